What follows belongs to an exercise in optimizing a design on an open flow for small area, a short achievable clock period and few clock cycles per item; a production flow would make more cautious choices.
RTL that was checked went through simulation tests only; none was proved equivalent to the original.
The runs stand in the order in which they began. Some may have run side by side, so a run need not build on the results above it, and the first need not be the original design.
Not every run is shown, and edits may drop behaviour that the tests do not exercise.
For runs 7 to 9, 18, 25, 27, 31 to 33, 35 to 38 and 40, only the layout was checked, not whether the RTL still works.
The clock cells of runs 12 to 14 and 16 to 50 come from the design's own scripts or RTL, not from TritonCTS.
The clock input has no modelled driver; a real chip could not lean on it and would need a root buffer or a full tree.
No activity file was given, so power comes from the tool's default toggle rates.

[flow/config.mk]
export PLATFORM = sky130hd
export DESIGN_NAME = sys
export DESIGN_NICKNAME = sys
export VERILOG_FILES = /design/flow/design.v
export SDC_FILE = /design/flow/constraint.sdc
export NUM_CORES = 4
export LEC_CHECK = 0
export CAP_MARGIN = 20
export CORE_AREA = 5 5 295 295
export DIE_AREA = 0 0 300 300
export SLEW_MARGIN = 20
[flow/constraint.sdc]
create_clock -name core_clock -period 3.2 [get_ports {clk}]
set_input_delay 0.6400 -clock core_clock [delete_from_list [all_inputs] [get_ports {clk}]]
set_output_delay 0.6400 -clock core_clock [all_outputs]
set_load 0.01 [all_outputs]
[flow/design.v]
module gups(
    clk,
    reset,
    address,
    data_in,
    dout,
    req,
    wr,
    ready,
    seed,
    range
);
input           clk, reset;
input   [63:0]  data_in;
output  [63:0]  dout;
output  [63:0]  address;
input   [63:0]  seed;
output          req;
output          wr;
input           ready;
input   [63:0]  range;
reg             write;
reg     [63:0]  data_out;
reg             request;
reg     [63:0]  addr;
reg     [31:0]  mask;
reg     [2:0]   count;
reg     [63:0]  data;
always @(posedge clk) begin
    if(reset == 1'b1) begin
        addr  <= seed;
        mask  <= 32'b1010_0001_1110_0110_0010_1011_1011_1000;
        count <= 3'b000;
        request <= 1'b0;
    end
    else if (count < 3'b100) begin
        addr  <= {addr[47:0], addr[63:48]^mask[15:0]};
        mask  <= {mask[30:0], mask[31]};
        count <= count + 1;
    end 
    if(count == 3'b100 && request == 1'b0) begin
        request <= 1'b1;
        write   <= 1'b0;
    end
    if(ready == 1'b1 && write == 1'b0) begin
        data_out <= data_in + 1;
        write    <= 1'b1;
    end
    if(ready == 1'b1 && write == 1'b1) begin
        request <= 1'b0;
        count   <= 2'b00;
    end
end 
assign req      = request;
assign dout     = data_out;
assign address  = addr & range;
assign wr       = write;
endmodule
module arb (
	clk,
	reset,
	addr_a,
	din_a,
	dout_a,
	req_a,
	wr_a,
	rdy_a,
	addr_m,
	din_m,
	dout_m,
	req_m,
	wr_m,
	rdy_m
);
input			clk, reset;
input	[255:0]	addr_a;
output	[255:0] din_a;
input	[255:0] dout_a;
input	[3:0]	req_a;
input	[3:0]	wr_a;
output	reg [3:0]	rdy_a;
output	reg [63:0]	addr_m;
input	[63:0]	din_m;
output	reg [63:0]	dout_m;
output	reg		req_m;
output	reg		wr_m;
input			rdy_m;
reg		[1:0]	current;
reg		[1:0]	last;
reg				working;
wire	[3:0]	shfand;
always @(posedge clk) begin
	if(reset == 1'b1) begin
		current <= 2'b00;
		last	<= 2'b11;
		working	<= 1'b0;
	end
	else if (working == 1'b0) begin
		if (((1 << ((last + 1) % 4)) & req_a) != 0) begin
			current <= (last + 1) % 4;
			working <= 1'b1;
		end
		else if (((1 << ((last + 2) % 4)) & req_a) != 0) begin
			current <= (last + 2) % 4;
			working <= 1'b1;
		end
		else if (((1 << ((last + 3) % 4)) & req_a) != 0) begin
			current <= (last + 3) % 4;
			working <= 1'b1;
		end
		else if (((1 << ((last + 4) % 4)) & req_a) != 0) begin
			current <= (last + 4) % 4;
			working <= 1'b1;
		end
	end
	else if (rdy_m == 1'b1) begin
		last 	<= current;
		working <= 1'b0;
	end
end
always @(posedge clk) begin
    if(working != 1'b1) begin
        req_m   = 1'b0;
        rdy_a   = 4'b0000;
        wr_m    = 1'b0;
    end
	else if (current == 2'b00) begin
		rdy_a 	= rdy_m ? 4'b0001 : 4'b0000; 
		addr_m 	= addr_a[063:000];
		dout_m	= dout_a[063:000];
		req_m	= req_a[0];
		wr_m	= wr_a[0];
	end
	else if (current == 2'b01) begin
		rdy_a 	= rdy_m ? 4'b0010 : 4'b0000; 
		addr_m 	= addr_a[127:064];
		dout_m	= dout_a[127:064];
		req_m	= req_a[1];
		wr_m	= wr_a[1];
	end
	else if (current == 2'b10) begin
		rdy_a 	= rdy_m ? 4'b0100 : 4'b0000; 
		addr_m 	= addr_a[191:128];
		dout_m	= dout_a[191:128];
		req_m	= req_a[2];
		wr_m	= wr_a[2];
	end
	else if (current == 2'b11) begin
		rdy_a 	= rdy_m ? 4'b1000 : 4'b0000; 
		addr_m 	= addr_a[255:192];
		dout_m	= dout_a[255:192];
		req_m	= req_a[3];
		wr_m	= wr_a[3];
	end		
end
assign din_a[255:192] = din_m;
assign din_a[191:128] = din_m;
assign din_a[127:064] = din_m;
assign din_a[063:000] = din_m;
endmodule
module sys (
	clk,
	reset,
	addr,
	din,
	dout,
	req,
	wr,
	rdy,
	seed0,
	seed1,
	seed2,
	seed3,
	range
);
input           clk, reset;
input   [63:0]  din;
output  [63:0]  dout;
output  [63:0]  addr;
input   [63:0]  seed0, seed1, seed2, seed3;
output          req;
output          wr;
input           rdy;
input   [63:0]  range;
wire	[255:0]	addr_a;
wire	[255:0] din_a;
wire	[255:0] dout_a;
wire	[3:0]	req_a;
wire	[3:0]	wr_a;
wire	[3:0]	rdy_a;
arb arbiter(clk, reset, addr_a, din_a, dout_a, req_a, wr_a,
	rdy_a, addr, din, dout,req, wr, rdy);
gups g0(clk, reset, addr_a[063:000], din_a[063:000], dout_a[063:000],
	req_a[0], wr_a[0], rdy_a[0], seed0, range);
gups g1(clk, reset, addr_a[127:064], din_a[127:064], dout_a[127:064],
	req_a[1], wr_a[1], rdy_a[1], seed1, range);
gups g2(clk, reset, addr_a[191:128], din_a[191:128], dout_a[191:128],
	req_a[2], wr_a[2], rdy_a[2], seed2, range);
gups g3(clk, reset, addr_a[255:192], din_a[255:192], dout_a[255:192],
	req_a[3], wr_a[3], rdy_a[3], seed3, range);
endmodule
[flow/run.sh]
#!/bin/bash
# synth_recipe.tcl (not shown) runs the flow's synth.tcl, then flattens the netlist and writes it again
# the make line also repeats each setting of config.mk as NAME=value (left out here)
make -C /OpenROAD-flow-scripts/flow DESIGN_CONFIG=/design/flow/config.mk WORK_HOME=/design/flow/orfs CLKGATE_MAP_FILE= SYNTH_SCRIPT=/design/flow/synth_recipe.tcl finish
==> run summary, run 1 <==
- Most common cell in the netlist: edfxtp_1
- Critical path fanouts, max: 5
- Detailed Route WL: 92900 um
- Boundary Pins: 517
- Total power: 31.2 mW
- Area share of the largest cell type after synthesis: 57.9%
- Crit path DAT: 2.87 ns
- Clk Latency, worst-skew pair: 0.63 ns
- Peak supply drop: 670 uV
- TritonRoute pass-1 iters: 7
- Initial antenna violation count: 25
- Post CTS Setup Buffer Count: 0
- Worst Path Required: 3.62 ns
- Clk sinks: 799
- Clock slew at the register clock pins of the worst setup and hold paths: 0.06 ns
- NumNets Final: 3007
- R2R cell count: 7
- Vias in the first global route: 20800
- Die ar.: 90000 um2
- Slew @ Worst Pin: 0.839 ns
- Crit path time final: 2.45 ns
- Post-synth net total: 2455
- Max Buffers Root-to-Sink: 3
- Switching share of power: 26.8%
- Die height: 300 um
- Core area: 83600 um2
- Clock Skew: 0.0238 ns
- Sequential Power Share: 45.6%
- Hold WS: 0.469 ns
- Mapped Avg Cell Area: 16.2 um2
- Cells after Synth: 2055
- Fmax: 0.409 GHz
- Number of max-cap violations: 0
- Max-slew violation count: 0
- Register-to-register setup slack: 0.91 ns
- Rows: 106
- Hold Buf Count CTS: 0
- Initial Util: 39.7%
- WHS Path Cells: 2
- Worst Setup End Kind: flip-flop
- Clock share of power: 31.8%
- Tcrit/Tclk final: 76.5%
- Clock buffer count from CTS: 87
- H-tree level count: 3
- CP Launch Type: primary input
- HPWL after DPL: 64600 um
- Sw power: 8.37 mW
- RSZ-0062 raised after global routing: false
- Residual DRC: 0
- GRT overflow: 0
- Seq/Total Area, Yosys: 67.5%
- PD cells: 728 nW/um2
- Final Wtd Congestion: 0.881
- Via count: 19600
- Combinational Power Share: 22.6%
- Most frequent cells after synthesis: edfxtp_1, mux2_2, nand2_1
- Final Hold Violating Endpoints: 0
- Synth cell types: 41
- Post-synth EDFFs: 640
- Root Buffer: clkbuf_16
- Mapped Area: 33200 um2
- Synth Warn #: 2
- Final setup viols: 0
- Async S/R FF share, synth: 0%
- Post-CTS sizing: 0
- TritonCTS clock tree: built
- Port bufs: 516
- Int Power: 22.8 mW
- Layout cells sized above 1: 19.3%
- First-pass GRT wire length: 137000 um
- Synth area leader: edfxtp_1
- WHS Endpoint: g3.mask[18]
- Worst R2R End: arbiter.current[1]
- Reg2reg start: arbiter.last[0]
- Lkg Pwr: 14.6 nW
- Util after Layout: 51.2%
- Worst hold start: g3.mask[17]
- Crit Path Category: in2reg
- Synth area leaders: edfxtp_1, dfxtp_1, mux4_2
- DP Area: 40000 um2
- Main synth FF type: edfxtp_1
- Outcome: timing/DRC/antenna clean
- Iteration-0 DRC Markers: 1345
- Via density: 5.19
- Post-route ant nets: 0
- Largest net degree at the start of global routing: 147
- Die width: 300 um
- Fin area: 42800 um2
- Headroom to the max-slew limit: 44.1%
- Syn-to-layout area delta: 28.9%
- HP Class: reg2reg
- Register bit total from synthesis: 799
- GRT Util Overall: 20.1%
- Avg WL per Cell: 24.6 um
-- power by group through the flow --
stage / combinational (mW) / sequential [mW] / clock, mW
2_1_floorplan: 4.09 / 14.2 / 0
3_3_place_gp: 7.13 / 14.4 / 0
3_5_place_dp: 7.19 / 14.4 / 0
4_1_cts: 7.22 / 14.2 / 10.2
5_1_grt: 7.59 / 14.4 / 10.6
6_report: 7.05 / 14.2 / 9.92
-- critical path, cell delays in order --
cell and delay, ns:
clkdlybuf4s50_1 0.52, and4_1 0.31, and4_1 0.42, buf_4 0.20, nand4_2 0.15, buf_4 0.21, nor2_1 0.14, xor2_1 0.28
-- area by class of cell --
type / instances / area (um2)
timing repair buffer: 564 / 5740
multi-input combinational: 1136 / 10400
clock inverter: 36 / 422
inverter: 19 / 72.6
sequential: 799 / 22400
antenna: 18 / 45.0
clock buffer: 122 / 2380
tap: 1080 / 1350
fill: 6879 / 40700
-- layout by cell type, fill, tap and decap left out, types with 3 or more instances in the layout --
cell type	Yosys	final
mux4_2	130	130
clkinv_1	0	8
a22oi_1	4	4
nand2_4	0	4
nor2_1	111	111
clkbuf_16	0	88
edfxtp_1	640	640
clkbuf_8	0	5
inv_1	18	18
o21ai_0	66	66
nor2b_4	0	4
buf_12	0	17
dfxtp_4	0	3
a221oi_1	3	3
mux2_2	192	192
xnor2_1	105	105
ha_1	13	13
dfxtp_2	0	4
and4_1	7	7
a21oi_1	15	15
nor3_1	11	11
nand4_1	20	20
mux2i_1	132	132
clkinv_2	0	13
clkdlybuf4s50_1	0	515
clkbuf_1	48	27
and2_1	71	71
diode_2	0	18
bufinv_16	0	7
and3_1	9	9
dfxtp_1	159	152
buf_4	0	31
nand3_1	25	25
xor2_1	26	26
nand4_2	3	3
nand2_1	174	170
-- per-stage QoR --
step	std cells	setup TNS [ns]	setup slack, ns
after floorplan	2055	-9.59	-0.0375
after global placement	3598	0	0.172
after detailed placement	3598	0	0.0822
after CTS	3756	0	0.761
after global routing	3761	0	0.632
final	3774	0	0.753
-- worst max-delay path by stage --
| stage | from | end | slack, ns |
|---|---|---|---|
| after detailed placement | din[12] | g3.data_out[46] | 0.08 |
| after global placement | din[12] | g0.data_out[46] | 0.17 |
| after floorplan | reset | g1.addr[0] | -0.04 |
| after global routing | din[12] | g0.data_out[46] | 0.63 |
| final | din[12] | g0.data_out[46] | 0.75 |
| after CTS | din[12] | g1.data_out[46] | 0.76 |
-- metal layers --
layer	part of all wire [%]	global-route usage (%)	vias up
met4	1.6	4.55	16
met1	41	25.7	9910
met3	8.5	6.36	114
li1	-	-	8931
met2	49	33.8	625
met5	0.11	0	-
-- sequential cells by signal (all words and copies together) (netlist names), 3 cells and up --
name,cells
g3.mask,32
g3.count,3
g0.addr,64
g0.data_out,64
g0.count,3
g2.mask,32
g2.addr,64
arbiter.dout_m,64
arbiter.rdy_a,4
g3.addr,64
arbiter.addr_m,64
g2.data_out,64
g3.data_out,64
g1.count,3
g0.mask,32
g1.mask,32
g1.data_out,64
g1.addr,64
g2.count,3
-- cell families (layout without fill, tap and decap cells) --
| group | count (synthesis) | in the layout | synth area share (%) |
|---|---|---|---|
| xor+xnor | 131 | 131 | 3.45 |
| compound gates | 94 | 94 | 1.54 |
| fa+ha+maj | 13 | 13 | 0.490 |
| simple gates | 444 | 444 | 6.29 |
| flops | 799 | 799 | 67.5 |
| other cells | 0 | 18 | 0 |
| mux | 454 | 454 | 19.3 |
| buf+inv | 120 | 741 | 1.47 |
Testbench counts, summed over its fixed seeds: cycles 160,019, items 16,000.
==> run 2, diff against run 1 <==
==> flow/design.v (replaced) <==
module sys (
	clk,
	reset,
	addr,
	din,
	dout,
	req,
	wr,
	rdy,
	seed0,
	seed1,
	seed2,
	seed3,
	range
);
input           clk, reset;
input   [63:0]  din;
output  [63:0]  dout;
output  [63:0]  addr;
input   [63:0]  seed0, seed1, seed2, seed3;
output          req;
output          wr;
input           rdy;
input   [63:0]  range;
reg     [63:0]  s0, s1, s2, s3;      
reg     [6:0]   t;                   
reg     [63:0]  addr_r;
reg     [63:0]  dout_r;
reg             req_r;
reg             wr_r;
reg     [63:0]  xpat;
always @(*) begin
	case (t[6:3])
		4'd0: xpat = 64'h2bb85771aee25dc5;
		4'd1: xpat = 64'h9032206540ca8195;
		4'd2: xpat = 64'h28935126a24d449a;
		4'd3: xpat = 64'ha28d451a8a341469;
		4'd4: xpat = 64'h036b06d60dac1b58;
		4'd5: xpat = 64'h1d093a137426e84d;
		4'd6: xpat = 64'hfb22f644ec88d910;
		4'd7: xpat = 64'h999933336666cccc;
		4'd8: xpat = 64'hb2216442c8849109;
		4'd9: xpat = 64'h09ab135626ac4d59;
		4'd10: xpat = 64'hb10a6215c42b8856;
		4'd11: xpat = 64'h3b147629ec52d8a5;
		4'd12: xpat = 64'h9af235e56bcad794;
		4'd13: xpat = 64'h8490092012402481;
		4'd14: xpat = 64'h62bbc5778aee15dc;
		4'd15: xpat = 64'h0000000000000000;
	default: xpat = 64'h0;
	endcase
end
reg     [63:0]  cur;
always @(*) begin
	case (t[2:1])
	2'd0: cur = s0;
	2'd1: cur = s1;
	2'd2: cur = s2;
	default: cur = s3;
	endcase
end
always @(posedge clk) begin
	if (reset) begin
		s0 <= seed0;
		s1 <= seed1;
		s2 <= seed2;
		s3 <= seed3;
	end
	if (reset)
		t <= 7'd0;
	else if (rdy)
		t <= t + 7'd1;
	req_r  <= ~reset;
	wr_r   <= t[0];
	addr_r <= (cur ^ xpat) & range;
	dout_r <= din + 64'd1;
end
assign req  = req_r;
assign wr   = wr_r;
assign addr = addr_r;
assign dout = dout_r;
endmodule
==> run 2 against run 1 <==
Compared with the run above:
- synthesized cell count down 56%
- critical endpoint is now dout_r[40]
- sequential power down 57%
- still clean
- power shrank 58%
- combinational power fell by about 80%
- area after synthesis decreased by 54%
- die area unchanged
- largest cell class unchanged
==> run summary, run 2 <==
- Outcome: timing/DRC/antenna clean
- Crit path largest cell delay: 0.52 ns
- First-pass GRT wire length: 74000 um
- Synth area leaders: edfxtp_1, dfxtp_1, mux4_2
- Clock slew at the register clock pins of the worst setup and hold paths: 0.06 ns
- Worst Setup End Kind: flip-flop
- Post-synth net total: 1297
- Initial Util: 18.2%
- Detailed Route WL: 52400 um
- Die width: 300 um
- Final setup TNS: 0 ns
- Die height: 300 um
- Max layer used: met5
- Peak supply drop: 317 uV
- Most common cell in the netlist: edfxtp_1
- Async S/R FF share, synth: 0%
- PD cells: 564 nW/um2
- HP Class: in2reg
- Worst path cell trace: clkdlybuf4s50_1 > ha_1 > and4_1 > nor3b_4 > nand4_1 > buf_4 > nor3_1 > xor2_1
- Largest net degree at the start of global routing: 170
- Area share of the largest cell type after synthesis: 50.6%
- RSZ-0062 raised after global routing: false
- Die ar.: 90000 um2
- H-tree level count: 2
- Synth Warn #: 1
- Switching share of power: 21.9%
- Synth cell types: 42
- Slowest stage cell, crit path: clkdlybuf4s50_1
- Max-slew violation count: 0
- CP Buf/Inv Count: 2
- Seq/Total Area, Yosys: 71.1%
- Crit path time final: 2.38 ns
- Rows: 106
- Final Hold Violating Endpoints: 0
- Residual DRC: 0
- Clock buffer count from CTS: 50
- Post CTS Setup Buffer Count: 0
- TritonCTS clock tree: built
- Most frequent cells in the layout: clkdlybuf4s50_1, edfxtp_1, dfxtp_1, xor2_1, and2_1
- Mapped Avg Cell Area: 16.9 um2
- Hold Buf Count CTS: 0
- Fin area: 23500 um2
- Max Buffers Root-to-Sink: 3
- GRT overflow: 0
- Main synth FF type: edfxtp_1
- HPWL after DPL: 39700 um
- Clock share of power: 42.8%
- Initial antenna violation count: 15
- Post-CTS sizing: 0
- Synth area leader: edfxtp_1
- Headroom to the max-slew limit: 22.3%
- Tcrit/Tclk final: 74.2%
- Sequential Power Share: 46.6%
- Layout cells sized above 1: 11.4%
- Met2 wire len: 25100 um
- Final WS setup: 0.824 ns
- Sw power: 2.89 mW
- Met1 WL: 19700 um
- Avg WL per Cell: 20.3 um
- Crit path DAT: 2.88 ns
- GRT Util Overall: 11.2%
- DP Area: 21800 um2
- Iteration-0 DRC Markers: 444
- Core area: 83600 um2
- Final Wtd Congestion: 0.928
- Clock Skew: 0.0172 ns
- Layout fillers: 8450
- Worst path top cell family by delay: simple AND/OR/NAND/NOR gates
- Fmax: 0.421 GHz
- TritonRoute pass-1 iters: 4
- Int Power: 10.3 mW
- Post-route ant nets: 0
- Setup WS pre-CTS: 0.261 ns
- Post-synth EDFFs: 256
- Register bit total from synthesis: 412
- Root Buffer: clkbuf_16
- Via density: 3.76
- Vias in the first global route: 10800
- CP Launch Type: primary input
- Port bufs: 516
- Util after Layout: 28.1%
- Met3 WL: 5720 um
- Worst Path Required: 3.71 ns
- Clk Latency, worst-skew pair: 0.59 ns
- Boundary Pins: 517
- Combinational Power Share: 10.6%
- Most frequent cells after synthesis: edfxtp_1, dfxtp_1, xor2_1
- NumNets Final: 1858
- Via count: 9724
- Mapped Area: 15200 um2
- Clk sinks: 412
- Slew @ Worst Pin: 1.17 ns
- Commonest non-fill, non-tap cell in the layout: clkdlybuf4s50_1
- Cells after Synth: 900
- Crit Path Category: in2reg
- Syn-to-layout area delta: 54.3%
- Final setup viols: 0
- Lkg Pwr: 8.17 nW
- Number of max-cap violations: 0
- Critical path fanouts, max: 11
==> run 2: changes by cell type after synthesis, sizes merged, moves of 35 or more <==
cell,change
buf,-35
clkbuf,-44
edfxtp,-384
mux2,-192
mux2i,-120
mux4,-66
nand2,-140
nor2,-82
o21ai,-66
xnor2,-64
xor2,+70
==> run 2: cells by family after synthesis <==
kind of cell	after synthesis	synth area share, %
flip-flops	412	71.1
multiplexers	76	10.3
adder cells (fa/ha/maj)	10	0.823
AND/OR/NAND/NOR	222	8.60
AO/OA/AOI/OAI	7	0.321
XOR/XNOR	137	7.89
buffers and inverters	36	1.01
==> run 2: routing by layer <==
metal | vias up | global-route usage [%]
li1 | 4458 | -
met1 | 4685 | 12.3
met2 | 461 | 19.1
met3 | 102 | 5.44
met4 | 18 | 3.82
met5 | - | 0
==> run 2: metrics by stage <==
| stage | std cells | hold slack, ns | total power [mW] |
|---|---|---|---|
| 3_3_place_gp | 2489 | 0.419 | 7.69 |
| 2_1_floorplan | 900 | 0.392 | 6.71 |
| 4_1_cts | 2583 | 0.237 | 13.5 |
| 3_5_place_dp | 2489 | 0.418 | 7.72 |
| 5_1_grt | 2585 | 0.261 | 13.8 |
| 6_report | 2587 | 0.291 | 13.2 |
==> run 2: path summary, 6_finish.rpt <==
path | from | to | slack, ns | cells past startpoint
worst min-delay path | reset | t[4] | 0.29 | 2
worst max register to register | t[1] | addr_r[47] | 1.04 | 4
worst max-delay path | din[0] | dout_r[40] | 0.82 | 8
worst min register to register | t[0] | wr_r | 0.43 | 0
==> run 2: final cells by class <==
type	count	area (um2)	area share [%]
timing repair buffer	531	5330	22.7
clock inverter	26	258	1.10
clock buffer	68	1400	5.98
inverter	14	52.6	0.224
sequential	412	10800	46.1
multi-input combinational	452	4240	18.1
antenna	4	10.0	0.0427
tap	1080	1350	5.76
==> run 2: power by group through the flow <==
stage               Clock (mW)  Combinational [mW]  Sequential [mW]
floorplan                    0               0.403             6.30
global placement             0                1.42             6.27
detailed placement           0                1.43             6.29
CTS                       5.91                1.43             6.18
global route              6.13                1.50             6.21
finish                    5.67                1.40             6.17
Testbench counts for the RTL of run 2, summed over its fixed seeds: cycles 128,027, items 16,000.
==> run 3, diff against run 2 <==
--- a/flow/config.mk
+++ b/flow/config.mk
@@ -6,6 +6,7 @@
 export NUM_CORES = 4
 export LEC_CHECK = 0
 export CAP_MARGIN = 20
-export CORE_AREA = 5 5 295 295
-export DIE_AREA = 0 0 300 300
+export CORE_MARGIN = 2
+export CORE_UTILIZATION = 50
+export PLACE_DENSITY = 0.7
 export SLEW_MARGIN = 20
==> run 3 against run 2 <==
Compared with the run above:
- area after synthesis stayed put
- register-to-register slack better by 0.11 ns
- worst setup slack worse by 0.038 ns
==> run summary, run 3 <==
- Initial Util: 51.0%
- Final setup TNS: 0 ns
- Commonest non-fill, non-tap cell in the layout: clkdlybuf4s50_1
- Initial antenna violation count: 23
- Post-route ant nets: 0
- Die ar.: 31800 um2
- Worst Path Required: 3.64 ns
- Residual DRC: 0
- Cells after Synth: 900
- Mapped Area: 15200 um2
- Tcrit/Tclk final: 75.4%
- PD cells: 561 nW/um2
- Vias in the first global route: 9758
- First-pass GRT wire length: 58700 um
- Headroom to the max-slew limit: 40.9%
- Port bufs: 516
- Root Buffer: clkbuf_16
- Post-synth net total: 1297
- Synth cell types: 42
- Clock slew at the register clock pins of the worst setup and hold paths: 0.06 ns
- Via density: 5.02
- Seq/Total Area, Yosys: 71.1%
- Slew @ Worst Pin: 0.887 ns
- NumNets Final: 1849
- Final WS setup: 0.786 ns
- RSZ-0062 raised after global routing: false
- Syn-to-layout area delta: 47.2%
- Clock Skew: 0.0172 ns
- Critical path fanouts, max: 11
- Crit path DAT: 2.85 ns
- Peak supply drop: 329 uV
- GRT overflow: 0
- Iteration-0 DRC Markers: 486
- Main synth FF type: edfxtp_1
- Hold Buf Count CTS: 0
- Fin area: 22400 um2
- Most frequent cells after synthesis: edfxtp_1, dfxtp_1, xor2_1
- Crit path time final: 2.41 ns
- H-tree level count: 2
- Max Buffers Root-to-Sink: 3
- Via count: 9487
- Synth area leaders: edfxtp_1, dfxtp_1, mux4_2
- HP Class: reg2reg
- CP Launch Type: primary input
- Post-CTS sizing: 0
- Clk sinks: 412
- GRT Util Overall: 25.7%
- Final Wtd Congestion: 0.880
- Die height: 178 um
- Crit Path Category: in2reg
- Post CTS Setup Buffer Count: 0
- Most common cell in the netlist: edfxtp_1
- Lkg Pwr: 8.07 nW
- HPWL after DPL: 31500 um
- Setup WS pre-CTS: 0.352 ns
- Util after Layout: 75.1%
- Fmax: 0.414 GHz
- Area share of the largest cell type after synthesis: 50.6%
- Worst Setup End Kind: flip-flop
- Clk Latency, worst-skew pair: 0.52 ns
- Post-synth EDFFs: 256
- Final setup viols: 0
- Async S/R FF share, synth: 0%
- Boundary Pins: 517
- Rows: 63
- Largest net degree at the start of global routing: 105
- Number of max-cap violations: 0
- TritonRoute pass-1 iters: 5
- Most frequent cells in the layout: clkdlybuf4s50_1, edfxtp_1, dfxtp_1, xor2_1, and2_1
- Register bit total from synthesis: 412
- Outcome: timing/DRC/antenna clean
- Avg WL per Cell: 22.2 um
- Synth area leader: edfxtp_1
- TritonCTS clock tree: built
- Max-slew violation count: 0
- Mapped Avg Cell Area: 16.9 um2
- Clock buffer count from CTS: 42
- Final Hold Violating Endpoints: 0
- Synth Warn #: 1
- Die width: 178 um
- Detailed Route WL: 41900 um
- Layout cells sized above 1: 10.9%
- DP Area: 20900 um2
- Core area: 29800 um2
-- run 3: cell count changes in the layout (fill, tap and decap cells not counted), sizes merged --
cell	delta
diode	+12
clkbuf	-7
clkinv	-7
clkinvlp	-3
buf	-1
bufinv	+1
inv	-1
-- run 3: final cells by class --
cell class                      count  area [um2]
Sequential cell                   412       10800
Fill cell                        1929        7410
Timing Repair Buffer              530        5310
Multi-Input combinational cell    452        4240
Clock buffer                       61        1220
Tap cell                          390         488
Clock inverter                     16         205
Inverter                           14        52.6
Antenna cell                       16        40.0
-- run 3: path summary, 6_finish.rpt --
kind	start	to	slack (ns)	cells after the start
min reg2reg	t[0]	wr_r	0.45	0
max reg2reg	t[0]	xpat[51]	1.15	8
max	din[0]	dout_r[38]	0.79	8
min	t[0]	wr_r	0.45	0
-- run 3: kinds of logic after synthesis --
kind of cell             share of synthesized area (%)
buffers and inverters                             1.01
multiplexers                                      10.3
XOR/XNOR                                          7.89
AND/OR/NAND/NOR                                   8.60
AO/OA/AOI/OAI                                    0.321
adder cells (fa/ha/maj)                          0.823
flip-flops                                        71.1
-- run 3: power breakdown --
group	total, mW	internal [mW]	switching [mW]
Clock	5.03	3.06	1.98
Combinational	1.36	0.886	0.470
Sequential	6.16	6.05	0.106
Total	12.6	10.0	2.55
-- run 3: per-layer routing --
metal	vias to the layer above	track usage [%]	wire, um
met5	-	0	81
met4	12	10.4	1440
met3	92	9.27	4050
met2	383	45.0	21800
met1	4561	28.3	14500
li1	4439	-	-
-- run 3: metrics by stage --
step / cells / total power [mW] / hold WS (ns)
after floorplan: 900 / 6.71 / 0.392
after global placement: 1798 / 7.61 / 0.428
after detailed placement: 1798 / 7.64 / 0.431
after CTS: 1875 / 12.7 / 0.438
after global routing: 1888 / 13.0 / 0.466
final: 1891 / 12.6 / 0.447
-- run 3: critical path, stage by stage --
cell,delay [ns]
clkdlybuf4s50_1,0.52
ha_1,0.22
and4_1,0.25
nor3b_4,0.35
nand4_1,0.18
buf_4,0.24
nor3_1,0.24
xor2_1,0.20
==> run 4, diff against run 3 <==
--- a/flow/config.mk
+++ b/flow/config.mk
@@ -9,4 +9,5 @@
 export CORE_MARGIN = 2
 export CORE_UTILIZATION = 50
 export PLACE_DENSITY = 0.7
+export SETUP_SLACK_MARGIN = 1.2
 export SLEW_MARGIN = 20
==> run 4 against run 3 <==
Compared with the run above:
- still clean
- worst setup slack gained 0.42 ns
- via count up 3.2%
- area after synthesis is the same
- clock power is 3% lower
- critical path type unchanged
==> run summary, run 4 <==
- Outcome: timing/DRC/antenna clean
- Util after Layout: 76.3%
- Largest net degree at the start of global routing: 135
- Boundary Pins: 517
- TritonRoute pass-1 iters: 5
- Via count: 9786
- Headroom to the max-slew limit: 52.7%
- Final Hold Violating Endpoints: 0
- Synth Warn #: 1
- HPWL after DPL: 31700 um
- Iteration-0 DRC Markers: 588
- Sequential Power Share: 49.8%
- Hold Buf Count CTS: 0
- Port bufs: 516
- Slowest stage cell, crit path: or4_4
- Reg2reg start: t[1]
- Residual DRC: 0
- Most common cell in the netlist: edfxtp_1
- Clock share of power: 39.6%
- NumNets Final: 1879
- Main synth FF type: edfxtp_1
- Core area: 29800 um2
- Synth cell types: 42
- Final Wtd Congestion: 0.925
- Crit Path Category: in2reg
- Final setup TNS: 0 ns
- RSZ-0062 raised after global routing: true
- Area share of the largest cell type after synthesis: 50.6%
- Die ar.: 31800 um2
- Initial antenna violation count: 18
- Fmax: 0.502 GHz
- Seq/Total Area, Yosys: 71.1%
- Initial Util: 51.0%
- Most frequent cells after synthesis: edfxtp_1, dfxtp_1, xor2_1
- Max-slew violation count: 0
- TritonCTS clock tree: built
- CP Launch Type: primary input
- Max Buffers Root-to-Sink: 3
- Critical path fanouts, max: 3
- Register bit total from synthesis: 412
- Lkg Pwr: 8.75 nW
- Crit path largest cell delay: 0.58 ns
- Int Power: 9.78 mW
- Clock Skew: 0.0177 ns
- Worst path cell trace: clkdlybuf4s50_1 > nand3_1 > or2_4 > or4_4 > nor3_2 > xor2_1
- Number of max-cap violations: 0
- Avg WL per Cell: 22.5 um
- Switching share of power: 20.8%
- Crit path launch: din[48]
- Mapped Avg Cell Area: 16.9 um2
- First-pass GRT wire length: 59500 um
- H-tree level count: 2
- Worst R2R End: xpat[0]
- Sw power: 2.57 mW
- Tcrit/Tclk final: 62.3%
- Async S/R FF share, synth: 0%
- Final setup viols: 0
- Clk Latency, worst-skew pair: 0.53 ns
- Rows: 63
- Die height: 178 um
- Mapped Area: 15200 um2
- Die width: 178 um
- HP Class: in2reg
- GRT Util Overall: 26.1%
- Post-synth net total: 1297
- Crit path DAT: 2.45 ns
- Synth area leaders: edfxtp_1, dfxtp_1, mux4_2
- Placed Cells: 1797
- Register-to-register setup slack: 1.26 ns
- Crit path time final: 1.99 ns
- Worst Setup End Kind: flip-flop
- R2R cell count: 8
- Slew @ Worst Pin: 0.710 ns
- Synth area leader: edfxtp_1
- Clock buffer count from CTS: 43
- Clk sinks: 412
- GRT overflow: 0
- Via density: 5.09
- Syn-to-layout area delta: 49.5%
- Total power: 12.4 mW
- Post-route ant nets: 0
- Worst Path Required: 3.66 ns
- Detailed Route WL: 43300 um
- Clock slew at the register clock pins of the worst setup and hold paths: 0.06 ns
- Non-Filler Instances: 1922
- Combinational Power Share: 10.6%
- Peak supply drop: 480 uV
- Vias in the first global route: 10100
- Layout cells sized above 1: 14.7%
- Worst setup path endpoint: dout_r[60]
- Root Buffer: clkbuf_16
- Most frequent cells in the layout: clkdlybuf4s50_1, edfxtp_1, dfxtp_1, dlygate4sd2_1, xor2_1
- PD cells: 543 nW/um2
- Commonest non-fill, non-tap cell in the layout: clkdlybuf4s50_1
- Cells after Synth: 900
- Post-synth EDFFs: 256
-- run 4: cell counts after synthesis --
Identical to the previous run, type by type.
-- run 4: timing repair --
| item | 4_1_cts | 5_1_grt |
|---|---|---|
| buffers inserted | 16 | 12 |
| gates resized for setup | 171 | 44 |
| setup endpoints to repair | 233 | 34 |
| pin swaps | 11 | 12 |
| cloned | 1 | 1 |
-- run 4: worst max-delay path: cells and delay by family --
kind          cells  cell delay [ns]
buf+inv           1             0.54
xor+xnor          1             0.15
simple gates      4             1.11
-- run 4: cell families (layout without fill, tap and decap cells) --
logic type                 Yosys count  in the layout  synth area share (%)
and+or+nand+nor                    222            222                  8.60
other                                0             16                     0
DFF                                412            412                  71.1
buffers and inverters               36            652                  1.01
muxes                               76             76                  10.3
adders and majority gates           10             10                 0.823
xor gates and xnor gates           137            137                  7.89
AOI/OAI and AO/OA                    7              7                 0.321
-- run 4: per-layer routing --
metal / track usage [%] / part of all wire [%]
met5: 0 / 0.21
met4: 10.2 / 3.4
met3: 10.5 / 10
met2: 47.0 / 53
met1: 26.9 / 33
-- run 4: metrics by stage --
step,setup slack [ns],hold slack (ns),area [um2]
after floorplan,1.12,0.392,15300
after global placement,0.385,0.429,21000
after detailed placement,0.358,0.426,21000
after CTS,1.19,0.439,22400
after global routing,1.12,0.336,22700
final,1.21,0.343,22700
-- run 4: worst min path at each step --
stage	depth (start not counted)	slack, ns	startpoint	end
6_report	2	0.34	din[0]	dout_r[0]
5_1_grt	2	0.34	din[0]	dout_r[0]
4_1_cts	0	0.44	t[0]	wr_r
3_5_place_dp	0	0.43	t[0]	wr_r
3_3_place_gp	0	0.43	t[0]	wr_r
2_1_floorplan	0	0.39	t[0]	wr_r
-- run 4: area by class of cell --
cell class	count	area (um2)
clock buffers	64	1280
repair buffers	559	5440
fillers	1889	7060
well taps	390	488
clock inverters	15	121
flip-flops and latches	412	10800
inverters	14	57.6
multi-input cells	452	4490
diodes	16	40.0
-- run 4: power by group through the flow --
stage               combinational (mW)  clock [mW]  sequential (mW)
global placement                  1.34           0             6.27
global route                      1.40        5.20             6.19
CTS                               1.31        4.99             6.16
finish                            1.31        4.89             6.16
floorplan                        0.405           0             6.30
detailed placement                1.36           0             6.29
==> run 5, diff against run 4 <==
==> flow/flow/run.sh (new file) <==
#!/bin/bash
# Standard ORFS layout, except that the port buffers are buf_1 cells
# (buffer_ports otherwise picks clkdlybuf4s50_1, a slow delay cell).
set -euo pipefail
bash standard.sh BUFFER_PORTS_ARGS="-buffer_cell sky130_fd_sc_hd__buf_1" finish > make_finish.log 2>&1
==> flow/standard.sh (new file) <==
#!/bin/bash
# synth_recipe.tcl (not shown) runs the flow's synth.tcl, then flattens the netlist and writes it again
# the make line also repeats each setting of config.mk as NAME=value (left out here)
make -C /OpenROAD-flow-scripts/flow DESIGN_CONFIG=/design/flow/config.mk WORK_HOME=/design/flow/orfs CLKGATE_MAP_FILE= SYNTH_SCRIPT=/design/flow/synth_recipe.tcl "${@:-finish}"
removed: flow/run.sh
==> run 5 against run 4 <==
Compared with the run above:
- count of clock-buffer cells in the layout fell by 6
- register-to-register slack improved by 0.03 ns
- flip-flop and latch count did not move
- core utilization fell by 11 points
- critical path type unchanged
- largest cell class unchanged
==> run summary, run 5 <==
- RSZ-0062 raised after global routing: true
- Rows: 63
- Most frequent cells in the layout: buf_1, edfxtp_1, dfxtp_1, xor2_1, and2_1
- Mapped Avg Cell Area: 16.9 um2
- TritonCTS clock tree: built
- GRT overflow: 0
- Clk Latency, worst-skew pair: 0.53 ns
- Max Buffers Root-to-Sink: 3
- Lkg Pwr: 6.77 nW
- Layout fillers: 2244
- Via density: 5.03
- Die width: 178 um
- Tcrit/Tclk final: 60.2%
- Worst Path Required: 3.65 ns
- TritonRoute pass-1 iters: 5
- Residual DRC: 0
- Final setup viols: 0
- HPWL after DPL: 28300 um
- Root Buffer: clkbuf_16
- Main synth FF type: edfxtp_1
- Initial Util: 51.0%
- Register bit total from synthesis: 412
- Area taken by multi-input logic gates: 4340 um2
- Clk sinks: 412
- Non-Filler Instances: 1888
- Headroom to the max-slew limit: 45.9%
- Layout cells sized above 1: 12.7%
- Synth area leader: edfxtp_1
- Peak supply drop: 575 uV
- Slew @ Worst Pin: 0.812 ns
- Fmax: 0.519 GHz
- Worst Setup End Kind: flip-flop
- Clock Skew: 0.0207 ns
- PD cells: 640 nW/um2
- Register-to-register setup slack: 1.29 ns
- Most frequent cells after synthesis: edfxtp_1, dfxtp_1, xor2_1
- Initial antenna violation count: 6
- GRT Util Overall: 23.6%
- Slowest stage cell, crit path: nor4_1
- Worst path top cell family by delay: simple AND/OR/NAND/NOR gates
- Mapped Area: 15200 um2
- Port bufs: 516
- Final Wtd Congestion: 0.886
- Boundary Pins: 517
- Crit path DAT: 2.38 ns
- Clock slew at the register clock pins of the worst setup and hold paths: 0.06 ns
- First-pass GRT wire length: 55300 um
- Most common cell in the netlist: edfxtp_1
- Iteration-0 DRC Markers: 520
- Die height: 178 um
- Die ar.: 31800 um2
- Detailed Route WL: 38600 um
- Async S/R FF share, synth: 0%
- Via count: 9496
- Largest net degree at the start of global routing: 133
- NumNets Final: 1855
- CP Buf/Inv Count: 3
- Placed Cells: 1793
- Post-synth EDFFs: 256
- Cells after Synth: 900
- Cell repeated most along the worst path: buf_4
- Core area: 29800 um2
- Avg WL per Cell: 20.4 um
- Synth area leaders: edfxtp_1, dfxtp_1, mux4_2
- Synth Warn #: 1
- Outcome: timing/DRC/antenna clean
- Seq/Total Area, Yosys: 71.1%
- Hold Buf Count CTS: 0
- Crit path largest cell delay: 0.30 ns
- Critical path fanouts, max: 11
- Clock buffer count from CTS: 43
- Crit Path Category: in2reg
- Reg area: 10800 um2
- H-tree level count: 2
- Post-synth net total: 1297
- Post-route ant nets: 0
- Util after Layout: 65.2%
- HP Class: in2reg
- Final setup TNS: 0 ns
- Synth cell types: 42
- Number of max-cap violations: 0
- Final Hold Violating Endpoints: 0
- Area share of the largest cell type after synthesis: 50.6%
- Max-slew violation count: 0
- Commonest non-fill, non-tap cell in the layout: buf_1
- Syn-to-layout area delta: 27.7%
- Crit path time final: 1.93 ns
- Worst path cell trace: buf_1 > ha_4 > and4_1 > nor3b_4 > buf_4 > nand4_1 > buf_4 > nor4_1 > xor2_1
- Vias in the first global route: 9826
- CP Launch Type: primary input
## run 5: worst reg2reg max path, stage by stage, from the launching register on
cell and delay, ns:
dfxtp_4 0.40, buf_16 0.35, mux4_2 0.62, xor2_1 0.26, and2_1 0.21
## run 5: cell families (layout without fill, tap and decap cells)
kind of cell,Yosys count,count (layout),share of synthesized area (%)
other,0,6,0
adder cells (fa/ha/maj),10,10,0.823
buffers and inverters,36,628,1.01
multiplexers,76,76,10.3
XOR/XNOR,137,137,7.89
flip-flops,412,412,71.1
AND/OR/NAND/NOR,222,222,8.60
AO/OA/AOI/OAI,7,7,0.321
## run 5: cell type report
class,instances,area share [%]
Clock inverter,21,1.43
Multi-Input combinational cell,452,22.3
Tap cell,390,2.51
Sequential cell,412,55.7
Inverter,14,0.296
Timing Repair Buffer,535,11.1
Clock buffer,58,6.59
Antenna cell,6,0.0773
## run 5: path summary, 6_finish.rpt
kind              startpoint          to  cells past startpoint
hold / removal     seed3[44]      s3[44]                      1
setup / recovery      din[0]  dout_r[48]                      9
setup reg to reg        t[1]  addr_r[25]                      4
hold reg to reg         t[0]        wr_r                      0
## run 5: repair_timing
item                                    CTS  global route
hold endpoints to repair                  0             0
buffers inserted                          4             6
endpoints found under the setup margin   62            20
pin swaps                                 1             0
gates cloned                              0             0
resized for setup                         7            10
## run 5: metal layers
layer / share of wire [%] / track usage, % / up-vias
li1: - / - / 4448
met1: 35 / 26.3 / 4567
met2: 53 / 42.7 / 401
met3: 9.1 / 6.84 / 78
met4: 3.1 / 8.71 / 2
met5: 0.034 / 0 / -
## run 5: stage by stage
step                      hold slack [ns]  setup WS [ns]  cell area (um2)  total power [mW]
final                               0.276           1.27            19400              12.4
after global placement              0.441          0.681            17700              7.15
after CTS                           0.254           1.18            19300              12.5
after global routing                0.253           1.19            19400              12.9
after floorplan                     0.392           1.12            15300              6.71
after detailed placement            0.434          0.631            17700              7.19
## run 5: where the power goes
group	total, mW	internal (mW)	leakage, nW	switching [mW]
combinational	0.911	0.441	2.20	0.469
sequential	6.17	6.06	3.81	0.109
clock	5.35	3.37	0.770	1.98
==> run 6, diff against run 5 <==
==> flow/flow/run.sh (replaced) <==
#!/bin/bash
# Standard ORFS layout, except that the port buffers are buf_2 cells
# (buffer_ports otherwise picks clkdlybuf4s50_1, a slow delay cell).
set -euo pipefail
bash standard.sh BUFFER_PORTS_ARGS="-buffer_cell sky130_fd_sc_hd__buf_2" finish > make_finish.log 2>&1
==> run 6 against run 5 <==
Compared with the run above:
- die area unchanged
- final area grew 3.0%
- flip-flop and latch count is the same
- wire length up 2.8%
- clock power decreased by 8.4%
- critical path type is now reg2reg
- critical endpoint is now xpat[0]
- largest power group unchanged
==> run summary, run 6 <==
- Outcome: timing/DRC/antenna clean
- Headroom to the max-slew limit: 38.1%
- First-pass GRT wire length: 56100 um
- Worst Path Required: 3.60 ns
- Mapped Area: 15200 um2
- Most frequent cells in the layout: buf_2, edfxtp_1, dfxtp_1, xor2_1, and2_1
- Die height: 178 um
- Worst hold start: seed1[33]
- H-tree level count: 2
- Die width: 178 um
- TritonRoute pass-1 iters: 4
- Crit Path Category: reg2reg
- Rows: 63
- Synth area leaders: edfxtp_1, dfxtp_1, mux4_2
- Final Wtd Congestion: 0.864
- Via count: 9528
- Port bufs: 516
- Non-Filler Instances: 1902
- Avg WL per Cell: 20.8 um
- Post-synth EDFFs: 256
- Hold WS: 0.282 ns
- Clock Skew: 0.0141 ns
- Detailed Route WL: 39700 um
- Crit path launch: t[0]
- Seq/Total Area, Yosys: 71.1%
- Post-synth net total: 1297
- Final setup TNS: 0 ns
- Tcrit/Tclk final: 59.5%
- Post-route ant nets: 0
- PD cells: 604 nW/um2
- Synth area leader: edfxtp_1
- Final setup viols: 0
- Vias in the first global route: 9864
- Initial Util: 51.0%
- RSZ-0062 raised after global routing: true
- Crit path DAT: 2.30 ns
- Mapped Avg Cell Area: 16.9 um2
- Placed Cells: 1791
- Setup WS pre-CTS: 0.742 ns
- HP Class: in2reg
- Final Hold Violating Endpoints: 0
- Register bit total from synthesis: 412
- Clk sinks: 412
- Fmax: 0.525 GHz
- TritonCTS clock tree: built
- Via density: 5.01
- Async S/R FF share, synth: 0%
- Iteration-0 DRC Markers: 559
- Lkg Pwr: 8.21 nW
- Core area: 29800 um2
- Slew @ Worst Pin: 0.929 ns
- Most common cell in the netlist: edfxtp_1
- Util after Layout: 67.1%
- Clock slew at the register clock pins of the worst setup and hold paths: 0.06 ns
- Max-slew violation count: 0
- Residual DRC: 0
- Main synth FF type: edfxtp_1
- Crit path time final: 1.90 ns
- Area share of the largest cell type after synthesis: 50.6%
- Worst Setup End Kind: flip-flop
- Syn-to-layout area delta: 31.6%
- Boundary Pins: 517
- GRT overflow: 0
- Hold Buf Count CTS: 0
- Initial antenna violation count: 21
- NumNets Final: 1857
- Most frequent cells after synthesis: edfxtp_1, dfxtp_1, xor2_1
- HPWL after DPL: 29300 um
- Layout cells sized above 1: 46.8%
- Layout fillers: 2199
- Synth cell types: 42
- Critical path fanouts, max: 8
- Final WS setup: 1.30 ns
- Commonest non-fill, non-tap cell in the layout: buf_2
- Cells after Synth: 900
- Clk Latency, worst-skew pair: 0.53 ns
- Reg2reg start: t[0]
- Clock buffer count from CTS: 42
- Peak supply drop: 519 uV
- GRT Util Overall: 24.1%
- Number of max-cap violations: 0
- Synth Warn #: 1
- CP Launch Type: flip-flop
- Largest net degree at the start of global routing: 155
- Die ar.: 31800 um2
- Max Buffers Root-to-Sink: 3
- Root Buffer: clkbuf_16
[run 6: cell counts after synthesis]
Identical to the previous run, type by type.
[run 6: final cells by class]
class,instances,area (um2),share of cell area (%)
clock buffers,70,1310,6.55
repair buffers,538,2850,14.2
inverters,14,57.6,0.288
flip-flops and latches,412,10800,54.1
diodes,18,45.0,0.225
well taps,390,488,2.44
clock inverters,8,93.8,0.469
multi-input cells,452,4340,21.7
[run 6: cell families after synthesis]
| group | after synthesis | synth area share (%) |
|---|---|---|
| xor+xnor | 137 | 7.89 |
| buf+inv | 36 | 1.01 |
| compound gates | 7 | 0.321 |
| mux | 76 | 10.3 |
| fa+ha+maj | 10 | 0.823 |
| simple gates | 222 | 8.60 |
| flops | 412 | 71.1 |
[run 6: per-layer routing]
layer | wire length [um] | up-vias | track usage, %
li1 | - | 4473 | -
met1 | 13700 | 4544 | 26.5
met2 | 21100 | 412 | 44.0
met3 | 3680 | 87 | 7.33
met4 | 1160 | 12 | 8.30
met5 | 79 | - | 0
[run 6: worst max-delay path, cell delays in order, from the launching register on]
cell and delay [ns]:
dfxtp_4 0.37, ha_2 0.19, nand4_1 0.14, xor2_2 0.22
nor2_4 0.16, clkinvlp_4 0.20, ha_2 0.22, and2_1 0.14
o21bai_1 0.15
[run 6: path summary, 6_finish.rpt]
check	end	slack (ns)	depth (start not counted)
hold / removal	s1[33]	0.28	1
setup reg to reg	xpat[0]	1.30	8
hold reg to reg	wr_r	0.39	0
setup / recovery	xpat[0]	1.30	8
[run 6: repair_timing]
item,4_1_cts,5_1_grt
endpoints found under the setup margin,67,26
resized for setup,1,10
pin swaps,1,4
gates cloned,0,1
buffers inserted,10,4
[run 6: per-stage QoR]
step / power [mW] / cell area [um2]
after global routing: 12.5 / 20000
after global placement: 7.24 / 18300
after floorplan: 6.71 / 15300
final: 12.1 / 20000
after CTS: 12.2 / 19900
after detailed placement: 7.28 / 18300
[run 6: power breakdown]
part           internal (mW)  switching (mW)  leakage [nW]
Clock                   2.96            1.95         0.689
Combinational          0.545           0.479          3.71
Sequential              6.06           0.101          3.81
==> run 7, diff against run 6 <==
==> flow/design.v (replaced) <==
module sys (
	clk,
	reset,
	addr,
	din,
	dout,
	req,
	wr,
	rdy,
	seed0,
	seed1,
	seed2,
	seed3,
	range
);
input           clk, reset;
input   [63:0]  din;
output  [63:0]  dout;
output  [63:0]  addr;
input   [63:0]  seed0, seed1, seed2, seed3;
output          req;
output          wr;
input           rdy;
input   [63:0]  range;
reg     [63:0]  s0, s1, s2, s3;      
reg     [6:0]   t;                   
reg     [63:0]  addr_r;
reg     [63:0]  dout_r;
reg             req_r;
reg             wr_r;
reg     [7:1]   pre;                 
wire    [63:0]  xpat;
localparam [15:0] X0 = 16'h2b2b;
assign xpat[0] = X0[t[6:3]];
localparam [15:0] X1 = 16'h0404;
assign xpat[1] = X1[t[6:3]];
localparam [15:0] X2 = 16'h5ca3;
assign xpat[2] = X2[t[6:3]];
localparam [15:0] X3 = 16'h43bc;
assign xpat[3] = X3[t[6:3]];
localparam [15:0] X4 = 16'h5656;
assign xpat[4] = X4[t[6:3]];
localparam [15:0] X5 = 16'h0808;
assign xpat[5] = X5[t[6:3]];
localparam [15:0] X6 = 16'h46b9;
assign xpat[6] = X6[t[6:3]];
localparam [15:0] X7 = 16'h7887;
assign xpat[7] = X7[t[6:3]];
localparam [15:0] X8 = 16'h5353;
assign xpat[8] = X8[t[6:3]];
localparam [15:0] X9 = 16'h1010;
assign xpat[9] = X9[t[6:3]];
localparam [15:0] X10 = 16'h728d;
assign xpat[10] = X10[t[6:3]];
localparam [15:0] X11 = 16'h0ef1;
assign xpat[11] = X11[t[6:3]];
localparam [15:0] X12 = 16'h5959;
assign xpat[12] = X12[t[6:3]];
localparam [15:0] X13 = 16'h2020;
assign xpat[13] = X13[t[6:3]];
localparam [15:0] X14 = 16'h1ae5;
assign xpat[14] = X14[t[6:3]];
localparam [15:0] X15 = 16'h1de2;
assign xpat[15] = X15[t[6:3]];
localparam [15:0] X16 = 16'h0404;
assign xpat[16] = X16[t[6:3]];
localparam [15:0] X17 = 16'h5ca3;
assign xpat[17] = X17[t[6:3]];
localparam [15:0] X18 = 16'h43bc;
assign xpat[18] = X18[t[6:3]];
localparam [15:0] X19 = 16'h5656;
assign xpat[19] = X19[t[6:3]];
localparam [15:0] X20 = 16'h0808;
assign xpat[20] = X20[t[6:3]];
localparam [15:0] X21 = 16'h46b9;
assign xpat[21] = X21[t[6:3]];
localparam [15:0] X22 = 16'h7887;
assign xpat[22] = X22[t[6:3]];
localparam [15:0] X23 = 16'h5353;
assign xpat[23] = X23[t[6:3]];
localparam [15:0] X24 = 16'h1010;
assign xpat[24] = X24[t[6:3]];
localparam [15:0] X25 = 16'h728d;
assign xpat[25] = X25[t[6:3]];
localparam [15:0] X26 = 16'h0ef1;
assign xpat[26] = X26[t[6:3]];
localparam [15:0] X27 = 16'h5959;
assign xpat[27] = X27[t[6:3]];
localparam [15:0] X28 = 16'h2020;
assign xpat[28] = X28[t[6:3]];
localparam [15:0] X29 = 16'h1ae5;
assign xpat[29] = X29[t[6:3]];
localparam [15:0] X30 = 16'h1de2;
assign xpat[30] = X30[t[6:3]];
localparam [15:0] X31 = 16'h4d4d;
assign xpat[31] = X31[t[6:3]];
localparam [15:0] X32 = 16'h5ca3;
assign xpat[32] = X32[t[6:3]];
localparam [15:0] X33 = 16'h43bc;
assign xpat[33] = X33[t[6:3]];
localparam [15:0] X34 = 16'h5656;
assign xpat[34] = X34[t[6:3]];
localparam [15:0] X35 = 16'h0808;
assign xpat[35] = X35[t[6:3]];
localparam [15:0] X36 = 16'h46b9;
assign xpat[36] = X36[t[6:3]];
localparam [15:0] X37 = 16'h7887;
assign xpat[37] = X37[t[6:3]];
localparam [15:0] X38 = 16'h5353;
assign xpat[38] = X38[t[6:3]];
localparam [15:0] X39 = 16'h1010;
assign xpat[39] = X39[t[6:3]];
localparam [15:0] X40 = 16'h728d;
assign xpat[40] = X40[t[6:3]];
localparam [15:0] X41 = 16'h0ef1;
assign xpat[41] = X41[t[6:3]];
localparam [15:0] X42 = 16'h5959;
assign xpat[42] = X42[t[6:3]];
localparam [15:0] X43 = 16'h2020;
assign xpat[43] = X43[t[6:3]];
localparam [15:0] X44 = 16'h1ae5;
assign xpat[44] = X44[t[6:3]];
localparam [15:0] X45 = 16'h1de2;
assign xpat[45] = X45[t[6:3]];
localparam [15:0] X46 = 16'h4d4d;
assign xpat[46] = X46[t[6:3]];
localparam [15:0] X47 = 16'h4040;
assign xpat[47] = X47[t[6:3]];
localparam [15:0] X48 = 16'h43bc;
assign xpat[48] = X48[t[6:3]];
localparam [15:0] X49 = 16'h5656;
assign xpat[49] = X49[t[6:3]];
localparam [15:0] X50 = 16'h0808;
assign xpat[50] = X50[t[6:3]];
localparam [15:0] X51 = 16'h46b9;
assign xpat[51] = X51[t[6:3]];
localparam [15:0] X52 = 16'h7887;
assign xpat[52] = X52[t[6:3]];
localparam [15:0] X53 = 16'h5353;
assign xpat[53] = X53[t[6:3]];
localparam [15:0] X54 = 16'h1010;
assign xpat[54] = X54[t[6:3]];
localparam [15:0] X55 = 16'h728d;
assign xpat[55] = X55[t[6:3]];
localparam [15:0] X56 = 16'h0ef1;
assign xpat[56] = X56[t[6:3]];
localparam [15:0] X57 = 16'h5959;
assign xpat[57] = X57[t[6:3]];
localparam [15:0] X58 = 16'h2020;
assign xpat[58] = X58[t[6:3]];
localparam [15:0] X59 = 16'h1ae5;
assign xpat[59] = X59[t[6:3]];
localparam [15:0] X60 = 16'h1de2;
assign xpat[60] = X60[t[6:3]];
localparam [15:0] X61 = 16'h4d4d;
assign xpat[61] = X61[t[6:3]];
localparam [15:0] X62 = 16'h4040;
assign xpat[62] = X62[t[6:3]];
localparam [15:0] X63 = 16'h35ca;
assign xpat[63] = X63[t[6:3]];
reg     [63:0]  cur;
always @(*) begin
	case (t[2:1])
	2'd0: cur = s0;
	2'd1: cur = s1;
	2'd2: cur = s2;
	default: cur = s3;
	endcase
end
wire    [63:0]  carry;
genvar          i;
generate
	for (i = 0; i < 64; i = i + 1) begin : g_carry
		if (i < 8)
			assign carry[i] = &{1'b1, din[i - i%8 +: 8] | (8'hff << (i%8))};
		else
			assign carry[i] = pre[i/8] & &(din[i - i%8 +: 8] | (8'hff << (i%8)));
	end
	for (i = 1; i < 8; i = i + 1) begin : g_pre
		always @(posedge clk)
			pre[i] <= &din[8*i-1:0];
	end
endgenerate
always @(posedge clk) begin
	if (reset) begin
		s0 <= seed0;
		s1 <= seed1;
		s2 <= seed2;
		s3 <= seed3;
	end
	if (reset)
		t <= 7'd0;
	else if (rdy)
		t <= t + 7'd1;
	req_r  <= ~reset;
	wr_r   <= t[0];
	addr_r <= (cur ^ xpat) & range;
	dout_r <= din ^ carry;
end
assign req  = req_r;
assign wr   = wr_r;
assign addr = addr_r;
assign dout = dout_r;
endmodule
==> flow/flow/run.sh (replaced) <==
#!/bin/bash
# Standard ORFS layout, except that the port buffers are buf_1 cells
# (buffer_ports otherwise picks clkdlybuf4s50_1, a slow delay cell).
set -euo pipefail
bash standard.sh BUFFER_PORTS_ARGS="-buffer_cell sky130_fd_sc_hd__buf_1" finish > make_finish.log 2>&1
--- a/flow/config.mk
+++ b/flow/config.mk
@@ -9,5 +9,5 @@
 export CORE_MARGIN = 2
 export CORE_UTILIZATION = 50
 export PLACE_DENSITY = 0.7
-export SETUP_SLACK_MARGIN = 1.2
+export SETUP_SLACK_MARGIN = 1.6
 export SLEW_MARGIN = 20
==> run 7 against run 6 <==
Compared with the run above:
- still clean
- flip-flop and latch count fell by 12
- register-to-register slack is essentially flat
- die area shrank 2.8%
- sequential share of layout area down 1.6 points
- non-clock buffer count grew 38
- clock skew down 0.0019 ns
- global-route usage up 0.33 points
- combinational power rose by 13%
- maximum frequency fell by 0.20%
- count of clock-buffer cells in the layout decreased by 14
- worst setup slack lost 0.0038 ns
- critical path type unchanged
- largest power group unchanged
- highest routed layer unchanged
==> run summary, run 7 <==
- Outcome: timing/DRC/antenna clean
- Layout cells sized above 1: 30.9%
- CP Buf/Inv Count: 1
- Most frequent cells after synthesis: edfxtp_1, dfxtp_1, mux4_2
- Sequential Power Share: 50.6%
- Max-slew violation count: 0
- Slowest stage cell, crit path: mux4_2
- Vias in the first global route: 9907
- Setup WS pre-CTS: 1.01 ns
- Via count: 9378
- Avg WL per Cell: 20.9 um
- Largest net degree at the start of global routing: 56
- HPWL after DPL: 27500 um
- Detailed Route WL: 38700 um
- Final Wtd Congestion: 0.839
- TritonCTS clock tree: built
- Layout fillers: 1962
- Tcrit/Tclk final: 59.6%
- Most common cell in the netlist: edfxtp_1
- Boundary Pins: 517
- Synth Warn #: 1
- Util after Layout: 70.4%
- Int Power: 9.42 mW
- Fmax: 0.524 GHz
- NumNets Final: 1843
- Worst path top cell family by delay: multiplexers
- Port bufs: 516
- PD cells: 586 nW/um2
- Initial antenna violation count: 8
- GRT Util Overall: 24.4%
- Fin area: 20400 um2
- Residual DRC: 0
- Peak supply drop: 465 uV
- Clk sinks: 400
- DP Area: 17300 um2
- Cells after Synth: 839
- Commonest non-fill, non-tap cell in the layout: buf_1
- Via density: 5.05
- Register bit total from synthesis: 400
- Hold WS: 0.282 ns
- HP Class: in2reg
- Rows: 62
- Die width: 176 um
- Crit path time final: 1.91 ns
- Switching share of power: 21.2%
- Post-synth net total: 1245
- GRT overflow: 0
- Max Buffers Root-to-Sink: 3
- Core area: 28900 um2
- Most frequent cells in the layout: buf_1, edfxtp_1, buf_6, dfxtp_2, mux4_2
- H-tree level count: 2
- Main synth FF type: edfxtp_1
- Mapped Avg Cell Area: 17.6 um2
- Initial Util: 51.1%
- Final setup viols: 0
- Synth area leader: edfxtp_1
- Async S/R FF share, synth: 0%
- Post-route ant nets: 0
- Combinational Power Share: 9.6%
- Number of max-cap violations: 0
- Die ar.: 30900 um2
- Clock Skew: 0.0122 ns
- Critical path fanouts, max: 4
- Final setup TNS: 0 ns
- Lkg Pwr: 7.49 nW
- Total power: 11.9 mW
- Crit path largest cell delay: 0.59 ns
- Synth cell types: 38
- Hold Buf Count CTS: 0
- Die height: 176 um
- Clock slew at the register clock pins of the worst setup and hold paths: 0.06 ns
- Clock share of power: 39.8%
- Worst path cell trace: buf_12 > ha_4 > or2_4 > mux4_2 > xor2_1 > and2_1
- Worst Path Required: 3.61 ns
- First-pass GRT wire length: 55900 um
- CP Launch Type: flip-flop
- Synth area leaders: edfxtp_1, dfxtp_1, mux4_2
- Clk Latency, worst-skew pair: 0.52 ns
- Mapped Area: 14800 um2
- Sw power: 2.53 mW
- Syn-to-layout area delta: 37.9%
- Crit path DAT: 2.32 ns
- Final WS setup: 1.29 ns
- Root Buffer: clkbuf_16
- Non-Filler Instances: 1856
- Crit Path Category: reg2reg
- Placed Cells: 1733
- Final Hold Violating Endpoints: 0
- Area share of the largest cell type after synthesis: 52.0%
- TritonRoute pass-1 iters: 4
- Seq/Total Area, Yosys: 71.5%
- Headroom to the max-slew limit: 58.5%
- RSZ-0062 raised after global routing: true
- Iteration-0 DRC Markers: 408
- Slew @ Worst Pin: 0.623 ns
- Clock buffer count from CTS: 41
- Post-synth EDFFs: 256
- Worst Setup End Kind: flip-flop
[run 7: power groups by stage]
stage,sequential (mW),clock (mW),combinational (mW)
final,6.05,4.75,1.15
after global routing,6.07,5.05,1.24
after CTS,6.03,4.84,1.10
after detailed placement,6.15,0,0.880
after global placement,6.13,0,0.858
after floorplan,6.15,0,0.407
[run 7: cells by family after synthesis]
family,Yosys count,share of synthesized area [%]
AOI/OAI and AO/OA,22,0.948
xor gates and xnor gates,119,7.75
adders and majority gates,19,1.61
buffers and inverters,32,1.35
DFF,400,71.5
muxes,71,10.3
and+or+nand+nor,176,6.48
[run 7: final cells by class]
cell class,instances,area [um2],area share [%]
Sequential cell,400,10700,52.5
Multi-Input combinational cell,407,4300,21.1
Timing Repair Buffer,576,3490,17.1
Clock buffer,56,1180,5.81
Tap cell,384,480,2.36
Clock inverter,17,168,0.823
Inverter,11,48.8,0.239
Antenna cell,5,12.5,0.0614
[run 7: timing repair]
action	4_1_cts	5_1_grt
endpoints found under the setup margin	197	195
pin swaps	58	53
resized for setup	265	123
gates cloned	6	0
buffers inserted	28	11
[run 7: final timing paths]
kind / start / end / slack (ns) / cells after the start
worst max-delay path: t[4] / addr_r[14] / 1.29 / 6
worst min-delay path: din[0] / dout_r[0] / 0.28 / 2
worst max register to register: t[4] / addr_r[14] / 1.29 / 6
worst min register to register: t[0] / wr_r / 0.43 / 0
[run 7: metal layers]
layer | global-route usage (%) | vias to the layer above | routed length [um]
li1 | - | 4330 | -
met1 | 26.6 | 4543 | 13400
met2 | 45.0 | 411 | 20900
met3 | 6.32 | 86 | 2970
met4 | 10.3 | 8 | 1450
met5 | 0 | - | 48
[run 7: worst register-to-register path, cell delays in order (launching register included)]
cell and delay (ns):
dfxtp_4 0.36, buf_12 0.13, ha_4 0.16, or2_4 0.23
mux4_2 0.59, xor2_1 0.20, and2_1 0.13
==> run 8, diff against run 7 <==
--- a/flow/config.mk
+++ b/flow/config.mk
@@ -8,6 +8,9 @@
 export CAP_MARGIN = 20
 export CORE_MARGIN = 2
 export CORE_UTILIZATION = 50
+export CTS_BUF_LIST = sky130_fd_sc_hd__clkbuf_8
+export CTS_CLUSTER_DIAMETER = 60
+export CTS_CLUSTER_SIZE = 30
 export PLACE_DENSITY = 0.7
 export SETUP_SLACK_MARGIN = 1.6
 export SLEW_MARGIN = 20
==> run 8 against run 7 <==
Compared with the run above:
- wire length fell by 1.9%
- register-to-register slack barely moved
- global-route usage down 0.53 points
- count of clock-buffer cells in the layout shrank 25
- synthesized cell count unchanged
- area after synthesis did not move
- maximum frequency is 0.29% higher
==> run summary, run 8 <==
- Outcome: timing/DRC/antenna clean
- Lkg Pwr: 7.18 nW
- Peak supply drop: 512 uV
- HP Class: in2reg
- Post-synth EDFFs: 256
- Most frequent cells in the layout: buf_1, edfxtp_1, buf_6, dfxtp_2, mux4_2
- RSZ-0062 raised after global routing: true
- Tcrit/Tclk final: 59.4%
- Initial Util: 51.1%
- Clock share of power: 31.9%
- Mapped Area: 14800 um2
- Initial antenna violation count: 10
- Boundary Pins: 517
- Port bufs: 516
- Avg WL per Cell: 20.6 um
- Sequential Power Share: 57.4%
- Worst Path Required: 3.72 ns
- Final setup TNS: 0 ns
- Iteration-0 DRC Markers: 407
- Register-to-register setup slack: 1.30 ns
- Sw power: 2.49 mW
- Most frequent cells after synthesis: edfxtp_1, dfxtp_1, mux4_2
- TritonRoute pass-1 iters: 4
- Layout cells sized above 1: 30.0%
- Largest net degree at the start of global routing: 56
- CP Launch Type: flip-flop
- HPWL after DPL: 27500 um
- Clk sinks: 400
- Area share of the largest cell type after synthesis: 52.0%
- Fmax: 0.526 GHz
- Async S/R FF share, synth: 0%
- Cells after Synth: 839
- PD cells: 532 nW/um2
- Clock Skew: 0.0288 ns
- Final setup viols: 0
- Final Wtd Congestion: 0.839
- Switching share of power: 23.7%
- Critical path fanouts, max: 4
- Headroom to the max-slew limit: 58.6%
- Seq/Total Area, Yosys: 71.5%
- Via density: 5.02
- Die width: 176 um
- WHS Path Cells: 1
- GRT Util Overall: 23.9%
- Worst R2R End: addr_r[14]
- Slew @ Worst Pin: 0.621 ns
- Number of max-cap violations: 0
- H-tree level count: 1
- Reg2reg start: t[4]
- Worst Setup End Kind: flip-flop
- Final Hold Violating Endpoints: 0
- Residual DRC: 0
- Util after Layout: 68.3%
- Register bit total from synthesis: 400
- Crit path DAT: 2.42 ns
- WHS Endpoint: s3[32]
- Worst hold start: seed3[32]
- Most common cell in the netlist: edfxtp_1
- Commonest non-fill, non-tap cell in the layout: buf_1
- Die height: 176 um
- Synth cell types: 38
- R2R cell count: 6
- Synth Warn #: 1
- Clock buffer count from CTS: 31
- DP Area: 17300 um2
- TritonCTS clock tree: built
- Root Buffer: clkbuf_8
- Clk Latency, worst-skew pair: 0.63 ns
- Via count: 9252
- Int Power: 8.01 mW
- Clock slew at the register clock pins of the worst setup and hold paths: 0.12 ns
- Core area: 28900 um2
- Main synth FF type: edfxtp_1
- Syn-to-layout area delta: 33.7%
- Fin area: 19800 um2
- Synth area leader: edfxtp_1
- Max Buffers Root-to-Sink: 3
- Max-slew violation count: 0
- Crit Path Category: reg2reg
- Detailed Route WL: 38000 um
- Crit path time final: 1.90 ns
- Mapped Avg Cell Area: 17.6 um2
- Combinational Power Share: 10.7%
- Post-synth net total: 1245
- NumNets Final: 1833
- Vias in the first global route: 9664
- GRT overflow: 0
- Rows: 62
- Post-route ant nets: 0
- Die ar.: 30900 um2
- Synth area leaders: edfxtp_1, dfxtp_1, mux4_2
- First-pass GRT wire length: 54600 um
run 8: cell counts after synthesis:
Identical to the previous run, type by type.
run 8: kinds of logic (layout without fill, tap and decap cells):
kind of cell,after synthesis,after routing,synth area share (%)
flip-flops,400,400,71.5
AND/OR/NAND/NOR,176,176,6.48
XOR/XNOR,119,119,7.75
multiplexers,71,71,10.3
buffers and inverters,32,645,1.35
AO/OA/AOI/OAI,22,22,0.948
adder cells (fa/ha/maj),19,19,1.61
other,0,8,0
run 8: worst max-delay path by stage:
stage | start | to | slack [ns] | cells after the start
finish | t[4] | addr_r[14] | 1.30 | 6
global route | t[4] | addr_r[14] | 1.25 | 6
CTS | t[4] | addr_r[14] | 1.27 | 6
detailed placement | t[3] | addr_r[6] | 1.01 | 6
global placement | t[3] | addr_r[6] | 1.02 | 6
floorplan | t[3] | addr_r[14] | 1.36 | 7
run 8: repair_timing:
action,CTS,global route
hold buffers,0,0
setup buffers,27,12
resized for setup,260,112
endpoints found under the setup margin,196,196
pin swaps,46,42
cloned,6,0
run 8: area by class of cell:
type,instances,area [um2]
Clock buffer,31,427
Clock inverter,27,379
Antenna cell,8,20.0
Inverter,11,51.3
Sequential cell,400,10700
Fill cell,2053,9170
Timing Repair Buffer,576,3470
Tap cell,384,480
Multi-Input combinational cell,407,4240
run 8: per-layer routing:
layer / vias to the layer above / wire length, um / track usage (%)
met5: - / 50 / 0
met4: 8 / 1400 / 8.92
met3: 83 / 3030 / 6.26
met2: 386 / 20300 / 44.0
met1: 4475 / 13100 / 26.5
li1: 4300 / - / -
run 8: metrics by stage:
| stage | instances | power, mW | hold WS, ns | worst slack [ns] |
|---|---|---|---|---|
| 2_1_floorplan | 839 | 6.56 | 0.375 | 1.36 |
| 3_3_place_gp | 1733 | 6.99 | 0.392 | 1.02 |
| 3_5_place_dp | 1733 | 7.03 | 0.388 | 1.01 |
| 4_1_cts | 1824 | 10.5 | 0.123 | 1.27 |
| 5_1_grt | 1841 | 10.9 | 0.119 | 1.25 |
| 6_report | 1844 | 10.5 | 0.171 | 1.30 |
run 8: critical path, cell delays in order (launching register included):
cell and delay, ns:
dfxtp_4 0.38, buf_12 0.13, ha_4 0.16, or2_4 0.22
mux4_2 0.59, xor2_1 0.18, and2_1 0.14
run 8: power groups by stage:
stage,combinational (mW),clock [mW],sequential [mW]
CTS,1.09,3.43,6.02
detailed placement,0.880,0,6.15
finish,1.13,3.35,6.03
floorplan,0.407,0,6.15
global placement,0.858,0,6.13
global route,1.22,3.63,6.06
==> run 9, diff against run 8 <==
==> flow/design.v (replaced) <==
module sys (
	clk,
	reset,
	addr,
	din,
	dout,
	req,
	wr,
	rdy,
	seed0,
	seed1,
	seed2,
	seed3,
	range
);
input           clk, reset;
input   [63:0]  din;
output  [63:0]  dout;
output  [63:0]  addr;
input   [63:0]  seed0, seed1, seed2, seed3;
output          req;
output          wr;
input           rdy;
input   [63:0]  range;
reg     [63:0]  s0, s1, s2, s3;      
reg     [6:0]   t;                   
reg     [63:0]  addr_r;
reg     [63:0]  dout_r;
reg             req_r;
reg             wr_r;
reg     [7:1]   pre;                 
wire    [1:0]   gn = t[2:1] + {1'b0, t[0]};
wire    [3:0]   kn = t[6:3] + {3'b000, &t[2:0]};
reg     [3:0]   h;                   
reg     [18:0]  xc;                  
localparam [15:0] X0 = 16'h0404;
localparam [15:0] X1 = 16'h0808;
localparam [15:0] X2 = 16'h0ef1;
localparam [15:0] X3 = 16'h1010;
localparam [15:0] X4 = 16'h1ae5;
localparam [15:0] X5 = 16'h1de2;
localparam [15:0] X6 = 16'h2020;
localparam [15:0] X7 = 16'h2b2b;
localparam [15:0] X8 = 16'h35ca;
localparam [15:0] X9 = 16'h4040;
localparam [15:0] X10 = 16'h43bc;
localparam [15:0] X11 = 16'h46b9;
localparam [15:0] X12 = 16'h4d4d;
localparam [15:0] X13 = 16'h5353;
localparam [15:0] X14 = 16'h5656;
localparam [15:0] X15 = 16'h5959;
localparam [15:0] X16 = 16'h5ca3;
localparam [15:0] X17 = 16'h728d;
localparam [15:0] X18 = 16'h7887;
wire    [63:0]  xpat;
assign xpat[0] = xc[7];
assign xpat[1] = xc[0];
assign xpat[2] = xc[16];
assign xpat[3] = xc[10];
assign xpat[4] = xc[14];
assign xpat[5] = xc[1];
assign xpat[6] = xc[11];
assign xpat[7] = xc[18];
assign xpat[8] = xc[13];
assign xpat[9] = xc[3];
assign xpat[10] = xc[17];
assign xpat[11] = xc[2];
assign xpat[12] = xc[15];
assign xpat[13] = xc[6];
assign xpat[14] = xc[4];
assign xpat[15] = xc[5];
assign xpat[16] = xc[0];
assign xpat[17] = xc[16];
assign xpat[18] = xc[10];
assign xpat[19] = xc[14];
assign xpat[20] = xc[1];
assign xpat[21] = xc[11];
assign xpat[22] = xc[18];
assign xpat[23] = xc[13];
assign xpat[24] = xc[3];
assign xpat[25] = xc[17];
assign xpat[26] = xc[2];
assign xpat[27] = xc[15];
assign xpat[28] = xc[6];
assign xpat[29] = xc[4];
assign xpat[30] = xc[5];
assign xpat[31] = xc[12];
assign xpat[32] = xc[16];
assign xpat[33] = xc[10];
assign xpat[34] = xc[14];
assign xpat[35] = xc[1];
assign xpat[36] = xc[11];
assign xpat[37] = xc[18];
assign xpat[38] = xc[13];
assign xpat[39] = xc[3];
assign xpat[40] = xc[17];
assign xpat[41] = xc[2];
assign xpat[42] = xc[15];
assign xpat[43] = xc[6];
assign xpat[44] = xc[4];
assign xpat[45] = xc[5];
assign xpat[46] = xc[12];
assign xpat[47] = xc[9];
assign xpat[48] = xc[10];
assign xpat[49] = xc[14];
assign xpat[50] = xc[1];
assign xpat[51] = xc[11];
assign xpat[52] = xc[18];
assign xpat[53] = xc[13];
assign xpat[54] = xc[3];
assign xpat[55] = xc[17];
assign xpat[56] = xc[2];
assign xpat[57] = xc[15];
assign xpat[58] = xc[6];
assign xpat[59] = xc[4];
assign xpat[60] = xc[5];
assign xpat[61] = xc[12];
assign xpat[62] = xc[9];
assign xpat[63] = xc[8];
wire    [63:0]  cur = (s0 & {64{h[0]}}) | (s1 & {64{h[1]}}) |
                      (s2 & {64{h[2]}}) | (s3 & {64{h[3]}});
wire    [63:0]  carry;
genvar          i;
generate
	for (i = 0; i < 64; i = i + 1) begin : g_carry
		if (i < 8)
			assign carry[i] = &{1'b1, din[i - i%8 +: 8] | (8'hff << (i%8))};
		else
			assign carry[i] = pre[i/8] & &(din[i - i%8 +: 8] | (8'hff << (i%8)));
	end
	for (i = 1; i < 8; i = i + 1) begin : g_pre
		always @(posedge clk)
			pre[i] <= &din[8*i-1:0];
	end
endgenerate
always @(posedge clk) begin
	if (reset) begin
		s0 <= seed0;
		s1 <= seed1;
		s2 <= seed2;
		s3 <= seed3;
	end
	if (reset)
		t <= 7'd0;
	else if (rdy)
		t <= t + 7'd1;
	h      <= 4'b0001 << gn;
	xc[0] <= X0[kn];
	xc[1] <= X1[kn];
	xc[2] <= X2[kn];
	xc[3] <= X3[kn];
	xc[4] <= X4[kn];
	xc[5] <= X5[kn];
	xc[6] <= X6[kn];
	xc[7] <= X7[kn];
	xc[8] <= X8[kn];
	xc[9] <= X9[kn];
	xc[10] <= X10[kn];
	xc[11] <= X11[kn];
	xc[12] <= X12[kn];
	xc[13] <= X13[kn];
	xc[14] <= X14[kn];
	xc[15] <= X15[kn];
	xc[16] <= X16[kn];
	xc[17] <= X17[kn];
	xc[18] <= X18[kn];
	req_r  <= ~reset;
	wr_r   <= t[0];
	addr_r <= (cur ^ xpat) & range;
	dout_r <= din ^ carry;
end
assign req  = req_r;
assign wr   = wr_r;
assign addr = addr_r;
assign dout = dout_r;
endmodule
--- a/flow/config.mk
+++ b/flow/config.mk
@@ -8,9 +8,6 @@
 export CAP_MARGIN = 20
 export CORE_MARGIN = 2
 export CORE_UTILIZATION = 50
-export CTS_BUF_LIST = sky130_fd_sc_hd__clkbuf_8
-export CTS_CLUSTER_DIAMETER = 60
-export CTS_CLUSTER_SIZE = 30
 export PLACE_DENSITY = 0.7
-export SETUP_SLACK_MARGIN = 1.6
+export SETUP_SLACK_MARGIN = 1.4
 export SLEW_MARGIN = 20
==> run 9 against run 8 <==
Compared with the run above:
- worst setup slack worse by 0.014 ns
- critical path type unchanged
- die area is 3.7% higher
- largest power group unchanged
- still clean
- first-iteration DRC count is 36% higher
- highest routed layer unchanged
- core utilization is 4.3 points lower
- register-to-register slack hardly changed
- via count is 7.8% higher
==> run summary, run 9 <==
- H-tree level count: 2
- Synth cell types: 36
- First-pass GRT wire length: 58200 um
- Synth area leaders: edfxtp_1, dfxtp_1, a221oi_2
- Post-route ant nets: 0
- Cell repeated most along the worst path: ha_4
- WHS Path Cells: 1
- HP Class: in2reg
- Clock Skew: 0.0137 ns
- Most frequent cells in the layout: buf_1, edfxtp_1, dfxtp_1, xnor2_1, and2_1
- Slew @ Worst Pin: 0.616 ns
- Synth Warn #: 1
- Iteration-0 DRC Markers: 555
- Max-slew violation count: 0
- Mapped Area: 15300 um2
- Clk sinks: 423
- Avg WL per Cell: 21.4 um
- R2R cell count: 7
- Commonest non-fill, non-tap cell in the layout: buf_1
- Number of max-cap violations: 0
- Outcome: timing/DRC/antenna clean
- Lkg Pwr: 6.92 nW
- Worst R2R End: xc[10]
- Initial Util: 50.4%
- Root Buffer: clkbuf_16
- Peak supply drop: 455 uV
- GRT Util Overall: 24.6%
- RSZ-0062 raised after global routing: true
- Worst path cell trace: ha_4 > ha_4 > ha_4 > ha_4 > ha_4 > inv_2 > mux4_2
- Syn-to-layout area delta: 26.8%
- Final setup viols: 0
- Via density: 5.18
- DP Area: 17800 um2
- Vias in the first global route: 10100
- Die ar.: 32100 um2
- Max Buffers Root-to-Sink: 3
- Post-synth EDFFs: 256
- Register bit total from synthesis: 423
- CP Launch Type: flip-flop
- Tcrit/Tclk final: 59.9%
- Largest net degree at the start of global routing: 88
- Cells after Synth: 950
- WHS Endpoint: s0[42]
- Seq/Total Area, Yosys: 71.9%
- Fmax: 0.522 GHz
- Final Wtd Congestion: 0.828
- Async S/R FF share, synth: 0%
- Worst hold start: seed0[42]
- Die height: 179 um
- Crit path time final: 1.92 ns
- Most frequent cells after synthesis: edfxtp_1, dfxtp_1, xnor2_1
- Die width: 179 um
- Initial antenna violation count: 5
- Clock buffer count from CTS: 44
- Worst Path Required: 3.61 ns
- Port bufs: 516
- Rows: 64
- Post-synth net total: 1360
- TritonRoute pass-1 iters: 4
- PD cells: 655 nW/um2
- Layout cells sized above 1: 11.5%
- Layout fillers: 2367
- Final setup TNS: 0 ns
- HPWL after DPL: 29600 um
- Residual DRC: 0
- Crit Path Category: reg2reg
- Crit path largest cell delay: 0.45 ns
- Detailed Route WL: 41300 um
- Boundary Pins: 517
- GRT overflow: 0
- Area share of the largest cell type after synthesis: 50.1%
- Reg2reg start: t[0]
- NumNets Final: 1901
- Synth area leader: edfxtp_1
- Core area: 30400 um2
- Register-to-register setup slack: 1.28 ns
- Headroom to the max-slew limit: 58.9%
- Slowest stage cell, crit path: mux4_2
- Main synth FF type: edfxtp_1
- Via count: 9976
- Critical path fanouts, max: 5
- TritonCTS clock tree: built
- Most common cell in the netlist: edfxtp_1
- Crit path DAT: 2.32 ns
- Hold Buf Count CTS: 0
- Fin area: 19500 um2
- Clock slew at the register clock pins of the worst setup and hold paths: 0.06 ns
- Clk Latency, worst-skew pair: 0.54 ns
- Worst Setup End Kind: flip-flop
- Final Hold Violating Endpoints: 0
- Mapped Avg Cell Area: 16.2 um2
## run 9: cell count changes in the layout (fill, tap and decap cells not counted), sizes merged, moves of 36 or more
cell    delta
a221oi    +64
xnor2     +43
a22o      +64
mux4      -64
clkbuf    +36
buf       -39
## run 9: power breakdown
group / switching [mW] / internal (mW)
Sequential: 0.230 / 6.25
Combinational: 0.686 / 0.670
Clock: 2.01 / 2.89
Total: 2.93 / 9.81
## run 9: critical path, delay by kind of cell, from the launching register on
family                     cells  cell delay, ns
adders and majority gates      5            0.96
buffers and inverters          1            0.04
DFF                            1            0.35
muxes                          1            0.45
## run 9: what timing repair did
action	CTS	global route
endpoints found under the hold margin	0	0
gates resized for setup	11	10
pin swaps	4	4
endpoints found under the setup margin	41	14
setup buffers	11	1
cloned	1	1
## run 9: kinds of logic after synthesis
logic type      count (synthesis)  synth area share (%)
flops                         423                  71.9
simple gates                  171                  6.40
compound gates                149                  10.5
xor+xnor                      126                  7.46
buf+inv                        54                  1.53
fa+ha+maj                      23                  1.88
mux                             4                 0.342
## run 9: how the worst max path moves through the flow
stage	start	end	slack (ns)	cells after the start
2_1_floorplan	t[0]	xc[10]	1.36	7
3_3_place_gp	din[0]	pre[7]	1.12	6
3_5_place_dp	din[0]	pre[7]	1.01	6
4_1_cts	t[1]	xc[10]	1.27	6
5_1_grt	t[1]	xc[18]	1.23	7
6_report	t[0]	xc[10]	1.28	7
## run 9: stage by stage
stage                     utilization (%)  std cells  setup slack (ns)  hold slack, ns  power (mW)
after global placement               58.6       1827              1.12           0.393        7.91
after floorplan                         -        950              1.36           0.386        7.33
after CTS                            63.7       1921              1.27           0.246        12.8
final                                64.0       1927              1.28           0.265        12.7
after global routing                 63.9       1926              1.23           0.253        13.2
after detailed placement             58.6       1827              1.01           0.401        7.95
## run 9: cell type report
type	instances	area [um2]	share of cell area (%)
Inverter	10	43.8	0.225
Timing Repair Buffer	538	2250	11.6
Multi-Input combinational cell	474	4220	21.7
Tap cell	396	495	2.55
Antenna cell	4	10.0	0.0514
Sequential cell	423	11100	56.8
Clock buffer	66	1260	6.50
Clock inverter	16	129	0.662
## run 9: routing by layer
metal	wire length [um]	GRT usage [%]	vias to the layer above
li1	-	-	4657
met1	14800	27.2	4802
met2	21800	45.5	430
met3	3450	6.68	83
met4	1170	8.17	4
met5	34	0	-
==> run 10, diff against run 9 <==
--- a/flow/design.v
+++ b/flow/design.v
@@ -23,14 +23,9 @@
 input           rdy;
 input   [63:0]  range;
 reg     [63:0]  s0, s1, s2, s3;      
-reg     [6:0]   t;                   
-reg     [63:0]  addr_r;
-reg     [63:0]  dout_r;
-reg             req_r;
-reg             wr_r;
-reg     [7:1]   pre;                 
-wire    [1:0]   gn = t[2:1] + {1'b0, t[0]};
-wire    [3:0]   kn = t[6:3] + {3'b000, &t[2:0]};
+reg             wr_n;                
+reg     [3:0]   g_n;                 
+reg     [3:0]   k_n;                 
 reg     [3:0]   h;                   
 reg     [18:0]  xc;                  
 localparam [15:0] X0 = 16'h0404;
@@ -52,6 +47,11 @@
 localparam [15:0] X16 = 16'h5ca3;
 localparam [15:0] X17 = 16'h728d;
 localparam [15:0] X18 = 16'h7887;
+reg     [63:0]  addr_r;
+reg     [63:0]  dout_r;
+reg             req_r;
+reg             wr_r;
+reg     [6:0]   gq;                  
 wire    [63:0]  xpat;
 assign xpat[0] = xc[7];
 assign xpat[1] = xc[0];
@@ -126,11 +126,11 @@
 		if (i < 8)
 			assign carry[i] = &{1'b1, din[i - i%8 +: 8] | (8'hff << (i%8))};
 		else
-			assign carry[i] = pre[i/8] & &(din[i - i%8 +: 8] | (8'hff << (i%8)));
+			assign carry[i] = &gq[i/8-1:0] & &(din[i - i%8 +: 8] | (8'hff << (i%8)));
 	end
-	for (i = 1; i < 8; i = i + 1) begin : g_pre
+	for (i = 0; i < 7; i = i + 1) begin : g_gq
 		always @(posedge clk)
-			pre[i] <= &din[8*i-1:0];
+			gq[i] <= &din[8*i+7:8*i];
 	end
 endgenerate
 always @(posedge clk) begin
@@ -140,32 +140,41 @@
 		s2 <= seed2;
 		s3 <= seed3;
 	end
-	if (reset)
-		t <= 7'd0;
-	else if (rdy)
-		t <= t + 7'd1;
-	h      <= 4'b0001 << gn;
-	xc[0] <= X0[kn];
-	xc[1] <= X1[kn];
-	xc[2] <= X2[kn];
-	xc[3] <= X3[kn];
-	xc[4] <= X4[kn];
-	xc[5] <= X5[kn];
-	xc[6] <= X6[kn];
-	xc[7] <= X7[kn];
-	xc[8] <= X8[kn];
-	xc[9] <= X9[kn];
-	xc[10] <= X10[kn];
-	xc[11] <= X11[kn];
-	xc[12] <= X12[kn];
-	xc[13] <= X13[kn];
-	xc[14] <= X14[kn];
-	xc[15] <= X15[kn];
-	xc[16] <= X16[kn];
-	xc[17] <= X17[kn];
-	xc[18] <= X18[kn];
+	if (reset) begin
+		wr_n <= 1'b0;
+		g_n  <= 4'b0001;
+		k_n  <= 4'd0;
+	end
+	else if (rdy) begin
+		wr_n <= ~wr_n;
+		if (!wr_n) begin
+			g_n <= {g_n[2:0], g_n[3]};
+			if (g_n[3])
+				k_n <= k_n + 4'd1;
+		end
+	end
+	h      <= g_n;
+	xc[0] <= X0[k_n];
+	xc[1] <= X1[k_n];
+	xc[2] <= X2[k_n];
+	xc[3] <= X3[k_n];
+	xc[4] <= X4[k_n];
+	xc[5] <= X5[k_n];
+	xc[6] <= X6[k_n];
+	xc[7] <= X7[k_n];
+	xc[8] <= X8[k_n];
+	xc[9] <= X9[k_n];
+	xc[10] <= X10[k_n];
+	xc[11] <= X11[k_n];
+	xc[12] <= X12[k_n];
+	xc[13] <= X13[k_n];
+	xc[14] <= X14[k_n];
+	xc[15] <= X15[k_n];
+	xc[16] <= X16[k_n];
+	xc[17] <= X17[k_n];
+	xc[18] <= X18[k_n];
 	req_r  <= ~reset;
-	wr_r   <= t[0];
+	wr_r   <= wr_n;
 	addr_r <= (cur ^ xpat) & range;
 	dout_r <= din ^ carry;
 end
--- a/flow/config.mk
+++ b/flow/config.mk
@@ -7,7 +7,9 @@
 export LEC_CHECK = 0
 export CAP_MARGIN = 20
 export CORE_MARGIN = 2
-export CORE_UTILIZATION = 50
-export PLACE_DENSITY = 0.7
-export SETUP_SLACK_MARGIN = 1.4
+export CORE_UTILIZATION = 65
+export CTS_CLUSTER_DIAMETER = 50
+export CTS_CLUSTER_SIZE = 25
+export PLACE_DENSITY = 0.8
+export SETUP_SLACK_MARGIN = 1.5
 export SLEW_MARGIN = 20
==> run 10 against run 9 <==
Compared with the run above:
- clock skew is 0.0018 ns higher
- cell count is 5.4% lower
- combinational power is 26% lower
- first-iteration DRC count is 39% higher
- largest cell class unchanged
==> run summary, run 10 <==
- H-tree level count: 2
- Clock slew at the register clock pins of the worst setup and hold paths: 0.08 ns
- Initial antenna violation count: 11
- Setup WS pre-CTS: 1.29 ns
- Rows: 56
- Final WS setup: 1.52 ns
- Number of max-cap violations: 0
- First-pass GRT wire length: 57900 um
- Post-synth net total: 1347
- GRT Util Overall: 32.1%
- Core area: 23300 um2
- Clock buffer count from CTS: 37
- Boundary Pins: 517
- Crit Path Category: reg2out
- GRT overflow: 0
- Largest net degree at the start of global routing: 77
- Max Buffers Root-to-Sink: 3
- Final setup viols: 0
- Root Buffer: clkbuf_16
- TritonCTS clock tree: built
- Final setup TNS: 0 ns
- Mapped Avg Cell Area: 16.3 um2
- Post-synthesis mux area share: 0.456%
- Lkg Pwr: 6.86 nW
- Synth Area in XOR/XNOR: 7.24%
- Worst path cell trace: buf_1
- Synth area leader: edfxtp_1
- Area share of the largest cell type after synthesis: 50.0%
- TritonRoute pass-1 iters: 5
- Vias in the first global route: 10300
- Seq/Total Area, Yosys: 72.1%
- Via density: 5.57
- Most frequent cells after synthesis: edfxtp_1, dfxtp_1, xnor2_1
- Commonest non-fill, non-tap cell in the layout: buf_1
- Avg WL per Cell: 22.8 um
- Worst Setup End Kind: output pin
- Async S/R FF share, synth: 0%
- Crit path DAT: 1.04 ns
- NumNets Final: 1869
- Layout cells sized above 1: 12.4%
- Initial Util: 65.8%
- Most common cell in the netlist: edfxtp_1
- Tcrit/Tclk final: 52.5%
- Hold WS: 0.280 ns
- Via count: 10100
- Detailed Route WL: 41600 um
- Main synth FF type: edfxtp_1
- Clk Latency, worst-skew pair: 0.52 ns
- Clock Skew: 0.0155 ns
- Most frequent cells in the layout: buf_1, edfxtp_1, dfxtp_1, xnor2_1, and2_1
- Fmax: 0.596 GHz
- Port bufs: 516
- Total power: 12.1 mW
- Register bit total from synthesis: 425
- Worst path top cell family by delay: flip-flops
- Post-Synth Adder-Cell Area: 1.38%
- Crit path largest cell delay: 0.32 ns
- Final Hold Violating Endpoints: 0
- Synth area leaders: edfxtp_1, dfxtp_1, a221oi_2
- Clk sinks: 425
- Synth Area in Simple Gates: 6.34%
- Synth cell types: 34
- Syn-to-layout area delta: 23.5%
- Final Wtd Congestion: 0.869
- HP Class: in2reg
- RSZ-0062 raised after global routing: false
- HPWL after DPL: 29500 um
- Iteration-0 DRC Markers: 774
- Crit path time final: 1.68 ns
- Slowest stage cell, crit path: dfxtp_1
- Max-slew violation count: 0
- Outcome: timing/DRC/antenna clean
- Post-synth EDFFs: 256
- Synth Area in Compound Gates: 10.3%
- Die ar.: 24900 um2
- Critical path fanouts, max: 1
- Peak supply drop: 605 uV
- Mapped Area: 15400 um2
- Largest family of logic cells by synthesized area: compound AO/OA/AOI/OAI gates
- Worst Path Required: 2.56 ns
- Cells after Synth: 943
- Die height: 158 um
- Slew @ Worst Pin: 0.593 ns
- PD cells: 637 nW/um2
- Die width: 158 um
- Residual DRC: 0
- CP Buf/Inv Count: 1
- Post-route ant nets: 0
- CP Launch Type: flip-flop
- Synth Warn #: 1
- Headroom to the max-slew limit: 60.4%
run 10: what timing repair did:
| item | CTS | global route |
|---|---|---|
| endpoints found under the setup margin | 79 | 33 |
| hold buffers | 0 | 0 |
| gates resized for setup | 23 | 19 |
| buffers inserted | 2 | 0 |
run 10: cell type report:
| type | count | area [um2] |
|---|---|---|
| Timing Repair Buffer | 530 | 2170 |
| Inverter | 10 | 37.5 |
| Clock inverter | 24 | 250 |
| Sequential cell | 425 | 11100 |
| Multi-Input combinational cell | 461 | 3950 |
| Fill cell | 1344 | 4360 |
| Clock buffer | 41 | 1030 |
| Tap cell | 319 | 399 |
| Antenna cell | 12 | 30.0 |
run 10: path summary, 6_finish.rpt:
| kind | slack, ns | to | startpoint | cells past startpoint |
|---|---|---|---|---|
| max reg2reg | 1.52 | addr_r[3] | h[0] | 5 |
| max | 1.52 | addr[20] | addr_r[20] | 1 |
| min reg2reg | 0.36 | h[0] | g_n[0] | 0 |
| min | 0.28 | s0[44] | seed0[44] | 1 |
run 10: power by group:
group          switching [mW]  leakage (nW)  internal, mW  total [mW]
logic                   0.525          2.31         0.483        1.01
registers               0.186          3.92          6.23        6.41
clock network            2.10         0.635          2.57        4.67
total                    2.81          6.86          9.28        12.1
run 10: metrics by stage:
stage                     util [%]  cell area (um2)  std cells
after floorplan                  -            15400        943
after global placement        75.3            17600       1743
after detailed placement      75.3            17600       1743
after CTS                     81.1            18900       1810
after global routing          81.2            19000       1816
final                         81.3            19000       1822
run 10: cells by family (layout without fill, tap and decap cells):
family                   count (synthesis)  after routing
flip-flops                             425            425
AND/OR/NAND/NOR                        171            171
AO/OA/AOI/OAI                          139            139
XOR/XNOR                               127            127
buffers and inverters                   57            605
adder cells (fa/ha/maj)                 17             17
multiplexers                             7              7
other                                    0             12
run 10: layer usage:
metal | share of wire, % | GRT usage [%]
met1 | 33 | 34.7
met2 | 52 | 56.3
met3 | 9.7 | 10.2
met4 | 4.4 | 16.7
met5 | 0.12 | 0
Testbench counts for the RTL of run 10, summed over its fixed seeds: cycles 128,027, items 16,000.
==> run 11, diff against run 10 <==
--- a/flow/config.mk
+++ b/flow/config.mk
@@ -8,8 +8,6 @@
 export CAP_MARGIN = 20
 export CORE_MARGIN = 2
 export CORE_UTILIZATION = 65
-export CTS_CLUSTER_DIAMETER = 50
-export CTS_CLUSTER_SIZE = 25
 export PLACE_DENSITY = 0.8
 export SETUP_SLACK_MARGIN = 1.5
 export SLEW_MARGIN = 20
==> run 11 against run 10 <==
Compared with the run above:
- flip-flop and latch count is the same
- count of clock-buffer cells in the layout is 24 higher
- critical endpoint is now addr[56]
- global-route usage unchanged
- sequential share of layout area decreased by 0.26 points
- largest power group unchanged
- area after synthesis is the same
- combinational power barely moved
- sequential power about the same
- non-clock buffer count unchanged
- cell count is 0.66% higher
- still clean
==> run summary, run 11 <==
- Outcome: timing/DRC/antenna clean
- DP Area: 17600 um2
- Placed Cells: 1743
- Post-synthesis mux area share: 0.456%
- NumNets Final: 1874
- Hold WS: 0.273 ns
- Final Wtd Congestion: 0.869
- Die width: 158 um
- Area share of the largest cell type after synthesis: 50.0%
- Mapped Avg Cell Area: 16.3 um2
- Lkg Pwr: 6.91 nW
- Boundary Pins: 517
- Clock slew at the register clock pins of the worst setup and hold paths: 0.06 ns
- PD cells: 639 nW/um2
- Residual DRC: 0
- Synth Area in Simple Gates: 6.34%
- Die height: 158 um
- Largest family of logic cells by synthesized area: compound AO/OA/AOI/OAI gates
- Slowest stage cell, crit path: dfxtp_2
- Worst Setup End Kind: output pin
- Post-synth EDFFs: 256
- Clock Skew: 0.0153 ns
- Via count: 10100
- Via density: 5.51
- Synth cell types: 34
- HP Class: in2reg
- Synth Warn #: 1
- Non-Filler Instances: 1834
- Most frequent cells in the layout: buf_1, edfxtp_1, dfxtp_1, xnor2_1, and2_1
- Avg WL per Cell: 22.6 um
- Clk Latency, worst-skew pair: 0.53 ns
- Worst path top cell family by delay: flip-flops
- Synth Area in Compound Gates: 10.3%
- H-tree level count: 2
- Clk sinks: 425
- Final WS setup: 1.52 ns
- Most common cell in the netlist: edfxtp_1
- Register bit total from synthesis: 425
- Crit Path Category: reg2out
- Async S/R FF share, synth: 0%
- Crit path largest cell delay: 0.37 ns
- CP Buf/Inv Count: 1
- Hold Buf Count CTS: 0
- Die ar.: 24900 um2
- Critical path fanouts, max: 1
- HPWL after DPL: 29500 um
- Synth area leader: edfxtp_1
- Worst Path Required: 2.56 ns
- Headroom to the max-slew limit: 60.7%
- Port bufs: 516
- Most frequent cells after synthesis: edfxtp_1, dfxtp_1, xnor2_1
- Initial antenna violation count: 10
- Crit path DAT: 1.04 ns
- Number of max-cap violations: 0
- Mapped Area: 15400 um2
- Post-route ant nets: 0
- Synth area leaders: edfxtp_1, dfxtp_1, a221oi_2
- Setup WS pre-CTS: 1.29 ns
- Max Buffers Root-to-Sink: 3
- Synth Area in XOR/XNOR: 7.24%
- Core area: 23300 um2
- Util after Layout: 81.7%
- Fmax: 0.594 GHz
- Layout cells sized above 1: 12.6%
- TritonRoute pass-1 iters: 6
- Final Hold Violating Endpoints: 0
- Rows: 56
- Seq/Total Area, Yosys: 72.1%
- First-pass GRT wire length: 57800 um
- Root Buffer: clkbuf_16
- Final setup viols: 0
- RSZ-0062 raised after global routing: false
- Cells after Synth: 943
- GRT overflow: 0
- Detailed Route WL: 41500 um
- Layout fillers: 1331
- Commonest non-fill, non-tap cell in the layout: buf_1
- Worst path cell trace: buf_2
- Fin area: 19100 um2
- Largest net degree at the start of global routing: 77
- Post-Synth Adder-Cell Area: 1.38%
- Clock buffer count from CTS: 42
- Vias in the first global route: 10200
- Post-synth net total: 1347
- Syn-to-layout area delta: 24.0%
- Crit path time final: 1.68 ns
- Slew @ Worst Pin: 0.589 ns
- Final setup TNS: 0 ns
- Iteration-0 DRC Markers: 736
- CP Launch Type: flip-flop
- Max-slew violation count: 0
- Main synth FF type: edfxtp_1
- Initial Util: 65.8%
- Tcrit/Tclk final: 52.6%
- Total power: 12.2 mW
- TritonCTS clock tree: built
- GRT Util Overall: 32.1%
- Peak supply drop: 515 uV
==> run 11: cell counts after synthesis <==
Identical to the previous run, type by type.
==> run 11: repair_timing <==
action / 4_1_cts / 5_1_grt
setup endpoints to repair: 71 / 43
resized for setup: 23 / 25
buffers inserted: 2 / 0
pin swaps: 0 / 0
==> run 11: routing by layer <==
layer	up-vias	wire, um	global-route usage (%)
met5	-	25	0
met2	505	21700	56.8
met3	113	3910	9.53
met1	4890	14200	35.2
met4	4	1730	15.5
li1	4589	-	-
==> run 11: area by class of cell <==
type	instances	area, um2	area share (%)
clock buffer	65	1280	6.73
antenna	11	27.5	0.144
timing repair buffer	530	2190	11.5
sequential	425	11100	58.3
clock inverter	13	65.1	0.341
multi-input combinational	461	3950	20.8
tap	319	399	2.09
inverter	10	37.5	0.197
==> run 11: kinds of logic (layout without fill, tap and decap cells) <==
logic type	count (synthesis)	in the layout
flip-flops	425	425
AND/OR/NAND/NOR	171	171
multiplexers	7	7
buffers and inverters	57	618
adder cells (fa/ha/maj)	17	17
XOR/XNOR	127	127
AO/OA/AOI/OAI	139	139
other	0	11
==> run 11: where the power goes <==
| part | total (mW) | internal [mW] | leakage (nW) | switching (mW) |
|---|---|---|---|---|
| sequential | 6.42 | 6.23 | 3.92 | 0.186 |
| combinational | 1.01 | 0.486 | 2.33 | 0.525 |
| clock | 4.74 | 2.76 | 0.659 | 1.97 |
==> run 11: worst paths after layout <==
check	from	to	slack (ns)	cells after the start
worst min register to register	g_n[0]	h[0]	0.36	0
worst max register to register	h[0]	addr_r[3]	1.56	5
worst min-delay path	seed1[38]	s1[38]	0.27	1
worst max-delay path	addr_r[56]	addr[56]	1.52	1
==> run 12, diff against run 11 <==
==> flow/flow/run.sh (replaced) <==
#!/bin/bash
# Standard ORFS layout with two changes:
#  - port buffers are buf_1 cells (buffer_ports otherwise picks
#    clkdlybuf4s50_1, a slow delay cell);
#  - the clock tree is built by flow/cts.tcl (two buffer levels) instead of
#    TritonCTS (three levels), which lowers the clock latency.
# Each step's full output goes to make_<step>.log here; ORFS's own logs are
# under orfs/logs.
set -euo pipefail
here=$(pwd)
export CTREE_TCL=$here/flow/ctree.tcl
A=(BUFFER_PORTS_ARGS="-buffer_cell sky130_fd_sc_hd__buf_1")
bash standard.sh "${A[@]}" place > make_place.log 2>&1
bash standard.sh "${A[@]}" run RUN_SCRIPT="$here/flow/cts.tcl" RUN_LOG_NAME_STEM=4_1_cts > make_cts.log 2>&1
bash standard.sh "${A[@]}" finish > make_finish.log 2>&1
==> flow/flow/ctree.tcl (new file) <==
# Custom two-level clock tree: the clock port drives NMID buffers, each of
# which drives NLEAF/NMID leaf buffers; each leaf drives one cluster of
# flip-flops. Clusters come from splitting the sinks into equal-count
# columns by x, then each column into equal-count groups by y.
proc ctree_build {clk_port nmid_x nmid_y nleaf_x nleaf_y mid_cell leaf_cell} {
  set block [ord::get_db_block]
  set net [[$block findBTerm $clk_port] getNet]
  set sinks {}
  foreach it [$net getITerms] {
    set inst [$it getInst]
    set bb [$inst getBBox]
    set x [expr {([$bb xMin] + [$bb xMax]) / 2}]
    set y [expr {([$bb yMin] + [$bb yMax]) / 2}]
    lappend sinks [list $x $y [$inst getName] [[$it getMTerm] getName]]
  }
  set n [llength $sinks]
  puts "ctree: $n sinks"
  # split into nmid_x*nleaf_x columns, then each into nmid_y*nleaf_y rows
  set ncol [expr {$nmid_x * $nleaf_x}]
  set nrow [expr {$nmid_y * $nleaf_y}]
  set byx [lsort -integer -index 0 $sinks]
  set leaves {}
  for {set c 0} {$c < $ncol} {incr c} {
    set lo [expr {($c * $n) / $ncol}]
    set hi [expr {(($c + 1) * $n) / $ncol - 1}]
    set col [lsort -integer -index 1 [lrange $byx $lo $hi]]
    set m [llength $col]
    for {set r 0} {$r < $nrow} {incr r} {
      set lo2 [expr {($r * $m) / $nrow}]
      set hi2 [expr {(($r + 1) * $m) / $nrow - 1}]
      lappend leaves [list $c $r [lrange $col $lo2 $hi2]]
    }
  }
  set site_w 460
  set row_h 2720
  # leaf buffers
  set li 0
  array set mids {}
  foreach lf $leaves {
    lassign $lf c r members
    set sx 0; set sy 0
    foreach s $members { incr sx [lindex $s 0]; incr sy [lindex $s 1] }
    set cx [expr {$sx / [llength $members]}]
    set cy [expr {$sy / [llength $members]}]
    set name "ctree_leaf_$li"
    set nname "ctree_leafnet_$li"
    make_instance $name $leaf_cell
    odb::dbNet_create $block $nname
    foreach s $members {
      set pin "[lindex $s 2]/[lindex $s 3]"
      disconnect_pin $clk_port $pin
      connect_pin $nname $pin
    }
    connect_pin $nname $name/X
    set inst [$block findInst $name]
    $inst setLocation [expr {($cx / $site_w) * $site_w}] [expr {($cy / $row_h) * $row_h}]
    $inst setPlacementStatus PLACED
    [$block findNet $nname] setSigType CLOCK
    set mx [expr {$c / $nleaf_x}]
    set my [expr {$r / $nleaf_y}]
    lappend mids($mx,$my) [list $name $cx $cy]
    incr li
  }
  # mid buffers
  set mi 0
  foreach key [lsort [array names mids]] {
    set sx 0; set sy 0
    foreach l $mids($key) { incr sx [lindex $l 1]; incr sy [lindex $l 2] }
    set k [llength $mids($key)]
    set cx [expr {$sx / $k}]; set cy [expr {$sy / $k}]
    set name "ctree_mid_$mi"
    set nname "ctree_midnet_$mi"
    make_instance $name $mid_cell
    odb::dbNet_create $block $nname
    foreach l $mids($key) { connect_pin $nname [lindex $l 0]/A }
    connect_pin $nname $name/X
    connect_pin $clk_port $name/A
    set inst [$block findInst $name]
    $inst setLocation [expr {($cx / $site_w) * $site_w}] [expr {($cy / $row_h) * $row_h}]
    $inst setPlacementStatus PLACED
    [$block findNet $nname] setSigType CLOCK
    incr mi
  }
  $net setSigType CLOCK
  puts "ctree: $li leaf buffers, $mi mid buffers"
}
==> flow/flow/cts.tcl (new file) <==
# ORFS's cts.tcl with TritonCTS replaced by a two-level clock tree built by
# ctree.tcl (clock port -> 4 buffers -> 16 leaf buffers -> flip-flops).
utl::set_metrics_stage "cts__{}"
source $::env(SCRIPTS_DIR)/load.tcl
erase_non_stage_variables cts
load_design 3_place.odb 3_place.sdc

repair_clock_inverters

set_dont_use $::env(DONT_USE_CELLS)

source $::env(CTREE_TCL)
ctree_build clk 2 2 2 2 sky130_fd_sc_hd__clkbuf_16 sky130_fd_sc_hd__clkbuf_16
set_propagated_clock [all_clocks]

estimate_parasitics -placement

set_placement_padding -global \
  -left $::env(CELL_PAD_IN_SITES_DETAIL_PLACEMENT) \
  -right $::env(CELL_PAD_IN_SITES_DETAIL_PLACEMENT)
detailed_placement
estimate_parasitics -placement

repair_timing_helper
detailed_placement
check_placement -verbose

report_clock_latency
report_metrics 4 "cts final"

orfs_write_db $::env(RESULTS_DIR)/4_1_cts.odb
orfs_write_sdc $::env(RESULTS_DIR)/4_cts.sdc
==> run 12 against run 11 <==
Compared with the run above:
- cell count shrank 2.9%
- power shrank 18%
- final area shrank 4.7%
- critical path type is now reg2reg
- largest cell class unchanged
==> run summary, run 12 <==
- Final Wtd Congestion: 0.869
- Critical path fanouts, max: 24
- Via count: 9835
- Syn-to-layout area delta: 18.2%
- Area taken by multi-input logic gates: 3950 um2
- Fin area: 18200 um2
- Post-synth EDFFs: 256
- Synth area leader: edfxtp_1
- Final WS setup: 1.59 ns
- HP Class: reg2reg
- Most frequent cells in the layout: buf_1, edfxtp_1, dfxtp_1, xnor2_1, and2_1
- Largest family of logic cells by synthesized area: compound AO/OA/AOI/OAI gates
- Placed Cells: 1743
- Register bit total from synthesis: 425
- Synth cell types: 34
- Rows: 56
- Initial antenna violation count: 11
- Boundary Pins: 517
- Main synth FF type: edfxtp_1
- Setup WS pre-CTS: 1.29 ns
- Mapped Avg Cell Area: 16.3 um2
- HPWL after DPL: 29500 um
- GRT Util Overall: 30.3%
- Synth Area in Compound Gates: 10.3%
- Post-Synth Adder-Cell Area: 1.38%
- Largest net degree at the start of global routing: 77
- Avg WL per Cell: 22.4 um
- Port bufs: 516
- Final setup viols: 0
- Post-synth net total: 1347
- Crit Path Category: reg2reg
- Via density: 5.53
- Synth Warn #: 1
- Worst Setup End Kind: flip-flop
- Core area: 23300 um2
- CP Launch Type: flip-flop
- Layout cells sized above 1: 7.54%
- Die width: 158 um
- Synth Area in XOR/XNOR: 7.24%
- Fmax: 0.621 GHz
- Crit path time final: 1.61 ns
- Clock slew at the register clock pins of the worst setup and hold paths: 0.10 ns
- Seq/Total Area, Yosys: 72.1%
- DP Area: 17600 um2
- Commonest non-fill, non-tap cell in the layout: buf_1
- Lkg Pwr: 6.38 nW
- Iteration-0 DRC Markers: 757
- Slew @ Worst Pin: 0.584 ns
- Mapped Area: 15400 um2
- Worst Path Required: 3.44 ns
- GRT overflow: 0
- Cells after Synth: 943
- Number of max-cap violations: 0
- Hold Buf Count CTS: 0
- Non-Filler Instances: 1780
- Crit path DAT: 1.85 ns
- First-pass GRT wire length: 55100 um
- Post-synthesis mux area share: 0.456%
- Vias in the first global route: 9738
- Reg area: 11100 um2
- Most frequent cells after synthesis: edfxtp_1, dfxtp_1, xnor2_1
- Area share of the largest cell type after synthesis: 50.0%
- Outcome: timing/DRC/antenna clean
- Detailed Route WL: 39900 um
- Synth area leaders: edfxtp_1, dfxtp_1, a221oi_2
- Tcrit/Tclk final: 50.3%
- Initial Util: 65.8%
- Synth Area in Simple Gates: 6.34%
- PD cells: 551 nW/um2
- Die ar.: 24900 um2
- Clock Skew: 0.0139 ns
- Die height: 158 um
- Clk Latency, worst-skew pair: 0.33 ns
- Headroom to the max-slew limit: 61.0%
- Layout fillers: 1476
- Peak supply drop: 340 uV
- Most common cell in the netlist: edfxtp_1
- Final Hold Violating Endpoints: 0
- Max-slew violation count: 0
- Final setup TNS: 0 ns
- TritonRoute pass-1 iters: 4
- Post-route ant nets: 0
- Residual DRC: 0
- NumNets Final: 1852
- Async S/R FF share, synth: 0%
- Total power: 10.0 mW
- RSZ-0062 raised after global routing: false
[run 12: cell types whose count changed in the layout (fill, tap and decap cells not counted), sizes merged]
cell      change
clkinvlp      -2
diode         +4
clkbuf       -63
clkinv       -11
buf          +18
[run 12: metal layers]
metal / routed length, um / global-route usage [%] / up-vias / part of all wire (%)
met5: 40 / 0 / - / 0.10
met2: 20500 / 53.8 / 492 / 51
li1: - / - / 4511 / -
met4: 1880 / 13.7 / 6 / 4.7
met3: 3860 / 8.16 / 106 / 9.7
met1: 13600 / 34.2 / 4720 / 34
[run 12: logic make-up (layout without fill, tap and decap cells)]
kind of cell               Yosys count  in the layout
AOI/OAI and AO/OA                  139            139
xor gates and xnor gates           127            127
adders and majority gates           17             17
buffers and inverters               57            560
DFF                                425            425
muxes                                7              7
other                                0             15
and+or+nand+nor                    171            171
[run 12: what timing repair did]
action                                  4_1_cts  5_1_grt
setup buffers                                 2        0
resized for setup                             3        3
endpoints found under the setup margin       60       23
[run 12: worst max-delay path: stages (launching register included)]
cell,delay (ns)
dfxtp_4,0.46
buf_4,0.25
a22o_1,0.23
a221oi_2,0.30
xnor2_1,0.10
and2_1,0.16
[run 12: report_power, final]
group	internal [mW]	total, mW	switching [mW]
clock	1.13	2.62	1.48
combinational	0.474	0.988	0.514
sequential	6.22	6.40	0.181
[run 12: worst paths after layout]
path	startpoint	to	slack [ns]	cells after the start
setup / recovery	h[0]	addr_r[3]	1.59	5
hold / removal	g_n[0]	h[0]	0.37	0
setup reg to reg	h[0]	addr_r[3]	1.59	5
hold reg to reg	g_n[0]	h[0]	0.37	0
[run 12: area by class of cell]
cell class | instances | area share [%]
Buffer | 20 | 2.76
Tap cell | 319 | 2.20
Antenna cell | 15 | 0.207
Timing Repair Buffer | 530 | 11.8
Multi-Input combinational cell | 461 | 21.8
Inverter | 10 | 0.207
Sequential cell | 425 | 61.1
[run 12: through the flow]
stage	hold slack, ns	utilization [%]
floorplan	0.350	-
detailed placement	0.354	75.3
finish	0.368	77.8
global route	0.376	77.7
global placement	0.350	75.3
==> run 13, diff against run 12 <==
--- a/flow/design.v
+++ b/flow/design.v
@@ -24,9 +24,9 @@
 input   [63:0]  range;
 reg     [63:0]  s0, s1, s2, s3;      
 reg             wr_n;                
-reg     [3:0]   g_n;                 
 reg     [3:0]   k_n;                 
-reg     [3:0]   h;                   
+reg             rr;                  
+reg     [15:0]  h;                   
 reg     [18:0]  xc;                  
 localparam [15:0] X0 = 16'h0404;
 localparam [15:0] X1 = 16'h0808;
@@ -117,10 +117,17 @@
 assign xpat[61] = xc[12];
 assign xpat[62] = xc[9];
 assign xpat[63] = xc[8];
-wire    [63:0]  cur = (s0 & {64{h[0]}}) | (s1 & {64{h[1]}}) |
-                      (s2 & {64{h[2]}}) | (s3 & {64{h[3]}});
+wire    [63:0]  cur;
+genvar          i;
+integer         c;
+generate
+	for (i = 0; i < 4; i = i + 1) begin : g_cur
+		assign cur[16*i +: 16] =
+			(s0[16*i +: 16] & {16{h[4*i]}})   | (s1[16*i +: 16] & {16{h[4*i+1]}}) |
+			(s2[16*i +: 16] & {16{h[4*i+2]}}) | (s3[16*i +: 16] & {16{h[4*i+3]}});
+	end
+endgenerate
 wire    [63:0]  carry;
-genvar          i;
 generate
 	for (i = 0; i < 64; i = i + 1) begin : g_carry
 		if (i < 8)
@@ -142,18 +149,19 @@
 	end
 	if (reset) begin
 		wr_n <= 1'b0;
-		g_n  <= 4'b0001;
 		k_n  <= 4'd0;
 	end
 	else if (rdy) begin
 		wr_n <= ~wr_n;
-		if (!wr_n) begin
-			g_n <= {g_n[2:0], g_n[3]};
-			if (g_n[3])
-				k_n <= k_n + 4'd1;
-		end
+		if (!wr_n && h[3])
+			k_n <= k_n + 4'd1;
 	end
-	h      <= g_n;
+	rr     <= ~reset & rdy & ~wr_n;
+	for (c = 0; c < 4; c = c + 1)
+		if (reset)
+			h[4*c +: 4] <= 4'b0001;
+		else if (rr)
+			h[4*c +: 4] <= {h[4*c +: 3], h[4*c+3]};
 	xc[0] <= X0[k_n];
 	xc[1] <= X1[k_n];
 	xc[2] <= X2[k_n];
==> run 13 against run 12 <==
Compared with the run above:
- core utilization increased by 0.46 points
- clock skew decreased by 0.0040 ns
- synthesized cell count increased by 13%
- sequential share of layout area increased by 0.057 points
- via count increased by 12%
- final area increased by 1.5%
- maximum frequency decreased by 1.6%
- worst setup slack got worse by 0.026 ns
- flip-flop and latch count increased by 9
- critical endpoint is now addr_r[31]
- largest power group unchanged
==> run summary, run 13 <==
- Synth area leader: edfxtp_1
- Crit path DAT: 1.86 ns
- Vias in the first global route: 11000
- Clock slew at the register clock pins of the worst setup and hold paths: 0.10 ns
- Iteration-0 DRC Markers: 987
- Boundary Pins: 517
- Syn-to-layout area delta: 17.9%
- RSZ-0062 raised after global routing: false
- Setup WS pre-CTS: 1.12 ns
- Met1 usage in global routing: 39.6%
- Max-slew violation count: 0
- Worst hold start: wr_n
- Core area: 23500 um2
- Layout cells sized above 1: 3.00%
- Peak supply drop: 411 uV
- Seq/Total Area, Yosys: 72.0%
- First-pass GRT wire length: 63100 um
- Die width: 159 um
- Final setup viols: 0
- Clock Skew: 0.00992 ns
- Area share of the largest cell type after synthesis: 49.2%
- Synth cell types: 36
- Crit path time final: 1.64 ns
- GRT Util Overall: 32.7%
- Die height: 159 um
- Residual DRC: 0
- HPWL after DPL: 32200 um
- Largest net degree at the start of global routing: 88
- GRT overflow: 0
- HP Class: reg2reg
- Detailed Route WL: 42800 um
- Async S/R FF share, synth: 0%
- Fmax: 0.611 GHz
- Outcome: timing/DRC/antenna clean
- Initial Util: 66.4%
- Tcrit/Tclk final: 51.1%
- CP Launch Type: flip-flop
- Main synth FF type: edfxtp_1
- GRT Max-Usage Layer: met2
- Worst Setup End Kind: flip-flop
- Post-route ant nets: 0
- Mapped Avg Cell Area: 14.7 um2
- Reg2reg start: h[7]
- Initial antenna violation count: 7
- Die ar.: 25300 um2
- Synth Warn #: 1
- Final Hold Violating Endpoints: 0
- Crit path launch: h[7]
- Synth area leaders: edfxtp_1, dfxtp_1, a22o_1
- Placed Cells: 1859
- Slew @ Worst Pin: 0.966 ns
- Most frequent cells after synthesis: edfxtp_1, dfxtp_1, a22o_1
- Port bufs: 516
- Final Wtd Congestion: 0.987
- Final WS setup: 1.56 ns
- Mapped Area: 15600 um2
- Crit Path Category: reg2reg
- Number of max-cap violations: 0
- Non-Filler Instances: 1893
- PD cells: 541 nW/um2
- Lkg Pwr: 6.65 nW
- Clk Latency, worst-skew pair: 0.33 ns
- Most frequent cells in the layout: buf_1, edfxtp_1, dfxtp_1, a22o_1, nor3_1
- Commonest non-fill, non-tap cell in the layout: buf_1
- Worst Path Required: 3.43 ns
- Layout fillers: 1474
- Headroom to the max-slew limit: 35.5%
- Util after Layout: 78.3%
- Most common cell in the netlist: edfxtp_1
- Critical path fanouts, max: 18
- Cells after Synth: 1063
- TritonRoute pass-1 iters: 7
- Post-synth EDFFs: 256
- Post-synth net total: 1469
- Register bit total from synthesis: 434
- Final setup TNS: 0 ns
- GR Layer Usage met3: 6.41%
- Met2 Use GR: 57.0%
- Via density: 5.80
- NumNets Final: 1974
- Avg WL per Cell: 22.6 um
- Via count: 11000
- Rows: 56
- Register-to-register setup slack: 1.56 ns
==> run 13: logic make-up after synthesis <==
logic type	Yosys count	synth area share, %
fa+ha+maj	19	1.52
mux	19	1.22
buf+inv	63	1.86
simple gates	258	10.2
xor+xnor	60	3.36
compound gates	210	9.89
flops	434	72.0
==> run 13: routing by layer <==
layer	part of all wire, %	routed length [um]
met5	0.061	26
met4	5.1	2200
met3	8.4	3590
met2	50	21400
met1	37	15600
==> run 13: area by class of cell <==
| cell class | count | area [um2] | share of cell area [%] |
|---|---|---|---|
| flip-flops and latches | 434 | 11300 | 61.1 |
| multi-input cells | 567 | 4110 | 22.3 |
| repair buffers | 525 | 2050 | 11.1 |
| plain buffers | 20 | 500 | 2.72 |
| well taps | 319 | 399 | 2.17 |
| inverters | 20 | 75.1 | 0.407 |
| diodes | 8 | 20.0 | 0.109 |
==> run 13: metrics by stage <==
step	instance area, um2	power [mW]	hold WS (ns)
2_1_floorplan	15600	6.95	0.371
3_3_place_gp	17800	7.39	0.383
3_5_place_dp	17800	7.44	0.385
5_1_grt	18400	10.3	0.410
6_report	18400	9.97	0.397
==> run 13: critical path: stages, from the launching register on <==
cell,delay [ns]
dfxtp_1,0.92
a22o_1,0.30
o21ai_0,0.11
and3b_1,0.21
==> run 13: final timing paths <==
kind,to,cells past startpoint
worst max register to register,addr_r[31],3
worst min register to register,wr_r,0
worst min-delay path,wr_r,0
worst max-delay path,addr_r[31],3
==> run 13: timing repair <==
action / in CTS / in global routing
pin swaps: 1 / 1
endpoints found under the setup margin: 31 / 70
resized for setup: 3 / 10
cloned: 1 / 0
buffers inserted: 0 / 5
hold buffers: 0 / 0
==> run 13: where the power goes <==
group          leakage (nW)  internal [mW]  switching (mW)
clock                 0.247           1.13            1.51
sequential             3.99           6.33           0.200
combinational          2.41          0.367           0.424
total                  6.65           7.83            2.14
Testbench counts for the RTL of run 13, summed over its fixed seeds: cycles 128,027, items 16,000.
==> run 14, diff against run 13 <==
--- a/flow/config.mk
+++ b/flow/config.mk
@@ -9,5 +9,5 @@
 export CORE_MARGIN = 2
 export CORE_UTILIZATION = 65
 export PLACE_DENSITY = 0.8
-export SETUP_SLACK_MARGIN = 1.5
+export SETUP_SLACK_MARGIN = 1.9
 export SLEW_MARGIN = 20
==> run 14 against run 13 <==
Compared with the run above:
- largest cell class unchanged
- synthesized cell count did not move
- highest routed layer is now met4
- sequential share of layout area fell by 3.1 points
- power rose by 1.8%
- critical path type is now reg2out
- largest power group unchanged
==> run summary, run 14 <==
- GR Layer Usage met3: 7.84%
- Seq/Total Area, Yosys: 72.0%
- Met1 usage in global routing: 38.4%
- Layout cells sized above 1: 20.3%
- TritonRoute pass-1 iters: 5
- Residual DRC: 0
- Total power: 10.1 mW
- Register bit total from synthesis: 434
- HP Class: reg2reg
- Worst Path Required: 2.56 ns
- Synth area leader: edfxtp_1
- Synth cell types: 36
- Die width: 159 um
- Crit path largest cell delay: 0.38 ns
- Main synth FF type: edfxtp_1
- GRT Util Overall: 32.9%
- Worst Setup End Kind: output pin
- Final Wtd Congestion: 0.907
- NumNets Final: 1992
- Crit path DAT: 0.82 ns
- First-pass GRT wire length: 63000 um
- Vias in the first global route: 10900
- Fmax: 0.685 GHz
- Synth Warn #: 1
- Worst path cell trace: buf_6
- Worst hold start: wr_n
- Crit Path Category: reg2out
- Initial antenna violation count: 12
- Met2 Use GR: 58.0%
- Crit path launch: addr_r[43]
- Via density: 5.86
- GRT Max-Usage Layer: met2
- Post-route ant nets: 0
- Headroom to the max-slew limit: 66.0%
- Slowest stage cell, crit path: dfxtp_4
- Final WS setup: 1.74 ns
- Post-synth net total: 1469
- Crit path time final: 1.46 ns
- Via count: 11200
- Most frequent cells in the layout: buf_1, edfxtp_1, a22o_1, dfxtp_2, buf_6
- CP Buf/Inv Count: 1
- Post-synth EDFFs: 256
- Syn-to-layout area delta: 25.9%
- Final setup viols: 0
- Avg WL per Cell: 23.2 um
- Iteration-0 DRC Markers: 921
- Final Hold Violating Endpoints: 0
- Clk Latency, worst-skew pair: 0.33 ns
- Lkg Pwr: 7.38 nW
- Number of max-cap violations: 0
- Outcome: timing/DRC/antenna clean
- Setup WS pre-CTS: 1.24 ns
- Die ar.: 25300 um2
- Area share of the largest cell type after synthesis: 49.2%
- Most frequent cells after synthesis: edfxtp_1, dfxtp_1, a22o_1
- Mapped Area: 15600 um2
- Detailed Route WL: 44500 um
- RSZ-0062 raised after global routing: true
- Most common cell in the netlist: edfxtp_1
- Mapped Avg Cell Area: 14.7 um2
- Initial Util: 66.4%
- Worst path top cell family by delay: flip-flops
- Util after Layout: 83.6%
- Clock slew at the register clock pins of the worst setup and hold paths: 0.10 ns
- Layout fillers: 1261
- Final setup TNS: 0 ns
- Commonest non-fill, non-tap cell in the layout: buf_1
- Boundary Pins: 517
- Tcrit/Tclk final: 45.6%
- Core area: 23500 um2
- PD cells: 516 nW/um2
- Port bufs: 516
- Max-slew violation count: 0
- Reg2reg start: gq[0]
- Cells after Synth: 1063
- CP Launch Type: flip-flop
- GRT overflow: 0
- Rows: 56
- Die height: 159 um
- Async S/R FF share, synth: 0%
- Slew @ Worst Pin: 0.510 ns
- HPWL after DPL: 31800 um
- Largest net degree at the start of global routing: 51
- Critical path fanouts, max: 1
- Peak supply drop: 464 uV
- Clock Skew: 0.0153 ns
- Synth area leaders: edfxtp_1, dfxtp_1, a22o_1
==> run 14: per-layer routing <==
| layer | share of wire (%) | up-vias |
|---|---|---|
| li1 | - | 5076 |
| met4 | 5.2 | 0 |
| met5 | 0 | - |
| met1 | 34 | 5371 |
| met3 | 9.7 | 131 |
| met2 | 51 | 647 |
==> run 14: path summary, 6_finish.rpt <==
check,end,depth (start not counted),slack [ns]
setup reg to reg,dout_r[45],4,1.83
setup / recovery,addr[43],1,1.74
hold / removal,wr_r,0,0.39
hold reg to reg,wr_r,0,0.39
==> run 14: through the flow <==
| stage | hold WS (ns) | std cells | instance area [um2] |
|---|---|---|---|
| after global placement | 0.381 | 1865 | 17900 |
| after floorplan | 0.371 | 1063 | 15700 |
| after detailed placement | 0.384 | 1865 | 17900 |
| final | 0.393 | 1917 | 19700 |
| after global routing | 0.401 | 1912 | 19700 |
==> run 14: logic make-up (layout without fill, tap and decap cells) <==
group	count (synthesis)	count (layout)	synth area share [%]
AO/OA/AOI/OAI	210	210	9.89
XOR/XNOR	60	60	3.36
adder cells (fa/ha/maj)	19	19	1.52
buffers and inverters	63	584	1.86
flip-flops	434	434	72.0
multiplexers	19	19	1.22
other	0	14	0
AND/OR/NAND/NOR	258	258	10.2
==> run 14: cell type report <==
type                            count  area (um2)  share of cell area [%]
Tap cell                          319         399                    2.03
Inverter                           20        82.6                   0.420
Multi-Input combinational cell    566        4300                    21.9
Antenna cell                       14        35.0                   0.178
Buffer                             20         500                    2.54
Timing Repair Buffer              544        2930                    14.9
Sequential cell                   434       11400                    58.1
==> run 14: repair_timing <==
item	CTS	global route
hold buffers	0	0
endpoints found under the setup margin	475	202
gates resized for setup	305	97
pin swaps	4	10
buffers inserted	12	6
==> run 14: power by group <==
| group | internal [mW] | leakage (nW) | total (mW) | switching, mW |
|---|---|---|---|---|
| sequential | 6.34 | 4.01 | 6.56 | 0.218 |
| clock | 1.14 | 0.247 | 2.65 | 1.52 |
| combinational | 0.502 | 3.12 | 0.940 | 0.438 |
==> run 15, diff against run 14 <==
--- a/flow/config.mk
+++ b/flow/config.mk
@@ -7,7 +7,7 @@
 export LEC_CHECK = 0
 export CAP_MARGIN = 20
 export CORE_MARGIN = 2
-export CORE_UTILIZATION = 65
-export PLACE_DENSITY = 0.8
+export CORE_UTILIZATION = 75
+export PLACE_DENSITY = 0.85
 export SETUP_SLACK_MARGIN = 1.9
 export SLEW_MARGIN = 20
==> run 15 against run 14 <==
Compared with the run above:
- the run now fails in global routing (5_1_grt)
- area after synthesis is the same
- synthesized cell count is the same
==> run summary, run 15 <==
- Synth Warn #: 1
- Area share of the largest cell type after synthesis: 49.2%
- HPWL after DPL: 33900 um
- Port bufs: 516
- Synth area leaders: edfxtp_1, dfxtp_1, a22o_1
- Most frequent cells after synthesis: edfxtp_1, dfxtp_1, a22o_1
- Mapped Avg Cell Area: 14.7 um2
- Die width: 148 um
- Boundary Pins: 517
- Register bit total from synthesis: 434
- GRT worst endpoint: addr[31]
- Worst endpoint type: top-level output
- Err: [ERROR GRT-0232] Routing congestion too high. Check the congestion heatmap in the GUI.
- Synth cell types: 36
- Post-synth EDFFs: 256
- Main synth FF type: edfxtp_1
- Largest net degree at the start of global routing: 54
- Post-synth net total: 1469
- Synth area leader: edfxtp_1
- Async S/R FF share, synth: 0%
- Final Wtd Congestion: 0.879
- Stopped at: global routing (5_1_grt)
- Seq/Total Area, Yosys: 72.0%
- Mapped Area: 15600 um2
- GRT Util Overall: 98.9%
- Outcome: stopped before the end
- GRT overflow: 1199
- Most common cell in the netlist: edfxtp_1
- Die height: 148 um
- Cells after Synth: 1063
- Initial Util: 76.8%
- Rows: 52
run 15: worst max-delay path by stage:
stage,from,to,slack [ns]
after global placement,reset,s2[17],1.38
after floorplan,k_n[1],xc[4],1.84
after detailed placement,reset,s2[20],1.36
after CTS,addr_r[31],addr[31],1.74
run 15: layer usage:
metal | GRT usage (%) | GRT overflow
met2 | 117 | 758
met5 | 53.2 | 4
met3 | 82.1 | 10
met1 | 89.5 | 3
met4 | 117 | 424
run 15: power by group through the flow:
| stage | sequential (mW) | combinational (mW) | clock, mW |
|---|---|---|---|
| floorplan | 6.61 | 0.344 | 0 |
| global placement | 6.63 | 0.756 | 0 |
| detailed placement | 6.66 | 0.805 | 0 |
| CTS | 6.56 | 0.952 | 2.63 |
run 15: timing repair:
item                                    4_1_cts
hold buffers                                  0
cloned                                        2
endpoints found under the setup margin      457
pin swaps                                     5
gates resized for setup                     339
buffers inserted                             10
run 15: logic make-up after synthesis:
family,Yosys count,share of synthesized area [%]
multiplexers,19,1.22
XOR/XNOR,60,3.36
AND/OR/NAND/NOR,258,10.2
AO/OA/AOI/OAI,210,9.89
flip-flops,434,72.0
buffers and inverters,63,1.86
adder cells (fa/ha/maj),19,1.52
run 15: through the flow:
step                      hold WS (ns)  worst slack, ns  power, mW  area (um2)  instances
after detailed placement         0.386             1.36       7.47       17800       1812
after global placement           0.379             1.38       7.39       17800       1812
after floorplan                  0.371             1.84       6.96       15700       1063
==> run 16, diff against run 15 <==
--- a/flow/config.mk
+++ b/flow/config.mk
@@ -7,7 +7,7 @@
 export LEC_CHECK = 0
 export CAP_MARGIN = 20
 export CORE_MARGIN = 2
-export CORE_UTILIZATION = 75
-export PLACE_DENSITY = 0.85
-export SETUP_SLACK_MARGIN = 1.9
+export CORE_UTILIZATION = 65
+export PLACE_DENSITY = 0.8
+export SETUP_SLACK_MARGIN = 1.75
 export SLEW_MARGIN = 20
==> run 16 against run 15 <==
Compared with the run above:
- the run now finishes clean
- area after synthesis stayed put
- synthesized cell count unchanged
==> run summary, run 16 <==
- Rows: 56
- Clock Skew: 0.0131 ns
- Peak supply drop: 387 uV
- Fmax: 0.684 GHz
- Lkg Pwr: 7.11 nW
- Syn-to-layout area delta: 21.0%
- Slew @ Worst Pin: 0.633 ns
- Seq/Total Area, Yosys: 72.0%
- Crit path DAT: 0.82 ns
- Port bufs: 516
- Clock slew at the register clock pins of the worst setup and hold paths: 0.10 ns
- Worst path cell trace: buf_4
- Initial Util: 66.4%
- DP Area: 17900 um2
- Combinational Power Share: 8.5%
- Synth Warn #: 1
- Die ar.: 25300 um2
- Initial antenna violation count: 11
- Clk Latency, worst-skew pair: 0.33 ns
- Fin area: 18900 um2
- Residual DRC: 0
- Crit path largest cell delay: 0.35 ns
- Mapped Area: 15600 um2
- Die width: 159 um
- Register bit total from synthesis: 434
- Via density: 5.80
- Final Wtd Congestion: 0.925
- Main synth FF type: edfxtp_1
- Register-to-register setup slack: 1.78 ns
- Via count: 11100
- GRT overflow: 0
- Synth cell types: 36
- Avg WL per Cell: 22.3 um
- Switching share of power: 21.3%
- Most frequent cells after synthesis: edfxtp_1, dfxtp_1, a22o_1
- HP Class: reg2reg
- Area share of the largest cell type after synthesis: 49.2%
- Final WS setup: 1.74 ns
- Final setup TNS: 0 ns
- Worst R2R End: xc[4]
- Crit Path Category: reg2out
- GRT Util Overall: 32.4%
- Mapped Avg Cell Area: 14.7 um2
- Layout cells sized above 1: 15.0%
- Commonest non-fill, non-tap cell in the layout: buf_1
- Vias in the first global route: 11300
- Boundary Pins: 517
- R2R cell count: 5
- Detailed Route WL: 42500 um
- PD cells: 530 nW/um2
- WP depth: 1
- WHS Endpoint: wr_r
- First-pass GRT wire length: 62600 um
- Setup WS pre-CTS: 1.23 ns
- CP Buf/Inv Count: 1
- Async S/R FF share, synth: 0%
- Final Hold Violating Endpoints: 0
- Clock share of power: 26.3%
- Core area: 23500 um2
- Headroom to the max-slew limit: 57.7%
- HPWL after DPL: 31500 um
- Sequential Power Share: 65.2%
- Worst hold start: wr_n
- Post-synth EDFFs: 256
- CP Launch Type: flip-flop
- Hold Buf Count CTS: 0
- Worst path top cell family by delay: flip-flops
- Number of max-cap violations: 0
- Post-synth net total: 1469
- Int Power: 7.90 mW
- TritonRoute pass-1 iters: 5
- Die height: 159 um
- Slowest stage cell, crit path: dfxtp_1
- NumNets Final: 1981
- WHS Path Cells: 0
- Most frequent cells in the layout: buf_1, edfxtp_1, a22o_1, dfxtp_1, nor3_1
- Cells after Synth: 1063
- Max-slew violation count: 0
- RSZ-0062 raised after global routing: true
- Worst Path Required: 2.56 ns
- Worst Setup End Kind: output pin
- Synth area leader: edfxtp_1
- Post-route ant nets: 0
- Tcrit/Tclk final: 45.7%
- Sw power: 2.13 mW
- Iteration-0 DRC Markers: 1232
- Reg2reg start: k_n[0]
- Final setup viols: 0
- Critical path fanouts, max: 1
- Most common cell in the netlist: edfxtp_1
- Synth area leaders: edfxtp_1, dfxtp_1, a22o_1
- Largest net degree at the start of global routing: 79
- Crit path time final: 1.46 ns
- Outcome: timing/DRC/antenna clean
run 16: cell counts after synthesis:
No cell type changed its count.
run 16: per-layer routing:
metal	share of wire, %	wire length [um]	GRT usage (%)
met1	35	14900	37.6
met2	51	21600	57.9
met3	8.7	3700	5.99
met4	5.5	2360	15.7
met5	0.031	13	0
run 16: power groups by stage:
stage / Sequential (mW) / Clock [mW] / Combinational [mW]
floorplan: 6.61 / 0 / 0.342
global placement: 6.63 / 0 / 0.761
detailed placement: 6.65 / 0 / 0.788
CTS: 6.53 / 2.67 / 0.821
global route: 6.57 / 2.85 / 0.932
finish: 6.54 / 2.64 / 0.854
run 16: metrics by stage:
| step | utilization (%) | total power [mW] | hold slack, ns | instances |
|---|---|---|---|---|
| after floorplan | - | 6.95 | 0.371 | 1063 |
| after global placement | 75.8 | 7.39 | 0.381 | 1863 |
| after detailed placement | 75.8 | 7.44 | 0.390 | 1863 |
| after global routing | 80.3 | 10.4 | 0.415 | 1903 |
| final | 80.4 | 10.0 | 0.404 | 1906 |
run 16: worst register-to-register path, cell delays in order, from the launching register on:
cell and delay (ns):
dfxtp_4 0.38, clkinvlp_4 0.15, ha_4 0.21, or3_4 0.36
a21oi_2 0.12, a21oi_1 0.06
run 16: worst max-delay path by stage:
stage                     from  endpoint  slack, ns
global placement         reset     s2[1]       1.27
finish              addr_r[54]  addr[54]       1.74
floorplan               k_n[1]     xc[4]       1.75
CTS                 addr_r[40]  addr[40]       1.73
global route        dout_r[58]  dout[58]       1.71
detailed placement       reset     s2[1]       1.23
run 16: cell families after synthesis:
kind of cell | count (synthesis) | share of synthesized area, %
DFF | 434 | 72.0
and+or+nand+nor | 258 | 10.2
AOI/OAI and AO/OA | 210 | 9.89
buffers and inverters | 63 | 1.86
xor gates and xnor gates | 60 | 3.36
muxes | 19 | 1.22
adders and majority gates | 19 | 1.52
run 16: layout make-up:
class                   instances  area (um2)
well taps                     319         399
inverters                      20        78.8
multi-input cells             566        4160
repair buffers                533        2410
flip-flops and latches        434       11300
fillers                      1406        4620
diodes                         14        35.0
plain buffers                  20         500
run 16: repair_timing:
item / 4_1_cts / 5_1_grt
setup buffers: 5 / 4
setup endpoints to repair: 416 / 148
gates resized for setup: 119 / 117
hold endpoints to repair: 0 / 0
pin swaps: 1 / 3
==> run 17, diff against run 16 <==
--- a/flow/config.mk
+++ b/flow/config.mk
@@ -7,7 +7,7 @@
 export LEC_CHECK = 0
 export CAP_MARGIN = 20
 export CORE_MARGIN = 2
-export CORE_UTILIZATION = 65
+export CORE_UTILIZATION = 70
 export PLACE_DENSITY = 0.8
 export SETUP_SLACK_MARGIN = 1.75
 export SLEW_MARGIN = 20
==> run 17 against run 16 <==
Compared with the run above:
- critical path type is now reg2reg
- core utilization grew 5.6 points
- via count grew 3.8%
- flip-flop and latch count is the same
- power grew 0.56%
- area after synthesis is the same
- cell count shrank 2.4%
- hold slack gained 0.012 ns
- worst setup slack lost 0.0095 ns
- sequential share of layout area grew 0.30 points
- clock skew grew 0.0023 ns
==> run summary, run 17 <==
- Critical path fanouts, max: 18
- Number of max-cap violations: 0
- Most frequent cells in the layout: buf_1, edfxtp_1, a22o_1, dfxtp_1, nor3_1
- Die height: 153 um
- Die ar.: 23500 um2
- Crit path launch: h[4]
- Fmax: 0.680 GHz
- Crit path largest cell delay: 0.66 ns
- Cells after Synth: 1063
- RSZ-0062 raised after global routing: true
- Layout cells sized above 1: 14.3%
- Reg area: 11300 um2
- Max-slew violation count: 0
- Vias in the first global route: 11300
- Crit path time final: 1.47 ns
- Synth area leaders: edfxtp_1, dfxtp_1, a22o_1
- Hold Buf Count CTS: 0
- Worst R2R End: addr_r[30]
- Initial Util: 71.4%
- Async S/R FF share, synth: 0%
- Port bufs: 516
- Register bit total from synthesis: 434
- Die width: 153 um
- Worst setup path endpoint: addr_r[30]
- Boundary Pins: 517
- Reg2reg start: h[4]
- Peak supply drop: 475 uV
- Post-route ant nets: 0
- Lkg Pwr: 7.08 nW
- Slowest stage cell, crit path: dfxtp_2
- Worst path cell trace: a22o_1 > o21ai_0 > and3b_1
- Tcrit/Tclk final: 46.0%
- Via count: 11500
- Area taken by multi-input logic gates: 4160 um2
- Final setup viols: 0
- Detailed Route WL: 45400 um
- GRT overflow: 0
- Area share of the largest cell type after synthesis: 49.2%
- WP depth: 3
- Worst path top cell family by delay: flip-flops
- CP Buf/Inv Count: 0
- Worst Path Required: 3.42 ns
- Residual DRC: 0
- Largest net degree at the start of global routing: 69
- Layout fillers: 1104
- Post-synth net total: 1469
- Seq/Total Area, Yosys: 72.0%
- TritonRoute pass-1 iters: 5
- Synth cell types: 36
- Crit path DAT: 1.69 ns
- Clock slew at the register clock pins of the worst setup and hold paths: 0.10 ns
- Initial antenna violation count: 12
- Clock Skew: 0.0154 ns
- Outcome: timing/DRC/antenna clean
- Final Wtd Congestion: 0.919
- CP Launch Type: flip-flop
- Iteration-0 DRC Markers: 1200
- Crit Path Category: reg2reg
- Mapped Avg Cell Area: 14.7 um2
- Post-synth EDFFs: 256
- HP Class: reg2reg
- Syn-to-layout area delta: 20.4%
- GRT Util Overall: 35.6%
- Most common cell in the netlist: edfxtp_1
- NumNets Final: 1978
- PD cells: 536 nW/um2
- Rows: 54
- Core area: 21900 um2
- Main synth FF type: edfxtp_1
- Most frequent cells after synthesis: edfxtp_1, dfxtp_1, a22o_1
- Worst Setup End Kind: flip-flop
- Avg WL per Cell: 24.4 um
- Register-to-register setup slack: 1.73 ns
- HPWL after DPL: 32500 um
- Via density: 6.17
- Placed Cells: 1823
- Headroom to the max-slew limit: 58.1%
- Clk Latency, worst-skew pair: 0.33 ns
- Final setup TNS: 0 ns
- Final Hold Violating Endpoints: 0
- Mapped Area: 15600 um2
- Synth Warn #: 1
- Slew @ Worst Pin: 0.627 ns
- Synth area leader: edfxtp_1
- Non-Filler Instances: 1861
- R2R cell count: 3
- First-pass GRT wire length: 63500 um
- Commonest non-fill, non-tap cell in the layout: buf_1
[run 17: cell types whose count changed in the layout (fill, tap and decap cells not counted), moves of 2 or more]
cell	change
diode_2	-3
buf_2	+6
buf_1	+4
buf_4	-10
dfxtp_1	+2
buf_12	+2
clkbuf_2	-3
buf_6	-3
dfxtp_2	-2
[run 17: area by class of cell]
cell class	instances	area share, %
Antenna cell	11	0.146
Buffer	20	2.66
Inverter	20	0.399
Multi-Input combinational cell	567	22.1
Sequential cell	434	60.2
Tap cell	280	1.86
Timing Repair Buffer	529	12.6
[run 17: worst min path at each step]
| stage | start | to | slack (ns) | depth (start not counted) |
|---|---|---|---|---|
| 6_report | wr_n | wr_r | 0.42 | 0 |
| 5_1_grt | wr_n | wr_r | 0.43 | 0 |
| 4_1_cts | wr_n | wr_r | 0.41 | 0 |
| 3_5_place_dp | wr_n | wr_r | 0.39 | 0 |
| 3_3_place_gp | wr_n | wr_r | 0.38 | 0 |
| 2_1_floorplan | wr_n | wr_r | 0.37 | 0 |
[run 17: kinds of logic (layout without fill, tap and decap cells)]
kind of cell             count (synthesis)  after routing  share of synthesized area (%)
flip-flops                             434            434                           72.0
AND/OR/NAND/NOR                        258            259                           10.2
AO/OA/AOI/OAI                          210            210                           9.89
buffers and inverters                   63            569                           1.86
XOR/XNOR                                60             60                           3.36
adder cells (fa/ha/maj)                 19             19                           1.52
multiplexers                            19             19                           1.22
other                                    0             11                              0
[run 17: metal layers]
layer | wire length [um] | GRT usage [%] | up-vias
met4 | 2580 | 15.9 | 4
met1 | 15000 | 40.4 | 5530
li1 | - | - | 5033
met2 | 23100 | 64.0 | 752
met3 | 4710 | 8.56 | 160
met5 | 27 | 0 | -
[run 17: power breakdown]
group          internal [mW]  switching (mW)
combinational          0.427           0.446
sequential              6.34           0.209
clock                   1.14            1.53
[run 17: timing repair]
| item | 4_1_cts | 5_1_grt |
|---|---|---|
| gates resized for setup | 111 | 105 |
| pin swaps | 1 | 2 |
| hold endpoints to repair | 0 | 0 |
| setup buffers | 4 | 2 |
| gates cloned | 1 | 0 |
| setup endpoints to repair | 395 | 118 |
[run 17: metrics by stage]
step | utilization (%) | total power [mW] | area, um2 | setup slack (ns) | hold WS [ns]
floorplan | - | 6.95 | 15600 | 1.75 | 0.371
global placement | 81.4 | 7.39 | 17800 | 1.25 | 0.384
detailed placement | 81.4 | 7.45 | 17800 | 1.14 | 0.391
global route | 86.0 | 10.4 | 18800 | 1.71 | 0.426
finish | 86.0 | 10.1 | 18800 | 1.73 | 0.416
==> run 18, diff against run 17 <==
==> flow/design.v (replaced) <==
module sys (
	clk,
	reset,
	addr,
	din,
	dout,
	req,
	wr,
	rdy,
	seed0,
	seed1,
	seed2,
	seed3,
	range
);
input           clk, reset;
input   [63:0]  din;
output  [63:0]  dout;
output  [63:0]  addr;
input   [63:0]  seed0, seed1, seed2, seed3;
output          req;
output          wr;
input           rdy;
input   [63:0]  range;
reg     [63:0]  s0, s1, s2, s3;      
reg             wr_n;                
reg     [3:0]   k_n;                 
reg             rr;                  
reg     [15:0]  h;                   
reg     [3:0]   k_d;                 
reg     [63:0]  addr_r;
reg     [63:0]  dout_r;
reg             req_r;
reg             wr_r;
reg     [6:0]   gq;                  
wire    [63:0]  xpat;
localparam [15:0] X0 = 16'h2b2b;
assign xpat[0] = X0[k_d];
localparam [15:0] X1 = 16'h0404;
assign xpat[1] = X1[k_d];
localparam [15:0] X2 = 16'h5ca3;
assign xpat[2] = X2[k_d];
localparam [15:0] X3 = 16'h43bc;
assign xpat[3] = X3[k_d];
localparam [15:0] X4 = 16'h5656;
assign xpat[4] = X4[k_d];
localparam [15:0] X5 = 16'h0808;
assign xpat[5] = X5[k_d];
localparam [15:0] X6 = 16'h46b9;
assign xpat[6] = X6[k_d];
localparam [15:0] X7 = 16'h7887;
assign xpat[7] = X7[k_d];
localparam [15:0] X8 = 16'h5353;
assign xpat[8] = X8[k_d];
localparam [15:0] X9 = 16'h1010;
assign xpat[9] = X9[k_d];
localparam [15:0] X10 = 16'h728d;
assign xpat[10] = X10[k_d];
localparam [15:0] X11 = 16'h0ef1;
assign xpat[11] = X11[k_d];
localparam [15:0] X12 = 16'h5959;
assign xpat[12] = X12[k_d];
localparam [15:0] X13 = 16'h2020;
assign xpat[13] = X13[k_d];
localparam [15:0] X14 = 16'h1ae5;
assign xpat[14] = X14[k_d];
localparam [15:0] X15 = 16'h1de2;
assign xpat[15] = X15[k_d];
localparam [15:0] X16 = 16'h0404;
assign xpat[16] = X16[k_d];
localparam [15:0] X17 = 16'h5ca3;
assign xpat[17] = X17[k_d];
localparam [15:0] X18 = 16'h43bc;
assign xpat[18] = X18[k_d];
localparam [15:0] X19 = 16'h5656;
assign xpat[19] = X19[k_d];
localparam [15:0] X20 = 16'h0808;
assign xpat[20] = X20[k_d];
localparam [15:0] X21 = 16'h46b9;
assign xpat[21] = X21[k_d];
localparam [15:0] X22 = 16'h7887;
assign xpat[22] = X22[k_d];
localparam [15:0] X23 = 16'h5353;
assign xpat[23] = X23[k_d];
localparam [15:0] X24 = 16'h1010;
assign xpat[24] = X24[k_d];
localparam [15:0] X25 = 16'h728d;
assign xpat[25] = X25[k_d];
localparam [15:0] X26 = 16'h0ef1;
assign xpat[26] = X26[k_d];
localparam [15:0] X27 = 16'h5959;
assign xpat[27] = X27[k_d];
localparam [15:0] X28 = 16'h2020;
assign xpat[28] = X28[k_d];
localparam [15:0] X29 = 16'h1ae5;
assign xpat[29] = X29[k_d];
localparam [15:0] X30 = 16'h1de2;
assign xpat[30] = X30[k_d];
localparam [15:0] X31 = 16'h4d4d;
assign xpat[31] = X31[k_d];
localparam [15:0] X32 = 16'h5ca3;
assign xpat[32] = X32[k_d];
localparam [15:0] X33 = 16'h43bc;
assign xpat[33] = X33[k_d];
localparam [15:0] X34 = 16'h5656;
assign xpat[34] = X34[k_d];
localparam [15:0] X35 = 16'h0808;
assign xpat[35] = X35[k_d];
localparam [15:0] X36 = 16'h46b9;
assign xpat[36] = X36[k_d];
localparam [15:0] X37 = 16'h7887;
assign xpat[37] = X37[k_d];
localparam [15:0] X38 = 16'h5353;
assign xpat[38] = X38[k_d];
localparam [15:0] X39 = 16'h1010;
assign xpat[39] = X39[k_d];
localparam [15:0] X40 = 16'h728d;
assign xpat[40] = X40[k_d];
localparam [15:0] X41 = 16'h0ef1;
assign xpat[41] = X41[k_d];
localparam [15:0] X42 = 16'h5959;
assign xpat[42] = X42[k_d];
localparam [15:0] X43 = 16'h2020;
assign xpat[43] = X43[k_d];
localparam [15:0] X44 = 16'h1ae5;
assign xpat[44] = X44[k_d];
localparam [15:0] X45 = 16'h1de2;
assign xpat[45] = X45[k_d];
localparam [15:0] X46 = 16'h4d4d;
assign xpat[46] = X46[k_d];
localparam [15:0] X47 = 16'h4040;
assign xpat[47] = X47[k_d];
localparam [15:0] X48 = 16'h43bc;
assign xpat[48] = X48[k_d];
localparam [15:0] X49 = 16'h5656;
assign xpat[49] = X49[k_d];
localparam [15:0] X50 = 16'h0808;
assign xpat[50] = X50[k_d];
localparam [15:0] X51 = 16'h46b9;
assign xpat[51] = X51[k_d];
localparam [15:0] X52 = 16'h7887;
assign xpat[52] = X52[k_d];
localparam [15:0] X53 = 16'h5353;
assign xpat[53] = X53[k_d];
localparam [15:0] X54 = 16'h1010;
assign xpat[54] = X54[k_d];
localparam [15:0] X55 = 16'h728d;
assign xpat[55] = X55[k_d];
localparam [15:0] X56 = 16'h0ef1;
assign xpat[56] = X56[k_d];
localparam [15:0] X57 = 16'h5959;
assign xpat[57] = X57[k_d];
localparam [15:0] X58 = 16'h2020;
assign xpat[58] = X58[k_d];
localparam [15:0] X59 = 16'h1ae5;
assign xpat[59] = X59[k_d];
localparam [15:0] X60 = 16'h1de2;
assign xpat[60] = X60[k_d];
localparam [15:0] X61 = 16'h4d4d;
assign xpat[61] = X61[k_d];
localparam [15:0] X62 = 16'h4040;
assign xpat[62] = X62[k_d];
localparam [15:0] X63 = 16'h35ca;
assign xpat[63] = X63[k_d];
wire    [63:0]  cur;
genvar          i;
integer         c;
generate
	for (i = 0; i < 4; i = i + 1) begin : g_cur
		assign cur[16*i +: 16] =
			(s0[16*i +: 16] & {16{h[4*i]}})   | (s1[16*i +: 16] & {16{h[4*i+1]}}) |
			(s2[16*i +: 16] & {16{h[4*i+2]}}) | (s3[16*i +: 16] & {16{h[4*i+3]}});
	end
endgenerate
wire    [63:0]  carry;
generate
	for (i = 0; i < 64; i = i + 1) begin : g_carry
		if (i < 8)
			assign carry[i] = &{1'b1, din[i - i%8 +: 8] | (8'hff << (i%8))};
		else
			assign carry[i] = &gq[i/8-1:0] & &(din[i - i%8 +: 8] | (8'hff << (i%8)));
	end
	for (i = 0; i < 7; i = i + 1) begin : g_gq
		always @(posedge clk)
			gq[i] <= &din[8*i+7:8*i];
	end
endgenerate
always @(posedge clk) begin
	if (reset) begin
		s0 <= seed0;
		s1 <= seed1;
		s2 <= seed2;
		s3 <= seed3;
	end
	if (reset) begin
		wr_n <= 1'b0;
		k_n  <= 4'd0;
	end
	else if (rdy) begin
		wr_n <= ~wr_n;
		if (!wr_n && h[3])
			k_n <= k_n + 4'd1;
	end
	rr     <= ~reset & rdy & ~wr_n;
	for (c = 0; c < 4; c = c + 1)
		if (reset)
			h[4*c +: 4] <= 4'b0001;
		else if (rr)
			h[4*c +: 4] <= {h[4*c +: 3], h[4*c+3]};
	k_d    <= k_n;
	req_r  <= ~reset;
	wr_r   <= wr_n;
	addr_r <= (cur ^ xpat) & range;
	dout_r <= din ^ carry;
end
assign req  = req_r;
assign wr   = wr_r;
assign addr = addr_r;
assign dout = dout_r;
endmodule
--- a/flow/config.mk
+++ b/flow/config.mk
@@ -7,7 +7,7 @@
 export LEC_CHECK = 0
 export CAP_MARGIN = 20
 export CORE_MARGIN = 2
-export CORE_UTILIZATION = 70
+export CORE_UTILIZATION = 65
 export PLACE_DENSITY = 0.8
 export SETUP_SLACK_MARGIN = 1.75
 export SLEW_MARGIN = 20
==> run 18 against run 17 <==
Compared with the run above:
- sequential share of layout area down 1.4 points
- largest power group unchanged
- critical endpoint is now addr_r[21]
- wire length fell by 6.2%
- via count down 9.4%
==> run summary, run 18 <==
- Worst path top cell family by delay: flip-flops
- Synth area leader: edfxtp_1
- Register-to-register setup slack: 1.50 ns
- NumNets Final: 1924
- Post-synthesis mux area share: 2.18%
- Crit path DAT: 1.93 ns
- Final setup viols: 0
- Fmax: 0.588 GHz
- Syn-to-layout area delta: 24.4%
- Synth cell types: 44
- Async S/R FF share, synth: 0%
- GRT Util Overall: 32.3%
- Crit path largest cell delay: 0.62 ns
- Total power: 9.91 mW
- WHS Endpoint: k_d[3]
- Final Hold Violating Endpoints: 0
- Die height: 156 um
- Non-Filler Instances: 1812
- Max-slew violation count: 0
- Placed Cells: 1759
- Peak supply drop: 419 uV
- Rows: 55
- Core area: 22700 um2
- Largest net degree at the start of global routing: 59
- Register bit total from synthesis: 419
- Clock slew at the register clock pins of the worst setup and hold paths: 0.10 ns
- Commonest non-fill, non-tap cell in the layout: buf_1
- WHS Path Cells: 0
- RSZ-0062 raised after global routing: true
- Post-synth EDFFs: 256
- Vias in the first global route: 9963
- First-pass GRT wire length: 58200 um
- Clk Latency, worst-skew pair: 0.33 ns
- Seq/Total Area, Yosys: 72.7%
- Lkg Pwr: 7.01 nW
- Largest family of logic cells by synthesized area: compound AO/OA/AOI/OAI gates
- Crit Path Category: reg2reg
- Initial antenna violation count: 5
- Die ar.: 24400 um2
- Tcrit/Tclk final: 53.1%
- R2R cell count: 5
- Worst Setup End Kind: flip-flop
- Die width: 156 um
- Synth Area in Simple Gates: 7.11%
- Most common cell in the netlist: edfxtp_1
- Avg WL per Cell: 23.5 um
- Synth Area in Compound Gates: 8.23%
- Via count: 10400
- Post-synth net total: 1392
- TritonRoute pass-1 iters: 5
- Layout cells sized above 1: 17.6%
- Util after Layout: 82.6%
- Most frequent cells in the layout: buf_1, edfxtp_1, dfxtp_1, xor2_1, and2_1
- Slew @ Worst Pin: 0.567 ns
- Clock Skew: 0.0144 ns
- Final WS setup: 1.50 ns
- Boundary Pins: 517
- Final setup TNS: 0 ns
- Final Wtd Congestion: 0.942
- Area share of the largest cell type after synthesis: 51.0%
- Synth area leaders: edfxtp_1, dfxtp_1, xor2_1
- Headroom to the max-slew limit: 62.2%
- HPWL after DPL: 31200 um
- Reg2reg start: k_d[2]
- PD cells: 528 nW/um2
- GRT overflow: 0
- Synth Warn #: 1
- CP Launch Type: flip-flop
- Detailed Route WL: 42600 um
- Critical path fanouts, max: 27
- Via density: 5.74
- CP Buf/Inv Count: 1
- Hold Buf Count CTS: 0
- Worst R2R End: addr_r[21]
- Most frequent cells after synthesis: edfxtp_1, dfxtp_1, xor2_1
- Main synth FF type: edfxtp_1
- Post-route ant nets: 0
- Outcome: timing/DRC/antenna clean
- Number of max-cap violations: 0
- Cells after Synth: 986
- Post-Synth Adder-Cell Area: 1.58%
- Worst hold start: k_n[3]
- Worst Path Required: 3.43 ns
- Mapped Area: 15100 um2
- Slowest stage cell, crit path: dfxtp_4
- Iteration-0 DRC Markers: 861
- HP Class: reg2reg
- Port bufs: 516
- Synth Area in XOR/XNOR: 6.74%
- Mapped Avg Cell Area: 15.3 um2
- Worst path cell trace: mux2_2 > mux2i_4 > buf_12 > xor2_1 > and2_1
- Setup WS pre-CTS: 1.02 ns
- Crit path time final: 1.70 ns
- Residual DRC: 0
- Initial Util: 66.3%
-- run 18: cell types whose count changed after synthesis, sizes merged, moves of 23 or more --
cell    before  now
xor2        33   63
nor3        87    2
o21ai       69    2
a221oi       0   53
nand2       20   49
and3b       64    1
a22oi        0   23
and2         3   54
xnor2       27   52
a22o       128   53
-- run 18: timing repair --
action | 4_1_cts | 5_1_grt
pin swaps | 20 | 9
endpoints found under the setup margin | 405 | 148
setup buffers | 15 | 7
resized for setup | 143 | 117
-- run 18: cell families after synthesis --
kind of cell / Yosys count
flip-flops: 419
AND/OR/NAND/NOR: 207
AO/OA/AOI/OAI: 144
XOR/XNOR: 115
buffers and inverters: 51
multiplexers: 31
adder cells (fa/ha/maj): 19
-- run 18: layout make-up --
| class | count | area, um2 |
|---|---|---|
| Buffer | 20 | 500 |
| Timing Repair Buffer | 551 | 2620 |
| Fill cell | 1268 | 3960 |
| Multi-Input combinational cell | 516 | 4160 |
| Sequential cell | 419 | 11000 |
| Antenna cell | 11 | 27.5 |
| Tap cell | 285 | 357 |
| Inverter | 10 | 51.3 |
-- run 18: where the power goes --
group / switching, mW / internal, mW / total (mW) / leakage (nW)
clock network: 1.48 / 1.13 / 2.61 / 0.247
registers: 0.198 / 6.15 / 6.35 / 3.88
logic: 0.473 / 0.470 / 0.944 / 2.89
-- run 18: metal layers --
layer / routed length (um) / track usage, % / vias to the layer above / part of all wire [%]
li1: - / - / 4727 / -
met1: 14400 / 37.0 / 5008 / 34
met2: 22100 / 58.8 / 554 / 52
met3: 4030 / 7.53 / 115 / 9.5
met4: 1990 / 12.3 / 0 / 4.7
met5: 0 / 0 / - / 0
-- run 18: per-stage QoR --
| step | hold WS, ns | instance area [um2] |
|---|---|---|
| 3_3_place_gp | 0.359 | 17400 |
| 6_report | 0.365 | 18700 |
| 3_5_place_dp | 0.365 | 17400 |
| 2_1_floorplan | 0.349 | 15100 |
| 5_1_grt | 0.372 | 18700 |
-- run 18: worst max-delay path by stage --
stage	from	endpoint	slack (ns)	cells past startpoint
2_1_floorplan	k_d[1]	addr_r[14]	1.59	6
3_3_place_gp	k_d[2]	addr_r[46]	1.08	4
3_5_place_dp	k_d[2]	addr_r[15]	1.02	4
4_1_cts	k_d[0]	addr_r[59]	1.52	6
5_1_grt	k_d[2]	addr_r[21]	1.43	5
6_report	k_d[2]	addr_r[21]	1.50	5
==> run 19, diff against run 18 <==
==> flow/design.v: back to that of run 13 <==
--- a/flow/config.mk
+++ b/flow/config.mk
@@ -8,6 +8,6 @@
 export CAP_MARGIN = 20
 export CORE_MARGIN = 2
 export CORE_UTILIZATION = 65
-export PLACE_DENSITY = 0.8
+export PLACE_DENSITY = 0.9
 export SETUP_SLACK_MARGIN = 1.75
 export SLEW_MARGIN = 20
==> run 19 against run 18 <==
Compared with the run above:
- still clean on timing, DRC and antenna
- sequential share of layout area rose by 0.82 points
- combinational power fell by 6.1%
- clock power rose by 3%
- area after synthesis rose by 3.8%
- wire length rose by 6.5%
- largest power group unchanged
==> run summary, run 19 <==
- GRT overflow: 0
- Register bit total from synthesis: 434
- First-pass GRT wire length: 65300 um
- Hold Buf Count CTS: 0
- Final setup viols: 0
- Post-synth net total: 1469
- Layout cells sized above 1: 15.7%
- Post-route ant nets: 0
- Tcrit/Tclk final: 46.1%
- Slowest stage cell, crit path: dfxtp_4
- Final setup TNS: 0 ns
- Final Hold Violating Endpoints: 0
- Number of max-cap violations: 0
- CP Buf/Inv Count: 1
- Die ar.: 25300 um2
- Vias in the first global route: 11500
- Crit path DAT: 0.83 ns
- GRT Util Overall: 33.9%
- RSZ-0062 raised after global routing: true
- Via density: 6.01
- Most frequent cells after synthesis: edfxtp_1, dfxtp_1, a22o_1
- Worst R2R End: xc[4]
- Fmax: 0.678 GHz
- Reg area: 11400 um2
- Headroom to the max-slew limit: 58.3%
- Crit Path Category: reg2out
- Syn-to-layout area delta: 21.8%
- Avg WL per Cell: 23.8 um
- HP Class: reg2reg
- CP Launch Type: flip-flop
- Rows: 56
- Area share of the largest cell type after synthesis: 49.2%
- Register-to-register setup slack: 1.76 ns
- Port bufs: 516
- Final WS setup: 1.73 ns
- Worst path cell trace: buf_6
- Post-synth EDFFs: 256
- Crit path time final: 1.47 ns
- Worst Setup End Kind: output pin
- Max-slew violation count: 0
- Mapped Area: 15600 um2
- Critical path fanouts, max: 1
- Core area: 23500 um2
- Clock slew at the register clock pins of the worst setup and hold paths: 0.10 ns
- Outcome: timing/DRC/antenna clean
- R2R cell count: 5
- Synth Warn #: 1
- HPWL after DPL: 32800 um
- Most common cell in the netlist: edfxtp_1
- Clock Skew: 0.0112 ns
- Die height: 159 um
- Most frequent cells in the layout: buf_1, edfxtp_1, a22o_1, dfxtp_1, nor3_1
- Die width: 159 um
- Async S/R FF share, synth: 0%
- Via count: 11400
- Main synth FF type: edfxtp_1
- Synth cell types: 36
- Commonest non-fill, non-tap cell in the layout: buf_1
- Peak supply drop: 431 uV
- Worst hold start: wr_n
- Layout fillers: 1305
- Placed Cells: 1860
- Boundary Pins: 517
- Lkg Pwr: 7.15 nW
- Clk Latency, worst-skew pair: 0.33 ns
- NumNets Final: 1978
- Reg2reg start: k_n[0]
- Area taken by multi-input logic gates: 4150 um2
- Non-Filler Instances: 1904
- Initial antenna violation count: 12
- TritonRoute pass-1 iters: 5
- Initial Util: 66.4%
- Iteration-0 DRC Markers: 1160
- PD cells: 531 nW/um2
- WHS Path Cells: 0
- Seq/Total Area, Yosys: 72.0%
- Mapped Avg Cell Area: 14.7 um2
- Synth area leader: edfxtp_1
- Residual DRC: 0
- Detailed Route WL: 45400 um
- Cells after Synth: 1063
- Synth area leaders: edfxtp_1, dfxtp_1, a22o_1
- Crit path largest cell delay: 0.38 ns
- Setup WS pre-CTS: 1.18 ns
- Worst Path Required: 2.56 ns
- WHS Endpoint: wr_r
- Slew @ Worst Pin: 0.624 ns
- Largest net degree at the start of global routing: 68
- Worst path top cell family by delay: flip-flops
- Final Wtd Congestion: 0.965
==> run 19: report_power, final <==
part | internal (mW) | switching [mW] | leakage, nW
Combinational | 0.444 | 0.442 | 2.90
Sequential | 6.34 | 0.211 | 4.00
Clock | 1.14 | 1.54 | 0.247
Total | 7.92 | 2.20 | 7.15
==> run 19: final cells by class <==
cell class	instances	area share (%)
well taps	319	2.10
diodes	15	0.197
flip-flops and latches	434	59.7
multi-input cells	567	21.8
inverters	20	0.394
repair buffers	529	13.2
plain buffers	20	2.63
==> run 19: cells by family after synthesis <==
| group | synth area share [%] |
|---|---|
| and+or+nand+nor | 10.2 |
| AOI/OAI and AO/OA | 9.89 |
| adders and majority gates | 1.52 |
| DFF | 72.0 |
| xor gates and xnor gates | 3.36 |
| muxes | 1.22 |
| buffers and inverters | 1.86 |
==> run 19: what timing repair did <==
| action | 4_1_cts | 5_1_grt |
|---|---|---|
| gates cloned | 1 | 0 |
| endpoints found under the hold margin | 0 | 0 |
| endpoints found under the setup margin | 382 | 106 |
| setup buffers | 3 | 5 |
| resized for setup | 145 | 125 |
| pin swaps | 1 | 1 |
==> run 19: worst max-delay path by stage <==
stage,from,end,slack (ns),cells past startpoint
finish,addr_r[55],addr[55],1.73,1
global route,k_n[0],xc[4],1.70,5
CTS,addr_r[55],addr[55],1.73,1
detailed placement,gq[0],dout_r[41],1.18,5
global placement,gq[0],dout_r[41],1.26,5
floorplan,k_n[1],xc[4],1.75,6
==> run 19: per-stage QoR <==
step                      hold WS (ns)  instance area (um2)  utilization (%)  total power, mW
after floorplan                  0.371                15600                -             6.95
after global placement           0.383                17900             75.8             7.39
after detailed placement         0.390                17900             75.8             7.45
after global routing             0.418                19000             80.8             10.4
final                            0.405                19000             80.9             10.1
==> run 19: routing by layer <==
metal	up-vias	track usage [%]	share of wire (%)
met4	2	19.0	6.4
met3	177	7.11	9.2
met1	5462	37.8	33
met5	-	0	0.029
met2	751	60.7	51
li1	5046	-	-
Testbench counts for the RTL of run 19, summed over its fixed seeds: cycles 128,027, items 16,000.
==> run 20, diff against run 19 <==
--- a/flow/config.mk
+++ b/flow/config.mk
@@ -7,7 +7,7 @@
 export LEC_CHECK = 0
 export CAP_MARGIN = 20
 export CORE_MARGIN = 2
-export CORE_UTILIZATION = 65
-export PLACE_DENSITY = 0.9
+export CORE_UTILIZATION = 60
+export PLACE_DENSITY = 0.75
 export SETUP_SLACK_MARGIN = 1.75
 export SLEW_MARGIN = 20
==> run 20 against run 19 <==
Compared with the run above:
- maximum frequency about the same
- clock power about the same
- cell count rose by 0.68%
- area after synthesis did not move
- wire length decreased by 8.5%
==> run summary, run 20 <==
- Clk Latency, worst-skew pair: 0.34 ns
- Lkg Pwr: 7.19 nW
- Post-synth EDFFs: 256
- Most common cell in the netlist: edfxtp_1
- Worst path top cell family by delay: flip-flops
- Setup WS pre-CTS: 1.33 ns
- Met1 usage in global routing: 36.1%
- Slowest stage cell, crit path: dfxtp_4
- Number of max-cap violations: 0
- Synth cell types: 36
- Tcrit/Tclk final: 46.1%
- Sw power: 2.15 mW
- Die width: 165 um
- Main synth FF type: edfxtp_1
- Async S/R FF share, synth: 0%
- Layout cells sized above 1: 17.1%
- Final Hold Violating Endpoints: 0
- Mapped Area: 15600 um2
- GRT Max-Usage Layer: met2
- Final WS setup: 1.73 ns
- Switching share of power: 21.3%
- Hold Buf Count CTS: 0
- Clock slew at the register clock pins of the worst setup and hold paths: 0.11 ns
- Initial antenna violation count: 5
- Rows: 59
- Iteration-0 DRC Markers: 1077
- Syn-to-layout area delta: 22.3%
- Final Wtd Congestion: 0.832
- Boundary Pins: 517
- NumNets Final: 1983
- Register-to-register setup slack: 1.75 ns
- Reg2reg start: k_n[0]
- Crit Path Category: reg2out
- Via density: 5.65
- Avg WL per Cell: 21.7 um
- Worst R2R End: xc[4]
- WHS Path Cells: 0
- Fmax: 0.678 GHz
- Int Power: 7.93 mW
- Most frequent cells in the layout: buf_1, edfxtp_1, a22o_1, dfxtp_1, nor3_1
- RSZ-0062 raised after global routing: true
- Post-synth net total: 1469
- Crit path DAT: 0.83 ns
- Register bit total from synthesis: 434
- Residual DRC: 0
- First-pass GRT wire length: 57800 um
- WHS Endpoint: wr_r
- Most frequent cells after synthesis: edfxtp_1, dfxtp_1, a22o_1
- CP Launch Type: flip-flop
- Sequential Power Share: 64.9%
- Mapped Avg Cell Area: 14.7 um2
- Peak supply drop: 496 uV
- Outcome: timing/DRC/antenna clean
- Synth Warn #: 1
- Initial Util: 60.5%
- R2R cell count: 5
- Met2 Use GR: 49.8%
- Headroom to the max-slew limit: 60.5%
- PD cells: 527 nW/um2
- Clock share of power: 26.4%
- Crit path time final: 1.47 ns
- Largest net degree at the start of global routing: 82
- Commonest non-fill, non-tap cell in the layout: buf_1
- Die ar.: 27400 um2
- Vias in the first global route: 10200
- Synth area leader: edfxtp_1
- HP Class: reg2reg
- TritonRoute pass-1 iters: 5
- GRT Util Overall: 28.5%
- Crit path largest cell delay: 0.38 ns
- Worst Path Required: 2.56 ns
- Post-route ant nets: 0
- HPWL after DPL: 30500 um
- Area share of the largest cell type after synthesis: 49.2%
- Max-slew violation count: 0
- Clock Skew: 0.0186 ns
- Cells after Synth: 1063
- Final setup TNS: 0 ns
- Critical path fanouts, max: 1
- CP Buf/Inv Count: 1
- Slew @ Worst Pin: 0.591 ns
- Detailed Route WL: 41500 um
- GR Layer Usage met3: 5.59%
- Via count: 10800
- Combinational Power Share: 8.6%
- Worst hold start: wr_n
- Port bufs: 516
- Synth area leaders: edfxtp_1, dfxtp_1, a22o_1
- Final setup viols: 0
- Die height: 165 um
- GRT overflow: 0
- Worst Setup End Kind: output pin
- Core area: 25800 um2
- Worst path cell trace: buf_6
- Seq/Total Area, Yosys: 72.0%
-- run 20: worst max path at each step --
stage	slack, ns	depth (start not counted)	startpoint	endpoint
after global placement	1.36	2	reset	s2[47]
after floorplan	1.75	6	k_n[1]	xc[4]
after CTS	1.72	4	k_n[2]	k_n[2]
final	1.73	1	dout_r[56]	dout[56]
after global routing	1.66	5	k_n[0]	xc[4]
after detailed placement	1.33	2	reset	s2[59]
-- run 20: timing repair --
action,4_1_cts,5_1_grt
setup buffers,3,8
pin swaps,1,2
cloned,1,0
endpoints found under the hold margin,0,0
endpoints found under the setup margin,335,129
resized for setup,130,177
-- run 20: area by class of cell --
class,instances,area [um2]
timing repair buffer,535,2600
sequential,434,11400
antenna,7,17.5
buffer,20,500
tap,335,419
multi-input combinational,566,4140
fill,1715,6710
inverter,20,78.8
-- run 20: through the flow --
stage	utilization [%]	cells	hold WS, ns	area [um2]	power [mW]
floorplan	-	1063	0.371	15600	6.95
global placement	69.1	1878	0.381	17900	7.39
detailed placement	69.1	1878	0.387	17900	7.43
global route	74.0	1913	0.419	19100	10.4
finish	74.0	1917	0.402	19100	10.1
-- run 20: cell families after synthesis --
| kind of cell | after synthesis | share of synthesized area, % |
|---|---|---|
| DFF | 434 | 72.0 |
| and+or+nand+nor | 258 | 10.2 |
| AOI/OAI and AO/OA | 210 | 9.89 |
| buffers and inverters | 63 | 1.86 |
| xor gates and xnor gates | 60 | 3.36 |
| muxes | 19 | 1.22 |
| adders and majority gates | 19 | 1.52 |
-- run 20: power by group through the flow --
stage / registers (mW) / clock network, mW / logic (mW)
finish: 6.54 / 2.67 / 0.871
global route: 6.58 / 2.87 / 0.959
CTS: 6.53 / 2.68 / 0.824
detailed placement: 6.65 / 0 / 0.778
global placement: 6.64 / 0 / 0.754
floorplan: 6.61 / 0 / 0.342
-- run 20: routing by layer --
layer  up-vias  routed length, um
li1       5042                  -
met3        89               3810
met4         4               1300
met1      5190              15500
met2       506              20900
met5         -                 29
==> run 21, diff against run 20 <==
--- a/flow/config.mk
+++ b/flow/config.mk
@@ -7,7 +7,7 @@
 export LEC_CHECK = 0
 export CAP_MARGIN = 20
 export CORE_MARGIN = 2
-export CORE_UTILIZATION = 60
-export PLACE_DENSITY = 0.75
-export SETUP_SLACK_MARGIN = 1.75
+export CORE_UTILIZATION = 65
+export PLACE_DENSITY = 0.8
+export SETUP_SLACK_MARGIN = 1.68
 export SLEW_MARGIN = 20
==> run 21 against run 20 <==
Compared with the run above:
- still clean
- power shrank 1.3%
- area after synthesis did not move
- worst setup slack got worse by 0.026 ns
- hold slack lost 0.00054 ns
- sequential share of layout area is 1.6 points higher
- clock power fell by 1%
- via count up 1.5%
- first-iteration DRC count shrank 22%
- core utilization is 4.5 points higher
- critical path type unchanged
==> run summary, run 21 <==
- Worst path cell trace: buf_1
- Initial Util: 66.4%
- Via density: 5.80
- Crit path launch: addr_r[33]
- Reg2reg start: k_n[1]
- Slowest stage cell, crit path: dfxtp_1
- Crit path largest cell delay: 0.33 ns
- Residual DRC: 0
- Reg area: 11300 um2
- Most frequent cells after synthesis: edfxtp_1, dfxtp_1, a22o_1
- Initial antenna violation count: 7
- Synth cell types: 36
- Clock slew at the register clock pins of the worst setup and hold paths: 0.10 ns
- Most frequent cells in the layout: buf_1, edfxtp_1, dfxtp_1, a22o_1, nor3_1
- Layout cells sized above 1: 5.55%
- Setup WS pre-CTS: 1.30 ns
- Post-synth EDFFs: 256
- Seq/Total Area, Yosys: 72.0%
- Crit Path Category: reg2out
- GRT overflow: 0
- WHS Path Cells: 0
- Rows: 56
- Final setup TNS: 0 ns
- Core area: 23500 um2
- Final Wtd Congestion: 0.943
- Crit path time final: 1.50 ns
- Critical path fanouts, max: 1
- Detailed Route WL: 42200 um
- Via count: 11000
- Boundary Pins: 517
- Slew @ Worst Pin: 0.596 ns
- Worst R2R End: xc[4]
- Cells after Synth: 1063
- WP depth: 1
- Area taken by multi-input logic gates: 4110 um2
- Lkg Pwr: 6.72 nW
- Tcrit/Tclk final: 46.9%
- Mapped Area: 15600 um2
- Register-to-register setup slack: 1.74 ns
- Number of max-cap violations: 0
- Worst Path Required: 2.56 ns
- Register bit total from synthesis: 434
- Met1 usage in global routing: 37.4%
- Crit path DAT: 0.86 ns
- HPWL after DPL: 32300 um
- Headroom to the max-slew limit: 60.2%
- R2R cell count: 5
- Clock Skew: 0.0112 ns
- Die ar.: 25300 um2
- Die width: 159 um
- Mapped Avg Cell Area: 14.7 um2
- Final WS setup: 1.70 ns
- Iteration-0 DRC Markers: 844
- Synth Warn #: 1
- Port bufs: 516
- TritonRoute pass-1 iters: 5
- GR Layer Usage met3: 7.48%
- Max-slew violation count: 0
- Fmax: 0.666 GHz
- GRT Util Overall: 32.3%
- Commonest non-fill, non-tap cell in the layout: buf_1
- Worst Setup End Kind: output pin
- Async S/R FF share, synth: 0%
- CP Buf/Inv Count: 1
- Syn-to-layout area delta: 18.3%
- GRT Max-Usage Layer: met2
- Clk Latency, worst-skew pair: 0.33 ns
- HP Class: reg2reg
- PD cells: 538 nW/um2
- Vias in the first global route: 10800
- Met2 Use GR: 58.7%
- Post-synth net total: 1469
- Largest net degree at the start of global routing: 77
- Die height: 159 um
- NumNets Final: 1976
- Most common cell in the netlist: edfxtp_1
- Outcome: timing/DRC/antenna clean
- Post-route ant nets: 0
- Worst path top cell family by delay: flip-flops
- Synth area leader: edfxtp_1
- Hold Buf Count CTS: 0
- Area share of the largest cell type after synthesis: 49.2%
- Synth area leaders: edfxtp_1, dfxtp_1, a22o_1
- Avg WL per Cell: 22.3 um
- Main synth FF type: edfxtp_1
- Final setup viols: 0
- Final Hold Violating Endpoints: 0
- CP Launch Type: flip-flop
- Worst setup path endpoint: addr[33]
- Peak supply drop: 418 uV
- RSZ-0062 raised after global routing: true
- Layout fillers: 1462
- First-pass GRT wire length: 62100 um
[run 21: cell count changes in the layout (fill, tap and decap cells not counted), moves of 15 or more]
cell      previous run  this run
buf_1              386       496
dfxtp_1             94       151
dfxtp_2             78        23
buf_6               43         0
buf_2               47         8
clkbuf_2            31        11
buf_4               24         9
[run 21: layer usage]
layer,vias up,wire length (um)
met2,549,21600
met5,-,44
met1,5308,14900
met3,109,3820
li1,5022,-
met4,6,1800
[run 21: area by class of cell]
cell class | instances | share of cell area, %
flip-flops and latches | 434 | 61.1
multi-input cells | 566 | 22.2
plain buffers | 20 | 2.71
repair buffers | 528 | 11.3
inverters | 20 | 0.406
diodes | 7 | 0.0947
well taps | 319 | 2.16
[run 21: worst min path at each step]
stage,from,end,slack [ns]
finish,wr_n,wr_r,0.40
global route,wr_n,wr_r,0.41
CTS,wr_n,wr_r,0.40
detailed placement,wr_n,wr_r,0.38
global placement,wr_n,wr_r,0.38
floorplan,wr_n,wr_r,0.37
[run 21: timing repair]
item / CTS / global route
pin swaps: 1 / 1
endpoints found under the setup margin: 300 / 30
buffers inserted: 5 / 1
resized for setup: 32 / 21
[run 21: per-stage QoR]
step / power (mW) / hold slack, ns / std cells / utilization, % / instance area [um2]
after global routing: 10.3 / 0.409 / 1890 / 78.5 / 18500
final: 9.95 / 0.402 / 1894 / 78.5 / 18500
after floorplan: 6.95 / 0.371 / 1063 / - / 15600
after detailed placement: 7.44 / 0.385 / 1861 / 75.8 / 17800
after global placement: 7.39 / 0.378 / 1861 / 75.8 / 17800
[run 21: cells by family (layout without fill, tap and decap cells)]
family,Yosys count,in the layout,synth area share [%]
simple gates,258,258,10.2
compound gates,210,210,9.89
xor+xnor,60,60,3.36
flops,434,434,72.0
other cells,0,7,0
fa+ha+maj,19,19,1.52
mux,19,19,1.22
buf+inv,63,568,1.86
[run 21: report_power, final]
part | internal (mW) | switching [mW]
Clock | 1.13 | 1.50
Combinational | 0.373 | 0.422
Sequential | 6.33 | 0.194
Total | 7.84 | 2.11
==> run 22, diff against run 21 <==
--- a/flow/config.mk
+++ b/flow/config.mk
@@ -9,5 +9,5 @@
 export CORE_MARGIN = 2
 export CORE_UTILIZATION = 65
 export PLACE_DENSITY = 0.8
-export SETUP_SLACK_MARGIN = 1.68
+export SETUP_SLACK_MARGIN = 1.82
 export SLEW_MARGIN = 20
==> run 22 against run 21 <==
Compared with the run above:
- clock power about the same
- die area unchanged
- maximum frequency increased by 2.5%
- via count increased by 2.2%
- critical path type unchanged
==> run summary, run 22 <==
- Async S/R FF share, synth: 0%
- Via count: 11200
- Port bufs: 516
- Die height: 159 um
- Worst hold start: wr_n
- Area share of the largest cell type after synthesis: 49.2%
- Number of max-cap violations: 0
- Boundary Pins: 517
- Commonest non-fill, non-tap cell in the layout: buf_1
- Clock slew at the register clock pins of the worst setup and hold paths: 0.10 ns
- Lkg Pwr: 7.28 nW
- Worst Setup End Kind: output pin
- Final Wtd Congestion: 0.906
- Avg WL per Cell: 23.1 um
- Detailed Route WL: 44200 um
- Reg2reg start: h[14]
- Syn-to-layout area delta: 24.4%
- Hold WS: 0.403 ns
- Max-slew violation count: 0
- Die width: 159 um
- Slew @ Worst Pin: 0.635 ns
- CP Buf/Inv Count: 1
- Main synth FF type: edfxtp_1
- Synth Warn #: 1
- Register bit total from synthesis: 434
- Final WS setup: 1.74 ns
- Synth cell types: 36
- Worst path top cell family by delay: flip-flops
- Initial Util: 66.4%
- HPWL after DPL: 31800 um
- Cells after Synth: 1063
- Clk Latency, worst-skew pair: 0.33 ns
- Crit path DAT: 0.82 ns
- Register-to-register setup slack: 1.84 ns
- Core area: 23500 um2
- Most frequent cells in the layout: buf_1, edfxtp_1, a22o_1, dfxtp_2, dfxtp_1
- Final Hold Violating Endpoints: 0
- Crit Path Category: reg2out
- First-pass GRT wire length: 62800 um
- Worst R2R End: addr_r[60]
- Fmax: 0.683 GHz
- Clock Skew: 0.0139 ns
- Synth area leader: edfxtp_1
- R2R cell count: 3
- Residual DRC: 0
- CP Launch Type: flip-flop
- Most frequent cells after synthesis: edfxtp_1, dfxtp_1, a22o_1
- Initial antenna violation count: 15
- Rows: 56
- Util after Layout: 82.6%
- Mapped Area: 15600 um2
- Worst Path Required: 2.56 ns
- Setup WS pre-CTS: 1.28 ns
- Die ar.: 25300 um2
- Largest net degree at the start of global routing: 93
- GRT Util Overall: 32.7%
- Layout fillers: 1292
- Placed Cells: 1861
- Total power: 10.2 mW
- Fin area: 19500 um2
- Post-synth net total: 1469
- RSZ-0062 raised after global routing: true
- Worst path cell trace: buf_6
- Peak supply drop: 423 uV
- Final setup TNS: 0 ns
- Vias in the first global route: 11100
- Critical path fanouts, max: 1
- Synth area leaders: edfxtp_1, dfxtp_1, a22o_1
- HP Class: reg2reg
- Mapped Avg Cell Area: 14.7 um2
- WP depth: 1
- Tcrit/Tclk final: 45.8%
- GRT overflow: 0
- Outcome: timing/DRC/antenna clean
- Non-Filler Instances: 1914
- Reg area: 11400 um2
- Area taken by multi-input logic gates: 4190 um2
- Iteration-0 DRC Markers: 968
- Final setup viols: 0
- Post-route ant nets: 0
- Slowest stage cell, crit path: dfxtp_4
- TritonRoute pass-1 iters: 5
- Layout cells sized above 1: 18.8%
- WHS Path Cells: 0
- Most common cell in the netlist: edfxtp_1
- Crit path time final: 1.46 ns
- Headroom to the max-slew limit: 57.6%
- Crit path largest cell delay: 0.38 ns
- PD cells: 522 nW/um2
- WHS Endpoint: wr_r
- Seq/Total Area, Yosys: 72.0%
- Post-synth EDFFs: 256
- DP Area: 17900 um2
- NumNets Final: 1987
- Via density: 5.87
run 22: cell types whose count changed in the layout (fill, tap and decap cells not counted), sizes merged:
cell    before  now
clkbuf      32   23
buf        516  535
diode        7   16
bufbuf       0    1
run 22: cell type report:
class / count / share of cell area, %
diodes: 16 / 0.206
repair buffers: 539 / 14.6
multi-input cells: 566 / 21.5
inverters: 20 / 0.399
well taps: 319 / 2.05
flip-flops and latches: 434 / 58.6
plain buffers: 20 / 2.57
run 22: layer usage:
metal | global-route usage, % | wire [um] | share of wire, % | up-vias
met3 | 5.89 | 3820 | 8.6 | 138
met5 | 0 | 0 | 0 | -
li1 | - | - | - | 5057
met2 | 57.7 | 22500 | 51 | 639
met4 | 17.5 | 2590 | 5.9 | 0
met1 | 38.4 | 15300 | 35 | 5406
run 22: worst max-delay path by stage:
stage	from	end	slack, ns
5_1_grt	addr_r[63]	addr[63]	1.71
4_1_cts	addr_r[41]	addr[41]	1.73
2_1_floorplan	k_n[0]	xc[4]	1.80
6_report	addr_r[63]	addr[63]	1.74
3_5_place_dp	gq[0]	dout_r[54]	1.28
3_3_place_gp	reset	s3[36]	1.36
run 22: power breakdown:
part | internal (mW) | switching [mW] | leakage [nW]
clock | 1.14 | 1.52 | 0.247
sequential | 6.34 | 0.224 | 4.01
combinational | 0.495 | 0.434 | 3.02
run 22: cells by family after synthesis:
logic type                 count (synthesis)  synth area share [%]
adders and majority gates                 19                  1.52
muxes                                     19                  1.22
AOI/OAI and AO/OA                        210                  9.89
and+or+nand+nor                          258                  10.2
buffers and inverters                     63                  1.86
xor gates and xnor gates                  60                  3.36
DFF                                      434                  72.0
run 22: timing repair:
action | 4_1_cts | 5_1_grt
pin swaps | 1 | 5
setup endpoints to repair | 426 | 205
hold buffers | 0 | 0
gates cloned | 1 | 1
setup buffers | 10 | 5
resized for setup | 277 | 65
==> run 23, diff against run 22 <==
--- a/flow/flow/run.sh
+++ b/flow/flow/run.sh
@@ -9,6 +9,7 @@
 set -euo pipefail
 here=$(pwd)
 export CTREE_TCL=$here/flow/ctree.tcl
+export PULL_TCL=$here/flow/pull.tcl
 A=(BUFFER_PORTS_ARGS="-buffer_cell sky130_fd_sc_hd__buf_1")
 bash standard.sh "${A[@]}" place > make_place.log 2>&1
 bash standard.sh "${A[@]}" run RUN_SCRIPT="$here/flow/cts.tcl" RUN_LOG_NAME_STEM=4_1_cts > make_cts.log 2>&1
--- a/flow/flow/ctree.tcl
+++ b/flow/flow/ctree.tcl
@@ -63,6 +63,14 @@
   }
   # mid buffers
   set mi 0
+  if {$mid_cell eq "none"} {
+    foreach key [lsort [array names mids]] {
+      foreach l $mids($key) { connect_pin $clk_port [lindex $l 0]/A }
+    }
+    $net setSigType CLOCK
+    puts "ctree: $li leaf buffers driven by the port"
+    return
+  }
   foreach key [lsort [array names mids]] {
     set sx 0; set sy 0
     foreach l $mids($key) { incr sx [lindex $l 1]; incr sy [lindex $l 2] }
--- a/flow/flow/cts.tcl
+++ b/flow/flow/cts.tcl
@@ -1,5 +1,7 @@
 # ORFS's cts.tcl with TritonCTS replaced by a two-level clock tree built by
 # ctree.tcl (clock port -> 4 buffers -> 16 leaf buffers -> flip-flops).
+# Before that, pull.tcl moves each output port's flip-flop next to the
+# port's buffer.
 utl::set_metrics_stage "cts__{}"
 source $::env(SCRIPTS_DIR)/load.tcl
 erase_non_stage_variables cts
@@ -10,6 +12,8 @@
 set_dont_use $::env(DONT_USE_CELLS)
 
 source $::env(CTREE_TCL)
+source $::env(PULL_TCL)
+pull_output_flops
 ctree_build clk 2 2 2 2 sky130_fd_sc_hd__clkbuf_16 sky130_fd_sc_hd__clkbuf_16
 set_propagated_clock [all_clocks]
 
==> flow/flow/pull.tcl (new file) <==
# Move the flip-flop that drives each output port's buffer next to that
# buffer, so the flip-flop's output wire is short.
proc pull_output_flops {} {
  set block [ord::get_db_block]
  set n 0
  foreach bt [$block getBTerms] {
    if {[$bt getIoType] ne "OUTPUT"} { continue }
    set net [$bt getNet]
    if {$net eq "NULL"} { continue }
    set buf ""
    foreach it [$net getITerms] { if {[$it isOutputSignal]} { set buf [$it getInst] } }
    if {$buf eq ""} { continue }
    set in_net ""
    foreach it [$buf getITerms] { if {[$it isInputSignal]} { set in_net [$it getNet] } }
    if {$in_net eq "" || $in_net eq "NULL"} { continue }
    set drv ""
    foreach it [$in_net getITerms] { if {[$it isOutputSignal]} { set drv [$it getInst] } }
    if {$drv eq ""} { continue }
    if {![[$drv getMaster] isSequential]} { continue }
    if {[llength [$in_net getITerms]] != 2} { continue }
    set loc [$buf getLocation]
    $drv setLocation [lindex $loc 0] [lindex $loc 1]
    incr n
  }
  puts "pull_output_flops: moved $n flip-flops"
}
--- a/flow/config.mk
+++ b/flow/config.mk
@@ -9,5 +9,5 @@
 export CORE_MARGIN = 2
 export CORE_UTILIZATION = 65
 export PLACE_DENSITY = 0.8
-export SETUP_SLACK_MARGIN = 1.82
+export SETUP_SLACK_MARGIN = 1.75
 export SLEW_MARGIN = 20
==> run 23 against run 22 <==
Compared with the run above:
- still clean on timing, DRC and antenna
- clock skew rose by 0.0058 ns
- cell count fell by 0.31%
- flip-flop and latch count stayed put
- final area is 2.5% lower
- worst setup slack better by 0.014 ns
- wire length rose by 2.9%
- maximum frequency rose by 0.95%
- sequential share of layout area rose by 1.2 points
- register-to-register slack lost 0.05 ns
==> run summary, run 23 <==
- Outcome: timing/DRC/antenna clean
- Final setup viols: 0
- Crit path DAT: 0.81 ns
- Seq/Total Area, Yosys: 72.0%
- Register bit total from synthesis: 434
- Post-synth EDFFs: 256
- CP Launch Type: flip-flop
- Boundary Pins: 517
- Initial Util: 66.4%
- Peak supply drop: 533 uV
- Int Power: 7.91 mW
- Syn-to-layout area delta: 21.3%
- Worst path cell trace: buf_6
- Worst path top cell family by delay: flip-flops
- Clock share of power: 26.4%
- Clk Latency, worst-skew pair: 0.33 ns
- Worst Setup End Kind: output pin
- Clock Skew: 0.0198 ns
- Most frequent cells after synthesis: edfxtp_1, dfxtp_1, a22o_1
- Largest net degree at the start of global routing: 79
- Layout fillers: 1373
- Area share of the largest cell type after synthesis: 49.2%
- Sequential Power Share: 64.7%
- Final setup TNS: 0 ns
- Post-synthesis mux area share: 1.22%
- Tcrit/Tclk final: 45.3%
- PD cells: 533 nW/um2
- Main synth FF type: edfxtp_1
- TritonRoute pass-1 iters: 6
- Clock slew at the register clock pins of the worst setup and hold paths: 0.10 ns
- R2R cell count: 5
- Hold Buf Count CTS: 0
- Hold WS: 0.401 ns
- NumNets Final: 1982
- Lkg Pwr: 7.11 nW
- Crit Path Category: reg2out
- Synth Warn #: 1
- Mapped Avg Cell Area: 14.7 um2
- Cells after Synth: 1063
- Most frequent cells in the layout: buf_1, edfxtp_1, a22o_1, dfxtp_1, nor3_1
- Critical path fanouts, max: 1
- Die width: 159 um
- Most common cell in the netlist: edfxtp_1
- Synth Area in XOR/XNOR: 3.36%
- Fmax: 0.689 GHz
- Sw power: 2.20 mW
- Synth Area in Compound Gates: 9.89%
- Synth Area in Simple Gates: 10.2%
- Synth area leaders: edfxtp_1, dfxtp_1, a22o_1
- Initial antenna violation count: 12
- Slew @ Worst Pin: 0.587 ns
- Commonest non-fill, non-tap cell in the layout: buf_1
- Final Wtd Congestion: 0.925
- Via count: 11400
- Rows: 56
- Largest family of logic cells by synthesized area: simple AND/OR/NAND/NOR gates
- Vias in the first global route: 11700
- GRT Util Overall: 34.5%
- RSZ-0062 raised after global routing: true
- Post-route ant nets: 0
- WHS Path Cells: 0
- Post-synth net total: 1469
- Die height: 159 um
- Post-Synth Adder-Cell Area: 1.52%
- Synth area leader: edfxtp_1
- Mapped Area: 15600 um2
- WP depth: 1
- Number of max-cap violations: 0
- Combinational Power Share: 8.9%
- Final Hold Violating Endpoints: 0
- Worst Path Required: 2.56 ns
- Crit path largest cell delay: 0.37 ns
- Layout cells sized above 1: 15.1%
- Residual DRC: 0
- Async S/R FF share, synth: 0%
- Via density: 5.99
- Switching share of power: 21.8%
- Die ar.: 25300 um2
- CP Buf/Inv Count: 1
- Core area: 23500 um2
- Slowest stage cell, crit path: dfxtp_1
- Detailed Route WL: 45500 um
- Port bufs: 516
- First-pass GRT wire length: 66700 um
- Avg WL per Cell: 23.9 um
- Synth cell types: 36
- Headroom to the max-slew limit: 60.8%
- HP Class: reg2reg
- Iteration-0 DRC Markers: 1298
- GRT overflow: 0
- Max-slew violation count: 0
- Crit path time final: 1.45 ns
- HPWL after DPL: 31500 um
-- run 23: area by class of cell --
class	instances	area [um2]	area share, %
multi-input cells	566	4120	21.7
plain buffers	20	500	2.64
well taps	319	399	2.10
inverters	20	75.1	0.396
diodes	15	37.5	0.198
flip-flops and latches	434	11300	59.8
repair buffers	534	2480	13.1
-- run 23: through the flow --
stage	setup slack (ns)	utilization [%]	total power, mW	cell area (um2)	std cells
2_1_floorplan	1.75	-	6.95	15600	1063
3_3_place_gp	1.27	75.8	7.39	17900	1863
3_5_place_dp	1.23	75.8	7.44	17900	1863
5_1_grt	1.71	80.5	10.4	18900	1903
6_report	1.75	80.5	10.1	19000	1908
-- run 23: power groups by stage --
stage / sequential, mW / clock (mW) / combinational [mW]
2_1_floorplan: 6.61 / 0 / 0.342
3_3_place_gp: 6.63 / 0 / 0.761
3_5_place_dp: 6.65 / 0 / 0.788
4_1_cts: 6.52 / 2.68 / 0.843
5_1_grt: 6.57 / 2.85 / 0.966
6_report: 6.54 / 2.67 / 0.896
-- run 23: final timing paths --
check,startpoint,end,slack [ns]
worst min-delay path,wr_n,wr_r,0.40
worst max register to register,k_n[0],xc[4],1.79
worst min register to register,wr_n,wr_r,0.40
worst max-delay path,addr_r[55],addr[55],1.75
-- run 23: cells by family (layout without fill, tap and decap cells) --
kind of cell               count (synthesis)  in the layout
DFF                                      434            434
xor gates and xnor gates                  60             60
and+or+nand+nor                          258            258
buffers and inverters                     63            574
other                                      0             15
AOI/OAI and AO/OA                        210            210
adders and majority gates                 19             19
muxes                                     19             19
-- run 23: per-layer routing --
layer | up-vias | share of wire (%) | track usage, %
met2 | 755 | 50 | 59.2
li1 | 5053 | - | -
met5 | - | 0 | 0
met3 | 195 | 8.6 | 6.25
met1 | 5422 | 35 | 40.5
met4 | 0 | 6.8 | 21.4
-- run 23: timing repair --
action                     in CTS  in global routing
gates cloned                    0                  0
setup buffers                   6                  4
pin swaps                       1                  2
gates resized for setup       105                145
setup endpoints to repair     424                199
-- run 23: worst reg2reg max path, delay by kind of cell, from the launching register on --
family                     cells  cell delay (ns)
buffers and inverters          1             0.11
DFF                            1             0.36
adders and majority gates      1             0.24
AOI/OAI and AO/OA              2             0.22
and+or+nand+nor                1             0.34
==> run 24, diff against run 23 <==
--- a/flow/config.mk
+++ b/flow/config.mk
@@ -5,6 +5,7 @@
 export SDC_FILE = /design/flow/constraint.sdc
 export NUM_CORES = 4
 export LEC_CHECK = 0
+export ABC_AREA = 1
 export CAP_MARGIN = 20
 export CORE_MARGIN = 2
 export CORE_UTILIZATION = 65
==> run 24 against run 23 <==
Compared with the run above:
- worst setup slack worse by 0.011 ns
- register-to-register slack better by 0.05 ns
- sequential share of layout area down 1.1 points
- maximum frequency down 0.73%
- cell count up 23%
- wire length up 1.8%
- hold slack worse by 0.021 ns
- global-route usage down 1.0 points
- critical endpoint is now dout[37]
- largest power group unchanged
==> run summary, run 24 <==
- Synth area leader: edfxtp_1
- Die width: 161 um
- Commonest non-fill, non-tap cell in the layout: nand2_1
- Fmax: 0.684 GHz
- Residual DRC: 0
- HP Class: reg2reg
- Area share of the largest cell type after synthesis: 48.1%
- Iteration-0 DRC Markers: 1586
- Clock slew at the register clock pins of the worst setup and hold paths: 0.11 ns
- Detailed Route WL: 46300 um
- Via count: 12800
- CP Launch Type: flip-flop
- NumNets Final: 2409
- Final setup TNS: 0 ns
- WP depth: 1
- Main synth FF type: edfxtp_1
- Layout cells sized above 1: 12.4%
- Outcome: timing/DRC/antenna clean
- Seq/Total Area, Yosys: 70.4%
- Hold Buf Count CTS: 0
- Via density: 5.48
- First-pass GRT wire length: 66000 um
- Post-synth net total: 1902
- Sequential Power Share: 63.9%
- TritonRoute pass-1 iters: 5
- Port bufs: 516
- Combinational Power Share: 10.3%
- Synth cell types: 27
- Tcrit/Tclk final: 45.7%
- Most common cell in the netlist: nand2_1
- CP Buf/Inv Count: 1
- Lkg Pwr: 8.12 nW
- WHS Path Cells: 0
- GRT overflow: 0
- Mapped Area: 16000 um2
- Clock Skew: 0.0160 ns
- Critical path fanouts, max: 1
- Worst Path Required: 2.56 ns
- Async S/R FF share, synth: 0%
- Worst path top cell family by delay: flip-flops
- RSZ-0062 raised after global routing: true
- Worst Setup End Kind: output pin
- Post-route ant nets: 0
- Die height: 161 um
- Crit path DAT: 0.82 ns
- Cells after Synth: 1496
- Rows: 57
- Post-synth EDFFs: 256
- Avg WL per Cell: 19.8 um
- Clock share of power: 25.8%
- Die ar.: 25900 um2
- R2R cell count: 6
- Mapped Avg Cell Area: 10.7 um2
- Switching share of power: 23.6%
- Max-slew violation count: 0
- Final setup viols: 0
- HPWL after DPL: 31000 um
- Vias in the first global route: 12200
- Sw power: 2.46 mW
- Final Wtd Congestion: 0.924
- Final Hold Violating Endpoints: 0
- Hold WS: 0.380 ns
- Synth Warn #: 1
- Initial antenna violation count: 11
- Initial Util: 65.9%
- Layout fillers: 1478
- Crit path time final: 1.46 ns
- Clk Latency, worst-skew pair: 0.33 ns
- Worst path cell trace: clkbuf_2
- Largest net degree at the start of global routing: 64
- Slowest stage cell, crit path: dfxtp_1
- Most frequent cells in the layout: nand2_1, buf_1, edfxtp_1, nor2_1, dfxtp_1
- Number of max-cap violations: 0
- Syn-to-layout area delta: 21.0%
- Boundary Pins: 517
- Headroom to the max-slew limit: 54.1%
- Register bit total from synthesis: 434
- Crit Path Category: reg2out
- Crit path largest cell delay: 0.34 ns
- Synth area leaders: edfxtp_1, dfxtp_1, nand2_1
- Slew @ Worst Pin: 0.687 ns
- Most frequent cells after synthesis: nand2_1, edfxtp_1, dfxtp_1
- Core area: 24200 um2
- Peak supply drop: 509 uV
- PD cells: 540 nW/um2
- GRT Util Overall: 33.5%
- Int Power: 7.97 mW
## run 24: cell count changes after synthesis, sizes merged, moves of 22 or more
cell / change
inv: +23
o21ai: +30
xnor2: -22
a22o: -128
nand2: +551
and3b: -64
nor2: +104
## run 24: logic make-up after synthesis
| logic type | Yosys count | share of synthesized area (%) |
|---|---|---|
| AND/OR/NAND/NOR | 822 | 20.9 |
| XOR/XNOR | 25 | 1.37 |
| flip-flops | 434 | 70.4 |
| AO/OA/AOI/OAI | 110 | 3.47 |
| buffers and inverters | 86 | 2.40 |
| adder cells (fa/ha/maj) | 19 | 1.49 |
## run 24: final cells by class
cell class / instances / area (um2) / share of cell area, %
inverter: 46 / 191 / 0.990
antenna: 17 / 42.5 / 0.220
sequential: 434 / 11400 / 58.7
multi-input combinational: 976 / 4360 / 22.5
timing repair inverter: 1 / 7.51 / 0.0388
timing repair buffer: 524 / 2480 / 12.8
buffer: 20 / 500 / 2.59
tap: 324 / 405 / 2.10
## run 24: through the flow
stage,total power [mW],utilization (%),instances,setup WS [ns],area (um2)
3_5_place_dp,7.70,75.1,2300,1.35,18200
3_3_place_gp,7.64,75.1,2300,1.37,18200
2_1_floorplan,7.14,-,1496,1.79,16000
5_1_grt,10.8,79.7,2336,1.72,19300
6_report,10.4,79.7,2342,1.74,19300
## run 24: per-layer routing
layer	up-vias	global-route usage [%]	wire, um
met5	-	0	0
met4	0	16.0	2480
met3	155	4.96	3770
met2	728	60.3	23800
met1	5965	39.7	16300
li1	5985	-	-
## run 24: final timing paths
path,start,end,slack (ns)
max,dout_r[37],dout[37],1.74
max reg2reg,gq[0],dout_r[49],1.84
min,wr_n,wr_r,0.38
min reg2reg,wr_n,wr_r,0.38
## run 24: power by group through the flow
stage	sequential (mW)	clock (mW)	combinational, mW
floorplan	6.68	0	0.453
global placement	6.74	0	0.896
global route	6.71	2.87	1.19
CTS	6.64	2.67	1.00
finish	6.67	2.69	1.08
detailed placement	6.76	0	0.932
## run 24: repair_timing
item	in CTS	in global routing
setup buffers	0	3
cloned	1	1
pin swaps	0	1
resized for setup	103	170
endpoints found under the setup margin	203	173
hold endpoints to repair	0	0
==> run 25, diff against run 24 <==
--- a/flow/design.v
+++ b/flow/design.v
@@ -26,7 +26,7 @@
 reg             wr_n;                
 reg     [3:0]   k_n;                 
 reg             rr;                  
-reg     [15:0]  h;                   
+reg     [7:0]   h;                   
 reg     [18:0]  xc;                  
 localparam [15:0] X0 = 16'h0404;
 localparam [15:0] X1 = 16'h0808;
@@ -121,10 +121,10 @@
 genvar          i;
 integer         c;
 generate
-	for (i = 0; i < 4; i = i + 1) begin : g_cur
-		assign cur[16*i +: 16] =
-			(s0[16*i +: 16] & {16{h[4*i]}})   | (s1[16*i +: 16] & {16{h[4*i+1]}}) |
-			(s2[16*i +: 16] & {16{h[4*i+2]}}) | (s3[16*i +: 16] & {16{h[4*i+3]}});
+	for (i = 0; i < 2; i = i + 1) begin : g_cur
+		assign cur[32*i +: 32] =
+			(s0[32*i +: 32] & {32{h[4*i]}})   | (s1[32*i +: 32] & {32{h[4*i+1]}}) |
+			(s2[32*i +: 32] & {32{h[4*i+2]}}) | (s3[32*i +: 32] & {32{h[4*i+3]}});
 	end
 endgenerate
 wire    [63:0]  carry;
@@ -157,7 +157,7 @@
 			k_n <= k_n + 4'd1;
 	end
 	rr     <= ~reset & rdy & ~wr_n;
-	for (c = 0; c < 4; c = c + 1)
+	for (c = 0; c < 2; c = c + 1)
 		if (reset)
 			h[4*c +: 4] <= 4'b0001;
 		else if (rr)
--- a/flow/config.mk
+++ b/flow/config.mk
@@ -5,7 +5,6 @@
 export SDC_FILE = /design/flow/constraint.sdc
 export NUM_CORES = 4
 export LEC_CHECK = 0
-export ABC_AREA = 1
 export CAP_MARGIN = 20
 export CORE_MARGIN = 2
 export CORE_UTILIZATION = 65
==> run 25 against run 24 <==
Compared with the run above:
- maximum frequency up 0.60%
- final area down 1.7%
- die area down 3.1%
- sequential power down 3.7%
- cell count down 23%
- sequential share of layout area up 0.16 points
- combinational power up 5%
- flip-flop and latch count down 8
- clock power down 2%
- area after synthesis down 3.1%
- global-route usage down 0.37 points
- synthesized cell count down 36%
- critical path type unchanged
==> run summary, run 25 <==
- Outcome: timing/DRC/antenna clean
- Mapped Avg Cell Area: 16.2 um2
- Cells after Synth: 955
- CP Buf/Inv Count: 1
- PD cells: 535 nW/um2
- Most common cell in the netlist: edfxtp_1
- Crit path largest cell delay: 0.34 ns
- Tcrit/Tclk final: 45.4%
- Die width: 158 um
- RSZ-0062 raised after global routing: true
- Post-synth EDFFs: 256
- Die height: 158 um
- GRT overflow: 0
- Final Wtd Congestion: 0.835
- WP depth: 1
- Crit path time final: 1.45 ns
- Initial Util: 66.2%
- Worst Setup End Kind: output pin
- Post-synth net total: 1359
- First-pass GRT wire length: 60600 um
- Synth Warn #: 1
- Async S/R FF share, synth: 0%
- Die ar.: 25100 um2
- Synth area leader: edfxtp_1
- Layout fillers: 1332
- Synth area leaders: edfxtp_1, dfxtp_1, a221oi_2
- Port bufs: 516
- Seq/Total Area, Yosys: 71.6%
- Critical path fanouts, max: 1
- Worst path top cell family by delay: flip-flops
- HP Class: reg2reg
- Crit path DAT: 0.81 ns
- HPWL after DPL: 30800 um
- Via count: 10300
- Syn-to-layout area delta: 22.8%
- Boundary Pins: 517
- Clock Skew: 0.0159 ns
- Worst hold start: wr_n
- Slowest stage cell, crit path: dfxtp_2
- Avg WL per Cell: 24.6 um
- Lkg Pwr: 7.06 nW
- Layout cells sized above 1: 22.1%
- Worst Path Required: 2.56 ns
- Commonest non-fill, non-tap cell in the layout: buf_1
- CP Launch Type: flip-flop
- Hold Buf Count CTS: 0
- Slew @ Worst Pin: 0.584 ns
- Fmax: 0.688 GHz
- Most frequent cells in the layout: buf_1, edfxtp_1, dfxtp_1, xnor2_1, and2_1
- Final setup TNS: 0 ns
- Peak supply drop: 416 uV
- Detailed Route WL: 44300 um
- Mapped Area: 15500 um2
- Most frequent cells after synthesis: edfxtp_1, dfxtp_1, xnor2_1
- Rows: 56
- WHS Path Cells: 0
- Util after Layout: 81.3%
- Via density: 5.73
- Worst path cell trace: buf_4
- Post-route ant nets: 0
- Clk Latency, worst-skew pair: 0.33 ns
- Final setup viols: 0
- Number of max-cap violations: 0
- Area share of the largest cell type after synthesis: 49.7%
- Iteration-0 DRC Markers: 680
- Core area: 23400 um2
- Vias in the first global route: 10300
- Headroom to the max-slew limit: 61.0%
- Clock slew at the register clock pins of the worst setup and hold paths: 0.10 ns
- Crit path launch: addr_r[6]
- Max-slew violation count: 0
- Final Hold Violating Endpoints: 0
- TritonRoute pass-1 iters: 5
- Residual DRC: 0
- Synth cell types: 35
- R2R cell count: 5
- Reg2reg start: h[0]
- Largest net degree at the start of global routing: 53
- Total power: 10.2 mW
- Main synth FF type: edfxtp_1
- NumNets Final: 1883
- GRT Util Overall: 33.1%
- Crit Path Category: reg2out
- Register bit total from synthesis: 426
- Initial antenna violation count: 7
## run 25: cell count changes after synthesis, sizes merged, moves of 11 or more
cell	delta
a221oi	+64
a22o	+64
and2	+67
clkbuf	+15
inv	-33
mux2i	+11
nand2	-554
nand3b	-14
nand4	+11
nor2	-102
nor3	-63
o21ai	-96
xnor2	+100
## run 25: path summary, 6_finish.rpt
check | endpoint | slack [ns]
worst max-delay path | addr[6] | 1.75
worst min-delay path | wr_r | 0.41
worst max register to register | addr_r[29] | 1.75
worst min register to register | wr_r | 0.41
## run 25: cells by family after synthesis
family,share of synthesized area (%)
simple gates,6.38
compound gates,10.2
flops,71.6
fa+ha+maj,1.37
xor+xnor,7.24
mux,0.711
buf+inv,2.44
## run 25: timing repair
item,4_1_cts,5_1_grt
cloned,0,1
buffers inserted,17,5
resized for setup,92,174
pin swaps,0,6
hold endpoints to repair,0,0
setup endpoints to repair,379,142
## run 25: power by group
group	internal [mW]	switching [mW]	leakage, nW
clock network	1.13	1.50	0.247
logic	0.578	0.556	2.88
registers	6.24	0.182	3.94
## run 25: area by class of cell
class	count	area (um2)	share of cell area, %
Sequential cell	426	11200	58.9
Buffer	20	500	2.63
Tap cell	319	399	2.10
Multi-Input combinational cell	466	4050	21.3
Antenna cell	9	22.5	0.118
Timing Repair Buffer	555	2820	14.8
Inverter	10	37.5	0.197
## run 25: layer usage
layer / GRT usage [%] / vias up / wire length (um)
met5: 0 / - / 43
li1: - / 4585 / -
met2: 60.6 / 580 / 23600
met4: 11.0 / 6 / 1700
met3: 7.08 / 116 / 4010
met1: 38.8 / 5047 / 15000
## run 25: metrics by stage
stage / worst slack, ns / hold WS, ns / area, um2 / instances
2_1_floorplan: 1.77 / 0.372 / 15500 / 955
3_3_place_gp: 1.22 / 0.385 / 17700 / 1753
3_5_place_dp: 1.18 / 0.387 / 17700 / 1753
5_1_grt: 1.70 / 0.417 / 19000 / 1799
6_report: 1.75 / 0.406 / 19000 / 1805
## run 25: worst register-to-register path, cell delays in order, from the launching register on
cell	delay, ns
dfxtp_4	0.44
clkbuf_16	0.20
a22o_1	0.23
a221oi_2	0.21
xnor2_1	0.10
and2_1	0.17
==> run 26, diff against run 25 <==
--- a/flow/design.v
+++ b/flow/design.v
@@ -26,7 +26,7 @@
 reg             wr_n;                
 reg     [3:0]   k_n;                 
 reg             rr;                  
-reg     [7:0]   h;                   
+reg     [15:0]  h;                   
 reg     [18:0]  xc;                  
 localparam [15:0] X0 = 16'h0404;
 localparam [15:0] X1 = 16'h0808;
@@ -121,10 +121,10 @@
 genvar          i;
 integer         c;
 generate
-	for (i = 0; i < 2; i = i + 1) begin : g_cur
-		assign cur[32*i +: 32] =
-			(s0[32*i +: 32] & {32{h[4*i]}})   | (s1[32*i +: 32] & {32{h[4*i+1]}}) |
-			(s2[32*i +: 32] & {32{h[4*i+2]}}) | (s3[32*i +: 32] & {32{h[4*i+3]}});
+	for (i = 0; i < 4; i = i + 1) begin : g_cur
+		assign cur[16*i +: 16] =
+			(s0[16*i +: 16] & {16{h[4*i]}})   | (s1[16*i +: 16] & {16{h[4*i+1]}}) |
+			(s2[16*i +: 16] & {16{h[4*i+2]}}) | (s3[16*i +: 16] & {16{h[4*i+3]}});
 	end
 endgenerate
 wire    [63:0]  carry;
@@ -157,7 +157,7 @@
 			k_n <= k_n + 4'd1;
 	end
 	rr     <= ~reset & rdy & ~wr_n;
-	for (c = 0; c < 2; c = c + 1)
+	for (c = 0; c < 4; c = c + 1)
 		if (reset)
 			h[4*c +: 4] <= 4'b0001;
 		else if (rr)
--- a/flow/config.mk
+++ b/flow/config.mk
@@ -8,6 +8,7 @@
 export CAP_MARGIN = 20
 export CORE_MARGIN = 2
 export CORE_UTILIZATION = 65
+export GPL_ROUTABILITY_DRIVEN = 0
 export PLACE_DENSITY = 0.8
 export SETUP_SLACK_MARGIN = 1.75
 export SLEW_MARGIN = 20
==> run 26 against run 25 <==
Compared with the run above:
- clock skew rose by 0.0039 ns
- worst setup slack better by 0.0020 ns
- sequential share of layout area grew 0.98 points
- final area down 0.30%
- core utilization down 0.72 points
- power is 0.74% lower
- maximum frequency grew 0.14%
- clock power rose by 2%
- area after synthesis rose by 0.97%
- first-iteration DRC count rose by 91%
- combinational power fell by 21%
- sequential power grew 2%
- critical path type unchanged
==> run summary, run 26 <==
- Outcome: timing/DRC/antenna clean
- Layout fillers: 1373
- Final Hold Violating Endpoints: 0
- Worst Path Required: 2.56 ns
- Worst path cell trace: buf_6
- Avg WL per Cell: 23.9 um
- Tcrit/Tclk final: 45.3%
- Max-slew violation count: 0
- Fmax: 0.689 GHz
- Lkg Pwr: 7.11 nW
- Peak supply drop: 533 uV
- Seq/Total Area, Yosys: 72.0%
- Initial antenna violation count: 12
- GRT Util Overall: 34.5%
- Clock Skew: 0.0198 ns
- Async S/R FF share, synth: 0%
- Hold WS: 0.401 ns
- Post-synth net total: 1469
- Detailed Route WL: 45500 um
- PD cells: 533 nW/um2
- Commonest non-fill, non-tap cell in the layout: buf_1
- Vias in the first global route: 11700
- Hold Buf Count CTS: 0
- Final setup viols: 0
- Register-to-register setup slack: 1.79 ns
- Clk Latency, worst-skew pair: 0.33 ns
- Most common cell in the netlist: edfxtp_1
- Synth Warn #: 1
- Clock slew at the register clock pins of the worst setup and hold paths: 0.10 ns
- Crit path DAT: 0.81 ns
- Largest net degree at the start of global routing: 79
- Core area: 23500 um2
- R2R cell count: 5
- Area share of the largest cell type after synthesis: 49.2%
- Initial Util: 66.4%
- CP Launch Type: flip-flop
- Most frequent cells after synthesis: edfxtp_1, dfxtp_1, a22o_1
- Setup WS pre-CTS: 1.23 ns
- Worst R2R End: xc[4]
- WHS Path Cells: 0
- Crit path largest cell delay: 0.37 ns
- RSZ-0062 raised after global routing: true
- Crit Path Category: reg2out
- Boundary Pins: 517
- Via density: 5.99
- Reg2reg start: k_n[0]
- CP Buf/Inv Count: 1
- Rows: 56
- HPWL after DPL: 31500 um
- Final setup TNS: 0 ns
- Fin area: 19000 um2
- TritonRoute pass-1 iters: 6
- Mapped Area: 15600 um2
- Iteration-0 DRC Markers: 1298
- Die ar.: 25300 um2
- Slowest stage cell, crit path: dfxtp_1
- Register bit total from synthesis: 434
- Worst hold start: wr_n
- Worst Setup End Kind: output pin
- Headroom to the max-slew limit: 60.8%
- Layout cells sized above 1: 15.1%
- First-pass GRT wire length: 66700 um
- Cells after Synth: 1063
- Die width: 159 um
- Main synth FF type: edfxtp_1
- WHS Endpoint: wr_r
- Syn-to-layout area delta: 21.3%
- Slew @ Worst Pin: 0.587 ns
- Number of max-cap violations: 0
- HP Class: reg2reg
- Synth area leader: edfxtp_1
- Port bufs: 516
- Most frequent cells in the layout: buf_1, edfxtp_1, a22o_1, dfxtp_1, nor3_1
- NumNets Final: 1982
- Die height: 159 um
- Post-route ant nets: 0
- Residual DRC: 0
- GRT overflow: 0
- Mapped Avg Cell Area: 14.7 um2
- Synth area leaders: edfxtp_1, dfxtp_1, a22o_1
- Final WS setup: 1.75 ns
- Worst path top cell family by delay: flip-flops
- Via count: 11400
- Post-synth EDFFs: 256
- DP Area: 17900 um2
- Crit path time final: 1.45 ns
- Synth cell types: 36
- Critical path fanouts, max: 1
## run 26: routing by layer
metal / GRT usage (%) / wire length (um) / vias to the layer above
li1: - / - / 5053
met1: 40.5 / 15800 / 5422
met2: 59.2 / 22700 / 755
met3: 6.25 / 3920 / 195
met4: 21.4 / 3080 / 0
met5: 0 / 0 / -
## run 26: kinds of logic (layout without fill, tap and decap cells)
group	after synthesis	in the layout	synth area share, %
XOR/XNOR	60	60	3.36
adder cells (fa/ha/maj)	19	19	1.52
multiplexers	19	19	1.22
other	0	15	0
flip-flops	434	434	72.0
AND/OR/NAND/NOR	258	258	10.2
buffers and inverters	63	574	1.86
AO/OA/AOI/OAI	210	210	9.89
## run 26: timing repair
item / 4_1_cts / 5_1_grt
setup buffers: 6 / 4
pin swaps: 1 / 2
endpoints found under the setup margin: 424 / 199
resized for setup: 105 / 145
## run 26: worst max-delay path by stage
stage               start  endpoint  slack, ns  cells past startpoint
2_1_floorplan      k_n[1]     xc[4]       1.75                      6
3_3_place_gp        reset     s2[1]       1.27                      2
3_5_place_dp        reset     s2[1]       1.23                      2
4_1_cts        addr_r[15]  addr[15]       1.75                      1
5_1_grt            k_n[1]     xc[4]       1.71                      5
6_report       addr_r[55]  addr[55]       1.75                      1
## run 26: power breakdown
part	internal [mW]	leakage [nW]	switching [mW]
Clock	1.14	0.247	1.54
Sequential	6.34	4.00	0.201
Combinational	0.434	2.87	0.461
## run 26: metrics by stage
step / util [%] / std cells / total power [mW]
2_1_floorplan: - / 1063 / 6.95
3_3_place_gp: 75.8 / 1863 / 7.39
3_5_place_dp: 75.8 / 1863 / 7.44
5_1_grt: 80.5 / 1903 / 10.4
6_report: 80.5 / 1908 / 10.1
## run 26: layout make-up
class | count | area [um2] | share of cell area, %
antenna | 15 | 37.5 | 0.198
buffer | 20 | 500 | 2.64
sequential | 434 | 11300 | 59.8
tap | 319 | 399 | 2.10
inverter | 20 | 75.1 | 0.396
timing repair buffer | 534 | 2480 | 13.1
multi-input combinational | 566 | 4120 | 21.7
Testbench counts for the RTL of run 26, summed over its fixed seeds: cycles 128,027, items 16,000.
==> run 27, diff against run 26 <==
--- a/flow/design.v
+++ b/flow/design.v
@@ -51,7 +51,6 @@
 reg     [63:0]  dout_r;
 reg             req_r;
 reg             wr_r;
-reg     [6:0]   gq;                  
 wire    [63:0]  xpat;
 assign xpat[0] = xc[7];
 assign xpat[1] = xc[0];
@@ -130,14 +129,10 @@
 wire    [63:0]  carry;
 generate
 	for (i = 0; i < 64; i = i + 1) begin : g_carry
-		if (i < 8)
-			assign carry[i] = &{1'b1, din[i - i%8 +: 8] | (8'hff << (i%8))};
+		if (i == 0)
+			assign carry[i] = 1'b1;
 		else
-			assign carry[i] = &gq[i/8-1:0] & &(din[i - i%8 +: 8] | (8'hff << (i%8)));
-	end
-	for (i = 0; i < 7; i = i + 1) begin : g_gq
-		always @(posedge clk)
-			gq[i] <= &din[8*i+7:8*i];
+			assign carry[i] = &din[i-1:0];
 	end
 endgenerate
 always @(posedge clk) begin
--- a/flow/config.mk
+++ b/flow/config.mk
@@ -8,7 +8,6 @@
 export CAP_MARGIN = 20
 export CORE_MARGIN = 2
 export CORE_UTILIZATION = 65
-export GPL_ROUTABILITY_DRIVEN = 0
 export PLACE_DENSITY = 0.8
 export SETUP_SLACK_MARGIN = 1.75
 export SLEW_MARGIN = 20
==> run 27 against run 26 <==
Compared with the run above:
- clock skew barely moved
- register-to-register slack got worse by 0.04 ns
- highest routed layer is now met5
- clock power rose by 1%
- critical endpoint is now dout_r[38]
==> run summary, run 27 <==
- Outcome: timing/DRC/antenna clean
- Final Hold Violating Endpoints: 0
- Area share of the largest cell type after synthesis: 50.2%
- Int Power: 7.98 mW
- CP Launch Type: primary input
- Synth cell types: 38
- Synth area leader: edfxtp_1
- Lkg Pwr: 7.58 nW
- Most frequent cells in the layout: buf_1, edfxtp_1, xnor2_1, dfxtp_1, buf_6
- Via density: 6.14
- Final Wtd Congestion: 0.879
- Met1 WL: 16300 um
- Final setup TNS: 0 ns
- DP Area: 17700 um2
- Boundary Pins: 517
- Crit path DAT: 2.21 ns
- GRT Util Overall: 35.2%
- Worst Path Required: 3.41 ns
- Synth Warn #: 1
- Headroom to the max-slew limit: 62.2%
- Sw power: 2.35 mW
- Worst hold start: wr_n
- Setup WS pre-CTS: 0.726 ns
- Hold WS: 0.408 ns
- Clk Latency, worst-skew pair: 0.34 ns
- Sequential Power Share: 62.6%
- Slew @ Worst Pin: 0.567 ns
- First-pass GRT wire length: 64300 um
- Final setup viols: 0
- Vias in the first global route: 11200
- Max-slew violation count: 0
- Avg WL per Cell: 27.3 um
- Commonest non-fill, non-tap cell in the layout: buf_1
- Fmax: 0.498 GHz
- Worst Setup End Kind: flip-flop
- Met3 WL: 5380 um
- Post-synth EDFFs: 256
- Synth area leaders: edfxtp_1, dfxtp_1, xnor2_1
- Cell repeated most along the worst path: nand4_1
- Reg2reg start: h[4]
- Core area: 23300 um2
- Most frequent cells after synthesis: edfxtp_1, dfxtp_1, xnor2_1
- Cells after Synth: 1008
- Layout cells sized above 1: 28.3%
- RSZ-0062 raised after global routing: true
- Combinational Power Share: 11.2%
- Initial antenna violation count: 16
- Clock slew at the register clock pins of the worst setup and hold paths: 0.11 ns
- Largest net degree at the start of global routing: 82
- Post-route ant nets: 0
- Detailed Route WL: 51700 um
- Via count: 11600
- Critical path fanouts, max: 5
- HPWL after DPL: 30700 um
- Clock share of power: 26.2%
- PD cells: 513 nW/um2
- NumNets Final: 1954
- Final WS setup: 1.19 ns
- Async S/R FF share, synth: 0%
- Crit path largest cell delay: 0.37 ns
- Met2 wire len: 25700 um
- Post-synth net total: 1409
- Die width: 158 um
- Tcrit/Tclk final: 62.8%
- Number of max-cap violations: 0
- Hold Buf Count CTS: 0
- Worst path cell trace: buf_8 > nand4_1 > nor4_4 > buf_4 > nand3_4 > clkinv_4 > nand4_1 > xnor2_1
- Peak supply drop: 435 uV
- Register-to-register setup slack: 1.75 ns
- Main synth FF type: edfxtp_1
- Residual DRC: 0
- Die ar.: 24800 um2
- Max layer used: met5
- Slowest stage cell, crit path: xnor2_1
- Switching share of power: 22.8%
- Die height: 158 um
- HP Class: reg2reg
- Initial Util: 65.7%
- Crit path time final: 2.01 ns
- Seq/Total Area, Yosys: 72.5%
- Clock Skew: 0.0200 ns
- GRT overflow: 0
- Fin area: 20200 um2
- Mapped Avg Cell Area: 15.2 um2
- Crit Path Category: in2reg
- Iteration-0 DRC Markers: 1388
- Port bufs: 516
- Syn-to-layout area delta: 31.6%
- Register bit total from synthesis: 427
- TritonRoute pass-1 iters: 5
- Mapped Area: 15300 um2
- Crit path launch: din[18]
- Most common cell in the netlist: edfxtp_1
- Rows: 56
-- run 27: cell count changes after synthesis, sizes merged, moves of 7 or more --
cell	delta
and2	+64
inv	-9
and3b	-63
clkbuf	+44
o21ai	-64
nor2	+7
a22o	-64
buf	-30
xnor2	+76
a221oi	+64
nor3	-70
dfxtp	-7
-- run 27: power by group through the flow --
stage	sequential [mW]	clock [mW]	combinational, mW
after floorplan	6.52	0	0.426
after global placement	6.53	0	0.879
after detailed placement	6.55	0	0.907
final	6.47	2.71	1.16
after CTS	6.43	2.67	1.01
after global routing	6.50	2.86	1.23
-- run 27: timing repair --
item | CTS | global route
buffers inserted | 34 | 19
resized for setup | 262 | 244
endpoints found under the setup margin | 292 | 344
gates cloned | 2 | 1
pin swaps | 53 | 48
-- run 27: cells by family after synthesis --
kind of cell / synth area share [%]
xor gates and xnor gates: 7.49
muxes: 1.31
DFF: 72.5
buffers and inverters: 1.78
AOI/OAI and AO/OA: 7.85
and+or+nand+nor: 7.91
adders and majority gates: 1.14
-- run 27: routing by layer --
layer  track usage, %  up-vias
met5                0        -
met4             19.4       10
met3             8.34      305
met2             62.2      902
met1             39.2     5562
li1                 -     4832
-- run 27: worst max-delay path: cells and delay by family --
kind	cells	cell delay, ns
simple gates	4	0.78
buf+inv	3	0.42
xor+xnor	1	0.37
-- run 27: final timing paths --
path / endpoint / cells past startpoint
max: dout_r[38] / 8
min: wr_r / 0
max reg2reg: addr_r[27] / 5
min reg2reg: wr_r / 0
-- run 27: final cells by class --
type,count,area [um2]
Antenna cell,21,52.6
Buffer,20,500
Fill cell,1013,3170
Inverter,13,62.6
Multi-Input combinational cell,512,4630
Sequential cell,427,11200
Tap cell,319,399
Timing Repair Buffer,578,3260
Timing Repair inverter,1,16.3
-- run 27: stage by stage --
stage / power [mW] / util (%) / cells
finish: 10.3 / 86.4 / 1891
detailed placement: 7.46 / 75.7 / 1794
global placement: 7.41 / 75.7 / 1794
floorplan: 6.95 / - / 1008
global route: 10.6 / 86.4 / 1884
==> run 28, diff against run 27 <==
--- a/flow/design.v
+++ b/flow/design.v
@@ -51,6 +51,7 @@
 reg     [63:0]  dout_r;
 reg             req_r;
 reg             wr_r;
+reg     [6:0]   gq;                  
 wire    [63:0]  xpat;
 assign xpat[0] = xc[7];
 assign xpat[1] = xc[0];
@@ -129,10 +130,14 @@
 wire    [63:0]  carry;
 generate
 	for (i = 0; i < 64; i = i + 1) begin : g_carry
-		if (i == 0)
-			assign carry[i] = 1'b1;
+		if (i < 8)
+			assign carry[i] = &{1'b1, din[i - i%8 +: 8] | (8'hff << (i%8))};
 		else
-			assign carry[i] = &din[i-1:0];
+			assign carry[i] = &gq[i/8-1:0] & &(din[i - i%8 +: 8] | (8'hff << (i%8)));
+	end
+	for (i = 0; i < 7; i = i + 1) begin : g_gq
+		always @(posedge clk)
+			gq[i] <= &din[8*i+7:8*i];
 	end
 endgenerate
 always @(posedge clk) begin
--- a/flow/flow/run.sh
+++ b/flow/flow/run.sh
@@ -3,7 +3,8 @@
 #  - port buffers are buf_1 cells (buffer_ports otherwise picks
 #    clkdlybuf4s50_1, a slow delay cell);
 #  - the clock tree is built by flow/cts.tcl (two buffer levels) instead of
-#    TritonCTS (three levels), which lowers the clock latency.
+#    TritonCTS (three levels of buffers): two levels of clock inverters,
+#    which lowers the clock latency.
 # Each step's full output goes to make_<step>.log here; ORFS's own logs are
 # under orfs/logs.
 set -euo pipefail
--- a/flow/flow/ctree.tcl
+++ b/flow/flow/ctree.tcl
@@ -2,8 +2,18 @@
 # which drives NLEAF/NMID leaf buffers; each leaf drives one cluster of
 # flip-flops. Clusters come from splitting the sinks into equal-count
 # columns by x, then each column into equal-count groups by y.
+proc ctree_outpin {cell} {
+  set m [[ord::get_db] findMaster $cell]
+  foreach mt [$m getMTerms] {
+    if {[$mt getIoType] eq "OUTPUT"} { return [$mt getName] }
+  }
+  error "no output pin on $cell"
+}
+
 proc ctree_build {clk_port nmid_x nmid_y nleaf_x nleaf_y mid_cell leaf_cell} {
   set block [ord::get_db_block]
+  set leaf_out [ctree_outpin $leaf_cell]
+  if {$mid_cell ne "none"} { set mid_out [ctree_outpin $mid_cell] }
   set net [[$block findBTerm $clk_port] getNet]
   set sinks {}
   foreach it [$net getITerms] {
@@ -51,7 +61,7 @@
       disconnect_pin $clk_port $pin
       connect_pin $nname $pin
     }
-    connect_pin $nname $name/X
+    connect_pin $nname $name/$leaf_out
     set inst [$block findInst $name]
     $inst setLocation [expr {($cx / $site_w) * $site_w}] [expr {($cy / $row_h) * $row_h}]
     $inst setPlacementStatus PLACED
@@ -81,7 +91,7 @@
     make_instance $name $mid_cell
     odb::dbNet_create $block $nname
     foreach l $mids($key) { connect_pin $nname [lindex $l 0]/A }
-    connect_pin $nname $name/X
+    connect_pin $nname $name/$mid_out
     connect_pin $clk_port $name/A
     set inst [$block findInst $name]
     $inst setLocation [expr {($cx / $site_w) * $site_w}] [expr {($cy / $row_h) * $row_h}]
--- a/flow/flow/cts.tcl
+++ b/flow/flow/cts.tcl
@@ -1,5 +1,5 @@
 # ORFS's cts.tcl with TritonCTS replaced by a two-level clock tree built by
-# ctree.tcl (clock port -> 4 buffers -> 16 leaf buffers -> flip-flops).
+# ctree.tcl (clock port -> 4 inverters -> 16 leaf inverters -> flip-flops).
 # Before that, pull.tcl moves each output port's flip-flop next to the
 # port's buffer.
 utl::set_metrics_stage "cts__{}"
@@ -14,7 +14,7 @@
 source $::env(CTREE_TCL)
 source $::env(PULL_TCL)
 pull_output_flops
-ctree_build clk 2 2 2 2 sky130_fd_sc_hd__clkbuf_16 sky130_fd_sc_hd__clkbuf_16
+ctree_build clk 2 2 2 2 sky130_fd_sc_hd__clkinv_16 sky130_fd_sc_hd__clkinv_16
 set_propagated_clock [all_clocks]
 
 estimate_parasitics -placement
--- a/flow/config.mk
+++ b/flow/config.mk
@@ -9,5 +9,5 @@
 export CORE_MARGIN = 2
 export CORE_UTILIZATION = 65
 export PLACE_DENSITY = 0.8
-export SETUP_SLACK_MARGIN = 1.75
+export SETUP_SLACK_MARGIN = 1.9
 export SLEW_MARGIN = 20
==> run 28 against run 27 <==
Compared with the run above:
- die area rose by 2.0%
- maximum frequency rose by 26%
- core utilization up 0.089 points
- flip-flop and latch count up 7
- clock skew is essentially flat
- largest cell class unchanged
==> run summary, run 28 <==
- First-pass GRT wire length: 69100 um
- Sequential Power Share: 64.3%
- Post-Synth Adder-Cell Area: 1.52%
- Slew @ Worst Pin: 0.548 ns
- Core area: 23500 um2
- Clk Latency, worst-skew pair: 0.22 ns
- Residual DRC: 0
- Detailed Route WL: 55900 um
- CP Buf/Inv Count: 2
- Register bit total from synthesis: 434
- Switching share of power: 27.9%
- Seq/Total Area, Yosys: 72.0%
- Synth Warn #: 1
- Async S/R FF share, synth: 0%
- Final setup viols: 0
- Int Power: 7.39 mW
- Commonest non-fill, non-tap cell in the layout: buf_1
- Die ar.: 25300 um2
- Main synth FF type: edfxtp_1
- Port bufs: 516
- Crit Path Category: in2reg
- Post-synth net total: 1469
- Worst Setup End Kind: flip-flop
- Die width: 159 um
- Combinational Power Share: 10.7%
- Largest net degree at the start of global routing: 50
- TritonRoute pass-1 iters: 7
- Peak supply drop: 429 uV
- GRT overflow: 0
- Boundary Pins: 517
- Synth cell types: 36
- Post-synthesis mux area share: 1.22%
- Avg WL per Cell: 28.8 um
- Cells after Synth: 1063
- Lkg Pwr: 7.64 nW
- Initial Util: 66.4%
- Die height: 159 um
- Via density: 6.35
- Synth Area in Compound Gates: 9.89%
- Most frequent cells after synthesis: edfxtp_1, dfxtp_1, a22o_1
- PD cells: 503 nW/um2
- Largest family of logic cells by synthesized area: simple AND/OR/NAND/NOR gates
- Max-slew violation count: 0
- Post-route ant nets: 0
- Most frequent cells in the layout: buf_1, edfxtp_1, a22o_1, buf_6, dfxtp_2
- Worst path top cell family by delay: simple AND/OR/NAND/NOR gates
- Final Wtd Congestion: 0.907
- Synth Area in Simple Gates: 10.2%
- Mapped Avg Cell Area: 14.7 um2
- Total power: 10.2 mW
- Tcrit/Tclk final: 49.6%
- Post-synth EDFFs: 256
- Area share of the largest cell type after synthesis: 49.2%
- Crit path largest cell delay: 0.43 ns
- Synth area leader: edfxtp_1
- Final Hold Violating Endpoints: 0
- NumNets Final: 2011
- Reg2reg start: s0[34]
- Clock share of power: 25.0%
- Clock Skew: 0.0199 ns
- Vias in the first global route: 11500
- HP Class: reg2reg
- Rows: 56
- GRT Util Overall: 36.1%
- Worst Path Required: 3.25 ns
- Crit path launch: din[32]
- Initial antenna violation count: 19
- Via count: 12300
- Slowest stage cell, crit path: nor3_1
- Synth Area in XOR/XNOR: 3.36%
- Crit path DAT: 1.64 ns
- Worst path cell trace: buf_8 > nand4_1 > buf_4 > nor3_1
- Outcome: timing/DRC/antenna clean
- Number of max-cap violations: 0
- Crit path time final: 1.59 ns
- Most common cell in the netlist: edfxtp_1
- Syn-to-layout area delta: 30.3%
- Worst hold start: wr_n
- Layout cells sized above 1: 24.6%
- Clock slew at the register clock pins of the worst setup and hold paths: 0.07 ns
- CP Launch Type: primary input
- Mapped Area: 15600 um2
- Final setup TNS: 0 ns
- RSZ-0062 raised after global routing: true
- Sw power: 2.86 mW
- Iteration-0 DRC Markers: 1574
- Synth area leaders: edfxtp_1, dfxtp_1, a22o_1
- Headroom to the max-slew limit: 63.4%
- Fmax: 0.630 GHz
- HPWL after DPL: 31800 um
- Critical path fanouts, max: 4
-- run 28: cell types whose count changed after synthesis, sizes merged, moves of 7 or more --
cell    delta
xnor2     -76
nor3      +70
a221oi    -64
a22o      +64
and2      -64
o21ai     +64
and3b     +63
clkbuf    -44
buf       +30
inv        +9
dfxtp      +7
nor2       -7
-- run 28: power by group through the flow --
stage                     Sequential (mW)  Combinational, mW  Clock, mW
after global routing                 6.61               1.15       2.76
after global placement               6.64              0.764          0
final                                6.59               1.09       2.56
after CTS                            6.54              0.915       2.53
after detailed placement             6.65              0.796          0
after floorplan                      6.61              0.344          0
-- run 28: cell families (layout without fill, tap and decap cells) --
kind of cell	after synthesis	in the layout
compound gates	210	210
mux	19	19
buf+inv	63	603
other cells	0	17
fa+ha+maj	19	19
xor+xnor	60	60
flops	434	434
simple gates	258	258
-- run 28: final timing paths --
path	endpoint	slack (ns)	depth (start not counted)
max reg2reg	addr_r[34]	1.69	3
max	gq[4]	1.61	4
min	wr_r	0.39	0
min reg2reg	wr_r	0.39	0
-- run 28: repair_timing --
action	CTS	global route
buffers inserted	16	19
pin swaps	10	24
hold buffers	0	0
endpoints found under the setup margin	513	262
gates cloned	2	0
resized for setup	270	254
-- run 28: metrics by stage --
| step | utilization (%) | worst slack, ns | cell area (um2) | hold WS (ns) | instances |
|---|---|---|---|---|---|
| 2_1_floorplan | - | 1.84 | 15700 | 0.371 | 1063 |
| 3_3_place_gp | 76.2 | 1.27 | 17900 | 0.381 | 1865 |
| 3_5_place_dp | 76.2 | 1.24 | 17900 | 0.384 | 1865 |
| 5_1_grt | 86.5 | 1.53 | 20400 | 0.393 | 1936 |
| 6_report | 86.5 | 1.61 | 20400 | 0.386 | 1939 |
-- run 28: cell type report --
| cell class | instances | area (um2) |
|---|---|---|
| fill | 1058 | 3170 |
| antenna | 17 | 42.5 |
| tap | 319 | 399 |
| timing repair buffer | 563 | 3410 |
| inverter | 40 | 683 |
| multi-input combinational | 566 | 4380 |
| sequential | 434 | 11500 |
-- run 28: routing by layer --
| metal | vias to the layer above | GRT usage, % | wire, um |
|---|---|---|---|
| li1 | 5094 | - | - |
| met1 | 5893 | 42.9 | 17200 |
| met4 | 8 | 16.8 | 4580 |
| met2 | 1027 | 63.3 | 27500 |
| met3 | 297 | 7.84 | 6440 |
| met5 | - | 0 | 106 |
Testbench counts for the RTL of run 28, summed over its fixed seeds: cycles 128,027, items 16,000.
==> run 29, diff against run 28 <==
--- a/flow/config.mk
+++ b/flow/config.mk
@@ -9,5 +9,5 @@
 export CORE_MARGIN = 2
 export CORE_UTILIZATION = 65
 export PLACE_DENSITY = 0.8
-export SETUP_SLACK_MARGIN = 1.9
+export SETUP_SLACK_MARGIN = 1.8
 export SLEW_MARGIN = 20
==> run 29 against run 28 <==
Compared with the run above:
- worst setup slack improved by 0.15 ns
- synthesized cell count unchanged
- cell count decreased by 1.4%
- first-iteration DRC count decreased by 27%
- still clean
- sequential share of layout area increased by 3.4 points
- final area decreased by 7.0%
- core utilization decreased by 6.1 points
- critical path depth increased by 1
- largest cell class unchanged
- register-to-register slack improved by 0.07 ns
- maximum frequency increased by 10%
- sequential power decreased by 0.9%
==> run summary, run 29 <==
- Tcrit/Tclk final: 45.1%
- Clock slew at the register clock pins of the worst setup and hold paths: 0.07 ns
- Final Hold Violating Endpoints: 0
- Avg WL per Cell: 23.7 um
- Die height: 159 um
- Worst Path Required: 3.27 ns
- Port bufs: 516
- Final Wtd Congestion: 0.889
- Slew @ Worst Pin: 0.658 ns
- Clock Skew: 0.0108 ns
- Core area: 23500 um2
- Lkg Pwr: 6.83 nW
- Clk Latency, worst-skew pair: 0.21 ns
- Util after Layout: 80.4%
- Outcome: timing/DRC/antenna clean
- Number of max-cap violations: 0
- Worst Setup End Kind: flip-flop
- Synth Warn #: 1
- Most frequent cells in the layout: buf_1, edfxtp_1, dfxtp_1, a22o_1, nor3_1
- Most common cell in the netlist: edfxtp_1
- Detailed Route WL: 45300 um
- Layout cells sized above 1: 8.03%
- Max-slew violation count: 0
- Met1 WL: 16000 um
- WHS Path Cells: 0
- Crit Path Category: reg2reg
- RSZ-0062 raised after global routing: true
- Seq/Total Area, Yosys: 72.0%
- NumNets Final: 1990
- Main synth FF type: edfxtp_1
- Most frequent cells after synthesis: edfxtp_1, dfxtp_1, a22o_1
- HPWL after DPL: 31900 um
- Fmax: 0.693 GHz
- Crit path DAT: 1.51 ns
- Synth area leader: edfxtp_1
- Synth area leaders: edfxtp_1, dfxtp_1, a22o_1
- Post-synth EDFFs: 256
- R2R cell count: 5
- CP Launch Type: flip-flop
- TritonRoute pass-1 iters: 5
- Post-route ant nets: 0
- Via density: 5.90
- HP Class: reg2reg
- Residual DRC: 0
- Commonest non-fill, non-tap cell in the layout: buf_1
- Async S/R FF share, synth: 0%
- GRT Util Overall: 34.4%
- Total power: 9.89 mW
- Via count: 11300
- Iteration-0 DRC Markers: 1156
- Met2 wire len: 22700 um
- Hold WS: 0.402 ns
- Boundary Pins: 517
- Initial Util: 66.4%
- Hold Buf Count CTS: 0
- Mapped Area: 15600 um2
- Area share of the largest cell type after synthesis: 49.2%
- GRT overflow: 0
- Die ar.: 25300 um2
- Mapped Avg Cell Area: 14.7 um2
- Register bit total from synthesis: 434
- Initial antenna violation count: 6
- Rows: 56
- Headroom to the max-slew limit: 56.1%
- PD cells: 522 nW/um2
- Syn-to-layout area delta: 21.1%
- Vias in the first global route: 11400
- Final setup viols: 0
- Largest net degree at the start of global routing: 59
- Peak supply drop: 402 uV
- Final setup TNS: 0 ns
- First-pass GRT wire length: 66400 um
- Crit path time final: 1.44 ns
- Max layer used: met4
- Post-synth net total: 1469
- Critical path fanouts, max: 6
- Cells after Synth: 1063
- Met3 WL: 4290 um
- Synth cell types: 36
- Die width: 159 um
-- run 29: cell counts after synthesis --
Identical to the previous run, type by type.
-- run 29: metrics by stage --
stage	std cells	instance area [um2]	setup slack, ns
finish	1911	18900	1.76
global route	1906	18900	1.69
detailed placement	1861	17900	1.21
global placement	1861	17900	1.25
floorplan	1063	15700	1.77
-- run 29: per-layer routing --
layer | up-vias | global-route usage, %
met4 | 0 | 14.5
met1 | 5451 | 40.7
li1 | 5055 | -
met3 | 147 | 8.54
met5 | - | 0
met2 | 630 | 60.2
-- run 29: final timing paths --
| check | from | to | slack (ns) |
|---|---|---|---|
| max | k_n[0] | xc[4] | 1.76 |
| min | wr_n | wr_r | 0.40 |
| max reg2reg | k_n[0] | xc[4] | 1.76 |
| min reg2reg | wr_n | wr_r | 0.40 |
-- run 29: power by group --
part / switching [mW] / internal, mW
combinational: 0.452 / 0.383
clock: 2.04 / 0.479
sequential: 0.205 / 6.33
total: 2.70 / 7.19
-- run 29: logic make-up (layout without fill, tap and decap cells) --
logic type / count (synthesis) / in the layout / synth area share (%)
other: 0 / 10 / 0
and+or+nand+nor: 258 / 258 / 10.2
adders and majority gates: 19 / 19 / 1.52
muxes: 19 / 19 / 1.22
buffers and inverters: 63 / 582 / 1.86
xor gates and xnor gates: 60 / 60 / 3.36
DFF: 434 / 434 / 72.0
AOI/OAI and AO/OA: 210 / 210 / 9.89
-- run 29: critical path, cell delays in order (launching register included) --
cell        delay [ns]
dfxtp_4           0.36
clkinvlp_4        0.19
ha_4              0.23
or3_1             0.34
a21oi_1           0.13
a21oi_1           0.05
-- run 29: final cells by class --
type	instances	area [um2]
multi-input combinational	566	4270
timing repair buffer	542	2260
antenna	10	25.0
fill	1367	4600
tap	319	399
sequential	434	11300
inverter	40	682
-- run 29: timing repair --
action | in CTS | in global routing
setup endpoints to repair | 354 | 111
buffers inserted | 10 | 10
resized for setup | 44 | 45
pin swaps | 6 | 11
==> run 30, diff against run 29 <==
--- a/flow/config.mk
+++ b/flow/config.mk
@@ -9,5 +9,5 @@
 export CORE_MARGIN = 2
 export CORE_UTILIZATION = 65
 export PLACE_DENSITY = 0.8
-export SETUP_SLACK_MARGIN = 1.8
+export SETUP_SLACK_MARGIN = 1.85
 export SLEW_MARGIN = 20
==> run 30 against run 29 <==
Compared with the run above:
- still clean
- combinational power rose by 6.4%
- synthesized cell count did not move
- wire length rose by 3.9%
- maximum frequency fell by 0.63%
- clock power barely moved
- register-to-register slack improved by 0.02 ns
- critical path type is now in2reg
- largest cell class unchanged
- highest routed layer unchanged
==> run summary, run 30 <==
- Syn-to-layout area delta: 22.6%
- TritonRoute pass-1 iters: 5
- Sw power: 2.73 mW
- Boundary Pins: 517
- Die height: 159 um
- Slowest stage cell, crit path: nor4_4
- Worst path cell trace: buf_1 > nand3_2 > nor4_4 > xor2_1
- Slew @ Worst Pin: 0.614 ns
- Worst Setup End Kind: flip-flop
- Tcrit/Tclk final: 45.4%
- Vias in the first global route: 11500
- R2R cell count: 6
- CP Launch Type: primary input
- Layout fillers: 1317
- Switching share of power: 27.5%
- Final Hold Violating Endpoints: 0
- Outcome: timing/DRC/antenna clean
- WHS Path Cells: 0
- Main synth FF type: edfxtp_1
- Crit path DAT: 1.58 ns
- Seq/Total Area, Yosys: 72.0%
- Most common cell in the netlist: edfxtp_1
- Mapped Area: 15600 um2
- Number of max-cap violations: 0
- GRT overflow: 0
- WP depth: 4
- Commonest non-fill, non-tap cell in the layout: buf_1
- Post-route ant nets: 0
- Area share of the largest cell type after synthesis: 49.2%
- Initial Util: 66.4%
- Crit Path Category: in2reg
- Synth cell types: 36
- Peak supply drop: 413 uV
- Worst Path Required: 3.33 ns
- Worst path top cell family by delay: simple AND/OR/NAND/NOR gates
- HPWL after DPL: 31900 um
- Final setup viols: 0
- Post-synth EDFFs: 256
- Async S/R FF share, synth: 0%
- NumNets Final: 1991
- Lkg Pwr: 7.07 nW
- Synth Warn #: 1
- Via count: 11600
- Cells after Synth: 1063
- Most frequent cells in the layout: buf_1, edfxtp_1, dfxtp_1, a22o_1, nor3_1
- Sequential Power Share: 65.6%
- Post-synth net total: 1469
- Iteration-0 DRC Markers: 1331
- Most frequent cells after synthesis: edfxtp_1, dfxtp_1, a22o_1
- Crit path largest cell delay: 0.27 ns
- Core area: 23500 um2
- Initial antenna violation count: 12
- Int Power: 7.22 mW
- Port bufs: 516
- Register bit total from synthesis: 434
- Final Wtd Congestion: 0.897
- Layout cells sized above 1: 12.7%
- Clock share of power: 25.5%
- Max-slew violation count: 0
- Worst hold start: wr_n
- Largest net degree at the start of global routing: 42
- GRT Util Overall: 35.1%
- RSZ-0062 raised after global routing: true
- Critical path fanouts, max: 4
- Die width: 159 um
- Via density: 6.04
- PD cells: 519 nW/um2
- Die ar.: 25300 um2
- CP Buf/Inv Count: 1
- Detailed Route WL: 47000 um
- Final setup TNS: 0 ns
- Clock Skew: 0.0144 ns
- Total power: 9.95 mW
- Headroom to the max-slew limit: 59.0%
- Crit path time final: 1.45 ns
- Residual DRC: 0
- First-pass GRT wire length: 67400 um
- Rows: 56
- Clk Latency, worst-skew pair: 0.22 ns
- Synth area leader: edfxtp_1
- Fmax: 0.689 GHz
- Crit path launch: din[51]
- Mapped Avg Cell Area: 14.7 um2
- Avg WL per Cell: 24.5 um
- Hold Buf Count CTS: 0
- Reg2reg start: gq[0]
- HP Class: reg2reg
- Synth area leaders: edfxtp_1, dfxtp_1, a22o_1
- Combinational Power Share: 8.9%
- Clock slew at the register clock pins of the worst setup and hold paths: 0.07 ns
[run 30: cell counts after synthesis]
Identical to the previous run, type by type.
[run 30: final cells by class]
type | count | area [um2] | area share [%]
Antenna cell | 18 | 45.0 | 0.235
Inverter | 40 | 682 | 3.56
Multi-Input combinational cell | 566 | 4270 | 22.3
Sequential cell | 434 | 11300 | 59.1
Tap cell | 319 | 399 | 2.08
Timing Repair Buffer | 543 | 2450 | 12.8
[run 30: cells by family (layout without fill, tap and decap cells)]
group	count (synthesis)	count (layout)	synth area share, %
flops	434	434	72.0
simple gates	258	258	10.2
compound gates	210	210	9.89
buf+inv	63	583	1.86
xor+xnor	60	60	3.36
fa+ha+maj	19	19	1.52
mux	19	19	1.22
other cells	0	18	0
[run 30: power groups by stage]
stage	clock, mW	sequential [mW]	combinational, mW
final	2.54	6.53	0.887
after floorplan	0	6.61	0.343
after global routing	2.77	6.56	0.955
after detailed placement	0	6.65	0.796
after global placement	0	6.63	0.770
after CTS	2.55	6.53	0.854
[run 30: layer usage]
layer  vias up  wire [um]  GRT usage (%)
met5         -          0              0
met3       163       4250           5.60
met1      5597      16200           42.5
met4         0       2860           19.1
li1       5054          -              -
met2       791      23700           60.6
[run 30: stage by stage]
stage | util (%) | setup slack [ns] | cells | instance area, um2 | hold WS [ns]
3_3_place_gp | 75.9 | 1.29 | 1861 | 17900 | 0.384
6_report | 81.4 | 1.75 | 1920 | 19200 | 0.398
3_5_place_dp | 75.9 | 1.27 | 1861 | 17900 | 0.390
2_1_floorplan | - | 1.80 | 1063 | 15700 | 0.371
5_1_grt | 81.4 | 1.72 | 1914 | 19200 | 0.415
[run 30: repair_timing]
| item | 4_1_cts | 5_1_grt |
|---|---|---|
| endpoints found under the hold margin | 0 | 0 |
| setup buffers | 11 | 6 |
| gates cloned | 3 | 1 |
| setup endpoints to repair | 384 | 114 |
| resized for setup | 74 | 115 |
| pin swaps | 4 | 9 |
[run 30: path summary, 6_finish.rpt]
kind	end	slack (ns)
max reg2reg	dout_r[41]	1.78
min reg2reg	wr_r	0.40
min	wr_r	0.40
max	dout_r[54]	1.75
==> run 31, diff against run 30 <==
--- a/flow/design.v
+++ b/flow/design.v
@@ -24,7 +24,7 @@
 input   [63:0]  range;
 reg     [63:0]  s0, s1, s2, s3;      
 reg             wr_n;                
-reg     [3:0]   k_n;                 
+reg     [7:0]   k_n;                 
 reg             rr;                  
 reg     [15:0]  h;                   
 reg     [18:0]  xc;                  
@@ -53,6 +53,16 @@
 reg             wr_r;
 reg     [6:0]   gq;                  
 wire    [63:0]  xpat;
+genvar          i;
+wire    [15:0]  kd;
+assign kd[0] = ~k_n[7] & ~k_n[0];
+assign kd[8] =  k_n[7] &  k_n[0];
+generate
+	for (i = 1; i < 8; i = i + 1) begin : g_kd
+		assign kd[i]     =  k_n[i-1] & ~k_n[i];
+		assign kd[i + 8] = ~k_n[i-1] &  k_n[i];
+	end
+endgenerate
 assign xpat[0] = xc[7];
 assign xpat[1] = xc[0];
 assign xpat[2] = xc[16];
@@ -118,7 +128,6 @@
 assign xpat[62] = xc[9];
 assign xpat[63] = xc[8];
 wire    [63:0]  cur;
-genvar          i;
 integer         c;
 generate
 	for (i = 0; i < 4; i = i + 1) begin : g_cur
@@ -149,12 +158,12 @@
 	end
 	if (reset) begin
 		wr_n <= 1'b0;
-		k_n  <= 4'd0;
+		k_n  <= 8'd0;
 	end
 	else if (rdy) begin
 		wr_n <= ~wr_n;
 		if (!wr_n && h[3])
-			k_n <= k_n + 4'd1;
+			k_n <= {k_n[6:0], ~k_n[7]};
 	end
 	rr     <= ~reset & rdy & ~wr_n;
 	for (c = 0; c < 4; c = c + 1)
@@ -162,25 +171,25 @@
 			h[4*c +: 4] <= 4'b0001;
 		else if (rr)
 			h[4*c +: 4] <= {h[4*c +: 3], h[4*c+3]};
-	xc[0] <= X0[k_n];
-	xc[1] <= X1[k_n];
-	xc[2] <= X2[k_n];
-	xc[3] <= X3[k_n];
-	xc[4] <= X4[k_n];
-	xc[5] <= X5[k_n];
-	xc[6] <= X6[k_n];
-	xc[7] <= X7[k_n];
-	xc[8] <= X8[k_n];
-	xc[9] <= X9[k_n];
-	xc[10] <= X10[k_n];
-	xc[11] <= X11[k_n];
-	xc[12] <= X12[k_n];
-	xc[13] <= X13[k_n];
-	xc[14] <= X14[k_n];
-	xc[15] <= X15[k_n];
-	xc[16] <= X16[k_n];
-	xc[17] <= X17[k_n];
-	xc[18] <= X18[k_n];
+	xc[0] <= |(kd & X0);
+	xc[1] <= |(kd & X1);
+	xc[2] <= |(kd & X2);
+	xc[3] <= |(kd & X3);
+	xc[4] <= |(kd & X4);
+	xc[5] <= |(kd & X5);
+	xc[6] <= |(kd & X6);
+	xc[7] <= |(kd & X7);
+	xc[8] <= |(kd & X8);
+	xc[9] <= |(kd & X9);
+	xc[10] <= |(kd & X10);
+	xc[11] <= |(kd & X11);
+	xc[12] <= |(kd & X12);
+	xc[13] <= |(kd & X13);
+	xc[14] <= |(kd & X14);
+	xc[15] <= |(kd & X15);
+	xc[16] <= |(kd & X16);
+	xc[17] <= |(kd & X17);
+	xc[18] <= |(kd & X18);
 	req_r  <= ~reset;
 	wr_r   <= wr_n;
 	addr_r <= (cur ^ xpat) & range;
--- a/flow/config.mk
+++ b/flow/config.mk
@@ -9,5 +9,5 @@
 export CORE_MARGIN = 2
 export CORE_UTILIZATION = 65
 export PLACE_DENSITY = 0.8
-export SETUP_SLACK_MARGIN = 1.85
+export SETUP_SLACK_MARGIN = 1.88
 export SLEW_MARGIN = 20
==> run 31 against run 30 <==
Compared with the run above:
- cell count is 1.1% lower
- highest routed layer unchanged
- maximum frequency is 4.6% lower
- final area is 5.6% higher
- wire length is 2.9% higher
- area after synthesis is 0.60% higher
- core utilization is 4.3 points higher
==> run summary, run 31 <==
- Mapped Area: 15700 um2
- Clock slew at the register clock pins of the worst setup and hold paths: 0.07 ns
- Fmax: 0.657 GHz
- Outcome: timing/DRC/antenna clean
- Layout cells sized above 1: 26.7%
- Hold WS: 0.389 ns
- Post-synth net total: 1423
- Final Hold Violating Endpoints: 0
- Post-synthesis mux area share: 1.15%
- Die height: 160 um
- Largest net degree at the start of global routing: 47
- Headroom to the max-slew limit: 63.5%
- Post-route ant nets: 0
- Port bufs: 516
- Tcrit/Tclk final: 47.5%
- Peak supply drop: 404 uV
- Synth Warn #: 1
- Most frequent cells after synthesis: edfxtp_1, dfxtp_1, xnor2_1
- Slew @ Worst Pin: 0.547 ns
- Worst Setup End Kind: flip-flop
- Most common cell in the netlist: edfxtp_1
- Residual DRC: 0
- Non-Filler Instances: 1899
- Placed Cells: 1805
- Seq/Total Area, Yosys: 72.1%
- GRT overflow: 0
- Initial Util: 66.6%
- Crit Path Category: reg2reg
- Area share of the largest cell type after synthesis: 48.9%
- Critical path fanouts, max: 5
- Util after Layout: 85.8%
- GRT Max-Usage Layer: met2
- Vias in the first global route: 11200
- Initial antenna violation count: 19
- Most frequent cells in the layout: buf_1, edfxtp_1, dfxtp_1, xnor2_1, dfxtp_2
- Synth cell types: 38
- Final Wtd Congestion: 0.939
- Register bit total from synthesis: 438
- Core area: 23600 um2
- Synth Area in XOR/XNOR: 6.68%
- GRT Util Overall: 33.5%
- Hold Buf Count CTS: 0
- Synth area leaders: edfxtp_1, dfxtp_1, xnor2_1
- Met1 usage in global routing: 37.8%
- Crit path time final: 1.52 ns
- Max-slew violation count: 0
- HPWL after DPL: 30700 um
- Main synth FF type: edfxtp_1
- Largest family of logic cells by synthesized area: compound AO/OA/AOI/OAI gates
- Clk Latency, worst-skew pair: 0.21 ns
- Async S/R FF share, synth: 0%
- Crit path DAT: 1.60 ns
- CP Launch Type: flip-flop
- Layout fillers: 1103
- Met2 Use GR: 62.1%
- Post-synth EDFFs: 256
- TritonRoute pass-1 iters: 5
- Clock Skew: 0.0120 ns
- RSZ-0062 raised after global routing: true
- Via count: 11300
- Detailed Route WL: 48400 um
- Via density: 5.96
- Avg WL per Cell: 25.5 um
- Boundary Pins: 517
- Rows: 56
- Post-Synth Adder-Cell Area: 1.59%
- Syn-to-layout area delta: 28.8%
- Iteration-0 DRC Markers: 1088
- Synth area leader: edfxtp_1
- First-pass GRT wire length: 64500 um
- Final setup viols: 0
- PD cells: 512 nW/um2
- Synth Area in Simple Gates: 7.19%
- Final setup TNS: 0 ns
- GR Layer Usage met3: 5.70%
- HP Class: reg2reg
- Mapped Avg Cell Area: 15.5 um2
- Die ar.: 25500 um2
- Lkg Pwr: 7.52 nW
- Number of max-cap violations: 0
- Cells after Synth: 1016
- Total power: 10.4 mW
- Worst Path Required: 3.28 ns
- NumNets Final: 1968
- Die width: 160 um
- Commonest non-fill, non-tap cell in the layout: buf_1
- Synth Area in Compound Gates: 9.21%
-- run 31: report_power, final --
part,internal (mW),switching (mW),leakage (nW)
Combinational,0.627,0.573,3.25
Sequential,6.39,0.222,4.04
Clock,0.481,2.07,0.228
-- run 31: metal layers --
layer  vias to the layer above  wire, um
li1                       4838         -
met1                      5508     15600
met2                       775     25200
met3                       194      4280
met4                         0      3250
met5                         -         0
-- run 31: repair_timing --
item,in CTS,in global routing
endpoints found under the setup margin,459,207
cloned,5,1
pin swaps,32,69
hold endpoints to repair,0,0
setup buffers,29,18
resized for setup,203,205
-- run 31: worst max-delay path, cell delays in order, from the launching register on --
cell and delay, ns:
dfxtp_4 0.37, and2b_1 0.22, a21oi_1 0.04, or3_1 0.34, or4_1 0.42
-- run 31: path summary, 6_finish.rpt --
kind	slack, ns	to	from	cells past startpoint
setup / recovery	1.68	xc[17]	k_n[1]	4
hold / removal	0.39	wr_r	wr_n	0
setup reg to reg	1.68	xc[17]	k_n[1]	4
hold reg to reg	0.39	wr_r	wr_n	0
-- run 31: cells by family after synthesis --
| group | count (synthesis) |
|---|---|
| DFF | 438 |
| and+or+nand+nor | 207 |
| AOI/OAI and AO/OA | 141 |
| xor gates and xnor gates | 120 |
| buffers and inverters | 72 |
| adders and majority gates | 20 |
| muxes | 18 |
-- run 31: stage by stage --
step	area (um2)	worst slack, ns
after floorplan	15800	1.78
after global placement	18000	1.19
after detailed placement	18000	1.15
after global routing	20200	1.60
final	20200	1.68
-- run 31: cell type report --
| type | instances | area, um2 | share of cell area [%] |
|---|---|---|---|
| timing repair buffer | 575 | 3210 | 15.9 |
| sequential | 438 | 11500 | 56.6 |
| inverter | 40 | 678 | 3.35 |
| tap | 319 | 399 | 1.97 |
| multi-input combinational | 506 | 4440 | 21.9 |
| antenna | 21 | 52.6 | 0.260 |
==> run 32, diff against run 31 <==
--- a/flow/config.mk
+++ b/flow/config.mk
@@ -9,5 +9,5 @@
 export CORE_MARGIN = 2
 export CORE_UTILIZATION = 65
 export PLACE_DENSITY = 0.8
-export SETUP_SLACK_MARGIN = 1.88
+export SETUP_SLACK_MARGIN = 1.8
 export SLEW_MARGIN = 20
==> run 32 against run 31 <==
Compared with the run above:
- global-route usage fell by 1.3 points
- first-iteration DRC count fell by 2.1%
- critical path depth did not move
- still clean on timing, DRC and antenna
- final area fell by 5.8%
- register-to-register slack barely moved
- clock power barely moved
- worst setup slack got worse by 0.015 ns
- flip-flop and latch count did not move
- largest power group unchanged
- critical path type unchanged
- maximum frequency fell by 0.95%
- wire length fell by 9.8%
- power fell by 2.4%
==> run summary, run 32 <==
- Cells after Synth: 1016
- Mapped Avg Cell Area: 15.5 um2
- Critical path fanouts, max: 5
- Clock slew at the register clock pins of the worst setup and hold paths: 0.07 ns
- Register-to-register setup slack: 1.66 ns
- Util after Layout: 80.8%
- WHS Path Cells: 0
- Non-Filler Instances: 1877
- Layout cells sized above 1: 11.9%
- Peak supply drop: 378 uV
- HPWL after DPL: 30400 um
- Largest net degree at the start of global routing: 53
- Clock Skew: 0.0117 ns
- Synth area leaders: edfxtp_1, dfxtp_1, xnor2_1
- Final setup TNS: 0 ns
- Hold WS: 0.411 ns
- Worst path top cell family by delay: simple AND/OR/NAND/NOR gates
- Synth cell types: 38
- Slew @ Worst Pin: 0.599 ns
- Post-route ant nets: 0
- CP Launch Type: flip-flop
- Hold Buf Count CTS: 0
- Outcome: timing/DRC/antenna clean
- Tcrit/Tclk final: 48.0%
- RSZ-0062 raised after global routing: true
- Main synth FF type: edfxtp_1
- Synth Warn #: 1
- Number of max-cap violations: 0
- Syn-to-layout area delta: 21.3%
- Final WS setup: 1.66 ns
- Slowest stage cell, crit path: or4_1
- Crit path time final: 1.54 ns
- Via count: 10700
- Max-slew violation count: 0
- Reg area: 11400 um2
- Initial antenna violation count: 17
- Crit Path Category: reg2reg
- Crit path DAT: 1.61 ns
- TritonRoute pass-1 iters: 5
- Fmax: 0.651 GHz
- Crit path largest cell delay: 0.43 ns
- Die height: 160 um
- Final Wtd Congestion: 0.918
- Residual DRC: 0
- Final setup viols: 0
- Boundary Pins: 517
- Vias in the first global route: 10900
- Avg WL per Cell: 23.3 um
- Rows: 56
- Final Hold Violating Endpoints: 0
- Setup WS pre-CTS: 1.30 ns
- PD cells: 530 nW/um2
- Worst Path Required: 3.28 ns
- Lkg Pwr: 6.76 nW
- Via density: 5.69
- NumNets Final: 1942
- Layout fillers: 1364
- CP Buf/Inv Count: 0
- Headroom to the max-slew limit: 60.1%
- Placed Cells: 1812
- Mapped Area: 15700 um2
- Worst path cell trace: and2b_1 > a21oi_1 > or3_1 > or4_1
- HP Class: reg2reg
- Port bufs: 516
- GRT overflow: 0
- Most common cell in the netlist: edfxtp_1
- Area taken by multi-input logic gates: 4230 um2
- Post-synth EDFFs: 256
- Synth area leader: edfxtp_1
- Worst R2R End: xc[17]
- Total power: 10.1 mW
- Initial Util: 66.6%
- Iteration-0 DRC Markers: 1065
- Core area: 23600 um2
- WHS Endpoint: wr_r
- First-pass GRT wire length: 62100 um
- GRT Util Overall: 32.2%
- Fin area: 19100 um2
- Die width: 160 um
- Seq/Total Area, Yosys: 72.1%
- Register bit total from synthesis: 438
- Worst Setup End Kind: flip-flop
- Worst hold start: wr_n
- Async S/R FF share, synth: 0%
- R2R cell count: 4
- Detailed Route WL: 43700 um
- Area share of the largest cell type after synthesis: 48.9%
- Post-synth net total: 1423
- DP Area: 18000 um2
- Commonest non-fill, non-tap cell in the layout: buf_1
- Most frequent cells in the layout: buf_1, edfxtp_1, dfxtp_1, xnor2_1, and2_1
- Reg2reg start: k_n[1]
- Most frequent cells after synthesis: edfxtp_1, dfxtp_1, xnor2_1
- Die ar.: 25500 um2
- Clk Latency, worst-skew pair: 0.21 ns
## run 32: power by group
group / internal (mW) / switching (mW)
Clock: 0.479 / 2.07
Combinational: 0.471 / 0.505
Sequential: 6.38 / 0.211
## run 32: worst register-to-register path, cell delays in order, from the launching register on
cell     delay [ns]
dfxtp_4        0.37
and2b_1        0.21
a21oi_1        0.06
or3_1          0.33
or4_1          0.43
## run 32: how the worst max path moves through the flow
stage / endpoint / depth (start not counted) / start / slack (ns)
after floorplan: xc[18] / 4 / k_n[5] / 1.78
after global placement: s2[60] / 2 / reset / 1.30
after detailed placement: s0[58] / 2 / reset / 1.30
after CTS: xc[17] / 4 / k_n[2] / 1.69
after global routing: xc[17] / 4 / k_n[1] / 1.64
final: xc[17] / 4 / k_n[1] / 1.66
## run 32: per-layer routing
metal	vias up	wire length, um	global-route usage [%]
met5	-	0	0
met4	0	2160	17.0
met3	126	3270	5.50
met2	584	23000	58.0
met1	5184	15300	36.8
li1	4789	-	-
## run 32: kinds of logic (layout without fill, tap and decap cells)
kind of cell / after synthesis / count (layout) / synth area share [%]
XOR/XNOR: 120 / 120 / 6.68
multiplexers: 18 / 18 / 1.15
buffers and inverters: 72 / 589 / 2.12
AO/OA/AOI/OAI: 141 / 141 / 9.21
adder cells (fa/ha/maj): 20 / 20 / 1.59
other: 0 / 25 / 0
flip-flops: 438 / 438 / 72.1
AND/OR/NAND/NOR: 207 / 207 / 7.19
## run 32: repair_timing
action,4_1_cts,5_1_grt
endpoints found under the setup margin,345,66
setup buffers,7,13
gates resized for setup,42,51
pin swaps,2,8
## run 32: final cells by class
class                   instances  area share [%]
flip-flops and latches        438            59.8
multi-input cells             506            22.1
repair buffers                549            12.1
inverters                      40            3.55
well taps                     319            2.09
diodes                         25           0.328
==> run 33, diff against run 32 <==
--- a/flow/design.v
+++ b/flow/design.v
@@ -24,7 +24,7 @@
 input   [63:0]  range;
 reg     [63:0]  s0, s1, s2, s3;      
 reg             wr_n;                
-reg     [7:0]   k_n;                 
+reg     [15:0]  k_n;                 
 reg             rr;                  
 reg     [15:0]  h;                   
 reg     [18:0]  xc;                  
@@ -54,15 +54,6 @@
 reg     [6:0]   gq;                  
 wire    [63:0]  xpat;
 genvar          i;
-wire    [15:0]  kd;
-assign kd[0] = ~k_n[7] & ~k_n[0];
-assign kd[8] =  k_n[7] &  k_n[0];
-generate
-	for (i = 1; i < 8; i = i + 1) begin : g_kd
-		assign kd[i]     =  k_n[i-1] & ~k_n[i];
-		assign kd[i + 8] = ~k_n[i-1] &  k_n[i];
-	end
-endgenerate
 assign xpat[0] = xc[7];
 assign xpat[1] = xc[0];
 assign xpat[2] = xc[16];
@@ -158,12 +149,12 @@
 	end
 	if (reset) begin
 		wr_n <= 1'b0;
-		k_n  <= 8'd0;
+		k_n  <= 16'd1;
 	end
 	else if (rdy) begin
 		wr_n <= ~wr_n;
 		if (!wr_n && h[3])
-			k_n <= {k_n[6:0], ~k_n[7]};
+			k_n <= {k_n[14:0], k_n[15]};
 	end
 	rr     <= ~reset & rdy & ~wr_n;
 	for (c = 0; c < 4; c = c + 1)
@@ -171,25 +162,25 @@
 			h[4*c +: 4] <= 4'b0001;
 		else if (rr)
 			h[4*c +: 4] <= {h[4*c +: 3], h[4*c+3]};
-	xc[0] <= |(kd & X0);
-	xc[1] <= |(kd & X1);
-	xc[2] <= |(kd & X2);
-	xc[3] <= |(kd & X3);
-	xc[4] <= |(kd & X4);
-	xc[5] <= |(kd & X5);
-	xc[6] <= |(kd & X6);
-	xc[7] <= |(kd & X7);
-	xc[8] <= |(kd & X8);
-	xc[9] <= |(kd & X9);
-	xc[10] <= |(kd & X10);
-	xc[11] <= |(kd & X11);
-	xc[12] <= |(kd & X12);
-	xc[13] <= |(kd & X13);
-	xc[14] <= |(kd & X14);
-	xc[15] <= |(kd & X15);
-	xc[16] <= |(kd & X16);
-	xc[17] <= |(kd & X17);
-	xc[18] <= |(kd & X18);
+	xc[0] <= |(k_n & X0);
+	xc[1] <= |(k_n & X1);
+	xc[2] <= |(k_n & X2);
+	xc[3] <= |(k_n & X3);
+	xc[4] <= |(k_n & X4);
+	xc[5] <= |(k_n & X5);
+	xc[6] <= |(k_n & X6);
+	xc[7] <= |(k_n & X7);
+	xc[8] <= |(k_n & X8);
+	xc[9] <= |(k_n & X9);
+	xc[10] <= |(k_n & X10);
+	xc[11] <= |(k_n & X11);
+	xc[12] <= |(k_n & X12);
+	xc[13] <= |(k_n & X13);
+	xc[14] <= |(k_n & X14);
+	xc[15] <= |(k_n & X15);
+	xc[16] <= |(k_n & X16);
+	xc[17] <= |(k_n & X17);
+	xc[18] <= |(k_n & X18);
 	req_r  <= ~reset;
 	wr_r   <= wr_n;
 	addr_r <= (cur ^ xpat) & range;
==> run 33 against run 32 <==
Compared with the run above:
- hold slack improved by 0.035 ns
- final area up 0.13%
- worst setup slack better by 0.076 ns
- critical path depth stayed put
- flip-flop and latch count grew 8
- global-route usage increased by 2.5 points
- clock power hardly changed
- power is essentially flat
- sequential power grew 1%
- area after synthesis increased by 0.79%
- via count rose by 10%
- largest power group unchanged
==> run summary, run 33 <==
- Outcome: timing/DRC/antenna clean
- Post-synth net total: 1497
- Most frequent cells in the layout: buf_1, edfxtp_1, dfxtp_1, a22o_1, nor3_1
- CP Launch Type: primary input
- First-pass GRT wire length: 67200 um
- Crit path DAT: 1.58 ns
- Initial Util: 65.8%
- Number of max-cap violations: 0
- Most frequent cells after synthesis: edfxtp_1, dfxtp_1, a22o_1
- Critical path fanouts, max: 4
- Via density: 6.03
- HP Class: reg2reg
- Iteration-0 DRC Markers: 1439
- Layout fillers: 1417
- GRT Util Overall: 34.7%
- Register bit total from synthesis: 446
- Detailed Route WL: 47300 um
- Most common cell in the netlist: edfxtp_1
- Worst Setup End Kind: flip-flop
- Mapped Avg Cell Area: 14.4 um2
- Crit Path Category: in2reg
- Vias in the first global route: 11400
- R2R cell count: 4
- NumNets Final: 2013
- Fin area: 19100 um2
- WHS Endpoint: wr_r
- Rows: 57
- Clock Skew: 0.0142 ns
- Final Hold Violating Endpoints: 0
- Layout cells sized above 1: 6.20%
- Max-slew violation count: 0
- WHS Path Cells: 0
- Post-synth EDFFs: 256
- Synth area leader: edfxtp_1
- TritonRoute pass-1 iters: 9
- PD cells: 530 nW/um2
- Final setup TNS: 0 ns
- Syn-to-layout area delta: 20.5%
- Clock slew at the register clock pins of the worst setup and hold paths: 0.07 ns
- Worst Path Required: 3.32 ns
- GRT overflow: 0
- Initial antenna violation count: 13
- Final Wtd Congestion: 0.945
- HPWL after DPL: 31900 um
- Fmax: 0.685 GHz
- Synth Warn #: 1
- Slew @ Worst Pin: 0.535 ns
- Worst R2R End: dout_r[54]
- Avg WL per Cell: 24.2 um
- DP Area: 18100 um2
- Via count: 11800
- Die width: 160 um
- Peak supply drop: 457 uV
- Headroom to the max-slew limit: 64.3%
- Reg2reg start: gq[3]
- Cells after Synth: 1100
- Synth cell types: 34
- Final setup viols: 0
- Final WS setup: 1.74 ns
- Synth area leaders: edfxtp_1, dfxtp_1, a22o_1
- Mapped Area: 15900 um2
- Worst hold start: wr_n
- Core area: 24100 um2
- Setup WS pre-CTS: 1.18 ns
- Lkg Pwr: 6.86 nW
- Largest net degree at the start of global routing: 91
- Async S/R FF share, synth: 0%
- Boundary Pins: 517
- Tcrit/Tclk final: 45.6%
- Seq/Total Area, Yosys: 72.5%
- Commonest non-fill, non-tap cell in the layout: buf_1
- Die height: 160 um
- Main synth FF type: edfxtp_1
- Clk Latency, worst-skew pair: 0.22 ns
- Residual DRC: 0
- Port bufs: 516
- Post-route ant nets: 0
- Area share of the largest cell type after synthesis: 48.5%
- Crit path time final: 1.46 ns
- Register-to-register setup slack: 1.84 ns
- RSZ-0062 raised after global routing: true
- Die ar.: 25600 um2
run 33: cell types whose count changed in the layout (fill, tap and decap cells not counted), sizes merged, moves of 9 or more:
cell / delta
a22o: +64
ha: -10
o21ai: +63
clkbuf: -9
diode: -9
nor3: +86
nand2: +33
and3b: +66
nor2: -22
xnor2: -71
a221oi: -64
and2: -63
run 33: how the worst max path moves through the flow:
| stage | startpoint | endpoint | cells after the start |
|---|---|---|---|
| after CTS | reset | s2[56] | 2 |
| after global placement | gq[0] | dout_r[41] | 5 |
| after global routing | din[17] | dout_r[23] | 4 |
| after floorplan | din[0] | gq[0] | 4 |
| final | din[43] | dout_r[46] | 4 |
| after detailed placement | gq[0] | dout_r[41] | 5 |
run 33: final cells by class:
class,count,area (um2),share of cell area [%]
Timing Repair Buffer,534,2250,11.8
Antenna cell,16,40.0,0.210
Sequential cell,446,11500,60.4
Multi-Input combinational cell,596,4210,22.0
Tap cell,324,405,2.12
Inverter,38,668,3.50
run 33: critical path, cell delays in order:
cell     delay [ns]
buf_1          0.20
and3_1         0.28
nand4_1        0.18
xnor2_1        0.28
run 33: metal layers:
metal  part of all wire, %  GRT usage, %  vias up
met1                    35          42.8     5584
met5                 0.028             0        -
met4                   4.8          13.6        2
met3                    10          6.52      156
li1                      -             -     5200
met2                    50          61.1      831
run 33: logic make-up after synthesis:
logic type | Yosys count | synth area share [%]
AOI/OAI and AO/OA | 207 | 9.57
xor gates and xnor gates | 54 | 2.98
and+or+nand+nor | 307 | 11.4
adders and majority gates | 10 | 0.789
buffers and inverters | 60 | 1.76
muxes | 16 | 1.01
DFF | 446 | 72.5
run 33: through the flow:
step	hold slack, ns	instances	util (%)	power, mW
finish	0.446	1954	79.2	10.1
global route	0.460	1949	79.2	10.4
detailed placement	0.407	1902	74.9	7.60
global placement	0.395	1902	74.9	7.55
floorplan	0.379	1100	-	7.11
run 33: power breakdown:
group | internal (mW) | switching (mW)
logic | 0.390 | 0.470
clock network | 0.480 | 2.10
registers | 6.48 | 0.204
total | 7.35 | 2.78
run 33: repair_timing:
item	in CTS	in global routing
buffers inserted	4	6
gates resized for setup	32	43
pin swaps	4	10
cloned	2	4
endpoints found under the setup margin	381	300
hold buffers	0	0
==> run 34, diff against run 33 <==
--- a/flow/design.v
+++ b/flow/design.v
@@ -24,7 +24,7 @@
 input   [63:0]  range;
 reg     [63:0]  s0, s1, s2, s3;      
 reg             wr_n;                
-reg     [15:0]  k_n;                 
+reg     [3:0]   k_n;                 
 reg             rr;                  
 reg     [15:0]  h;                   
 reg     [18:0]  xc;                  
@@ -53,7 +53,6 @@
 reg             wr_r;
 reg     [6:0]   gq;                  
 wire    [63:0]  xpat;
-genvar          i;
 assign xpat[0] = xc[7];
 assign xpat[1] = xc[0];
 assign xpat[2] = xc[16];
@@ -119,6 +118,7 @@
 assign xpat[62] = xc[9];
 assign xpat[63] = xc[8];
 wire    [63:0]  cur;
+genvar          i;
 integer         c;
 generate
 	for (i = 0; i < 4; i = i + 1) begin : g_cur
@@ -149,12 +149,12 @@
 	end
 	if (reset) begin
 		wr_n <= 1'b0;
-		k_n  <= 16'd1;
+		k_n  <= 4'd0;
 	end
 	else if (rdy) begin
 		wr_n <= ~wr_n;
 		if (!wr_n && h[3])
-			k_n <= {k_n[14:0], k_n[15]};
+			k_n <= k_n + 4'd1;
 	end
 	rr     <= ~reset & rdy & ~wr_n;
 	for (c = 0; c < 4; c = c + 1)
@@ -162,25 +162,25 @@
 			h[4*c +: 4] <= 4'b0001;
 		else if (rr)
 			h[4*c +: 4] <= {h[4*c +: 3], h[4*c+3]};
-	xc[0] <= |(k_n & X0);
-	xc[1] <= |(k_n & X1);
-	xc[2] <= |(k_n & X2);
-	xc[3] <= |(k_n & X3);
-	xc[4] <= |(k_n & X4);
-	xc[5] <= |(k_n & X5);
-	xc[6] <= |(k_n & X6);
-	xc[7] <= |(k_n & X7);
-	xc[8] <= |(k_n & X8);
-	xc[9] <= |(k_n & X9);
-	xc[10] <= |(k_n & X10);
-	xc[11] <= |(k_n & X11);
-	xc[12] <= |(k_n & X12);
-	xc[13] <= |(k_n & X13);
-	xc[14] <= |(k_n & X14);
-	xc[15] <= |(k_n & X15);
-	xc[16] <= |(k_n & X16);
-	xc[17] <= |(k_n & X17);
-	xc[18] <= |(k_n & X18);
+	xc[0] <= X0[k_n];
+	xc[1] <= X1[k_n];
+	xc[2] <= X2[k_n];
+	xc[3] <= X3[k_n];
+	xc[4] <= X4[k_n];
+	xc[5] <= X5[k_n];
+	xc[6] <= X6[k_n];
+	xc[7] <= X7[k_n];
+	xc[8] <= X8[k_n];
+	xc[9] <= X9[k_n];
+	xc[10] <= X10[k_n];
+	xc[11] <= X11[k_n];
+	xc[12] <= X12[k_n];
+	xc[13] <= X13[k_n];
+	xc[14] <= X14[k_n];
+	xc[15] <= X15[k_n];
+	xc[16] <= X16[k_n];
+	xc[17] <= X17[k_n];
+	xc[18] <= X18[k_n];
 	req_r  <= ~reset;
 	wr_r   <= wr_n;
 	addr_r <= (cur ^ xpat) & range;
--- a/flow/config.mk
+++ b/flow/config.mk
@@ -9,5 +9,5 @@
 export CORE_MARGIN = 2
 export CORE_UTILIZATION = 65
 export PLACE_DENSITY = 0.8
-export SETUP_SLACK_MARGIN = 1.8
+export SETUP_SLACK_MARGIN = 1.75
 export SLEW_MARGIN = 20
==> run 34 against run 33 <==
Compared with the run above:
- critical endpoint is now k_n[2]
- die area down 1.3%
- clock power shrank 2%
- largest power group unchanged
- cell count decreased by 2.4%
- worst setup slack gained 0.011 ns
- still clean
==> run summary, run 34 <==
- Async S/R FF share, synth: 0%
- Placed Cells: 1863
- Vias in the first global route: 11600
- Synth area leaders: edfxtp_1, dfxtp_1, a22o_1
- Crit path largest cell delay: 0.36 ns
- Fin area: 18700 um2
- Crit Path Category: reg2reg
- GRT Util Overall: 34.5%
- Tcrit/Tclk final: 45.3%
- WHS Endpoint: wr_r
- HPWL after DPL: 31500 um
- Worst path cell trace: buf_4 > ha_1 > ha_1 > or2_2 > a21oi_2
- NumNets Final: 1983
- Syn-to-layout area delta: 19.8%
- Peak supply drop: 402 uV
- Final setup TNS: 0 ns
- Die height: 159 um
- Worst path top cell family by delay: adder cells
- Critical path fanouts, max: 3
- Cells after Synth: 1063
- Synth area leader: edfxtp_1
- Hold Buf Count CTS: 0
- Mapped Area: 15600 um2
- Boundary Pins: 517
- Hold WS: 0.405 ns
- Detailed Route WL: 45100 um
- Outcome: timing/DRC/antenna clean
- Headroom to the max-slew limit: 61.3%
- Area share of the largest cell type after synthesis: 49.2%
- Iteration-0 DRC Markers: 1268
- CP Buf/Inv Count: 1
- Most common cell in the netlist: edfxtp_1
- Clock slew at the register clock pins of the worst setup and hold paths: 0.07 ns
- Final setup viols: 0
- TritonRoute pass-1 iters: 5
- Util after Layout: 79.5%
- Post-synth net total: 1469
- Worst Path Required: 3.34 ns
- Residual DRC: 0
- Avg WL per Cell: 23.7 um
- R2R cell count: 5
- Clk Latency, worst-skew pair: 0.21 ns
- HP Class: reg2reg
- Crit path launch: k_n[0]
- Commonest non-fill, non-tap cell in the layout: buf_1
- Register-to-register setup slack: 1.75 ns
- Synth cell types: 36
- Initial antenna violation count: 13
- Mapped Avg Cell Area: 14.7 um2
- Max-slew violation count: 0
- Via density: 5.93
- Number of max-cap violations: 0
- Lkg Pwr: 6.69 nW
- Rows: 56
- Die width: 159 um
- First-pass GRT wire length: 66500 um
- Post-synth EDFFs: 256
- GRT overflow: 0
- Crit path DAT: 1.59 ns
- Reg2reg start: k_n[0]
- Slew @ Worst Pin: 0.579 ns
- Main synth FF type: edfxtp_1
- Crit path time final: 1.45 ns
- Largest net degree at the start of global routing: 67
- PD cells: 528 nW/um2
- Port bufs: 516
- Core area: 23500 um2
- Final Hold Violating Endpoints: 0
- RSZ-0062 raised after global routing: true
- Layout cells sized above 1: 5.14%
- Worst Setup End Kind: flip-flop
- Most frequent cells in the layout: buf_1, edfxtp_1, dfxtp_1, a22o_1, nor3_1
- Cell repeated most along the worst path: ha_1
- Seq/Total Area, Yosys: 72.0%
- DP Area: 17900 um2
- CP Launch Type: flip-flop
- Initial Util: 66.4%
- Non-Filler Instances: 1907
- Most frequent cells after synthesis: edfxtp_1, dfxtp_1, a22o_1
- Register bit total from synthesis: 434
- Worst R2R End: k_n[2]
- Fmax: 0.690 GHz
- WP depth: 5
- Clock Skew: 0.0129 ns
- Final Wtd Congestion: 0.925
- Post-route ant nets: 0
- Slowest stage cell, crit path: dfxtp_4
- Worst hold start: wr_n
- WHS Path Cells: 0
- Synth Warn #: 1
- Via count: 11300
- Die ar.: 25300 um2
run 34: cell count changes in the layout (fill, tap and decap cells not counted), sizes merged, moves of 8 or more:
| cell | before | now |
|---|---|---|
| buf | 519 | 532 |
| nand2 | 51 | 20 |
| clkbuf | 15 | 2 |
| dfxtp | 190 | 178 |
| ha | 10 | 19 |
| a21oi | 15 | 7 |
run 34: what timing repair did:
item,in CTS,in global routing
gates resized for setup,29,12
pin swaps,2,4
setup buffers,9,1
endpoints found under the setup margin,346,21
gates cloned,1,0
run 34: where the power goes:
part / internal [mW] / total, mW / switching [mW]
registers: 6.33 / 6.53 / 0.197
clock network: 0.480 / 2.53 / 2.05
logic: 0.378 / 0.838 / 0.461
run 34: cell families after synthesis:
logic type | share of synthesized area (%)
flops | 72.0
compound gates | 9.89
mux | 1.22
simple gates | 10.2
xor+xnor | 3.36
fa+ha+maj | 1.52
buf+inv | 1.86
run 34: stage by stage:
step / power, mW / setup WS (ns)
after floorplan: 6.95 / 1.75
after global placement: 7.39 / 1.27
after detailed placement: 7.44 / 1.23
after global routing: 10.2 / 1.69
final: 9.90 / 1.75
run 34: worst max-delay path by stage:
stage          slack (ns)      to
2_1_floorplan        1.75   xc[4]
3_3_place_gp         1.27   s2[1]
3_5_place_dp         1.23   s2[1]
4_1_cts              1.76   xc[4]
5_1_grt              1.69   xc[4]
6_report             1.75  k_n[2]
run 34: cell type report:
class / instances / area [um2]
Antenna cell: 13 / 32.5
Inverter: 40 / 679
Tap cell: 319 / 399
Sequential cell: 434 / 11300
Fill cell: 1398 / 4820
Multi-Input combinational cell: 566 / 4150
Timing Repair Buffer: 535 / 2180
run 34: layer usage:
metal	GRT usage [%]	share of wire, %
met5	0	0.029
met4	20.3	7.0
met3	6.20	8.5
met2	59.4	49
met1	40.8	35
Testbench counts for the RTL of run 34, summed over its fixed seeds: cycles 128,027, items 16,000.
==> run 35, diff against run 34 <==
--- a/flow/design.v
+++ b/flow/design.v
@@ -24,7 +24,7 @@
 input   [63:0]  range;
 reg     [63:0]  s0, s1, s2, s3;      
 reg             wr_n;                
-reg     [3:0]   k_n;                 
+reg     [15:0]  k_n;                 
 reg             rr;                  
 reg     [15:0]  h;                   
 reg     [18:0]  xc;                  
@@ -51,8 +51,9 @@
 reg     [63:0]  dout_r;
 reg             req_r;
 reg             wr_r;
-reg     [6:0]   gq;                  
+reg     [14:0]  gq;                  
 wire    [63:0]  xpat;
+genvar          i;
 assign xpat[0] = xc[7];
 assign xpat[1] = xc[0];
 assign xpat[2] = xc[16];
@@ -118,7 +119,6 @@
 assign xpat[62] = xc[9];
 assign xpat[63] = xc[8];
 wire    [63:0]  cur;
-genvar          i;
 integer         c;
 generate
 	for (i = 0; i < 4; i = i + 1) begin : g_cur
@@ -130,14 +130,14 @@
 wire    [63:0]  carry;
 generate
 	for (i = 0; i < 64; i = i + 1) begin : g_carry
-		if (i < 8)
-			assign carry[i] = &{1'b1, din[i - i%8 +: 8] | (8'hff << (i%8))};
+		if (i < 4)
+			assign carry[i] = &{1'b1, din[i - i%4 +: 4] | (4'hf << (i%4))};
 		else
-			assign carry[i] = &gq[i/8-1:0] & &(din[i - i%8 +: 8] | (8'hff << (i%8)));
+			assign carry[i] = &gq[i/4-1:0] & &(din[i - i%4 +: 4] | (4'hf << (i%4)));
 	end
-	for (i = 0; i < 7; i = i + 1) begin : g_gq
+	for (i = 0; i < 15; i = i + 1) begin : g_gq
 		always @(posedge clk)
-			gq[i] <= &din[8*i+7:8*i];
+			gq[i] <= &din[4*i+3:4*i];
 	end
 endgenerate
 always @(posedge clk) begin
@@ -149,12 +149,12 @@
 	end
 	if (reset) begin
 		wr_n <= 1'b0;
-		k_n  <= 4'd0;
+		k_n  <= 16'd1;
 	end
 	else if (rdy) begin
 		wr_n <= ~wr_n;
 		if (!wr_n && h[3])
-			k_n <= k_n + 4'd1;
+			k_n <= {k_n[14:0], k_n[15]};
 	end
 	rr     <= ~reset & rdy & ~wr_n;
 	for (c = 0; c < 4; c = c + 1)
@@ -162,25 +162,25 @@
 			h[4*c +: 4] <= 4'b0001;
 		else if (rr)
 			h[4*c +: 4] <= {h[4*c +: 3], h[4*c+3]};
-	xc[0] <= X0[k_n];
-	xc[1] <= X1[k_n];
-	xc[2] <= X2[k_n];
-	xc[3] <= X3[k_n];
-	xc[4] <= X4[k_n];
-	xc[5] <= X5[k_n];
-	xc[6] <= X6[k_n];
-	xc[7] <= X7[k_n];
-	xc[8] <= X8[k_n];
-	xc[9] <= X9[k_n];
-	xc[10] <= X10[k_n];
-	xc[11] <= X11[k_n];
-	xc[12] <= X12[k_n];
-	xc[13] <= X13[k_n];
-	xc[14] <= X14[k_n];
-	xc[15] <= X15[k_n];
-	xc[16] <= X16[k_n];
-	xc[17] <= X17[k_n];
-	xc[18] <= X18[k_n];
+	xc[0] <= |(k_n & X0);
+	xc[1] <= |(k_n & X1);
+	xc[2] <= |(k_n & X2);
+	xc[3] <= |(k_n & X3);
+	xc[4] <= |(k_n & X4);
+	xc[5] <= |(k_n & X5);
+	xc[6] <= |(k_n & X6);
+	xc[7] <= |(k_n & X7);
+	xc[8] <= |(k_n & X8);
+	xc[9] <= |(k_n & X9);
+	xc[10] <= |(k_n & X10);
+	xc[11] <= |(k_n & X11);
+	xc[12] <= |(k_n & X12);
+	xc[13] <= |(k_n & X13);
+	xc[14] <= |(k_n & X14);
+	xc[15] <= |(k_n & X15);
+	xc[16] <= |(k_n & X16);
+	xc[17] <= |(k_n & X17);
+	xc[18] <= |(k_n & X18);
 	req_r  <= ~reset;
 	wr_r   <= wr_n;
 	addr_r <= (cur ^ xpat) & range;
--- a/flow/config.mk
+++ b/flow/config.mk
@@ -9,5 +9,5 @@
 export CORE_MARGIN = 2
 export CORE_UTILIZATION = 65
 export PLACE_DENSITY = 0.8
-export SETUP_SLACK_MARGIN = 1.75
+export SETUP_SLACK_MARGIN = 1.8
 export SLEW_MARGIN = 20
==> run 35 against run 34 <==
Compared with the run above:
- core utilization up 1.2 points
- die area increased by 2.3%
- cell count down 0.63%
- largest cell class unchanged
- highest routed layer unchanged
==> run summary, run 35 <==
- Async S/R FF share, synth: 0%
- Util after Layout: 80.7%
- Hold WS: 0.428 ns
- Final WS setup: 1.72 ns
- Headroom to the max-slew limit: 61.0%
- Core area: 24200 um2
- GRT Util Overall: 33.7%
- Synth Warn #: 1
- GRT overflow: 0
- Post-synth net total: 1433
- Vias in the first global route: 11100
- Worst Setup End Kind: flip-flop
- Via count: 11100
- Register bit total from synthesis: 454
- Final setup TNS: 0 ns
- Rows: 57
- Largest net degree at the start of global routing: 71
- HP Class: reg2reg
- Die width: 161 um
- Crit path DAT: 1.61 ns
- HPWL after DPL: 31600 um
- Avg WL per Cell: 24.7 um
- Synth cell types: 40
- Slew @ Worst Pin: 0.585 ns
- Die height: 161 um
- Boundary Pins: 517
- CP Launch Type: flip-flop
- Detailed Route WL: 46700 um
- Cells after Synth: 1037
- Clock Skew: 0.0109 ns
- Hold Buf Count CTS: 0
- Most frequent cells in the layout: buf_1, edfxtp_1, dfxtp_1, xnor2_1, and2_1
- Layout cells sized above 1: 11.5%
- Most frequent cells after synthesis: edfxtp_1, dfxtp_1, xnor2_1
- Lkg Pwr: 6.87 nW
- Post-synth EDFFs: 256
- Initial Util: 66.0%
- Final Hold Violating Endpoints: 0
- Setup WS pre-CTS: 1.37 ns
- Final setup viols: 0
- Via density: 5.87
- Iteration-0 DRC Markers: 1399
- Final Wtd Congestion: 0.913
- Max-slew violation count: 0
- Initial antenna violation count: 15
- Syn-to-layout area delta: 22.4%
- Tcrit/Tclk final: 46.3%
- Clock slew at the register clock pins of the worst setup and hold paths: 0.07 ns
- Clk Latency, worst-skew pair: 0.21 ns
- Crit Path Category: reg2reg
- TritonRoute pass-1 iters: 5
- Total power: 10.4 mW
- PD cells: 531 nW/um2
- First-pass GRT wire length: 65000 um
- Synth area leader: edfxtp_1
- Layout fillers: 1329
- Main synth FF type: edfxtp_1
- Most common cell in the netlist: edfxtp_1
- Synth area leaders: edfxtp_1, dfxtp_1, xnor2_1
- Worst Path Required: 3.33 ns
- Outcome: timing/DRC/antenna clean
- Post-route ant nets: 0
- Residual DRC: 0
- NumNets Final: 1951
- Seq/Total Area, Yosys: 72.8%
- Area share of the largest cell type after synthesis: 48.1%
- Port bufs: 516
- Mapped Avg Cell Area: 15.4 um2
- Critical path fanouts, max: 6
- Mapped Area: 16000 um2
- Crit path time final: 1.48 ns
- Commonest non-fill, non-tap cell in the layout: buf_1
- RSZ-0062 raised after global routing: true
- Number of max-cap violations: 0
- Die ar.: 25900 um2
- Peak supply drop: 491 uV
- Fmax: 0.676 GHz
## run 35: cell count changes in the layout (fill, tap and decap cells not counted), moves of 13 or more
cell,delta
xor2_1,-21
and3b_1,-64
a22o_1,-64
xnor2_1,+72
dfxtp_1,+13
a221oi_1,+14
o21ai_0,-69
nand2_1,+33
dfxtp_4,+15
and2_1,+69
nor3_1,-78
a221oi_2,+50
inv_1,-15
## run 35: critical path, cell delays in order, from the launching register on
cell     delay, ns
dfxtp_2       0.36
nand4_4       0.11
buf_12        0.16
nor3_4        0.27
and2_1        0.17
ha_1          0.15
xor2_1        0.18
## run 35: worst paths after layout
check	start	to	slack (ns)	cells after the start
max	gq[2]	dout_r[53]	1.72	6
min	wr_n	wr_r	0.43	0
max reg2reg	gq[2]	dout_r[53]	1.72	6
min reg2reg	wr_n	wr_r	0.43	0
## run 35: metal layers
layer	global-route usage [%]	wire length [um]
met1	40.6	16700
met2	58.0	23300
met3	7.59	4320
met4	16.2	2390
met5	0	69
## run 35: through the flow
stage          area [um2]  cells
5_1_grt             19600   1886
2_1_floorplan       16000   1037
6_report            19600   1895
3_3_place_gp        18200   1828
3_5_place_dp        18200   1828
## run 35: cells by family after synthesis
group,count (synthesis),share of synthesized area [%]
fa+ha+maj,9,0.704
flops,454,72.8
compound gates,143,8.73
mux,16,1.00
simple gates,238,8.59
xor+xnor,119,6.52
buf+inv,58,1.61
## run 35: power by group
group	internal [mW]	switching, mW
Clock	0.482	2.10
Combinational	0.482	0.523
Sequential	6.58	0.225
## run 35: final cells by class
cell class | instances | area, um2 | area share (%)
multi-input cells | 526 | 4380 | 22.4
diodes | 18 | 45.0 | 0.230
repair buffers | 550 | 2400 | 12.3
well taps | 324 | 405 | 2.07
flip-flops and latches | 454 | 11700 | 59.9
inverters | 23 | 612 | 3.12
## run 35: timing repair
item,in CTS,in global routing
resized for setup,58,58
setup endpoints to repair,268,185
pin swaps,11,21
setup buffers,15,10
cloned,1,3
==> run 36, diff against run 35 <==
--- a/flow/config.mk
+++ b/flow/config.mk
@@ -9,5 +9,5 @@
 export CORE_MARGIN = 2
 export CORE_UTILIZATION = 65
 export PLACE_DENSITY = 0.8
-export SETUP_SLACK_MARGIN = 1.8
+export SETUP_SLACK_MARGIN = 1.86
 export SLEW_MARGIN = 20
==> run 36 against run 35 <==
Compared with the run above:
- sequential power barely moved
- clock skew rose by 0.0049 ns
- core utilization rose by 3.4 points
- flip-flop and latch count did not move
- final area rose by 4.3%
- wire length rose by 9.7%
- power rose by 2.2%
- die area did not move
- critical endpoint is now addr_r[5]
- highest routed layer unchanged
- worst setup slack got worse by 0.036 ns
- via count rose by 4.9%
- register-to-register slack got worse by 0.04 ns
- sequential share of layout area fell by 2.3 points
- still clean on timing, DRC and antenna
==> run summary, run 36 <==
- CP Buf/Inv Count: 1
- First-pass GRT wire length: 68200 um
- Slowest stage cell, crit path: dfxtp_4
- Synth area leader: edfxtp_1
- HPWL after DPL: 31800 um
- Hold Buf Count CTS: 0
- GRT overflow: 0
- Async S/R FF share, synth: 0%
- Fmax: 0.660 GHz
- Largest net degree at the start of global routing: 43
- Synth area leaders: edfxtp_1, dfxtp_1, xnor2_1
- NumNets Final: 1983
- Crit path DAT: 1.64 ns
- Post-synth EDFFs: 256
- Seq/Total Area, Yosys: 72.8%
- Tcrit/Tclk final: 47.4%
- Int Power: 7.66 mW
- Die width: 161 um
- Iteration-0 DRC Markers: 1411
- Crit path largest cell delay: 0.39 ns
- Reg area: 11800 um2
- Headroom to the max-slew limit: 63.5%
- PD cells: 521 nW/um2
- Combinational Power Share: 11.2%
- GRT Util Overall: 35.5%
- Non-Filler Instances: 1926
- Via density: 6.05
- Die ar.: 25900 um2
- Critical path fanouts, max: 7
- Total power: 10.6 mW
- Most frequent cells in the layout: buf_1, edfxtp_1, dfxtp_1, xnor2_1, clkbuf_2
- Via count: 11700
- Final setup viols: 0
- RSZ-0062 raised after global routing: true
- Clock share of power: 24.6%
- Setup WS pre-CTS: 1.23 ns
- TritonRoute pass-1 iters: 6
- Avg WL per Cell: 26.6 um
- Clock slew at the register clock pins of the worst setup and hold paths: 0.07 ns
- Vias in the first global route: 11400
- Clk Latency, worst-skew pair: 0.22 ns
- Slew @ Worst Pin: 0.548 ns
- Layout cells sized above 1: 22.4%
- Synth Warn #: 1
- Peak supply drop: 425 uV
- Detailed Route WL: 51300 um
- Final setup TNS: 0 ns
- Worst Setup End Kind: flip-flop
- Final Hold Violating Endpoints: 0
- Initial antenna violation count: 18
- Final Wtd Congestion: 0.938
- Worst path top cell family by delay: compound AO/OA/AOI/OAI gates
- Cells after Synth: 1037
- Sw power: 2.97 mW
- Post-route ant nets: 0
- Max-slew violation count: 0
- Number of max-cap violations: 0
- Initial Util: 66.0%
- Crit path time final: 1.52 ns
- Worst Path Required: 3.32 ns
- Switching share of power: 28.0%
- Worst path cell trace: buf_6 > a22o_1 > a221oi_2 > xnor2_1 > and2_1
- Clock Skew: 0.0159 ns
- Synth cell types: 40
- Core area: 24200 um2
- Sequential Power Share: 64.1%
- CP Launch Type: flip-flop
- Residual DRC: 0
- Die height: 161 um
- Crit Path Category: reg2reg
- Layout fillers: 1184
- Hold WS: 0.451 ns
- HP Class: reg2reg
- Placed Cells: 1831
- Lkg Pwr: 7.49 nW
- Most common cell in the netlist: edfxtp_1
- Boundary Pins: 517
- Final WS setup: 1.68 ns
- Syn-to-layout area delta: 27.6%
- Main synth FF type: edfxtp_1
- Outcome: timing/DRC/antenna clean
- Register bit total from synthesis: 454
- Most frequent cells after synthesis: edfxtp_1, dfxtp_1, xnor2_1
- Commonest non-fill, non-tap cell in the layout: buf_1
- Post-synth net total: 1433
- Area share of the largest cell type after synthesis: 48.1%
- Rows: 57
- Mapped Area: 16000 um2
- Port bufs: 516
- Mapped Avg Cell Area: 15.4 um2
- Area taken by multi-input logic gates: 4620 um2
[run 36: area by class of cell]
class | instances | area share, %
sequential | 454 | 57.6
multi-input combinational | 526 | 22.6
timing repair buffer | 582 | 14.6
inverter | 23 | 3.00
tap | 324 | 1.99
antenna | 17 | 0.208
[run 36: logic make-up (layout without fill, tap and decap cells)]
kind of cell               Yosys count  in the layout  synth area share, %
muxes                               16             16                 1.00
DFF                                454            454                 72.8
buffers and inverters               58            605                 1.61
xor gates and xnor gates           119            119                 6.52
other                                0             17                    0
adders and majority gates            9              9                0.704
AOI/OAI and AO/OA                  143            143                 8.73
and+or+nand+nor                    238            239                 8.59
[run 36: worst paths after layout]
check,from,end,slack (ns),depth (start not counted)
setup / recovery,h[0],addr_r[5],1.68,5
hold reg to reg,wr_n,wr_r,0.45,0
setup reg to reg,h[0],addr_r[5],1.68,5
hold / removal,wr_n,wr_r,0.45,0
[run 36: metal layers]
| layer | up-vias | global-route usage, % | routed length, um |
|---|---|---|---|
| met2 | 839 | 59.7 | 25300 |
| met1 | 5661 | 43.9 | 17400 |
| met4 | 12 | 16.7 | 3090 |
| met5 | - | 0 | 72 |
| met3 | 215 | 8.47 | 5340 |
| li1 | 4930 | - | - |
[run 36: stage by stage]
step | util [%] | instance area [um2]
after floorplan | - | 16000
after global placement | 75.3 | 18300
after detailed placement | 75.3 | 18300
after global routing | 84.1 | 20400
final | 84.2 | 20400
[run 36: power by group through the flow]
stage / combinational [mW] / clock, mW / sequential [mW]
global placement: 0.882 / 0 / 6.91
CTS: 1.06 / 2.62 / 6.79
floorplan: 0.440 / 0 / 6.89
global route: 1.26 / 2.85 / 6.84
detailed placement: 0.908 / 0 / 6.94
finish: 1.19 / 2.62 / 6.81
[run 36: repair_timing]
action	in CTS	in global routing
cloned	4	1
pin swaps	22	82
setup buffers	36	17
resized for setup	138	169
setup endpoints to repair	435	211
==> run 37, diff against run 36 <==
--- a/flow/config.mk
+++ b/flow/config.mk
@@ -5,9 +5,10 @@
 export SDC_FILE = /design/flow/constraint.sdc
 export NUM_CORES = 4
 export LEC_CHECK = 0
+export ABC_CLOCK_PERIOD_IN_PS = 1300
 export CAP_MARGIN = 20
 export CORE_MARGIN = 2
 export CORE_UTILIZATION = 65
 export PLACE_DENSITY = 0.8
-export SETUP_SLACK_MARGIN = 1.86
+export SETUP_SLACK_MARGIN = 1.8
 export SLEW_MARGIN = 20
==> run 37 against run 36 <==
Compared with the run above:
- still clean on timing, DRC and antenna
- final area shrank 4.1%
- clock skew fell by 0.0049 ns
- synthesized cell count unchanged
==> run summary, run 37 <==
- Post-synth net total: 1433
- Worst path top cell family by delay: simple AND/OR/NAND/NOR gates
- Boundary Pins: 517
- Clk Latency, worst-skew pair: 0.21 ns
- Commonest non-fill, non-tap cell in the layout: buf_1
- Mapped Area: 16000 um2
- Lkg Pwr: 6.87 nW
- Crit path launch: gq[2]
- Vias in the first global route: 11100
- Synth area leaders: edfxtp_1, dfxtp_1, xnor2_1
- Hold WS: 0.428 ns
- Tcrit/Tclk final: 46.3%
- Final Wtd Congestion: 0.913
- Slowest stage cell, crit path: dfxtp_2
- Via density: 5.87
- Initial Util: 66.0%
- Syn-to-layout area delta: 22.4%
- Crit Path Category: reg2reg
- Port bufs: 516
- Worst Setup End Kind: flip-flop
- CP Launch Type: flip-flop
- Hold Buf Count CTS: 0
- Detailed Route WL: 46700 um
- GRT Max-Usage Layer: met2
- Synth cell types: 40
- Final setup viols: 0
- Worst hold start: wr_n
- Max-slew violation count: 0
- Headroom to the max-slew limit: 61.0%
- Core area: 24200 um2
- Die width: 161 um
- Final setup TNS: 0 ns
- Synth area leader: edfxtp_1
- Die height: 161 um
- Initial antenna violation count: 15
- Final WS setup: 1.72 ns
- Critical path fanouts, max: 6
- Avg WL per Cell: 24.7 um
- Slew @ Worst Pin: 0.585 ns
- First-pass GRT wire length: 65000 um
- Met1 usage in global routing: 40.6%
- Crit path time final: 1.48 ns
- NumNets Final: 1951
- Die ar.: 25900 um2
- Crit path DAT: 1.61 ns
- Residual DRC: 0
- Iteration-0 DRC Markers: 1399
- Most common cell in the netlist: edfxtp_1
- GRT Util Overall: 33.7%
- Rows: 57
- Most frequent cells in the layout: buf_1, edfxtp_1, dfxtp_1, xnor2_1, and2_1
- Clock Skew: 0.0109 ns
- GR Layer Usage met3: 7.59%
- Cells after Synth: 1037
- Worst Path Required: 3.33 ns
- Number of max-cap violations: 0
- Non-Filler Instances: 1895
- Seq/Total Area, Yosys: 72.8%
- Clock slew at the register clock pins of the worst setup and hold paths: 0.07 ns
- Layout cells sized above 1: 11.5%
- Fmax: 0.676 GHz
- Register bit total from synthesis: 454
- Synth Warn #: 1
- RSZ-0062 raised after global routing: true
- Setup WS pre-CTS: 1.37 ns
- Async S/R FF share, synth: 0%
- Placed Cells: 1828
- Via count: 11100
- HPWL after DPL: 31600 um
- PD cells: 531 nW/um2
- Worst path cell trace: nand4_4 > buf_12 > nor3_4 > and2_1 > ha_1 > xor2_1
- HP Class: reg2reg
- Peak supply drop: 491 uV
- Main synth FF type: edfxtp_1
- Most frequent cells after synthesis: edfxtp_1, dfxtp_1, xnor2_1
- Post-route ant nets: 0
- Area share of the largest cell type after synthesis: 48.1%
- Met2 Use GR: 58.0%
- Reg2reg start: gq[2]
- GRT overflow: 0
- CP Buf/Inv Count: 1
- Crit path largest cell delay: 0.36 ns
- Outcome: timing/DRC/antenna clean
- TritonRoute pass-1 iters: 5
- Mapped Avg Cell Area: 15.4 um2
- Post-synth EDFFs: 256
- Largest net degree at the start of global routing: 71
- Final Hold Violating Endpoints: 0
run 37: cell count changes in the layout (fill, tap and decap cells not counted), moves of 23 or more:
cell,delta
buf_2,-27
buf_4,-23
buf_1,+103
clkbuf_2,-62
run 37: what timing repair did:
action / in CTS / in global routing
pin swaps: 11 / 21
gates resized for setup: 58 / 58
buffers inserted: 15 / 10
setup endpoints to repair: 268 / 185
gates cloned: 1 / 3
run 37: power by group:
| part | switching (mW) | internal [mW] | leakage (nW) |
|---|---|---|---|
| logic | 0.523 | 0.482 | 2.48 |
| registers | 0.225 | 6.58 | 4.16 |
| clock network | 2.10 | 0.482 | 0.228 |
| total | 2.85 | 7.55 | 6.87 |
run 37: metal layers:
metal / up-vias / routed length (um) / share of wire (%)
li1: 4873 / - / -
met1: 5447 / 16700 / 36
met2: 652 / 23300 / 50
met3: 134 / 4320 / 9.3
met4: 10 / 2390 / 5.1
met5: - / 69 / 0.15
run 37: path summary, 6_finish.rpt:
check | to | slack (ns) | cells after the start
worst min-delay path | wr_r | 0.43 | 0
worst max-delay path | dout_r[53] | 1.72 | 6
worst min register to register | wr_r | 0.43 | 0
worst max register to register | dout_r[53] | 1.72 | 6
run 37: logic make-up (layout without fill, tap and decap cells):
family / count (synthesis) / in the layout / synth area share [%]
compound gates: 143 / 143 / 8.73
xor+xnor: 119 / 119 / 6.52
fa+ha+maj: 9 / 9 / 0.704
buf+inv: 58 / 573 / 1.61
flops: 454 / 454 / 72.8
mux: 16 / 16 / 1.00
other cells: 0 / 18 / 0
simple gates: 238 / 239 / 8.59
run 37: worst reg2reg max path, stage by stage (launching register included):
cell     delay, ns
dfxtp_2       0.36
nand4_4       0.11
buf_12        0.16
nor3_4        0.27
and2_1        0.17
ha_1          0.15
xor2_1        0.18
run 37: per-stage QoR:
stage	util (%)	instance area (um2)	total power, mW
final	80.7	19600	10.4
after detailed placement	75.0	18200	7.83
after floorplan	-	16000	7.33
after global routing	80.7	19600	10.8
after global placement	75.0	18200	7.79
run 37: area by class of cell:
type,instances,area (um2)
antenna,18,45.0
sequential,454,11700
timing repair buffer,550,2400
tap,324,405
inverter,23,612
multi-input combinational,526,4380
fill,1329,4670
==> run 38, diff against run 37 <==
--- a/flow/design.v
+++ b/flow/design.v
@@ -51,7 +51,7 @@
 reg     [63:0]  dout_r;
 reg             req_r;
 reg             wr_r;
-reg     [14:0]  gq;                  
+reg     [6:0]   gq;                  
 wire    [63:0]  xpat;
 genvar          i;
 assign xpat[0] = xc[7];
@@ -130,14 +130,14 @@
 wire    [63:0]  carry;
 generate
 	for (i = 0; i < 64; i = i + 1) begin : g_carry
-		if (i < 4)
-			assign carry[i] = &{1'b1, din[i - i%4 +: 4] | (4'hf << (i%4))};
+		if (i < 8)
+			assign carry[i] = &{1'b1, din[i - i%8 +: 8] | (8'hff << (i%8))};
 		else
-			assign carry[i] = &gq[i/4-1:0] & &(din[i - i%4 +: 4] | (4'hf << (i%4)));
+			assign carry[i] = &gq[i/8-1:0] & &(din[i - i%8 +: 8] | (8'hff << (i%8)));
 	end
-	for (i = 0; i < 15; i = i + 1) begin : g_gq
+	for (i = 0; i < 7; i = i + 1) begin : g_gq
 		always @(posedge clk)
-			gq[i] <= &din[4*i+3:4*i];
+			gq[i] <= &din[8*i+7:8*i];
 	end
 endgenerate
 always @(posedge clk) begin
==> run 38 against run 37 <==
Compared with the run above:
- still clean on timing, DRC and antenna
- sequential power is 2% lower
- power is 2.6% lower
- register-to-register slack better by 0.12 ns
- maximum frequency is 1.4% higher
- worst setup slack better by 0.020 ns
- first-iteration DRC count is 2.9% higher
- via count is 5.9% higher
- critical path depth is 2 lower
- critical endpoint is now dout_r[46]
- largest power group unchanged
- highest routed layer unchanged
==> run summary, run 38 <==
- Met1 WL: 16400 um
- Detailed Route WL: 47300 um
- Die width: 160 um
- NumNets Final: 2013
- Crit path largest cell delay: 0.28 ns
- Final Hold Violating Endpoints: 0
- Rows: 57
- Residual DRC: 0
- Area share of the largest cell type after synthesis: 48.5%
- Met2 wire len: 23900 um
- Boundary Pins: 517
- Most frequent cells in the layout: buf_1, edfxtp_1, dfxtp_1, a22o_1, nor3_1
- Synth cell types: 34
- Commonest non-fill, non-tap cell in the layout: buf_1
- Avg WL per Cell: 24.2 um
- Non-Filler Instances: 1954
- TritonRoute pass-1 iters: 9
- Iteration-0 DRC Markers: 1439
- WHS Path Cells: 0
- Crit path DAT: 1.58 ns
- Max-slew violation count: 0
- RSZ-0062 raised after global routing: true
- Register-to-register setup slack: 1.84 ns
- Crit path time final: 1.46 ns
- Cells after Synth: 1100
- HP Class: reg2reg
- Util after Layout: 79.2%
- Core area: 24100 um2
- Most common cell in the netlist: edfxtp_1
- Clock slew at the register clock pins of the worst setup and hold paths: 0.07 ns
- Initial Util: 65.8%
- Syn-to-layout area delta: 20.5%
- GRT overflow: 0
- Total power: 10.1 mW
- Vias in the first global route: 11400
- GRT Util Overall: 34.7%
- Die ar.: 25600 um2
- Fmax: 0.685 GHz
- Mapped Avg Cell Area: 14.4 um2
- Clk Latency, worst-skew pair: 0.22 ns
- Worst hold start: wr_n
- HPWL after DPL: 31900 um
- Worst path cell trace: buf_1 > and3_1 > nand4_1 > xnor2_1
- Post-synth net total: 1497
- Peak supply drop: 457 uV
- Clock Skew: 0.0142 ns
- Final setup viols: 0
- Main synth FF type: edfxtp_1
- Number of max-cap violations: 0
- Placed Cells: 1902
- Final setup TNS: 0 ns
- Synth area leaders: edfxtp_1, dfxtp_1, a22o_1
- Post-synth EDFFs: 256
- Crit Path Category: in2reg
- Tcrit/Tclk final: 45.6%
- CP Launch Type: primary input
- R2R cell count: 4
- Slew @ Worst Pin: 0.535 ns
- Outcome: timing/DRC/antenna clean
- Slowest stage cell, crit path: and3_1
- Synth area leader: edfxtp_1
- First-pass GRT wire length: 67200 um
- Mapped Area: 15900 um2
- Via density: 6.03
- Seq/Total Area, Yosys: 72.5%
- WHS Endpoint: wr_r
- Worst Path Required: 3.32 ns
- Initial antenna violation count: 13
- Lkg Pwr: 6.86 nW
- Via count: 11800
- Largest net degree at the start of global routing: 91
- Final Wtd Congestion: 0.945
- Most frequent cells after synthesis: edfxtp_1, dfxtp_1, a22o_1
- Async S/R FF share, synth: 0%
- PD cells: 530 nW/um2
- Critical path fanouts, max: 4
- Worst R2R End: dout_r[54]
- Die height: 160 um
- Met3 WL: 4760 um
- Layout cells sized above 1: 6.20%
- Max layer used: met5
- Register bit total from synthesis: 446
- Port bufs: 516
- Synth Warn #: 1
- Post-route ant nets: 0
- Reg2reg start: gq[3]
- Worst Setup End Kind: flip-flop
- Headroom to the max-slew limit: 64.3%
-- run 38: final cells by class --
cell class	count	area [um2]
fillers	1417	5000
well taps	324	405
repair buffers	534	2250
inverters	38	668
diodes	16	40.0
flip-flops and latches	446	11500
multi-input cells	596	4210
-- run 38: worst max-delay path by stage --
stage / from / end / slack [ns] / cells past startpoint
after detailed placement: gq[0] / dout_r[41] / 1.18 / 5
after CTS: reset / s2[56] / 1.71 / 2
after global routing: din[17] / dout_r[23] / 1.73 / 4
final: din[43] / dout_r[46] / 1.74 / 4
after floorplan: din[0] / gq[0] / 1.77 / 4
after global placement: gq[0] / dout_r[41] / 1.23 / 5
-- run 38: worst max-delay path: cells and delay by family --
family | cells | cell delay, ns
AND/OR/NAND/NOR | 2 | 0.46
XOR/XNOR | 1 | 0.28
buffers and inverters | 1 | 0.20
-- run 38: logic make-up (layout without fill, tap and decap cells) --
group                      after synthesis  after routing  synth area share [%]
adders and majority gates               10             10                 0.789
muxes                                   16             16                  1.01
xor gates and xnor gates                54             54                  2.98
AOI/OAI and AO/OA                      207            207                  9.57
other                                    0             16                     0
and+or+nand+nor                        307            309                  11.4
DFF                                    446            446                  72.5
buffers and inverters                   60            572                  1.76
-- run 38: power breakdown --
group | internal, mW | switching (mW)
registers | 6.48 | 0.204
logic | 0.390 | 0.470
clock network | 0.480 | 2.10
total | 7.35 | 2.78
-- run 38: through the flow --
step | area (um2) | hold WS, ns | worst slack [ns]
final | 19100 | 0.446 | 1.74
after global routing | 19100 | 0.460 | 1.73
after detailed placement | 18100 | 0.407 | 1.18
after global placement | 18100 | 0.395 | 1.23
after floorplan | 15900 | 0.379 | 1.77
-- run 38: per-layer routing --
layer	up-vias	track usage [%]
met5	-	0
met4	2	13.6
met3	156	6.52
met2	831	61.1
met1	5584	42.8
li1	5200	-
-- run 38: what timing repair did --
action,in CTS,in global routing
endpoints found under the setup margin,381,300
gates resized for setup,32,43
setup buffers,4,6
pin swaps,4,10
endpoints found under the hold margin,0,0
cloned,2,4
hold buffers,0,0
==> run 39, diff against run 38 <==
--- a/flow/design.v
+++ b/flow/design.v
@@ -24,7 +24,7 @@
 input   [63:0]  range;
 reg     [63:0]  s0, s1, s2, s3;      
 reg             wr_n;                
-reg     [15:0]  k_n;                 
+reg     [3:0]   k_n;                 
 reg             rr;                  
 reg     [15:0]  h;                   
 reg     [18:0]  xc;                  
@@ -53,7 +53,6 @@
 reg             wr_r;
 reg     [6:0]   gq;                  
 wire    [63:0]  xpat;
-genvar          i;
 assign xpat[0] = xc[7];
 assign xpat[1] = xc[0];
 assign xpat[2] = xc[16];
@@ -119,6 +118,7 @@
 assign xpat[62] = xc[9];
 assign xpat[63] = xc[8];
 wire    [63:0]  cur;
+genvar          i;
 integer         c;
 generate
 	for (i = 0; i < 4; i = i + 1) begin : g_cur
@@ -149,12 +149,12 @@
 	end
 	if (reset) begin
 		wr_n <= 1'b0;
-		k_n  <= 16'd1;
+		k_n  <= 4'd0;
 	end
 	else if (rdy) begin
 		wr_n <= ~wr_n;
 		if (!wr_n && h[3])
-			k_n <= {k_n[14:0], k_n[15]};
+			k_n <= k_n + 4'd1;
 	end
 	rr     <= ~reset & rdy & ~wr_n;
 	for (c = 0; c < 4; c = c + 1)
@@ -162,25 +162,25 @@
 			h[4*c +: 4] <= 4'b0001;
 		else if (rr)
 			h[4*c +: 4] <= {h[4*c +: 3], h[4*c+3]};
-	xc[0] <= |(k_n & X0);
-	xc[1] <= |(k_n & X1);
-	xc[2] <= |(k_n & X2);
-	xc[3] <= |(k_n & X3);
-	xc[4] <= |(k_n & X4);
-	xc[5] <= |(k_n & X5);
-	xc[6] <= |(k_n & X6);
-	xc[7] <= |(k_n & X7);
-	xc[8] <= |(k_n & X8);
-	xc[9] <= |(k_n & X9);
-	xc[10] <= |(k_n & X10);
-	xc[11] <= |(k_n & X11);
-	xc[12] <= |(k_n & X12);
-	xc[13] <= |(k_n & X13);
-	xc[14] <= |(k_n & X14);
-	xc[15] <= |(k_n & X15);
-	xc[16] <= |(k_n & X16);
-	xc[17] <= |(k_n & X17);
-	xc[18] <= |(k_n & X18);
+	xc[0] <= X0[k_n];
+	xc[1] <= X1[k_n];
+	xc[2] <= X2[k_n];
+	xc[3] <= X3[k_n];
+	xc[4] <= X4[k_n];
+	xc[5] <= X5[k_n];
+	xc[6] <= X6[k_n];
+	xc[7] <= X7[k_n];
+	xc[8] <= X8[k_n];
+	xc[9] <= X9[k_n];
+	xc[10] <= X10[k_n];
+	xc[11] <= X11[k_n];
+	xc[12] <= X12[k_n];
+	xc[13] <= X13[k_n];
+	xc[14] <= X14[k_n];
+	xc[15] <= X15[k_n];
+	xc[16] <= X16[k_n];
+	xc[17] <= X17[k_n];
+	xc[18] <= X18[k_n];
 	req_r  <= ~reset;
 	wr_r   <= wr_n;
 	addr_r <= (cur ^ xpat) & range;
--- a/flow/flow/cts.tcl
+++ b/flow/flow/cts.tcl
@@ -14,7 +14,7 @@
 source $::env(CTREE_TCL)
 source $::env(PULL_TCL)
 pull_output_flops
-ctree_build clk 2 2 2 2 sky130_fd_sc_hd__clkinv_16 sky130_fd_sc_hd__clkinv_16
+ctree_build clk 2 2 2 2 sky130_fd_sc_hd__clkinv_16 sky130_fd_sc_hd__clkinv_8
 set_propagated_clock [all_clocks]
 
 estimate_parasitics -placement
==> flow/config.mk (replaced) <==
export PLATFORM = sky130hd
export DESIGN_NAME = sys
export DESIGN_NICKNAME = sys
export VERILOG_FILES = /design/flow/design.v
export SDC_FILE = /design/flow/constraint.sdc
export NUM_CORES = 4
export LEC_CHECK = 0
export CAP_MARGIN = 20
export CORE_MARGIN = 2
export CORE_UTILIZATION = 65
export PLACE_DENSITY = 0.8
export SETUP_SLACK_MARGIN = 1.75
export SLEW_MARGIN = 20
==> run 39 against run 38 <==
Compared with the run above:
- hold slack worse by 0.045 ns
- register-to-register slack worse by 0.06 ns
- first-iteration DRC count is 19% lower
- clock power is about 20% lower
- final area is 2.8% lower
- core utilization is 0.38 points lower
- combinational power is 3.5% lower
- worst setup slack worse by 0.0012 ns
- sequential power is 2% lower
- critical path type unchanged
- highest routed layer is now met4
==> run summary, run 39 <==
- HPWL after DPL: 31500 um
- GRT Max-Usage Layer: met2
- GRT Util Overall: 33.9%
- Placed Cells: 1863
- Area share of the largest cell type after synthesis: 49.2%
- Crit path DAT: 1.58 ns
- TritonRoute pass-1 iters: 7
- WHS Path Cells: 0
- Met2 Use GR: 59.4%
- Layout cells sized above 1: 5.90%
- Detailed Route WL: 44600 um
- Initial antenna violation count: 10
- Via count: 11300
- Final Hold Violating Endpoints: 0
- Mapped Avg Cell Area: 14.7 um2
- Critical path fanouts, max: 5
- Synth area leaders: edfxtp_1, dfxtp_1, a22o_1
- HP Class: reg2reg
- Boundary Pins: 517
- Clock Skew: 0.0193 ns
- Most frequent cells in the layout: buf_1, edfxtp_1, dfxtp_1, a22o_1, nor3_1
- Post-synth net total: 1469
- Worst path cell trace: buf_1 > nand4_1 > nor3_1 > xnor2_1
- WHS Endpoint: wr_r
- Headroom to the max-slew limit: 57.8%
- Slowest stage cell, crit path: nor3_1
- Async S/R FF share, synth: 0%
- Crit path largest cell delay: 0.32 ns
- Most common cell in the netlist: edfxtp_1
- Max-slew violation count: 0
- Post-route ant nets: 0
- Crit path time final: 1.46 ns
- Peak supply drop: 355 uV
- Post-synth EDFFs: 256
- Register bit total from synthesis: 434
- Lkg Pwr: 6.63 nW
- Layout fillers: 1429
- Port bufs: 516
- First-pass GRT wire length: 65700 um
- PD cells: 507 nW/um2
- Final Wtd Congestion: 0.925
- Clk Latency, worst-skew pair: 0.19 ns
- Fmax: 0.684 GHz
- Synth area leader: edfxtp_1
- Worst Setup End Kind: flip-flop
- Seq/Total Area, Yosys: 72.0%
- Worst hold start: wr_n
- Number of max-cap violations: 0
- Crit Path Category: in2reg
- Core area: 23500 um2
- Main synth FF type: edfxtp_1
- Tcrit/Tclk final: 45.7%
- Iteration-0 DRC Markers: 1170
- RSZ-0062 raised after global routing: true
- Die ar.: 25300 um2
- Final setup viols: 0
- Clock slew at the register clock pins of the worst setup and hold paths: 0.10 ns
- Met1 usage in global routing: 40.1%
- Final setup TNS: 0 ns
- Worst R2R End: xc[4]
- Via density: 5.94
- Avg WL per Cell: 23.4 um
- Commonest non-fill, non-tap cell in the layout: buf_1
- GRT overflow: 0
- Reg2reg start: k_n[0]
- CP Launch Type: primary input
- NumNets Final: 1985
- Setup WS pre-CTS: 1.23 ns
- Residual DRC: 0
- Vias in the first global route: 11600
- Most frequent cells after synthesis: edfxtp_1, dfxtp_1, a22o_1
- Syn-to-layout area delta: 18.8%
- Mapped Area: 15600 um2
- Register-to-register setup slack: 1.78 ns
- Die width: 159 um
- Slew @ Worst Pin: 0.632 ns
- Hold WS: 0.401 ns
- Hold Buf Count CTS: 0
- Outcome: timing/DRC/antenna clean
- Synth cell types: 36
- Cells after Synth: 1063
- Initial Util: 66.4%
- Final WS setup: 1.74 ns
- R2R cell count: 5
- Synth Warn #: 1
- Util after Layout: 78.9%
- Die height: 159 um
- Non-Filler Instances: 1907
- Rows: 56
- GR Layer Usage met3: 5.89%
- Largest net degree at the start of global routing: 67
- Worst Path Required: 3.32 ns
run 39: changes by cell type after synthesis, sizes merged, moves of 4 or more:
cell   delta
ha        +9
nor2      -4
dfxtp    -12
xnor2     +6
nand2    -31
nor4      -6
a21oi     -8
buf       +4
o21ai     +5
nor3      -5
nand3     -4
run 39: cell families (layout without fill, tap and decap cells):
kind of cell	count (synthesis)	count (layout)	synth area share, %
compound gates	210	210	9.89
xor+xnor	60	60	3.36
fa+ha+maj	19	19	1.52
buf+inv	63	577	1.86
flops	434	434	72.0
mux	19	19	1.22
other cells	0	11	0
simple gates	258	258	10.2
run 39: worst max-delay path by stage:
| stage | startpoint | end | slack, ns | cells after the start |
|---|---|---|---|---|
| after floorplan | k_n[1] | xc[4] | 1.75 | 6 |
| after global placement | reset | s2[1] | 1.27 | 2 |
| after detailed placement | reset | s2[1] | 1.23 | 2 |
| after CTS | k_n[0] | k_n[2] | 1.76 | 5 |
| after global routing | din[49] | dout_r[51] | 1.69 | 4 |
| final | din[33] | dout_r[39] | 1.74 | 4 |
run 39: area by class of cell:
class / count / area (um2) / share of cell area (%)
sequential: 434 / 11300 / 60.8
multi-input combinational: 566 / 4220 / 22.7
timing repair buffer: 537 / 2180 / 11.7
inverter: 40 / 459 / 2.47
tap: 319 / 399 / 2.15
antenna: 11 / 27.5 / 0.148
run 39: stage by stage:
step                instance area [um2]  power [mW]
floorplan                         15600        6.95
global placement                  17900        7.39
detailed placement                17900        7.44
global route                      18600        9.73
finish                            18600        9.42
run 39: power by group:
| group | internal [mW] | leakage (nW) | total (mW) | switching, mW |
|---|---|---|---|---|
| clock | 0.335 | 0.156 | 2.06 | 1.72 |
| combinational | 0.376 | 2.48 | 0.830 | 0.454 |
| sequential | 6.33 | 3.99 | 6.53 | 0.194 |
| total | 7.04 | 6.63 | 9.42 | 2.37 |
run 39: worst max-delay path: cells and delay by family:
family	cells	cell delay [ns]
xor+xnor	1	0.15
buf+inv	1	0.18
simple gates	2	0.61
run 39: what timing repair did:
item / in CTS / in global routing
cloned: 1 / 0
endpoints found under the setup margin: 347 / 65
setup buffers: 8 / 4
pin swaps: 2 / 4
gates resized for setup: 29 / 26
endpoints found under the hold margin: 0 / 0
run 39: routing by layer:
metal / up-vias / wire [um]
met2: 688 / 22200
met3: 156 / 3890
li1: 5045 / -
met4: 0 / 2860
met1: 5446 / 15600
met5: - / 0
Testbench counts for the RTL of run 39, summed over its fixed seeds: cycles 128,027, items 16,000.
==> run 40, diff against run 39 <==
--- a/flow/design.v
+++ b/flow/design.v
@@ -24,7 +24,7 @@
 input   [63:0]  range;
 reg     [63:0]  s0, s1, s2, s3;      
 reg             wr_n;                
-reg     [3:0]   k_n;                 
+reg     [15:0]  k_n;                 
 reg             rr;                  
 reg     [15:0]  h;                   
 reg     [18:0]  xc;                  
@@ -53,6 +53,7 @@
 reg             wr_r;
 reg     [6:0]   gq;                  
 wire    [63:0]  xpat;
+genvar          i;
 assign xpat[0] = xc[7];
 assign xpat[1] = xc[0];
 assign xpat[2] = xc[16];
@@ -118,7 +119,6 @@
 assign xpat[62] = xc[9];
 assign xpat[63] = xc[8];
 wire    [63:0]  cur;
-genvar          i;
 integer         c;
 generate
 	for (i = 0; i < 4; i = i + 1) begin : g_cur
@@ -149,12 +149,12 @@
 	end
 	if (reset) begin
 		wr_n <= 1'b0;
-		k_n  <= 4'd0;
+		k_n  <= 16'd1;
 	end
 	else if (rdy) begin
 		wr_n <= ~wr_n;
 		if (!wr_n && h[3])
-			k_n <= k_n + 4'd1;
+			k_n <= {k_n[14:0], k_n[15]};
 	end
 	rr     <= ~reset & rdy & ~wr_n;
 	for (c = 0; c < 4; c = c + 1)
@@ -162,25 +162,25 @@
 			h[4*c +: 4] <= 4'b0001;
 		else if (rr)
 			h[4*c +: 4] <= {h[4*c +: 3], h[4*c+3]};
-	xc[0] <= X0[k_n];
-	xc[1] <= X1[k_n];
-	xc[2] <= X2[k_n];
-	xc[3] <= X3[k_n];
-	xc[4] <= X4[k_n];
-	xc[5] <= X5[k_n];
-	xc[6] <= X6[k_n];
-	xc[7] <= X7[k_n];
-	xc[8] <= X8[k_n];
-	xc[9] <= X9[k_n];
-	xc[10] <= X10[k_n];
-	xc[11] <= X11[k_n];
-	xc[12] <= X12[k_n];
-	xc[13] <= X13[k_n];
-	xc[14] <= X14[k_n];
-	xc[15] <= X15[k_n];
-	xc[16] <= X16[k_n];
-	xc[17] <= X17[k_n];
-	xc[18] <= X18[k_n];
+	xc[0] <= |(k_n & X0);
+	xc[1] <= |(k_n & X1);
+	xc[2] <= |(k_n & X2);
+	xc[3] <= |(k_n & X3);
+	xc[4] <= |(k_n & X4);
+	xc[5] <= |(k_n & X5);
+	xc[6] <= |(k_n & X6);
+	xc[7] <= |(k_n & X7);
+	xc[8] <= |(k_n & X8);
+	xc[9] <= |(k_n & X9);
+	xc[10] <= |(k_n & X10);
+	xc[11] <= |(k_n & X11);
+	xc[12] <= |(k_n & X12);
+	xc[13] <= |(k_n & X13);
+	xc[14] <= |(k_n & X14);
+	xc[15] <= |(k_n & X15);
+	xc[16] <= |(k_n & X16);
+	xc[17] <= |(k_n & X17);
+	xc[18] <= |(k_n & X18);
 	req_r  <= ~reset;
 	wr_r   <= wr_n;
 	addr_r <= (cur ^ xpat) & range;
==> run 40 against run 39 <==
Compared with the run above:
- worst setup slack worse by 0.0096 ns
- critical path depth unchanged
- maximum frequency fell by 0.65%
- combinational power rose by 0.6%
- sequential share of layout area up 0.71 points
- cell count rose by 2.1%
- wire length up 1.4%
- clock power is 2% higher
- area after synthesis rose by 1.4%
- first-iteration DRC count fell by 2.4%
- critical endpoint is now dout_r[28]
==> run summary, run 40 <==
- Outcome: timing/DRC/antenna clean
- Lkg Pwr: 6.68 nW
- Core area: 24100 um2
- Main synth FF type: edfxtp_1
- Clk Latency, worst-skew pair: 0.19 ns
- Vias in the first global route: 11300
- Headroom to the max-slew limit: 64.1%
- Detailed Route WL: 45200 um
- Crit path time final: 1.47 ns
- Commonest non-fill, non-tap cell in the layout: buf_1
- Max-slew violation count: 0
- Clock Skew: 0.0169 ns
- Most common cell in the netlist: edfxtp_1
- Seq/Total Area, Yosys: 72.5%
- Final Hold Violating Endpoints: 0
- Post-synth EDFFs: 256
- Post-synth net total: 1497
- Largest net degree at the start of global routing: 52
- Via density: 5.91
- Die width: 160 um
- Crit Path Category: in2reg
- Worst path cell trace: buf_1 > nand3_2 > nor3_2 > xor2_1
- Port bufs: 516
- Crit path largest cell delay: 0.36 ns
- Die height: 160 um
- Avg WL per Cell: 23.2 um
- Initial Util: 65.8%
- Boundary Pins: 517
- Final Wtd Congestion: 0.912
- Combinational Power Share: 8.7%
- First-pass GRT wire length: 65800 um
- Initial antenna violation count: 11
- Int Power: 7.20 mW
- Most frequent cells in the layout: buf_1, edfxtp_1, dfxtp_1, a22o_1, nor3_1
- CP Launch Type: primary input
- Tcrit/Tclk final: 46.0%
- Switching share of power: 25.2%
- Slowest stage cell, crit path: xor2_1
- Mapped Area: 15900 um2
- Peak supply drop: 410 uV
- Register bit total from synthesis: 446
- Worst path top cell family by delay: XOR/XNOR gates
- TritonRoute pass-1 iters: 6
- HP Class: reg2reg
- Layout fillers: 1493
- PD cells: 514 nW/um2
- Crit path DAT: 1.53 ns
- Final setup viols: 0
- Clock slew at the register clock pins of the worst setup and hold paths: 0.10 ns
- Rows: 57
- Die ar.: 25600 um2
- Synth area leaders: edfxtp_1, dfxtp_1, a22o_1
- Total power: 9.63 mW
- Iteration-0 DRC Markers: 1142
- Via count: 11500
- GRT overflow: 0
- Layout cells sized above 1: 5.03%
- Post-route ant nets: 0
- Synth Warn #: 1
- Mapped Avg Cell Area: 14.4 um2
- Slew @ Worst Pin: 0.538 ns
- Final setup TNS: 0 ns
- NumNets Final: 2010
- Async S/R FF share, synth: 0%
- Worst Path Required: 3.26 ns
- Reg area: 11500 um2
- GRT Util Overall: 33.9%
- Area share of the largest cell type after synthesis: 48.5%
- Sequential Power Share: 69.4%
- Number of max-cap violations: 0
- Fmax: 0.680 GHz
- RSZ-0062 raised after global routing: true
- CP Buf/Inv Count: 1
- Most frequent cells after synthesis: edfxtp_1, dfxtp_1, a22o_1
- Synth cell types: 34
- HPWL after DPL: 32000 um
- Residual DRC: 0
- Clock share of power: 21.9%
- Synth area leader: edfxtp_1
- Cells after Synth: 1100
- Worst Setup End Kind: flip-flop
- Sw power: 2.43 mW
- Critical path fanouts, max: 6
- Area taken by multi-input logic gates: 4160 um2
- Syn-to-layout area delta: 18.1%
==> run 40: cell types whose count changed after synthesis, sizes merged, moves of 6 or more <==
cell,previous run,this run
nand2,20,51
dfxtp,178,190
ha,19,10
a21oi,7,15
nor4,5,11
xnor2,27,21
==> run 40: what timing repair did <==
item / CTS / global route
endpoints found under the setup margin: 355 / 32
gates resized for setup: 22 / 16
buffers inserted: 4 / 2
pin swaps: 4 / 4
hold buffers: 0 / 0
endpoints found under the hold margin: 0 / 0
==> run 40: worst register-to-register path, cell delays in order (launching register included) <==
cell and delay (ns):
dfxtp_1 0.43, nand4_4 0.20, buf_4 0.24, nor3_1 0.28, xor2_1 0.19
==> run 40: metal layers <==
metal | wire length (um) | up-vias | global-route usage [%]
met4 | 2110 | 0 | 13.5
met3 | 4560 | 127 | 7.74
met1 | 15700 | 5508 | 40.4
li1 | - | 5179 | -
met2 | 22800 | 692 | 60.0
met5 | 0 | - | 0
==> run 40: cells by family (layout without fill, tap and decap cells) <==
group / Yosys count / count (layout) / synth area share, %
compound gates: 207 / 207 / 9.57
xor+xnor: 54 / 54 / 2.98
fa+ha+maj: 10 / 10 / 0.789
buf+inv: 60 / 571 / 1.76
flops: 446 / 446 / 72.5
mux: 16 / 16 / 1.01
other cells: 0 / 13 / 0
simple gates: 307 / 307 / 11.4
==> run 40: through the flow <==
step	area (um2)	instances	setup slack (ns)	utilization [%]	hold WS, ns
final	18700	1948	1.73	77.7	0.420
after global routing	18700	1946	1.69	77.6	0.436
after detailed placement	18200	1909	1.25	75.3	0.401
after global placement	18200	1909	1.26	75.3	0.398
after floorplan	15900	1100	1.76	-	0.379
==> run 40: final timing paths <==
path            from    endpoint  slack (ns)  cells after the start
min             wr_n        wr_r        0.42                      0
max reg2reg    gq[1]  dout_r[37]        1.79                      4
min reg2reg     wr_n        wr_r        0.42                      0
max          din[25]  dout_r[28]        1.73                      4
==> run 40: power by group through the flow <==
stage / registers [mW] / logic [mW] / clock network (mW)
after floorplan: 6.77 / 0.344 / 0
after global placement: 6.79 / 0.767 / 0
after detailed placement: 6.81 / 0.796 / 0
after CTS: 6.68 / 0.829 / 2.13
after global routing: 6.71 / 0.908 / 2.31
final: 6.68 / 0.835 / 2.11
==> run 40: layout make-up <==
type	count	area share (%)
Tap cell	324	2.17
Antenna cell	13	0.174
Timing Repair Buffer	533	11.6
Inverter	38	2.39
Multi-Input combinational cell	594	22.2
Sequential cell	446	61.5
==> run 41, diff against run 40 <==
--- a/flow/design.v
+++ b/flow/design.v
@@ -24,7 +24,7 @@
 input   [63:0]  range;
 reg     [63:0]  s0, s1, s2, s3;      
 reg             wr_n;                
-reg     [15:0]  k_n;                 
+reg     [3:0]   k_n;                 
 reg             rr;                  
 reg     [15:0]  h;                   
 reg     [18:0]  xc;                  
@@ -51,9 +51,9 @@
 reg     [63:0]  dout_r;
 reg             req_r;
 reg             wr_r;
-reg     [6:0]   gq;                  
+reg     [15:0]  gq;                  
+reg     [2:0]   gb;                  
 wire    [63:0]  xpat;
-genvar          i;
 assign xpat[0] = xc[7];
 assign xpat[1] = xc[0];
 assign xpat[2] = xc[16];
@@ -119,6 +119,7 @@
 assign xpat[62] = xc[9];
 assign xpat[63] = xc[8];
 wire    [63:0]  cur;
+genvar          i;
 integer         c;
 generate
 	for (i = 0; i < 4; i = i + 1) begin : g_cur
@@ -130,14 +131,18 @@
 wire    [63:0]  carry;
 generate
 	for (i = 0; i < 64; i = i + 1) begin : g_carry
-		if (i < 8)
-			assign carry[i] = &{1'b1, din[i - i%8 +: 8] | (8'hff << (i%8))};
-		else
-			assign carry[i] = &gq[i/8-1:0] & &(din[i - i%8 +: 8] | (8'hff << (i%8)));
+		wire [3:0] blk = (i < 16) ? 4'hf : {1'b1, gb | ~(3'b111 >> (3 - i/16))};
+		wire [3:0] nib = (i % 16 < 4) ? 4'hf :
+		                 (4'hf & ({1'b1, gq[(i/16)*4 +: 3]} | ~(4'hf >> (4 - (i%16)/4))));
+		assign carry[i] = &blk & &nib & &(din[i - i%4 +: 4] | (4'hf << (i%4)));
 	end
-	for (i = 0; i < 7; i = i + 1) begin : g_gq
+	for (i = 0; i < 16; i = i + 1) begin : g_gq
 		always @(posedge clk)
-			gq[i] <= &din[8*i+7:8*i];
+			gq[i] <= &din[4*i+3:4*i];
+	end
+	for (i = 0; i < 3; i = i + 1) begin : g_gb
+		always @(posedge clk)
+			gb[i] <= &din[16*i+15:16*i];
 	end
 endgenerate
 always @(posedge clk) begin
@@ -149,12 +154,12 @@
 	end
 	if (reset) begin
 		wr_n <= 1'b0;
-		k_n  <= 16'd1;
+		k_n  <= 4'd0;
 	end
 	else if (rdy) begin
 		wr_n <= ~wr_n;
 		if (!wr_n && h[3])
-			k_n <= {k_n[14:0], k_n[15]};
+			k_n <= k_n + 4'd1;
 	end
 	rr     <= ~reset & rdy & ~wr_n;
 	for (c = 0; c < 4; c = c + 1)
@@ -162,25 +167,25 @@
 			h[4*c +: 4] <= 4'b0001;
 		else if (rr)
 			h[4*c +: 4] <= {h[4*c +: 3], h[4*c+3]};
-	xc[0] <= |(k_n & X0);
-	xc[1] <= |(k_n & X1);
-	xc[2] <= |(k_n & X2);
-	xc[3] <= |(k_n & X3);
-	xc[4] <= |(k_n & X4);
-	xc[5] <= |(k_n & X5);
-	xc[6] <= |(k_n & X6);
-	xc[7] <= |(k_n & X7);
-	xc[8] <= |(k_n & X8);
-	xc[9] <= |(k_n & X9);
-	xc[10] <= |(k_n & X10);
-	xc[11] <= |(k_n & X11);
-	xc[12] <= |(k_n & X12);
-	xc[13] <= |(k_n & X13);
-	xc[14] <= |(k_n & X14);
-	xc[15] <= |(k_n & X15);
-	xc[16] <= |(k_n & X16);
-	xc[17] <= |(k_n & X17);
-	xc[18] <= |(k_n & X18);
+	xc[0] <= X0[k_n];
+	xc[1] <= X1[k_n];
+	xc[2] <= X2[k_n];
+	xc[3] <= X3[k_n];
+	xc[4] <= X4[k_n];
+	xc[5] <= X5[k_n];
+	xc[6] <= X6[k_n];
+	xc[7] <= X7[k_n];
+	xc[8] <= X8[k_n];
+	xc[9] <= X9[k_n];
+	xc[10] <= X10[k_n];
+	xc[11] <= X11[k_n];
+	xc[12] <= X12[k_n];
+	xc[13] <= X13[k_n];
+	xc[14] <= X14[k_n];
+	xc[15] <= X15[k_n];
+	xc[16] <= X16[k_n];
+	xc[17] <= X17[k_n];
+	xc[18] <= X18[k_n];
 	req_r  <= ~reset;
 	wr_r   <= wr_n;
 	addr_r <= (cur ^ xpat) & range;
==> run 41 against run 40 <==
Compared with the run above:
- power shrank 0.76%
- clock skew is 0.0051 ns higher
- flip-flop and latch count fell by 4
- die area up 0.39%
- wire length is 2.8% lower
- core utilization fell by 1.1 points
- critical path type is now reg2reg
- largest cell class unchanged
- highest routed layer is now met5
==> run summary, run 41 <==
- Outcome: timing/DRC/antenna clean
- Most common cell in the netlist: edfxtp_1
- Die width: 160 um
- Register bit total from synthesis: 442
- WHS Endpoint: wr_r
- CP Launch Type: flip-flop
- Vias in the first global route: 11000
- Syn-to-layout area delta: 16.4%
- Register-to-register setup slack: 1.75 ns
- Post-synth net total: 1454
- Die height: 160 um
- WHS Path Cells: 0
- GRT overflow: 0
- Core area: 24200 um2
- Synth area leader: edfxtp_1
- Final Wtd Congestion: 0.930
- Area share of the largest cell type after synthesis: 48.3%
- Die ar.: 25800 um2
- Peak supply drop: 398 uV
- Initial Util: 65.8%
- Synth cell types: 38
- Synth Warn #: 1
- HPWL after DPL: 31400 um
- DP Area: 18000 um2
- Initial antenna violation count: 12
- Via count: 11000
- Lkg Pwr: 6.59 nW
- Worst Setup End Kind: flip-flop
- Worst R2R End: xc[4]
- NumNets Final: 1961
- Final setup viols: 0
- Worst path cell trace: clkinvlp_4 > ha_2 > or3_1 > a21oi_1 > a21oi_1
- Cell repeated most along the worst path: a21oi_1
- Tcrit/Tclk final: 45.4%
- Post-synth EDFFs: 256
- Mapped Area: 15900 um2
- Iteration-0 DRC Markers: 1120
- Util after Layout: 76.6%
- Synth area leaders: edfxtp_1, dfxtp_1, a22o_1
- Via density: 5.83
- Layout cells sized above 1: 6.39%
- First-pass GRT wire length: 63000 um
- Most frequent cells after synthesis: edfxtp_1, dfxtp_1, a22o_1
- HP Class: reg2reg
- Mapped Avg Cell Area: 15.2 um2
- R2R cell count: 5
- Setup WS pre-CTS: 1.17 ns
- Largest net degree at the start of global routing: 57
- Avg WL per Cell: 23.2 um
- Cells after Synth: 1045
- Final Hold Violating Endpoints: 0
- Fin area: 18500 um2
- Worst Path Required: 3.26 ns
- Crit path DAT: 1.51 ns
- Most frequent cells in the layout: buf_1, edfxtp_1, dfxtp_1, a22o_1, nor3_1
- Fmax: 0.688 GHz
- Final setup TNS: 0 ns
- Clock slew at the register clock pins of the worst setup and hold paths: 0.10 ns
- GRT Util Overall: 32.6%
- Slowest stage cell, crit path: dfxtp_4
- Slew @ Worst Pin: 0.583 ns
- Post-route ant nets: 0
- Async S/R FF share, synth: 0%
- Crit path time final: 1.45 ns
- Port bufs: 516
- Clk Latency, worst-skew pair: 0.19 ns
- Crit path largest cell delay: 0.38 ns
- Detailed Route WL: 43900 um
- PD cells: 516 nW/um2
- Rows: 57
- Headroom to the max-slew limit: 61.1%
- Max-slew violation count: 0
- RSZ-0062 raised after global routing: true
- Critical path fanouts, max: 5
- Hold Buf Count CTS: 0
- Residual DRC: 0
- Reg2reg start: k_n[0]
- Worst hold start: wr_n
- Boundary Pins: 517
- CP Buf/Inv Count: 1
- Crit Path Category: reg2reg
- Final WS setup: 1.75 ns
- Clock Skew: 0.0220 ns
- Worst path top cell family by delay: flip-flops
- Main synth FF type: edfxtp_1
- Commonest non-fill, non-tap cell in the layout: buf_1
- Seq/Total Area, Yosys: 71.7%
- Number of max-cap violations: 0
- TritonRoute pass-1 iters: 4
[run 41: cell types whose count changed in the layout (fill, tap and decap cells not counted), sizes merged, moves of 8 or more]
cell,before,now
nor4,11,0
and4,1,13
a21oi,15,7
xnor2,21,40
nor3,92,66
ha,10,22
nand2,51,22
xor2,33,17
nor2,32,20
inv,18,5
[run 41: layout make-up]
type / instances / area (um2)
well taps: 324 / 405
repair buffers: 530 / 2130
fillers: 1470 / 5650
inverters: 26 / 407
flip-flops and latches: 442 / 11400
diodes: 15 / 37.5
multi-input cells: 552 / 4100
[run 41: per-stage QoR]
| step | total power, mW | hold slack, ns | cells |
|---|---|---|---|
| floorplan | 7.09 | 0.376 | 1045 |
| global placement | 7.50 | 0.388 | 1848 |
| detailed placement | 7.56 | 0.392 | 1848 |
| finish | 9.56 | 0.410 | 1889 |
| global route | 9.85 | 0.422 | 1881 |
[run 41: cells by family (layout without fill, tap and decap cells)]
group	after synthesis	count (layout)	synth area share [%]
flops	442	442	71.7
simple gates	244	244	9.63
compound gates	210	210	9.97
xor+xnor	57	57	3.14
buf+inv	51	556	2.63
fa+ha+maj	22	22	1.73
mux	19	19	1.20
other cells	0	15	0
[run 41: worst max-delay path by stage]
stage,slack (ns),endpoint,depth (start not counted),from
global placement,1.20,s3[31],2,reset
floorplan,1.78,xc[4],6,k_n[1]
CTS,1.73,k_n[2],5,k_n[0]
finish,1.75,xc[4],5,k_n[0]
global route,1.71,xc[4],5,k_n[0]
detailed placement,1.17,s0[26],2,reset
[run 41: layer usage]
layer	vias up	wire length [um]	global-route usage (%)
met5	-	35	0
met4	6	1960	15.4
met3	116	4010	7.70
met2	592	21800	55.3
met1	5315	16200	39.8
li1	4989	-	-
[run 41: power breakdown]
group,internal [mW],leakage [nW],total [mW],switching [mW]
Clock,0.334,0.156,2.10,1.76
Combinational,0.389,2.37,0.827,0.438
Sequential,6.43,4.06,6.63,0.198
Total,7.16,6.59,9.56,2.40
[run 41: what timing repair did]
action,in CTS,in global routing
endpoints found under the setup margin,316,11
setup buffers,2,4
gates resized for setup,27,7
pin swaps,0,0
Testbench counts for the RTL of run 41, summed over its fixed seeds: cycles 128,027, items 16,000.
==> run 42, diff against run 41 <==
--- a/flow/config.mk
+++ b/flow/config.mk
@@ -9,5 +9,5 @@
 export CORE_MARGIN = 2
 export CORE_UTILIZATION = 65
 export PLACE_DENSITY = 0.8
-export SETUP_SLACK_MARGIN = 1.75
+export SETUP_SLACK_MARGIN = 1.88
 export SLEW_MARGIN = 20
==> run 42 against run 41 <==
Compared with the run above:
- still clean on timing, DRC and antenna
- critical path depth down 4
- hold slack worse by 0.012 ns
- sequential share of layout area down 1.4 points
- worst setup slack better by 0.11 ns
- register-to-register slack better by 0.14 ns
- sequential power about the same
- core utilization up 2.2 points
- area after synthesis unchanged
- power up 1.0%
- synthesized cell count unchanged
- critical path type is now reg2out
- largest cell class unchanged
- highest routed layer unchanged
==> run summary, run 42 <==
- Cells after Synth: 1045
- WHS Path Cells: 0
- Post-route ant nets: 0
- Boundary Pins: 517
- Peak supply drop: 386 uV
- Die width: 160 um
- Detailed Route WL: 45400 um
- Register bit total from synthesis: 442
- R2R cell count: 5
- Critical path fanouts, max: 1
- Switching share of power: 25.2%
- Syn-to-layout area delta: 19.8%
- Slew @ Worst Pin: 0.626 ns
- Reg2reg start: k_n[0]
- Final Hold Violating Endpoints: 0
- Tcrit/Tclk final: 41.8%
- Clock share of power: 21.8%
- Clock slew at the register clock pins of the worst setup and hold paths: 0.10 ns
- Total power: 9.66 mW
- Post-synth net total: 1454
- Worst Path Required: 2.56 ns
- WHS Endpoint: wr_r
- Crit path time final: 1.34 ns
- Crit path largest cell delay: 0.34 ns
- Initial antenna violation count: 14
- Synth area leaders: edfxtp_1, dfxtp_1, a22o_1
- Rows: 57
- Clk Latency, worst-skew pair: 0.19 ns
- Sequential Power Share: 68.8%
- Headroom to the max-slew limit: 58.2%
- PD cells: 507 nW/um2
- Vias in the first global route: 11200
- Post-synth EDFFs: 256
- Worst R2R End: xc[4]
- Largest net degree at the start of global routing: 43
- Crit Path Category: reg2out
- Final setup TNS: 0 ns
- Hold Buf Count CTS: 0
- Via density: 5.89
- Die height: 160 um
- Seq/Total Area, Yosys: 71.7%
- Commonest non-fill, non-tap cell in the layout: buf_1
- Most frequent cells in the layout: buf_1, edfxtp_1, dfxtp_1, a22o_1, and3b_1
- Max-slew violation count: 0
- HPWL after DPL: 31900 um
- First-pass GRT wire length: 64800 um
- Fin area: 19100 um2
- Mapped Avg Cell Area: 15.2 um2
- NumNets Final: 1965
- Synth area leader: edfxtp_1
- Crit path launch: addr_r[3]
- RSZ-0062 raised after global routing: true
- HP Class: reg2reg
- Area share of the largest cell type after synthesis: 48.3%
- Int Power: 7.22 mW
- DP Area: 18000 um2
- Slowest stage cell, crit path: dfxtp_1
- Core area: 24200 um2
- WP depth: 1
- Port bufs: 516
- Mapped Area: 15900 um2
- Number of max-cap violations: 0
- CP Buf/Inv Count: 1
- Fmax: 0.747 GHz
- Lkg Pwr: 7.09 nW
- Worst path top cell family by delay: flip-flops
- Crit path DAT: 0.70 ns
- Synth cell types: 38
- Initial Util: 65.8%
- Worst path cell trace: buf_1
- Outcome: timing/DRC/antenna clean
- Iteration-0 DRC Markers: 1217
- Avg WL per Cell: 24.0 um
- Layout cells sized above 1: 17.1%
- Setup WS pre-CTS: 1.25 ns
- CP Launch Type: flip-flop
- GRT overflow: 0
- Most common cell in the netlist: edfxtp_1
- Combinational Power Share: 9.4%
- Worst hold start: wr_n
- Final WS setup: 1.86 ns
- GRT Util Overall: 33.4%
- Die ar.: 25800 um2
- Worst Setup End Kind: output pin
- Final Wtd Congestion: 0.922
- Via count: 11100
- Async S/R FF share, synth: 0%
- Register-to-register setup slack: 1.89 ns
- Sw power: 2.43 mW
- Main synth FF type: edfxtp_1
- Most frequent cells after synthesis: edfxtp_1, dfxtp_1, a22o_1
- Residual DRC: 0
- Synth Warn #: 1
- Final setup viols: 0
- Clock Skew: 0.0112 ns
- TritonRoute pass-1 iters: 5
run 42: per-stage QoR:
step | hold WS [ns] | utilization [%] | std cells
6_report | 0.398 | 78.9 | 1893
5_1_grt | 0.414 | 78.8 | 1889
2_1_floorplan | 0.376 | - | 1045
3_3_place_gp | 0.386 | 74.5 | 1848
3_5_place_dp | 0.390 | 74.5 | 1848
run 42: timing repair:
action	in CTS	in global routing
cloned	0	3
pin swaps	2	1
endpoints found under the setup margin	437	242
endpoints found under the hold margin	0	0
gates resized for setup	115	135
setup buffers	5	2
run 42: power by group through the flow:
stage               Sequential (mW)  Clock (mW)  Combinational [mW]
finish                         6.64        2.11               0.911
global route                   6.67        2.31               0.983
CTS                            6.63        2.11               0.857
detailed placement             6.76           0               0.805
global placement               6.75           0               0.773
floorplan                      6.72           0               0.372
run 42: logic make-up after synthesis:
kind of cell             after synthesis  synth area share [%]
AO/OA/AOI/OAI                        210                  9.97
XOR/XNOR                              57                  3.14
adder cells (fa/ha/maj)               22                  1.73
buffers and inverters                 51                  2.63
flip-flops                           442                  71.7
multiplexers                          19                  1.20
AND/OR/NAND/NOR                      244                  9.63
run 42: area by class of cell:
cell class                      count  area [um2]
Timing Repair Buffer              534        2510
Sequential cell                   442       11500
Tap cell                          324         405
Multi-Input combinational cell    552        4180
Inverter                           26         405
Fill cell                        1404        5110
Antenna cell                       15        37.5
run 42: worst max-delay path by stage:
stage | to | slack, ns
global route | addr[3] | 1.83
finish | addr[3] | 1.86
floorplan | xc[4] | 1.83
CTS | k_n[3] | 1.85
detailed placement | s2[39] | 1.25
global placement | s0[40] | 1.29
run 42: layer usage:
| metal | routed length (um) | vias to the layer above | global-route usage [%] |
|---|---|---|---|
| li1 | - | 5004 | - |
| met1 | 16700 | 5390 | 41.6 |
| met2 | 22700 | 633 | 57.2 |
| met3 | 4050 | 112 | 7.08 |
| met4 | 1910 | 2 | 14.0 |
| met5 | 15 | - | 0 |
==> run 43, diff against run 42 <==
--- a/flow/config.mk
+++ b/flow/config.mk
@@ -9,5 +9,5 @@
 export CORE_MARGIN = 2
 export CORE_UTILIZATION = 65
 export PLACE_DENSITY = 0.8
-export SETUP_SLACK_MARGIN = 1.88
+export SETUP_SLACK_MARGIN = 1.94
 export SLEW_MARGIN = 20
==> run 43 against run 42 <==
Compared with the run above:
- register-to-register slack got worse by 0.07 ns
- critical path depth grew 3
- maximum frequency fell by 2.9%
- area after synthesis did not move
- die area unchanged
- power increased by 2.1%
- global-route usage up 2.3 points
- first-iteration DRC count is 9.0% higher
- largest cell class unchanged
- highest routed layer is now met4
==> run summary, run 43 <==
- Slew @ Worst Pin: 0.643 ns
- TritonRoute pass-1 iters: 6
- Layout cells sized above 1: 24.0%
- Main synth FF type: edfxtp_1
- Reg2reg start: h[4]
- First-pass GRT wire length: 69000 um
- Crit path time final: 1.38 ns
- Register bit total from synthesis: 442
- Outcome: timing/DRC/antenna clean
- Final setup TNS: 0 ns
- NumNets Final: 1987
- Residual DRC: 0
- Reg area: 11600 um2
- Core area: 24200 um2
- Clk Latency, worst-skew pair: 0.19 ns
- Post-route ant nets: 0
- Headroom to the max-slew limit: 57.1%
- Rows: 57
- Boundary Pins: 517
- Initial antenna violation count: 8
- Number of max-cap violations: 0
- Via count: 11700
- Lkg Pwr: 7.41 nW
- Crit path largest cell delay: 0.43 ns
- CP Launch Type: flip-flop
- Post-synth net total: 1454
- WP depth: 4
- Iteration-0 DRC Markers: 1327
- Synth area leader: edfxtp_1
- Seq/Total Area, Yosys: 71.7%
- Die height: 160 um
- Tcrit/Tclk final: 43.1%
- Final Wtd Congestion: 0.932
- GRT overflow: 0
- HPWL after DPL: 31600 um
- Avg WL per Cell: 26.1 um
- Most frequent cells after synthesis: edfxtp_1, dfxtp_1, a22o_1
- CP Buf/Inv Count: 1
- Clock Skew: 0.0202 ns
- Final setup viols: 0
- DP Area: 18000 um2
- Area share of the largest cell type after synthesis: 48.3%
- Crit path launch: h[4]
- Slowest stage cell, crit path: dfxtp_4
- Cells after Synth: 1045
- Synth cell types: 38
- Hold WS: 0.423 ns
- Synth area leaders: edfxtp_1, dfxtp_1, a22o_1
- Crit path DAT: 1.45 ns
- RSZ-0062 raised after global routing: true
- Mapped Area: 15900 um2
- Mapped Avg Cell Area: 15.2 um2
- Worst path cell trace: buf_6 > a22o_2 > nor3_1 > and3b_1
- Fmax: 0.725 GHz
- Port bufs: 516
- Most common cell in the netlist: edfxtp_1
- Fin area: 19900 um2
- PD cells: 494 nW/um2
- R2R cell count: 4
- Placed Cells: 1850
- Most frequent cells in the layout: buf_1, edfxtp_1, buf_6, dfxtp_2, a22o_1
- Syn-to-layout area delta: 25.3%
- Worst Setup End Kind: flip-flop
- Crit Path Category: reg2reg
- Vias in the first global route: 11700
- Post-synth EDFFs: 256
- Clock slew at the register clock pins of the worst setup and hold paths: 0.11 ns
- Via density: 6.11
- Worst hold start: wr_n
- Non-Filler Instances: 1912
- Largest net degree at the start of global routing: 29
- Worst Path Required: 3.27 ns
- Async S/R FF share, synth: 0%
- HP Class: reg2reg
- GRT Util Overall: 35.7%
- Commonest non-fill, non-tap cell in the layout: buf_1
- Die ar.: 25800 um2
- Die width: 160 um
- Synth Warn #: 1
- Worst path top cell family by delay: flip-flops
- Initial Util: 65.8%
- Critical path fanouts, max: 10
- Max-slew violation count: 0
- Peak supply drop: 461 uV
- Layout fillers: 1275
- Detailed Route WL: 49800 um
- Final Hold Violating Endpoints: 0
- Area taken by multi-input logic gates: 4270 um2
- WHS Path Cells: 0
[run 43: path summary, 6_finish.rpt]
check	endpoint	slack (ns)
max reg2reg	addr_r[17]	1.82
max	addr_r[17]	1.82
min reg2reg	wr_r	0.42
min	wr_r	0.42
[run 43: where the power goes]
group          switching, mW  internal, mW
Combinational          0.501         0.562
Sequential             0.234          6.45
Clock                   1.78         0.336
Total                   2.52          7.34
[run 43: cell families (layout without fill, tap and decap cells)]
family / count (synthesis) / after routing / share of synthesized area, %
and+or+nand+nor: 244 / 244 / 9.63
buffers and inverters: 51 / 582 / 2.63
muxes: 19 / 19 / 1.20
xor gates and xnor gates: 57 / 57 / 3.14
adders and majority gates: 22 / 22 / 1.73
AOI/OAI and AO/OA: 210 / 210 / 9.97
DFF: 442 / 442 / 71.7
other: 0 / 12 / 0
[run 43: layout make-up]
| class | count | area share, % |
|---|---|---|
| antenna | 12 | 0.151 |
| inverter | 26 | 2.06 |
| multi-input combinational | 552 | 21.4 |
| sequential | 442 | 58.2 |
| tap | 324 | 2.03 |
| timing repair buffer | 556 | 16.1 |
[run 43: timing repair]
item                       4_1_cts  5_1_grt
setup buffers                   20        5
cloned                           5        0
pin swaps                        3        6
hold buffers                     0        0
setup endpoints to repair      495      170
gates resized for setup        339       96
[run 43: stage by stage]
step,util [%],setup slack (ns),power [mW]
floorplan,-,1.92,7.09
global placement,74.4,1.23,7.51
detailed placement,74.4,1.18,7.56
global route,82.4,1.74,10.1
finish,82.5,1.82,9.86
[run 43: layer usage]
metal	global-route usage (%)	share of wire (%)	vias up
met1	41.5	34	5596
met3	9.48	11	199
met4	17.3	6.1	0
met5	0	0	-
met2	61.8	49	845
li1	-	-	5045
==> run 44, diff against run 43 <==
--- a/flow/config.mk
+++ b/flow/config.mk
@@ -9,5 +9,5 @@
 export CORE_MARGIN = 2
 export CORE_UTILIZATION = 65
 export PLACE_DENSITY = 0.8
-export SETUP_SLACK_MARGIN = 1.94
+export SETUP_SLACK_MARGIN = 1.82
 export SLEW_MARGIN = 20
==> run 44 against run 43 <==
Compared with the run above:
- still clean
- synthesized cell count unchanged
- die area stayed put
- clock skew is 0.0039 ns lower
- hold slack lost 0.0049 ns
- combinational power shrank about 20%
- area after synthesis stayed put
- register-to-register slack better by 0.03 ns
- flip-flop and latch count is the same
- sequential power down 0.7%
- critical path type is now in2reg
- largest power group unchanged
- highest routed layer is now met5
==> run summary, run 44 <==
- Worst path cell trace: clkbuf_16 > buf_12
- Slowest stage cell, crit path: buf_12
- Avg WL per Cell: 23.8 um
- Initial antenna violation count: 4
- Non-Filler Instances: 1886
- GRT overflow: 0
- Tcrit/Tclk final: 43.0%
- Hold WS: 0.418 ns
- Detailed Route WL: 44800 um
- RSZ-0062 raised after global routing: false
- Clock Skew: 0.0163 ns
- Cells after Synth: 1045
- Crit path largest cell delay: 0.28 ns
- Placed Cells: 1850
- Core area: 24200 um2
- Synth cell types: 38
- NumNets Final: 1965
- Critical path fanouts, max: 46
- Vias in the first global route: 11100
- HP Class: reg2reg
- Final setup viols: 0
- Fin area: 18600 um2
- Synth area leaders: edfxtp_1, dfxtp_1, a22o_1
- Die width: 160 um
- Syn-to-layout area delta: 17.0%
- Most common cell in the netlist: edfxtp_1
- Post-synth EDFFs: 256
- Max-slew violation count: 0
- Final Hold Violating Endpoints: 0
- Lkg Pwr: 6.68 nW
- Number of max-cap violations: 0
- Fmax: 0.727 GHz
- CP Launch Type: primary input
- CP Buf/Inv Count: 2
- Area share of the largest cell type after synthesis: 48.3%
- Async S/R FF share, synth: 0%
- Post-synth net total: 1454
- Mapped Avg Cell Area: 15.2 um2
- Most frequent cells after synthesis: edfxtp_1, dfxtp_1, a22o_1
- Most frequent cells in the layout: buf_1, edfxtp_1, dfxtp_1, a22o_1, nor3_1
- Layout cells sized above 1: 7.85%
- Main synth FF type: edfxtp_1
- Crit Path Category: in2reg
- PD cells: 515 nW/um2
- Final WS setup: 1.82 ns
- Crit path DAT: 1.25 ns
- Crit path time final: 1.38 ns
- Outcome: timing/DRC/antenna clean
- Boundary Pins: 517
- Worst Path Required: 3.07 ns
- Port bufs: 516
- Commonest non-fill, non-tap cell in the layout: buf_1
- Largest net degree at the start of global routing: 47
- Final setup TNS: 0 ns
- HPWL after DPL: 31900 um
- DP Area: 18000 um2
- Iteration-0 DRC Markers: 1191
- Clock slew at the register clock pins of the worst setup and hold paths: 0.10 ns
- GRT Util Overall: 33.5%
- Synth Warn #: 1
- Setup WS pre-CTS: 1.24 ns
- Initial Util: 65.8%
- Final Wtd Congestion: 0.919
- Headroom to the max-slew limit: 59.8%
- Worst Setup End Kind: flip-flop
- Total power: 9.58 mW
- Via count: 11100
- Mapped Area: 15900 um2
- GR Layer Usage met3: 7.88%
- Util after Layout: 77.0%
- Clk Latency, worst-skew pair: 0.19 ns
- Met1 usage in global routing: 41.5%
- Seq/Total Area, Yosys: 71.7%
- Rows: 57
- Slew @ Worst Pin: 0.602 ns
- Synth area leader: edfxtp_1
- TritonRoute pass-1 iters: 5
- Hold Buf Count CTS: 0
- Met2 Use GR: 57.3%
- Residual DRC: 0
- Register bit total from synthesis: 442
- Die height: 160 um
- Peak supply drop: 504 uV
- Die ar.: 25800 um2
- Via density: 5.91
- GRT Max-Usage Layer: met2
- Post-route ant nets: 0
- First-pass GRT wire length: 65000 um
- Worst path top cell family by delay: buffers and inverters
-- run 44: changes by cell type in the layout (fill, tap and decap cells not counted), sizes merged --
cell and delta:
buf -35, diode -4, clkbuf +13
-- run 44: cell families (layout without fill, tap and decap cells) --
group                    count (synthesis)  count (layout)  synth area share [%]
other                                    0               8                     0
buffers and inverters                   51             560                  2.63
XOR/XNOR                                57              57                  3.14
AO/OA/AOI/OAI                          210             210                  9.97
adder cells (fa/ha/maj)                 22              22                  1.73
flip-flops                             442             442                  71.7
AND/OR/NAND/NOR                        244             244                  9.63
multiplexers                            19              19                  1.20
-- run 44: area by class of cell --
class	instances	area, um2
Timing Repair Buffer	534	2200
Multi-Input combinational cell	552	4110
Antenna cell	8	20.0
Tap cell	324	405
Sequential cell	442	11500
Inverter	26	403
Fill cell	1513	5560
-- run 44: power breakdown --
group / total (mW) / switching, mW / internal, mW / leakage, nW
combinational: 0.851 / 0.453 / 0.398 / 2.47
sequential: 6.63 / 0.202 / 6.43 / 4.06
clock: 2.10 / 1.76 / 0.336 / 0.156
total: 9.58 / 2.42 / 7.16 / 6.68
-- run 44: final timing paths --
kind	start	cells past startpoint	slack (ns)	end
setup / recovery	reset	2	1.82	s1[2]
hold reg to reg	wr_n	0	0.42	wr_r
setup reg to reg	h[14]	3	1.85	addr_r[55]
hold / removal	wr_n	0	0.42	wr_r
-- run 44: what timing repair did --
item | in CTS | in global routing
cloned | 0 | 0
endpoints found under the setup margin | 369 | 51
setup buffers | 3 | 5
resized for setup | 30 | 36
-- run 44: metal layers --
metal / share of wire, % / wire length (um)
met3: 9.8 / 4400
met5: 0.029 / 13
met1: 36 / 16300
met2: 50 / 22200
met4: 4.3 / 1920
==> run 45, diff against run 44 <==
--- a/flow/config.mk
+++ b/flow/config.mk
@@ -7,7 +7,7 @@
 export LEC_CHECK = 0
 export CAP_MARGIN = 20
 export CORE_MARGIN = 2
-export CORE_UTILIZATION = 65
+export CORE_UTILIZATION = 60
 export PLACE_DENSITY = 0.8
-export SETUP_SLACK_MARGIN = 1.82
+export SETUP_SLACK_MARGIN = 1.85
 export SLEW_MARGIN = 20
==> run 45 against run 44 <==
Compared with the run above:
- still clean on timing, DRC and antenna
- synthesized cell count is the same
- sequential share of layout area is essentially flat
- wire length fell by 1.8%
- critical path depth unchanged
- maximum frequency decreased by 5.0%
- hold slack worse by 0.019 ns
- clock skew shrank 0.0057 ns
- largest cell class unchanged
==> run summary, run 45 <==
- Area share of the largest cell type after synthesis: 48.3%
- Die width: 167 um
- Reg2reg start: k_n[0]
- Async S/R FF share, synth: 0%
- Iteration-0 DRC Markers: 980
- Clock share of power: 21.9%
- Slowest stage cell, crit path: buf_16
- Via density: 5.87
- Clock slew at the register clock pins of the worst setup and hold paths: 0.10 ns
- Avg WL per Cell: 23.3 um
- Syn-to-layout area delta: 17.0%
- Crit Path Category: in2reg
- HPWL after DPL: 31200 um
- Die ar.: 27800 um2
- Crit path DAT: 1.28 ns
- Sw power: 2.41 mW
- Detailed Route WL: 44000 um
- Outcome: timing/DRC/antenna clean
- Fmax: 0.691 GHz
- Mapped Area: 15900 um2
- Largest net degree at the start of global routing: 99
- Max-slew violation count: 0
- WP depth: 2
- Clk Latency, worst-skew pair: 0.19 ns
- Worst path top cell family by delay: buffers and inverters
- Worst R2R End: k_n[2]
- Headroom to the max-slew limit: 58.8%
- First-pass GRT wire length: 64600 um
- Main synth FF type: edfxtp_1
- Post-synth EDFFs: 256
- Lkg Pwr: 6.77 nW
- Hold WS: 0.399 ns
- Register-to-register setup slack: 1.80 ns
- Synth area leader: edfxtp_1
- Port bufs: 516
- Critical path fanouts, max: 98
- Number of max-cap violations: 0
- Crit path largest cell delay: 0.36 ns
- Tcrit/Tclk final: 45.2%
- Cells after Synth: 1045
- Synth Warn #: 1
- Final setup viols: 0
- Boundary Pins: 517
- Most frequent cells in the layout: buf_1, edfxtp_1, dfxtp_1, a22o_1, nor3_1
- Layout fillers: 1759
- Synth cell types: 38
- Final Wtd Congestion: 0.945
- Crit path time final: 1.45 ns
- GRT overflow: 0
- Worst path cell trace: clkbuf_4 > buf_16
- Mapped Avg Cell Area: 15.2 um2
- Layout cells sized above 1: 10.3%
- Residual DRC: 0
- Switching share of power: 25.1%
- RSZ-0062 raised after global routing: true
- Final setup TNS: 0 ns
- NumNets Final: 1957
- Vias in the first global route: 11100
- Most common cell in the netlist: edfxtp_1
- Post-route ant nets: 0
- Post-synth net total: 1454
- Worst hold start: wr_n
- Die height: 167 um
- Int Power: 7.16 mW
- Peak supply drop: 525 uV
- Most frequent cells after synthesis: edfxtp_1, dfxtp_1, a22o_1
- CP Buf/Inv Count: 2
- Initial Util: 61.1%
- CP Launch Type: primary input
- Register bit total from synthesis: 442
- Combinational Power Share: 8.7%
- Core area: 26100 um2
- Worst Setup End Kind: flip-flop
- R2R cell count: 4
- WHS Path Cells: 0
- PD cells: 514 nW/um2
- Seq/Total Area, Yosys: 71.7%
- WHS Endpoint: wr_r
- TritonRoute pass-1 iters: 7
- Via count: 11100
- GRT Util Overall: 30.3%
- Clock Skew: 0.0107 ns
- HP Class: reg2reg
- Slew @ Worst Pin: 0.618 ns
- Worst Path Required: 3.03 ns
- Commonest non-fill, non-tap cell in the layout: buf_1
- Rows: 59
- Final Hold Violating Endpoints: 0
- Sequential Power Share: 69.4%
- Synth area leaders: edfxtp_1, dfxtp_1, a22o_1
- Initial antenna violation count: 6
-- run 45: repair_timing --
item,CTS,global route
resized for setup,59,59
pin swaps,0,2
buffers inserted,5,2
cloned,0,0
endpoints found under the setup margin,380,346
hold buffers,0,0
-- run 45: metrics by stage --
| stage | instances | power (mW) | area [um2] | setup WS, ns | utilization [%] |
|---|---|---|---|---|---|
| finish | 1888 | 9.57 | 18600 | 1.75 | 71.5 |
| global route | 1887 | 9.89 | 18600 | 1.68 | 71.5 |
| detailed placement | 1854 | 7.56 | 17900 | 1.51 | 68.8 |
| global placement | 1854 | 7.51 | 17900 | 1.53 | 68.8 |
| floorplan | 1045 | 7.09 | 15900 | 1.83 | - |
-- run 45: cell type report --
class	count	area (um2)	share of cell area, %
Tap cell	335	419	2.25
Inverter	26	410	2.20
Timing Repair Buffer	526	2150	11.5
Multi-Input combinational cell	552	4140	22.3
Antenna cell	7	17.5	0.0941
Sequential cell	442	11500	61.7
-- run 45: power by group through the flow --
stage                     registers (mW)  clock network (mW)  logic [mW]
after floorplan                     6.72                   0       0.372
after global placement              6.76                   0       0.753
after detailed placement            6.77                   0       0.786
after CTS                           6.64                2.13       0.826
after global routing                6.67                2.31       0.909
final                               6.64                2.10       0.837
-- run 45: worst max path at each step --
stage / slack, ns / end / from
after global routing: 1.68 / h[0] / reset
after CTS: 1.76 / req_r / reset
after floorplan: 1.83 / xc[4] / k_n[1]
after detailed placement: 1.51 / k_n[2] / k_n[2]
final: 1.75 / s3[54] / reset
after global placement: 1.53 / k_n[3] / h[3]
-- run 45: routing by layer --
| metal | GRT usage [%] | wire, um | vias to the layer above |
|---|---|---|---|
| met5 | 0 | 0 | - |
| met4 | 9.48 | 1490 | 0 |
| met3 | 5.25 | 3580 | 92 |
| met2 | 53.7 | 22500 | 613 |
| met1 | 38.2 | 16400 | 5396 |
| li1 | - | - | 4978 |
-- run 45: kinds of logic after synthesis --
family / after synthesis / share of synthesized area [%]
flip-flops: 442 / 71.7
AND/OR/NAND/NOR: 244 / 9.63
AO/OA/AOI/OAI: 210 / 9.97
XOR/XNOR: 57 / 3.14
buffers and inverters: 51 / 2.63
adder cells (fa/ha/maj): 22 / 1.73
multiplexers: 19 / 1.20
==> run 46, diff against run 45 <==
--- a/flow/config.mk
+++ b/flow/config.mk
@@ -7,7 +7,7 @@
 export LEC_CHECK = 0
 export CAP_MARGIN = 20
 export CORE_MARGIN = 2
-export CORE_UTILIZATION = 60
+export CORE_UTILIZATION = 70
 export PLACE_DENSITY = 0.8
 export SETUP_SLACK_MARGIN = 1.85
 export SLEW_MARGIN = 20
==> run 46 against run 45 <==
Compared with the run above:
- critical path depth did not move
- flip-flop and latch count is the same
- clock skew increased by 0.0092 ns
- cell count decreased by 2.2%
- still clean
- critical endpoint is now s3[35]
- combinational power up 1%
==> run summary, run 46 <==
- Outcome: timing/DRC/antenna clean
- Most common cell in the netlist: edfxtp_1
- WP depth: 2
- Crit path time final: 1.36 ns
- Post-route ant nets: 0
- Synth area leaders: edfxtp_1, dfxtp_1, a22o_1
- Area share of the largest cell type after synthesis: 48.3%
- Largest net degree at the start of global routing: 56
- Setup WS pre-CTS: 1.28 ns
- Core area: 22500 um2
- Mapped Avg Cell Area: 15.2 um2
- Reg2reg start: k_n[0]
- Final Wtd Congestion: 0.858
- Lkg Pwr: 6.78 nW
- Async S/R FF share, synth: 0%
- Post-synth EDFFs: 256
- Critical path fanouts, max: 55
- Synth cell types: 38
- Vias in the first global route: 11200
- Main synth FF type: edfxtp_1
- Via count: 11200
- CP Launch Type: primary input
- Clock Skew: 0.0198 ns
- Worst path cell trace: buf_8 > buf_16
- Layout cells sized above 1: 9.74%
- HPWL after DPL: 31400 um
- Post-synth net total: 1454
- Clk Latency, worst-skew pair: 0.19 ns
- Final setup TNS: 0 ns
- Slowest stage cell, crit path: buf_16
- Via density: 6.04
- Die height: 155 um
- RSZ-0062 raised after global routing: true
- Register-to-register setup slack: 1.89 ns
- Cells after Synth: 1045
- Mapped Area: 15900 um2
- Crit path launch: reset
- Worst Path Required: 3.07 ns
- NumNets Final: 1961
- Final WS setup: 1.84 ns
- Worst Setup End Kind: flip-flop
- PD cells: 514 nW/um2
- HP Class: reg2reg
- Number of max-cap violations: 0
- Rows: 55
- Worst path top cell family by delay: buffers and inverters
- Synth Warn #: 1
- Initial Util: 70.7%
- CP Buf/Inv Count: 2
- Worst R2R End: xc[4]
- Die ar.: 24000 um2
- First-pass GRT wire length: 63800 um
- Syn-to-layout area delta: 17.0%
- Worst setup path endpoint: s3[35]
- Tcrit/Tclk final: 42.4%
- Max-slew violation count: 0
- Crit path DAT: 1.23 ns
- Boundary Pins: 517
- Slew @ Worst Pin: 0.598 ns
- Crit Path Category: in2reg
- Final Hold Violating Endpoints: 0
- Most frequent cells in the layout: buf_1, edfxtp_1, dfxtp_1, a22o_1, nor3_1
- Synth area leader: edfxtp_1
- Die width: 155 um
- Crit path largest cell delay: 0.30 ns
- GRT overflow: 0
- R2R cell count: 5
- Detailed Route WL: 44200 um
- Seq/Total Area, Yosys: 71.7%
- Commonest non-fill, non-tap cell in the layout: buf_1
- Fmax: 0.737 GHz
- Initial antenna violation count: 12
- Iteration-0 DRC Markers: 989
- GRT Util Overall: 35.2%
- Residual DRC: 0
- Peak supply drop: 373 uV
- Avg WL per Cell: 23.9 um
- Final setup viols: 0
- Register bit total from synthesis: 442
- Clock slew at the register clock pins of the worst setup and hold paths: 0.10 ns
- Port bufs: 516
- Most frequent cells after synthesis: edfxtp_1, dfxtp_1, a22o_1
- TritonRoute pass-1 iters: 7
- Headroom to the max-slew limit: 60.1%
-- run 46: changes by cell type in the layout (fill, tap and decap cells not counted), moves of 2 or more --
cell,previous run,this run
xnor2_1,38,40
buf_2,20,14
inv_2,0,2
buf_1,457,465
xnor2_2,2,0
buf_4,6,8
clkbuf_4,2,0
clkbuf_2,37,35
ha_2,0,2
dfxtp_4,18,16
diode_2,7,12
buf_16,2,5
-- run 46: area by class of cell --
cell class                 count  area (um2)
multi-input combinational    552        4110
fill                        1235        3880
antenna                       12        30.0
tap                          285         357
inverter                      26         403
timing repair buffer         530        2250
sequential                   442       11500
-- run 46: cells by family after synthesis --
logic type | synth area share, %
buffers and inverters | 2.63
adders and majority gates | 1.73
DFF | 71.7
xor gates and xnor gates | 3.14
muxes | 1.20
AOI/OAI and AO/OA | 9.97
and+or+nand+nor | 9.63
-- run 46: how the worst min path moves through the flow --
stage | start | slack [ns] | cells after the start | end
finish | wr_n | 0.44 | 0 | wr_r
global route | wr_n | 0.44 | 0 | wr_r
CTS | wr_n | 0.42 | 0 | wr_r
detailed placement | wr_n | 0.40 | 0 | wr_r
global placement | wr_n | 0.39 | 0 | wr_r
floorplan | wr_n | 0.38 | 0 | wr_r
-- run 46: repair_timing --
item                       CTS  global route
hold buffers                 0             0
pin swaps                    0             1
buffers inserted             5             2
setup endpoints to repair  381           245
gates resized for setup     56            58
gates cloned                 2             1
-- run 46: where the power goes --
part / internal (mW) / switching [mW] / total, mW
Combinational: 0.409 / 0.439 / 0.848
Clock: 0.335 / 1.75 / 2.09
Sequential: 6.43 / 0.200 / 6.63
-- run 46: routing by layer --
layer / global-route usage, % / share of wire (%)
met5: 0 / 0
met4: 15.0 / 5.0
met3: 7.96 / 9.1
met2: 62.2 / 51
met1: 41.8 / 35
-- run 46: stage by stage --
step	power, mW	utilization [%]	std cells	hold slack, ns	area [um2]
final	9.56	82.8	1847	0.437	18600
after detailed placement	7.54	79.4	1805	0.398	17900
after global placement	7.49	79.4	1805	0.391	17900
after floorplan	7.09	-	1045	0.376	15900
after global routing	9.87	82.8	1847	0.444	18600
==> run 47, diff against run 46 <==
--- a/flow/config.mk
+++ b/flow/config.mk
@@ -7,7 +7,7 @@
 export LEC_CHECK = 0
 export CAP_MARGIN = 20
 export CORE_MARGIN = 2
-export CORE_UTILIZATION = 70
-export PLACE_DENSITY = 0.8
+export CORE_UTILIZATION = 72
+export PLACE_DENSITY = 0.82
 export SETUP_SLACK_MARGIN = 1.85
 export SLEW_MARGIN = 20
==> run 47 against run 46 <==
Compared with the run above:
- still clean
- flip-flop and latch count unchanged
- clock skew decreased by 0.0045 ns
- cell count about the same
- via count increased by 3.3%
- sequential power about the same
- area after synthesis unchanged
- final area increased by 0.42%
- first-iteration DRC count increased by 16%
- largest power group unchanged
==> run summary, run 47 <==
- Cells after Synth: 1045
- Worst Path Required: 2.56 ns
- Via count: 11500
- Clock slew at the register clock pins of the worst setup and hold paths: 0.10 ns
- Worst Setup End Kind: output pin
- Vias in the first global route: 11500
- Final Hold Violating Endpoints: 0
- Crit path DAT: 0.73 ns
- Largest family of logic cells by synthesized area: compound AO/OA/AOI/OAI gates
- Most frequent cells in the layout: buf_1, edfxtp_1, dfxtp_1, a22o_1
- Tcrit/Tclk final: 42.8%
- Commonest non-fill, non-tap cell in the layout: buf_1
- HPWL after DPL: 31800 um
- NumNets Final: 1963
- Met2 wire len: 23300 um
- Most common cell in the netlist: edfxtp_1
- Residual DRC: 0
- Post-synth net total: 1454
- Die height: 153 um
- CP Launch Type: flip-flop
- Worst path cell trace: buf_1
- Via density: 6.23
- Lkg Pwr: 6.82 nW
- Clk Latency, worst-skew pair: 0.19 ns
- Synth cell types: 38
- HP Class: reg2reg
- Synth area leaders: edfxtp_1, dfxtp_1, a22o_1
- Initial Util: 73.1%
- Die width: 153 um
- Non-Filler Instances: 1848
- Crit path time final: 1.37 ns
- Avg WL per Cell: 25.1 um
- Synth area leader: edfxtp_1
- CP Buf/Inv Count: 1
- Main synth FF type: edfxtp_1
- Headroom to the max-slew limit: 60.9%
- Clock share of power: 21.8%
- Initial antenna violation count: 14
- PD cells: 514 nW/um2
- Sequential Power Share: 69.0%
- Mapped Area: 15900 um2
- Synth Area in Compound Gates: 9.97%
- TritonRoute pass-1 iters: 5
- Combinational Power Share: 9.1%
- Final setup viols: 0
- Final Wtd Congestion: 0.877
- Slowest stage cell, crit path: dfxtp_1
- Core area: 21800 um2
- Max layer used: met5
- Placed Cells: 1799
- First-pass GRT wire length: 66300 um
- Rows: 54
- Peak supply drop: 323 uV
- Critical path fanouts, max: 1
- Layout cells sized above 1: 10.3%
- Fmax: 0.731 GHz
- Switching share of power: 25.3%
- Worst path top cell family by delay: flip-flops
- Iteration-0 DRC Markers: 1143
- Final setup TNS: 0 ns
- Crit Path Category: reg2out
- Util after Layout: 86.0%
- Syn-to-layout area delta: 17.5%
- Seq/Total Area, Yosys: 71.7%
- Detailed Route WL: 46400 um
- Synth Warn #: 1
- Sw power: 2.43 mW
- Post-route ant nets: 0
- Die ar.: 23300 um2
- GRT overflow: 0
- Register bit total from synthesis: 442
- Most frequent cells after synthesis: edfxtp_1, dfxtp_1, a22o_1
- Synth Area in Simple Gates: 9.63%
- Post-Synth Adder-Cell Area: 1.73%
- Async S/R FF share, synth: 0%
- Crit path largest cell delay: 0.36 ns
- Number of max-cap violations: 0
- Synth Area in XOR/XNOR: 3.14%
- Port bufs: 516
- Clock Skew: 0.0153 ns
- Met1 WL: 15000 um
- Max-slew violation count: 0
- Mapped Avg Cell Area: 15.2 um2
- Int Power: 7.18 mW
- GRT Util Overall: 37.5%
- Boundary Pins: 517
- Slew @ Worst Pin: 0.585 ns
- RSZ-0062 raised after global routing: true
- Met3 WL: 5000 um
- Outcome: timing/DRC/antenna clean
- Area share of the largest cell type after synthesis: 48.3%
- Post-synth EDFFs: 256
- Post-synthesis mux area share: 1.20%
- Largest net degree at the start of global routing: 48
run 47: cells by family (layout without fill, tap and decap cells):
group,after synthesis,in the layout
muxes,19,19
buffers and inverters,51,558
xor gates and xnor gates,57,57
and+or+nand+nor,244,244
other,0,16
AOI/OAI and AO/OA,210,210
adders and majority gates,22,22
DFF,442,442
run 47: power groups by stage:
stage	logic (mW)	registers, mW	clock network, mW
final	0.878	6.64	2.10
after CTS	0.845	6.63	2.08
after detailed placement	0.790	6.76	0
after global placement	0.755	6.74	0
after global routing	0.941	6.67	2.27
after floorplan	0.372	6.72	0
run 47: final cells by class:
cell class	count	area, um2
sequential	442	11500
multi-input combinational	552	4110
fill	1059	3050
timing repair buffer	532	2320
inverter	26	403
tap	280	350
antenna	16	40.0
run 47: repair_timing:
action | CTS | global route
hold buffers | 0 | 0
cloned | 3 | 2
resized for setup | 59 | 57
endpoints found under the setup margin | 363 | 111
setup buffers | 5 | 3
run 47: worst paths after layout:
| path | startpoint | endpoint | slack (ns) | depth (start not counted) |
|---|---|---|---|---|
| max | dout_r[24] | dout[24] | 1.83 | 1 |
| min | wr_n | wr_r | 0.44 | 0 |
| max reg2reg | h[0] | addr_r[11] | 1.83 | 3 |
| min reg2reg | wr_n | wr_r | 0.44 | 0 |
run 47: routing by layer:
layer  track usage (%)  vias to the layer above
met4              20.0                        2
met1              43.6                     5481
met5                 0                        -
met3              8.36                      198
li1                  -                     4997
met2              65.4                      844
run 47: through the flow:
stage	power, mW	cell area [um2]	hold slack, ns	setup WS, ns
final	9.61	18700	0.437	1.83
after floorplan	7.09	15900	0.376	1.83
after global routing	9.88	18700	0.445	1.64
after detailed placement	7.55	17900	0.393	1.26
after global placement	7.49	17900	0.387	1.29
==> run 48, diff against run 47 <==
--- a/flow/config.mk
+++ b/flow/config.mk
@@ -7,7 +7,7 @@
 export LEC_CHECK = 0
 export CAP_MARGIN = 20
 export CORE_MARGIN = 2
-export CORE_UTILIZATION = 72
-export PLACE_DENSITY = 0.82
-export SETUP_SLACK_MARGIN = 1.85
+export CORE_UTILIZATION = 70
+export PLACE_DENSITY = 0.8
+export SETUP_SLACK_MARGIN = 1.9
 export SLEW_MARGIN = 20
==> run 48 against run 47 <==
Compared with the run above:
- synthesized cell count stayed put
- sequential share of layout area down 2.0 points
- power rose by 1.8%
- critical path depth is 4 higher
- hold slack better by 0.010 ns
- cell count up 0.27%
- register-to-register slack worse by 0.07 ns
- via count grew 0.72%
- sequential power is essentially flat
- largest power group unchanged
==> run summary, run 48 <==
- Mapped Avg Cell Area: 15.2 um2
- Number of max-cap violations: 0
- Die height: 155 um
- Rows: 55
- Seq/Total Area, Yosys: 71.7%
- Avg WL per Cell: 26.3 um
- Synth Warn #: 1
- Vias in the first global route: 11400
- Initial antenna violation count: 13
- Int Power: 7.30 mW
- Lkg Pwr: 7.25 nW
- Crit path largest cell delay: 0.42 ns
- WHS Endpoint: wr_r
- Largest net degree at the start of global routing: 80
- Total power: 9.78 mW
- Fmax: 0.697 GHz
- RSZ-0062 raised after global routing: true
- Max-slew violation count: 0
- R2R cell count: 5
- Port bufs: 516
- Fin area: 19500 um2
- Worst Setup End Kind: flip-flop
- TritonRoute pass-1 iters: 5
- Worst path cell trace: inv_8 > ha_4 > or3_1 > a21oi_2 > a21oi_2
- Initial Util: 70.7%
- NumNets Final: 1967
- Reg2reg start: k_n[0]
- HP Class: reg2reg
- Critical path fanouts, max: 6
- Via count: 11600
- Sw power: 2.48 mW
- Peak supply drop: 400 uV
- Slowest stage cell, crit path: dfxtp_4
- Final WS setup: 1.76 ns
- Register bit total from synthesis: 442
- CP Buf/Inv Count: 1
- Setup WS pre-CTS: 1.24 ns
- Layout cells sized above 1: 21.5%
- Hold Buf Count CTS: 0
- Crit Path Category: reg2reg
- Worst R2R End: xc[4]
- Clock slew at the register clock pins of the worst setup and hold paths: 0.10 ns
- Die ar.: 24000 um2
- Cells after Synth: 1045
- Synth cell types: 38
- Die width: 155 um
- Main synth FF type: edfxtp_1
- Final Hold Violating Endpoints: 0
- Synth area leader: edfxtp_1
- Syn-to-layout area delta: 22.7%
- DP Area: 17900 um2
- Async S/R FF share, synth: 0%
- Most frequent cells in the layout: buf_1, edfxtp_1, a22o_1, dfxtp_2, buf_6
- Core area: 22500 um2
- Layout fillers: 1024
- Worst path top cell family by delay: flip-flops
- Post-route ant nets: 0
- GRT Util Overall: 36.4%
- Combinational Power Share: 10.2%
- Hold WS: 0.447 ns
- GRT overflow: 0
- PD cells: 501 nW/um2
- Clock Skew: 0.0150 ns
- Register-to-register setup slack: 1.76 ns
- WHS Path Cells: 0
- Worst hold start: wr_n
- Outcome: timing/DRC/antenna clean
- Switching share of power: 25.4%
- Synth area leaders: edfxtp_1, dfxtp_1, a22o_1
- CP Launch Type: flip-flop
- Sequential Power Share: 68.2%
- Crit path DAT: 1.48 ns
- Cell repeated most along the worst path: a21oi_2
- Clk Latency, worst-skew pair: 0.20 ns
- Non-Filler Instances: 1853
- Commonest non-fill, non-tap cell in the layout: buf_1
- Boundary Pins: 517
- Post-synth net total: 1454
- Residual DRC: 0
- Iteration-0 DRC Markers: 1190
- Worst Path Required: 3.25 ns
- Area share of the largest cell type after synthesis: 48.3%
- Via density: 6.26
- Headroom to the max-slew limit: 55.0%
- Final Wtd Congestion: 0.871
- Detailed Route WL: 48800 um
- Most common cell in the netlist: edfxtp_1
- Mapped Area: 15900 um2
- Placed Cells: 1804
- Final setup viols: 0
- Most frequent cells after synthesis: edfxtp_1, dfxtp_1, a22o_1
- Slew @ Worst Pin: 0.674 ns
- Tcrit/Tclk final: 44.9%
- Final setup TNS: 0 ns
- Post-synth EDFFs: 256
- First-pass GRT wire length: 65400 um
- Util after Layout: 86.8%
- Crit path time final: 1.44 ns
- Clock share of power: 21.6%
- HPWL after DPL: 31500 um
run 48: cell counts after synthesis:
No cell type changed its count.
run 48: timing repair:
| item | 4_1_cts | 5_1_grt |
|---|---|---|
| pin swaps | 2 | 7 |
| setup endpoints to repair | 471 | 350 |
| gates resized for setup | 179 | 227 |
| hold endpoints to repair | 0 | 0 |
| setup buffers | 8 | 3 |
| gates cloned | 3 | 3 |
run 48: logic make-up after synthesis:
group	count (synthesis)	share of synthesized area [%]
XOR/XNOR	57	3.14
multiplexers	19	1.20
AO/OA/AOI/OAI	210	9.97
adder cells (fa/ha/maj)	22	1.73
buffers and inverters	51	2.63
AND/OR/NAND/NOR	244	9.63
flip-flops	442	71.7
run 48: layout make-up:
cell class	count	area (um2)	share of cell area, %
diodes	12	30.0	0.154
multi-input cells	552	4160	21.3
flip-flops and latches	442	11600	59.4
repair buffers	536	2960	15.2
inverters	26	413	2.11
well taps	285	357	1.83
run 48: worst max-delay path by stage:
| stage | start | end | slack [ns] | cells past startpoint |
|---|---|---|---|---|
| final | k_n[0] | xc[4] | 1.76 | 5 |
| after CTS | reset | s1[7] | 1.79 | 2 |
| after floorplan | k_n[1] | xc[4] | 1.83 | 6 |
| after detailed placement | reset | req_r | 1.24 | 3 |
| after global routing | k_n[0] | xc[4] | 1.75 | 5 |
| after global placement | reset | s0[34] | 1.28 | 2 |
run 48: power by group through the flow:
| stage | clock [mW] | sequential [mW] | combinational, mW |
|---|---|---|---|
| CTS | 2.10 | 6.63 | 0.871 |
| detailed placement | 0 | 6.76 | 0.791 |
| floorplan | 0 | 6.72 | 0.372 |
| finish | 2.11 | 6.67 | 0.996 |
| global route | 2.30 | 6.71 | 1.06 |
| global placement | 0 | 6.74 | 0.758 |
run 48: per-layer routing:
metal	up-vias	wire length, um	share of wire, %	GRT usage, %
li1	5011	-	-	-
met1	5575	15700	32	42.8
met2	812	24800	51	64.6
met3	201	5170	11	8.27
met4	6	3000	6.1	15.4
met5	-	43	0.088	0
run 48: worst reg2reg max path, stage by stage, from the launching register on:
cell     delay [ns]
dfxtp_4        0.42
inv_8          0.06
ha_4           0.17
or3_1          0.37
a21oi_2        0.22
a21oi_2        0.06
==> run 49, diff against run 48 <==
--- a/flow/flow/run.sh
+++ b/flow/flow/run.sh
@@ -1,10 +1,16 @@
 #!/bin/bash
-# Standard ORFS layout with two changes:
+# Standard ORFS layout (standard.sh, standard synthesis) with three
+# changes:
 #  - port buffers are buf_1 cells (buffer_ports otherwise picks
 #    clkdlybuf4s50_1, a slow delay cell);
-#  - the clock tree is built by flow/cts.tcl (two buffer levels) instead of
-#    TritonCTS (three levels of buffers): two levels of clock inverters,
-#    which lowers the clock latency.
+#  - flow/cts.tcl replaces ORFS's CTS step: pull.tcl first moves each output
+#    port's flip-flop next to that port's buffer, then ctree.tcl builds a
+#    balanced two-level clock tree of clock inverters (port -> 4 clkinv_16
+#    -> 16 clkinv_8 -> flip-flops, an even number of inversions) instead of
+#    TritonCTS's three levels of buffers, which lowers the clock latency of
+#    every flip-flop alike; the rest of ORFS's CTS step (placement
+#    legalisation, timing repair) then runs as usual;
+#  - the rest (routing, finish) is the standard flow.
 # Each step's full output goes to make_<step>.log here; ORFS's own logs are
 # under orfs/logs.
 set -euo pipefail
--- a/flow/config.mk
+++ b/flow/config.mk
@@ -9,5 +9,5 @@
 export CORE_MARGIN = 2
 export CORE_UTILIZATION = 70
 export PLACE_DENSITY = 0.8
-export SETUP_SLACK_MARGIN = 1.9
+export SETUP_SLACK_MARGIN = 1.85
 export SLEW_MARGIN = 20
==> run 49 against run 48 <==
Compared with the run above:
- power fell by 2.2%
- largest power group unchanged
- area after synthesis did not move
- largest cell class unchanged
- critical endpoint is now s3[35]
- highest routed layer is now met4
- cell count fell by 0.32%
==> run summary, run 49 <==
- Port bufs: 516
- Lkg Pwr: 6.78 nW
- Setup WS pre-CTS: 1.28 ns
- Outcome: timing/DRC/antenna clean
- Boundary Pins: 517
- Die height: 155 um
- Worst Path Required: 3.07 ns
- Clock Skew: 0.0198 ns
- Crit path DAT: 1.23 ns
- WHS Endpoint: wr_r
- WHS Path Cells: 0
- Final Hold Violating Endpoints: 0
- CP Buf/Inv Count: 2
- Core area: 22500 um2
- Worst path cell trace: buf_8 > buf_16
- RSZ-0062 raised after global routing: true
- Initial Util: 70.7%
- Synth area leader: edfxtp_1
- Main synth FF type: edfxtp_1
- Tcrit/Tclk final: 42.4%
- Post-synth EDFFs: 256
- Most frequent cells after synthesis: edfxtp_1, dfxtp_1, a22o_1
- Worst R2R End: xc[4]
- Register-to-register setup slack: 1.89 ns
- Largest net degree at the start of global routing: 56
- Number of max-cap violations: 0
- Fin area: 18600 um2
- Final setup TNS: 0 ns
- Cells after Synth: 1045
- Die ar.: 24000 um2
- Synth Warn #: 1
- Synth cell types: 38
- Worst Setup End Kind: flip-flop
- Synth area leaders: edfxtp_1, dfxtp_1, a22o_1
- Rows: 55
- Peak supply drop: 373 uV
- Post-synth net total: 1454
- Vias in the first global route: 11200
- Layout fillers: 1235
- Crit path time final: 1.36 ns
- HPWL after DPL: 31400 um
- Critical path fanouts, max: 55
- Iteration-0 DRC Markers: 989
- DP Area: 17900 um2
- Syn-to-layout area delta: 17.0%
- Detailed Route WL: 44200 um
- Async S/R FF share, synth: 0%
- Reg2reg start: k_n[0]
- Final WS setup: 1.84 ns
- Hold Buf Count CTS: 0
- Worst path top cell family by delay: buffers and inverters
- Final setup viols: 0
- Register bit total from synthesis: 442
- R2R cell count: 5
- PD cells: 514 nW/um2
- Most frequent cells in the layout: buf_1, edfxtp_1, dfxtp_1, a22o_1, nor3_1
- Seq/Total Area, Yosys: 71.7%
- Worst hold start: wr_n
- Die width: 155 um
- Commonest non-fill, non-tap cell in the layout: buf_1
- Residual DRC: 0
- First-pass GRT wire length: 63800 um
- TritonRoute pass-1 iters: 7
- GRT overflow: 0
- GRT Util Overall: 35.2%
- Layout cells sized above 1: 9.74%
- Avg WL per Cell: 23.9 um
- Slowest stage cell, crit path: buf_16
- Area share of the largest cell type after synthesis: 48.3%
- Via density: 6.04
- Max-slew violation count: 0
- Most common cell in the netlist: edfxtp_1
- Area taken by multi-input logic gates: 4110 um2
- HP Class: reg2reg
- Crit path largest cell delay: 0.30 ns
- Mapped Avg Cell Area: 15.2 um2
- Post-route ant nets: 0
- Headroom to the max-slew limit: 60.1%
- Mapped Area: 15900 um2
- Crit Path Category: in2reg
- Final Wtd Congestion: 0.858
- CP Launch Type: primary input
- Via count: 11200
- Reg area: 11500 um2
- Initial antenna violation count: 12
- Clk Latency, worst-skew pair: 0.19 ns
- Hold WS: 0.437 ns
- Total power: 9.56 mW
- Fmax: 0.737 GHz
- Slew @ Worst Pin: 0.598 ns
- Clock slew at the register clock pins of the worst setup and hold paths: 0.10 ns
- NumNets Final: 1961
## run 49: report_power, final
part           switching, mW  internal [mW]  total [mW]
logic                  0.439          0.409       0.848
registers              0.200           6.43        6.63
clock network           1.75          0.335        2.09
total                   2.39           7.17        9.56
## run 49: logic make-up after synthesis
| group | count (synthesis) | share of synthesized area (%) |
|---|---|---|
| xor+xnor | 57 | 3.14 |
| simple gates | 244 | 9.63 |
| buf+inv | 51 | 2.63 |
| fa+ha+maj | 22 | 1.73 |
| flops | 442 | 71.7 |
| compound gates | 210 | 9.97 |
| mux | 19 | 1.20 |
## run 49: worst max path at each step
stage	depth (start not counted)	end	from
floorplan	6	xc[4]	k_n[1]
global placement	2	s2[39]	reset
detailed placement	2	s3[39]	reset
CTS	2	s0[26]	reset
global route	2	s2[34]	reset
finish	2	s3[35]	reset
## run 49: area by class of cell
class                           instances  area share [%]
Antenna cell                           12           0.161
Inverter                               26            2.16
Multi-Input combinational cell        552            22.1
Sequential cell                       442            61.6
Tap cell                              285            1.91
Timing Repair Buffer                  530            12.1
## run 49: stage by stage
step           utilization (%)  instances
3_3_place_gp              79.4       1805
6_report                  82.8       1847
2_1_floorplan                -       1045
3_5_place_dp              79.4       1805
5_1_grt                   82.8       1847
## run 49: metal layers
metal	wire length (um)	global-route usage (%)	part of all wire [%]
met1	15600	41.8	35
met2	22400	62.2	51
met3	4050	7.96	9.1
met4	2200	15.0	5.0
met5	0	0	0
## run 49: what timing repair did
item	4_1_cts	5_1_grt
setup endpoints to repair	381	245
gates cloned	2	1
setup buffers	5	2
gates resized for setup	56	58
pin swaps	0	1
==> run 50, diff against run 49 <==
--- a/flow/config.mk
+++ b/flow/config.mk
@@ -7,7 +7,7 @@
 export LEC_CHECK = 0
 export CAP_MARGIN = 20
 export CORE_MARGIN = 2
-export CORE_UTILIZATION = 70
+export CORE_UTILIZATION = 68
 export PLACE_DENSITY = 0.8
 export SETUP_SLACK_MARGIN = 1.85
 export SLEW_MARGIN = 20
==> run 50 against run 49 <==
Compared with the run above:
- still clean
- register-to-register slack got worse by 0.08 ns
- largest power group unchanged
- maximum frequency fell by 2.2%
- combinational power is 3.5% higher
- largest cell class unchanged
- synthesized cell count stayed put
- cell count rose by 1.6%
- clock skew is 0.0057 ns lower
- critical path depth increased by 3
==> run summary, run 50 <==
- Layout cells sized above 1: 11.6%
- Reg area: 11500 um2
- Largest net degree at the start of global routing: 47
- Synth area leader: edfxtp_1
- Via count: 11400
- Post-route ant nets: 0
- WHS Path Cells: 0
- Max-slew violation count: 0
- Clock share of power: 21.9%
- Post-synth net total: 1454
- Fin area: 18800 um2
- Util after Layout: 82.4%
- Commonest non-fill, non-tap cell in the layout: buf_1
- Crit Path Category: reg2reg
- Initial Util: 69.9%
- RSZ-0062 raised after global routing: true
- GRT Max-Usage Layer: met2
- Synth cell types: 38
- Clock slew at the register clock pins of the worst setup and hold paths: 0.10 ns
- Sw power: 2.44 mW
- TritonRoute pass-1 iters: 5
- Fmax: 0.721 GHz
- GRT overflow: 0
- R2R cell count: 5
- Die height: 157 um
- Initial antenna violation count: 12
- Syn-to-layout area delta: 17.9%
- Clk Latency, worst-skew pair: 0.20 ns
- Area taken by multi-input logic gates: 4140 um2
- Most frequent cells after synthesis: edfxtp_1, dfxtp_1, a22o_1
- Avg WL per Cell: 24.7 um
- Lkg Pwr: 6.88 nW
- Vias in the first global route: 11400
- Final Wtd Congestion: 0.861
- Worst Path Required: 3.25 ns
- Boundary Pins: 517
- PD cells: 512 nW/um2
- Worst R2R End: xc[4]
- Clock Skew: 0.0142 ns
- Area share of the largest cell type after synthesis: 48.3%
- Iteration-0 DRC Markers: 1179
- Most frequent cells in the layout: buf_1, edfxtp_1, dfxtp_1, a22o_1, nor3_1
- Met2 Use GR: 62.2%
- Slew @ Worst Pin: 0.614 ns
- Core area: 22800 um2
- Hold Buf Count CTS: 0
- Worst hold start: wr_n
- Sequential Power Share: 69.0%
- Main synth FF type: edfxtp_1
- Mapped Avg Cell Area: 15.2 um2
- Number of max-cap violations: 0
- Hold WS: 0.413 ns
- Combinational Power Share: 9.1%
- Detailed Route WL: 46400 um
- DP Area: 17900 um2
- Setup WS pre-CTS: 1.24 ns
- WHS Endpoint: wr_r
- Async S/R FF share, synth: 0%
- Met1 usage in global routing: 42.0%
- Via density: 6.08
- Layout fillers: 1253
- CP Launch Type: flip-flop
- Cells after Synth: 1045
- HP Class: reg2reg
- Synth Warn #: 1
- Residual DRC: 0
- Port bufs: 516
- Seq/Total Area, Yosys: 71.7%
- Die width: 157 um
- Final WS setup: 1.81 ns
- Final setup viols: 0
- Headroom to the max-slew limit: 59.0%
- Reg2reg start: k_n[1]
- Register-to-register setup slack: 1.81 ns
- GRT Util Overall: 35.7%
- NumNets Final: 1962
- First-pass GRT wire length: 65000 um
- Synth area leaders: edfxtp_1, dfxtp_1, a22o_1
- Final setup TNS: 0 ns
- Tcrit/Tclk final: 43.4%
- Most common cell in the netlist: edfxtp_1
- Mapped Area: 15900 um2
- Outcome: timing/DRC/antenna clean
- Post-synth EDFFs: 256
- HPWL after DPL: 31700 um
- Peak supply drop: 390 uV
- Int Power: 7.18 mW
- Critical path fanouts, max: 6
- Final Hold Violating Endpoints: 0
- Switching share of power: 25.3%
- Worst Setup End Kind: flip-flop
- Crit path DAT: 1.44 ns
- GR Layer Usage met3: 8.73%
- Crit path time final: 1.39 ns
- Register bit total from synthesis: 442
- Die ar.: 24600 um2
- Rows: 55
run 50: cell counts after synthesis:
Identical to the previous run, type by type.
run 50: how the worst max path moves through the flow:
stage / startpoint / to / slack, ns / depth (start not counted)
4_1_cts: addr_r[39] / addr[39] / 1.85 / 1
5_1_grt: k_n[1] / xc[4] / 1.76 / 5
6_report: k_n[1] / xc[4] / 1.81 / 5
2_1_floorplan: k_n[1] / xc[4] / 1.83 / 6
3_5_place_dp: reset / s2[33] / 1.24 / 2
3_3_place_gp: reset / s0[33] / 1.28 / 2
run 50: cells by family (layout without fill, tap and decap cells):
| group | after synthesis | after routing | synth area share, % |
|---|---|---|---|
| other | 0 | 12 | 0 |
| AND/OR/NAND/NOR | 244 | 244 | 9.63 |
| XOR/XNOR | 57 | 57 | 3.14 |
| adder cells (fa/ha/maj) | 22 | 22 | 1.73 |
| flip-flops | 442 | 442 | 71.7 |
| AO/OA/AOI/OAI | 210 | 210 | 9.97 |
| multiplexers | 19 | 19 | 1.20 |
| buffers and inverters | 51 | 557 | 2.63 |
run 50: critical path: stages, from the launching register on:
cell,delay [ns]
dfxtp_4,0.40
inv_1,0.11
ha_2,0.20
or3_1,0.34
a21oi_2,0.14
a21oi_1,0.07
run 50: metrics by stage:
step	instances	power, mW
after floorplan	1045	7.09
after global placement	1832	7.49
after detailed placement	1832	7.55
after global routing	1872	9.92
final	1876	9.62
run 50: routing by layer:
metal	up-vias	wire, um
li1	5006	-
met3	150	4810
met5	-	25
met1	5543	15700
met2	697	23500
met4	4	2370
run 50: timing repair:
item	CTS	global route
endpoints found under the hold margin	0	0
setup endpoints to repair	366	121
cloned	4	0
pin swaps	1	0
gates resized for setup	61	79
buffers inserted	6	2
run 50: power by group through the flow:
stage / clock network (mW) / registers, mW / logic [mW]
final: 2.11 / 6.63 / 0.878
after global routing: 2.30 / 6.66 / 0.953
after CTS: 2.11 / 6.63 / 0.850
after detailed placement: 0 / 6.76 / 0.787
after global placement: 0 / 6.74 / 0.750
after floorplan: 0 / 6.72 / 0.372
run 50: cell type report:
type / instances / share of cell area, %
inverter: 26 / 2.16
multi-input combinational: 552 / 22.1
timing repair buffer: 531 / 12.3
antenna: 12 / 0.160
sequential: 442 / 61.2
tap: 313 / 2.09

what the ideal ports hide:
Ports are ideal in the flow. The routed layouts listed here were re-timed in OpenROAD.
Step 1: set_driving_cell puts a clkbuf_16 on clk and a buf_2 on each other input, an assumption about the parent block.
Step 2, shift: input delay + t, output delay - t, t = (earliest + latest rising clock arrival at the registers) / 2. This alone moves slack from input paths to output paths.
Three values: no drivers, after step 1, after step 2; two values: the first two.
run | shift t [ns] | slack for setup (ns) | slew at the worst register clock pin (ns)
run 1 | 0.673 | 0.753 / 0.787 / 0.114 | 0.06 / 0.06
run 2 | 0.631 | 0.824 / 0.857 / 0.226 | 0.06 / 0.06
run 3 | 0.569 | 0.786 / 0.813 / 0.244 | 0.06 / 0.06
run 4 | 0.575 | 1.206 / 1.184 / 0.609 | 0.06 / 0.06
run 5 | 0.568 | 1.274 / 1.287 / 0.719 | 0.06 / 0.06
run 6 | 0.573 | 1.296 / 1.296 / 0.786 | 0.06 / 0.06
run 7 | 0.560 | 1.292 / 1.292 / 1.178 | 0.07 / 0.07
run 8 | 0.661 | 1.298 / 1.298 / 1.126 | 0.12 / 0.12
run 9 | 0.582 | 1.283 / 1.283 / 1.038 | 0.06 / 0.06
run 10 | 0.565 | 1.521 / 1.469 / 1.273 | 0.08 / 0.08
run 11 | 0.571 | 1.516 / 1.466 / 1.266 | 0.06 / 0.06
run 12 | 0.426 | 1.591 / 1.520 / 1.274 | 0.10 / 0.10
run 13 | 0.426 | 1.564 / 1.513 / 1.244 | 0.11 / 0.11
run 14 | 0.427 | 1.740 / 1.633 / 1.458 | 0.10 / 0.10
run 16 | 0.434 | 1.738 / 1.628 / 1.437 | 0.11 / 0.11
run 17 | 0.425 | 1.729 / 1.642 / 1.438 | 0.11 / 0.11
run 18 | 0.433 | 1.499 / 1.499 / 1.441 | 0.10 / 0.10
run 19 | 0.430 | 1.726 / 1.622 / 1.425 | 0.10 / 0.10
run 20 | 0.427 | 1.725 / 1.624 / 1.456 | 0.11 / 0.11
run 21 | 0.425 | 1.699 / 1.595 / 1.451 | 0.10 / 0.10
run 22 | 0.425 | 1.736 / 1.634 / 1.479 | 0.10 / 0.10
run 23 | 0.431 | 1.749 / 1.642 / 1.428 | 0.11 / 0.11
run 24 | 0.438 | 1.739 / 1.628 / 1.391 | 0.11 / 0.11
run 25 | 0.427 | 1.747 / 1.640 / 1.438 | 0.11 / 0.11
run 26 | 0.431 | 1.749 / 1.642 / 1.428 | 0.11 / 0.11
run 27 | 0.438 | 1.191 / 1.224 / 0.786 | 0.11 / 0.11
run 28 | 0.453 | 1.612 / 1.585 / 1.183 | 0.08 / 0.08
run 29 | 0.446 | 1.757 / 1.587 / 1.550 | 0.07 / 0.07
run 30 | 0.443 | 1.748 / 1.612 / 1.517 | 0.07 / 0.08
run 31 | 0.449 | 1.679 / 1.586 / 1.502 | 0.08 / 0.08
run 32 | 0.447 | 1.664 / 1.589 / 1.578 | 0.07 / 0.07
run 33 | 0.453 | 1.740 / 1.554 / 1.503 | 0.07 / 0.08
run 34 | 0.450 | 1.751 / 1.535 / 1.494 | 0.08 / 0.08
run 35 | 0.444 | 1.720 / 1.582 / 1.512 | 0.07 / 0.08
run 36 | 0.448 | 1.684 / 1.595 / 1.577 | 0.08 / 0.08
run 37 | 0.444 | 1.720 / 1.582 / 1.512 | 0.07 / 0.08
run 38 | 0.453 | 1.740 / 1.554 / 1.503 | 0.07 / 0.08
run 39 | 0.411 | 1.738 / 1.561 / 1.496 | 0.10 / 0.11
run 40 | 0.413 | 1.729 / 1.529 / 1.522 | 0.10 / 0.11
run 41 | 0.416 | 1.747 / 1.547 / 1.552 | 0.10 / 0.10
run 42 | 0.416 | 1.861 / 1.627 / 1.638 | 0.10 / 0.10
run 43 | 0.422 | 1.821 / 1.599 / 1.601 | 0.11 / 0.11
run 44 | 0.416 | 1.825 / 1.609 / 1.577 | 0.10 / 0.10
run 45 | 0.418 | 1.752 / 1.611 / 1.542 | 0.11 / 0.11
run 46 | 0.410 | 1.843 / 1.634 / 1.599 | 0.10 / 0.11
run 47 | 0.416 | 1.832 / 1.596 / 1.594 | 0.10 / 0.11
run 48 | 0.419 | 1.764 / 1.631 / 1.650 | 0.10 / 0.11
run 49 | 0.410 | 1.843 / 1.634 / 1.599 | 0.10 / 0.11
run 50 | 0.416 | 1.813 / 1.623 / 1.602 | 0.10 / 0.11
After both steps every run listed still meets setup and hold. For run 1, which loses most, drivers alone change the setup slack by +0.034 ns; drivers and shift together by -0.639 ns.
